Context: an optimization exercise on an open-source flow, tuned for small area and few clock cycles per item. The choices shown serve that exercise and are no tape-out recipe. RTL that was checked went through simulation tests only; none was proved equivalent to the original. Order is by start time. A run may have started before the one above it ended, and the first run may already hold edits. The series may have gaps, and a smaller design here may also do less where the tests do not look. No functional check of the RTL was part of runs 2, 14, 18 and 22. No activity file was given, so power comes from the tool's default toggle rates.

==> flow/design.v <==
module MyDesign (dut_run, dut_busy, reset_b, clk, dut_sram_write_address,
		 dut_sram_write_data, dut_sram_write_enable, 
		 dut_sram_read_address,	sram_dut_read_data,
		 dut_wmem_read_address, wmem_dut_read_data);
input clk;
input signed [15:0] sram_dut_read_data, wmem_dut_read_data;
input dut_run, reset_b;
output signed [15:0] dut_sram_write_data;
output [11:0] dut_sram_write_address;
output dut_sram_write_enable;
wire signed [15:0] dut_sram_write_data;
wire [11:0] dut_sram_write_address;
wire dut_sram_write_enable;
output [11:0] dut_sram_read_address, dut_wmem_read_address;
output dut_busy;
wire [11:0] dut_sram_read_address, dut_wmem_read_address;
wire dut_busy;
reg signed [15:0] input_stage1, weight_stage1;
reg enable_write_stage1, select_adder_stage1; 
reg [2:0] select_input, select_weight;
reg signed [7:0] input_mul_1, input_mul_2, weight_mul_1, weight_mul_2;
wire signed [15:0] output_mul_1, output_mul_2;
reg signed [15:0] output_mul_1_stage2, output_mul_2_stage2;
reg select_adder_stage2, enable_write_stage2; 
wire signed [15:0] adder_input_1, adder_input_2, adder_input_3;
wire signed [16:0] output_adder;
reg enable_write_stage3; 
reg signed [16:0] output_adder_stage3;
reg [11:0] register_address_input, register_address_weight, register_address_output;
reg [1:0] address_input_select, address_weight_select, address_output_select;
reg [11:0] address_input, address_weight, address_output;
reg [3:0] control_input_shift;
reg [7:0] count_input_column, count_weight_column, count_input_row, count_weight_row;
reg [7:0] size_input, size_weight;
reg busy;
reg size_input_control, size_weight_control;
reg [1:0] input_column_control, weight_column_control;
reg [1:0] input_row_control, weight_row_control;
reg [7:0] input_column_subtract, weight_column_subtract;
wire [7:0] size_input_mux_output, size_weight_mux_output;
reg [7:0] count_input_column_mux_output, count_input_row_mux_output;
reg [7:0] count_weight_column_mux_output, count_weight_row_mux_output;
reg [3:0] bits_input, bits_weight;
reg bits_input_control, bits_weight_control;
wire [3:0] bits_input_mux_output, bits_weight_mux_output;
reg register_busy;
parameter [3:0]	
	S0 = 4'b0000,
	S1 = 4'b0001,
	S2 = 4'b0010,
	S3 = 4'b0011,
	S4 = 4'b0100,
	S5 = 4'b0101,
	S6 = 4'b0110,
	S7 = 4'b0111,
	S8 = 4'b1000,
	S9 = 4'b1001,
	S10 = 4'b1010,
	S11 = 4'b1011,
	S12 = 4'b1100,
	S13 = 4'b1101;
reg [3:0]  current_state_input, current_state_weight, next_state_input, next_state_weight; 
reg[2:0] select_input_control, select_weight_control;
reg adder_control, enable_write_control;
always @ (posedge clk)
begin 
	if(!reset_b)
	begin 
		input_stage1 <= 16'b0;
		weight_stage1 <= 16'b0;
		enable_write_stage1 <= 1'b0;
		select_adder_stage1 <= 1'b0;
		select_input <= 3'b0;
		select_weight <= 3'b0;
	end
	else 
	begin
		input_stage1 <= sram_dut_read_data;
		weight_stage1 <=wmem_dut_read_data;
		select_adder_stage1 <= adder_control;
		select_input <= select_input_control;
		select_weight <= select_weight_control;
		enable_write_stage1 <= enable_write_control; 
	end
end
always @ (*)
begin
	case(select_input)
		3'b000: begin
			input_mul_1 = 8'b0;
			input_mul_2 = 8'b0;
			end 
		3'b001: begin 
			input_mul_1 = {{6{input_stage1[1]}},input_stage1[1:0]};
			input_mul_2 = {{6{input_stage1[3]}},input_stage1[3:2]};
			end
		3'b010: begin 
			input_mul_1 = {{6{input_stage1[5]}},input_stage1[5:4]};
			input_mul_2 = {{6{input_stage1[7]}},input_stage1[7:6]};
			end
		3'b011: begin 
			input_mul_1 = {{6{input_stage1[9]}},input_stage1[9:8]};	
			input_mul_2 = {{6{input_stage1[11]}},input_stage1[11:10]};
			end
		3'b100: begin 
			input_mul_1 = {{6{input_stage1[13]}},input_stage1[13:12]};
			input_mul_2 = {{6{input_stage1[15]}},input_stage1[15:14]};
			end
		3'b101: begin 
			input_mul_1 = {{4{input_stage1[3]}},input_stage1[3:0]};
			input_mul_2 = {{4{input_stage1[7]}},input_stage1[7:4]};
			end 
		3'b110: begin 
			input_mul_1 = {{4{input_stage1[11]}},input_stage1[11:8]};
			input_mul_2 = {{4{input_stage1[15]}},input_stage1[15:12]};
 			end 
		3'b111:begin 
			input_mul_1 = input_stage1[7:0];
			input_mul_2 = input_stage1[15:8];
			end
	endcase
	case(select_weight)
		3'b000: begin 
			weight_mul_1 = 8'b0;
			weight_mul_2 = 8'b0;
			end
		3'b001: begin 
			weight_mul_1 = {{6{weight_stage1[1]}},weight_stage1[1:0]};
			weight_mul_2 = {{6{weight_stage1[3]}},weight_stage1[3:2]};
			end
		3'b010: begin 
			weight_mul_1 = {{6{weight_stage1[5]}},weight_stage1[5:4]};
			weight_mul_2 = {{6{weight_stage1[7]}},weight_stage1[7:6]};
			end
		3'b011: begin 
			weight_mul_1 = {{6{weight_stage1[9]}},weight_stage1[9:8]};
			weight_mul_2 = {{6{weight_stage1[11]}},weight_stage1[11:10]};
			end
		3'b100: begin 
			weight_mul_1 = {{6{weight_stage1[13]}},weight_stage1[13:12]};
			weight_mul_2 = {{6{weight_stage1[15]}},weight_stage1[15:14]};
			end
		3'b101: begin 
			weight_mul_1 = {{4{weight_stage1[3]}},weight_stage1[3:0]};
			weight_mul_2 = {{4{weight_stage1[7]}},weight_stage1[7:4]};
			end 
		3'b110: begin 
			weight_mul_1 = {{4{weight_stage1[11]}},weight_stage1[11:8]};
			weight_mul_2 = {{4{weight_stage1[15]}},weight_stage1[15:12]};
 			end 
		3'b111:begin 
			weight_mul_1 = weight_stage1[7:0];
			weight_mul_2 = weight_stage1[15:8];
			end
	endcase
end
assign output_mul_1 = input_mul_1 * weight_mul_1;
assign output_mul_2 = input_mul_2 * weight_mul_2;
always @ (posedge clk)
begin 
	if(!reset_b)
	begin
		select_adder_stage2 <= 1'b0;
		enable_write_stage2 <= 1'b0;
		output_mul_1_stage2 <= 16'b0;
		output_mul_2_stage2 <= 16'b0; 
	end 
	else
	begin
		select_adder_stage2 <= select_adder_stage1;
		enable_write_stage2 <= enable_write_stage1;
		output_mul_1_stage2 <= output_mul_1;
		output_mul_2_stage2 <= output_mul_2; 
	end 
end
assign adder_input_1 = output_mul_1_stage2;
assign adder_input_2 = output_mul_2_stage2;
assign adder_input_3 = select_adder_stage2? output_adder_stage3 : 16'b0;
assign output_adder = (adder_input_1+adder_input_2)+adder_input_3; 
always @ (posedge clk)
begin 
	if(!reset_b)
	begin
		enable_write_stage3 <= 1'b0;
		output_adder_stage3 <= 17'b0;
	end 
	else 
	begin
		enable_write_stage3 <= enable_write_stage2;
		output_adder_stage3 <= output_adder; 
	end	
end 
assign dut_sram_write_address = register_address_output;
assign dut_sram_write_enable = enable_write_stage3;
assign dut_sram_write_data = output_adder_stage3[15:0];
always @ (posedge clk)
begin
	if(!reset_b)
	begin 
		register_address_weight <= 12'b0;
		register_address_input <= 12'b0;
		register_address_output <= 12'b111111111111;
	end
	else
	begin
		register_address_weight <=address_weight;
		register_address_input <= address_input;
		register_address_output <= address_output; 
	end
end 
always @ (*)
begin 
	address_weight = register_address_weight;
	case(address_weight_select)
	2'b00: address_weight = register_address_weight;
	2'b01: address_weight = register_address_weight+12'b1;
	2'b10: address_weight = 12'b0;
	endcase 
end
always @ (*)
begin 
	case(address_input_select)
	2'b00: address_input = register_address_input;
	2'b01: address_input = register_address_input+12'b1;
	2'b10: address_input = (register_address_input+12'b1)-(size_input>>control_input_shift);
	2'b11: address_input = 12'b0;
	endcase
end
assign dut_sram_read_address = address_input;
assign dut_wmem_read_address = address_weight;
always @ (*)
begin
	address_output = register_address_output;
	case(address_output_select)
	2'b00: address_output = register_address_output;
	2'b01: address_output = register_address_output+12'b1;
	2'b10: address_output = 12'hfff;
	endcase
end 
assign size_input_mux_output = size_input_control?sram_dut_read_data:size_input;
assign size_weight_mux_output = size_weight_control?wmem_dut_read_data:size_weight;
always @ (posedge clk)
begin
	if(!reset_b)
	begin 
		size_input <= 8'b0;
		size_weight <= 8'b0;
	end 
	else
	begin
		size_input <= size_input_mux_output;
		size_weight <= size_weight_mux_output; 
	end
end
always @ (posedge clk)
begin
	if(!reset_b)
	begin 
		count_input_column <= 8'b0;
		count_input_row <= 8'b0;
		count_weight_column <= 8'b0;
		count_weight_row <= 8'b0;
	end 
	else
	begin 
	 	count_input_column <= count_input_column_mux_output;
		count_input_row <= count_input_row_mux_output;
		count_weight_column <= count_weight_column_mux_output;
		count_weight_row <= count_weight_row_mux_output;
	end 
end 
always @ (*)
begin 
	case(input_column_control)
		2'b00: count_input_column_mux_output = size_input_mux_output;
		2'b01: count_input_column_mux_output = count_input_column;
		2'b10: count_input_column_mux_output = count_input_column - input_column_subtract;
		2'b11: count_input_column_mux_output = count_input_column;
	endcase
	case(input_row_control)
		2'b00: count_input_row_mux_output = size_input_mux_output;
		2'b01: count_input_row_mux_output = count_input_row;
		2'b10: count_input_row_mux_output = count_input_row - 8'b1;
		2'b11: count_input_row_mux_output = count_input_row;
	endcase
end
always @ (*)
begin 
	case(weight_column_control)
		2'b00: count_weight_column_mux_output = size_weight_mux_output;
		2'b01: count_weight_column_mux_output = count_weight_column;
		2'b10: count_weight_column_mux_output = count_weight_column - weight_column_subtract;
		2'b11: count_weight_column_mux_output = count_weight_column;
	endcase
	case(weight_row_control)
		2'b00: count_weight_row_mux_output = size_weight_mux_output;
		2'b01: count_weight_row_mux_output = count_weight_row;
		2'b10: count_weight_row_mux_output = count_weight_row - 8'b1;
		2'b11: count_weight_row_mux_output = count_weight_row;
	endcase
end
always @(posedge clk)
begin 
	if(!reset_b)
	begin
		bits_input <= 4'b0;
		bits_weight <= 4'b0; 
	end
	else
	begin
		bits_input <= bits_input_mux_output;
		bits_weight <= bits_weight_mux_output; 
	end
end 
assign bits_input_mux_output = bits_input_control?sram_dut_read_data:bits_input;
assign bits_weight_mux_output = bits_weight_control?wmem_dut_read_data:bits_weight;
always @ (posedge clk)
begin 
	if(!reset_b)
	begin
		current_state_input <= S0;
		current_state_weight <= S0;
	end
	else
	begin 
		current_state_input <= next_state_input;
		current_state_weight <= next_state_weight;
	end
end 
always @ (posedge clk)
begin
	if(!reset_b)
		register_busy <= 1'b0;
	else
		register_busy <= busy; 
end
always @ (*)
begin
	input_column_subtract = 4'b0;
	control_input_shift = 4'b0;
	bits_input_control = 1'b0;
	input_column_control = 2'b0;
	input_row_control = 2'b0;
	size_input_control = 1'b0;
	address_input_select = 2'b0;
	address_output_select = 2'b0;
	adder_control = 1'b0;
	select_input_control = 3'b0;
	enable_write_control = 1'b0;
	next_state_input = S0;
	weight_column_subtract = 4'b0;
	bits_weight_control = 1'b0;
	weight_column_control = 2'b0;
	weight_row_control = 2'b0;
	size_weight_control = 1'b0;
	address_weight_select = 1'b0;
	select_weight_control = 3'b0;
	next_state_weight = S0;
	busy = 1'b1;
	case(current_state_input)  
		S0:
			begin
				if(dut_run)
				begin 
					address_input_select = 2'b11;
					address_output_select = 2'b10;
					next_state_input = S1;
				end
				else
				begin 
					busy = 1'b0;
					next_state_input = S0;
				end 
			end
		S1:
			begin
				size_input_control = 1'b1;
				address_input_select = 2'b1;
				next_state_input = S2;
				if(sram_dut_read_data[7:0]==8'hff)
				begin 
					next_state_input=S10;
				end	
			end
		S2: 
			begin
				bits_input_control = 1'b1;
				input_column_control = 2'b1;
				input_row_control = 2'b1;
				address_input_select = 2'b1;
				if(sram_dut_read_data[3:0]== 4'b0010)
					next_state_input = S3;
				else if(sram_dut_read_data[3:0]==4'b0100)
					next_state_input = S7;
				else if(sram_dut_read_data[3:0]==4'b1000)
					next_state_input = S9;
			end
		S3:
			begin 
				input_column_control = 2'b1;
				input_row_control = 2'b1;
				select_input_control = 3'b1;
				if(count_input_column == size_input)
					adder_control=1'b0;
				else
					adder_control=1'b1;
				next_state_input=S4;		
			end
		S4:
			begin
				input_column_control = 2'b1;
				input_row_control = 2'b1;
				adder_control=1'b1;
				select_input_control = 3'b10;
				next_state_input = S5;			 
			end
		S5:
			begin 
				input_column_control = 2'b1;
				input_row_control = 2'b1;
				adder_control=1'b1;
				select_input_control = 3'b11;
				next_state_input = S6;
			end
		S6:
			begin
				input_column_subtract = 8'b1000;
				control_input_shift = 8'b11;
				adder_control = 1'b1;
				select_input_control = 3'b100;
				address_input_select = 2'b01;
				next_state_input = S3;
				input_row_control = 2'b1;
				if(count_input_column == 8'b1000)
				begin 
					input_column_control = 2'b00;
					enable_write_control = 1'b1;
					address_output_select = 2'b1;
					if(count_input_row == 8'b1)
					begin
						next_state_input=S1; 
					end
					else
					begin
						address_input_select = 2'b10;
						input_row_control = 2'b10; 
					end
				end
				else
					input_column_control = 2'b10; 
			end
		S7:
			begin
				input_column_control = 2'b1;
				input_row_control = 2'b1;
				select_input_control = 3'b101;
				if(count_input_column == size_input)
					adder_control = 1'b0;
				else
					adder_control = 1'b1;
				next_state_input = S8;
			end	
		S8: 
			begin 
				input_column_subtract = 8'b0100;
				control_input_shift = 8'b10;
				adder_control = 1'b1;
				select_input_control = 3'b110;
				address_input_select = 2'b01;
				next_state_input = S7;
				input_row_control = 2'b1;
				if(count_input_column == 8'b0100)
				begin 
					input_column_control = 2'b00;
					enable_write_control = 1'b1;
					address_output_select = 2'b01;			
					if(count_input_row == 8'b1)
					begin
						next_state_input = S1; 
					end
					else
					begin 
						address_input_select = 2'b10;
						input_row_control = 2'b10;		
					end
				end 
				else
					input_column_control = 2'b10;
			end
		S9:
			begin 
				input_column_subtract = 8'b0010;
				control_input_shift = 8'b001;
				if(count_input_column == size_input)
					adder_control = 1'b0;
				else 
					adder_control = 1'b1;
				select_input_control = 3'b111;
				address_input_select = 2'b01;
				next_state_input = S9;
				input_row_control = 2'b1;
				if(count_input_column == 8'b0010)
				begin 
					input_column_control = 2'b00;
					enable_write_control = 1'b1;
					address_output_select = 2'b1;
					if(count_input_row == 8'b1)
						next_state_input = S1;
					else
					begin 
						address_input_select = 2'b10;
						input_row_control = 2'b10;
					end
				end
				else 
					input_column_control = 2'b10;
			end
		S10: 
			begin 
			next_state_input = S11;
			end
		S11: 
			begin 
				busy = 1'b0;
				next_state_input = S0; 
			end
		default : next_state_input = S0;
	endcase
	case(current_state_weight) 
	S0: begin
			if(dut_run)
			begin
				address_weight_select = 2'b10;
				next_state_weight = S1; 
			end 
			else
			begin 
				next_state_weight = S0;
			end 
	     end 
	S1:
		begin
			size_weight_control = 1'b1;
			address_weight_select = 1'b1;
			next_state_weight = S2;
			if(sram_dut_read_data[7:0]==8'hff)
				next_state_weight = S10;
		end
	S2:
		begin 
			bits_weight_control = 1'b1;
			weight_column_control = 2'b1;
			weight_row_control = 2'b1;
			address_weight_select = 1'b1;
			if(wmem_dut_read_data[3:0]==4'b1000)
				next_state_weight = S9;
			else if(wmem_dut_read_data[3:0] == 4'b0100)
				next_state_weight = S7;
			else 
				next_state_weight = S3;
		end
	S3: 	
		begin 
			weight_column_control = 2'b1;
			weight_row_control = 2'b1;
			select_weight_control = 3'b1;
			next_state_weight = S4;
		end
	S4: 
		begin 
			weight_column_control = 2'b1;
			weight_row_control = 2'b1;
			select_weight_control = 3'b10;
			next_state_weight = S5;
		end
	S5: 
		begin 
			weight_column_control = 2'b1;
			weight_row_control = 2'b1;
			select_weight_control = 3'b11;
			next_state_weight = S6;
		end 
	S6: 
		begin 
			weight_column_subtract = 8'b1000;
			address_weight_select = 1'b1;
			next_state_weight = S3;
			select_weight_control = 3'b100;
			if(count_weight_column==8'b1000)
			begin 
				weight_column_control = 2'b00;
				weight_row_control = 2'b10;
				if(count_weight_row==8'b1)
					next_state_weight = S1;
			end
			else
			begin
				weight_column_control = 2'b10;
				weight_row_control = 2'b01;
			end
		end
	S7: 
		begin 
			weight_column_control = 2'b01;
			weight_row_control = 2'b01;
			select_weight_control = 3'b101;
			next_state_weight = S8;
		end
	S8: 
		begin 
			weight_column_subtract = 8'b0100;
			address_weight_select = 1'b1;
			select_weight_control = 3'b110;
			next_state_weight = S7;
			if(count_weight_column==8'b0100)
			begin
				weight_column_control=2'b00;
				weight_row_control = 2'b10;
				if(count_weight_row==8'b1)
					next_state_weight = S1; 
			end
			else
			begin
				weight_column_control = 2'b10;
				weight_row_control = 2'b01; 
			end
		end
	S9: 
		begin 
			weight_column_subtract = 8'b0010;
			address_weight_select = 1'b1;
			select_weight_control = 3'b111;
			next_state_weight = S9;
			if(count_weight_column==8'b0010)
			begin
				weight_column_control=2'b00;
				weight_row_control = 2'b10;
				if(count_weight_row==8'b1)
					next_state_weight = S1; 
			end
			else
			begin
				weight_column_control = 2'b10;
				weight_row_control = 2'b01; 
			end
		end
	S10: next_state_weight = S11;
	S11: next_state_weight = S0;
	default: next_state_weight = S0;	
	endcase
end
assign dut_busy = register_busy;
endmodule
==> flow/run.sh <==
#!/bin/bash
# synth_recipe.tcl (not shown) runs the flow's synth.tcl, then flattens the netlist and writes it again
# the make line also repeats each setting of config.mk as NAME=value (left out here)
make -C /OpenROAD-flow-scripts/flow DESIGN_CONFIG=/design/flow/config.mk WORK_HOME=/design/flow/orfs CLKGATE_MAP_FILE= SYNTH_SCRIPT=/design/flow/synth_recipe.tcl finish
==> flow/config.mk <==
export PLATFORM = sky130hd
export DESIGN_NAME = MyDesign
export DESIGN_NICKNAME = MyDesign
export VERILOG_FILES = /design/flow/design.v
export SDC_FILE = /design/flow/constraint.sdc
export NUM_CORES = 4
export LEC_CHECK = 0
export CAP_MARGIN = 20
export CORE_MARGIN = 2
export CORE_UTILIZATION = 40
export SLEW_MARGIN = 20
==> flow/constraint.sdc <==
create_clock -name core_clock -period 6.0 [get_ports {clk}]
set_input_delay 1.2000 -clock core_clock [delete_from_list [all_inputs] [get_ports {clk}]]
set_output_delay 1.2000 -clock core_clock [all_outputs]
set_load 0.01 [all_outputs]
==> results of run 1 <==
-- cell usage after synthesis (all sizes together), types with 29 or more instances --
library cell | number | area share
nand3 | 30 | 0.010
dfxtp | 184 | 0.24
o21ai | 89 | 0.030
nand2b | 29 | 0.012
mux2i | 34 | 0.022
nor2 | 236 | 0.058
and2 | 74 | 0.030
nor3 | 49 | 0.016
ha | 94 | 0.077
a21oi | 97 | 0.032
xnor2 | 51 | 0.029
clkbuf | 50 | 0.012
inv | 198 | 0.049
fa | 130 | 0.17
nand2 | 106 | 0.026
xor2 | 44 | 0.025
-- cell type report --
class                   count  share of cell area
multi-input cells        1349              0.6066
flip-flops and latches    184              0.2112
repair buffers            134             0.07000
inverters                 198             0.04259
well taps                 511             0.03658
clock buffers              18             0.02512
clock inverters            13            0.007945
-- registers in the layout (all words and copies together) (netlist names), 8 cells and up --
signal / flops
input_stage1: 16
output_adder_stage3: 16
output_mul_1_stage2: 16
output_mul_2_stage2: 16
weight_stage1: 16
register_address_input: 12
register_address_output: 12
register_address_weight: 12
count_input_column: 8
count_input_row: 8
count_weight_column: 8
count_weight_row: 8
size_input: 8
size_weight: 8
-- cell families (layout without fill, tap and decap cells) --
logic type	Yosys count	after routing	synth area share
xor gates and xnor gates	95	95	0.05478
buffers and inverters	258	363	0.06524
muxes	52	52	0.03872
and+or+nand+nor	643	643	0.2086
adders and majority gates	224	224	0.2488
DFF	184	184	0.2425
AOI/OAI and AO/OA	335	335	0.1414
-- stage by stage --
stage	instance area, µm²	hold WS, ns
after floorplan	15190	0.4119
after global placement	16800	0.4203
after detailed placement	16800	0.4218
after CTS	17390	0.4389
after global routing	17480	0.4591
final	17480	0.4364
-- final timing paths --
check | from | to
worst max-delay path | select_weight[0] | output_mul_2_stage2[15]
worst min register to register | select_adder_stage1 | select_adder_stage2
worst min-delay path | select_adder_stage1 | select_adder_stage2
worst max register to register | select_weight[0] | output_mul_2_stage2[15]
-- power by group through the flow --
stage                     registers [µW]  logic, µW  clock network [µW]
after floorplan                     1370        441                   0
after global placement              1390        624                   0
after detailed placement            1390        635                   0
after CTS                           1370        639                1170
after global routing                1380        713                1210
final                               1370        640                1130
-- layer usage --
layer	wire length (µm)	share of wire	GRT usage	up-vias
li1	-	-	-	6168
met1	17120	0.45	0.2484	5986
met2	18810	0.49	0.3521	254
met3	1133	0.030	0.02950	54
met4	965	0.025	0.06882	0
met5	0	0	0	-
-- worst reg2reg max path, delay by kind of cell, from the launching register on --
kind / cells / cell delay, ns
fa+ha+maj: 5 / 2.45
compound gates: 7 / 1.69
flops: 1 / 0.46
mux: 1 / 0.37
buf+inv: 3 / 0.28
xor+xnor: 1 / 0.16
simple gates: 2 / 0.15
==> out/qor.yml, run 1 <==
status: "timing/DRC/antenna clean"
ctsHoldBuffers: 0
antenna_found_initial: 0
netlist_instances: 1791
critPathRequiredTime_ns: 6.34
path_class: "flip-flop to flip-flop"
hold_path_class: "flip-flop to flip-flop"
synth.avg_cell_area_um2: 8.481
place_ws_ns: -0.004208
ys_seq_area_frac: 0.2425
clock-root-buffer: "clkbuf_16"
synth-async-reset-ratio: 0
drt-wirelength-per-cell_um: 15.80
io_buffer_count: 88
dp_hpwl_um: 30250
total_power_uw: 3135
h-tree-depth: 4
switchingPower_uw: 972.9
gr-total-overflow: 0
dp_cells: 2376
num_rows: 71
grt_pass1_wl_um: 62710
path_depth: 19
fin_cells: 2407
final_cell_mix: "nor2_1 (233), inv_1 (195), dfxtp_1 (178)"
fmax_ghz: 0.1762
relSlewSlack: 0.3843
rsz0062_at_grt: "no"
first_global_vias: 12500
die_h_um: 198.9
maxCapViolations: 0
post_cts_buffers: 0
cp_max_fo: 12
vias_per_cell: 5.177
critPathBufInv: 3
crit_path_cell_trace: "mux2_2 -> a221oi_1 -> buf_4 -> a31o_2 -> nor2b_1 -> fa_1 -> inv_1 -> fa_1 -> fa_1 -> fa_1 -> inv_1 -> ha_1 -> o21a_1 -> a21oi_1 -> o21ai_0 -> a41o_1 -> o41ai_2 -> xnor2_1 -> nor2_1"
startpoint_type: "flip-flop"
clkPwrFrac: 0.360
insertion_delay_ns: 0.47
synth_edf_count: 0
routed_wl_um: 38030
min_path_cells: 1
cp_common_cell: "fa_1"
setup_viol_count_final: 0
cpLargestDelayFamily: "adder cells"
multi_input_area_um2: 10600
worstMarginPinSlew_ns: 0.9202
drt_iter0_drc: 763
slew_violations: 0
route.detailed.drc: 0
vias: 12460
layout_commonest_cell: "nor2_1"
initial_core_util: 0.4052
io_pins: 89
areaGrowthSynthToFinish_pct: 15.08
cts_buffer_depth: 2
drive_gt1_frac: 0.08808
critical-path-max-stage-delay_ns: 0.55
core_um2: 37490
intPower_uw: 2162
ant_nets: 0
p_sw_frac: 0.3103
leakagePower_uw: 0.007549
cts_resized: 1
nFillCells: 3710
gp_congestion: 0.9121
worst_ep_arrival_time_ns: 6.01
numClockSinks: 184
p_seq_frac: 0.436
nNetsFinal: 2143
grt.total_usage: 0.1997
setup_ws_ns: 0.3257
fin_skew_ns: 0.01246
finalHoldViolCount: 0
p_comb_frac: 0.204
period_minus_slack_ns: 5.674
grt_max_degree: 77
dieArea_um2: 39550
diodes: 0
synth_cell_types: 88
cts.clk_slew.worst_paths_ns: 0.07
numCtsBuffers: 17
drt-pass1-iter-count: 5
ys_warn_count: 1
synth-seq-cells: 184
fp.dieW_um: 198.9
peakVddDrop_mv: 0.2146
synth_area_um2: 15190
utilization: 0.4663
p_per_area_nw_per_um2: 179.4
worst-r2r-setup-slack_ns: 0.33
regArea_um2: 3691
critPathCaptureType: "flip-flop"
tritoncts: "done"
crit_path_top_delay_cell: "fa_1"
finalCritPeriodShare: 0.9457
fin_tns_setup_ns: 0
synth_ff_type: "dfxtp_1"
r2r_cells: 19
Testbench counts, summed over its fixed seeds: cycles 154,234, macs 306,944.
==> inputs of run 2 (changes only) <==
==> flow/design.v (replaced) <==
module MyDesign (dut_run, dut_busy, reset_b, clk, dut_sram_write_address,
		 dut_sram_write_data, dut_sram_write_enable,
		 dut_sram_read_address,	sram_dut_read_data,
		 dut_wmem_read_address, wmem_dut_read_data);
input clk;
input signed [15:0] sram_dut_read_data, wmem_dut_read_data;
input dut_run, reset_b;
output signed [15:0] dut_sram_write_data;
output [11:0] dut_sram_write_address;
output dut_sram_write_enable;
output [11:0] dut_sram_read_address, dut_wmem_read_address;
output dut_busy;
localparam [2:0] IDLE = 3'd0, HDR = 3'd1, SZ = 3'd2, PR = 3'd3, RUN = 3'd4;
reg [2:0] st;
reg [11:0] xa, wa, xb, oa;
reg [6:0] col;           
reg [7:0] row;           
reg [4:0] s8;            
reg [1:0] ph;            
reg x4, x8, w4, w8;      
reg lc, we, first_c;
reg [1:0] ph_c;
reg [21:0] acc;
wire [21:0] acc_next;
wire [15:0] X = sram_dut_read_data;
wire [15:0] Wd = wmem_dut_read_data;
wire ix4 = (st == PR) ? X[2] : x4;
wire ix8 = (st == PR) ? X[3] : x8;
wire iw4 = (st == PR) ? Wd[2] : w4;
wire iw8 = (st == PR) ? Wd[3] : w8;
wire ib8 = ix8 | iw8;
wire ib4 = ~ib8 & (ix4 | iw4);
wire ixn = ib8 ? ~ix8 : (ib4 & ~ix4);   
wire iwn = ib8 ? ~iw8 : (ib4 & ~iw4);
wire ir4 = ib8 & ((~ix4 & ~ix8) | (~iw4 & ~iw8));  
wire nlast = ~(ixn | iwn) | (ir4 ? (ph == 2'd3) : ph[0]);
wire [6:0] lh = ib8 ? 7'd1 : ib4 ? 7'd2 : 7'd4;    
wire row_end = (col == lh);
wire layer_end = row_end & (row == 8'd1);
wire stepping = (st == PR) | (st == RUN);
wire is_end = &X[7:0];
always @(posedge clk) begin
	if (!reset_b) begin
		st <= IDLE;
		xa <= 12'd0;
		wa <= 12'd0;
		lc <= 1'b0;
		we <= 1'b0;
	end else begin
		lc <= stepping & row_end;
		we <= lc;
		case (st)
		IDLE: if (dut_run) begin
			st <= SZ;
			xa <= xa + 12'd1;
			wa <= wa + 12'd1;
		end
		HDR: begin
			st <= SZ;
			xa <= xa + 12'd1;
			wa <= wa + 12'd1;
		end
		SZ: if (is_end) begin
			st <= IDLE;
			xa <= 12'd0;
			wa <= 12'd0;
		end else begin
			st <= PR;
			xa <= xa + 12'd1;
			wa <= wa + 12'd1;
		end
		default: begin  
			st <= layer_end ? HDR : RUN;
			if (row_end & ~layer_end)
				xa <= xb;
			else if (~ixn | nlast)
				xa <= xa + 12'd1;
			if (~iwn | nlast)
				wa <= wa + 12'd1;
		end
		endcase
	end
end
always @(posedge clk) begin
	if (st == SZ) begin
		s8 <= X[7:3];
		row <= X[7:0];
		col <= X[7:1];
	end else begin
		if (row_end) begin
			col <= {s8, 2'b00};
			row <= row - 8'd1;
		end else
			col <= col - lh;
	end
	if (st == SZ)
		xb <= xa + 12'd1;
	if (st == PR) begin
		x4 <= X[2];
		x8 <= X[3];
		w4 <= Wd[2];
		w8 <= Wd[3];
	end
	ph <= stepping ? ph + 2'd1 : 2'd0;
	ph_c <= ph;
	first_c <= lc | (st == PR);
	oa <= (st == IDLE) ? 12'd0 : oa + {11'd0, we};
	acc <= acc_next;
end
wire m8 = x8 | w8;
wire m4 = ~m8 & (x4 | w4);
wire m2 = ~m8 & ~m4;
wire [21:0] acc_in = first_c ? 22'd0 : acc;
reg [15:0] xo, wo;
integer l, n;
always @(*) begin
	xo = 16'd0;
	wo = 16'd0;
	if (m8) begin
		for (l = 0; l < 2; l = l + 1) begin
			if (x8) xo[8*l +: 8] = X[8*l +: 8];
			else if (x4) begin n = 2*ph_c[0] + l; xo[8*l +: 8] = {{4{X[4*n+3]}}, X[4*n +: 4]}; end
			else begin n = 2*ph_c + l; xo[8*l +: 8] = {{6{X[2*n+1]}}, X[2*n +: 2]}; end
			if (w8) wo[8*l +: 8] = Wd[8*l +: 8];
			else if (w4) begin n = 2*ph_c[0] + l; wo[8*l +: 8] = {{4{Wd[4*n+3]}}, Wd[4*n +: 4]}; end
			else begin n = 2*ph_c + l; wo[8*l +: 8] = {{6{Wd[2*n+1]}}, Wd[2*n +: 2]}; end
		end
	end else if (m4) begin
		for (l = 0; l < 4; l = l + 1) begin
			if (x4) xo[4*l +: 4] = X[4*l +: 4];
			else begin n = 4*ph_c[0] + l; xo[4*l +: 4] = {{2{X[2*n+1]}}, X[2*n +: 2]}; end
			if (w4) wo[4*(2*(l/2) + 1 - (l%2)) +: 4] = Wd[4*l +: 4];
			else begin n = 4*ph_c[0] + l; wo[4*(2*(l/2) + 1 - (l%2)) +: 4] = {{2{Wd[2*n+1]}}, Wd[2*n +: 2]}; end
		end
	end else begin
		for (l = 0; l < 8; l = l + 1) begin
			xo[2*l +: 2] = X[2*l +: 2];
			wo[2*(4*(l/4) + 3 - (l%4)) +: 2] = Wd[2*l +: 2];
		end
	end
end
  wire mo_82 = m8 | m2;
  wire mo_42 = m4 | m2;
  wire mo_84 = m8 | m4;
  wire pp_0_0_0 = (xo[0] & wo[0]) & m8;
  wire pp_0_0_1 = (xo[0] & wo[1]) & m8;
  wire pp_0_0_2 = (xo[0] & wo[2]) & m8;
  wire pp_0_0_3 = (xo[0] & wo[3]) & m8;
  wire pp_0_0_4 = (xo[0] & wo[4]) & mo_84;
  wire pp_0_0_5 = (xo[0] & wo[5]) & mo_84;
  wire pp_0_0_6 = (xo[0] & wo[6]);
  wire pp_0_0_7 = ~(xo[0] & wo[7]);
  wire pp_0_1_0 = (xo[1] & wo[0]) & m8;
  wire pp_0_1_1 = (xo[1] & wo[1]) & m8;
  wire pp_0_1_2 = (xo[1] & wo[2]) & m8;
  wire pp_0_1_3 = (xo[1] & wo[3]) & m8;
  wire pp_0_1_4 = (xo[1] & wo[4]) & mo_84;
  wire pp_0_1_5 = (xo[1] & wo[5]) & mo_84;
  wire pp_0_1_6 = (xo[1] & wo[6]) ? mo_84 : m2;
  wire pp_0_1_7 = (xo[1] & wo[7]) ? m2 : mo_84;
  wire pp_0_2_0 = (xo[2] & wo[0]) & m8;
  wire pp_0_2_1 = (xo[2] & wo[1]) & m8;
  wire pp_0_2_2 = (xo[2] & wo[2]) & m8;
  wire pp_0_2_3 = (xo[2] & wo[3]) & m8;
  wire pp_0_2_4 = (xo[2] & wo[4]);
  wire pp_0_2_5 = (xo[2] & wo[5]) ? mo_84 : m2;
  wire pp_0_2_6 = (xo[2] & wo[6]) & mo_84;
  wire pp_0_2_7 = ~(xo[2] & wo[7]) & mo_84;
  wire pp_0_3_0 = (xo[3] & wo[0]) & m8;
  wire pp_0_3_1 = (xo[3] & wo[1]) & m8;
  wire pp_0_3_2 = (xo[3] & wo[2]) & m8;
  wire pp_0_3_3 = (xo[3] & wo[3]) & m8;
  wire pp_0_3_4 = (xo[3] & wo[4]) ? m8 : mo_42;
  wire pp_0_3_5 = (xo[3] & wo[5]) ? mo_82 : m4;
  wire pp_0_3_6 = (xo[3] & wo[6]) ? m8 : m4;
  wire pp_0_3_7 = (xo[3] & wo[7]) ? m4 : m8;
  wire pp_0_4_0 = (xo[4] & wo[0]) & mo_84;
  wire pp_0_4_1 = (xo[4] & wo[1]) & mo_84;
  wire pp_0_4_2 = (xo[4] & wo[2]);
  wire pp_0_4_3 = (xo[4] & wo[3]) ? m8 : mo_42;
  wire pp_0_4_4 = (xo[4] & wo[4]) & m8;
  wire pp_0_4_5 = (xo[4] & wo[5]) & m8;
  wire pp_0_4_6 = (xo[4] & wo[6]) & m8;
  wire pp_0_4_7 = ~(xo[4] & wo[7]) & m8;
  wire pp_0_5_0 = (xo[5] & wo[0]) & mo_84;
  wire pp_0_5_1 = (xo[5] & wo[1]) & mo_84;
  wire pp_0_5_2 = (xo[5] & wo[2]) ? mo_84 : m2;
  wire pp_0_5_3 = (xo[5] & wo[3]) ? mo_82 : m4;
  wire pp_0_5_4 = (xo[5] & wo[4]) & m8;
  wire pp_0_5_5 = (xo[5] & wo[5]) & m8;
  wire pp_0_5_6 = (xo[5] & wo[6]) & m8;
  wire pp_0_5_7 = ~(xo[5] & wo[7]) & m8;
  wire pp_0_6_0 = (xo[6] & wo[0]);
  wire pp_0_6_1 = (xo[6] & wo[1]) ? mo_84 : m2;
  wire pp_0_6_2 = (xo[6] & wo[2]) & mo_84;
  wire pp_0_6_3 = (xo[6] & wo[3]) ? m8 : m4;
  wire pp_0_6_4 = (xo[6] & wo[4]) & m8;
  wire pp_0_6_5 = (xo[6] & wo[5]) & m8;
  wire pp_0_6_6 = (xo[6] & wo[6]) & m8;
  wire pp_0_6_7 = ~(xo[6] & wo[7]) & m8;
  wire pp_0_7_0 = ~(xo[7] & wo[0]);
  wire pp_0_7_1 = (xo[7] & wo[1]) ? m2 : mo_84;
  wire pp_0_7_2 = ~(xo[7] & wo[2]) & mo_84;
  wire pp_0_7_3 = (xo[7] & wo[3]) ? m4 : m8;
  wire pp_0_7_4 = ~(xo[7] & wo[4]) & m8;
  wire pp_0_7_5 = ~(xo[7] & wo[5]) & m8;
  wire pp_0_7_6 = ~(xo[7] & wo[6]) & m8;
  wire pp_0_7_7 = (xo[7] & wo[7]) & m8;
  wire pp_1_0_0 = (xo[8] & wo[8]) & m8;
  wire pp_1_0_1 = (xo[8] & wo[9]) & m8;
  wire pp_1_0_2 = (xo[8] & wo[10]) & m8;
  wire pp_1_0_3 = (xo[8] & wo[11]) & m8;
  wire pp_1_0_4 = (xo[8] & wo[12]) & mo_84;
  wire pp_1_0_5 = (xo[8] & wo[13]) & mo_84;
  wire pp_1_0_6 = (xo[8] & wo[14]);
  wire pp_1_0_7 = ~(xo[8] & wo[15]);
  wire pp_1_1_0 = (xo[9] & wo[8]) & m8;
  wire pp_1_1_1 = (xo[9] & wo[9]) & m8;
  wire pp_1_1_2 = (xo[9] & wo[10]) & m8;
  wire pp_1_1_3 = (xo[9] & wo[11]) & m8;
  wire pp_1_1_4 = (xo[9] & wo[12]) & mo_84;
  wire pp_1_1_5 = (xo[9] & wo[13]) & mo_84;
  wire pp_1_1_6 = (xo[9] & wo[14]) ? mo_84 : m2;
  wire pp_1_1_7 = (xo[9] & wo[15]) ? m2 : mo_84;
  wire pp_1_2_0 = (xo[10] & wo[8]) & m8;
  wire pp_1_2_1 = (xo[10] & wo[9]) & m8;
  wire pp_1_2_2 = (xo[10] & wo[10]) & m8;
  wire pp_1_2_3 = (xo[10] & wo[11]) & m8;
  wire pp_1_2_4 = (xo[10] & wo[12]);
  wire pp_1_2_5 = (xo[10] & wo[13]) ? mo_84 : m2;
  wire pp_1_2_6 = (xo[10] & wo[14]) & mo_84;
  wire pp_1_2_7 = ~(xo[10] & wo[15]) & mo_84;
  wire pp_1_3_0 = (xo[11] & wo[8]) & m8;
  wire pp_1_3_1 = (xo[11] & wo[9]) & m8;
  wire pp_1_3_2 = (xo[11] & wo[10]) & m8;
  wire pp_1_3_3 = (xo[11] & wo[11]) & m8;
  wire pp_1_3_4 = (xo[11] & wo[12]) ? m8 : mo_42;
  wire pp_1_3_5 = (xo[11] & wo[13]) ? mo_82 : m4;
  wire pp_1_3_6 = (xo[11] & wo[14]) ? m8 : m4;
  wire pp_1_3_7 = (xo[11] & wo[15]) ? m4 : m8;
  wire pp_1_4_0 = (xo[12] & wo[8]) & mo_84;
  wire pp_1_4_1 = (xo[12] & wo[9]) & mo_84;
  wire pp_1_4_2 = (xo[12] & wo[10]);
  wire pp_1_4_3 = (xo[12] & wo[11]) ? m8 : mo_42;
  wire pp_1_4_4 = (xo[12] & wo[12]) & m8;
  wire pp_1_4_5 = (xo[12] & wo[13]) & m8;
  wire pp_1_4_6 = (xo[12] & wo[14]) & m8;
  wire pp_1_4_7 = ~(xo[12] & wo[15]) & m8;
  wire pp_1_5_0 = (xo[13] & wo[8]) & mo_84;
  wire pp_1_5_1 = (xo[13] & wo[9]) & mo_84;
  wire pp_1_5_2 = (xo[13] & wo[10]) ? mo_84 : m2;
  wire pp_1_5_3 = (xo[13] & wo[11]) ? mo_82 : m4;
  wire pp_1_5_4 = (xo[13] & wo[12]) & m8;
  wire pp_1_5_5 = (xo[13] & wo[13]) & m8;
  wire pp_1_5_6 = (xo[13] & wo[14]) & m8;
  wire pp_1_5_7 = ~(xo[13] & wo[15]) & m8;
  wire pp_1_6_0 = (xo[14] & wo[8]);
  wire pp_1_6_1 = (xo[14] & wo[9]) ? mo_84 : m2;
  wire pp_1_6_2 = (xo[14] & wo[10]) & mo_84;
  wire pp_1_6_3 = (xo[14] & wo[11]) ? m8 : m4;
  wire pp_1_6_4 = (xo[14] & wo[12]) & m8;
  wire pp_1_6_5 = (xo[14] & wo[13]) & m8;
  wire pp_1_6_6 = (xo[14] & wo[14]) & m8;
  wire pp_1_6_7 = ~(xo[14] & wo[15]) & m8;
  wire pp_1_7_0 = ~(xo[15] & wo[8]);
  wire pp_1_7_1 = (xo[15] & wo[9]) ? m2 : mo_84;
  wire pp_1_7_2 = ~(xo[15] & wo[10]) & mo_84;
  wire pp_1_7_3 = (xo[15] & wo[11]) ? m4 : m8;
  wire pp_1_7_4 = ~(xo[15] & wo[12]) & m8;
  wire pp_1_7_5 = ~(xo[15] & wo[13]) & m8;
  wire pp_1_7_6 = ~(xo[15] & wo[14]) & m8;
  wire pp_1_7_7 = (xo[15] & wo[15]) & m8;
  wire k_9 = m8;
  wire k_10 = m4;
  wire k_11 = m2;
  wire k_12 = m2;
  wire k_13 = mo_42;
  wire k_14 = mo_42;
  wire k_15 = mo_42;
  wire k_16 = 1'b1;
  wire k_17 = 1'b1;
  wire k_18 = 1'b1;
  wire k_19 = 1'b1;
  wire k_20 = 1'b1;
  wire k_21 = 1'b1;
  wire t1 = pp_0_0_6 ^ pp_0_1_5 ^ pp_0_2_4;
  wire t2 = (pp_0_0_6 & pp_0_1_5) | (pp_0_0_6 & pp_0_2_4) | (pp_0_1_5 & pp_0_2_4);
  wire t3 = pp_0_0_7 ^ pp_0_1_6 ^ pp_0_2_5;
  wire t4 = (pp_0_0_7 & pp_0_1_6) | (pp_0_0_7 & pp_0_2_5) | (pp_0_1_6 & pp_0_2_5);
  wire t5 = pp_0_3_4 ^ pp_0_4_3 ^ pp_0_5_2;
  wire t6 = (pp_0_3_4 & pp_0_4_3) | (pp_0_3_4 & pp_0_5_2) | (pp_0_4_3 & pp_0_5_2);
  wire t7 = pp_0_6_1 ^ pp_0_7_0;
  wire t8 = pp_0_6_1 & pp_0_7_0;
  wire t9 = pp_0_1_7 ^ pp_0_2_6 ^ pp_0_3_5;
  wire t10 = (pp_0_1_7 & pp_0_2_6) | (pp_0_1_7 & pp_0_3_5) | (pp_0_2_6 & pp_0_3_5);
  wire t11 = pp_0_4_4 ^ pp_0_5_3 ^ pp_0_6_2;
  wire t12 = (pp_0_4_4 & pp_0_5_3) | (pp_0_4_4 & pp_0_6_2) | (pp_0_5_3 & pp_0_6_2);
  wire t13 = pp_0_7_1 ^ pp_1_1_7;
  wire t14 = pp_0_7_1 & pp_1_1_7;
  wire t15 = pp_0_2_7 ^ pp_0_3_6 ^ pp_0_4_5;
  wire t16 = (pp_0_2_7 & pp_0_3_6) | (pp_0_2_7 & pp_0_4_5) | (pp_0_3_6 & pp_0_4_5);
  wire t17 = pp_0_5_4 ^ pp_0_6_3 ^ pp_0_7_2;
  wire t18 = (pp_0_5_4 & pp_0_6_3) | (pp_0_5_4 & pp_0_7_2) | (pp_0_6_3 & pp_0_7_2);
  wire t19 = pp_0_3_7 ^ pp_0_4_6;
  wire t20 = pp_0_3_7 & pp_0_4_6;
  wire t21 = pp_0_0_4 ^ pp_0_1_3 ^ pp_0_2_2;
  wire t22 = (pp_0_0_4 & pp_0_1_3) | (pp_0_0_4 & pp_0_2_2) | (pp_0_1_3 & pp_0_2_2);
  wire t23 = pp_0_0_5 ^ pp_0_1_4 ^ pp_0_2_3;
  wire t24 = (pp_0_0_5 & pp_0_1_4) | (pp_0_0_5 & pp_0_2_3) | (pp_0_1_4 & pp_0_2_3);
  wire t25 = pp_0_3_2 ^ pp_0_4_1 ^ pp_0_5_0;
  wire t26 = (pp_0_3_2 & pp_0_4_1) | (pp_0_3_2 & pp_0_5_0) | (pp_0_4_1 & pp_0_5_0);
  wire t27 = pp_1_0_5 ^ pp_1_1_4;
  wire t28 = pp_1_0_5 & pp_1_1_4;
  wire t29 = pp_0_3_3 ^ pp_0_4_2 ^ pp_0_5_1;
  wire t30 = (pp_0_3_3 & pp_0_4_2) | (pp_0_3_3 & pp_0_5_1) | (pp_0_4_2 & pp_0_5_1);
  wire t31 = pp_0_6_0 ^ pp_1_0_6 ^ pp_1_1_5;
  wire t32 = (pp_0_6_0 & pp_1_0_6) | (pp_0_6_0 & pp_1_1_5) | (pp_1_0_6 & pp_1_1_5);
  wire t33 = pp_1_2_4 ^ pp_1_3_3 ^ pp_1_4_2;
  wire t34 = (pp_1_2_4 & pp_1_3_3) | (pp_1_2_4 & pp_1_4_2) | (pp_1_3_3 & pp_1_4_2);
  wire t35 = pp_1_5_1 ^ pp_1_6_0;
  wire t36 = pp_1_5_1 & pp_1_6_0;
  wire t37 = pp_1_0_7 ^ pp_1_1_6 ^ pp_1_2_5;
  wire t38 = (pp_1_0_7 & pp_1_1_6) | (pp_1_0_7 & pp_1_2_5) | (pp_1_1_6 & pp_1_2_5);
  wire t39 = pp_1_3_4 ^ pp_1_4_3 ^ pp_1_5_2;
  wire t40 = (pp_1_3_4 & pp_1_4_3) | (pp_1_3_4 & pp_1_5_2) | (pp_1_4_3 & pp_1_5_2);
  wire t41 = pp_1_6_1 ^ pp_1_7_0 ^ acc_in[7];
  wire t42 = (pp_1_6_1 & pp_1_7_0) | (pp_1_6_1 & acc_in[7]) | (pp_1_7_0 & acc_in[7]);
  wire t43 = t2 ^ t3 ^ t5;
  wire t44 = (t2 & t3) | (t2 & t5) | (t3 & t5);
  wire t45 = pp_1_2_6 ^ pp_1_3_5 ^ pp_1_4_4;
  wire t46 = (pp_1_2_6 & pp_1_3_5) | (pp_1_2_6 & pp_1_4_4) | (pp_1_3_5 & pp_1_4_4);
  wire t47 = pp_1_5_3 ^ pp_1_6_2 ^ pp_1_7_1;
  wire t48 = (pp_1_5_3 & pp_1_6_2) | (pp_1_5_3 & pp_1_7_1) | (pp_1_6_2 & pp_1_7_1);
  wire t49 = acc_in[8] ^ t4 ^ t6;
  wire t50 = (acc_in[8] & t4) | (acc_in[8] & t6) | (t4 & t6);
  wire t51 = t8 ^ t9 ^ t11;
  wire t52 = (t8 & t9) | (t8 & t11) | (t9 & t11);
  wire t53 = pp_1_2_7 ^ pp_1_3_6 ^ pp_1_4_5;
  wire t54 = (pp_1_2_7 & pp_1_3_6) | (pp_1_2_7 & pp_1_4_5) | (pp_1_3_6 & pp_1_4_5);
  wire t55 = pp_1_5_4 ^ pp_1_6_3 ^ pp_1_7_2;
  wire t56 = (pp_1_5_4 & pp_1_6_3) | (pp_1_5_4 & pp_1_7_2) | (pp_1_6_3 & pp_1_7_2);
  wire t57 = k_9 ^ acc_in[9] ^ t10;
  wire t58 = (k_9 & acc_in[9]) | (k_9 & t10) | (acc_in[9] & t10);
  wire t59 = t12 ^ t14 ^ t15;
  wire t60 = (t12 & t14) | (t12 & t15) | (t14 & t15);
  wire t61 = pp_0_5_5 ^ pp_0_6_4 ^ pp_0_7_3;
  wire t62 = (pp_0_5_5 & pp_0_6_4) | (pp_0_5_5 & pp_0_7_3) | (pp_0_6_4 & pp_0_7_3);
  wire t63 = pp_1_3_7 ^ pp_1_4_6 ^ pp_1_5_5;
  wire t64 = (pp_1_3_7 & pp_1_4_6) | (pp_1_3_7 & pp_1_5_5) | (pp_1_4_6 & pp_1_5_5);
  wire t65 = pp_1_6_4 ^ pp_1_7_3 ^ k_10;
  wire t66 = (pp_1_6_4 & pp_1_7_3) | (pp_1_6_4 & k_10) | (pp_1_7_3 & k_10);
  wire t67 = acc_in[10] ^ t16 ^ t18;
  wire t68 = (acc_in[10] & t16) | (acc_in[10] & t18) | (t16 & t18);
  wire t69 = pp_0_4_7 ^ pp_0_5_6 ^ pp_0_6_5;
  wire t70 = (pp_0_4_7 & pp_0_5_6) | (pp_0_4_7 & pp_0_6_5) | (pp_0_5_6 & pp_0_6_5);
  wire t71 = pp_0_7_4 ^ pp_1_4_7 ^ pp_1_5_6;
  wire t72 = (pp_0_7_4 & pp_1_4_7) | (pp_0_7_4 & pp_1_5_6) | (pp_1_4_7 & pp_1_5_6);
  wire t73 = pp_1_6_5 ^ pp_1_7_4 ^ k_11;
  wire t74 = (pp_1_6_5 & pp_1_7_4) | (pp_1_6_5 & k_11) | (pp_1_7_4 & k_11);
  wire t75 = pp_0_5_7 ^ pp_0_6_6 ^ pp_0_7_5;
  wire t76 = (pp_0_5_7 & pp_0_6_6) | (pp_0_5_7 & pp_0_7_5) | (pp_0_6_6 & pp_0_7_5);
  wire t77 = pp_0_0_2 ^ pp_0_1_1;
  wire t78 = pp_0_0_2 & pp_0_1_1;
  wire t79 = pp_0_0_3 ^ pp_0_1_2 ^ pp_0_2_1;
  wire t80 = (pp_0_0_3 & pp_0_1_2) | (pp_0_0_3 & pp_0_2_1) | (pp_0_1_2 & pp_0_2_1);
  wire t81 = pp_0_3_0 ^ pp_1_0_3 ^ pp_1_1_2;
  wire t82 = (pp_0_3_0 & pp_1_0_3) | (pp_0_3_0 & pp_1_1_2) | (pp_1_0_3 & pp_1_1_2);
  wire t83 = pp_0_3_1 ^ pp_0_4_0 ^ pp_1_0_4;
  wire t84 = (pp_0_3_1 & pp_0_4_0) | (pp_0_3_1 & pp_1_0_4) | (pp_0_4_0 & pp_1_0_4);
  wire t85 = pp_1_1_3 ^ pp_1_2_2 ^ pp_1_3_1;
  wire t86 = (pp_1_1_3 & pp_1_2_2) | (pp_1_1_3 & pp_1_3_1) | (pp_1_2_2 & pp_1_3_1);
  wire t87 = pp_1_4_0 ^ acc_in[4];
  wire t88 = pp_1_4_0 & acc_in[4];
  wire t89 = pp_1_2_3 ^ pp_1_3_2 ^ pp_1_4_1;
  wire t90 = (pp_1_2_3 & pp_1_3_2) | (pp_1_2_3 & pp_1_4_1) | (pp_1_3_2 & pp_1_4_1);
  wire t91 = pp_1_5_0 ^ acc_in[5] ^ t22;
  wire t92 = (pp_1_5_0 & acc_in[5]) | (pp_1_5_0 & t22) | (acc_in[5] & t22);
  wire t93 = t23 ^ t25 ^ t27;
  wire t94 = (t23 & t25) | (t23 & t27) | (t25 & t27);
  wire t95 = acc_in[6] ^ t1 ^ t24;
  wire t96 = (acc_in[6] & t1) | (acc_in[6] & t24) | (t1 & t24);
  wire t97 = t26 ^ t28 ^ t29;
  wire t98 = (t26 & t28) | (t26 & t29) | (t28 & t29);
  wire t99 = t31 ^ t33 ^ t35;
  wire t100 = (t31 & t33) | (t31 & t35) | (t33 & t35);
  wire t101 = t7 ^ t30 ^ t32;
  wire t102 = (t7 & t30) | (t7 & t32) | (t30 & t32);
  wire t103 = t34 ^ t36 ^ t37;
  wire t104 = (t34 & t36) | (t34 & t37) | (t36 & t37);
  wire t105 = t39 ^ t41 ^ t43;
  wire t106 = (t39 & t41) | (t39 & t43) | (t41 & t43);
  wire t107 = t13 ^ t38 ^ t40;
  wire t108 = (t13 & t38) | (t13 & t40) | (t38 & t40);
  wire t109 = t42 ^ t44 ^ t45;
  wire t110 = (t42 & t44) | (t42 & t45) | (t44 & t45);
  wire t111 = t47 ^ t49 ^ t51;
  wire t112 = (t47 & t49) | (t47 & t51) | (t49 & t51);
  wire t113 = t17 ^ t46 ^ t48;
  wire t114 = (t17 & t46) | (t17 & t48) | (t46 & t48);
  wire t115 = t50 ^ t52 ^ t53;
  wire t116 = (t50 & t52) | (t50 & t53) | (t52 & t53);
  wire t117 = t55 ^ t57 ^ t59;
  wire t118 = (t55 & t57) | (t55 & t59) | (t57 & t59);
  wire t119 = t19 ^ t54 ^ t56;
  wire t120 = (t19 & t54) | (t19 & t56) | (t54 & t56);
  wire t121 = t58 ^ t60 ^ t61;
  wire t122 = (t58 & t60) | (t58 & t61) | (t60 & t61);
  wire t123 = t63 ^ t65 ^ t67;
  wire t124 = (t63 & t65) | (t63 & t67) | (t65 & t67);
  wire t125 = acc_in[11] ^ t20 ^ t62;
  wire t126 = (acc_in[11] & t20) | (acc_in[11] & t62) | (t20 & t62);
  wire t127 = t64 ^ t66 ^ t68;
  wire t128 = (t64 & t66) | (t64 & t68) | (t66 & t68);
  wire t129 = t69 ^ t71 ^ t73;
  wire t130 = (t69 & t71) | (t69 & t73) | (t71 & t73);
  wire t131 = pp_1_5_7 ^ pp_1_6_6 ^ pp_1_7_5;
  wire t132 = (pp_1_5_7 & pp_1_6_6) | (pp_1_5_7 & pp_1_7_5) | (pp_1_6_6 & pp_1_7_5);
  wire t133 = k_12 ^ acc_in[12] ^ t70;
  wire t134 = (k_12 & acc_in[12]) | (k_12 & t70) | (acc_in[12] & t70);
  wire t135 = t72 ^ t74 ^ t75;
  wire t136 = (t72 & t74) | (t72 & t75) | (t74 & t75);
  wire t137 = pp_0_6_7 ^ pp_0_7_6 ^ pp_1_6_7;
  wire t138 = (pp_0_6_7 & pp_0_7_6) | (pp_0_6_7 & pp_1_6_7) | (pp_0_7_6 & pp_1_6_7);
  wire t139 = pp_1_7_6 ^ k_13 ^ acc_in[13];
  wire t140 = (pp_1_7_6 & k_13) | (pp_1_7_6 & acc_in[13]) | (k_13 & acc_in[13]);
  wire t141 = pp_0_0_1 ^ pp_0_1_0;
  wire t142 = pp_0_0_1 & pp_0_1_0;
  wire t143 = pp_0_2_0 ^ pp_1_0_2 ^ pp_1_1_1;
  wire t144 = (pp_0_2_0 & pp_1_0_2) | (pp_0_2_0 & pp_1_1_1) | (pp_1_0_2 & pp_1_1_1);
  wire t145 = pp_1_2_0 ^ acc_in[2];
  wire t146 = pp_1_2_0 & acc_in[2];
  wire t147 = pp_1_2_1 ^ pp_1_3_0 ^ acc_in[3];
  wire t148 = (pp_1_2_1 & pp_1_3_0) | (pp_1_2_1 & acc_in[3]) | (pp_1_3_0 & acc_in[3]);
  wire t149 = t78 ^ t79 ^ t81;
  wire t150 = (t78 & t79) | (t78 & t81) | (t79 & t81);
  wire t151 = t21 ^ t80 ^ t82;
  wire t152 = (t21 & t80) | (t21 & t82) | (t80 & t82);
  wire t153 = t83 ^ t85 ^ t87;
  wire t154 = (t83 & t85) | (t83 & t87) | (t85 & t87);
  wire t155 = t84 ^ t86 ^ t88;
  wire t156 = (t84 & t86) | (t84 & t88) | (t86 & t88);
  wire t157 = t89 ^ t91 ^ t93;
  wire t158 = (t89 & t91) | (t89 & t93) | (t91 & t93);
  wire t159 = t90 ^ t92 ^ t94;
  wire t160 = (t90 & t92) | (t90 & t94) | (t92 & t94);
  wire t161 = t95 ^ t97 ^ t99;
  wire t162 = (t95 & t97) | (t95 & t99) | (t97 & t99);
  wire t163 = t96 ^ t98 ^ t100;
  wire t164 = (t96 & t98) | (t96 & t100) | (t98 & t100);
  wire t165 = t101 ^ t103 ^ t105;
  wire t166 = (t101 & t103) | (t101 & t105) | (t103 & t105);
  wire t167 = t102 ^ t104 ^ t106;
  wire t168 = (t102 & t104) | (t102 & t106) | (t104 & t106);
  wire t169 = t107 ^ t109 ^ t111;
  wire t170 = (t107 & t109) | (t107 & t111) | (t109 & t111);
  wire t171 = t108 ^ t110 ^ t112;
  wire t172 = (t108 & t110) | (t108 & t112) | (t110 & t112);
  wire t173 = t113 ^ t115 ^ t117;
  wire t174 = (t113 & t115) | (t113 & t117) | (t115 & t117);
  wire t175 = t114 ^ t116 ^ t118;
  wire t176 = (t114 & t116) | (t114 & t118) | (t116 & t118);
  wire t177 = t119 ^ t121 ^ t123;
  wire t178 = (t119 & t121) | (t119 & t123) | (t121 & t123);
  wire t179 = t120 ^ t122 ^ t124;
  wire t180 = (t120 & t122) | (t120 & t124) | (t122 & t124);
  wire t181 = t125 ^ t127 ^ t129;
  wire t182 = (t125 & t127) | (t125 & t129) | (t127 & t129);
  wire t183 = t126 ^ t128 ^ t130;
  wire t184 = (t126 & t128) | (t126 & t130) | (t128 & t130);
  wire t185 = t131 ^ t133 ^ t135;
  wire t186 = (t131 & t133) | (t131 & t135) | (t133 & t135);
  wire t187 = t76 ^ t132 ^ t134;
  wire t188 = (t76 & t132) | (t76 & t134) | (t132 & t134);
  wire t189 = t136 ^ t137 ^ t139;
  wire t190 = (t136 & t137) | (t136 & t139) | (t137 & t139);
  wire t191 = pp_0_7_7 ^ pp_1_7_7 ^ k_14;
  wire t192 = (pp_0_7_7 & pp_1_7_7) | (pp_0_7_7 & k_14) | (pp_1_7_7 & k_14);
  wire t193 = acc_in[14] ^ t138 ^ t140;
  wire t194 = (acc_in[14] & t138) | (acc_in[14] & t140) | (t138 & t140);
  wire t195 = pp_1_0_1 ^ pp_1_1_0;
  wire t196 = pp_1_0_1 & pp_1_1_0;
  wire t197 = t77 ^ t142 ^ t143;
  wire t198 = (t77 & t142) | (t77 & t143) | (t142 & t143);
  wire t199 = t144 ^ t146 ^ t147;
  wire t200 = (t144 & t146) | (t144 & t147) | (t146 & t147);
  wire t201 = t148 ^ t150 ^ t151;
  wire t202 = (t148 & t150) | (t148 & t151) | (t150 & t151);
  wire t203 = t152 ^ t154 ^ t155;
  wire t204 = (t152 & t154) | (t152 & t155) | (t154 & t155);
  wire t205 = t156 ^ t158 ^ t159;
  wire t206 = (t156 & t158) | (t156 & t159) | (t158 & t159);
  wire t207 = t160 ^ t162 ^ t163;
  wire t208 = (t160 & t162) | (t160 & t163) | (t162 & t163);
  wire t209 = t164 ^ t166 ^ t167;
  wire t210 = (t164 & t166) | (t164 & t167) | (t166 & t167);
  wire t211 = t168 ^ t170 ^ t171;
  wire t212 = (t168 & t170) | (t168 & t171) | (t170 & t171);
  wire t213 = t172 ^ t174 ^ t175;
  wire t214 = (t172 & t174) | (t172 & t175) | (t174 & t175);
  wire t215 = t176 ^ t178 ^ t179;
  wire t216 = (t176 & t178) | (t176 & t179) | (t178 & t179);
  wire t217 = t180 ^ t182 ^ t183;
  wire t218 = (t180 & t182) | (t180 & t183) | (t182 & t183);
  wire t219 = t184 ^ t186 ^ t187;
  wire t220 = (t184 & t186) | (t184 & t187) | (t186 & t187);
  wire t221 = t188 ^ t190 ^ t191;
  wire t222 = (t188 & t190) | (t188 & t191) | (t190 & t191);
  wire t223 = k_15 ^ acc_in[15] ^ t192;
  wire t224 = (k_15 & acc_in[15]) | (k_15 & t192) | (acc_in[15] & t192);
  wire t225 = pp_0_0_0 ^ pp_1_0_0;
  wire t226 = pp_0_0_0 & pp_1_0_0;
  wire t227 = acc_in[1] ^ t141 ^ t195;
  wire t228 = (acc_in[1] & t141) | (acc_in[1] & t195) | (t141 & t195);
  wire t229 = t145 ^ t196 ^ t197;
  wire t230 = (t145 & t196) | (t145 & t197) | (t196 & t197);
  wire t231 = t149 ^ t198 ^ t199;
  wire t232 = (t149 & t198) | (t149 & t199) | (t198 & t199);
  wire t233 = t153 ^ t200 ^ t201;
  wire t234 = (t153 & t200) | (t153 & t201) | (t200 & t201);
  wire t235 = t157 ^ t202 ^ t203;
  wire t236 = (t157 & t202) | (t157 & t203) | (t202 & t203);
  wire t237 = t161 ^ t204 ^ t205;
  wire t238 = (t161 & t204) | (t161 & t205) | (t204 & t205);
  wire t239 = t165 ^ t206 ^ t207;
  wire t240 = (t165 & t206) | (t165 & t207) | (t206 & t207);
  wire t241 = t169 ^ t208 ^ t209;
  wire t242 = (t169 & t208) | (t169 & t209) | (t208 & t209);
  wire t243 = t173 ^ t210 ^ t211;
  wire t244 = (t173 & t210) | (t173 & t211) | (t210 & t211);
  wire t245 = t177 ^ t212 ^ t213;
  wire t246 = (t177 & t212) | (t177 & t213) | (t212 & t213);
  wire t247 = t181 ^ t214 ^ t215;
  wire t248 = (t181 & t214) | (t181 & t215) | (t214 & t215);
  wire t249 = t185 ^ t216 ^ t217;
  wire t250 = (t185 & t216) | (t185 & t217) | (t216 & t217);
  wire t251 = t189 ^ t218 ^ t219;
  wire t252 = (t189 & t218) | (t189 & t219) | (t218 & t219);
  wire t253 = t193 ^ t220 ^ t221;
  wire t254 = (t193 & t220) | (t193 & t221) | (t220 & t221);
  wire t255 = t194 ^ t222 ^ t223;
  wire t256 = (t194 & t222) | (t194 & t223) | (t222 & t223);
  wire t257 = k_16 ^ acc_in[16] ^ t224;
  wire t258 = (k_16 & acc_in[16]) | (k_16 & t224) | (acc_in[16] & t224);
  wire t259 = k_17 ^ acc_in[17];
  wire t260 = k_17 & acc_in[17];
  wire t261 = k_18 ^ acc_in[18];
  wire t262 = k_18 & acc_in[18];
  wire t263 = k_19 ^ acc_in[19];
  wire t264 = k_19 & acc_in[19];
  wire t265 = k_20 ^ acc_in[20];
  wire t266 = k_20 & acc_in[20];
  wire t267 = k_21 ^ acc_in[21];
  wire t268 = k_21 & acc_in[21];
  wire [21:0] row_a = {t266, t264, t262, t260, t258, t256, t254, t252, t250, t248, t246, t244, t242, t240, t238, t236, t234, t232, t230, t228, t226, acc_in[0]};
  wire [21:0] row_b = {t267, t265, t263, t261, t259, t257, t255, t253, t251, t249, t247, t245, t243, t241, t239, t237, t235, t233, t231, t229, t227, t225};
  assign acc_next = row_a + row_b;
assign dut_sram_read_address = xa;
assign dut_wmem_read_address = wa;
assign dut_sram_write_address = oa;
assign dut_sram_write_enable = we;
assign dut_sram_write_data = m8 ? acc[15:0] : m4 ? acc[19:4] : acc[21:6];
assign dut_busy = (st != IDLE);
endmodule
==> run 2 against run 1 <==
The layout now fails its checks (setup timing); core utilization rose by 9.0 points; critical endpoint is now acc[20]; critical path depth up 5; non-clock buffer count up 220; design area shrank 14%; highest routed layer unchanged; synthesized cell count shrank 28%; hold slack worse by 0.071 ns; routed wire length is 12% lower; clock skew increased by 0.0045 ns.
==> out/qor.yml, run 2 <==
synth_compound_area_frac: 0.1535  # +0.01206
fp.dieW_um: 170.1  # -14%
tritoncts: "done"
critPathCaptureType: "flip-flop"
gp_congestion: 0.9676  # +6.1%
nNetsFinal: 1793  # -16%
startpoint_type: "primary input"
num_rows: 60  # -15%
synth_area_um2: 11040  # -27%
gr-total-overflow: 0  # unchanged
largest-register: "acc"
drive_gt1_frac: 0.2730  # +0.1849
antenna_found_initial: 0  # unchanged
utilization: 0.5565  # +0.09019
cp_max_fo: 5  # -7
regArea_um2: 2332  # -37%
synth-async-reset-ratio: 0  # unchanged
status: "finished with violations"
maxCapViolations: 0  # unchanged
ctsHoldBuffers: 0  # unchanged
finalHoldViolCount: 0  # unchanged
worstMarginPinSlew_ns: 0.9240  # +0.003802 ns
layout_commonest_cell: "buf_4"
synth-simple-area-share: 0.1818  # -0.02673
yosys.area.top_type: "fa_1"
h-tree-depth: 3  # -1
multi_input_area_um2: 8498  # -20%
setup_ws_ns: -0.7496  # -1.075 ns
rsz0062_at_grt: "yes"
areaGrowthSynthToFinish_pct: 36.27
drt-pass1-iter-count: 6  # +1
ys_top_cells_by_count: "nand2_1 (159), inv_1 (147), fa_1 (119)"
synth_top_family_by_area: "adder cells"
synth_cell_types: 73  # -17%
io_buffer_count: 88  # unchanged
synth.area.top_cells: "fa_1 (22%), dfxtp_1 (14%), edfxtp_1 (6.8%)"
cts.clk_slew.worst_paths_ns: 0.08  # about the same
vias: 10220  # -18%
grt.total_usage: 0.2421  # +0.04235
worst-r2r-setup-slack_ns: -0.51  # -0.84 ns
cts_buffer_depth: 2  # unchanged
hold_path_class: "flip-flop to flip-flop"
post-synth-top-count-cell: "nand2_1"
synth_mux_area_frac: 0.05283  # +0.01411
drt_iter0_drc: 768  # +0.66%
numClockSinks: 104  # -43%
largest_register_ffs: 22
route.detailed.drc: 0  # unchanged
worstReg2RegStart: "ph_c[0]"
finalCritPeriodShare: 1.125  # +0.1792
fmax_ghz: 0.1482  # -16%
nFillCells: 2481  # -33%
synth_edf_count: 25  # +25
setup_viol_count_final: 14  # +14
grt_pass1_wl_um: 55180  # -12%
clock-root-buffer: "clkbuf_16"
slew_violations: 0  # unchanged
core_um2: 27030  # -28%
synth_top_area_share: 0.2158  # -0.02666
final_cell_mix: "buf_4 (254), nand2_1 (147), inv_1 (139)"
die_h_um: 170.1  # -14%
yosys.area_share.adder: 0.2646  # +0.01583
dp_hpwl_um: 26670  # -12%
period_minus_slack_ns: 6.750  # +1.075 ns
ant_nets: 0  # unchanged
synth.avg_cell_area_um2: 8.589  # +1.3%
vias_per_cell: 5.262  # +1.6%
insertion_delay_ns: 0.36  # -0.11 ns
synth-seq-cells: 104  # -43%
ys_seq_area_frac: 0.2113  # -0.03119
relSlewSlack: 0.3799  # -0.004402
dieArea_um2: 28940  # -27%
worst_ep_arrival_time_ns: 7.00  # +0.99 ns
ys_warn_count: 1  # unchanged
path_class: "primary input to flip-flop"
first_global_vias: 10550  # -16%
numCtsBuffers: 9  # -8
grt_max_degree: 42  # -45%
netlist_instances: 1285  # -28%
diodes: 0  # unchanged
initial_core_util: 0.4084  # +0.003200
check-failures: "setup timing"
drt-wirelength-per-cell_um: 17.31  # +9.5%
critPathRequiredTime_ns: 6.25  # -0.09 ns
yosys.area_share.xor_xnor: 0.06348  # +0.008707
crit_path_start: "sram_dut_read_data[13]"
synth_ff_type: "dfxtp_1"
io_pins: 89  # unchanged
whs_ns: 0.3654  # -0.07103 ns
fin_skew_ns: 0.01696  # +0.004499 ns
hold_start: "ph[1]"
routed_wl_um: 33610  # -12%
[run 2: changes by cell type after synthesis, moves of 25 or more]
| cell | before | now |
|---|---|---|
| nor3_1 | 48 | 20 |
| nand2_1 | 105 | 159 |
| and2_1 | 73 | 11 |
| nor2_1 | 235 | 103 |
| ha_1 | 94 | 43 |
| edfxtp_1 | 0 | 25 |
| inv_1 | 195 | 147 |
| dfxtp_1 | 184 | 79 |
[run 2: per-stage QoR]
stage / setup TNS [ns] / instances / area [µm²] / setup WS [ns]
floorplan: -6.901 / 1285 / 11120 / -0.7631
detailed placement: -19.94 / 1893 / 13970 / -1.560
global route: -10.46 / 1942 / 15040 / -0.9942
global placement: -19.42 / 1893 / 13970 / -1.502
finish: -7.153 / 1942 / 15040 / -0.7496
CTS: -7.005 / 1937 / 14770 / -0.7356
[run 2: cell type report]
cell class | count | area share
multi-input combinational | 978 | 0.5651
timing repair buffer | 354 | 0.1949
sequential | 104 | 0.1551
inverter | 149 | 0.03719
tap | 341 | 0.02837
clock buffer | 10 | 0.01522
clock inverter | 6 | 0.004160
[run 2: what timing repair did]
| item | 4_1_cts | 5_1_grt |
|---|---|---|
| pin swaps | 62 | 22 |
| resized for setup | 140 | 58 |
| setup buffers | 28 | 5 |
| gates cloned | 0 | 0 |
| setup endpoints to repair | 15 | 17 |
[run 2: layer usage]
metal | share of wire | GRT usage | vias to the layer above
li1 | - | - | 4938
met3 | 0.041 | 0.02884 | 65
met1 | 0.44 | 0.3109 | 4953
met4 | 0.029 | 0.07804 | 0
met5 | 0 | 0 | -
met2 | 0.49 | 0.4242 | 262
[run 2: cell families after synthesis]
family          count (synthesis)
simple gates                  426
xor+xnor                       80
fa+ha+maj                     162
compound gates                261
mux                            49
buf+inv                       203
flops                         104
[run 2: final timing paths]
| check | end | cells past startpoint |
|---|---|---|
| hold / removal | ph_c[1] | 0 |
| setup / recovery | acc[20] | 24 |
| setup reg to reg | acc[20] | 24 |
| hold reg to reg | ph_c[1] | 0 |
[run 2: critical path: stages]
cell	delay, ns
buf_6	0.10
mux4_2	0.50
nor2_4	0.13
nor3b_2	0.07
a21o_1	0.18
o21bai_4	0.20
a21oi_2	0.18
a31oi_4	0.05
fa_1	0.54
inv_2	0.05
fa_2	0.52
fa_1	0.44
fa_2	0.35
fa_1	0.49
inv_1	0.05
fa_1	0.52
inv_2	0.05
ha_4	0.25
a21oi_2	0.15
nand2_1	0.10
a41oi_2	0.23
o221ai_2	0.13
o41a_1	0.34
xor2_1	0.15
Power of run 2 is not shown: default switching activity piles up to over one toggle a cycle in this logic, so the estimate is an artifact.
==> inputs of run 3 (changes only) <==
--- a/flow/design.v
+++ b/flow/design.v
@@ -18,7 +18,8 @@
 reg [4:0] s8;            
 reg [1:0] ph;            
 reg x4, x8, w4, w8;      
-reg lc, we, first_c;
+reg lc, l2, we, first_c, first_t;
+reg [15:0] xo_r, wo_r;
 reg [1:0] ph_c;
 reg [21:0] acc;
 wire [21:0] acc_next;
@@ -45,10 +46,12 @@
 		xa <= 12'd0;
 		wa <= 12'd0;
 		lc <= 1'b0;
+		l2 <= 1'b0;
 		we <= 1'b0;
 	end else begin
 		lc <= stepping & row_end;
-		we <= lc;
+		l2 <= lc;
+		we <= l2;
 		case (st)
 		IDLE: if (dut_run) begin
 			st <= SZ;
@@ -104,13 +107,16 @@
 	ph <= stepping ? ph + 2'd1 : 2'd0;
 	ph_c <= ph;
 	first_c <= lc | (st == PR);
+	first_t <= first_c;
+	xo_r <= xo;
+	wo_r <= wo;
 	oa <= (st == IDLE) ? 12'd0 : oa + {11'd0, we};
 	acc <= acc_next;
 end
 wire m8 = x8 | w8;
 wire m4 = ~m8 & (x4 | w4);
 wire m2 = ~m8 & ~m4;
-wire [21:0] acc_in = first_c ? 22'd0 : acc;
+wire [21:0] acc_in = first_t ? 22'd0 : acc;
 reg [15:0] xo, wo;
 integer l, n;
 always @(*) begin
@@ -142,134 +148,134 @@
   wire mo_82 = m8 | m2;
   wire mo_42 = m4 | m2;
   wire mo_84 = m8 | m4;
-  wire pp_0_0_0 = (xo[0] & wo[0]) & m8;
-  wire pp_0_0_1 = (xo[0] & wo[1]) & m8;
-  wire pp_0_0_2 = (xo[0] & wo[2]) & m8;
-  wire pp_0_0_3 = (xo[0] & wo[3]) & m8;
-  wire pp_0_0_4 = (xo[0] & wo[4]) & mo_84;
-  wire pp_0_0_5 = (xo[0] & wo[5]) & mo_84;
-  wire pp_0_0_6 = (xo[0] & wo[6]);
-  wire pp_0_0_7 = ~(xo[0] & wo[7]);
-  wire pp_0_1_0 = (xo[1] & wo[0]) & m8;
-  wire pp_0_1_1 = (xo[1] & wo[1]) & m8;
-  wire pp_0_1_2 = (xo[1] & wo[2]) & m8;
-  wire pp_0_1_3 = (xo[1] & wo[3]) & m8;
-  wire pp_0_1_4 = (xo[1] & wo[4]) & mo_84;
-  wire pp_0_1_5 = (xo[1] & wo[5]) & mo_84;
-  wire pp_0_1_6 = (xo[1] & wo[6]) ? mo_84 : m2;
-  wire pp_0_1_7 = (xo[1] & wo[7]) ? m2 : mo_84;
-  wire pp_0_2_0 = (xo[2] & wo[0]) & m8;
-  wire pp_0_2_1 = (xo[2] & wo[1]) & m8;
-  wire pp_0_2_2 = (xo[2] & wo[2]) & m8;
-  wire pp_0_2_3 = (xo[2] & wo[3]) & m8;
-  wire pp_0_2_4 = (xo[2] & wo[4]);
-  wire pp_0_2_5 = (xo[2] & wo[5]) ? mo_84 : m2;
-  wire pp_0_2_6 = (xo[2] & wo[6]) & mo_84;
-  wire pp_0_2_7 = ~(xo[2] & wo[7]) & mo_84;
-  wire pp_0_3_0 = (xo[3] & wo[0]) & m8;
-  wire pp_0_3_1 = (xo[3] & wo[1]) & m8;
-  wire pp_0_3_2 = (xo[3] & wo[2]) & m8;
-  wire pp_0_3_3 = (xo[3] & wo[3]) & m8;
-  wire pp_0_3_4 = (xo[3] & wo[4]) ? m8 : mo_42;
-  wire pp_0_3_5 = (xo[3] & wo[5]) ? mo_82 : m4;
-  wire pp_0_3_6 = (xo[3] & wo[6]) ? m8 : m4;
-  wire pp_0_3_7 = (xo[3] & wo[7]) ? m4 : m8;
-  wire pp_0_4_0 = (xo[4] & wo[0]) & mo_84;
-  wire pp_0_4_1 = (xo[4] & wo[1]) & mo_84;
-  wire pp_0_4_2 = (xo[4] & wo[2]);
-  wire pp_0_4_3 = (xo[4] & wo[3]) ? m8 : mo_42;
-  wire pp_0_4_4 = (xo[4] & wo[4]) & m8;
-  wire pp_0_4_5 = (xo[4] & wo[5]) & m8;
-  wire pp_0_4_6 = (xo[4] & wo[6]) & m8;
-  wire pp_0_4_7 = ~(xo[4] & wo[7]) & m8;
-  wire pp_0_5_0 = (xo[5] & wo[0]) & mo_84;
-  wire pp_0_5_1 = (xo[5] & wo[1]) & mo_84;
-  wire pp_0_5_2 = (xo[5] & wo[2]) ? mo_84 : m2;
-  wire pp_0_5_3 = (xo[5] & wo[3]) ? mo_82 : m4;
-  wire pp_0_5_4 = (xo[5] & wo[4]) & m8;
-  wire pp_0_5_5 = (xo[5] & wo[5]) & m8;
-  wire pp_0_5_6 = (xo[5] & wo[6]) & m8;
-  wire pp_0_5_7 = ~(xo[5] & wo[7]) & m8;
-  wire pp_0_6_0 = (xo[6] & wo[0]);
-  wire pp_0_6_1 = (xo[6] & wo[1]) ? mo_84 : m2;
-  wire pp_0_6_2 = (xo[6] & wo[2]) & mo_84;
-  wire pp_0_6_3 = (xo[6] & wo[3]) ? m8 : m4;
-  wire pp_0_6_4 = (xo[6] & wo[4]) & m8;
-  wire pp_0_6_5 = (xo[6] & wo[5]) & m8;
-  wire pp_0_6_6 = (xo[6] & wo[6]) & m8;
-  wire pp_0_6_7 = ~(xo[6] & wo[7]) & m8;
-  wire pp_0_7_0 = ~(xo[7] & wo[0]);
-  wire pp_0_7_1 = (xo[7] & wo[1]) ? m2 : mo_84;
-  wire pp_0_7_2 = ~(xo[7] & wo[2]) & mo_84;
-  wire pp_0_7_3 = (xo[7] & wo[3]) ? m4 : m8;
-  wire pp_0_7_4 = ~(xo[7] & wo[4]) & m8;
-  wire pp_0_7_5 = ~(xo[7] & wo[5]) & m8;
-  wire pp_0_7_6 = ~(xo[7] & wo[6]) & m8;
-  wire pp_0_7_7 = (xo[7] & wo[7]) & m8;
-  wire pp_1_0_0 = (xo[8] & wo[8]) & m8;
-  wire pp_1_0_1 = (xo[8] & wo[9]) & m8;
-  wire pp_1_0_2 = (xo[8] & wo[10]) & m8;
-  wire pp_1_0_3 = (xo[8] & wo[11]) & m8;
-  wire pp_1_0_4 = (xo[8] & wo[12]) & mo_84;
-  wire pp_1_0_5 = (xo[8] & wo[13]) & mo_84;
-  wire pp_1_0_6 = (xo[8] & wo[14]);
-  wire pp_1_0_7 = ~(xo[8] & wo[15]);
-  wire pp_1_1_0 = (xo[9] & wo[8]) & m8;
-  wire pp_1_1_1 = (xo[9] & wo[9]) & m8;
-  wire pp_1_1_2 = (xo[9] & wo[10]) & m8;
-  wire pp_1_1_3 = (xo[9] & wo[11]) & m8;
-  wire pp_1_1_4 = (xo[9] & wo[12]) & mo_84;
-  wire pp_1_1_5 = (xo[9] & wo[13]) & mo_84;
-  wire pp_1_1_6 = (xo[9] & wo[14]) ? mo_84 : m2;
-  wire pp_1_1_7 = (xo[9] & wo[15]) ? m2 : mo_84;
-  wire pp_1_2_0 = (xo[10] & wo[8]) & m8;
-  wire pp_1_2_1 = (xo[10] & wo[9]) & m8;
-  wire pp_1_2_2 = (xo[10] & wo[10]) & m8;
-  wire pp_1_2_3 = (xo[10] & wo[11]) & m8;
-  wire pp_1_2_4 = (xo[10] & wo[12]);
-  wire pp_1_2_5 = (xo[10] & wo[13]) ? mo_84 : m2;
-  wire pp_1_2_6 = (xo[10] & wo[14]) & mo_84;
-  wire pp_1_2_7 = ~(xo[10] & wo[15]) & mo_84;
-  wire pp_1_3_0 = (xo[11] & wo[8]) & m8;
-  wire pp_1_3_1 = (xo[11] & wo[9]) & m8;
-  wire pp_1_3_2 = (xo[11] & wo[10]) & m8;
-  wire pp_1_3_3 = (xo[11] & wo[11]) & m8;
-  wire pp_1_3_4 = (xo[11] & wo[12]) ? m8 : mo_42;
-  wire pp_1_3_5 = (xo[11] & wo[13]) ? mo_82 : m4;
-  wire pp_1_3_6 = (xo[11] & wo[14]) ? m8 : m4;
-  wire pp_1_3_7 = (xo[11] & wo[15]) ? m4 : m8;
-  wire pp_1_4_0 = (xo[12] & wo[8]) & mo_84;
-  wire pp_1_4_1 = (xo[12] & wo[9]) & mo_84;
-  wire pp_1_4_2 = (xo[12] & wo[10]);
-  wire pp_1_4_3 = (xo[12] & wo[11]) ? m8 : mo_42;
-  wire pp_1_4_4 = (xo[12] & wo[12]) & m8;
-  wire pp_1_4_5 = (xo[12] & wo[13]) & m8;
-  wire pp_1_4_6 = (xo[12] & wo[14]) & m8;
-  wire pp_1_4_7 = ~(xo[12] & wo[15]) & m8;
-  wire pp_1_5_0 = (xo[13] & wo[8]) & mo_84;
-  wire pp_1_5_1 = (xo[13] & wo[9]) & mo_84;
-  wire pp_1_5_2 = (xo[13] & wo[10]) ? mo_84 : m2;
-  wire pp_1_5_3 = (xo[13] & wo[11]) ? mo_82 : m4;
-  wire pp_1_5_4 = (xo[13] & wo[12]) & m8;
-  wire pp_1_5_5 = (xo[13] & wo[13]) & m8;
-  wire pp_1_5_6 = (xo[13] & wo[14]) & m8;
-  wire pp_1_5_7 = ~(xo[13] & wo[15]) & m8;
-  wire pp_1_6_0 = (xo[14] & wo[8]);
-  wire pp_1_6_1 = (xo[14] & wo[9]) ? mo_84 : m2;
-  wire pp_1_6_2 = (xo[14] & wo[10]) & mo_84;
-  wire pp_1_6_3 = (xo[14] & wo[11]) ? m8 : m4;
-  wire pp_1_6_4 = (xo[14] & wo[12]) & m8;
-  wire pp_1_6_5 = (xo[14] & wo[13]) & m8;
-  wire pp_1_6_6 = (xo[14] & wo[14]) & m8;
-  wire pp_1_6_7 = ~(xo[14] & wo[15]) & m8;
-  wire pp_1_7_0 = ~(xo[15] & wo[8]);
-  wire pp_1_7_1 = (xo[15] & wo[9]) ? m2 : mo_84;
-  wire pp_1_7_2 = ~(xo[15] & wo[10]) & mo_84;
-  wire pp_1_7_3 = (xo[15] & wo[11]) ? m4 : m8;
-  wire pp_1_7_4 = ~(xo[15] & wo[12]) & m8;
-  wire pp_1_7_5 = ~(xo[15] & wo[13]) & m8;
-  wire pp_1_7_6 = ~(xo[15] & wo[14]) & m8;
-  wire pp_1_7_7 = (xo[15] & wo[15]) & m8;
+  wire pp_0_0_0 = (xo_r[0] & wo_r[0]) & m8;
+  wire pp_0_0_1 = (xo_r[0] & wo_r[1]) & m8;
+  wire pp_0_0_2 = (xo_r[0] & wo_r[2]) & m8;
+  wire pp_0_0_3 = (xo_r[0] & wo_r[3]) & m8;
+  wire pp_0_0_4 = (xo_r[0] & wo_r[4]) & mo_84;
+  wire pp_0_0_5 = (xo_r[0] & wo_r[5]) & mo_84;
+  wire pp_0_0_6 = (xo_r[0] & wo_r[6]);
+  wire pp_0_0_7 = ~(xo_r[0] & wo_r[7]);
+  wire pp_0_1_0 = (xo_r[1] & wo_r[0]) & m8;
+  wire pp_0_1_1 = (xo_r[1] & wo_r[1]) & m8;
+  wire pp_0_1_2 = (xo_r[1] & wo_r[2]) & m8;
+  wire pp_0_1_3 = (xo_r[1] & wo_r[3]) & m8;
+  wire pp_0_1_4 = (xo_r[1] & wo_r[4]) & mo_84;
+  wire pp_0_1_5 = (xo_r[1] & wo_r[5]) & mo_84;
+  wire pp_0_1_6 = (xo_r[1] & wo_r[6]) ? mo_84 : m2;
+  wire pp_0_1_7 = (xo_r[1] & wo_r[7]) ? m2 : mo_84;
+  wire pp_0_2_0 = (xo_r[2] & wo_r[0]) & m8;
+  wire pp_0_2_1 = (xo_r[2] & wo_r[1]) & m8;
+  wire pp_0_2_2 = (xo_r[2] & wo_r[2]) & m8;
+  wire pp_0_2_3 = (xo_r[2] & wo_r[3]) & m8;
+  wire pp_0_2_4 = (xo_r[2] & wo_r[4]);
+  wire pp_0_2_5 = (xo_r[2] & wo_r[5]) ? mo_84 : m2;
+  wire pp_0_2_6 = (xo_r[2] & wo_r[6]) & mo_84;
+  wire pp_0_2_7 = ~(xo_r[2] & wo_r[7]) & mo_84;
+  wire pp_0_3_0 = (xo_r[3] & wo_r[0]) & m8;
+  wire pp_0_3_1 = (xo_r[3] & wo_r[1]) & m8;
+  wire pp_0_3_2 = (xo_r[3] & wo_r[2]) & m8;
+  wire pp_0_3_3 = (xo_r[3] & wo_r[3]) & m8;
+  wire pp_0_3_4 = (xo_r[3] & wo_r[4]) ? m8 : mo_42;
+  wire pp_0_3_5 = (xo_r[3] & wo_r[5]) ? mo_82 : m4;
+  wire pp_0_3_6 = (xo_r[3] & wo_r[6]) ? m8 : m4;
+  wire pp_0_3_7 = (xo_r[3] & wo_r[7]) ? m4 : m8;
+  wire pp_0_4_0 = (xo_r[4] & wo_r[0]) & mo_84;
+  wire pp_0_4_1 = (xo_r[4] & wo_r[1]) & mo_84;
+  wire pp_0_4_2 = (xo_r[4] & wo_r[2]);
+  wire pp_0_4_3 = (xo_r[4] & wo_r[3]) ? m8 : mo_42;
+  wire pp_0_4_4 = (xo_r[4] & wo_r[4]) & m8;
+  wire pp_0_4_5 = (xo_r[4] & wo_r[5]) & m8;
+  wire pp_0_4_6 = (xo_r[4] & wo_r[6]) & m8;
+  wire pp_0_4_7 = ~(xo_r[4] & wo_r[7]) & m8;
+  wire pp_0_5_0 = (xo_r[5] & wo_r[0]) & mo_84;
+  wire pp_0_5_1 = (xo_r[5] & wo_r[1]) & mo_84;
+  wire pp_0_5_2 = (xo_r[5] & wo_r[2]) ? mo_84 : m2;
+  wire pp_0_5_3 = (xo_r[5] & wo_r[3]) ? mo_82 : m4;
+  wire pp_0_5_4 = (xo_r[5] & wo_r[4]) & m8;
+  wire pp_0_5_5 = (xo_r[5] & wo_r[5]) & m8;
+  wire pp_0_5_6 = (xo_r[5] & wo_r[6]) & m8;
+  wire pp_0_5_7 = ~(xo_r[5] & wo_r[7]) & m8;
+  wire pp_0_6_0 = (xo_r[6] & wo_r[0]);
+  wire pp_0_6_1 = (xo_r[6] & wo_r[1]) ? mo_84 : m2;
+  wire pp_0_6_2 = (xo_r[6] & wo_r[2]) & mo_84;
+  wire pp_0_6_3 = (xo_r[6] & wo_r[3]) ? m8 : m4;
+  wire pp_0_6_4 = (xo_r[6] & wo_r[4]) & m8;
+  wire pp_0_6_5 = (xo_r[6] & wo_r[5]) & m8;
+  wire pp_0_6_6 = (xo_r[6] & wo_r[6]) & m8;
+  wire pp_0_6_7 = ~(xo_r[6] & wo_r[7]) & m8;
+  wire pp_0_7_0 = ~(xo_r[7] & wo_r[0]);
+  wire pp_0_7_1 = (xo_r[7] & wo_r[1]) ? m2 : mo_84;
+  wire pp_0_7_2 = ~(xo_r[7] & wo_r[2]) & mo_84;
+  wire pp_0_7_3 = (xo_r[7] & wo_r[3]) ? m4 : m8;
+  wire pp_0_7_4 = ~(xo_r[7] & wo_r[4]) & m8;
+  wire pp_0_7_5 = ~(xo_r[7] & wo_r[5]) & m8;
+  wire pp_0_7_6 = ~(xo_r[7] & wo_r[6]) & m8;
+  wire pp_0_7_7 = (xo_r[7] & wo_r[7]) & m8;
+  wire pp_1_0_0 = (xo_r[8] & wo_r[8]) & m8;
+  wire pp_1_0_1 = (xo_r[8] & wo_r[9]) & m8;
+  wire pp_1_0_2 = (xo_r[8] & wo_r[10]) & m8;
+  wire pp_1_0_3 = (xo_r[8] & wo_r[11]) & m8;
+  wire pp_1_0_4 = (xo_r[8] & wo_r[12]) & mo_84;
+  wire pp_1_0_5 = (xo_r[8] & wo_r[13]) & mo_84;
+  wire pp_1_0_6 = (xo_r[8] & wo_r[14]);
+  wire pp_1_0_7 = ~(xo_r[8] & wo_r[15]);
+  wire pp_1_1_0 = (xo_r[9] & wo_r[8]) & m8;
+  wire pp_1_1_1 = (xo_r[9] & wo_r[9]) & m8;
+  wire pp_1_1_2 = (xo_r[9] & wo_r[10]) & m8;
+  wire pp_1_1_3 = (xo_r[9] & wo_r[11]) & m8;
+  wire pp_1_1_4 = (xo_r[9] & wo_r[12]) & mo_84;
+  wire pp_1_1_5 = (xo_r[9] & wo_r[13]) & mo_84;
+  wire pp_1_1_6 = (xo_r[9] & wo_r[14]) ? mo_84 : m2;
+  wire pp_1_1_7 = (xo_r[9] & wo_r[15]) ? m2 : mo_84;
+  wire pp_1_2_0 = (xo_r[10] & wo_r[8]) & m8;
+  wire pp_1_2_1 = (xo_r[10] & wo_r[9]) & m8;
+  wire pp_1_2_2 = (xo_r[10] & wo_r[10]) & m8;
+  wire pp_1_2_3 = (xo_r[10] & wo_r[11]) & m8;
+  wire pp_1_2_4 = (xo_r[10] & wo_r[12]);
+  wire pp_1_2_5 = (xo_r[10] & wo_r[13]) ? mo_84 : m2;
+  wire pp_1_2_6 = (xo_r[10] & wo_r[14]) & mo_84;
+  wire pp_1_2_7 = ~(xo_r[10] & wo_r[15]) & mo_84;
+  wire pp_1_3_0 = (xo_r[11] & wo_r[8]) & m8;
+  wire pp_1_3_1 = (xo_r[11] & wo_r[9]) & m8;
+  wire pp_1_3_2 = (xo_r[11] & wo_r[10]) & m8;
+  wire pp_1_3_3 = (xo_r[11] & wo_r[11]) & m8;
+  wire pp_1_3_4 = (xo_r[11] & wo_r[12]) ? m8 : mo_42;
+  wire pp_1_3_5 = (xo_r[11] & wo_r[13]) ? mo_82 : m4;
+  wire pp_1_3_6 = (xo_r[11] & wo_r[14]) ? m8 : m4;
+  wire pp_1_3_7 = (xo_r[11] & wo_r[15]) ? m4 : m8;
+  wire pp_1_4_0 = (xo_r[12] & wo_r[8]) & mo_84;
+  wire pp_1_4_1 = (xo_r[12] & wo_r[9]) & mo_84;
+  wire pp_1_4_2 = (xo_r[12] & wo_r[10]);
+  wire pp_1_4_3 = (xo_r[12] & wo_r[11]) ? m8 : mo_42;
+  wire pp_1_4_4 = (xo_r[12] & wo_r[12]) & m8;
+  wire pp_1_4_5 = (xo_r[12] & wo_r[13]) & m8;
+  wire pp_1_4_6 = (xo_r[12] & wo_r[14]) & m8;
+  wire pp_1_4_7 = ~(xo_r[12] & wo_r[15]) & m8;
+  wire pp_1_5_0 = (xo_r[13] & wo_r[8]) & mo_84;
+  wire pp_1_5_1 = (xo_r[13] & wo_r[9]) & mo_84;
+  wire pp_1_5_2 = (xo_r[13] & wo_r[10]) ? mo_84 : m2;
+  wire pp_1_5_3 = (xo_r[13] & wo_r[11]) ? mo_82 : m4;
+  wire pp_1_5_4 = (xo_r[13] & wo_r[12]) & m8;
+  wire pp_1_5_5 = (xo_r[13] & wo_r[13]) & m8;
+  wire pp_1_5_6 = (xo_r[13] & wo_r[14]) & m8;
+  wire pp_1_5_7 = ~(xo_r[13] & wo_r[15]) & m8;
+  wire pp_1_6_0 = (xo_r[14] & wo_r[8]);
+  wire pp_1_6_1 = (xo_r[14] & wo_r[9]) ? mo_84 : m2;
+  wire pp_1_6_2 = (xo_r[14] & wo_r[10]) & mo_84;
+  wire pp_1_6_3 = (xo_r[14] & wo_r[11]) ? m8 : m4;
+  wire pp_1_6_4 = (xo_r[14] & wo_r[12]) & m8;
+  wire pp_1_6_5 = (xo_r[14] & wo_r[13]) & m8;
+  wire pp_1_6_6 = (xo_r[14] & wo_r[14]) & m8;
+  wire pp_1_6_7 = ~(xo_r[14] & wo_r[15]) & m8;
+  wire pp_1_7_0 = ~(xo_r[15] & wo_r[8]);
+  wire pp_1_7_1 = (xo_r[15] & wo_r[9]) ? m2 : mo_84;
+  wire pp_1_7_2 = ~(xo_r[15] & wo_r[10]) & mo_84;
+  wire pp_1_7_3 = (xo_r[15] & wo_r[11]) ? m4 : m8;
+  wire pp_1_7_4 = ~(xo_r[15] & wo_r[12]) & m8;
+  wire pp_1_7_5 = ~(xo_r[15] & wo_r[13]) & m8;
+  wire pp_1_7_6 = ~(xo_r[15] & wo_r[14]) & m8;
+  wire pp_1_7_7 = (xo_r[15] & wo_r[15]) & m8;
   wire k_9 = m8;
   wire k_10 = m4;
   wire k_11 = m2;
@@ -559,5 +565,5 @@
 assign dut_sram_write_address = oa;
 assign dut_sram_write_enable = we;
 assign dut_sram_write_data = m8 ? acc[15:0] : m4 ? acc[19:4] : acc[21:6];
-assign dut_busy = (st != IDLE);
+assign dut_busy = (st != IDLE) | we;
 endmodule
==> run 3 against run 2 <==
Non-clock buffer count down 221; global-route usage down 3.1 points; area after synthesis up 7.2%; fmax up 16%; die area up 7.0%; first-iteration DRC count down 4.6%; the run now finishes clean; synthesized cell count up 3.0%; routed wire length down 4.3%; via count down 2.7%.
==> out/qor.yml, run 3 <==
critPathCaptureType: "flip-flop"
drt-pass1-iter-count: 5  # -1
nNetsFinal: 1604  # -11%
maxCapViolations: 0  # unchanged
dp_hpwl_um: 24020  # -9.9%
period_minus_slack_ns: 5.817  # -0.9325 ns
synth_cell_types: 75  # +2.7%
clock-root-buffer: "clkbuf_16"
synth-async-reset-ratio: 0  # unchanged
cp_max_fo: 7  # +2
status: "timing/DRC/antenna clean"
vias_per_cell: 5.510  # +4.7%
nFillCells: 2785  # +12%
synth_top_family_by_area: "adder cells"
finalCritPeriodShare: 0.9695  # -0.1554
largest_register_ffs: 22  # unchanged
gr-total-overflow: 0  # unchanged
relSlewSlack: 0.4127  # +0.03279
synth-simple-area-share: 0.1768  # -0.005088
synth_top_area_share: 0.1980  # -0.01784
netlist_instances: 1323  # +3.0%
synth.avg_cell_area_um2: 8.941  # +4.1%
worstMarginPinSlew_ns: 0.8729  # -0.05104 ns
io_buffer_count: 88  # unchanged
drive_gt1_frac: 0.08662  # -0.1863
diodes: 0  # unchanged
finalHoldViolCount: 0  # unchanged
post-synth-top-count-cell: "inv_1"
areaGrowthSynthToFinish_pct: 18.14
antenna_found_initial: 0  # unchanged
vias: 9940  # -2.7%
critPathRequiredTime_ns: 6.32  # +0.07 ns
num_rows: 62  # +3.3%
synth_compound_area_frac: 0.1424  # -0.01112
grt.total_usage: 0.2114  # -0.03070
dieArea_um2: 30960  # +7.0%
ys_warn_count: 1  # unchanged
synth_edf_count: 25  # unchanged
die_h_um: 176.0  # +3.4%
h-tree-depth: 4  # +1
grt_max_degree: 68  # +62%
largest-register: "acc"
numClockSinks: 138  # +33%
gp_congestion: 0.8909  # -7.9%
synth_ff_type: "dfxtp_1"
core_um2: 28940  # +7.1%
drt-wirelength-per-cell_um: 17.83  # +3.0%
utilization: 0.4830  # -0.07352
yosys.area.top_type: "fa_1"
path_class: "flip-flop to flip-flop"
ctsHoldBuffers: 0  # unchanged
ant_nets: 0  # unchanged
layout_commonest_cell: "inv_1"
ys_seq_area_frac: 0.2547  # +0.04339
initial_core_util: 0.4088  # +0.0004243
first_global_vias: 9816  # -7.0%
synth_mux_area_frac: 0.05532  # +0.002492
synth_area_um2: 11830  # +7.2%
insertion_delay_ns: 0.44  # +0.08 ns
final_cell_mix: "inv_1 (149), nand2_1 (144), fa_1 (117)"
drt_iter0_drc: 733  # -4.6%
ys_top_cells_by_count: "inv_1 (149), nand2_1 (145), fa_1 (117)"
slew_violations: 0  # unchanged
fp.dieW_um: 176.0  # +3.4%
yosys.area_share.adder: 0.2456  # -0.01899
startpoint_type: "flip-flop"
top_regs: "acc (22), wo_r (16), xo_r (16)"
route.detailed.drc: 0  # unchanged
worst_ep_arrival_time_ns: 6.13  # -0.87 ns
yosys.area_share.xor_xnor: 0.05183  # -0.01165
routed_wl_um: 32160  # -4.3%
cts.clk_slew.worst_paths_ns: 0.07  # about the same
numCtsBuffers: 17  # +8
io_pins: 89  # unchanged
synth.area.top_cells: "fa_1 (20%), dfxtp_1 (19%), edfxtp_1 (6.3%)"
hold_path_class: "flip-flop to flip-flop"
fmax_ghz: 0.1719  # +16%
tritoncts: "done"
grt_pass1_wl_um: 51780  # -6.2%
setup_viol_count_final: 0  # -14
synth-seq-cells: 138  # +33%
fin_skew_ns: 0.02206  # +0.005105 ns
cts_buffer_depth: 2  # unchanged
run 3: cell types whose count changed after synthesis, moves of 7 or more:
cell,delta
nor2_1,-50
a22oi_1,-7
clkbuf_1,+18
nand2_1,-14
a21o_1,-13
buf_2,-8
xor2_1,-8
dfxtp_1,+34
and3_1,+37
nand3_1,+21
a211oi_2,-9
run 3: final timing paths:
kind                              start       to  slack (ns)  cells after the start
worst max-delay path                 w8  acc[14]        0.18                     20
worst min-delay path            first_c  first_t        0.33                      0
worst max register to register       w8  acc[14]        0.18                     20
worst min register to register  first_c  first_t        0.33                      0
run 3: per-stage QoR:
step | hold WS (ns) | instance area, µm² | cells | setup slack (ns) | setup TNS (ns)
after global placement | 0.3152 | 13210 | 1765 | -0.03320 | -0.03704
after detailed placement | 0.3186 | 13210 | 1765 | -0.08297 | -0.2286
after floorplan | 0.3096 | 11860 | 1323 | 0.02859 | 0
after global routing | 0.3491 | 13970 | 1804 | -0.03126 | -0.05120
final | 0.3309 | 13970 | 1804 | 0.1829 | 0
after CTS | 0.3338 | 13830 | 1797 | 0.05173 | 0
run 3: area by class of cell:
class,instances,area [µm²],share of cell area
Clock buffer,17,425.4,0.03044
Clock inverter,15,193.9,0.01388
Inverter,152,574.3,0.04110
Timing Repair Buffer,133,1264,0.09043
Sequential cell,138,3013,0.2156
Multi-Input combinational cell,965,8024,0.5742
Tap cell,384,480.5,0.03438
run 3: cells by family (layout without fill, tap and decap cells):
logic type                 count (synthesis)  in the layout
xor gates and xnor gates                  70             70
DFF                                      138            138
and+or+nand+nor                          418            419
AOI/OAI and AO/OA                        260            260
buffers and inverters                    221            317
adders and majority gates                162            162
muxes                                     54             54
run 3: repair_timing:
| item | in CTS | in global routing |
|---|---|---|
| gates cloned | 0 | 2 |
| endpoints found under the hold margin | 0 | 0 |
| pin swaps | 0 | 1 |
| gates resized for setup | 1 | 13 |
| setup endpoints to repair | 5 | 7 |
| buffers inserted | 0 | 4 |
run 3: worst max-delay path, stage by stage, from the launching register on:
cell and delay [ns]:
dfxtp_1 0.32, or2_4 0.31, clkinvlp_4 0.14, nand2_4 0.08, buf_4 0.15, and3_1 0.18, fa_1 0.49, inv_1 0.05
fa_1 0.47, fa_1 0.49, inv_1 0.05, fa_1 0.38, fa_1 0.53, fa_1 0.41, ha_1 0.41, o21ai_0 0.14
a21oi_1 0.24, a21oi_2 0.13, o311ai_0 0.44, a21oi_1 0.15, xnor2_1 0.14
run 3: layer usage:
metal / vias to the layer above / track usage / wire, µm
met4: 0 / 0.06198 / 669
met2: 332 / 0.3556 / 15690
li1: 4698 / - / -
met1: 4870 / 0.2851 / 14160
met3: 40 / 0.02821 / 1633
met5: - / 0 / 0
Testbench counts for the RTL of run 3, summed over its fixed seeds: cycles 117,674, macs 306,944.
Power of run 3 is left out for the same reason.
==> inputs of run 4 (changes only) <==
--- a/flow/config.mk
+++ b/flow/config.mk
@@ -7,5 +7,5 @@
 export LEC_CHECK = 0
 export CAP_MARGIN = 20
 export CORE_MARGIN = 2
-export CORE_UTILIZATION = 40
+export CORE_UTILIZATION = 70
 export SLEW_MARGIN = 20
==> run 4 against run 3 <==
Via count increased by 3.5%; register-to-register slack hardly changed; core utilization up 35 points; hold slack better by 0.044 ns; global-route usage increased by 15 points; cell count is 9.6% lower; setup slack got worse by 0.010 ns; largest cell class unchanged; highest routed layer unchanged.
==> out/qor.yml, run 4 <==
cts.clk_slew.worst_paths_ns: 0.07  # about the same
critPathRequiredTime_ns: 6.35  # +0.03 ns
fin_skew_ns: 0.009510  # -0.01255 ns
antenna_found_initial: 0  # unchanged
setup_viol_count_final: 0  # unchanged
io_buffer_count: 88  # unchanged
synth.area.top_cells: "fa_1 (20%), dfxtp_1 (19%), edfxtp_1 (6.3%)"
fp.dieW_um: 134.0  # -24%
nNetsFinal: 1594  # -0.62%
fin_tns_setup_ns: 0  # unchanged
worstMarginPinSlew_ns: 0.9873  # +0.1144 ns
vias_per_cell: 6.311  # +15%
largest-register: "acc"
ys_seq_area_frac: 0.2547  # unchanged
critPathCaptureType: "flip-flop"
final_cell_mix: "inv_1 (149), nand2_1 (144), fa_1 (114)"
largest_register_ffs: 22  # unchanged
h-tree-depth: 4  # unchanged
period_minus_slack_ns: 5.827  # +0.009979 ns
synth_ff_type: "dfxtp_1"
hold_path_class: "flip-flop to flip-flop"
fmax_ghz: 0.1716  # -0.17%
dieArea_um2: 17950  # -42%
status: "timing/DRC/antenna clean"
startpoint_type: "flip-flop"
synth_top_area_share: 0.1980  # unchanged
synth.avg_cell_area_um2: 8.941  # unchanged
numClockSinks: 138  # unchanged
synth_edf_count: 25  # unchanged
initial_core_util: 0.7158  # +0.3070
finalCritPeriodShare: 0.9712  # +0.001663
insertion_delay_ns: 0.43  # about the same
rsz0062_at_grt: "yes"
worst_ep_arrival_time_ns: 6.18  # +0.05 ns
grt_pass1_wl_um: 51070  # -1.4%
dp_hpwl_um: 22640  # -5.7%
crit_path_top_delay_cell: "fa_1"
yosys.area.top_type: "fa_1"
route.detailed.drc: 0  # unchanged
finalHoldViolCount: 0  # unchanged
vias: 10290  # +3.5%
top_regs: "acc (22), wo_r (16), xo_r (16)"
ctsHoldBuffers: 0  # unchanged
areaGrowthSynthToFinish_pct: 15.95
die_h_um: 134.0  # -24%
critical-path-max-stage-delay_ns: 0.57  # +0.04 ns
synth-seq-cells: 138  # unchanged
relSlewSlack: 0.3357  # -0.07695
maxCapViolations: 0  # unchanged
gp_congestion: 0.9961  # +12%
grt.total_usage: 0.3609  # +0.1495
crit_path_cell_trace: "or2_2 -> inv_2 -> nand2_4 -> buf_12 -> xnor2_2 -> fa_1 -> fa_1 -> fa_2 -> fa_1 -> inv_1 -> fa_1 -> inv_1 -> fa_1 -> inv_1 -> ha_1 -> a21o_1 -> and3_4 -> a2111oi_4 -> nand2_1 -> a221oi_2 -> xor2_1"
grt_max_degree: 58  # -15%
path_class: "flip-flop to flip-flop"
num_rows: 47  # -24%
cts_buffer_depth: 2  # unchanged
drive_gt1_frac: 0.08652  # -0.00009490
layout_commonest_cell: "inv_1"
synth_cell_types: 75  # unchanged
core_um2: 16520  # -43%
worst-r2r-setup-slack_ns: 0.17  # about the same
drt-pass1-iter-count: 9  # +4
first_global_vias: 10210  # +4.0%
ant_nets: 0  # unchanged
critPathBufInv: 5  # +1
cp_max_fo: 17  # +10
synth-async-reset-ratio: 0  # unchanged
netlist_instances: 1323  # unchanged
synth_area_um2: 11830  # unchanged
cpLargestDelayFamily: "adder cells"
cp_common_cell: "fa_1"
drt-wirelength-per-cell_um: 19.28  # +8.1%
ys_top_cells_by_count: "inv_1 (149), nand2_1 (145), fa_1 (117)"
tritoncts: "done"
io_pins: 89  # unchanged
diodes: 0  # unchanged
ys_warn_count: 1  # unchanged
slew_violations: 0  # unchanged
numCtsBuffers: 17  # unchanged
gr-total-overflow: 0  # unchanged
routed_wl_um: 31420  # -2.3%
post-synth-top-count-cell: "inv_1"
clock-root-buffer: "clkbuf_16"
drt_iter0_drc: 976  # +33%
-- run 4: changes by cell type in the layout (fill, tap and decap cells not counted), sizes merged --
cell	previous run	this run
buf	44	35
inv	157	159
nand2	146	145
clkinv	9	7
-- run 4: area by class of cell --
class | count | area (µm²)
Clock buffer | 17 | 425.4
Multi-Input combinational cell | 964 | 8050
Clock inverter | 15 | 188.9
Tap cell | 220 | 275.3
Fill cell | 1041 | 2809
Timing Repair Buffer | 124 | 1189
Sequential cell | 138 | 3013
Inverter | 152 | 574.3
-- run 4: per-stage QoR --
stage / worst slack, ns / area, µm² / hold WS (ns) / instances / utilization
6_report: 0.1729 / 13720 / 0.3751 / 1630 / 0.8300
5_1_grt: -0.1426 / 13720 / 0.3748 / 1630 / 0.8300
2_1_floorplan: 0.02859 / 11860 / 0.3096 / 1323 / -
3_5_place_dp: 0.06857 / 12940 / 0.3634 / 1593 / 0.7833
3_3_place_gp: 0.2123 / 12940 / 0.3643 / 1593 / 0.7833
4_1_cts: 0.02785 / 13570 / 0.3708 / 1625 / 0.8210
-- run 4: logic make-up after synthesis --
| group | synth area share |
|---|---|
| xor+xnor | 0.05183 |
| mux | 0.05532 |
| compound gates | 0.1424 |
| fa+ha+maj | 0.2456 |
| buf+inv | 0.07341 |
| simple gates | 0.1768 |
| flops | 0.2547 |
-- run 4: what timing repair did --
action	in CTS	in global routing
pin swaps	0	6
cloned	0	1
setup buffers	0	4
resized for setup	2	20
hold endpoints to repair	0	0
endpoints found under the setup margin	1	6
-- run 4: metal layers --
| metal | wire, µm | up-vias | GRT usage | part of all wire |
|---|---|---|---|---|
| met5 | 0 | - | 0 | 0 |
| li1 | - | 4672 | - | - |
| met3 | 2696 | 129 | 0.05933 | 0.086 |
| met1 | 12060 | 4936 | 0.4601 | 0.38 |
| met4 | 1450 | 0 | 0.1791 | 0.046 |
| met2 | 15210 | 550 | 0.5997 | 0.48 |
-- run 4: worst paths after layout --
| kind | to | from | depth (start not counted) |
|---|---|---|---|
| setup / recovery | acc[21] | w8 | 21 |
| hold / removal | first_t | first_c | 0 |
| setup reg to reg | acc[21] | w8 | 21 |
| hold reg to reg | first_t | first_c | 0 |
Power of run 4 is left out for the same reason.
==> inputs of run 5 (changes only) <==
==> flow/design.v (replaced) <==
module MyDesign (dut_run, dut_busy, reset_b, clk, dut_sram_write_address,
		 dut_sram_write_data, dut_sram_write_enable,
		 dut_sram_read_address,	sram_dut_read_data,
		 dut_wmem_read_address, wmem_dut_read_data);
input clk;
input signed [15:0] sram_dut_read_data, wmem_dut_read_data;
input dut_run, reset_b;
output signed [15:0] dut_sram_write_data;
output [11:0] dut_sram_write_address;
output dut_sram_write_enable;
output [11:0] dut_sram_read_address, dut_wmem_read_address;
output dut_busy;
localparam [2:0] IDLE = 3'd0, HDR = 3'd1, SZ = 3'd2, PR = 3'd3, RUN = 3'd4;
reg [2:0] st;
reg [11:0] xa, wa, xb, oa;
reg [6:0] col;           
reg [7:0] row;           
reg [4:0] s8;            
reg [1:0] ph;            
reg x4, x8, w4, w8;      
reg lc, l2, we, first_c, first_t;
reg [15:0] xo_r, wo_r;
reg [1:0] ph_c;
reg [21:0] acc;
wire [21:0] acc_next;
wire [15:0] X = sram_dut_read_data;
wire [15:0] Wd = wmem_dut_read_data;
wire ix4 = (st == PR) ? X[2] : x4;
wire ix8 = (st == PR) ? X[3] : x8;
wire iw4 = (st == PR) ? Wd[2] : w4;
wire iw8 = (st == PR) ? Wd[3] : w8;
wire ib8 = ix8 | iw8;
wire ib4 = ~ib8 & (ix4 | iw4);
wire ixn = ib8 ? ~ix8 : (ib4 & ~ix4);   
wire iwn = ib8 ? ~iw8 : (ib4 & ~iw4);
wire ir4 = ib8 & ((~ix4 & ~ix8) | (~iw4 & ~iw8));  
wire nlast = ~(ixn | iwn) | (ir4 ? (ph == 2'd3) : ph[0]);
wire [6:0] lh = ib8 ? 7'd1 : ib4 ? 7'd2 : 7'd4;    
wire row_end = (col == lh);
wire layer_end = row_end & (row == 8'd1);
wire stepping = (st == PR) | (st == RUN);
wire is_end = &X[7:0];
always @(posedge clk) begin
	if (!reset_b) begin
		st <= IDLE;
		xa <= 12'd0;
		wa <= 12'd0;
		lc <= 1'b0;
		l2 <= 1'b0;
		we <= 1'b0;
	end else begin
		lc <= stepping & row_end;
		l2 <= lc;
		we <= l2;
		case (st)
		IDLE: if (dut_run) begin
			st <= SZ;
			xa <= xa + 12'd1;
			wa <= wa + 12'd1;
		end
		HDR: begin
			st <= SZ;
			xa <= xa + 12'd1;
			wa <= wa + 12'd1;
		end
		SZ: if (is_end) begin
			st <= IDLE;
			xa <= 12'd0;
			wa <= 12'd0;
		end else begin
			st <= PR;
			xa <= xa + 12'd1;
			wa <= wa + 12'd1;
		end
		default: begin  
			st <= layer_end ? HDR : RUN;
			if (row_end & ~layer_end)
				xa <= xb;
			else if (~ixn | nlast)
				xa <= xa + 12'd1;
			if (~iwn | nlast)
				wa <= wa + 12'd1;
		end
		endcase
	end
end
always @(posedge clk) begin
	if (st == SZ) begin
		s8 <= X[7:3];
		row <= X[7:0];
		col <= X[7:1];
	end else begin
		if (row_end) begin
			col <= {s8, 2'b00};
			row <= row - 8'd1;
		end else
			col <= col - lh;
	end
	if (st == SZ)
		xb <= xa + 12'd1;
	if (st == PR) begin
		x4 <= X[2];
		x8 <= X[3];
		w4 <= Wd[2];
		w8 <= Wd[3];
	end
	ph <= stepping ? ph + 2'd1 : 2'd0;
	ph_c <= ph;
	first_c <= lc | (st == PR);
	first_t <= first_c;
	xo_r <= xo;
	wo_r <= wo;
	oa <= (st == IDLE) ? 12'd0 : oa + {11'd0, we};
	acc <= acc_next;
end
wire m8 = x8 | w8;
wire m4 = ~m8 & (x4 | w4);
wire m2 = ~m8 & ~m4;
wire [21:0] acc_in = first_t ? 22'd0 : acc;
reg [15:0] xo, wo;
integer l, n;
always @(*) begin
	xo = 16'd0;
	wo = 16'd0;
	if (m8) begin
		for (l = 0; l < 2; l = l + 1) begin
			if (x8) xo[8*l +: 8] = X[8*l +: 8];
			else if (x4) begin n = 2*ph_c[0] + l; xo[8*l +: 8] = {{4{X[4*n+3]}}, X[4*n +: 4]}; end
			else begin n = 2*ph_c + l; xo[8*l +: 8] = {{6{X[2*n+1]}}, X[2*n +: 2]}; end
			if (w8) wo[8*l +: 8] = Wd[8*l +: 8];
			else if (w4) begin n = 2*ph_c[0] + l; wo[8*l +: 8] = {{4{Wd[4*n+3]}}, Wd[4*n +: 4]}; end
			else begin n = 2*ph_c + l; wo[8*l +: 8] = {{6{Wd[2*n+1]}}, Wd[2*n +: 2]}; end
		end
	end else if (m4) begin
		for (l = 0; l < 4; l = l + 1) begin
			if (x4) xo[4*l +: 4] = X[4*l +: 4];
			else begin n = 4*ph_c[0] + l; xo[4*l +: 4] = {{2{X[2*n+1]}}, X[2*n +: 2]}; end
			if (w4) wo[4*(2*(l/2) + 1 - (l%2)) +: 4] = Wd[4*l +: 4];
			else begin n = 4*ph_c[0] + l; wo[4*(2*(l/2) + 1 - (l%2)) +: 4] = {{2{Wd[2*n+1]}}, Wd[2*n +: 2]}; end
		end
	end else begin
		for (l = 0; l < 8; l = l + 1) begin
			xo[2*l +: 2] = X[2*l +: 2];
			wo[2*(4*(l/4) + 3 - (l%4)) +: 2] = Wd[2*l +: 2];
		end
	end
end
  wire mo_82 = m8 | m2;
  wire mo_42 = m4 | m2;
  wire mo_84 = m8 | m4;
  wire pp_0_0_0 = (xo_r[0] & wo_r[0]) & m8;
  wire pp_0_0_1 = (xo_r[0] & wo_r[1]) & m8;
  wire pp_0_0_2 = (xo_r[0] & wo_r[2]) & m8;
  wire pp_0_0_3 = (xo_r[0] & wo_r[3]) & m8;
  wire pp_0_0_4 = (xo_r[0] & wo_r[4]) & mo_84;
  wire pp_0_0_5 = (xo_r[0] & wo_r[5]) & mo_84;
  wire pp_0_0_6 = (xo_r[0] & wo_r[6]);
  wire pp_0_0_7 = ~(xo_r[0] & wo_r[7]);
  wire pp_0_1_0 = (xo_r[1] & wo_r[0]) & m8;
  wire pp_0_1_1 = (xo_r[1] & wo_r[1]) & m8;
  wire pp_0_1_2 = (xo_r[1] & wo_r[2]) & m8;
  wire pp_0_1_3 = (xo_r[1] & wo_r[3]) & m8;
  wire pp_0_1_4 = (xo_r[1] & wo_r[4]) & mo_84;
  wire pp_0_1_5 = (xo_r[1] & wo_r[5]) & mo_84;
  wire pp_0_1_6 = (xo_r[1] & wo_r[6]) ? mo_84 : m2;
  wire pp_0_1_7 = (xo_r[1] & wo_r[7]) ? m2 : mo_84;
  wire pp_0_2_0 = (xo_r[2] & wo_r[0]) & m8;
  wire pp_0_2_1 = (xo_r[2] & wo_r[1]) & m8;
  wire pp_0_2_2 = (xo_r[2] & wo_r[2]) & m8;
  wire pp_0_2_3 = (xo_r[2] & wo_r[3]) & m8;
  wire pp_0_2_4 = (xo_r[2] & wo_r[4]);
  wire pp_0_2_5 = (xo_r[2] & wo_r[5]) ? mo_84 : m2;
  wire pp_0_2_6 = (xo_r[2] & wo_r[6]) & mo_84;
  wire pp_0_2_7 = ~(xo_r[2] & wo_r[7]) & mo_84;
  wire pp_0_3_0 = (xo_r[3] & wo_r[0]) & m8;
  wire pp_0_3_1 = (xo_r[3] & wo_r[1]) & m8;
  wire pp_0_3_2 = (xo_r[3] & wo_r[2]) & m8;
  wire pp_0_3_3 = (xo_r[3] & wo_r[3]) & m8;
  wire pp_0_3_4 = (xo_r[3] & wo_r[4]) ? m8 : mo_42;
  wire pp_0_3_5 = (xo_r[3] & wo_r[5]) ? mo_82 : m4;
  wire pp_0_3_6 = (xo_r[3] & wo_r[6]) ? m8 : m4;
  wire pp_0_3_7 = (xo_r[3] & wo_r[7]) ? m4 : m8;
  wire pp_0_4_0 = (xo_r[4] & wo_r[0]) & mo_84;
  wire pp_0_4_1 = (xo_r[4] & wo_r[1]) & mo_84;
  wire pp_0_4_2 = (xo_r[4] & wo_r[2]);
  wire pp_0_4_3 = (xo_r[4] & wo_r[3]) ? m8 : mo_42;
  wire pp_0_4_4 = (xo_r[4] & wo_r[4]) & m8;
  wire pp_0_4_5 = (xo_r[4] & wo_r[5]) & m8;
  wire pp_0_4_6 = (xo_r[4] & wo_r[6]) & m8;
  wire pp_0_4_7 = ~(xo_r[4] & wo_r[7]) & m8;
  wire pp_0_5_0 = (xo_r[5] & wo_r[0]) & mo_84;
  wire pp_0_5_1 = (xo_r[5] & wo_r[1]) & mo_84;
  wire pp_0_5_2 = (xo_r[5] & wo_r[2]) ? mo_84 : m2;
  wire pp_0_5_3 = (xo_r[5] & wo_r[3]) ? mo_82 : m4;
  wire pp_0_5_4 = (xo_r[5] & wo_r[4]) & m8;
  wire pp_0_5_5 = (xo_r[5] & wo_r[5]) & m8;
  wire pp_0_5_6 = (xo_r[5] & wo_r[6]) & m8;
  wire pp_0_5_7 = ~(xo_r[5] & wo_r[7]) & m8;
  wire pp_0_6_0 = (xo_r[6] & wo_r[0]);
  wire pp_0_6_1 = (xo_r[6] & wo_r[1]) ? mo_84 : m2;
  wire pp_0_6_2 = (xo_r[6] & wo_r[2]) & mo_84;
  wire pp_0_6_3 = (xo_r[6] & wo_r[3]) ? m8 : m4;
  wire pp_0_6_4 = (xo_r[6] & wo_r[4]) & m8;
  wire pp_0_6_5 = (xo_r[6] & wo_r[5]) & m8;
  wire pp_0_6_6 = (xo_r[6] & wo_r[6]) & m8;
  wire pp_0_6_7 = ~(xo_r[6] & wo_r[7]) & m8;
  wire pp_0_7_0 = ~(xo_r[7] & wo_r[0]);
  wire pp_0_7_1 = (xo_r[7] & wo_r[1]) ? m2 : mo_84;
  wire pp_0_7_2 = ~(xo_r[7] & wo_r[2]) & mo_84;
  wire pp_0_7_3 = (xo_r[7] & wo_r[3]) ? m4 : m8;
  wire pp_0_7_4 = ~(xo_r[7] & wo_r[4]) & m8;
  wire pp_0_7_5 = ~(xo_r[7] & wo_r[5]) & m8;
  wire pp_0_7_6 = ~(xo_r[7] & wo_r[6]) & m8;
  wire pp_0_7_7 = (xo_r[7] & wo_r[7]) & m8;
  wire pp_1_0_0 = (xo_r[8] & wo_r[8]) & m8;
  wire pp_1_0_1 = (xo_r[8] & wo_r[9]) & m8;
  wire pp_1_0_2 = (xo_r[8] & wo_r[10]) & m8;
  wire pp_1_0_3 = (xo_r[8] & wo_r[11]) & m8;
  wire pp_1_0_4 = (xo_r[8] & wo_r[12]) & mo_84;
  wire pp_1_0_5 = (xo_r[8] & wo_r[13]) & mo_84;
  wire pp_1_0_6 = (xo_r[8] & wo_r[14]);
  wire pp_1_0_7 = ~(xo_r[8] & wo_r[15]);
  wire pp_1_1_0 = (xo_r[9] & wo_r[8]) & m8;
  wire pp_1_1_1 = (xo_r[9] & wo_r[9]) & m8;
  wire pp_1_1_2 = (xo_r[9] & wo_r[10]) & m8;
  wire pp_1_1_3 = (xo_r[9] & wo_r[11]) & m8;
  wire pp_1_1_4 = (xo_r[9] & wo_r[12]) & mo_84;
  wire pp_1_1_5 = (xo_r[9] & wo_r[13]) & mo_84;
  wire pp_1_1_6 = (xo_r[9] & wo_r[14]) ? mo_84 : m2;
  wire pp_1_1_7 = (xo_r[9] & wo_r[15]) ? m2 : mo_84;
  wire pp_1_2_0 = (xo_r[10] & wo_r[8]) & m8;
  wire pp_1_2_1 = (xo_r[10] & wo_r[9]) & m8;
  wire pp_1_2_2 = (xo_r[10] & wo_r[10]) & m8;
  wire pp_1_2_3 = (xo_r[10] & wo_r[11]) & m8;
  wire pp_1_2_4 = (xo_r[10] & wo_r[12]);
  wire pp_1_2_5 = (xo_r[10] & wo_r[13]) ? mo_84 : m2;
  wire pp_1_2_6 = (xo_r[10] & wo_r[14]) & mo_84;
  wire pp_1_2_7 = ~(xo_r[10] & wo_r[15]) & mo_84;
  wire pp_1_3_0 = (xo_r[11] & wo_r[8]) & m8;
  wire pp_1_3_1 = (xo_r[11] & wo_r[9]) & m8;
  wire pp_1_3_2 = (xo_r[11] & wo_r[10]) & m8;
  wire pp_1_3_3 = (xo_r[11] & wo_r[11]) & m8;
  wire pp_1_3_4 = (xo_r[11] & wo_r[12]) ? m8 : mo_42;
  wire pp_1_3_5 = (xo_r[11] & wo_r[13]) ? mo_82 : m4;
  wire pp_1_3_6 = (xo_r[11] & wo_r[14]) ? m8 : m4;
  wire pp_1_3_7 = (xo_r[11] & wo_r[15]) ? m4 : m8;
  wire pp_1_4_0 = (xo_r[12] & wo_r[8]) & mo_84;
  wire pp_1_4_1 = (xo_r[12] & wo_r[9]) & mo_84;
  wire pp_1_4_2 = (xo_r[12] & wo_r[10]);
  wire pp_1_4_3 = (xo_r[12] & wo_r[11]) ? m8 : mo_42;
  wire pp_1_4_4 = (xo_r[12] & wo_r[12]) & m8;
  wire pp_1_4_5 = (xo_r[12] & wo_r[13]) & m8;
  wire pp_1_4_6 = (xo_r[12] & wo_r[14]) & m8;
  wire pp_1_4_7 = ~(xo_r[12] & wo_r[15]) & m8;
  wire pp_1_5_0 = (xo_r[13] & wo_r[8]) & mo_84;
  wire pp_1_5_1 = (xo_r[13] & wo_r[9]) & mo_84;
  wire pp_1_5_2 = (xo_r[13] & wo_r[10]) ? mo_84 : m2;
  wire pp_1_5_3 = (xo_r[13] & wo_r[11]) ? mo_82 : m4;
  wire pp_1_5_4 = (xo_r[13] & wo_r[12]) & m8;
  wire pp_1_5_5 = (xo_r[13] & wo_r[13]) & m8;
  wire pp_1_5_6 = (xo_r[13] & wo_r[14]) & m8;
  wire pp_1_5_7 = ~(xo_r[13] & wo_r[15]) & m8;
  wire pp_1_6_0 = (xo_r[14] & wo_r[8]);
  wire pp_1_6_1 = (xo_r[14] & wo_r[9]) ? mo_84 : m2;
  wire pp_1_6_2 = (xo_r[14] & wo_r[10]) & mo_84;
  wire pp_1_6_3 = (xo_r[14] & wo_r[11]) ? m8 : m4;
  wire pp_1_6_4 = (xo_r[14] & wo_r[12]) & m8;
  wire pp_1_6_5 = (xo_r[14] & wo_r[13]) & m8;
  wire pp_1_6_6 = (xo_r[14] & wo_r[14]) & m8;
  wire pp_1_6_7 = ~(xo_r[14] & wo_r[15]) & m8;
  wire pp_1_7_0 = ~(xo_r[15] & wo_r[8]);
  wire pp_1_7_1 = (xo_r[15] & wo_r[9]) ? m2 : mo_84;
  wire pp_1_7_2 = ~(xo_r[15] & wo_r[10]) & mo_84;
  wire pp_1_7_3 = (xo_r[15] & wo_r[11]) ? m4 : m8;
  wire pp_1_7_4 = ~(xo_r[15] & wo_r[12]) & m8;
  wire pp_1_7_5 = ~(xo_r[15] & wo_r[13]) & m8;
  wire pp_1_7_6 = ~(xo_r[15] & wo_r[14]) & m8;
  wire pp_1_7_7 = (xo_r[15] & wo_r[15]) & m8;
  wire k_9 = m8;
  wire k_10 = m4;
  wire k_11 = m2;
  wire k_12 = m2;
  wire k_13 = mo_42;
  wire k_14 = mo_42;
  wire k_15 = mo_42;
  wire k_16 = 1'b1;
  wire k_17 = 1'b1;
  wire k_18 = 1'b1;
  wire k_19 = 1'b1;
  wire k_20 = 1'b1;
  wire k_21 = 1'b1;
  wire t1, t2;
  mpnn_fa u_t1 (.a(pp_0_0_6), .b(pp_0_1_5), .c(pp_0_2_4), .s(t1), .co(t2));
  wire t3, t4;
  mpnn_fa u_t3 (.a(pp_0_0_7), .b(pp_0_1_6), .c(pp_0_2_5), .s(t3), .co(t4));
  wire t5, t6;
  mpnn_fa u_t5 (.a(pp_0_3_4), .b(pp_0_4_3), .c(pp_0_5_2), .s(t5), .co(t6));
  wire t7, t8;
  mpnn_ha u_t7 (.a(pp_0_6_1), .b(pp_0_7_0), .s(t7), .co(t8));
  wire t9, t10;
  mpnn_fa u_t9 (.a(pp_0_1_7), .b(pp_0_2_6), .c(pp_0_3_5), .s(t9), .co(t10));
  wire t11, t12;
  mpnn_fa u_t11 (.a(pp_0_4_4), .b(pp_0_5_3), .c(pp_0_6_2), .s(t11), .co(t12));
  wire t13, t14;
  mpnn_ha u_t13 (.a(pp_0_7_1), .b(pp_1_1_7), .s(t13), .co(t14));
  wire t15, t16;
  mpnn_fa u_t15 (.a(pp_0_2_7), .b(pp_0_3_6), .c(pp_0_4_5), .s(t15), .co(t16));
  wire t17, t18;
  mpnn_fa u_t17 (.a(pp_0_5_4), .b(pp_0_6_3), .c(pp_0_7_2), .s(t17), .co(t18));
  wire t19, t20;
  mpnn_ha u_t19 (.a(pp_0_3_7), .b(pp_0_4_6), .s(t19), .co(t20));
  wire t21, t22;
  mpnn_fa u_t21 (.a(pp_0_0_4), .b(pp_0_1_3), .c(pp_0_2_2), .s(t21), .co(t22));
  wire t23, t24;
  mpnn_fa u_t23 (.a(pp_0_0_5), .b(pp_0_1_4), .c(pp_0_2_3), .s(t23), .co(t24));
  wire t25, t26;
  mpnn_fa u_t25 (.a(pp_0_3_2), .b(pp_0_4_1), .c(pp_0_5_0), .s(t25), .co(t26));
  wire t27, t28;
  mpnn_ha u_t27 (.a(pp_1_0_5), .b(pp_1_1_4), .s(t27), .co(t28));
  wire t29, t30;
  mpnn_fa u_t29 (.a(pp_0_3_3), .b(pp_0_4_2), .c(pp_0_5_1), .s(t29), .co(t30));
  wire t31, t32;
  mpnn_fa u_t31 (.a(pp_0_6_0), .b(pp_1_0_6), .c(pp_1_1_5), .s(t31), .co(t32));
  wire t33, t34;
  mpnn_fa u_t33 (.a(pp_1_2_4), .b(pp_1_3_3), .c(pp_1_4_2), .s(t33), .co(t34));
  wire t35, t36;
  mpnn_ha u_t35 (.a(pp_1_5_1), .b(pp_1_6_0), .s(t35), .co(t36));
  wire t37, t38;
  mpnn_fa u_t37 (.a(pp_1_0_7), .b(pp_1_1_6), .c(pp_1_2_5), .s(t37), .co(t38));
  wire t39, t40;
  mpnn_fa u_t39 (.a(pp_1_3_4), .b(pp_1_4_3), .c(pp_1_5_2), .s(t39), .co(t40));
  wire t41, t42;
  mpnn_fa u_t41 (.a(pp_1_6_1), .b(pp_1_7_0), .c(acc_in[7]), .s(t41), .co(t42));
  wire t43, t44;
  mpnn_fa u_t43 (.a(t2), .b(t3), .c(t5), .s(t43), .co(t44));
  wire t45, t46;
  mpnn_fa u_t45 (.a(pp_1_2_6), .b(pp_1_3_5), .c(pp_1_4_4), .s(t45), .co(t46));
  wire t47, t48;
  mpnn_fa u_t47 (.a(pp_1_5_3), .b(pp_1_6_2), .c(pp_1_7_1), .s(t47), .co(t48));
  wire t49, t50;
  mpnn_fa u_t49 (.a(acc_in[8]), .b(t4), .c(t6), .s(t49), .co(t50));
  wire t51, t52;
  mpnn_fa u_t51 (.a(t8), .b(t9), .c(t11), .s(t51), .co(t52));
  wire t53, t54;
  mpnn_fa u_t53 (.a(pp_1_2_7), .b(pp_1_3_6), .c(pp_1_4_5), .s(t53), .co(t54));
  wire t55, t56;
  mpnn_fa u_t55 (.a(pp_1_5_4), .b(pp_1_6_3), .c(pp_1_7_2), .s(t55), .co(t56));
  wire t57, t58;
  mpnn_fa u_t57 (.a(k_9), .b(acc_in[9]), .c(t10), .s(t57), .co(t58));
  wire t59, t60;
  mpnn_fa u_t59 (.a(t12), .b(t14), .c(t15), .s(t59), .co(t60));
  wire t61, t62;
  mpnn_fa u_t61 (.a(pp_0_5_5), .b(pp_0_6_4), .c(pp_0_7_3), .s(t61), .co(t62));
  wire t63, t64;
  mpnn_fa u_t63 (.a(pp_1_3_7), .b(pp_1_4_6), .c(pp_1_5_5), .s(t63), .co(t64));
  wire t65, t66;
  mpnn_fa u_t65 (.a(pp_1_6_4), .b(pp_1_7_3), .c(k_10), .s(t65), .co(t66));
  wire t67, t68;
  mpnn_fa u_t67 (.a(acc_in[10]), .b(t16), .c(t18), .s(t67), .co(t68));
  wire t69, t70;
  mpnn_fa u_t69 (.a(pp_0_4_7), .b(pp_0_5_6), .c(pp_0_6_5), .s(t69), .co(t70));
  wire t71, t72;
  mpnn_fa u_t71 (.a(pp_0_7_4), .b(pp_1_4_7), .c(pp_1_5_6), .s(t71), .co(t72));
  wire t73, t74;
  mpnn_fa u_t73 (.a(pp_1_6_5), .b(pp_1_7_4), .c(k_11), .s(t73), .co(t74));
  wire t75, t76;
  mpnn_fa u_t75 (.a(pp_0_5_7), .b(pp_0_6_6), .c(pp_0_7_5), .s(t75), .co(t76));
  wire t77, t78;
  mpnn_ha u_t77 (.a(pp_0_0_2), .b(pp_0_1_1), .s(t77), .co(t78));
  wire t79, t80;
  mpnn_fa u_t79 (.a(pp_0_0_3), .b(pp_0_1_2), .c(pp_0_2_1), .s(t79), .co(t80));
  wire t81, t82;
  mpnn_fa u_t81 (.a(pp_0_3_0), .b(pp_1_0_3), .c(pp_1_1_2), .s(t81), .co(t82));
  wire t83, t84;
  mpnn_fa u_t83 (.a(pp_0_3_1), .b(pp_0_4_0), .c(pp_1_0_4), .s(t83), .co(t84));
  wire t85, t86;
  mpnn_fa u_t85 (.a(pp_1_1_3), .b(pp_1_2_2), .c(pp_1_3_1), .s(t85), .co(t86));
  wire t87, t88;
  mpnn_ha u_t87 (.a(pp_1_4_0), .b(acc_in[4]), .s(t87), .co(t88));
  wire t89, t90;
  mpnn_fa u_t89 (.a(pp_1_2_3), .b(pp_1_3_2), .c(pp_1_4_1), .s(t89), .co(t90));
  wire t91, t92;
  mpnn_fa u_t91 (.a(pp_1_5_0), .b(acc_in[5]), .c(t22), .s(t91), .co(t92));
  wire t93, t94;
  mpnn_fa u_t93 (.a(t23), .b(t25), .c(t27), .s(t93), .co(t94));
  wire t95, t96;
  mpnn_fa u_t95 (.a(acc_in[6]), .b(t1), .c(t24), .s(t95), .co(t96));
  wire t97, t98;
  mpnn_fa u_t97 (.a(t26), .b(t28), .c(t29), .s(t97), .co(t98));
  wire t99, t100;
  mpnn_fa u_t99 (.a(t31), .b(t33), .c(t35), .s(t99), .co(t100));
  wire t101, t102;
  mpnn_fa u_t101 (.a(t7), .b(t30), .c(t32), .s(t101), .co(t102));
  wire t103, t104;
  mpnn_fa u_t103 (.a(t34), .b(t36), .c(t37), .s(t103), .co(t104));
  wire t105, t106;
  mpnn_fa u_t105 (.a(t39), .b(t41), .c(t43), .s(t105), .co(t106));
  wire t107, t108;
  mpnn_fa u_t107 (.a(t13), .b(t38), .c(t40), .s(t107), .co(t108));
  wire t109, t110;
  mpnn_fa u_t109 (.a(t42), .b(t44), .c(t45), .s(t109), .co(t110));
  wire t111, t112;
  mpnn_fa u_t111 (.a(t47), .b(t49), .c(t51), .s(t111), .co(t112));
  wire t113, t114;
  mpnn_fa u_t113 (.a(t17), .b(t46), .c(t48), .s(t113), .co(t114));
  wire t115, t116;
  mpnn_fa u_t115 (.a(t50), .b(t52), .c(t53), .s(t115), .co(t116));
  wire t117, t118;
  mpnn_fa u_t117 (.a(t55), .b(t57), .c(t59), .s(t117), .co(t118));
  wire t119, t120;
  mpnn_fa u_t119 (.a(t19), .b(t54), .c(t56), .s(t119), .co(t120));
  wire t121, t122;
  mpnn_fa u_t121 (.a(t58), .b(t60), .c(t61), .s(t121), .co(t122));
  wire t123, t124;
  mpnn_fa u_t123 (.a(t63), .b(t65), .c(t67), .s(t123), .co(t124));
  wire t125, t126;
  mpnn_fa u_t125 (.a(acc_in[11]), .b(t20), .c(t62), .s(t125), .co(t126));
  wire t127, t128;
  mpnn_fa u_t127 (.a(t64), .b(t66), .c(t68), .s(t127), .co(t128));
  wire t129, t130;
  mpnn_fa u_t129 (.a(t69), .b(t71), .c(t73), .s(t129), .co(t130));
  wire t131, t132;
  mpnn_fa u_t131 (.a(pp_1_5_7), .b(pp_1_6_6), .c(pp_1_7_5), .s(t131), .co(t132));
  wire t133, t134;
  mpnn_fa u_t133 (.a(k_12), .b(acc_in[12]), .c(t70), .s(t133), .co(t134));
  wire t135, t136;
  mpnn_fa u_t135 (.a(t72), .b(t74), .c(t75), .s(t135), .co(t136));
  wire t137, t138;
  mpnn_fa u_t137 (.a(pp_0_6_7), .b(pp_0_7_6), .c(pp_1_6_7), .s(t137), .co(t138));
  wire t139, t140;
  mpnn_fa u_t139 (.a(pp_1_7_6), .b(k_13), .c(acc_in[13]), .s(t139), .co(t140));
  wire t141, t142;
  mpnn_ha u_t141 (.a(pp_0_0_1), .b(pp_0_1_0), .s(t141), .co(t142));
  wire t143, t144;
  mpnn_fa u_t143 (.a(pp_0_2_0), .b(pp_1_0_2), .c(pp_1_1_1), .s(t143), .co(t144));
  wire t145, t146;
  mpnn_ha u_t145 (.a(pp_1_2_0), .b(acc_in[2]), .s(t145), .co(t146));
  wire t147, t148;
  mpnn_fa u_t147 (.a(pp_1_2_1), .b(pp_1_3_0), .c(acc_in[3]), .s(t147), .co(t148));
  wire t149, t150;
  mpnn_fa u_t149 (.a(t78), .b(t79), .c(t81), .s(t149), .co(t150));
  wire t151, t152;
  mpnn_fa u_t151 (.a(t21), .b(t80), .c(t82), .s(t151), .co(t152));
  wire t153, t154;
  mpnn_fa u_t153 (.a(t83), .b(t85), .c(t87), .s(t153), .co(t154));
  wire t155, t156;
  mpnn_fa u_t155 (.a(t84), .b(t86), .c(t88), .s(t155), .co(t156));
  wire t157, t158;
  mpnn_fa u_t157 (.a(t89), .b(t91), .c(t93), .s(t157), .co(t158));
  wire t159, t160;
  mpnn_fa u_t159 (.a(t90), .b(t92), .c(t94), .s(t159), .co(t160));
  wire t161, t162;
  mpnn_fa u_t161 (.a(t95), .b(t97), .c(t99), .s(t161), .co(t162));
  wire t163, t164;
  mpnn_fa u_t163 (.a(t96), .b(t98), .c(t100), .s(t163), .co(t164));
  wire t165, t166;
  mpnn_fa u_t165 (.a(t101), .b(t103), .c(t105), .s(t165), .co(t166));
  wire t167, t168;
  mpnn_fa u_t167 (.a(t102), .b(t104), .c(t106), .s(t167), .co(t168));
  wire t169, t170;
  mpnn_fa u_t169 (.a(t107), .b(t109), .c(t111), .s(t169), .co(t170));
  wire t171, t172;
  mpnn_fa u_t171 (.a(t108), .b(t110), .c(t112), .s(t171), .co(t172));
  wire t173, t174;
  mpnn_fa u_t173 (.a(t113), .b(t115), .c(t117), .s(t173), .co(t174));
  wire t175, t176;
  mpnn_fa u_t175 (.a(t114), .b(t116), .c(t118), .s(t175), .co(t176));
  wire t177, t178;
  mpnn_fa u_t177 (.a(t119), .b(t121), .c(t123), .s(t177), .co(t178));
  wire t179, t180;
  mpnn_fa u_t179 (.a(t120), .b(t122), .c(t124), .s(t179), .co(t180));
  wire t181, t182;
  mpnn_fa u_t181 (.a(t125), .b(t127), .c(t129), .s(t181), .co(t182));
  wire t183, t184;
  mpnn_fa u_t183 (.a(t126), .b(t128), .c(t130), .s(t183), .co(t184));
  wire t185, t186;
  mpnn_fa u_t185 (.a(t131), .b(t133), .c(t135), .s(t185), .co(t186));
  wire t187, t188;
  mpnn_fa u_t187 (.a(t76), .b(t132), .c(t134), .s(t187), .co(t188));
  wire t189, t190;
  mpnn_fa u_t189 (.a(t136), .b(t137), .c(t139), .s(t189), .co(t190));
  wire t191, t192;
  mpnn_fa u_t191 (.a(pp_0_7_7), .b(pp_1_7_7), .c(k_14), .s(t191), .co(t192));
  wire t193, t194;
  mpnn_fa u_t193 (.a(acc_in[14]), .b(t138), .c(t140), .s(t193), .co(t194));
  wire t195, t196;
  mpnn_ha u_t195 (.a(pp_1_0_1), .b(pp_1_1_0), .s(t195), .co(t196));
  wire t197, t198;
  mpnn_fa u_t197 (.a(t77), .b(t142), .c(t143), .s(t197), .co(t198));
  wire t199, t200;
  mpnn_fa u_t199 (.a(t144), .b(t146), .c(t147), .s(t199), .co(t200));
  wire t201, t202;
  mpnn_fa u_t201 (.a(t148), .b(t150), .c(t151), .s(t201), .co(t202));
  wire t203, t204;
  mpnn_fa u_t203 (.a(t152), .b(t154), .c(t155), .s(t203), .co(t204));
  wire t205, t206;
  mpnn_fa u_t205 (.a(t156), .b(t158), .c(t159), .s(t205), .co(t206));
  wire t207, t208;
  mpnn_fa u_t207 (.a(t160), .b(t162), .c(t163), .s(t207), .co(t208));
  wire t209, t210;
  mpnn_fa u_t209 (.a(t164), .b(t166), .c(t167), .s(t209), .co(t210));
  wire t211, t212;
  mpnn_fa u_t211 (.a(t168), .b(t170), .c(t171), .s(t211), .co(t212));
  wire t213, t214;
  mpnn_fa u_t213 (.a(t172), .b(t174), .c(t175), .s(t213), .co(t214));
  wire t215, t216;
  mpnn_fa u_t215 (.a(t176), .b(t178), .c(t179), .s(t215), .co(t216));
  wire t217, t218;
  mpnn_fa u_t217 (.a(t180), .b(t182), .c(t183), .s(t217), .co(t218));
  wire t219, t220;
  mpnn_fa u_t219 (.a(t184), .b(t186), .c(t187), .s(t219), .co(t220));
  wire t221, t222;
  mpnn_fa u_t221 (.a(t188), .b(t190), .c(t191), .s(t221), .co(t222));
  wire t223, t224;
  mpnn_fa u_t223 (.a(k_15), .b(acc_in[15]), .c(t192), .s(t223), .co(t224));
  wire t225, t226;
  mpnn_ha u_t225 (.a(pp_0_0_0), .b(pp_1_0_0), .s(t225), .co(t226));
  wire t227, t228;
  mpnn_fa u_t227 (.a(acc_in[1]), .b(t141), .c(t195), .s(t227), .co(t228));
  wire t229, t230;
  mpnn_fa u_t229 (.a(t145), .b(t196), .c(t197), .s(t229), .co(t230));
  wire t231, t232;
  mpnn_fa u_t231 (.a(t149), .b(t198), .c(t199), .s(t231), .co(t232));
  wire t233, t234;
  mpnn_fa u_t233 (.a(t153), .b(t200), .c(t201), .s(t233), .co(t234));
  wire t235, t236;
  mpnn_fa u_t235 (.a(t157), .b(t202), .c(t203), .s(t235), .co(t236));
  wire t237, t238;
  mpnn_fa u_t237 (.a(t161), .b(t204), .c(t205), .s(t237), .co(t238));
  wire t239, t240;
  mpnn_fa u_t239 (.a(t165), .b(t206), .c(t207), .s(t239), .co(t240));
  wire t241, t242;
  mpnn_fa u_t241 (.a(t169), .b(t208), .c(t209), .s(t241), .co(t242));
  wire t243, t244;
  mpnn_fa u_t243 (.a(t173), .b(t210), .c(t211), .s(t243), .co(t244));
  wire t245, t246;
  mpnn_fa u_t245 (.a(t177), .b(t212), .c(t213), .s(t245), .co(t246));
  wire t247, t248;
  mpnn_fa u_t247 (.a(t181), .b(t214), .c(t215), .s(t247), .co(t248));
  wire t249, t250;
  mpnn_fa u_t249 (.a(t185), .b(t216), .c(t217), .s(t249), .co(t250));
  wire t251, t252;
  mpnn_fa u_t251 (.a(t189), .b(t218), .c(t219), .s(t251), .co(t252));
  wire t253, t254;
  mpnn_fa u_t253 (.a(t193), .b(t220), .c(t221), .s(t253), .co(t254));
  wire t255, t256;
  mpnn_fa u_t255 (.a(t194), .b(t222), .c(t223), .s(t255), .co(t256));
  wire t257, t258;
  mpnn_fa u_t257 (.a(k_16), .b(acc_in[16]), .c(t224), .s(t257), .co(t258));
  wire t259, t260;
  mpnn_ha u_t259 (.a(k_17), .b(acc_in[17]), .s(t259), .co(t260));
  wire t261, t262;
  mpnn_ha u_t261 (.a(k_18), .b(acc_in[18]), .s(t261), .co(t262));
  wire t263, t264;
  mpnn_ha u_t263 (.a(k_19), .b(acc_in[19]), .s(t263), .co(t264));
  wire t265, t266;
  mpnn_ha u_t265 (.a(k_20), .b(acc_in[20]), .s(t265), .co(t266));
  wire t267, t268;
  mpnn_ha u_t267 (.a(k_21), .b(acc_in[21]), .s(t267), .co(t268));
  wire [21:0] row_a = {t266, t264, t262, t260, t258, t256, t254, t252, t250, t248, t246, t244, t242, t240, t238, t236, t234, t232, t230, t228, t226, acc_in[0]};
  wire [21:0] row_b = {t267, t265, t263, t261, t259, t257, t255, t253, t251, t249, t247, t245, t243, t241, t239, t237, t235, t233, t231, t229, t227, t225};
  assign acc_next = row_a + row_b;
assign dut_sram_read_address = xa;
assign dut_wmem_read_address = wa;
assign dut_sram_write_address = oa;
assign dut_sram_write_enable = we;
assign dut_sram_write_data = m8 ? acc[15:0] : m4 ? acc[19:4] : acc[21:6];
assign dut_busy = (st != IDLE) | we;
endmodule
module mpnn_fa (a, b, c, s, co);
input a, b, c;
output s, co;
assign s = a ^ b ^ c;
assign co = (a & b) | (a & c) | (b & c);
endmodule
module mpnn_ha (a, b, s, co);
input a, b;
output s, co;
assign s = a ^ b;
assign co = a & b;
endmodule
--- a/flow/config.mk
+++ b/flow/config.mk
@@ -7,5 +7,7 @@
 export LEC_CHECK = 0
 export CAP_MARGIN = 20
 export CORE_MARGIN = 2
-export CORE_UTILIZATION = 70
+export CORE_UTILIZATION = 40
 export SLEW_MARGIN = 20
+export SYNTH_HIERARCHICAL = 1
+export SYNTH_MINIMUM_KEEP_SIZE = 0
==> run 5 against run 4 <==
Design area down 3.2%; cell count up 2.2%; area after synthesis down 4.0%; non-clock buffer count down 9; critical endpoint is now acc[18]; die area up 66%.
==> out/qor.yml, run 5 <==
synth.area.top_cells: "fa_1 (21%), dfxtp_1 (20%), edfxtp_1 (6.6%)"
numClockSinks: 138  # unchanged
synth_top_area_share: 0.2116  # +0.01358
crit_path_cell_trace: "nor2_2 -> buf_4 -> inv_2 -> and3_1 -> fa_1 -> fa_1 -> fa_1 -> fa_1 -> fa_1 -> fa_1 -> ha_1 -> a2111oi_1 -> o211ai_1 -> a311o_1 -> xor2_1"
num_rows: 61  # +30%
synth_ff_type: "dfxtp_1"
diodes: 0  # unchanged
synth-seq-cells: 138  # unchanged
dp_hpwl_um: 23520  # +3.9%
rsz0062_at_grt: "no"
insertion_delay_ns: 0.42  # about the same
first_global_vias: 9212  # -9.8%
grt.total_usage: 0.2133  # -0.1476
initial_core_util: 0.4075  # -0.3083
place_area_um2: 12710  # -1.8%
ys_warn_count: 7  # +6
layout_commonest_cell: "nand2_1"
cts_resized: 0  # -2
nNetsFinal: 1477  # -7.3%
synth_edf_count: 25  # unchanged
largest-register: "acc"
yosys.area.top_type: "fa_1"
drt_iter0_drc: 735  # -25%
drive_gt1_frac: 0.06988  # -0.01665
die_h_um: 172.5  # +29%
tritoncts: "done"
fin_skew_ns: 0.01845  # +0.008939 ns
finalCritPeriodShare: 0.9511  # -0.02011
critical-path-max-stage-delay_ns: 0.53  # -0.04 ns
synth-async-reset-ratio: 0  # unchanged
hold_path_class: "flip-flop to flip-flop"
h-tree-depth: 4  # unchanged
clock-root-buffer: "clkbuf_16"
stdcell_area_um2: 13280  # -3.2%
slew_violations: 0  # unchanged
cp_max_fo: 28  # +11
gr-total-overflow: 0  # unchanged
synth.avg_cell_area_um2: 9.509  # +6.4%
netlist_instances: 1194  # -9.8%
crit_path_top_delay_cell: "fa_1"
fmax_ghz: 0.1752  # +2.1%
areaGrowthSynthToFinish_pct: 16.95
ant_nets: 0  # unchanged
dieArea_um2: 29750  # +66%
gp_congestion: 0.8929  # -10%
ys_seq_area_frac: 0.2654  # +0.01067
cpLargestDelayFamily: "adder cells"
io_pins: 89  # unchanged
vias_per_cell: 5.586  # -11%
io_buffer_count: 88  # unchanged
routed_wl_um: 30600  # -2.6%
worstMarginPinSlew_ns: 0.7730  # -0.2143 ns
drt-wirelength-per-cell_um: 18.37  # -4.7%
maxCapViolations: 0  # unchanged
grt_pass1_wl_um: 49190  # -3.7%
utilization: 0.4766  # -0.3534
vias: 9307  # -9.5%
cts_buffer_depth: 2  # unchanged
top_regs: "acc (22), wo_r (16), xo_r (16)"
antenna_found_initial: 0  # unchanged
finalHoldViolCount: 0  # unchanged
numCtsBuffers: 17  # unchanged
core_um2: 27860  # +69%
critPathRequiredTime_ns: 6.30  # -0.05 ns
period_minus_slack_ns: 5.706  # -0.1206 ns
drt-pass1-iter-count: 5  # -4
route.detailed.drc: 0  # unchanged
largest_register_ffs: 22  # unchanged
setup_viol_count_final: 0  # unchanged
ctsHoldBuffers: 0  # unchanged
critPathBufInv: 2  # -3
synth_cell_types: 69  # -8.0%
fin_tns_setup_ns: 0  # unchanged
path_class: "flip-flop to flip-flop"
post_cts_buffers: 0  # unchanged
cts.clk_slew.worst_paths_ns: 0.06  # about the same
grt_max_degree: 36  # -38%
post-synth-top-count-cell: "nand2_1"
relSlewSlack: 0.4799  # +0.1442
cp_common_cell: "fa_1"
synth_area_um2: 11350  # -4.0%
ys_top_cells_by_count: "nand2_1 (131), fa_1 (120), dfxtp_1 (113)"
worst_ep_arrival_time_ns: 6.01  # -0.17 ns
startpoint_type: "flip-flop"
critPathCaptureType: "flip-flop"
status: "timing/DRC/antenna clean"
fp.dieW_um: 172.5  # +29%
final_cell_mix: "nand2_1 (131), fa_1 (120), dfxtp_1 (113)"
## run 5: logic make-up after synthesis
logic type | after synthesis | share of synthesized area
buffers and inverters | 94 | 0.03284
flip-flops | 138 | 0.2654
XOR/XNOR | 67 | 0.05169
AND/OR/NAND/NOR | 414 | 0.1873
adder cells (fa/ha/maj) | 167 | 0.2634
AO/OA/AOI/OAI | 260 | 0.1434
multiplexers | 53 | 0.05565
other | 1 | 0.0003303
## run 5: final timing paths
check                             start       to  slack, ns  cells past startpoint
worst max-delay path                 x8  acc[18]       0.29                     15
worst min-delay path            first_c  first_t       0.33                      0
worst max register to register       x8  acc[18]       0.29                     15
worst min register to register  first_c  first_t       0.33                      0
## run 5: metal layers
metal | track usage | vias up | share of wire
met5 | 0 | - | 0
met4 | 0.05554 | 0 | 0.017
met3 | 0.03067 | 39 | 0.048
met1 | 0.2888 | 4600 | 0.44
li1 | - | 4391 | -
met2 | 0.3583 | 277 | 0.50
## run 5: metrics by stage
stage                     std cells  hold WS (ns)  setup WS, ns
after floorplan                1199        0.3096       0.06736
after global placement         1634        0.3173        0.3239
after detailed placement       1634        0.3171        0.2254
after CTS                      1666        0.3329        0.1919
after global routing           1666        0.3366       0.06355
final                          1666        0.3284        0.2935
## run 5: cell type report
type / count / area [µm²]
Tap cell: 378 / 473.0
Fill cell: 2667 / 14580
Inverter: 36 / 138.9
Multi-Input combinational cell: 967 / 8006
Clock buffer: 20 / 446.7
Clock inverter: 12 / 116.4
Sequential cell: 138 / 3013
Timing Repair Buffer: 115 / 1084
## run 5: Yosys stat by module, one instance, submodules excluded
module,area [µm²],cells
mpnn_fa,20.02,1
mpnn_ha,12.51,1
MyDesign,8791,1060
Testbench counts for the RTL of run 5, summed over its fixed seeds: cycles 117,674, macs 306,944.
Power of run 5 is left out for the same reason.
==> inputs of run 6 (changes only) <==
==> flow/flow/run.sh (new file) <==
#!/bin/bash
# Layout flow: the standard flow (standard.sh, all ORFS steps), with the
# port buffers that global placement inserts on every input and output made
# from the smallest buffer cell instead of the default choice.
set -o pipefail
cp standard.sh standard.sh.txt
export BUFFER_PORTS_ARGS="-buffer_cell sky130_fd_sc_hd__buf_1"
bash standard.sh > standard.log 2>&1
==> flow/standard.sh (new file) <==
#!/bin/bash
# synth_recipe.tcl (not shown) runs the flow's synth.tcl, then flattens the netlist and writes it again
# the make line also repeats each setting of config.mk as NAME=value (left out here)
make -C /OpenROAD-flow-scripts/flow DESIGN_CONFIG=/design/flow/config.mk WORK_HOME=/design/flow/orfs CLKGATE_MAP_FILE= SYNTH_SCRIPT=/design/flow/synth_recipe.tcl "${@:-finish}"
removed: flow/run.sh
==> run 6 against run 5 <==
Still clean; first-iteration DRC count increased by 4.5%; global-route usage barely moved; design area shrank 4.0%; synthesized cell count unchanged; area after synthesis unchanged; count of clock-buffer cells in the layout decreased by 1; via count is the same; hold slack improved by 0.042 ns; non-clock buffer count is the same; register-to-register slack improved by 0.13 ns.
==> out/qor.yml, run 6 <==
finalCritPeriodShare: 0.9287  # -0.02234
largest_register_ffs: 22  # unchanged
cts.clk_slew.worst_paths_ns: 0.06  # about the same
route.detailed.drc: 0  # unchanged
core_um2: 27860  # unchanged
hold_path_class: "flip-flop to flip-flop"
grt_max_degree: 34  # -5.6%
synth.area.top_cells: "fa_1 (21%), dfxtp_1 (20%), edfxtp_1 (6.6%)"
post-synth-top-count-cell: "nand2_1"
ctsHoldBuffers: 0  # unchanged
place_ws_ns: 0.1464  # -0.07895 ns
io_pins: 89  # unchanged
synth_top_area_share: 0.2116  # unchanged
yosys.area.top_type: "fa_1"
ant_nets: 0  # unchanged
synth_area_um2: 11350  # unchanged
finalHoldViolCount: 0  # unchanged
cpLargestDelayFamily: "adder cells"
status: "timing/DRC/antenna clean"
critical-path-max-stage-delay_ns: 0.56  # +0.03 ns
crit_path_start: "x8"
netlist_instances: 1194  # unchanged
drive_gt1_frac: 0.06988  # unchanged
routed_wl_um: 30490  # -0.38%
crit_path_top_delay_cell: "fa_1"
relSlewSlack: 0.2902  # -0.1897
numCtsBuffers: 17  # unchanged
initial_core_util: 0.4075  # unchanged
insertion_delay_ns: 0.43  # about the same
rsz0062_at_grt: "no"
synth-async-reset-ratio: 0  # unchanged
period_minus_slack_ns: 5.572  # -0.1340 ns
fin_tns_setup_ns: 0  # unchanged
nNetsFinal: 1477  # unchanged
ys_top_cells_by_count: "nand2_1 (131), fa_1 (120), dfxtp_1 (113)"
worst_ep_arrival_time_ns: 5.87  # -0.14 ns
gp_congestion: 0.8921  # about the same
ys_warn_count: 7  # unchanged
maxCapViolations: 0  # unchanged
setup_ws_ns: 0.4276  # +0.1340 ns
worstMarginPinSlew_ns: 1.062  # +0.2894 ns
areaGrowthSynthToFinish_pct: 12.23
grt_pass1_wl_um: 49280  # +0.18%
path_class: "flip-flop to flip-flop"
critPathBufInv: 2  # unchanged
startpoint_type: "flip-flop"
setup_viol_count_final: 0  # unchanged
layout_commonest_cell: "nand2_1"
top_regs: "acc (22), wo_r (16), xo_r (16)"
synth_cell_types: 69  # unchanged
vias: 9307  # unchanged
fp.dieW_um: 172.5  # unchanged
vias_per_cell: 5.586  # unchanged
drt_iter0_drc: 768  # +4.5%
drt-wirelength-per-cell_um: 18.30  # -0.38%
critPathRequiredTime_ns: 6.30  # about the same
tritoncts: "done"
synth.avg_cell_area_um2: 9.509  # unchanged
die_h_um: 172.5  # unchanged
fmax_ghz: 0.1795  # +2.4%
largest-register: "acc"
synth_edf_count: 25  # unchanged
slew_violations: 0  # unchanged
ys_seq_area_frac: 0.2654  # unchanged
fin_skew_ns: 0.01405  # -0.004399 ns
diodes: 0  # unchanged
cp_max_fo: 28  # unchanged
final_cell_mix: "nand2_1 (131), fa_1 (120), dfxtp_1 (113)"
synth-seq-cells: 138  # unchanged
first_global_vias: 9197  # -0.16%
dp_hpwl_um: 23590  # +0.29%
stdcell_area_um2: 12740  # -4.0%
synth_ff_type: "dfxtp_1"
h-tree-depth: 4  # unchanged
clock-root-buffer: "clkbuf_16"
dieArea_um2: 29750  # unchanged
gr-total-overflow: 0  # unchanged
post_cts_buffers: 0  # unchanged
numClockSinks: 138  # unchanged
drt-pass1-iter-count: 5  # unchanged
critPathCaptureType: "flip-flop"
hold_start: "ph[1]"
place_area_um2: 12160  # -4.3%
crit_path_cell_trace: "nor2_2 -> buf_6 -> inv_2 -> and3_1 -> fa_1 -> fa_1 -> fa_1 -> fa_1 -> fa_1 -> fa_1 -> ha_1 -> and4_1 -> and3_1 -> a22o_1 -> o41a_1 -> xor2_1"
num_rows: 61  # unchanged
antenna_found_initial: 2  # +2
grt.total_usage: 0.2134  # about the same
whs_ns: 0.3703  # +0.04195 ns
worstReg2RegStart: "x8"
cp_common_cell: "fa_1"
nFillCells: 2699  # +1.2%
io_buffer_count: 88  # unchanged
cts_buffer_depth: 2  # unchanged
run 6: cell types whose count changed in the layout (fill, tap and decap cells not counted), sizes merged:
| cell | delta |
|---|---|
| bufinv | +1 |
| clkdlybuf4s50 | -88 |
| clkinv | +1 |
| clkinvlp | -1 |
| clkbuf | -1 |
| buf | +88 |
run 6: stage by stage:
step                utilization  instances
floorplan                     -       1199
global placement         0.4363       1634
detailed placement       0.4363       1634
CTS                      0.4570       1666
global route             0.4574       1666
finish                   0.4574       1666
run 6: area by class of cell:
class | count | area, µm² | share of cell area
clock buffer | 19 | 432.9 | 0.03397
inverter | 36 | 135.1 | 0.01060
multi-input combinational | 967 | 8008 | 0.6284
timing repair buffer | 115 | 536.8 | 0.04212
clock inverter | 13 | 143.9 | 0.01129
tap | 378 | 473.0 | 0.03712
sequential | 138 | 3013 | 0.2364
run 6: what timing repair did:
action,in CTS,in global routing
hold endpoints to repair,0,0
endpoints found under the setup margin,0,4
resized for setup,0,4
run 6: path summary, 6_finish.rpt:
kind / end / slack (ns) / depth (start not counted)
worst max register to register: acc[15] / 0.43 / 16
worst min register to register: ph_c[1] / 0.37 / 0
worst min-delay path: ph_c[1] / 0.37 / 0
worst max-delay path: acc[15] / 0.43 / 16
run 6: per-module statistics from Yosys (local to each module, per instance):
| module | cells | copies in the design | cell area (µm²) | flops+latches |
|---|---|---|---|---|
| mpnn_fa | 1 | 118 | 20.02 | 0 |
| mpnn_ha | 1 | 16 | 12.51 | 0 |
| MyDesign | 1060 | 1 | 8791 | 138 |
run 6: logic make-up after synthesis:
family	count (synthesis)	share of synthesized area
simple gates	414	0.1873
other cells	1	0.0003303
mux	53	0.05565
xor+xnor	67	0.05169
compound gates	260	0.1434
fa+ha+maj	167	0.2634
flops	138	0.2654
buf+inv	94	0.03284
run 6: layer usage:
metal  up-vias  wire length (µm)  GRT usage
met3        50              1545    0.03571
met4         4               692    0.06869
met5         -                21          0
met1      4561             12890     0.2798
li1       4401                 -          -
met2       291             15340     0.3595
Power of run 6 is left out for the same reason.
==> inputs of run 7 (changes only) <==
==> flow/run.sh (new file) <==
#!/bin/bash
# synth_recipe.tcl (not shown) runs the flow's synth.tcl, then flattens the netlist and writes it again
# the make line also repeats each setting of config.mk as NAME=value (left out here)
make -C /OpenROAD-flow-scripts/flow DESIGN_CONFIG=/design/flow/config.mk WORK_HOME=/design/flow/orfs CLKGATE_MAP_FILE= SYNTH_SCRIPT=/design/flow/synth_recipe.tcl finish
--- a/flow/config.mk
+++ b/flow/config.mk
@@ -8,6 +8,7 @@
 export CAP_MARGIN = 20
 export CORE_MARGIN = 2
 export CORE_UTILIZATION = 40
+export CTS_BUF_LIST = sky130_fd_sc_hd__clkbuf_8
 export SLEW_MARGIN = 20
 export SYNTH_HIERARCHICAL = 1
 export SYNTH_MINIMUM_KEEP_SIZE = 0
removed: flow/flow/run.sh
removed: flow/standard.sh
==> run 7 against run 6 <==
Sequential share of layout area decreased by 0.62 points; still clean on timing, DRC and antenna; area after synthesis stayed put; non-clock buffer count unchanged; design area up 2.7%; global-route usage down 0.12 points; first-iteration DRC count shrank 7.9%; die area unchanged; cell count unchanged; routed wire length is essentially flat.
==> out/qor.yml, run 7 <==
yosys.area.top_type: "fa_1"
synth_cell_types: 69  # unchanged
core_um2: 27860  # unchanged
layout_commonest_cell: "nand2_1"
synth_area_um2: 11350  # unchanged
cts_buffer_depth: 2  # unchanged
worst_ep_arrival_time_ns: 6.04  # +0.17 ns
nFillCells: 2701  # +0.074%
cts.clk_slew.worst_paths_ns: 0.08  # +0.02 ns
synth.area.top_cells: "fa_1 (21%), dfxtp_1 (20%), edfxtp_1 (6.6%)"
synth.avg_cell_area_um2: 9.509  # unchanged
final_cell_mix: "nand2_1 (131), fa_1 (120), dfxtp_1 (113)"
insertion_delay_ns: 0.46  # +0.03 ns
path_class: "flip-flop to flip-flop"
initial_core_util: 0.4075  # unchanged
fp.dieW_um: 172.5  # unchanged
grt.total_usage: 0.2122  # -0.001189
largest-register: "acc"
utilization: 0.4698  # +0.01235
cts_resized: 0  # unchanged
whs_ns: 0.3310  # -0.03933 ns
antenna_found_initial: 0  # -2
worstMarginPinSlew_ns: 0.7717  # -0.2907 ns
critPathCaptureType: "flip-flop"
finalHoldViolCount: 0  # unchanged
setup_ws_ns: 0.2933  # -0.1343 ns
grt_max_degree: 36  # +5.9%
synth_ff_type: "dfxtp_1"
ys_seq_area_frac: 0.2654  # unchanged
post-synth-top-count-cell: "nand2_1"
rsz0062_at_grt: "no"
cp_max_fo: 28  # unchanged
post_cts_buffers: 0  # unchanged
maxCapViolations: 0  # unchanged
fmax_ghz: 0.1752  # -2.4%
routed_wl_um: 30500  # about the same
hold_path_class: "flip-flop to flip-flop"
io_pins: 89  # unchanged
synth-async-reset-ratio: 0  # unchanged
io_buffer_count: 88  # unchanged
grt_pass1_wl_um: 49020  # -0.53%
dieArea_um2: 29750  # unchanged
synth-seq-cells: 138  # unchanged
drt-pass1-iter-count: 7  # +2
setup_viol_count_final: 0  # unchanged
fin_tns_setup_ns: 0  # unchanged
slew_violations: 0  # unchanged
period_minus_slack_ns: 5.707  # +0.1343 ns
fin_skew_ns: 0.02408  # +0.01003 ns
vias: 9249  # -0.62%
clock-root-buffer: "clkbuf_8"
critPathRequiredTime_ns: 6.33  # +0.03 ns
numCtsBuffers: 17  # unchanged
numClockSinks: 138  # unchanged
largest_register_ffs: 22  # unchanged
top_regs: "acc (22), wo_r (16), xo_r (16)"
finalCritPeriodShare: 0.9511  # +0.02238
ant_nets: 0  # unchanged
die_h_um: 172.5  # unchanged
place_ws_ns: 0.2254  # +0.07895 ns
dp_hpwl_um: 23520  # -0.29%
nNetsFinal: 1477  # unchanged
drt_iter0_drc: 707  # -7.9%
num_rows: 61  # unchanged
h-tree-depth: 4  # unchanged
synth_top_area_share: 0.2116  # unchanged
status: "timing/DRC/antenna clean"
diodes: 0  # unchanged
netlist_instances: 1194  # unchanged
synth_edf_count: 25  # unchanged
drt-wirelength-per-cell_um: 18.31  # about the same
areaGrowthSynthToFinish_pct: 15.26
drive_gt1_frac: 0.06988  # unchanged
tritoncts: "done"
gr-total-overflow: 0  # unchanged
ys_warn_count: 7  # unchanged
ys_top_cells_by_count: "nand2_1 (131), fa_1 (120), dfxtp_1 (113)"
vias_per_cell: 5.552  # -0.62%
ctsHoldBuffers: 0  # unchanged
gp_congestion: 0.8929  # about the same
startpoint_type: "flip-flop"
relSlewSlack: 0.4808  # +0.1905
route.detailed.drc: 0  # unchanged
first_global_vias: 9156  # -0.45%
## run 7: logic make-up after synthesis
family / synth area share
and+or+nand+nor: 0.1873
buffers and inverters: 0.03284
other: 0.0003303
DFF: 0.2654
xor gates and xnor gates: 0.05169
adders and majority gates: 0.2634
AOI/OAI and AO/OA: 0.1434
muxes: 0.05565
## run 7: stage by stage
step	area (µm²)	cells
after global routing	13090	1666
after CTS	13080	1666
after global placement	12710	1634
after floorplan	11380	1199
after detailed placement	12710	1634
final	13090	1666
## run 7: per-module statistics from Yosys, one instance, submodules excluded
module	cells	cell area, µm²	flops+latches	copies in the design
MyDesign	1060	8791	138	1
mpnn_fa	1	20.02	0	118
mpnn_ha	1	12.51	0	16
## run 7: layer usage
layer,GRT usage,vias to the layer above,part of all wire
li1,-,4385,-
met1,0.2870,4606,0.45
met5,0,-,0
met3,0.03204,35,0.038
met2,0.3577,223,0.50
met4,0.05115,0,0.016
## run 7: critical path, cell delays in order (launching register included)
cell and delay [ns]:
dfxtp_1 0.32, nor2_2 0.14, buf_4 0.34, inv_2 0.14
and3_1 0.22, fa_1 0.46, fa_1 0.47, fa_1 0.49
fa_1 0.42, fa_1 0.53, fa_1 0.42, ha_1 0.24
a2111oi_1 0.49, o211ai_1 0.34, a311o_1 0.44, xor2_1 0.14
## run 7: final timing paths
kind                               from  endpoint  slack [ns]  depth (start not counted)
worst max-delay path                 x8   acc[18]        0.29                         15
worst min-delay path            first_c   first_t        0.33                          0
worst max register to register       x8   acc[18]        0.29                         15
worst min register to register  first_c   first_t        0.33                          0
## run 7: area by class of cell
type / count / area (µm²) / area share
inverters: 36 / 138.9 / 0.01061
repair buffers: 115 / 1084 / 0.08280
clock buffers: 18 / 247.7 / 0.01893
well taps: 378 / 473.0 / 0.03614
clock inverters: 14 / 123.9 / 0.009466
multi-input cells: 967 / 8006 / 0.6118
flip-flops and latches: 138 / 3013 / 0.2302
Power of run 7 is left out for the same reason.
==> inputs of run 8 (changes only) <==
==> flow/flow/run.sh (new file) <==
#!/bin/bash
# Layout flow: the standard flow (standard.sh, all ORFS steps) with two
# changes: the port buffers that global placement puts on every input and
# output use the smallest buffer cell, and clock tree synthesis uses
# clkbuf_8 buffers and adds no dummy loads.
set -o pipefail
export BUFFER_PORTS_ARGS="-buffer_cell sky130_fd_sc_hd__buf_1"
export CTS_ARGS="-sink_clustering_enable -repair_clock_nets -buf_list sky130_fd_sc_hd__clkbuf_8 -dont_use_dummy_load"
bash standard.sh > standard.log 2>&1
==> flow/standard.sh (new file) <==
#!/bin/bash
# synth_recipe.tcl (not shown) runs the flow's synth.tcl, then flattens the netlist and writes it again
# the make line also repeats each setting of config.mk as NAME=value (left out here)
make -C /OpenROAD-flow-scripts/flow DESIGN_CONFIG=/design/flow/config.mk WORK_HOME=/design/flow/orfs CLKGATE_MAP_FILE= SYNTH_SCRIPT=/design/flow/synth_recipe.tcl "${@:-finish}"
--- a/flow/config.mk
+++ b/flow/config.mk
@@ -8,7 +8,7 @@
 export CAP_MARGIN = 20
 export CORE_MARGIN = 2
 export CORE_UTILIZATION = 40
-export CTS_BUF_LIST = sky130_fd_sc_hd__clkbuf_8
+export GPL_TIMING_DRIVEN = 0
 export SLEW_MARGIN = 20
 export SYNTH_HIERARCHICAL = 1
 export SYNTH_MINIMUM_KEEP_SIZE = 0
removed: flow/run.sh
==> run 8 against run 7 <==
Cell count rose by 1.9%; area after synthesis did not move; global-route usage rose by 0.74 points; die area unchanged; hold slack gained 0.040 ns; non-clock buffer count grew 46; fmax decreased by 1.9%; core utilization is 1.3 points lower.
==> out/qor.yml, run 8 <==
grt_max_degree: 27  # -25%
worstReg2RegStart: "w8"
crit_path_cell_trace: "clkbuf_4 -> nor2_4 -> buf_12 -> clkinv_4 -> buf_6 -> and3_1 -> fa_2 -> fa_1 -> fa_1 -> fa_1 -> fa_1 -> fa_1 -> ha_2 -> and4_1 -> and3_1 -> a22o_2 -> o41a_1 -> xor2_1"
numCtsBuffers: 17  # unchanged
largest_register_ffs: 22  # unchanged
layout_commonest_cell: "nand2_1"
ys_seq_area_frac: 0.2654  # unchanged
synth.area.top_cells: "fa_1 (21%), dfxtp_1 (20%), edfxtp_1 (6.6%)"
finalHoldViolCount: 0  # unchanged
relSlewSlack: 0.3287  # -0.1521
hold_start: "ph[1]"
whs_ns: 0.3705  # +0.03956 ns
ctsHoldBuffers: 0  # unchanged
hold_path_class: "flip-flop to flip-flop"
setup_viol_count_final: 0  # unchanged
clock-root-buffer: "clkbuf_8"
gr-total-overflow: 0  # unchanged
dr_wl_met2_um: 16080  # +5.6%
synth-async-reset-ratio: 0  # unchanged
final_cell_mix: "nand2_1 (130), fa_1 (117), dfxtp_1 (112)"
maxCapViolations: 0  # unchanged
critical-path-max-stage-delay_ns: 0.58  # +0.05 ns
h-tree-depth: 4  # unchanged
finalCritPeriodShare: 0.9693  # +0.01817
ys_top_cells_by_count: "nand2_1 (131), fa_1 (120), dfxtp_1 (113)"
drt_iter0_drc: 700  # -0.99%
critPathRequiredTime_ns: 6.30  # -0.03 ns
vias: 9439  # +2.1%
antenna_found_initial: 1  # +1
critPathCaptureType: "flip-flop"
synth_edf_count: 25  # unchanged
routed_wl_um: 31950  # +4.8%
cts.clk_slew.worst_paths_ns: 0.07  # about the same
route.detailed.drc: 0  # unchanged
wl_met3_um: 1836  # +59%
first_global_vias: 9491  # +3.7%
drive_gt1_frac: 0.07652  # +0.006639
synth-seq-cells: 138  # unchanged
rsz0062_at_grt: "no"
ant_nets: 0  # unchanged
cp_common_cell: "fa_1"
initial_core_util: 0.4075  # unchanged
synth_ff_type: "dfxtp_1"
fmax_ghz: 0.1719  # -1.9%
grt_pass1_wl_um: 50280  # +2.6%
regArea_um2: 3014  # about the same
worst_ep_arrival_time_ns: 6.12  # +0.08 ns
top_regs: "acc (22), wo_r (16), xo_r (16)"
path_class: "flip-flop to flip-flop"
areaGrowthSynthToFinish_pct: 11.96
die_h_um: 172.5  # unchanged
numClockSinks: 138  # unchanged
hold_end: "ph_c[1]"
drt-wirelength-per-cell_um: 18.82  # +2.8%
io_pins: 89  # unchanged
fp.dieW_um: 172.5  # unchanged
cts_buffer_depth: 2  # unchanged
diodes: 0  # unchanged
startpoint_type: "flip-flop"
synth_top_area_share: 0.2116  # unchanged
synth_area_um2: 11350  # unchanged
min_path_cells: 0  # unchanged
crit_path_top_delay_cell: "fa_2"
netlist_instances: 1194  # unchanged
synth.avg_cell_area_um2: 9.509  # unchanged
period_minus_slack_ns: 5.816  # +0.1090 ns
r2r_cells: 18  # +3
largest-register: "acc"
insertion_delay_ns: 0.45  # about the same
post-synth-top-count-cell: "nand2_1"
slew_violations: 0  # unchanged
cp_max_fo: 10  # -64%
route.top_layer_used: "met5"
worst-r2r-setup-slack_ns: 0.18  # -0.11 ns
io_buffer_count: 88  # unchanged
grt.total_usage: 0.2197  # +0.007450
yosys.area.top_type: "fa_1"
tritoncts: "done"
nFillCells: 2754  # +2.0%
status: "timing/DRC/antenna clean"
worstMarginPinSlew_ns: 0.9993  # +0.2276 ns
fin_tns_setup_ns: 0  # unchanged
num_rows: 61  # unchanged
vias_per_cell: 5.559  # +0.13%
wl_met1_um: 13280  # -2.6%
ys_warn_count: 7  # unchanged
nNetsFinal: 1524  # +3.2%
gp_congestion: 0.9126  # +2.2%
dp_hpwl_um: 24580  # +4.5%
synth_cell_types: 69  # unchanged
dieArea_um2: 29750  # unchanged
fin_skew_ns: 0.03692  # +0.01284 ns
drt-pass1-iter-count: 5  # -2
multi_input_area_um2: 8102  # +1.2%
core_um2: 27860  # unchanged
rr_endpoint: "acc[15]"
==> run 8: cell count changes in the layout (fill, tap and decap cells not counted), sizes merged <==
| cell | change |
|---|---|
| buf | +89 |
| clkdlybuf4s50 | -88 |
| clkbuf | +44 |
| inv | -5 |
| clkinvlp | -4 |
| clkinv | -3 |
| bufinv | -1 |
==> run 8: worst max path at each step <==
stage	slack, ns	from	end	depth (start not counted)
after detailed placement	-1.17	x4	acc[18]	17
final	0.18	w8	acc[15]	18
after global placement	-1.20	x4	acc[18]	16
after global routing	0.03	w8	acc[15]	18
after floorplan	0.07	x8	acc[15]	18
after CTS	0.02	w8	acc[18]	19
==> run 8: cells by family (layout without fill, tap and decap cells) <==
family                   count (synthesis)  count (layout)  share of synthesized area
flip-flops                             138             138                     0.2654
AND/OR/NAND/NOR                        414             414                     0.1873
AO/OA/AOI/OAI                          260             260                     0.1434
multiplexers                            53              53                    0.05565
buffers and inverters                   94             215                    0.03284
other                                    1               6                  0.0003303
adder cells (fa/ha/maj)                167             167                     0.2634
XOR/XNOR                                67              67                    0.05169
==> run 8: Yosys stat by module (local to each module, per instance) <==
module	flops+latches	times used	cells	cell area, µm²
MyDesign	138	1	1060	8791
mpnn_fa	0	118	1	20.02
mpnn_ha	0	16	1	12.51
==> run 8: metrics by stage <==
stage | util | instances | setup slack (ns) | instance area (µm²)
after floorplan | - | 1199 | 0.06736 | 11380
after global placement | 0.4373 | 1665 | -1.196 | 12180
after detailed placement | 0.4375 | 1666 | -1.166 | 12190
after CTS | 0.4492 | 1686 | 0.01608 | 12510
after global routing | 0.4563 | 1698 | 0.03353 | 12710
final | 0.4563 | 1698 | 0.1842 | 12710
==> run 8: layout make-up <==
type                       instances  share of cell area
inverter                          36             0.01181
buffer                            56             0.02087
clock buffer                      17             0.01841
timing repair buffer             105             0.03681
sequential                       138              0.2371
multi-input combinational        967              0.6374
tap                              378             0.03721
timing repair inverter             1           0.0003937
==> run 8: what timing repair did <==
item | CTS | global route
buffers inserted | 5 | 11
endpoints found under the setup margin | 14 | 9
gates cloned | 0 | 1
gates resized for setup | 16 | 41
pin swaps | 3 | 3
==> run 8: layer usage <==
metal  vias to the layer above  GRT usage
met2                       307     0.3783
met5                         -          0
met4                         2    0.06978
met1                      4596     0.2764
met3                        56    0.04463
li1                       4478          -
==> run 8: critical path, delay by kind of cell, from the launching register on <==
family / cells / cell delay (ns)
xor+xnor: 1 / 0.15
flops: 1 / 0.30
compound gates: 2 / 0.62
fa+ha+maj: 7 / 3.16
simple gates: 4 / 0.83
buf+inv: 4 / 0.62
Power of run 8 is left out for the same reason.
==> inputs of run 9 (changes only) <==
--- a/flow/config.mk
+++ b/flow/config.mk
@@ -8,7 +8,6 @@
 export CAP_MARGIN = 20
 export CORE_MARGIN = 2
 export CORE_UTILIZATION = 40
-export GPL_TIMING_DRIVEN = 0
 export SLEW_MARGIN = 20
 export SYNTH_HIERARCHICAL = 1
 export SYNTH_MINIMUM_KEEP_SIZE = 0
==> run 9 against run 8 <==
Hold slack better by 0.0026 ns; flip-flop and latch count unchanged; still clean on timing, DRC and antenna; core utilization down 1.1 points; count of clock-buffer cells in the layout unchanged; routed wire length down 5.1%; first-iteration DRC count up 15%; largest cell class unchanged.
==> out/qor.yml, run 9 <==
status: "timing/DRC/antenna clean"
ant_nets: 0  # unchanged
drt-wirelength-per-cell_um: 18.35  # -2.5%
synth-simple-area-share: 0.1873  # unchanged
rr_endpoint: "acc[18]"
worstMarginPinSlew_ns: 1.104  # +0.1049 ns
crit_path_cell_trace: "nor2_2 -> buf_6 -> inv_2 -> and3_1 -> fa_1 -> fa_1 -> fa_1 -> fa_1 -> fa_1 -> fa_1 -> ha_1 -> a2111oi_1 -> o211ai_1 -> a311o_1 -> xor2_1"
core_um2: 27860  # unchanged
initial_core_util: 0.4075  # unchanged
antenna_found_initial: 2  # +1
critPathCaptureType: "flip-flop"
synth_top_area_share: 0.2116  # unchanged
hold_path_class: "flip-flop to flip-flop"
met1_usage: 0.2794  # +0.003028
critical-path-max-stage-delay_ns: 0.54  # -0.04 ns
final_cell_mix: "nand2_1 (131), fa_1 (120), dfxtp_1 (113)"
first_global_vias: 9097  # -4.2%
grt-busiest-layer: "met2"
diodes: 0  # unchanged
worstReg2RegStart: "x8"
numCtsBuffers: 17  # unchanged
cp_common_cell: "fa_1"
vias_per_cell: 5.577  # +0.32%
areaGrowthSynthToFinish_pct: 9.235
regArea_um2: 3013  # about the same
synth_area_um2: 11350  # unchanged
synth_edf_count: 25  # unchanged
gp_congestion: 0.8921  # -2.2%
grtUsageMet2: 0.3579  # -0.02035
worst_ep_arrival_time_ns: 5.98  # -0.14 ns
drt-pass1-iter-count: 6  # +1
yosys.area_share.adder: 0.2634  # unchanged
synth_cell_types: 69  # unchanged
nFillCells: 2744  # -0.36%
fmax_ghz: 0.1759  # +2.3%
drt_iter0_drc: 808  # +15%
r2r_cells: 15  # -3
synth.area.top_cells: "fa_1 (21%), dfxtp_1 (20%), edfxtp_1 (6.6%)"
nNetsFinal: 1478  # -3.0%
num_rows: 61  # unchanged
finalHoldViolCount: 0  # unchanged
largest-register: "acc"
io_buffer_count: 88  # unchanged
yosys.area_share.xor_xnor: 0.05169  # unchanged
synth-async-reset-ratio: 0  # unchanged
fin_skew_ns: 0.03398  # -0.002947 ns
synth_mux_area_frac: 0.05565  # unchanged
path_class: "flip-flop to flip-flop"
top_regs: "acc (22), wo_r (16), xo_r (16)"
worst-r2r-setup-slack_ns: 0.32  # +0.13 ns
crit_path_start: "x8"
routed_wl_um: 30310  # -5.1%
grt.total_usage: 0.2120  # -0.007680
critPathRequiredTime_ns: 6.30  # about the same
fp.dieW_um: 172.5  # unchanged
layout_commonest_cell: "nand2_1"
crit_path_end: "acc[18]"
gr-total-overflow: 0  # unchanged
maxCapViolations: 0  # unchanged
rsz0062_at_grt: "no"
cp_max_fo: 28  # +18
slew_violations: 0  # unchanged
tritoncts: "done"
cts.clk_slew.worst_paths_ns: 0.08  # about the same
synth_ff_type: "dfxtp_1"
cts_buffer_depth: 2  # unchanged
io_pins: 89  # unchanged
insertion_delay_ns: 0.45  # about the same
relSlewSlack: 0.2623  # -0.06633
synth_top_family_by_area: "adder cells"
die_h_um: 172.5  # unchanged
ys_seq_area_frac: 0.2654  # unchanged
period_minus_slack_ns: 5.684  # -0.1318 ns
drive_gt1_frac: 0.06044  # -0.01608
numClockSinks: 138  # unchanged
grt_use_met3: 0.03662  # -0.008011
synth-seq-cells: 138  # unchanged
ys_warn_count: 7  # unchanged
synth_compound_area_frac: 0.1434  # unchanged
finalCritPeriodShare: 0.9473  # -0.02197
synth.avg_cell_area_um2: 9.509  # unchanged
route.detailed.drc: 0  # unchanged
crit_path_top_delay_cell: "a2111oi_1"
vias: 9213  # -2.4%
h-tree-depth: 4  # unchanged
post-synth-top-count-cell: "nand2_1"
dieArea_um2: 29750  # unchanged
clock-root-buffer: "clkbuf_8"
yosys.area.top_type: "fa_1"
multi_input_area_um2: 8003  # -1.2%
dp_hpwl_um: 23590  # -4.0%
grt_max_degree: 34  # +26%
ys_top_cells_by_count: "nand2_1 (131), fa_1 (120), dfxtp_1 (113)"
grt_pass1_wl_um: 48990  # -2.6%
fin_tns_setup_ns: 0  # unchanged
startpoint_type: "flip-flop"
largest_register_ffs: 22  # unchanged
netlist_instances: 1194  # unchanged
setup_viol_count_final: 0  # unchanged
ctsHoldBuffers: 0  # unchanged
==> run 9: cell counts after synthesis <==
Identical to the previous run, type by type.
==> run 9: area by class of cell <==
type / instances / share of cell area
Sequential cell: 138 / 0.2429
Clock buffer: 17 / 0.01887
Inverter: 36 / 0.01090
Tap cell: 378 / 0.03814
Multi-Input combinational cell: 967 / 0.6453
Timing Repair Buffer: 116 / 0.04389
==> run 9: cells by family after synthesis <==
group,Yosys count
mux,53
simple gates,414
other cells,1
flops,138
xor+xnor,67
buf+inv,94
compound gates,260
fa+ha+maj,167
==> run 9: how the worst min path moves through the flow <==
stage / to / start / slack [ns] / cells past startpoint
floorplan: first_t / first_c / 0.31 / 0
global placement: ph_c[1] / ph[1] / 0.36 / 0
detailed placement: ph_c[1] / ph[1] / 0.37 / 0
CTS: ph_c[1] / ph[1] / 0.38 / 0
global route: ph_c[1] / ph[1] / 0.38 / 0
finish: ph_c[1] / ph[1] / 0.37 / 0
==> run 9: per-layer routing <==
layer  vias up  wire, µm
met5         -        21
met4         4       690
met3        56      1578
met2       287     15100
met1      4483     12930
li1       4383         -
==> run 9: per-stage QoR <==
stage / hold WS, ns / worst slack [ns] / util / cells / area [µm²]
after global routing: 0.3771 / 0.02733 / 0.4452 / 1652 / 12400
after global placement: 0.3629 / 0.2677 / 0.4363 / 1634 / 12160
after detailed placement: 0.3658 / 0.1464 / 0.4363 / 1634 / 12160
after CTS: 0.3765 / 0.1106 / 0.4447 / 1651 / 12390
final: 0.3732 / 0.3161 / 0.4452 / 1652 / 12400
after floorplan: 0.3096 / 0.06736 / - / 1199 / 11380
==> run 9: timing repair <==
item | 4_1_cts | 5_1_grt
resized for setup | 0 | 2
setup endpoints to repair | 0 | 3
setup buffers | 0 | 1
hold endpoints to repair | 0 | 0
==> run 9: worst max-delay path: cells and delay by family (launching register included) <==
kind / cells / cell delay [ns]
AND/OR/NAND/NOR: 2 / 0.38
adder cells (fa/ha/maj): 7 / 2.99
XOR/XNOR: 1 / 0.15
AO/OA/AOI/OAI: 3 / 1.29
flip-flops: 1 / 0.31
buffers and inverters: 2 / 0.43
==> run 9: Yosys stat by module, one instance, submodules excluded <==
module | copies in the design | area (µm²)
MyDesign | 1 | 8791
mpnn_fa | 118 | 20.02
mpnn_ha | 16 | 12.51
Power of run 9 is left out for the same reason.
==> inputs of run 10 (changes only) <==
==> flow/flow/run.sh (replaced) <==
#!/bin/bash
# Layout flow: the standard flow (standard.sh, all ORFS steps) with these
# changes: the port buffers that global placement puts on every input and
# output use the smallest buffer cell; timing-driven global placement does
# not keep the buffers its trial repair inserts; clock tree synthesis uses
# clkbuf_8 buffers and adds no dummy loads.
set -o pipefail
export BUFFER_PORTS_ARGS="-buffer_cell sky130_fd_sc_hd__buf_1"
export GPL_KEEP_OVERFLOW=0
export CTS_ARGS="-sink_clustering_enable -repair_clock_nets -buf_list sky130_fd_sc_hd__clkbuf_8 -dont_use_dummy_load"
bash standard.sh > standard.log 2>&1
==> run 10 against run 9 <==
Area after synthesis did not move; global-route usage is 0.12 points lower; hold slack gained 0.0037 ns; register-to-register slack got worse by 0.02 ns; routed wire length grew 1.3%; first-iteration DRC count increased by 3.7%; sequential share of layout area fell by 0.12 points.
==> out/qor.yml, run 10 <==
synth_cell_types: 69  # unchanged
synth.avg_cell_area_um2: 9.509  # unchanged
path_class: "flip-flop to flip-flop"
synth_ff_type: "dfxtp_1"
worst_ep_arrival_time_ns: 6.01  # +0.03 ns
dieArea_um2: 29750  # unchanged
fin_skew_ns: 0.04386  # +0.009885 ns
synth_edf_count: 25  # unchanged
finalHoldViolCount: 0  # unchanged
core_um2: 27860  # unchanged
numClockSinks: 138  # unchanged
grt.total_usage: 0.2108  # -0.001230
first_global_vias: 9083  # -0.15%
clock-root-buffer: "clkbuf_8"
maxCapViolations: 0  # unchanged
ys_warn_count: 7  # unchanged
io_pins: 89  # unchanged
cts.clk_slew.worst_paths_ns: 0.07  # about the same
setup_ws_ns: 0.2959  # -0.02017 ns
dp_hpwl_um: 23070  # -2.2%
grt_use_met3: 0.03296  # -0.003662
critical-path-max-stage-delay_ns: 0.54  # about the same
drt_iter0_drc: 838  # +3.7%
post-synth-top-count-cell: "nand2_1"
critPathCaptureType: "flip-flop"
grt_max_degree: 72  # +110%
status: "timing/DRC/antenna clean"
synth-async-reset-ratio: 0  # unchanged
drt-pass1-iter-count: 6  # unchanged
nNetsFinal: 1477  # -0.068%
h-tree-depth: 4  # unchanged
ctsHoldBuffers: 0  # unchanged
whs_ns: 0.3769  # +0.003738 ns
crit_path_top_delay_cell: "fa_1"
antenna_found_initial: 1  # -1
stdcell_area_um2: 12530  # +1.0%
areaGrowthSynthToFinish_pct: 10.36
ys_seq_area_frac: 0.2654  # unchanged
cts_buffer_depth: 2  # unchanged
die_h_um: 172.5  # unchanged
tritoncts: "done"
relSlewSlack: 0.4294  # +0.1670
insertion_delay_ns: 0.46  # about the same
gr-total-overflow: 0  # unchanged
vias: 9296  # +0.90%
initial_core_util: 0.4075  # unchanged
place_area_um2: 12000  # -1.3%
hold_path_class: "flip-flop to flip-flop"
gp_congestion: 0.8715  # -2.3%
grt-busiest-layer: "met2"
io_buffer_count: 88  # unchanged
slew_violations: 0  # unchanged
fmax_ghz: 0.1753  # -0.35%
crit_path_cell_trace: "nor2_4 -> buf_4 -> nand2_8 -> inv_16 -> xnor2_1 -> fa_1 -> fa_1 -> fa_1 -> fa_1 -> fa_1 -> fa_1 -> ha_2 -> and3_1 -> nand2_1 -> o211ai_1 -> buf_4 -> a31oi_1 -> o21ai_0 -> o31ai_1"
ys_top_cells_by_count: "nand2_1 (131), fa_1 (120), dfxtp_1 (113)"
grt_pass1_wl_um: 48600  # -0.80%
period_minus_slack_ns: 5.704  # +0.02017 ns
place_ws_ns: -2.370  # -2.517 ns
numCtsBuffers: 17  # unchanged
layout_commonest_cell: "nand2_1"
startpoint_type: "flip-flop"
rsz0062_at_grt: "no"
met1_usage: 0.2757  # -0.003737
vias_per_cell: 5.627  # +0.90%
synth_top_area_share: 0.2116  # unchanged
synth.area.top_cells: "fa_1 (21%), dfxtp_1 (20%), edfxtp_1 (6.6%)"
fin_cells: 1652  # unchanged
yosys.area.top_type: "fa_1"
grtUsageMet2: 0.3602  # +0.002261
top_regs: "acc (22), wo_r (16), xo_r (16)"
critPathRequiredTime_ns: 6.30  # about the same
drive_gt1_frac: 0.07384  # +0.01340
synth-seq-cells: 138  # unchanged
route.detailed.drc: 0  # unchanged
dp_cells: 1610  # -1.5%
netlist_instances: 1194  # unchanged
cp_max_fo: 28  # unchanged
synth_area_um2: 11350  # unchanged
largest_register_ffs: 22  # unchanged
final_cell_mix: "nand2_1 (130), fa_1 (120), dfxtp_1 (108)"
routed_wl_um: 30700  # +1.3%
largest-register: "acc"
finalCritPeriodShare: 0.9507  # +0.003362
cp_common_cell: "fa_1"
num_rows: 61  # unchanged
ant_nets: 0  # unchanged
worstMarginPinSlew_ns: 0.8547  # -0.2495 ns
drt-wirelength-per-cell_um: 18.58  # +1.3%
setup_viol_count_final: 0  # unchanged
fp.dieW_um: 172.5  # unchanged
## run 10: cell counts after synthesis
No cell type changed its count.
## run 10: path summary, 6_finish.rpt
path,to,slack (ns),start,cells past startpoint
worst max-delay path,acc[20],0.30,x8,19
worst min-delay path,first_t,0.38,first_c,0
worst max register to register,acc[20],0.30,x8,19
worst min register to register,first_t,0.38,first_c,0
## run 10: layout make-up
class / instances / area [µm²]
Fill cell: 2689 / 15330
Timing Repair inverter: 1 / 5.005
Tap cell: 378 / 473.0
Antenna cell: 1 / 2.502
Sequential cell: 138 / 3029
Clock buffer: 17 / 234.0
Multi-Input combinational cell: 969 / 8098
Inverter: 36 / 161.4
Timing Repair Buffer: 112 / 526.8
## run 10: per-stage QoR
| stage | setup TNS, ns | utilization |
|---|---|---|
| 5_1_grt | 0 | 0.4497 |
| 3_5_place_dp | -28.99 | 0.4308 |
| 6_report | 0 | 0.4498 |
| 2_1_floorplan | 0 | - |
| 4_1_cts | 0 | 0.4428 |
| 3_3_place_gp | -47.13 | 0.4287 |
## run 10: Yosys stat by module, one instance, submodules excluded
module / flops+latches / cells / cell area, µm² / copies in the design
MyDesign: 138 / 1060 / 8791 / 1
mpnn_ha: 0 / 1 / 12.51 / 16
mpnn_fa: 0 / 1 / 20.02 / 118
## run 10: worst max-delay path: cells and delay by family (launching register included)
kind,cells,cell delay (ns)
simple gates,4,0.52
xor+xnor,1,0.16
fa+ha+maj,7,3.20
buf+inv,3,0.56
compound gates,4,0.73
flops,1,0.39
## run 10: kinds of logic after synthesis
kind of cell | count (synthesis) | synth area share
AND/OR/NAND/NOR | 414 | 0.1873
AO/OA/AOI/OAI | 260 | 0.1434
adder cells (fa/ha/maj) | 167 | 0.2634
flip-flops | 138 | 0.2654
buffers and inverters | 94 | 0.03284
XOR/XNOR | 67 | 0.05169
multiplexers | 53 | 0.05565
other | 1 | 0.0003303
## run 10: per-layer routing
metal,share of wire,vias up
li1,-,4382
met1,0.42,4593
met2,0.51,275
met3,0.051,46
met4,0.022,0
met5,0,-
## run 10: repair_timing
| action | in CTS | in global routing |
|---|---|---|
| setup endpoints to repair | 17 | 9 |
| buffers inserted | 5 | 16 |
| gates resized for setup | 18 | 12 |
| pin swaps | 3 | 4 |
| gates cloned | 1 | 2 |
Power of run 10 is left out for the same reason.
==> inputs of run 11 (changes only) <==
==> flow/flow/run.sh (replaced) <==
#!/bin/bash
# Layout flow: the standard flow (standard.sh, all ORFS steps) with two
# changes: the port buffers that global placement puts on every input and
# output use the smallest buffer cell, and clock tree synthesis uses
# clkbuf_8 buffers and adds no dummy loads.
set -o pipefail
export BUFFER_PORTS_ARGS="-buffer_cell sky130_fd_sc_hd__buf_1"
export CTS_ARGS="-sink_clustering_enable -repair_clock_nets -buf_list sky130_fd_sc_hd__clkbuf_8 -dont_use_dummy_load"
bash standard.sh > standard.log 2>&1
--- a/flow/config.mk
+++ b/flow/config.mk
@@ -5,9 +5,9 @@
 export SDC_FILE = /design/flow/constraint.sdc
 export NUM_CORES = 4
 export LEC_CHECK = 0
-export CAP_MARGIN = 20
+export CAP_MARGIN = 0
 export CORE_MARGIN = 2
 export CORE_UTILIZATION = 40
-export SLEW_MARGIN = 20
+export SLEW_MARGIN = 0
 export SYNTH_HIERARCHICAL = 1
 export SYNTH_MINIMUM_KEEP_SIZE = 0
==> run 11 against run 10 <==
Still clean on timing, DRC and antenna; fmax increased by 0.35%; register-to-register slack better by 0.02 ns; sequential share of layout area rose by 0.12 points; routed wire length shrank 1.3%; hold slack worse by 0.0037 ns; cell count unchanged; core utilization fell by 0.46 points; clock skew down 0.0099 ns; flip-flop and latch count stayed put; via count shrank 0.89%; non-clock buffer count is 4 higher; critical path type unchanged; critical endpoint is now acc[18]; largest cell class unchanged.
==> out/qor.yml, run 11 <==
path_class: "flip-flop to flip-flop"
ys_top_cells_by_count: "nand2_1 (131), fa_1 (120), dfxtp_1 (113)"
post-synth-top-count-cell: "nand2_1"
nFillCells: 2744  # +2.0%
synth.area.top_cells: "fa_1 (21%), dfxtp_1 (20%), edfxtp_1 (6.6%)"
finalHoldViolCount: 0  # unchanged
grt-busiest-layer: "met2"
place_ws_ns: 0.1464  # +2.517 ns
ctsHoldBuffers: 0  # unchanged
dieArea_um2: 29750  # unchanged
vias: 9213  # -0.89%
startpoint_type: "flip-flop"
die_h_um: 172.5  # unchanged
ys_seq_area_frac: 0.2654  # unchanged
worst_ep_arrival_time_ns: 5.98  # -0.03 ns
layout_commonest_cell: "nand2_1"
grtUsageMet2: 0.3579  # -0.002261
setup_viol_count_final: 0  # unchanged
met1_usage: 0.2794  # +0.003737
worstMarginPinSlew_ns: 1.104  # +0.2495 ns
cp_max_fo: 28  # unchanged
synth_ff_type: "dfxtp_1"
crit_path_cell_trace: "nor2_2 -> buf_6 -> inv_2 -> and3_1 -> fa_1 -> fa_1 -> fa_1 -> fa_1 -> fa_1 -> fa_1 -> ha_1 -> a2111oi_1 -> o211ai_1 -> a311o_1 -> xor2_1"
synth-seq-cells: 138  # unchanged
netlist_instances: 1194  # unchanged
h-tree-depth: 4  # unchanged
yosys.area_share.xor_xnor: 0.05169  # unchanged
grt.total_usage: 0.2120  # +0.001230
clock-root-buffer: "clkbuf_8"
critical-path-max-stage-delay_ns: 0.54  # about the same
yosys.area_share.adder: 0.2634  # unchanged
synth_compound_area_frac: 0.1434  # unchanged
io_buffer_count: 88  # unchanged
initial_core_util: 0.4075  # unchanged
hold_path_class: "flip-flop to flip-flop"
vias_per_cell: 5.577  # -0.89%
drt-pass1-iter-count: 6  # unchanged
numCtsBuffers: 17  # unchanged
finalCritPeriodShare: 0.9473  # -0.003362
maxCapViolations: 0  # unchanged
fin_tns_setup_ns: 0  # unchanged
top_regs: "acc (22), wo_r (16), xo_r (16)"
drive_gt1_frac: 0.06044  # -0.01340
drt-wirelength-per-cell_um: 18.35  # -1.3%
gr-total-overflow: 0  # unchanged
critPathRequiredTime_ns: 6.30  # about the same
numClockSinks: 138  # unchanged
critPathCaptureType: "flip-flop"
first_global_vias: 9097  # +0.15%
cpLargestDelayFamily: "adder cells"
synth-simple-area-share: 0.1873  # unchanged
route.detailed.drc: 0  # unchanged
fp.dieW_um: 172.5  # unchanged
critPathBufInv: 2  # -1
utilization: 0.4452  # -0.004581
crit_path_top_delay_cell: "a2111oi_1"
rsz0062_at_grt: "no"
whs_ns: 0.3732  # -0.003738 ns
gp_congestion: 0.8921  # +2.4%
largest-register: "acc"
largest_register_ffs: 22  # unchanged
synth.avg_cell_area_um2: 9.509  # unchanged
areaGrowthSynthToFinish_pct: 9.235
synth_top_area_share: 0.2116  # unchanged
setup_ws_ns: 0.3161  # +0.02017 ns
period_minus_slack_ns: 5.684  # -0.02017 ns
nNetsFinal: 1478  # +0.068%
synth_edf_count: 25  # unchanged
fmax_ghz: 0.1759  # +0.35%
cts.clk_slew.worst_paths_ns: 0.08  # about the same
cts_buffer_depth: 2  # unchanged
final_cell_mix: "nand2_1 (131), fa_1 (120), dfxtp_1 (113)"
routed_wl_um: 30310  # -1.3%
yosys.area.top_type: "fa_1"
antenna_found_initial: 2  # +1
fin_skew_ns: 0.03398  # -0.009885 ns
synth_mux_area_frac: 0.05565  # unchanged
slew_violations: 0  # unchanged
tritoncts: "done"
synth_cell_types: 69  # unchanged
core_um2: 27860  # unchanged
synth_top_family_by_area: "adder cells"
synth-async-reset-ratio: 0  # unchanged
dp_hpwl_um: 23590  # +2.3%
cp_common_cell: "fa_1"
grt_use_met3: 0.03662  # +0.003662
relSlewSlack: 0.2623  # -0.1670
diodes: 0  # -1
io_pins: 89  # unchanged
grt_max_degree: 34  # -53%
grt_pass1_wl_um: 48990  # +0.81%
synth_area_um2: 11350  # unchanged
ys_warn_count: 7  # unchanged
drt_iter0_drc: 808  # -3.6%
num_rows: 61  # unchanged
insertion_delay_ns: 0.45  # about the same
ant_nets: 0  # unchanged
status: "timing/DRC/antenna clean"
==> run 11: cell count changes in the layout (fill, tap and decap cells not counted), sizes merged <==
cell and change:
nand2 -1, nor2 -1, diode -1, clkinv -1
buf +4
==> run 11: logic make-up (layout without fill, tap and decap cells) <==
family	count (synthesis)	count (layout)
buffers and inverters	94	169
AOI/OAI and AO/OA	260	260
muxes	53	53
xor gates and xnor gates	67	67
adders and majority gates	167	167
DFF	138	138
other	1	6
and+or+nand+nor	414	414
==> run 11: area by class of cell <==
type | count | area (µm²) | area share
multi-input combinational | 967 | 8003 | 0.6453
sequential | 138 | 3013 | 0.2429
timing repair buffer | 116 | 544.3 | 0.04389
tap | 378 | 473.0 | 0.03814
clock buffer | 17 | 234.0 | 0.01887
inverter | 36 | 135.1 | 0.01090
==> run 11: metrics by stage <==
stage,area [µm²],cells
after floorplan,11380,1199
after global placement,12160,1634
after detailed placement,12160,1634
after CTS,12390,1651
after global routing,12400,1652
final,12400,1652
==> run 11: worst reg2reg max path: cells and delay by family (launching register included) <==
family / cells / cell delay (ns)
XOR/XNOR: 1 / 0.15
flip-flops: 1 / 0.31
adder cells (fa/ha/maj): 7 / 3.00
buffers and inverters: 2 / 0.44
AO/OA/AOI/OAI: 3 / 1.29
AND/OR/NAND/NOR: 2 / 0.38
==> run 11: modules after synthesis, one instance, submodules excluded <==
module / cell area (µm²) / flops+latches
mpnn_fa: 20.02 / 0
mpnn_ha: 12.51 / 0
MyDesign: 8791 / 138
==> run 11: final timing paths <==
check / from / endpoint / slack [ns] / depth (start not counted)
max: x8 / acc[18] / 0.32 / 15
min: ph[1] / ph_c[1] / 0.37 / 0
max reg2reg: x8 / acc[18] / 0.32 / 15
min reg2reg: ph[1] / ph_c[1] / 0.37 / 0
==> run 11: timing repair <==
item | in CTS | in global routing
endpoints found under the setup margin | 0 | 3
buffers inserted | 0 | 1
resized for setup | 0 | 2
==> run 11: metal layers <==
metal  wire, µm  up-vias  share of wire
li1           -     4383              -
met1      12930     4483           0.43
met2      15100      287           0.50
met3       1578       56          0.052
met4        690        4          0.023
met5         21        -        0.00069
Power of run 11 is left out for the same reason.
==> inputs of run 12 (changes only) <==
--- a/flow/design.v
+++ b/flow/design.v
@@ -117,34 +117,9 @@
 wire m4 = ~m8 & (x4 | w4);
 wire m2 = ~m8 & ~m4;
 wire [21:0] acc_in = first_t ? 22'd0 : acc;
-reg [15:0] xo, wo;
-integer l, n;
-always @(*) begin
-	xo = 16'd0;
-	wo = 16'd0;
-	if (m8) begin
-		for (l = 0; l < 2; l = l + 1) begin
-			if (x8) xo[8*l +: 8] = X[8*l +: 8];
-			else if (x4) begin n = 2*ph_c[0] + l; xo[8*l +: 8] = {{4{X[4*n+3]}}, X[4*n +: 4]}; end
-			else begin n = 2*ph_c + l; xo[8*l +: 8] = {{6{X[2*n+1]}}, X[2*n +: 2]}; end
-			if (w8) wo[8*l +: 8] = Wd[8*l +: 8];
-			else if (w4) begin n = 2*ph_c[0] + l; wo[8*l +: 8] = {{4{Wd[4*n+3]}}, Wd[4*n +: 4]}; end
-			else begin n = 2*ph_c + l; wo[8*l +: 8] = {{6{Wd[2*n+1]}}, Wd[2*n +: 2]}; end
-		end
-	end else if (m4) begin
-		for (l = 0; l < 4; l = l + 1) begin
-			if (x4) xo[4*l +: 4] = X[4*l +: 4];
-			else begin n = 4*ph_c[0] + l; xo[4*l +: 4] = {{2{X[2*n+1]}}, X[2*n +: 2]}; end
-			if (w4) wo[4*(2*(l/2) + 1 - (l%2)) +: 4] = Wd[4*l +: 4];
-			else begin n = 4*ph_c[0] + l; wo[4*(2*(l/2) + 1 - (l%2)) +: 4] = {{2{Wd[2*n+1]}}, Wd[2*n +: 2]}; end
-		end
-	end else begin
-		for (l = 0; l < 8; l = l + 1) begin
-			xo[2*l +: 2] = X[2*l +: 2];
-			wo[2*(4*(l/4) + 3 - (l%4)) +: 2] = Wd[2*l +: 2];
-		end
-	end
-end
+wire [15:0] xo, wo;
+mpnn_steer u_steer (.X(X), .Wd(Wd), .m8(m8), .m4(m4), .m2(m2), .x8(x8), .x4(x4),
+	.w8(w8), .w4(w4), .ph_c(ph_c), .xo(xo), .wo(wo));
   wire mo_82 = m8 | m2;
   wire mo_42 = m4 | m2;
   wire mo_84 = m8 | m4;
@@ -579,3 +554,25 @@
 assign s = a ^ b;
 assign co = a & b;
 endmodule
+module mpnn_steer (X, Wd, m8, m4, m2, x8, x4, w8, w4, ph_c, xo, wo);
+input [15:0] X, Wd;
+input m8, m4, m2, x8, x4, w8, w4;
+input [1:0] ph_c;
+output [15:0] xo, wo;
+wire xfull = (m8 & x8) | (m4 & x4) | m2;       
+wire x84 = m8 & x4, x82 = m8 & ~x8 & ~x4, x42 = m4 & ~x4;
+wire wfull8 = m8 & w8, wfull4 = m4 & w4;
+wire w84 = m8 & w4, w82 = m8 & ~w8 & ~w4, w42 = m4 & ~w4;
+function [15:0] sp84; input [7:0] g; sp84 = {{4{g[7]}}, g[7:4], {4{g[3]}}, g[3:0]}; endfunction
+function [15:0] sp82; input [3:0] g; sp82 = {{6{g[3]}}, g[3:2], {6{g[1]}}, g[1:0]}; endfunction
+function [15:0] sp42; input [7:0] g; sp42 = {{2{g[7]}}, g[7:6], {2{g[5]}}, g[5:4], {2{g[3]}}, g[3:2], {2{g[1]}}, g[1:0]}; endfunction
+function [15:0] mir4; input [15:0] v; mir4 = {v[11:8], v[15:12], v[3:0], v[7:4]}; endfunction
+function [15:0] mir2; input [15:0] v; mir2 = {v[9:8], v[11:10], v[13:12], v[15:14], v[1:0], v[3:2], v[5:4], v[7:6]}; endfunction
+wire [7:0] gx8 = ph_c[0] ? X[15:8] : X[7:0];
+wire [3:0] gx4 = ph_c[1] ? (ph_c[0] ? X[15:12] : X[11:8]) : (ph_c[0] ? X[7:4] : X[3:0]);
+wire [7:0] gw8 = ph_c[0] ? Wd[15:8] : Wd[7:0];
+wire [3:0] gw4 = ph_c[1] ? (ph_c[0] ? Wd[15:12] : Wd[11:8]) : (ph_c[0] ? Wd[7:4] : Wd[3:0]);
+assign xo = ({16{xfull}} & X) | ({16{x84}} & sp84(gx8)) | ({16{x82}} & sp82(gx4)) | ({16{x42}} & sp42(gx8));
+assign wo = ({16{wfull8}} & Wd) | ({16{wfull4}} & mir4(Wd)) | ({16{m2}} & mir2(Wd))
+  | ({16{w84}} & sp84(gw8)) | ({16{w82}} & sp82(gw4)) | ({16{w42}} & mir4(sp42(gw8)));
+endmodule
--- a/flow/config.mk
+++ b/flow/config.mk
@@ -5,9 +5,9 @@
 export SDC_FILE = /design/flow/constraint.sdc
 export NUM_CORES = 4
 export LEC_CHECK = 0
-export CAP_MARGIN = 0
+export CAP_MARGIN = 20
 export CORE_MARGIN = 2
 export CORE_UTILIZATION = 40
-export SLEW_MARGIN = 0
+export SLEW_MARGIN = 20
 export SYNTH_HIERARCHICAL = 1
 export SYNTH_MINIMUM_KEEP_SIZE = 0
==> run 12 against run 11 <==
Count of clock-buffer cells in the layout did not move; critical path type unchanged; design area fell by 2.0%; area after synthesis is 1.9% lower; register-to-register slack got worse by 0.02 ns; clock skew is essentially flat; hold slack lost 0.041 ns; global-route usage is 1.5 points lower; routed wire length shrank 8.0%.
==> out/qor.yml, run 12 <==
vias: 8663  # -6.0%
drt_iter0_drc: 731  # -9.5%
cts_resized: 0  # unchanged
core_um2: 27630  # -0.82%
setup_ws_ns: 0.2953  # -0.02081 ns
antenna_found_initial: 2  # unchanged
critical-path-max-stage-delay_ns: 0.56  # +0.02 ns
drt-wirelength-per-cell_um: 17.80  # -3.0%
critPathCaptureType: "flip-flop"
areaGrowthSynthToFinish_pct: 9.061
largest_register_ffs: 22  # unchanged
fmax_ghz: 0.1753  # -0.36%
numClockSinks: 138  # unchanged
synth_area_um2: 11140  # -1.9%
gp_congestion: 0.9144  # +2.5%
utilization: 0.4399  # -0.005322
largest-register: "acc"
worst_ep_arrival_time_ns: 6.06  # +0.08 ns
synth_cell_types: 75  # +8.7%
drt-pass1-iter-count: 9  # +3
ant_nets: 0  # unchanged
netlist_instances: 1115  # -6.6%
crit_path_top_delay_cell: "fa_1"
finalCritPeriodShare: 0.9508  # +0.003468
grt.total_usage: 0.1967  # -0.01532
grt_pass1_wl_um: 45140  # -7.9%
final_cell_mix: "nand2_1 (126), fa_1 (120), dfxtp_1 (111)"
initial_core_util: 0.4033  # -0.004231
fin_skew_ns: 0.03381  # -0.0001701 ns
rsz0062_at_grt: "no"
layout_commonest_cell: "nand2_1"
route.detailed.drc: 0  # unchanged
synth.area.top_cells: "fa_1 (22%), dfxtp_1 (20%), edfxtp_1 (6.7%)"
ys_warn_count: 8  # +1
post-synth-top-count-cell: "nand2_1"
maxCapViolations: 0  # unchanged
period_minus_slack_ns: 5.705  # +0.02081 ns
die_h_um: 170.9  # -0.91%
worstMarginPinSlew_ns: 1.052  # -0.05265 ns
routed_wl_um: 27900  # -8.0%
io_pins: 89  # unchanged
dp_hpwl_um: 21490  # -8.9%
synth_ff_type: "dfxtp_1"
setup_viol_count_final: 0  # unchanged
fp.dieW_um: 170.9  # -0.91%
cts_buffer_depth: 2  # unchanged
vias_per_cell: 5.528  # -0.87%
relSlewSlack: 0.2990  # +0.03662
finalHoldViolCount: 0  # unchanged
slew_violations: 0  # unchanged
ctsHoldBuffers: 0  # unchanged
synth-seq-cells: 138  # unchanged
critPathRequiredTime_ns: 6.35  # +0.05 ns
gr-total-overflow: 0  # unchanged
tritoncts: "done"
cp_common_cell: "fa_1"
path_class: "flip-flop to flip-flop"
hold_path_class: "flip-flop to flip-flop"
clock-root-buffer: "clkbuf_8"
insertion_delay_ns: 0.45  # about the same
cp_max_fo: 19  # -32%
ys_top_cells_by_count: "nand2_1 (127), fa_1 (120), dfxtp_1 (113)"
top_regs: "acc (22), wo_r (16), xo_r (16)"
startpoint_type: "flip-flop"
numCtsBuffers: 17  # unchanged
synth.avg_cell_area_um2: 9.994  # +5.1%
status: "timing/DRC/antenna clean"
post_cts_buffers: 0  # unchanged
first_global_vias: 8467  # -6.9%
dieArea_um2: 29210  # -1.8%
yosys.area.top_type: "fa_1"
num_rows: 61  # unchanged
synth-async-reset-ratio: 0  # unchanged
drive_gt1_frac: 0.06902  # +0.008584
place_ws_ns: 0.1399  # -0.006508 ns
io_buffer_count: 88  # unchanged
synth_edf_count: 25  # unchanged
grt_max_degree: 36  # +5.9%
ys_seq_area_frac: 0.2704  # +0.005006
fin_tns_setup_ns: 0  # unchanged
nNetsFinal: 1392  # -5.8%
crit_path_cell_trace: "nor2_2 -> buf_4 -> inv_4 -> and3_1 -> fa_1 -> fa_1 -> fa_1 -> fa_1 -> fa_1 -> fa_1 -> ha_1 -> a21o_1 -> a21o_1 -> a41oi_1 -> o21ai_0 -> a41oi_2 -> a31oi_1 -> a31oi_1 -> xnor2_1"
cts.clk_slew.worst_paths_ns: 0.06  # -0.02 ns
synth_top_area_share: 0.2156  # +0.003991
h-tree-depth: 4  # unchanged
run 12: layout make-up:
class                   count  area, µm²
diodes                      1      2.502
clock buffers              17      234.0
fillers                  2752      15480
inverters                  22      85.08
multi-input cells         904       7866
flip-flops and latches    138       3015
well taps                 378      473.0
repair buffers            107      476.7
run 12: per-layer routing:
layer  routed length (µm)  global-route usage
met1                12320              0.2701
met2                13660              0.3186
met3                 1313             0.03354
met4                  586             0.05932
met5                   13                   0
run 12: modules after synthesis (local to each module, per instance):
module / times used / flip-flops and latches
MyDesign: 1 / 138
mpnn_fa: 118 / 0
mpnn_ha: 16 / 0
mpnn_steer: 1 / 0
run 12: worst paths after layout:
path / start / end / slack [ns] / depth (start not counted)
min reg2reg: first_c / first_t / 0.33 / 0
max: x8 / acc[20] / 0.30 / 19
min: first_c / first_t / 0.33 / 0
max reg2reg: x8 / acc[20] / 0.30 / 19
run 12: worst max-delay path: cells and delay by family (launching register included):
family,cells,cell delay (ns)
simple gates,2,0.38
flops,1,0.35
xor+xnor,1,0.13
compound gates,7,1.34
fa+ha+maj,7,3.13
buf+inv,2,0.30
run 12: logic make-up (layout without fill, tap and decap cells):
kind of cell    count (synthesis)  in the layout  share of synthesized area
simple gates                  385            385                     0.1814
compound gates                224            224                     0.1383
fa+ha+maj                     167            167                     0.2684
flops                         138            138                     0.2704
buf+inv                        78            146                    0.02796
xor+xnor                       71             71                    0.05580
mux                            51             51                    0.05738
other cells                     1              7                  0.0003365
run 12: metrics by stage:
step / cells / instance area, µm² / hold slack (ns)
2_1_floorplan: 1120 / 11170 / 0.3096
6_report: 1567 / 12150 / 0.3321
3_5_place_dp: 1549 / 11880 / 0.3150
4_1_cts: 1566 / 12120 / 0.3336
3_3_place_gp: 1549 / 11880 / 0.3130
5_1_grt: 1566 / 12150 / 0.3527
Testbench counts for the RTL of run 12, summed over its fixed seeds: cycles 117,674, macs 306,944.
Power of run 12 is left out for the same reason.
==> inputs of run 13 (changes only) <==
==> flow/flow/run.sh (replaced) <==
#!/bin/bash
# Layout flow: the standard flow (standard.sh, all ORFS steps) with two
# changes: the port buffers that global placement puts on every input and
# output use the smallest buffer cell, and clock tree synthesis uses
# clkbuf_8 buffers, in clusters of up to 20 sinks, and adds no dummy loads.
set -o pipefail
export BUFFER_PORTS_ARGS="-buffer_cell sky130_fd_sc_hd__buf_1"
export CTS_ARGS="-sink_clustering_enable -repair_clock_nets -buf_list sky130_fd_sc_hd__clkbuf_8 -sink_clustering_size 20 -sink_clustering_max_diameter 100 -dont_use_dummy_load"
bash standard.sh > standard.log 2>&1
==> run 13 against run 12 <==
Critical path depth stayed put; clock skew stayed put; area after synthesis stayed put; highest routed layer unchanged.
==> out/qor.yml, run 13 <==
fmax_ghz: 0.1753  # unchanged
yosys.area_share.xor_xnor: 0.05581  # unchanged
post-synth-top-count-cell: "nand2_1"
tritoncts: "done"
fin_tns_setup_ns: 0  # unchanged
die_h_um: 170.9  # unchanged
period_minus_slack_ns: 5.705  # unchanged
utilization: 0.4399  # unchanged
synth.avg_cell_area_um2: 9.994  # unchanged
areaGrowthSynthToFinish_pct: 9.061  # unchanged
synth_ff_type: "dfxtp_1"
yosys.area.top_type: "fa_1"
ys_warn_count: 8  # unchanged
core_um2: 27630  # unchanged
drt-wirelength-per-cell_um: 17.80  # unchanged
status: "timing/DRC/antenna clean"
grt_pass1_wl_um: 45140  # unchanged
numCtsBuffers: 17  # unchanged
worstMarginPinSlew_ns: 1.052  # unchanged
dp_hpwl_um: 21490  # unchanged
final_cell_mix: "nand2_1 (126), fa_1 (120), dfxtp_1 (111)"
path_class: "flip-flop to flip-flop"
fin_skew_ns: 0.03381  # unchanged
insertion_delay_ns: 0.45  # about the same
relSlewSlack: 0.2990  # unchanged
num_rows: 61  # unchanged
maxCapViolations: 0  # unchanged
numClockSinks: 138  # unchanged
worst_ep_arrival_time_ns: 6.06  # about the same
ant_nets: 0  # unchanged
io_pins: 89  # unchanged
drt_iter0_drc: 731  # unchanged
synth.area.top_cells: "fa_1 (22%), dfxtp_1 (20%), edfxtp_1 (6.7%)"
nFillCells: 2752  # unchanged
vias_per_cell: 5.528  # unchanged
synth-simple-area-share: 0.1815  # unchanged
h-tree-depth: 4  # unchanged
r2r_cells: 19  # unchanged
antenna_found_initial: 2  # unchanged
first_global_vias: 8467  # unchanged
nNetsFinal: 1392  # unchanged
drt-pass1-iter-count: 9  # unchanged
fp.dieW_um: 170.9  # unchanged
synth_cell_types: 75  # unchanged
cp_max_fo: 19  # unchanged
route.detailed.drc: 0  # unchanged
slew_violations: 0  # unchanged
grt.total_usage: 0.1967  # unchanged
synth_top_area_share: 0.2156  # unchanged
startpoint_type: "flip-flop"
hold_path_class: "flip-flop to flip-flop"
layout_commonest_cell: "nand2_1"
ys_seq_area_frac: 0.2704  # unchanged
critPathCaptureType: "flip-flop"
finalCritPeriodShare: 0.9508  # unchanged
min_path_cells: 0  # unchanged
setup_viol_count_final: 0  # unchanged
clock-root-buffer: "clkbuf_8"
synth_mux_area_frac: 0.05738  # unchanged
gp_congestion: 0.9144  # unchanged
cts.clk_slew.worst_paths_ns: 0.06  # about the same
dieArea_um2: 29210  # unchanged
vias: 8663  # unchanged
synth_area_um2: 11140  # unchanged
initial_core_util: 0.4033  # unchanged
cts_buffer_depth: 2  # unchanged
io_buffer_count: 88  # unchanged
synth_edf_count: 25  # unchanged
routed_wl_um: 27900  # unchanged
synth-seq-cells: 138  # unchanged
synth_top_family_by_area: "adder cells"
synth-async-reset-ratio: 0  # unchanged
yosys.area_share.adder: 0.2684  # unchanged
largest-register: "acc"
ys_top_cells_by_count: "nand2_1 (127), fa_1 (120), dfxtp_1 (113)"
rsz0062_at_grt: "no"
netlist_instances: 1115  # unchanged
synth_compound_area_frac: 0.1383  # unchanged
finalHoldViolCount: 0  # unchanged
gr-total-overflow: 0  # unchanged
ctsHoldBuffers: 0  # unchanged
drive_gt1_frac: 0.06902  # unchanged
largest_register_ffs: 22  # unchanged
critPathRequiredTime_ns: 6.35  # about the same
top_regs: "acc (22), wo_r (16), xo_r (16)"
grt_max_degree: 36  # unchanged
[run 13: critical path, cell delays in order, from the launching register on]
cell and delay, ns:
dfxtp_2 0.35, nor2_2 0.16, buf_4 0.19, inv_4 0.11, and3_1 0.22, fa_1 0.56, fa_1 0.44, fa_1 0.46
fa_1 0.41, fa_1 0.53, fa_1 0.42, ha_1 0.31, a21o_1 0.16, a21o_1 0.19, a41oi_1 0.15, o21ai_0 0.17
a41oi_2 0.28, a31oi_1 0.16, a31oi_1 0.23, xnor2_1 0.13
[run 13: per-layer routing]
metal / global-route usage / part of all wire / up-vias
met5: 0 / 0.00047 / -
met4: 0.05932 / 0.021 / 2
met3: 0.03354 / 0.047 / 38
met2: 0.3186 / 0.49 / 219
met1: 0.2701 / 0.44 / 4288
li1: - / - / 4116
[run 13: area by class of cell]
class | instances | area (µm²) | share of cell area
clock buffer | 17 | 234.0 | 0.01925
tap | 378 | 473.0 | 0.03892
inverter | 22 | 85.08 | 0.007001
timing repair buffer | 107 | 476.7 | 0.03923
multi-input combinational | 904 | 7866 | 0.6473
antenna | 1 | 2.502 | 0.0002059
sequential | 138 | 3015 | 0.2481
[run 13: metrics by stage]
| stage | std cells | area, µm² | hold slack [ns] | setup slack, ns |
|---|---|---|---|---|
| after detailed placement | 1549 | 11880 | 0.3150 | 0.1399 |
| final | 1567 | 12150 | 0.3321 | 0.2953 |
| after global placement | 1549 | 11880 | 0.3130 | 0.2899 |
| after CTS | 1566 | 12120 | 0.3336 | 0.1074 |
| after global routing | 1566 | 12150 | 0.3527 | 0.008647 |
| after floorplan | 1120 | 11170 | 0.3096 | 0.06059 |
[run 13: cell families (layout without fill, tap and decap cells)]
| kind of cell | count (synthesis) | count (layout) |
|---|---|---|
| buf+inv | 78 | 146 |
| flops | 138 | 138 |
| other cells | 1 | 7 |
| simple gates | 385 | 385 |
| compound gates | 224 | 224 |
| fa+ha+maj | 167 | 167 |
| xor+xnor | 71 | 71 |
| mux | 51 | 51 |
[run 13: final timing paths]
| check | start | endpoint | slack (ns) |
|---|---|---|---|
| worst max-delay path | x8 | acc[20] | 0.30 |
| worst min-delay path | first_c | first_t | 0.33 |
| worst min register to register | first_c | first_t | 0.33 |
| worst max register to register | x8 | acc[20] | 0.30 |
[run 13: Yosys stat by module (local to each module, per instance)]
module	flops+latches	times used	cell area (µm²)	cells inside
MyDesign	138	1	7472	837
mpnn_fa	0	118	20.02	1
mpnn_ha	0	16	12.51	1
mpnn_steer	0	1	1109	144
[run 13: what timing repair did]
action,in CTS,in global routing
resized for setup,0,10
endpoints found under the setup margin,0,8
setup buffers,0,0
Power of run 13 is left out for the same reason.
==> inputs of run 14 (changes only) <==
--- a/flow/design.v
+++ b/flow/design.v
@@ -40,11 +40,19 @@
 wire layer_end = row_end & (row == 8'd1);
 wire stepping = (st == PR) | (st == RUN);
 wire is_end = &X[7:0];
+wire clr = ~reset_b | ((st == SZ) & is_end);
+wire hdr_step = ((st == IDLE) & dut_run) | (st == HDR) | (st == SZ);
+wire rewind = stepping & row_end & ~layer_end;
+wire x_inc = hdr_step | (stepping & (~ixn | nlast));
+wire w_inc = hdr_step | (stepping & (~iwn | nlast));
+wire [11:0] xa1 = xa + {11'd0, x_inc};
 always @(posedge clk) begin
+	xa <= clr ? 12'd0 : rewind ? xb : xa1;
+	wa <= clr ? 12'd0 : wa + {11'd0, w_inc};
+	if (st == SZ)
+		xb <= xa1;
 	if (!reset_b) begin
 		st <= IDLE;
-		xa <= 12'd0;
-		wa <= 12'd0;
 		lc <= 1'b0;
 		l2 <= 1'b0;
 		we <= 1'b0;
@@ -53,34 +61,10 @@
 		l2 <= lc;
 		we <= l2;
 		case (st)
-		IDLE: if (dut_run) begin
-			st <= SZ;
-			xa <= xa + 12'd1;
-			wa <= wa + 12'd1;
-		end
-		HDR: begin
-			st <= SZ;
-			xa <= xa + 12'd1;
-			wa <= wa + 12'd1;
-		end
-		SZ: if (is_end) begin
-			st <= IDLE;
-			xa <= 12'd0;
-			wa <= 12'd0;
-		end else begin
-			st <= PR;
-			xa <= xa + 12'd1;
-			wa <= wa + 12'd1;
-		end
-		default: begin  
-			st <= layer_end ? HDR : RUN;
-			if (row_end & ~layer_end)
-				xa <= xb;
-			else if (~ixn | nlast)
-				xa <= xa + 12'd1;
-			if (~iwn | nlast)
-				wa <= wa + 12'd1;
-		end
+		IDLE: if (dut_run) st <= SZ;
+		HDR: st <= SZ;
+		SZ: st <= is_end ? IDLE : PR;
+		default: st <= layer_end ? HDR : RUN;   
 		endcase
 	end
 end
@@ -90,14 +74,9 @@
 		row <= X[7:0];
 		col <= X[7:1];
 	end else begin
-		if (row_end) begin
-			col <= {s8, 2'b00};
-			row <= row - 8'd1;
-		end else
-			col <= col - lh;
+		row <= row - {7'd0, row_end};
+		col <= row_end ? {s8, 2'b00} : col - lh;
 	end
-	if (st == SZ)
-		xb <= xa + 12'd1;
 	if (st == PR) begin
 		x4 <= X[2];
 		x8 <= X[3];
==> flow/flow/run.sh (replaced) <==
#!/bin/bash
# Layout flow: the standard flow (standard.sh, all ORFS steps) with two
# changes: the port buffers that global placement puts on every input and
# output use the smallest buffer cell, and clock tree synthesis uses
# clkbuf_8 buffers and adds no dummy loads.
set -o pipefail
export BUFFER_PORTS_ARGS="-buffer_cell sky130_fd_sc_hd__buf_1"
export CTS_ARGS="-sink_clustering_enable -repair_clock_nets -buf_list sky130_fd_sc_hd__clkbuf_8 -dont_use_dummy_load"
bash standard.sh > standard.log 2>&1
==> run 14 against run 13 <==
Global-route usage increased by 0.53 points; via count down 0.88%; cell count down 2.4%; non-clock buffer count rose by 2; synthesized cell count shrank 0.81%; fmax down 1.6%; setup slack worse by 0.091 ns; first-iteration DRC count up 8.1%.
==> out/qor.yml, run 14 <==
drt-wirelength-per-cell_um: 18.24  # +2.5%
core_um2: 26950  # -2.5%
die_h_um: 169.6  # -0.78%
fin_cells: 1530  # -2.4%
finalCritPeriodShare: 0.9660  # +0.01517
drt_iter0_drc: 790  # +8.1%
worst_ep_arrival_time_ns: 6.16  # +0.10 ns
crit_path_top_delay_cell: "fa_1"
num_rows: 60  # -1.6%
final_cell_mix: "dfxtp_1 (121), fa_1 (120), nand2_1 (107)"
yosys.area.top_type: "dfxtp_1"
grt_max_degree: 59  # +64%
synth_edf_count: 17  # -32%
setup_viol_count_final: 0  # unchanged
drive_gt1_frac: 0.06818  # -0.0008418
gr-total-overflow: 0  # unchanged
dp_hpwl_um: 21430  # -0.28%
path_class: "flip-flop to flip-flop"
crit_path_cell_trace: "nor2_2 -> nand2_2 -> buf_4 -> and3_1 -> fa_1 -> fa_1 -> fa_1 -> fa_1 -> fa_1 -> fa_1 -> ha_1 -> a21oi_2 -> nand2_1 -> nand3b_1 -> a21o_1 -> o211a_1 -> a211o_1 -> o311ai_1"
tritoncts: "done"
cts.clk_slew.worst_paths_ns: 0.08  # +0.02 ns
areaGrowthSynthToFinish_pct: 9.276
setup_ws_ns: 0.2042  # -0.09105 ns
synth.area.top_cells: "dfxtp_1 (22%), fa_1 (22%), ha_1 (5.6%)"
nFillCells: 2575  # -6.4%
grt_pass1_wl_um: 45620  # +1.1%
ys_seq_area_frac: 0.2675  # -0.002922
layout_commonest_cell: "dfxtp_1"
netlist_instances: 1106  # -0.81%
drt-pass1-iter-count: 8  # -1
routed_wl_um: 27910  # about the same
startpoint_type: "flip-flop"
slew_violations: 0  # unchanged
utilization: 0.4446  # +0.004754
place_ws_ns: 0.1562  # +0.01631 ns
ctsHoldBuffers: 0  # unchanged
fin_skew_ns: 0.04627  # +0.01247 ns
antenna_found_initial: 1  # -1
critPathCaptureType: "flip-flop"
post-synth-top-count-cell: "dfxtp_1"
synth_cell_types: 77  # +2.7%
cp_common_cell: "fa_1"
critical-path-max-stage-delay_ns: 0.53  # -0.03 ns
largest-register: "acc"
worstMarginPinSlew_ns: 0.8653  # -0.1863 ns
cp_max_fo: 21  # +2
period_minus_slack_ns: 5.796  # +0.09105 ns
maxCapViolations: 0  # unchanged
insertion_delay_ns: 0.48  # +0.03 ns
synth_ff_type: "dfxtp_1"
largest_register_ffs: 22  # unchanged
fmax_ghz: 0.1725  # -1.6%
dieArea_um2: 28750  # -1.6%
finalHoldViolCount: 0  # unchanged
synth_area_um2: 10970  # -1.6%
grt.total_usage: 0.2019  # +0.005253
clock-root-buffer: "clkbuf_8"
ys_warn_count: 8  # unchanged
route.detailed.drc: 0  # unchanged
nNetsFinal: 1394  # +0.14%
ant_nets: 0  # unchanged
initial_core_util: 0.4069  # +0.003556
ys_top_cells_by_count: "dfxtp_1 (121), fa_1 (120), nand2_1 (108)"
numCtsBuffers: 17  # unchanged
synth-async-reset-ratio: 0  # unchanged
fin_tns_setup_ns: 0  # unchanged
numClockSinks: 138  # unchanged
io_pins: 89  # unchanged
hold_path_class: "flip-flop to flip-flop"
gp_congestion: 0.8736  # -4.5%
cts_buffer_depth: 2  # unchanged
first_global_vias: 8502  # +0.41%
critPathRequiredTime_ns: 6.36  # about the same
relSlewSlack: 0.4219  # +0.1229
vias_per_cell: 5.612  # +1.5%
synth_top_area_share: 0.2209  # +0.005319
h-tree-depth: 4  # unchanged
vias: 8587  # -0.88%
io_buffer_count: 88  # unchanged
top_regs: "acc (22), wo_r (16), xo_r (16)"
fp.dieW_um: 169.6  # -0.78%
synth.avg_cell_area_um2: 9.915  # -0.79%
synth-seq-cells: 138  # unchanged
status: "timing/DRC/antenna clean"
dp_cells: 1508  # -2.6%
run 14: cell types whose count changed in the layout (fill, tap and decap cells not counted), sizes merged, moves of 9 or more:
| cell | change |
|---|---|
| nand2 | -19 |
| mux2i | +10 |
| nor2 | +22 |
| o21ai | -11 |
| inv | +9 |
run 14: path summary, 6_finish.rpt:
kind                start       to  slack, ns  depth (start not counted)
setup / recovery       x8  acc[18]       0.20                         18
hold / removal    first_c  first_t       0.34                          0
setup reg to reg       x8  acc[18]       0.20                         18
hold reg to reg   first_c  first_t       0.34                          0
run 14: critical path, delay by kind of cell (launching register included):
kind	cells	cell delay (ns)
fa+ha+maj	7	3.18
compound gates	5	1.14
simple gates	5	0.80
flops	1	0.34
buf+inv	1	0.23
run 14: area by class of cell:
cell class	instances	area, µm²	area share
antenna	1	2.502	0.0002088
tap	341	426.7	0.03561
clock buffer	17	234.0	0.01953
timing repair buffer	109	511.7	0.04271
sequential	138	2933	0.2448
inverter	33	127.6	0.01065
multi-input combinational	891	7747	0.6466
run 14: cell families (layout without fill, tap and decap cells):
| logic type | after synthesis | count (layout) | synth area share |
|---|---|---|---|
| buffers and inverters | 82 | 159 | 0.03081 |
| DFF | 138 | 138 | 0.2675 |
| and+or+nand+nor | 382 | 382 | 0.1774 |
| adders and majority gates | 169 | 169 | 0.2750 |
| xor gates and xnor gates | 75 | 75 | 0.05990 |
| muxes | 61 | 61 | 0.06698 |
| other | 1 | 7 | 0.0003420 |
| AOI/OAI and AO/OA | 198 | 198 | 0.1221 |
run 14: per-module statistics from Yosys, one instance, submodules excluded:
module | cells inside | area [µm²] | flip-flops and latches | copies in the design
mpnn_ha | 1 | 12.51 | 0 | 16
mpnn_fa | 1 | 20.02 | 0 | 118
mpnn_steer | 144 | 1109 | 0 | 1
MyDesign | 828 | 7294 | 138 | 1
run 14: layer usage:
| layer | global-route usage | part of all wire | vias to the layer above |
|---|---|---|---|
| met5 | 0 | 0 | - |
| met4 | 0.05277 | 0.018 | 0 |
| met3 | 0.03591 | 0.056 | 39 |
| met2 | 0.3207 | 0.48 | 263 |
| met1 | 0.2850 | 0.45 | 4231 |
| li1 | - | - | 4054 |
run 14: what timing repair did:
item | 4_1_cts | 5_1_grt
setup endpoints to repair | 0 | 4
gates resized for setup | 0 | 7
buffers inserted | 0 | 3
run 14: through the flow:
| step | instance area, µm² | hold slack, ns |
|---|---|---|
| floorplan | 10980 | 0.3096 |
| global placement | 11660 | 0.3199 |
| detailed placement | 11660 | 0.3190 |
| CTS | 11900 | 0.3469 |
| global route | 11980 | 0.3527 |
| finish | 11980 | 0.3440 |
Power of run 14 is left out for the same reason.
==> inputs of run 15 (changes only) <==
--- a/flow/design.v
+++ b/flow/design.v
@@ -10,7 +10,8 @@
 output dut_sram_write_enable;
 output [11:0] dut_sram_read_address, dut_wmem_read_address;
 output dut_busy;
-localparam [2:0] IDLE = 3'd0, HDR = 3'd1, SZ = 3'd2, PR = 3'd3, RUN = 3'd4;
+localparam [2:0] IDLE = 3'd0, HDR = 3'd1, SZ = 3'd2, PR = 3'd3, RUN = 3'd4,
+	RUN1 = 3'd5, RUN2 = 3'd6;
 reg [2:0] st;
 reg [11:0] xa, wa, xb, oa;
 reg [6:0] col;           
@@ -18,9 +19,8 @@
 reg [4:0] s8;            
 reg [1:0] ph;            
 reg x4, x8, w4, w8;      
-reg lc, l2, we, first_c, first_t;
+reg lc, l2, we;
 reg [15:0] xo_r, wo_r;
-reg [1:0] ph_c;
 reg [21:0] acc;
 wire [21:0] acc_next;
 wire [15:0] X = sram_dut_read_data;
@@ -38,7 +38,7 @@
 wire [6:0] lh = ib8 ? 7'd1 : ib4 ? 7'd2 : 7'd4;    
 wire row_end = (col == lh);
 wire layer_end = row_end & (row == 8'd1);
-wire stepping = (st == PR) | (st == RUN);
+wire stepping = (st == PR) | st[2];
 wire is_end = &X[7:0];
 wire clr = ~reset_b | ((st == SZ) & is_end);
 wire hdr_step = ((st == IDLE) & dut_run) | (st == HDR) | (st == SZ);
@@ -64,7 +64,7 @@
 		IDLE: if (dut_run) st <= SZ;
 		HDR: st <= SZ;
 		SZ: st <= is_end ? IDLE : PR;
-		default: st <= layer_end ? HDR : RUN;   
+		default: st <= layer_end ? HDR : (st == PR) ? RUN1 : (st == RUN1) ? RUN2 : RUN;
 		endcase
 	end
 end
@@ -84,9 +84,6 @@
 		w8 <= Wd[3];
 	end
 	ph <= stepping ? ph + 2'd1 : 2'd0;
-	ph_c <= ph;
-	first_c <= lc | (st == PR);
-	first_t <= first_c;
 	xo_r <= xo;
 	wo_r <= wo;
 	oa <= (st == IDLE) ? 12'd0 : oa + {11'd0, we};
@@ -95,6 +92,8 @@
 wire m8 = x8 | w8;
 wire m4 = ~m8 & (x4 | w4);
 wire m2 = ~m8 & ~m4;
+wire [1:0] ph_c = ph - 2'd1;   
+wire first_t = we | (st == RUN2);
 wire [21:0] acc_in = first_t ? 22'd0 : acc;
 wire [15:0] xo, wo;
 mpnn_steer u_steer (.X(X), .Wd(Wd), .m8(m8), .m4(m4), .m2(m2), .x8(x8), .x4(x4),
==> run 15 against run 14 <==
Still clean on timing, DRC and antenna; first-iteration DRC count decreased by 19%; routed wire length down 0.91%; via count fell by 2.0%; fmax grew 2.8%; die area decreased by 1.1%; non-clock buffer count fell by 2; sequential share of layout area down 0.27 points; design area decreased by 1.7%; flip-flop and latch count decreased by 4; highest routed layer unchanged.
==> out/qor.yml, run 15 <==
status: "timing/DRC/antenna clean"
num_rows: 60  # unchanged
stdcell_area_um2: 11780  # -1.7%
dieArea_um2: 28430  # -1.1%
worst-r2r-setup-slack_ns: 0.36  # +0.16 ns
insertion_delay_ns: 0.45  # -0.03 ns
clock-root-buffer: "clkbuf_8"
fin_skew_ns: 0.04691  # +0.0006321 ns
h-tree-depth: 4  # unchanged
ant_nets: 0  # unchanged
synth_edf_count: 17  # unchanged
period_minus_slack_ns: 5.636  # -0.1596 ns
synth-simple-area-share: 0.1801  # +0.002667
areaGrowthSynthToFinish_pct: 8.728
dp_hpwl_um: 21470  # +0.17%
synth-async-reset-ratio: 0  # unchanged
cts_resized: 0  # unchanged
startpoint_type: "flip-flop"
nNetsFinal: 1375  # -1.4%
io_pins: 89  # unchanged
maxCapViolations: 0  # unchanged
hold_end: "we"
routed_wl_um: 27650  # -0.91%
min_path_cells: 1  # +1
ys_seq_area_frac: 0.2632  # -0.004239
post_cts_buffers: 0  # unchanged
fin_tns_setup_ns: 0  # unchanged
layout_commonest_cell: "fa_1"
initial_core_util: 0.4044  # -0.002483
top_regs: "acc (22), wo_r (16), xo_r (16)"
multi_input_area_um2: 7684  # -0.82%
diodes: 0  # -1
rr_endpoint: "acc[20]"
yosys.area_share.adder: 0.2782  # +0.003238
r2r_cells: 19  # +1
grt_max_degree: 96  # +63%
ys_warn_count: 8  # unchanged
synth.avg_cell_area_um2: 9.925  # +0.10%
die_h_um: 168.6  # -0.57%
synth_cell_types: 75  # -2.6%
synth-seq-cells: 134  # -2.9%
critPathCaptureType: "flip-flop"
largest-register: "acc"
cp_max_fo: 8  # -62%
cp_common_cell: "fa_1"
final_cell_mix: "fa_1 (120), dfxtp_1 (117), nand2_1 (113)"
hold_start: "l2"
grt_pass1_wl_um: 44500  # -2.5%
first_global_vias: 8474  # -0.33%
synth_top_area_share: 0.2217  # +0.0007541
netlist_instances: 1092  # -1.3%
yosys.area_share.xor_xnor: 0.05899  # -0.0009108
io_buffer_count: 88  # unchanged
synth_compound_area_frac: 0.1221  # about the same
crit_path_cell_trace: "nor2_2 -> nand2_1 -> inv_1 -> buf_4 -> a21oi_1 -> fa_1 -> fa_1 -> fa_1 -> fa_1 -> fa_1 -> fa_1 -> ha_1 -> and3_4 -> and2_4 -> a221oi_2 -> a21bo_1 -> a21o_1 -> a21oi_2 -> xnor2_1"
drt-pass1-iter-count: 9  # +1
numClockSinks: 134  # -2.9%
synth.area.top_cells: "fa_1 (22%), dfxtp_1 (22%), ha_1 (5.7%)"
synth_ff_type: "dfxtp_1"
ctsHoldBuffers: 0  # unchanged
synth_top_family_by_area: "adder cells"
fp.dieW_um: 168.6  # -0.57%
tritoncts: "done"
grt.total_usage: 0.1968  # -0.005120
numCtsBuffers: 17  # unchanged
gp_congestion: 0.8662  # -0.85%
drt-wirelength-per-cell_um: 18.31  # +0.40%
setup_viol_count_final: 0  # unchanged
worst_ep_arrival_time_ns: 5.98  # -0.18 ns
cpLargestDelayFamily: "adder cells"
rsz0062_at_grt: "no"
hold_path_class: "flip-flop to flip-flop"
vias_per_cell: 5.575  # -0.66%
finalCritPeriodShare: 0.9394  # -0.02661
critPathRequiredTime_ns: 6.34  # -0.02 ns
route.detailed.drc: 0  # unchanged
core_um2: 26800  # -0.56%
antenna_found_initial: 0  # -1
worstMarginPinSlew_ns: 0.7913  # -0.07402 ns
cts_buffer_depth: 2  # unchanged
finalHoldViolCount: 0  # unchanged
ys_top_cells_by_count: "fa_1 (120), dfxtp_1 (117), nand2_1 (113)"
yosys.area.top_type: "fa_1"
drive_gt1_frac: 0.06330  # -0.004880
drt_iter0_drc: 642  # -19%
place_area_um2: 11530  # -1.1%
post-synth-top-count-cell: "fa_1"
nFillCells: 2641  # +2.6%
synth_mux_area_frac: 0.06719  # +0.0002115
critPathBufInv: 2  # +1
gr-total-overflow: 0  # unchanged
critical-path-max-stage-delay_ns: 0.57  # +0.04 ns
synth_area_um2: 10840  # -1.2%
crit_path_top_delay_cell: "fa_1"
whs_ns: 0.4395  # +0.09547 ns
cts.clk_slew.worst_paths_ns: 0.08  # about the same
slew_violations: 0  # unchanged
relSlewSlack: 0.4700  # +0.04813
fmax_ghz: 0.1774  # +2.8%
regArea_um2: 2853  # -2.7%
vias: 8419  # -2.0%
worstReg2RegStart: "x8"
largest_register_ffs: 22  # unchanged
path_class: "flip-flop to flip-flop"
==> run 15: cell count changes in the layout (fill, tap and decap cells not counted), sizes merged, moves of 4 or more <==
cell	delta
nor3b	-4
inv	-7
dfxtp	-4
nor2b	-22
or3	+4
and2	+21
nor3	+4
nand3	-4
and3	+5
nand2	+4
==> run 15: area by class of cell <==
cell class	instances	share of cell area
Clock buffer	17	0.01986
Inverter	25	0.007963
Multi-Input combinational cell	886	0.6520
Sequential cell	134	0.2421
Tap cell	341	0.03621
Timing Repair Buffer	107	0.04183
==> run 15: routing by layer <==
| metal | vias up | track usage | wire length [µm] |
|---|---|---|---|
| li1 | 4006 | - | - |
| met1 | 4150 | 0.2640 | 12620 |
| met2 | 235 | 0.3280 | 13140 |
| met3 | 28 | 0.03928 | 1517 |
| met4 | 0 | 0.04873 | 379 |
| met5 | - | 0 | 0 |
==> run 15: worst reg2reg max path: stages (launching register included) <==
cell	delay [ns]
dfxtp_1	0.35
nor2_2	0.20
nand2_1	0.09
inv_1	0.26
buf_4	0.23
a21oi_1	0.06
fa_1	0.40
fa_1	0.46
fa_1	0.40
fa_1	0.40
fa_1	0.57
fa_1	0.41
ha_1	0.39
and3_4	0.24
and2_4	0.18
a221oi_2	0.21
a21bo_1	0.25
a21o_1	0.19
a21oi_2	0.14
xnor2_1	0.12
==> run 15: per-module statistics from Yosys, one instance, submodules excluded <==
module / flip-flops and latches / cell area (µm²)
mpnn_steer: 0 / 1109
mpnn_ha: 0 / 12.51
MyDesign: 134 / 7167
mpnn_fa: 0 / 20.02
==> run 15: kinds of logic after synthesis <==
group,after synthesis
AOI/OAI and AO/OA,197
adders and majority gates,169
other,1
xor gates and xnor gates,73
and+or+nand+nor,380
DFF,134
buffers and inverters,77
muxes,61
==> run 15: how the worst max path moves through the flow <==
stage | from | to | cells after the start
floorplan | w4 | acc[20] | 20
global placement | x8 | acc[20] | 19
detailed placement | x8 | acc[20] | 19
CTS | x8 | acc[20] | 19
global route | x8 | acc[20] | 18
finish | x8 | acc[20] | 19
==> run 15: per-stage QoR <==
stage | util | cells | worst slack (ns)
6_report | 0.4397 | 1510 | 0.3638
5_1_grt | 0.4397 | 1510 | 0.05839
4_1_cts | 0.4391 | 1509 | 0.3823
3_5_place_dp | 0.4304 | 1492 | 0.4112
3_3_place_gp | 0.4304 | 1492 | 0.4860
2_1_floorplan | - | 1097 | 0.2438
Testbench counts for the RTL of run 15, summed over its fixed seeds: cycles 117,674, macs 306,944.
Power of run 15 is left out for the same reason.
==> inputs of run 16 (changes only) <==
--- a/flow/config.mk
+++ b/flow/config.mk
@@ -7,7 +7,7 @@
 export LEC_CHECK = 0
 export CAP_MARGIN = 20
 export CORE_MARGIN = 2
-export CORE_UTILIZATION = 40
+export CORE_UTILIZATION = 60
 export SLEW_MARGIN = 20
 export SYNTH_HIERARCHICAL = 1
 export SYNTH_MINIMUM_KEEP_SIZE = 0
==> run 16 against run 15 <==
First-iteration DRC count is 15% higher; critical endpoint is now acc[14]; core utilization is 21 points higher; non-clock buffer count is 1 higher; hold slack worse by 0.0036 ns; sequential share of layout area is 0.32 points higher; critical path type unchanged; die area is 33% lower; highest routed layer unchanged; cell count is 7.4% lower; routed wire length is 4.6% lower; design area is 1.3% lower.
==> out/qor.yml, run 16 <==
fmax_ghz: 0.1752  # -1.3%
synth-seq-cells: 134  # unchanged
relSlewSlack: 0.2888  # -0.1813
top_regs: "acc (22), wo_r (16), xo_r (16)"
insertion_delay_ns: 0.46  # about the same
critPathCaptureType: "flip-flop"
post-synth-top-count-cell: "fa_1"
drt_iter0_drc: 741  # +15%
synth_area_um2: 10840  # unchanged
cts_buffer_depth: 2  # unchanged
layout_commonest_cell: "fa_1"
dp_hpwl_um: 20550  # -4.3%
grt_pass1_wl_um: 43750  # -1.7%
largest-register: "acc"
core_um2: 17840  # -33%
regArea_um2: 2853  # unchanged
yosys.area.top_type: "fa_1"
synth-async-reset-ratio: 0  # unchanged
path_class: "flip-flop to flip-flop"
finalHoldViolCount: 0  # unchanged
startpoint_type: "flip-flop"
synth_edf_count: 17  # unchanged
synth.avg_cell_area_um2: 9.925  # unchanged
num_rows: 49  # -18%
period_minus_slack_ns: 5.708  # +0.07170 ns
worstReg2RegStart: "x8"
die_h_um: 138.4  # -18%
drt-pass1-iter-count: 6  # -3
status: "timing/DRC/antenna clean"
ant_nets: 0  # unchanged
first_global_vias: 8328  # -1.7%
vias: 8502  # +0.99%
post_cts_buffers: 0  # unchanged
worstMarginPinSlew_ns: 1.060  # +0.2690 ns
tritoncts: "done"
drive_gt1_frac: 0.06325  # about the same
h-tree-depth: 4  # unchanged
finalCritPeriodShare: 0.9513  # +0.01195
route.detailed.drc: 0  # unchanged
ctsHoldBuffers: 0  # unchanged
clock-root-buffer: "clkbuf_8"
numCtsBuffers: 17  # unchanged
largest_register_ffs: 22  # unchanged
setup_viol_count_final: 0  # unchanged
diodes: 0  # unchanged
synth.area.top_cells: "fa_1 (22%), dfxtp_1 (22%), ha_1 (5.7%)"
netlist_instances: 1092  # unchanged
io_pins: 89  # unchanged
fin_tns_setup_ns: 0  # unchanged
nFillCells: 1517  # -43%
slew_violations: 0  # unchanged
antenna_found_initial: 0  # unchanged
gp_congestion: 0.9392  # +8.4%
ys_warn_count: 8  # unchanged
whs_ns: 0.4359  # -0.003561 ns
fin_skew_ns: 0.03119  # -0.01572 ns
synth_top_area_share: 0.2217  # unchanged
synth_cell_types: 75  # unchanged
cp_max_fo: 51  # +43
grt.total_usage: 0.2836  # +0.08683
fp.dieW_um: 138.4  # -18%
critPathRequiredTime_ns: 6.32  # -0.02 ns
ys_top_cells_by_count: "fa_1 (120), dfxtp_1 (117), nand2_1 (113)"
nNetsFinal: 1376  # +0.073%
numClockSinks: 134  # unchanged
hold_start: "l2"
gr-total-overflow: 0  # unchanged
cts.clk_slew.worst_paths_ns: 0.07  # about the same
multi_input_area_um2: 7684  # unchanged
maxCapViolations: 0  # unchanged
ys_seq_area_frac: 0.2632  # unchanged
initial_core_util: 0.6075  # +0.2031
cts_resized: 0  # unchanged
hold_path_class: "flip-flop to flip-flop"
synth_ff_type: "dfxtp_1"
crit_path_start: "x8"
drt-wirelength-per-cell_um: 18.86  # +3.0%
vias_per_cell: 6.077  # +9.0%
areaGrowthSynthToFinish_pct: 7.320
routed_wl_um: 26380  # -4.6%
dieArea_um2: 19150  # -33%
io_buffer_count: 88  # unchanged
grt_max_degree: 52  # -46%
rsz0062_at_grt: "no"
final_cell_mix: "fa_1 (120), dfxtp_1 (117), nand2_1 (113)"
worst_ep_arrival_time_ns: 6.03  # +0.05 ns
-- run 16: area by class of cell --
type	instances	area share
multi-input cells	886	0.6606
flip-flops and latches	134	0.2453
repair buffers	108	0.04131
well taps	229	0.02463
clock buffers	17	0.02012
inverters	25	0.008068
-- run 16: cells by family after synthesis --
family	after synthesis	share of synthesized area
AO/OA/AOI/OAI	197	0.1221
XOR/XNOR	73	0.05899
adder cells (fa/ha/maj)	169	0.2782
buffers and inverters	77	0.02979
flip-flops	134	0.2632
multiplexers	61	0.06719
other	1	0.0003460
AND/OR/NAND/NOR	380	0.1801
-- run 16: critical path: stages (launching register included) --
cell and delay, ns:
dfxtp_1 0.39, nor2_2 0.09, inv_2 0.27, buf_4 0.47
and3_1 0.23, fa_1 0.45, fa_1 0.47, fa_1 0.43
fa_1 0.57, fa_1 0.42, ha_1 0.26, or3_1 0.40
a221oi_2 0.31, o21bai_2 0.15, a21oi_2 0.26, o21a_1 0.17
o21ai_0 0.10, xnor2_1 0.14
-- run 16: modules after synthesis, one instance, submodules excluded --
module / area [µm²] / copies in the design
MyDesign: 7167 / 1
mpnn_fa: 20.02 / 118
mpnn_ha: 12.51 / 16
mpnn_steer: 1109 / 1
-- run 16: worst paths after layout --
kind	end	slack, ns	depth (start not counted)
setup / recovery	acc[14]	0.29	17
hold / removal	we	0.44	1
setup reg to reg	acc[14]	0.29	17
hold reg to reg	we	0.44	1
-- run 16: metrics by stage --
| stage | instance area, µm² | instances | setup slack, ns | utilization |
|---|---|---|---|---|
| finish | 11630 | 1399 | 0.2921 | 0.6519 |
| global route | 11630 | 1399 | 0.002300 | 0.6519 |
| CTS | 11630 | 1399 | 0.3567 | 0.6519 |
| detailed placement | 11400 | 1382 | 0.3807 | 0.6388 |
| global placement | 11400 | 1382 | 0.3908 | 0.6388 |
| floorplan | 10860 | 1097 | 0.2438 | - |
-- run 16: layer usage --
layer  vias up  global-route usage  share of wire
met3        35             0.04815          0.058
met5         -                   0              0
met1      4135              0.3991           0.45
met4         0             0.07465          0.019
li1       4013                   -              -
met2       319              0.4604           0.48
Power of run 16 is left out for the same reason.
==> inputs of run 17 (changes only) <==
==> flow/flow/run.sh (replaced) <==
#!/bin/bash
# Layout flow: the standard flow (standard.sh, all ORFS steps) with these
# changes: synthesis maps adders with Yosys's own Brent-Kung carry logic
# instead of ORFS's Kogge-Stone map (SYNTH_OPERATIONS_ARGS set, so the
# -extra-map is not added); the port buffers that global placement puts on
# every input and output use the smallest buffer cell; clock tree synthesis
# uses clkbuf_8 buffers and adds no dummy loads.
set -o pipefail
export SYNTH_OPERATIONS_ARGS="-noshare"
export BUFFER_PORTS_ARGS="-buffer_cell sky130_fd_sc_hd__buf_1"
export CTS_ARGS="-sink_clustering_enable -repair_clock_nets -buf_list sky130_fd_sc_hd__clkbuf_8 -dont_use_dummy_load"
bash standard.sh > standard.log 2>&1
--- a/flow/config.mk
+++ b/flow/config.mk
@@ -7,7 +7,7 @@
 export LEC_CHECK = 0
 export CAP_MARGIN = 20
 export CORE_MARGIN = 2
-export CORE_UTILIZATION = 60
+export CORE_UTILIZATION = 40
 export SLEW_MARGIN = 20
 export SYNTH_HIERARCHICAL = 1
 export SYNTH_MINIMUM_KEEP_SIZE = 0
==> run 17 against run 16 <==
Still clean; hold slack gained 0.0094 ns; via count down 7.4%; critical path depth down 1; critical endpoint is now acc[21]; highest routed layer unchanged.
==> out/qor.yml, run 17 <==
cp_common_cell: "fa_1"
core_um2: 26210  # +47%
diodes: 0  # unchanged
relSlewSlack: 0.4550  # +0.1662
ys_seq_area_frac: 0.2664  # +0.003230
top_regs: "acc (22), wo_r (16), xo_r (16)"
critPathCaptureType: "flip-flop"
synth_area_um2: 10710  # -1.2%
dp_cells: 1418  # +2.6%
utilization: 0.4426  # -0.2093
netlist_instances: 1028  # -5.9%
die_h_um: 167.6  # +21%
worst_ep_arrival_time_ns: 6.03  # about the same
route.detailed.drc: 0  # unchanged
tritoncts: "done"
cts_buffer_depth: 2  # unchanged
maxCapViolations: 0  # unchanged
synth-async-reset-ratio: 0  # unchanged
fin_tns_setup_ns: 0  # unchanged
synth.area.top_cells: "fa_1 (24%), dfxtp_1 (22%), ha_1 (7.7%)"
first_global_vias: 8142  # -2.2%
crit_path_start: "x8"
drt_iter0_drc: 623  # -16%
hold_path_class: "flip-flop to flip-flop"
cpLargestDelayFamily: "adder cells"
status: "timing/DRC/antenna clean"
clock-root-buffer: "clkbuf_8"
worstReg2RegStart: "x8"
r2r_cells: 16  # -1
largest_register_ffs: 22  # unchanged
critical-path-max-stage-delay_ns: 0.46  # -0.11 ns
synth_edf_count: 17  # unchanged
ys_top_cells_by_count: "fa_1 (131), dfxtp_1 (117), and3_1 (86)"
numCtsBuffers: 17  # unchanged
drt-pass1-iter-count: 7  # +1
dp_hpwl_um: 20250  # -1.5%
ys_warn_count: 8  # unchanged
rr_endpoint: "acc[21]"
crit_path_top_delay_cell: "fa_1"
yosys.area.top_type: "fa_1"
grt_pass1_wl_um: 43630  # -0.27%
vias: 7875  # -7.4%
synth_cell_types: 63  # -16%
drt-wirelength-per-cell_um: 18.24  # -3.3%
crit_path_cell_trace: "nor2_4 -> inv_1 -> and3_1 -> fa_1 -> fa_1 -> fa_1 -> fa_1 -> fa_1 -> fa_1 -> ha_1 -> a21oi_1 -> o21ai_0 -> a2111oi_1 -> a22oi_1 -> fa_1 -> xnor2_1"
largest-register: "acc"
insertion_delay_ns: 0.48  # +0.02 ns
critPathBufInv: 1  # -1
startpoint_type: "flip-flop"
drive_gt1_frac: 0.06540  # +0.002147
fin_skew_ns: 0.04215  # +0.01096 ns
crit_path_end: "acc[21]"
final_cell_mix: "fa_1 (131), dfxtp_1 (117), buf_1 (88)"
critPathRequiredTime_ns: 6.31  # about the same
post-synth-top-count-cell: "fa_1"
fmax_ghz: 0.1749  # -0.17%
period_minus_slack_ns: 5.717  # +0.009581 ns
gr-total-overflow: 0  # unchanged
antenna_found_initial: 0  # unchanged
numClockSinks: 134  # unchanged
num_rows: 59  # +20%
io_pins: 89  # unchanged
synth.avg_cell_area_um2: 10.41  # +4.9%
dieArea_um2: 28090  # +47%
path_class: "flip-flop to flip-flop"
io_buffer_count: 88  # unchanged
cts.clk_slew.worst_paths_ns: 0.07  # about the same
synth-seq-cells: 134  # unchanged
fin_cells: 1436  # +2.6%
finalCritPeriodShare: 0.9529  # +0.001597
grt_max_degree: 35  # -33%
finalHoldViolCount: 0  # unchanged
h-tree-depth: 4  # unchanged
initial_core_util: 0.4085  # -0.1989
layout_commonest_cell: "fa_1"
slew_violations: 0  # unchanged
areaGrowthSynthToFinish_pct: 8.344
nNetsFinal: 1335  # -3.0%
regArea_um2: 2853  # unchanged
path_depth: 16  # -1
ctsHoldBuffers: 0  # unchanged
cp_max_fo: 11  # -78%
ant_nets: 0  # unchanged
synth_top_area_share: 0.2449  # +0.02329
gp_congestion: 0.8775  # -6.6%
multi_input_area_um2: 7512  # -2.2%
nFillCells: 2501  # +65%
routed_wl_um: 26200  # -0.69%
vias_per_cell: 5.484  # -9.8%
fp.dieW_um: 167.6  # +21%
worst-r2r-setup-slack_ns: 0.28  # about the same
grt.total_usage: 0.1978  # -0.08586
rsz0062_at_grt: "yes"
setup_viol_count_final: 0  # unchanged
synth_ff_type: "dfxtp_1"
worstMarginPinSlew_ns: 0.8158  # -0.2445 ns
hold_start: "l2"
run 17: Yosys stat by module (local to each module, per instance):
module | times used | cell area (µm²)
MyDesign | 1 | 7035
mpnn_fa | 118 | 20.02
mpnn_steer | 1 | 1109
mpnn_ha | 16 | 12.51
run 17: area by class of cell:
| type | count | share of cell area |
|---|---|---|
| sequential | 134 | 0.2459 |
| multi-input combinational | 814 | 0.6476 |
| clock buffer | 17 | 0.02017 |
| timing repair buffer | 106 | 0.04045 |
| tap | 335 | 0.03613 |
| inverter | 30 | 0.009708 |
run 17: cell families after synthesis:
| group | share of synthesized area |
|---|---|
| xor+xnor | 0.04172 |
| compound gates | 0.1087 |
| simple gates | 0.1642 |
| mux | 0.06054 |
| buf+inv | 0.03599 |
| flops | 0.2664 |
| fa+ha+maj | 0.3221 |
| other cells | 0.0003503 |
run 17: per-layer routing:
layer  GRT usage  vias to the layer above  part of all wire  wire length, µm
li1            -                     3736                 -                -
met1      0.2758                     3895              0.45            11890
met4     0.05671                        0             0.017              442
met3     0.03262                       33             0.051             1323
met5           0                        -                 0                0
met2      0.3188                      211              0.48            12540
run 17: through the flow:
stage          instance area (µm²)  hold WS (ns)  setup WS (ns)
2_1_floorplan                10730        0.4118         0.4357
3_3_place_gp                 11340        0.4158         0.1748
3_5_place_dp                 11340        0.4210         0.2156
4_1_cts                      11580        0.4447         0.1773
5_1_grt                      11600        0.4652       -0.03751
6_report                     11600        0.4453         0.2826
run 17: worst min-delay path by stage:
stage                     to  depth (start not counted)
final                     we                          1
after global routing      l2                          1
after CTS                 we                          1
after detailed placement  l2                          1
after global placement    l2                          1
after floorplan           l2                          1
run 17: repair_timing:
action,CTS,global route
setup buffers,0,1
setup endpoints to repair,0,9
resized for setup,0,4
Power of run 17 is left out for the same reason.
==> inputs of run 18 (changes only) <==
--- a/flow/design.v
+++ b/flow/design.v
@@ -510,9 +510,22 @@
   mpnn_ha u_t265 (.a(k_20), .b(acc_in[20]), .s(t265), .co(t266));
   wire t267, t268;
   mpnn_ha u_t267 (.a(k_21), .b(acc_in[21]), .s(t267), .co(t268));
-  wire [21:0] row_a = {t266, t264, t262, t260, t258, t256, t254, t252, t250, t248, t246, t244, t242, t240, t238, t236, t234, t232, t230, t228, t226, acc_in[0]};
-  wire [21:0] row_b = {t267, t265, t263, t261, t259, t257, t255, t253, t251, t249, t247, t245, t243, t241, t239, t237, t235, t233, t231, t229, t227, t225};
-  assign acc_next = row_a + row_b;
+  wire t269, t270;
+  mpnn_ha u_t269 (.a(acc_in[0]), .b(t225), .s(t269), .co(t270));
+  wire t271, t272;
+  mpnn_fa u_t271 (.a(t226), .b(t227), .c(t270), .s(t271), .co(t272));
+  wire t273, t274;
+  mpnn_fa u_t273 (.a(t228), .b(t229), .c(t272), .s(t273), .co(t274));
+  wire t275, t276;
+  mpnn_fa u_t275 (.a(t230), .b(t231), .c(t274), .s(t275), .co(t276));
+  wire t277, t278;
+  mpnn_fa u_t277 (.a(t232), .b(t233), .c(t276), .s(t277), .co(t278));
+  wire t279, t280;
+  mpnn_fa u_t279 (.a(t234), .b(t235), .c(t278), .s(t279), .co(t280));
+  wire [21:0] row_a = {t266, t264, t262, t260, t258, t256, t254, t252, t250, t248, t246, t244, t242, t240, t238, t236, t279, t277, t275, t273, t271, t269};
+  wire [21:0] row_b = {t267, t265, t263, t261, t259, t257, t255, t253, t251, t249, t247, t245, t243, t241, t239, t237, 1'b0, 1'b0, 1'b0, 1'b0, 1'b0, 1'b0};
+  assign acc_next[21:6] = row_a[21:6] + row_b[21:6] + {15'd0, t280};
+  assign acc_next[5:0] = row_a[5:0];
 assign dut_sram_read_address = xa;
 assign dut_wmem_read_address = wa;
 assign dut_sram_write_address = oa;
==> run 18 against run 17 <==
Register-to-register slack got worse by 0.14 ns; die area fell by 2.3%; highest routed layer unchanged; area after synthesis is 2.3% lower; critical endpoint unchanged; core utilization grew 1.3 points; largest cell class unchanged; synthesized cell count is 4.4% lower; setup slack got worse by 0.14 ns; hold slack lost 0.0054 ns; fmax decreased by 2.3%.
==> out/qor.yml, run 18 <==
multi_input_area_um2: 7367  # -1.9%
cp_max_fo: 12  # +1
path_depth: 20  # +4
fin_skew_ns: 0.03830  # -0.003848 ns
relSlewSlack: 0.4216  # -0.03336
cts.clk_slew.worst_paths_ns: 0.09  # +0.02 ns
worst_ep_arrival_time_ns: 6.17  # +0.14 ns
vias: 7730  # -1.8%
worstMarginPinSlew_ns: 0.8623  # +0.04648 ns
ys_top_cells_by_count: "fa_1 (134), dfxtp_1 (117), nand2_1 (96)"
antenna_found_initial: 0  # unchanged
finalHoldViolCount: 0  # unchanged
grt_max_degree: 31  # -11%
numCtsBuffers: 17  # unchanged
gp_congestion: 0.8645  # -1.5%
synth_edf_count: 17  # unchanged
ys_warn_count: 8  # unchanged
synth-seq-cells: 134  # unchanged
drive_gt1_frac: 0.1136  # +0.04816
hold_path_class: "flip-flop to flip-flop"
cts_buffer_depth: 2  # unchanged
insertion_delay_ns: 0.46  # -0.02 ns
layout_commonest_cell: "dfxtp_1"
route.detailed.drc: 0  # unchanged
path_class: "flip-flop to flip-flop"
nFillCells: 2484  # -0.68%
largest_register_ffs: 22  # unchanged
grt.total_usage: 0.1930  # -0.004762
fp.dieW_um: 165.7  # -1.1%
synth_cell_types: 59  # -6.3%
post-synth-top-count-cell: "fa_1"
nNetsFinal: 1323  # -0.90%
io_buffer_count: 88  # unchanged
drt-wirelength-per-cell_um: 18.09  # -0.87%
crit_path_top_delay_cell: "fa_1"
yosys.area.top_type: "fa_1"
areaGrowthSynthToFinish_pct: 12.56
synth_ff_type: "dfxtp_1"
top_regs: "acc (22), wo_r (16), xo_r (16)"
drt_iter0_drc: 668  # +7.2%
critPathRequiredTime_ns: 6.32  # about the same
period_minus_slack_ns: 5.853  # +0.1357 ns
numClockSinks: 134  # unchanged
num_rows: 59  # unchanged
regArea_um2: 2855  # about the same
status: "timing/DRC/antenna clean"
setup_viol_count_final: 0  # unchanged
largest-register: "acc"
synth.area.top_cells: "fa_1 (26%), dfxtp_1 (22%), ha_1 (7.2%)"
synth.avg_cell_area_um2: 10.64  # +2.1%
synth_area_um2: 10460  # -2.3%
place_area_um2: 11330  # -0.13%
fmax_ghz: 0.1708  # -2.3%
ant_nets: 0  # unchanged
ctsHoldBuffers: 0  # unchanged
clock-root-buffer: "clkbuf_8"
gr-total-overflow: 0  # unchanged
slew_violations: 0  # unchanged
dp_hpwl_um: 19830  # -2.1%
cp_common_cell: "fa_1"
drt-pass1-iter-count: 8  # +1
io_pins: 89  # unchanged
initial_core_util: 0.4047  # -0.003849
synth-async-reset-ratio: 0  # unchanged
grt_pass1_wl_um: 42370  # -2.9%
netlist_instances: 983  # -4.4%
core_um2: 25840  # -1.4%
h-tree-depth: 4  # unchanged
critPathBufInv: 2  # +1
dieArea_um2: 27450  # -2.3%
synth_top_area_share: 0.2566  # +0.01161
first_global_vias: 7978  # -2.0%
diodes: 0  # unchanged
final_cell_mix: "dfxtp_1 (115), fa_1 (114), nand2_1 (96)"
stdcell_area_um2: 11770  # +1.5%
critPathCaptureType: "flip-flop"
startpoint_type: "flip-flop"
critical-path-max-stage-delay_ns: 0.58  # +0.12 ns
r2r_cells: 20  # +4
maxCapViolations: 0  # unchanged
fin_tns_setup_ns: 0  # unchanged
routed_wl_um: 25810  # -1.5%
tritoncts: "done"
finalCritPeriodShare: 0.9755  # +0.02262
ys_seq_area_frac: 0.2728  # +0.006377
cpLargestDelayFamily: "adder cells"
min_path_cells: 1  # unchanged
die_h_um: 165.7  # -1.1%
crit_path_cell_trace: "nor2_4 -> buf_6 -> buf_12 -> o21ai_4 -> mux2i_1 -> fa_1 -> fa_1 -> fa_1 -> fa_2 -> fa_1 -> fa_1 -> ha_1 -> a21o_1 -> a21oi_2 -> o21ai_4 -> a41o_1 -> a31o_2 -> fa_2 -> xnor2_2 -> xnor2_1"
vias_per_cell: 5.417  # -1.2%
run 18: cell types whose count changed in the layout (fill, tap and decap cells not counted), moves of 16 or more:
cell | before | now
xor2_1 | 27 | 11
fa_2 | 0 | 20
buf_4 | 17 | 40
fa_1 | 131 | 114
a21oi_1 | 76 | 36
nand2_1 | 75 | 96
run 18: area by class of cell:
class / instances / area share
Clock buffer: 17 / 0.01988
Inverter: 36 / 0.01212
Multi-Input combinational cell: 769 / 0.6259
Sequential cell: 134 / 0.2426
Tap cell: 335 / 0.03561
Timing Repair Buffer: 136 / 0.06389
run 18: metrics by stage:
| stage | utilization | setup slack [ns] | std cells | hold WS, ns |
|---|---|---|---|---|
| after CTS | 0.4497 | 0.01568 | 1423 | 0.4441 |
| final | 0.4555 | 0.1469 | 1427 | 0.4399 |
| after global placement | 0.4385 | -0.01011 | 1404 | 0.4187 |
| after detailed placement | 0.4385 | -0.05669 | 1404 | 0.4225 |
| after floorplan | - | 0.005359 | 988 | 0.4118 |
| after global routing | 0.4555 | -0.01857 | 1427 | 0.4863 |
run 18: routing by layer:
metal  track usage  share of wire
met1        0.2677           0.44
met2        0.3083           0.47
met3       0.03919          0.059
met4       0.05369          0.025
met5             0              0
run 18: modules after synthesis (local to each module, per instance):
module      cell area [µm²]  cells inside
mpnn_fa               20.02             1
MyDesign               6673           699
mpnn_ha               12.51             1
mpnn_steer             1109           144
run 18: logic make-up (layout without fill, tap and decap cells):
group | after synthesis | after routing | share of synthesized area
compound gates | 148 | 148 | 0.09513
xor+xnor | 49 | 49 | 0.04104
fa+ha+maj | 194 | 194 | 0.3283
buf+inv | 85 | 189 | 0.03638
flops | 134 | 134 | 0.2728
mux | 61 | 61 | 0.07180
other cells | 1 | 6 | 0.0003586
simple gates | 311 | 311 | 0.1541
run 18: final timing paths:
| kind | startpoint | end | slack, ns |
|---|---|---|---|
| worst max-delay path | w8 | acc[21] | 0.15 |
| worst min-delay path | lc | l2 | 0.44 |
| worst max register to register | w8 | acc[21] | 0.15 |
| worst min register to register | lc | l2 | 0.44 |
run 18: repair_timing:
item | in CTS | in global routing
pin swaps | 4 | 16
setup endpoints to repair | 1 | 4
buffers inserted | 2 | 3
gates resized for setup | 11 | 32
hold endpoints to repair | 0 | 0
gates cloned | 0 | 1
Power of run 18 is left out for the same reason.
==> inputs of run 19 (changes only) <==
--- a/flow/design.v
+++ b/flow/design.v
@@ -510,22 +510,9 @@
   mpnn_ha u_t265 (.a(k_20), .b(acc_in[20]), .s(t265), .co(t266));
   wire t267, t268;
   mpnn_ha u_t267 (.a(k_21), .b(acc_in[21]), .s(t267), .co(t268));
-  wire t269, t270;
-  mpnn_ha u_t269 (.a(acc_in[0]), .b(t225), .s(t269), .co(t270));
-  wire t271, t272;
-  mpnn_fa u_t271 (.a(t226), .b(t227), .c(t270), .s(t271), .co(t272));
-  wire t273, t274;
-  mpnn_fa u_t273 (.a(t228), .b(t229), .c(t272), .s(t273), .co(t274));
-  wire t275, t276;
-  mpnn_fa u_t275 (.a(t230), .b(t231), .c(t274), .s(t275), .co(t276));
-  wire t277, t278;
-  mpnn_fa u_t277 (.a(t232), .b(t233), .c(t276), .s(t277), .co(t278));
-  wire t279, t280;
-  mpnn_fa u_t279 (.a(t234), .b(t235), .c(t278), .s(t279), .co(t280));
-  wire [21:0] row_a = {t266, t264, t262, t260, t258, t256, t254, t252, t250, t248, t246, t244, t242, t240, t238, t236, t279, t277, t275, t273, t271, t269};
-  wire [21:0] row_b = {t267, t265, t263, t261, t259, t257, t255, t253, t251, t249, t247, t245, t243, t241, t239, t237, 1'b0, 1'b0, 1'b0, 1'b0, 1'b0, 1'b0};
-  assign acc_next[21:6] = row_a[21:6] + row_b[21:6] + {15'd0, t280};
-  assign acc_next[5:0] = row_a[5:0];
+  wire [21:0] row_a = {t266, t264, t262, t260, t258, t256, t254, t252, t250, t248, t246, t244, t242, t240, t238, t236, t234, t232, t230, t228, t226, acc_in[0]};
+  wire [21:0] row_b = {t267, t265, t263, t261, t259, t257, t255, t253, t251, t249, t247, t245, t243, t241, t239, t237, t235, t233, t231, t229, t227, t225};
+  assign acc_next = row_a + row_b;
 assign dut_sram_read_address = xa;
 assign dut_wmem_read_address = wa;
 assign dut_sram_write_address = oa;
--- a/flow/config.mk
+++ b/flow/config.mk
@@ -8,6 +8,7 @@
 export CAP_MARGIN = 20
 export CORE_MARGIN = 2
 export CORE_UTILIZATION = 40
+export PLACE_DENSITY = 0.75
 export SLEW_MARGIN = 20
 export SYNTH_HIERARCHICAL = 1
 export SYNTH_MINIMUM_KEEP_SIZE = 0
==> run 19 against run 18 <==
Still clean; setup slack better by 0.094 ns; non-clock buffer count is 29 lower; core utilization is 1.2 points lower; design area down 1.3%; sequential share of layout area is 0.30 points higher; count of clock-buffer cells in the layout is the same; clock skew grew 0.012 ns; global-route usage is 0.24 points lower; flip-flop and latch count stayed put; critical path type unchanged; critical endpoint is now acc[15].
==> out/qor.yml, run 19 <==
die_h_um: 167.6  # +1.2%
crit_path_cell_trace: "nor2_4 -> nand2_2 -> buf_4 -> xor2_1 -> fa_1 -> fa_1 -> fa_1 -> fa_1 -> fa_1 -> fa_1 -> ha_1 -> a21oi_1 -> o21ai_0 -> a41oi_1 -> o21ai_0 -> fa_1 -> xor2_1"
netlist_instances: 1028  # +4.6%
critical-path-max-stage-delay_ns: 0.53  # -0.05 ns
setup_viol_count_final: 0  # unchanged
critPathRequiredTime_ns: 6.30  # -0.02 ns
areaGrowthSynthToFinish_pct: 8.508
tritoncts: "done"
routed_wl_um: 26100  # +1.1%
finalHoldViolCount: 0  # unchanged
io_buffer_count: 88  # unchanged
yosys.area.top_type: "fa_1"
rsz0062_at_grt: "yes"
fin_skew_ns: 0.05001  # +0.01170 ns
num_rows: 59  # unchanged
cts.clk_slew.worst_paths_ns: 0.09  # about the same
synth_top_area_share: 0.2449  # -0.01161
synth_compound_area_frac: 0.1087  # +0.01355
fmax_ghz: 0.1736  # +1.6%
synth.avg_cell_area_um2: 10.41  # -2.1%
grt_pass1_wl_um: 42720  # +0.83%
drt-pass1-iter-count: 6  # -2
regArea_um2: 2853  # about the same
cp_common_cell: "fa_1"
gp_congestion: 0.9209  # +6.5%
slew_violations: 0  # unchanged
ys_top_cells_by_count: "fa_1 (131), dfxtp_1 (117), and3_1 (86)"
multi_input_area_um2: 7503  # +1.9%
dieArea_um2: 28090  # +2.3%
insertion_delay_ns: 0.46  # about the same
hold_path_class: "flip-flop to flip-flop"
worst_ep_arrival_time_ns: 6.06  # -0.11 ns
critPathBufInv: 1  # -1
drive_gt1_frac: 0.06443  # -0.04912
synth-async-reset-ratio: 0  # unchanged
synth_edf_count: 17  # unchanged
numCtsBuffers: 17  # unchanged
first_global_vias: 8396  # +5.2%
ctsHoldBuffers: 0  # unchanged
yosys.area_share.xor_xnor: 0.04172  # +0.0006768
nFillCells: 2432  # -2.1%
cts_buffer_depth: 2  # unchanged
h-tree-depth: 4  # unchanged
antenna_found_initial: 0  # unchanged
cpLargestDelayFamily: "adder cells"
path_class: "flip-flop to flip-flop"
startpoint_type: "flip-flop"
synth_mux_area_frac: 0.06054  # -0.01126
yosys.area_share.adder: 0.3221  # -0.006272
layout_commonest_cell: "fa_1"
status: "timing/DRC/antenna clean"
grt_max_degree: 54  # +74%
vias: 8042  # +4.0%
synth_cell_types: 63  # +6.8%
final_cell_mix: "fa_1 (131), dfxtp_1 (117), buf_1 (88)"
numClockSinks: 134  # unchanged
largest_register_ffs: 22  # unchanged
drt_iter0_drc: 728  # +9.0%
critPathCaptureType: "flip-flop"
worstMarginPinSlew_ns: 0.7730  # -0.08930 ns
utilization: 0.4433  # -0.01224
post-synth-top-count-cell: "fa_1"
ys_warn_count: 8  # unchanged
synth_area_um2: 10710  # +2.4%
maxCapViolations: 0  # unchanged
synth_top_family_by_area: "adder cells"
route.detailed.drc: 0  # unchanged
gr-total-overflow: 0  # unchanged
synth-simple-area-share: 0.1642  # +0.01007
top_regs: "acc (22), wo_r (16), xo_r (16)"
io_pins: 89  # unchanged
crit_path_top_delay_cell: "fa_1"
fp.dieW_um: 167.6  # +1.2%
synth_ff_type: "dfxtp_1"
clock-root-buffer: "clkbuf_8"
diodes: 0  # unchanged
period_minus_slack_ns: 5.759  # -0.09426 ns
dp_hpwl_um: 20080  # +1.3%
grt.total_usage: 0.1906  # -0.002368
finalCritPeriodShare: 0.9598  # -0.01571
core_um2: 26210  # +1.4%
drt-wirelength-per-cell_um: 18.17  # +0.44%
relSlewSlack: 0.4834  # +0.06184
largest-register: "acc"
synth-seq-cells: 134  # unchanged
ant_nets: 0  # unchanged
synth.area.top_cells: "fa_1 (24%), dfxtp_1 (22%), ha_1 (7.7%)"
nNetsFinal: 1336  # +0.98%
vias_per_cell: 5.596  # +3.3%
ys_seq_area_frac: 0.2664  # -0.006377
initial_core_util: 0.4085  # +0.003849
cp_max_fo: 9  # -3
==> run 19: cell types whose count changed in the layout (fill, tap and decap cells not counted), sizes merged, moves of 10 or more <==
cell | previous run | this run
mux2i | 44 | 34
nor3 | 2 | 17
xor2 | 11 | 27
nand2 | 98 | 78
a21oi | 39 | 76
o21ai | 38 | 28
buf | 135 | 107
xnor2 | 38 | 24
==> run 19: area by class of cell <==
class / instances / area share
Timing Repair Buffer: 107 / 0.04265
Tap cell: 335 / 0.03608
Inverter: 30 / 0.009693
Clock buffer: 17 / 0.02014
Multi-Input combinational cell: 814 / 0.6459
Sequential cell: 134 / 0.2456
==> run 19: cells by family after synthesis <==
| group | after synthesis |
|---|---|
| AND/OR/NAND/NOR | 329 |
| adder cells (fa/ha/maj) | 197 |
| AO/OA/AOI/OAI | 178 |
| flip-flops | 134 |
| buffers and inverters | 85 |
| multiplexers | 53 |
| XOR/XNOR | 51 |
| other | 1 |
==> run 19: path summary, 6_finish.rpt <==
path / from / endpoint / depth (start not counted) / slack [ns]
max reg2reg: x8 / acc[15] / 17 / 0.24
max: x8 / acc[15] / 17 / 0.24
min reg2reg: l2 / we / 1 / 0.44
min: l2 / we / 1 / 0.44
==> run 19: metrics by stage <==
step | TNS, ns | std cells | hold slack, ns | setup WS, ns | cell area (µm²)
after CTS | 0 | 1436 | 0.4461 | 0.1761 | 11580
after global routing | -0.03124 | 1437 | 0.4524 | -0.01663 | 11620
after global placement | 0 | 1419 | 0.4146 | 0.3191 | 11340
after floorplan | 0 | 1033 | 0.4118 | 0.4357 | 10730
final | 0 | 1437 | 0.4406 | 0.2411 | 11620
after detailed placement | 0 | 1419 | 0.4210 | 0.2241 | 11340
==> run 19: per-module statistics from Yosys (local to each module, per instance) <==
| module | flip-flops and latches | area (µm²) |
|---|---|---|
| MyDesign | 134 | 7035 |
| mpnn_steer | 0 | 1109 |
| mpnn_fa | 0 | 20.02 |
| mpnn_ha | 0 | 12.51 |
==> run 19: metal layers <==
metal	vias to the layer above	routed length, µm	global-route usage
li1	3739	-	-
met3	49	1695	0.04042
met2	276	12870	0.3224
met4	0	675	0.06919
met5	-	0	0
met1	3978	10860	0.2415
==> run 19: repair_timing <==
item	4_1_cts	5_1_grt
setup buffers	0	0
gates resized for setup	0	7
endpoints found under the setup margin	0	8
Testbench counts for the RTL of run 19, summed over its fixed seeds: cycles 117,674, macs 306,944.
Power of run 19 is left out for the same reason.
==> inputs of run 20 (changes only) <==
--- a/flow/config.mk
+++ b/flow/config.mk
@@ -8,7 +8,7 @@
 export CAP_MARGIN = 20
 export CORE_MARGIN = 2
 export CORE_UTILIZATION = 40
-export PLACE_DENSITY = 0.75
+export GPL_ROUTABILITY_DRIVEN = 0
 export SLEW_MARGIN = 20
 export SYNTH_HIERARCHICAL = 1
 export SYNTH_MINIMUM_KEEP_SIZE = 0
==> run 20 against run 19 <==
First-iteration DRC count fell by 14%; still clean; core utilization fell by 0.067 points; largest cell class unchanged; critical endpoint is now acc[21]; via count fell by 2.1%; area after synthesis did not move; clock skew fell by 0.0079 ns; design area fell by 0.15%; die area did not move; count of clock-buffer cells in the layout did not move; register-to-register slack improved by 0.04 ns; cell count barely moved.
==> out/qor.yml, run 20 <==
synth_top_area_share: 0.2449  # unchanged
synth_cell_types: 63  # unchanged
drt-wirelength-per-cell_um: 18.24  # +0.43%
synth_mux_area_frac: 0.06054  # unchanged
io_buffer_count: 88  # unchanged
period_minus_slack_ns: 5.717  # -0.04145 ns
finalHoldViolCount: 0  # unchanged
hold_start: "l2"
fin_tns_setup_ns: 0  # unchanged
slew_violations: 0  # unchanged
gr-total-overflow: 0  # unchanged
top_regs: "acc (22), wo_r (16), xo_r (16)"
synth-seq-cells: 134  # unchanged
worst_ep_arrival_time_ns: 6.03  # -0.03 ns
insertion_delay_ns: 0.48  # +0.02 ns
r2r_cells: 16  # -1
yosys.area_share.adder: 0.3221  # unchanged
startpoint_type: "flip-flop"
finalCritPeriodShare: 0.9529  # -0.006908
relSlewSlack: 0.4550  # -0.02848
fin_skew_ns: 0.04215  # -0.007854 ns
rr_endpoint: "acc[21]"
hold_path_class: "flip-flop to flip-flop"
hold_end: "we"
grt_max_degree: 35  # -35%
synth.area.top_cells: "fa_1 (24%), dfxtp_1 (22%), ha_1 (7.7%)"
worstMarginPinSlew_ns: 0.8158  # +0.04283 ns
largest-register: "acc"
status: "timing/DRC/antenna clean"
routed_wl_um: 26200  # +0.36%
tritoncts: "done"
dp_hpwl_um: 20250  # +0.83%
drive_gt1_frac: 0.06540  # +0.0009668
ant_nets: 0  # unchanged
fp.dieW_um: 167.6  # unchanged
synth_ff_type: "dfxtp_1"
ys_seq_area_frac: 0.2664  # unchanged
critPathRequiredTime_ns: 6.31  # about the same
drt-pass1-iter-count: 7  # +1
nNetsFinal: 1335  # -0.075%
core_um2: 26210  # unchanged
areaGrowthSynthToFinish_pct: 8.344
path_class: "flip-flop to flip-flop"
die_h_um: 167.6  # unchanged
yosys.area_share.xor_xnor: 0.04172  # unchanged
synth_edf_count: 17  # unchanged
synth.avg_cell_area_um2: 10.41  # unchanged
route.detailed.drc: 0  # unchanged
synth_compound_area_frac: 0.1087  # unchanged
ys_top_cells_by_count: "fa_1 (131), dfxtp_1 (117), and3_1 (86)"
synth-async-reset-ratio: 0  # unchanged
numClockSinks: 134  # unchanged
post-synth-top-count-cell: "fa_1"
largest_register_ffs: 22  # unchanged
diodes: 0  # unchanged
critPathCaptureType: "flip-flop"
layout_commonest_cell: "fa_1"
dieArea_um2: 28090  # unchanged
rsz0062_at_grt: "yes"
vias: 7875  # -2.1%
cts_buffer_depth: 2  # unchanged
min_path_cells: 1  # unchanged
drt_iter0_drc: 623  # -14%
grt_pass1_wl_um: 43630  # +2.1%
antenna_found_initial: 0  # unchanged
numCtsBuffers: 17  # unchanged
setup_viol_count_final: 0  # unchanged
io_pins: 89  # unchanged
ys_warn_count: 8  # unchanged
nFillCells: 2501  # +2.8%
netlist_instances: 1028  # unchanged
vias_per_cell: 5.484  # -2.0%
clock-root-buffer: "clkbuf_8"
worstReg2RegStart: "x8"
first_global_vias: 8142  # -3.0%
cts.clk_slew.worst_paths_ns: 0.07  # -0.02 ns
final_cell_mix: "fa_1 (131), dfxtp_1 (117), buf_1 (88)"
maxCapViolations: 0  # unchanged
synth-simple-area-share: 0.1642  # unchanged
synth_top_family_by_area: "adder cells"
fmax_ghz: 0.1749  # +0.73%
num_rows: 59  # unchanged
worst-r2r-setup-slack_ns: 0.28  # +0.04 ns
grt.total_usage: 0.1978  # +0.007131
cp_max_fo: 11  # +2
synth_area_um2: 10710  # unchanged
h-tree-depth: 4  # unchanged
initial_core_util: 0.4085  # unchanged
yosys.area.top_type: "fa_1"
==> run 20: cell count changes in the layout (fill, tap and decap cells not counted), sizes merged <==
cell  previous run  this run
buf            107       106
==> run 20: how the worst max path moves through the flow <==
| stage | startpoint | endpoint | slack, ns | cells after the start |
|---|---|---|---|---|
| 2_1_floorplan | w4 | acc[21] | 0.44 | 18 |
| 3_3_place_gp | st[0] | acc[21] | 0.17 | 15 |
| 3_5_place_dp | w8 | acc[21] | 0.22 | 16 |
| 4_1_cts | w8 | acc[21] | 0.18 | 16 |
| 5_1_grt | x8 | acc[21] | -0.04 | 16 |
| 6_report | x8 | acc[21] | 0.28 | 16 |
==> run 20: final cells by class <==
type / instances / area, µm² / area share
well taps: 335 / 419.2 / 0.03613
clock buffers: 17 / 234.0 / 0.02017
repair buffers: 106 / 469.2 / 0.04045
multi-input cells: 814 / 7512 / 0.6476
flip-flops and latches: 134 / 2853 / 0.2459
inverters: 30 / 112.6 / 0.009708
==> run 20: layer usage <==
metal | GRT usage | part of all wire | up-vias
met2 | 0.3188 | 0.48 | 211
met1 | 0.2758 | 0.45 | 3895
li1 | - | - | 3736
met3 | 0.03262 | 0.051 | 33
met4 | 0.05671 | 0.017 | 0
met5 | 0 | 0 | -
==> run 20: cells by family (layout without fill, tap and decap cells) <==
logic type / count (synthesis) / count (layout)
buffers and inverters: 85 / 153
AOI/OAI and AO/OA: 178 / 178
xor gates and xnor gates: 51 / 51
adders and majority gates: 197 / 197
DFF: 134 / 134
other: 1 / 6
muxes: 53 / 53
and+or+nand+nor: 329 / 329
==> run 20: metrics by stage <==
stage | instance area (µm²) | worst slack [ns] | util | hold WS (ns) | std cells
3_3_place_gp | 11340 | 0.1748 | 0.4326 | 0.4158 | 1418
3_5_place_dp | 11340 | 0.2156 | 0.4328 | 0.4210 | 1418
4_1_cts | 11580 | 0.1773 | 0.4418 | 0.4447 | 1435
5_1_grt | 11600 | -0.03751 | 0.4426 | 0.4652 | 1436
6_report | 11600 | 0.2826 | 0.4426 | 0.4453 | 1436
2_1_floorplan | 10730 | 0.4357 | - | 0.4118 | 1033
==> run 20: worst max-delay path, cell delays in order (launching register included) <==
cell and delay [ns]:
dfxtp_1 0.39, nor2_4 0.26, inv_1 0.22, and3_1 0.26
fa_1 0.46, fa_1 0.46, fa_1 0.42, fa_1 0.43
fa_1 0.46, fa_1 0.46, ha_1 0.33, a21oi_1 0.19
o21ai_0 0.16, a2111oi_1 0.40, a22oi_1 0.17, fa_1 0.40
xnor2_1 0.13
==> run 20: repair_timing <==
item                                    CTS  global route
gates resized for setup                   0             4
hold buffers                              0             0
endpoints found under the setup margin    0             9
buffers inserted                          0             1
hold endpoints to repair                  0             0
==> run 20: per-module statistics from Yosys (local to each module, per instance) <==
module,times used,area [µm²],cells,flip-flops and latches
mpnn_fa,118,20.02,1,0
mpnn_steer,1,1109,144,0
mpnn_ha,16,12.51,1,0
MyDesign,1,7035,750,134
Power of run 20 is left out for the same reason.
==> inputs of run 21 (changes only) <==
--- a/flow/design.v
+++ b/flow/design.v
@@ -510,9 +510,16 @@
   mpnn_ha u_t265 (.a(k_20), .b(acc_in[20]), .s(t265), .co(t266));
   wire t267, t268;
   mpnn_ha u_t267 (.a(k_21), .b(acc_in[21]), .s(t267), .co(t268));
-  wire [21:0] row_a = {t266, t264, t262, t260, t258, t256, t254, t252, t250, t248, t246, t244, t242, t240, t238, t236, t234, t232, t230, t228, t226, acc_in[0]};
-  wire [21:0] row_b = {t267, t265, t263, t261, t259, t257, t255, t253, t251, t249, t247, t245, t243, t241, t239, t237, t235, t233, t231, t229, t227, t225};
-  assign acc_next = row_a + row_b;
+  wire t269, t270;
+  mpnn_ha u_t269 (.a(acc_in[0]), .b(t225), .s(t269), .co(t270));
+  wire t271, t272;
+  mpnn_fa u_t271 (.a(t226), .b(t227), .c(t270), .s(t271), .co(t272));
+  wire t273, t274;
+  mpnn_fa u_t273 (.a(t228), .b(t229), .c(t272), .s(t273), .co(t274));
+  wire [21:0] row_a = {t266, t264, t262, t260, t258, t256, t254, t252, t250, t248, t246, t244, t242, t240, t238, t236, t234, t232, t230, t273, t271, t269};
+  wire [21:0] row_b = {t267, t265, t263, t261, t259, t257, t255, t253, t251, t249, t247, t245, t243, t241, t239, t237, t235, t233, t231, 1'b0, 1'b0, 1'b0};
+  assign acc_next[21:3] = row_a[21:3] + row_b[21:3] + {18'd0, t274};
+  assign acc_next[2:0] = row_a[2:0];
 assign dut_sram_read_address = xa;
 assign dut_wmem_read_address = wa;
 assign dut_sram_write_address = oa;
--- a/flow/config.mk
+++ b/flow/config.mk
@@ -8,7 +8,6 @@
 export CAP_MARGIN = 20
 export CORE_MARGIN = 2
 export CORE_UTILIZATION = 40
-export GPL_ROUTABILITY_DRIVEN = 0
 export SLEW_MARGIN = 20
 export SYNTH_HIERARCHICAL = 1
 export SYNTH_MINIMUM_KEEP_SIZE = 0
==> run 21 against run 20 <==
Area after synthesis fell by 2.3%; die area decreased by 2.3%; count of clock-buffer cells in the layout is the same; first-iteration DRC count shrank 17%; flip-flop and latch count unchanged; highest routed layer unchanged; core utilization rose by 0.55 points; setup slack got worse by 0.096 ns; register-to-register slack worse by 0.096 ns; clock skew decreased by 0.011 ns; global-route usage down 1.1 points; hold slack worse by 0.0089 ns; critical path depth rose by 2.
==> out/qor.yml, run 21 <==
status: "timing/DRC/antenna clean"
tritoncts: "done"
period_minus_slack_ns: 5.813  # +0.09573 ns
cts_buffer_depth: 2  # unchanged
gp_congestion: 0.9017
grt_max_degree: 37  # +5.7%
insertion_delay_ns: 0.46  # -0.02 ns
worst_ep_arrival_time_ns: 6.15  # +0.12 ns
vias: 7693  # -2.3%
cp_max_fo: 24  # +13
gr-total-overflow: 0  # unchanged
io_buffer_count: 88  # unchanged
crit_path_top_delay_cell: "fa_1"
largest-register: "acc"
synth_compound_area_frac: 0.09726  # -0.01142
layout_commonest_cell: "fa_1"
numCtsBuffers: 17  # unchanged
drt-wirelength-per-cell_um: 18.07  # -0.93%
vias_per_cell: 5.418  # -1.2%
synth_area_um2: 10460  # -2.3%
dieArea_um2: 27460  # -2.3%
finalHoldViolCount: 0  # unchanged
die_h_um: 165.7  # -1.1%
nNetsFinal: 1318  # -1.3%
fmax_ghz: 0.1720  # -1.6%
cp_common_cell: "fa_1"
ant_nets: 0  # unchanged
drt-pass1-iter-count: 9  # +2
ys_warn_count: 8  # unchanged
core_um2: 25840  # -1.4%
drt_iter0_drc: 517  # -17%
yosys.area_share.adder: 0.3292  # +0.007150
post-synth-top-count-cell: "fa_1"
yosys.area_share.xor_xnor: 0.04271  # +0.0009882
hold_end: "l2"
clock-root-buffer: "clkbuf_8"
critPathCaptureType: "flip-flop"
cts.clk_slew.worst_paths_ns: 0.08  # about the same
initial_core_util: 0.4048  # -0.003752
hold_start: "lc"
fp.dieW_um: 165.7  # -1.1%
antenna_found_initial: 0  # unchanged
grt_pass1_wl_um: 41080  # -5.9%
worstReg2RegStart: "w8"
drive_gt1_frac: 0.08203  # +0.01663
crit_path_cell_trace: "nor2_4 -> nand2_1 -> buf_8 -> and3_1 -> fa_1 -> fa_1 -> fa_1 -> fa_1 -> fa_1 -> fa_1 -> ha_1 -> o21a_1 -> o211ai_1 -> o21ai_1 -> a31o_2 -> a31o_2 -> fa_1 -> xor2_1"
min_path_cells: 1  # unchanged
grt.total_usage: 0.1863  # -0.01145
critPathRequiredTime_ns: 6.33  # +0.02 ns
slew_violations: 0  # unchanged
synth_mux_area_frac: 0.07034  # +0.009808
num_rows: 59  # unchanged
maxCapViolations: 0  # unchanged
startpoint_type: "flip-flop"
ctsHoldBuffers: 0  # unchanged
ys_seq_area_frac: 0.2728  # +0.006311
synth_edf_count: 17  # unchanged
h-tree-depth: 4  # unchanged
critPathBufInv: 1  # unchanged
numClockSinks: 134  # unchanged
setup_viol_count_final: 0  # unchanged
netlist_instances: 988  # -3.9%
dp_hpwl_um: 20410  # +0.82%
areaGrowthSynthToFinish_pct: 10.70
fin_skew_ns: 0.03113  # -0.01102 ns
critical-path-max-stage-delay_ns: 0.54  # +0.08 ns
final_cell_mix: "fa_1 (132), dfxtp_1 (113), nand2_1 (94)"
top_regs: "acc (22), wo_r (16), xo_r (16)"
synth-simple-area-share: 0.1556  # -0.008552
r2r_cells: 18  # +2
routed_wl_um: 25670  # -2.0%
synth.avg_cell_area_um2: 10.59  # +1.6%
diodes: 0  # unchanged
yosys.area.top_type: "fa_1"
finalCritPeriodShare: 0.9689  # +0.01595
synth_cell_types: 60  # -4.8%
synth_top_family_by_area: "adder cells"
cpLargestDelayFamily: "adder cells"
hold_path_class: "flip-flop to flip-flop"
worst-r2r-setup-slack_ns: 0.19  # -0.10 ns
worstMarginPinSlew_ns: 0.9161  # +0.1003 ns
ys_top_cells_by_count: "fa_1 (132), dfxtp_1 (117), nand2_1 (94)"
synth_top_area_share: 0.2527  # +0.007716
synth_ff_type: "dfxtp_1"
largest_register_ffs: 22  # unchanged
route.detailed.drc: 0  # unchanged
synth-seq-cells: 134  # unchanged
synth-async-reset-ratio: 0  # unchanged
rr_endpoint: "acc[18]"
path_class: "flip-flop to flip-flop"
first_global_vias: 7659  # -5.9%
synth.area.top_cells: "fa_1 (25%), dfxtp_1 (22%), ha_1 (7.7%)"
io_pins: 89  # unchanged
relSlewSlack: 0.3846  # -0.07039
whs_ns: 0.4364  # -0.008934 ns
[run 21: changes by cell type in the layout (fill, tap and decap cells not counted), sizes merged, moves of 15 or more]
cell,delta
a21oi,-36
buf,+17
nand2,+17
nor3,-15
[run 21: cells by family (layout without fill, tap and decap cells)]
kind of cell / after synthesis / in the layout
XOR/XNOR: 51 / 51
AO/OA/AOI/OAI: 152 / 152
other: 1 / 6
AND/OR/NAND/NOR: 312 / 312
multiplexers: 62 / 62
buffers and inverters: 80 / 172
adder cells (fa/ha/maj): 196 / 196
flip-flops: 134 / 134
[run 21: worst max-delay path by stage]
stage          from       to  slack, ns  cells past startpoint
6_report         w8  acc[18]       0.19                     18
5_1_grt          w8  acc[18]      -0.01                     18
4_1_cts          w8  acc[18]       0.05                     18
3_5_place_dp     w8  acc[18]       0.06                     18
3_3_place_gp     w8  acc[18]       0.16                     18
2_1_floorplan    w4  acc[18]       0.01                     19
[run 21: final cells by class]
| cell class | instances | area, µm² |
|---|---|---|
| fill | 2517 | 14260 |
| multi-input combinational | 779 | 7332 |
| sequential | 134 | 2858 |
| timing repair buffer | 123 | 613.1 |
| tap | 335 | 419.2 |
| clock buffer | 17 | 234.0 |
| inverter | 32 | 121.4 |
[run 21: routing by layer]
layer,GRT usage,up-vias,wire [µm]
met1,0.2516,3767,11760
met5,0,-,0
li1,-,3637,-
met4,0.04499,0,345
met3,0.04325,31,1574
met2,0.3049,258,11980
[run 21: stage by stage]
| stage | setup TNS [ns] | worst slack [ns] | util | cell area [µm²] | cells |
|---|---|---|---|---|---|
| 2_1_floorplan | 0 | 0.01292 | - | 10490 | 993 |
| 3_3_place_gp | 0 | 0.1623 | 0.4375 | 11300 | 1403 |
| 3_5_place_dp | 0 | 0.05591 | 0.4375 | 11300 | 1403 |
| 4_1_cts | 0 | 0.04924 | 0.4465 | 11540 | 1420 |
| 5_1_grt | -0.01151 | -0.01151 | 0.4481 | 11580 | 1420 |
| 6_report | 0 | 0.1868 | 0.4481 | 11580 | 1420 |
[run 21: modules after synthesis, one instance, submodules excluded]
module	area, µm²	copies in the design	flops+latches	cells
MyDesign	6735	1	134	707
mpnn_fa	20.02	120	0	1
mpnn_ha	12.51	17	0	1
mpnn_steer	1109	1	0	144
[run 21: repair_timing]
| action | in CTS | in global routing |
|---|---|---|
| endpoints found under the setup margin | 0 | 2 |
| gates resized for setup | 0 | 12 |
| setup buffers | 0 | 0 |
Testbench counts for the RTL of run 21, summed over its fixed seeds: cycles 117,674, macs 306,944.
Power of run 21 is left out for the same reason.
==> inputs of run 22 (changes only) <==
--- a/flow/design.v
+++ b/flow/design.v
@@ -18,22 +18,25 @@
 reg [7:0] row;           
 reg [4:0] s8;            
 reg [1:0] ph;            
-reg x4, x8, w4, w8;      
+reg m8, m4;              
+reg xn, wn;              
+reg r4;                  
 reg lc, l2, we;
 reg [15:0] xo_r, wo_r;
 reg [21:0] acc;
 wire [21:0] acc_next;
 wire [15:0] X = sram_dut_read_data;
 wire [15:0] Wd = wmem_dut_read_data;
-wire ix4 = (st == PR) ? X[2] : x4;
-wire ix8 = (st == PR) ? X[3] : x8;
-wire iw4 = (st == PR) ? Wd[2] : w4;
-wire iw8 = (st == PR) ? Wd[3] : w8;
-wire ib8 = ix8 | iw8;
-wire ib4 = ~ib8 & (ix4 | iw4);
-wire ixn = ib8 ? ~ix8 : (ib4 & ~ix4);   
-wire iwn = ib8 ? ~iw8 : (ib4 & ~iw4);
-wire ir4 = ib8 & ((~ix4 & ~ix8) | (~iw4 & ~iw8));  
+wire d8 = X[3] | Wd[3];
+wire d4 = ~d8 & (X[2] | Wd[2]);
+wire dxn = d8 ? ~X[3] : (d4 & ~X[2]);
+wire dwn = d8 ? ~Wd[3] : (d4 & ~Wd[2]);
+wire dr4 = d8 & ((~X[2] & ~X[3]) | (~Wd[2] & ~Wd[3]));
+wire ib8 = (st == PR) ? d8 : m8;
+wire ib4 = (st == PR) ? d4 : m4;
+wire ixn = (st == PR) ? dxn : xn;
+wire iwn = (st == PR) ? dwn : wn;
+wire ir4 = (st == PR) ? dr4 : r4;
 wire nlast = ~(ixn | iwn) | (ir4 ? (ph == 2'd3) : ph[0]);
 wire [6:0] lh = ib8 ? 7'd1 : ib4 ? 7'd2 : 7'd4;    
 wire row_end = (col == lh);
@@ -78,10 +81,11 @@
 		col <= row_end ? {s8, 2'b00} : col - lh;
 	end
 	if (st == PR) begin
-		x4 <= X[2];
-		x8 <= X[3];
-		w4 <= Wd[2];
-		w8 <= Wd[3];
+		m8 <= d8;
+		m4 <= d4;
+		xn <= dxn;
+		wn <= dwn;
+		r4 <= dr4;
 	end
 	ph <= stepping ? ph + 2'd1 : 2'd0;
 	xo_r <= xo;
@@ -89,15 +93,13 @@
 	oa <= (st == IDLE) ? 12'd0 : oa + {11'd0, we};
 	acc <= acc_next;
 end
-wire m8 = x8 | w8;
-wire m4 = ~m8 & (x4 | w4);
 wire m2 = ~m8 & ~m4;
 wire [1:0] ph_c = ph - 2'd1;   
 wire first_t = we | (st == RUN2);
 wire [21:0] acc_in = first_t ? 22'd0 : acc;
 wire [15:0] xo, wo;
-mpnn_steer u_steer (.X(X), .Wd(Wd), .m8(m8), .m4(m4), .m2(m2), .x8(x8), .x4(x4),
-	.w8(w8), .w4(w4), .ph_c(ph_c), .xo(xo), .wo(wo));
+mpnn_steer u_steer (.X(X), .Wd(Wd), .m8(m8), .m4(m4), .m2(m2), .xn(xn), .wn(wn),
+	.r4(r4), .ph_c(ph_c), .xo(xo), .wo(wo));
   wire mo_82 = m8 | m2;
   wire mo_42 = m4 | m2;
   wire mo_84 = m8 | m4;
@@ -524,7 +526,7 @@
 assign dut_wmem_read_address = wa;
 assign dut_sram_write_address = oa;
 assign dut_sram_write_enable = we;
-assign dut_sram_write_data = m8 ? acc[15:0] : m4 ? acc[19:4] : acc[21:6];
+assign dut_sram_write_data = ({16{m8}} & acc[15:0]) | ({16{m4}} & acc[19:4]) | ({16{m2}} & acc[21:6]);
 assign dut_busy = (st != IDLE) | we;
 endmodule
 module mpnn_fa (a, b, c, s, co);
@@ -539,15 +541,15 @@
 assign s = a ^ b;
 assign co = a & b;
 endmodule
-module mpnn_steer (X, Wd, m8, m4, m2, x8, x4, w8, w4, ph_c, xo, wo);
+module mpnn_steer (X, Wd, m8, m4, m2, xn, wn, r4, ph_c, xo, wo);
 input [15:0] X, Wd;
-input m8, m4, m2, x8, x4, w8, w4;
+input m8, m4, m2, xn, wn, r4;
 input [1:0] ph_c;
 output [15:0] xo, wo;
-wire xfull = (m8 & x8) | (m4 & x4) | m2;       
-wire x84 = m8 & x4, x82 = m8 & ~x8 & ~x4, x42 = m4 & ~x4;
-wire wfull8 = m8 & w8, wfull4 = m4 & w4;
-wire w84 = m8 & w4, w82 = m8 & ~w8 & ~w4, w42 = m4 & ~w4;
+wire xfull = ~xn;                  
+wire x84 = m8 & xn & ~r4, x82 = m8 & xn & r4, x42 = m4 & xn;
+wire wfull8 = m8 & ~wn, wfull4 = m4 & ~wn;
+wire w84 = m8 & wn & ~r4, w82 = m8 & wn & r4, w42 = m4 & wn;
 function [15:0] sp84; input [7:0] g; sp84 = {{4{g[7]}}, g[7:4], {4{g[3]}}, g[3:0]}; endfunction
 function [15:0] sp82; input [3:0] g; sp82 = {{6{g[3]}}, g[3:2], {6{g[1]}}, g[1:0]}; endfunction
 function [15:0] sp42; input [7:0] g; sp42 = {{2{g[7]}}, g[7:6], {2{g[5]}}, g[5:4], {2{g[3]}}, g[3:2], {2{g[1]}}, g[1:0]}; endfunction
==> run 22 against run 21 <==
Still clean on timing, DRC and antenna; core utilization up 0.15 points; hold slack better by 0.0019 ns; via count up 0.43%; first-iteration DRC count up 16%; cell count up 0.28%; non-clock buffer count down 8; routed wire length up 3.2%; critical endpoint unchanged; highest routed layer unchanged.
==> out/qor.yml, run 22 <==
status: "timing/DRC/antenna clean"
crit_path_start: "m4"
worst_ep_arrival_time_ns: 6.13  # -0.02 ns
synth-simple-area-share: 0.1652  # +0.009510
io_buffer_count: 88  # unchanged
worstReg2RegStart: "m4"
path_class: "flip-flop to flip-flop"
top_regs: "acc (22), wo_r (16), xo_r (16)"
setup_viol_count_final: 0  # unchanged
hold_path_class: "flip-flop to flip-flop"
relSlewSlack: 0.2750  # -0.1096
ys_warn_count: 8  # unchanged
fmax_ghz: 0.1724  # +0.20%
synth-async-reset-ratio: 0  # unchanged
critPathRequiredTime_ns: 6.33  # about the same
period_minus_slack_ns: 5.802  # -0.01148 ns
synth_top_family_by_area: "adder cells"
yosys.area.top_type: "fa_1"
grt.total_usage: 0.1963  # +0.01002
crit_path_top_delay_cell: "fa_1"
insertion_delay_ns: 0.45  # about the same
maxCapViolations: 0  # unchanged
gr-total-overflow: 0  # unchanged
synth_top_area_share: 0.2528  # about the same
synth.area.top_cells: "fa_1 (25%), dfxtp_1 (23%), ha_1 (7.7%)"
dp_hpwl_um: 20070  # -1.7%
synth_ff_type: "dfxtp_1"
utilization: 0.4495  # +0.001453
whs_ns: 0.4383  # +0.001894 ns
cp_common_cell: "fa_1"
cp_max_fo: 11  # -54%
netlist_instances: 999  # +1.1%
fp.dieW_um: 165.7  # about the same
drt-pass1-iter-count: 8  # -1
cts_buffer_depth: 2  # unchanged
startpoint_type: "flip-flop"
antenna_found_initial: 2  # +2
synth_edf_count: 17  # unchanged
ys_top_cells_by_count: "fa_1 (132), dfxtp_1 (118), nand2_1 (112)"
io_pins: 89  # unchanged
synth-seq-cells: 135  # +0.75%
numCtsBuffers: 17  # unchanged
core_um2: 25840  # unchanged
numClockSinks: 135  # +0.75%
synth_area_um2: 10460  # about the same
synth_cell_types: 63  # +5.0%
ant_nets: 0  # unchanged
dieArea_um2: 27450  # about the same
initial_core_util: 0.4046  # about the same
crit_path_cell_trace: "or2_1 -> clkinv_4 -> xnor2_2 -> fa_1 -> fa_1 -> fa_1 -> fa_2 -> fa_1 -> fa_1 -> ha_1 -> a21o_2 -> a211oi_4 -> o31ai_4 -> a21o_1 -> a21o_1 -> fa_1 -> xor2_1"
first_global_vias: 7859  # +2.6%
tritoncts: "done"
fin_skew_ns: 0.04932  # +0.01819 ns
vias_per_cell: 5.426  # +0.15%
largest_register_ffs: 22  # unchanged
h-tree-depth: 4  # unchanged
areaGrowthSynthToFinish_pct: 11.09
yosys.area_share.xor_xnor: 0.03602  # -0.006686
final_cell_mix: "fa_1 (128), dfxtp_1 (115), nand2_1 (112)"
hold_start: "l2"
ctsHoldBuffers: 0  # unchanged
post-synth-top-count-cell: "fa_1"
routed_wl_um: 26480  # +3.2%
grt_max_degree: 64  # +73%
finalHoldViolCount: 0  # unchanged
rsz0062_at_grt: "no"
die_h_um: 165.7  # about the same
grt_pass1_wl_um: 42840  # +4.3%
clock-root-buffer: "clkbuf_8"
slew_violations: 0  # unchanged
finalCritPeriodShare: 0.9669  # -0.001913
drt_iter0_drc: 600  # +16%
cts.clk_slew.worst_paths_ns: 0.08  # about the same
synth.avg_cell_area_um2: 10.47  # -1.1%
gp_congestion: 0.9072  # +0.61%
critPathBufInv: 1  # unchanged
worstMarginPinSlew_ns: 1.085  # +0.1692 ns
vias: 7726  # +0.43%
synth_mux_area_frac: 0.04691  # -0.02343
route.detailed.drc: 0  # unchanged
nNetsFinal: 1321  # +0.23%
cpLargestDelayFamily: "adder cells"
yosys.area_share.adder: 0.3293  # about the same
fin_tns_setup_ns: 0  # unchanged
synth_compound_area_frac: 0.1145  # +0.01727
drive_gt1_frac: 0.08456  # +0.002531
layout_commonest_cell: "fa_1"
critical-path-max-stage-delay_ns: 0.57  # +0.03 ns
drt-wirelength-per-cell_um: 18.59  # +2.9%
largest-register: "acc"
ys_seq_area_frac: 0.2748  # +0.002013
num_rows: 59  # unchanged
critPathCaptureType: "flip-flop"
run 22: cell types whose count changed after synthesis, moves of 8 or more:
cell / before / now
and2_1: 49 / 41
xnor2_1: 38 / 28
nand2_1: 94 / 112
nor2b_1: 1 / 14
a22oi_1: 3 / 16
o21ai_1: 4 / 12
a21boi_0: 1 / 12
mux2i_1: 45 / 16
o21ai_0: 35 / 19
run 22: worst paths after layout:
kind | end | slack (ns) | cells after the start
worst max-delay path | acc[18] | 0.20 | 17
worst min-delay path | we | 0.44 | 1
worst max register to register | acc[18] | 0.20 | 17
worst min register to register | we | 0.44 | 1
run 22: worst register-to-register path: stages, from the launching register on:
cell and delay [ns]:
dfxtp_2 0.40, or2_1 0.21, clkinv_4 0.17, xnor2_2 0.22, fa_1 0.47, fa_1 0.57, fa_1 0.44, fa_2 0.36
fa_1 0.53, fa_1 0.42, ha_1 0.33, a21o_2 0.25, a211oi_4 0.32, o31ai_4 0.15, a21o_1 0.19, a21o_1 0.17
fa_1 0.37, xor2_1 0.16
run 22: cell families after synthesis:
family | after synthesis
and+or+nand+nor | 337
xor gates and xnor gates | 43
muxes | 36
other | 1
AOI/OAI and AO/OA | 168
DFF | 135
adders and majority gates | 196
buffers and inverters | 83
run 22: through the flow:
step	instances	cell area (µm²)	setup slack, ns
after floorplan	1004	10480	0.09485
after global placement	1402	11230	0.1685
after detailed placement	1402	11230	0.03117
after CTS	1419	11460	0.05453
after global routing	1424	11610	0.002869
final	1424	11610	0.1983
run 22: cell type report:
| cell class | instances | area (µm²) |
|---|---|---|
| antenna | 1 | 2.502 |
| timing repair buffer | 115 | 609.3 |
| multi-input combinational | 786 | 7335 |
| tap | 335 | 419.2 |
| fill | 2457 | 14220 |
| inverter | 35 | 136.4 |
| sequential | 135 | 2879 |
| clock buffer | 17 | 234.0 |
run 22: per-module statistics from Yosys (local to each module, per instance):
module      cells  cell area (µm²)  copies in the design
MyDesign      722             6753                     1
mpnn_fa         1            20.02                   120
mpnn_ha         1            12.51                    17
mpnn_steer    140             1087                     1
run 22: routing by layer:
layer | track usage | up-vias | wire (µm) | part of all wire
met5 | 0 | - | 0 | 0
met4 | 0.04159 | 0 | 381 | 0.014
met3 | 0.03608 | 25 | 1454 | 0.055
met2 | 0.3164 | 257 | 12480 | 0.47
met1 | 0.2776 | 3791 | 12160 | 0.46
li1 | - | 3653 | - | -
run 22: what timing repair did:
item	in CTS	in global routing
gates resized for setup	0	18
hold endpoints to repair	0	0
setup endpoints to repair	0	4
buffers inserted	0	2
Power of run 22 is left out for the same reason.

[separate check: timing with driven ports]
Ports are ideal in the flow. The routed layouts listed here were re-timed in OpenROAD.
Step 1 (the two cells are an assumption about what drives the block):
set clk [get_ports {clk}]
set_driving_cell -lib_cell sky130_fd_sc_hd__clkbuf_16 $clk
set_driving_cell -lib_cell sky130_fd_sc_hd__buf_2 [delete_from_list [all_inputs] $clk]
Step 2 times the ports against the registers' clock, not the clock port: input delays grow and output delays shrink by t, the midpoint of the rising clock arrivals with the driver on.
Slacks: ideal / step 1 / step 2; pairs: ideal / step 1.
run	t, ns	setup WS [ns]	worst setup path after step 2	latest minus earliest clock arrival (ns)	worst slew at a driven data input, ns
run 1	0.505	0.326 / 0.290 / 0.326	register to register	0.016 / 0.016	0.06
run 2	0.403	-0.750 / -0.733 / -1.137	input to register	0.019 / 0.019	0.05
run 3	0.478	0.183 / 0.183 / 0.183	register to register	0.024 / 0.024	0.04
run 4	0.478	0.173 / 0.173 / 0.173	register to register	0.012 / 0.011	0.05
run 5	0.462	0.294 / 0.294 / 0.294	register to register	0.021 / 0.020	0.03
run 6	0.468	0.428 / 0.428 / 0.428	register to register	0.014 / 0.015	0.06
run 7	0.490	0.293 / 0.293 / 0.293	register to register	0.027 / 0.026	0.03
run 8	0.473	0.184 / 0.184 / 0.184	register to register	0.057 / 0.057	0.06
run 9	0.474	0.316 / 0.316 / 0.316	register to register	0.041 / 0.041	0.06
run 10	0.476	0.296 / 0.296 / 0.296	register to register	0.047 / 0.047	0.06
run 11	0.474	0.316 / 0.316 / 0.316	register to register	0.041 / 0.041	0.06
run 12	0.476	0.295 / 0.295 / 0.295	register to register	0.039 / 0.039	0.08
run 13	0.476	0.295 / 0.295 / 0.295	register to register	0.039 / 0.039	0.08
run 14	0.492	0.204 / 0.204 / 0.204	register to register	0.060 / 0.060	0.06
run 15	0.475	0.364 / 0.364 / 0.364	register to register	0.049 / 0.048	0.04
run 16	0.486	0.292 / 0.292 / 0.292	register to register	0.035 / 0.035	0.04
run 17	0.494	0.283 / 0.283 / 0.283	register to register	0.057 / 0.056	0.05
run 18	0.482	0.147 / 0.147 / 0.147	register to register	0.042 / 0.042	0.06
run 19	0.479	0.241 / 0.241 / 0.241	register to register	0.050 / 0.050	0.06
run 20	0.494	0.283 / 0.283 / 0.283	register to register	0.057 / 0.056	0.05
run 21	0.480	0.187 / 0.187 / 0.187	register to register	0.040 / 0.040	0.06
run 22	0.473	0.198 / 0.198 / 0.198	register to register	0.054 / 0.054	0.08
For run 2, which loses most, drivers alone change the setup slack by +0.017 ns; drivers and shift together by -0.387 ns.
